Context: an optimization exercise on an open-source flow, tuned for small area. The choices shown serve that exercise and are no tape-out recipe.
At most, simulation tests tie the RTL to the original design; equivalence was not proved.
The runs stand in the order in which they began. Some may have run side by side, so a run need not build on the results above it, and the first need not be the original design.
Some runs may be left out. An edit can pass the tests and still lose a function that they never use.
For runs 2 to 8, 28 and 29, only the layout was checked, not whether the RTL still works.
The clock input has no modelled driver; a real chip could not lean on it and would need a root buffer or a full tree.
Power is estimated from default activity; no workload was simulated.

==> design/flow/design.v <==
`timescale 1ns / 1ps
module FIFO #(
	parameter WIDTH = 8,
	parameter DEPTH = 8
	)(
	input clk,
	input rst_n,
	input [WIDTH - 1:0] writeData,
	input writeEn,
	output [WIDTH - 1:0] readData,
	input readEn,
	output full,
	output empty
	);
	logic [WIDTH - 1:0] readDataReg;
	assign readData = readDataReg;
	logic [$clog2(DEPTH):0] readPtr, writePtr;
	logic [WIDTH - 1:0] mem [DEPTH - 1:0];
	assign full = (writePtr[$clog2(DEPTH) - 1:0] == readPtr[$clog2(DEPTH) - 1:0]) && (writePtr[$clog2(DEPTH)] != readPtr[$clog2(DEPTH)]);
	assign empty = writePtr == readPtr;
	always @(posedge clk) begin
		if (~rst_n) begin
			readPtr <= 0;
			writePtr <= 0;
			readDataReg <= 0;
		end else begin
		if (writeEn) begin  
			writePtr <= writePtr + 1;
			mem[writePtr[$clog2(DEPTH) - 1:0]] <= writeData;
		end
		if (readEn) begin
			readPtr <= readPtr + 1;
			readDataReg <= mem[readPtr[$clog2(DEPTH) - 1:0]];
		end
		end
	end
endmodule
`timescale 1ns / 1ps
module SPIwithFIFO #(
	parameter WIDTH = 8,
	parameter TxFIFODepth = 8,
	parameter RxFIFODepth = 8
	)(
	input clk,
	input rst_n,
    input CS_n,
    input SCLK,
    input MOSI,
    output MISO,
	output [WIDTH - 1:0] RXdata,
	input readEn,
	output RXFIFOempty,
	output RXFIFOfull,
	output TXFIFOempty,
	output TXFIFOfull,
	input [WIDTH - 1:0] TXdata,
	input writeEn
    );
	logic CS_nHist;  
	logic CS_nFallingEdge;
	assign CS_nFallingEdge = {CS_nHist, CS_n} == 2'b10;
    logic [WIDTH - 1:0] shiftIn;
    logic [WIDTH - 1:0] shiftOut;
    assign MISO = shiftOut[WIDTH - 1];
    logic [$clog2(WIDTH):0] rxBitCount;  
	logic [$clog2(WIDTH):0] txBitCount;
    logic prevSCLK;
	logic shiftInFull;  
    assign shiftInFull = rxBitCount == WIDTH;
	logic shiftOutEmpty;  
	assign shiftOutEmpty = txBitCount == 0;
	logic writeRXFIFO;
	FIFO #(.WIDTH(WIDTH), .DEPTH(RxFIFODepth)) RXFIFO (
		.clk(clk),
		.rst_n(rst_n),
		.writeData(shiftIn),
		.writeEn(writeRXFIFO),
		.readData(RXdata),
		.readEn(readEn),
		.full(RXFIFOfull),
		.empty(RXFIFOempty)
	);
	localparam IDLE = 2'b00;
	localparam WAIT_FOR_DATA = 2'b01;
	localparam LOAD_DATA = 2'b10;
	logic readTXFIFO;
	logic [WIDTH - 1:0] TXFIFOdata;
	logic [1:0] TXFIFOReadState;
	FIFO #(.WIDTH(WIDTH), .DEPTH(TxFIFODepth)) TXFIFO (
		.clk(clk),
		.rst_n(rst_n),
		.writeData(TXdata),
		.writeEn(writeEn),
		.readData(TXFIFOdata),
		.readEn(readTXFIFO),
		.full(TXFIFOfull),
		.empty(TXFIFOempty)
	);
    always @ (posedge clk) begin
		CS_nHist <= CS_n;
		if (~rst_n) begin
			shiftIn <= 0;
			shiftOut <= 0;
			rxBitCount <= 0;
			txBitCount <= WIDTH;
			prevSCLK <= 0;
			writeRXFIFO <= 1'b0;
			readTXFIFO <= 1'b0;
			TXFIFOReadState <= IDLE;
		end else begin
		case (TXFIFOReadState)
			IDLE: begin
				if (shiftOutEmpty && ~TXFIFOempty && ~CS_nFallingEdge) begin  
					readTXFIFO <= 1'b1;
					txBitCount <= WIDTH;
					TXFIFOReadState <= WAIT_FOR_DATA;
				end else readTXFIFO <= 1'b0;
			end
			WAIT_FOR_DATA: begin
				TXFIFOReadState <= LOAD_DATA;
				readTXFIFO <= 1'b0;
			end
			LOAD_DATA: begin
				shiftOut <= TXFIFOdata;
				TXFIFOReadState <= IDLE;
			end
			default: TXFIFOReadState <= IDLE;
		endcase
		if (shiftInFull && ~RXFIFOfull && ~CS_nFallingEdge) begin
			writeRXFIFO <= 1'b1;
			rxBitCount <= 0;
		end else begin
			writeRXFIFO <= 1'b0;
		end
    	if (CS_nFallingEdge) begin  
    		prevSCLK <= 0;
    		rxBitCount <= 0;
			txBitCount <= WIDTH;
		end else begin
    		prevSCLK <= SCLK;
    		if ({prevSCLK, SCLK} == 2'b01) begin  
    			shiftIn <= {shiftIn[WIDTH - 2:0], MOSI};
    			rxBitCount <= rxBitCount + 1'd1;
    		end else if ({prevSCLK, SCLK} == 2'b10) begin  
    			shiftOut <= {shiftOut[WIDTH - 2:0], 1'b0};
				txBitCount <= txBitCount - 1'd1;
    		end
    	end
		end
    end
endmodule
==> design/flow/run.sh <==
#!/bin/bash
# synth_recipe.tcl (not shown) runs the flow's synth.tcl, then flattens the netlist and writes it again
# the make line also repeats each setting of config.mk as NAME=value (left out here)
make -C /OpenROAD-flow-scripts/flow DESIGN_CONFIG=/design/flow/config.mk WORK_HOME=/design/flow/orfs CLKGATE_MAP_FILE= SYNTH_SCRIPT=/design/flow/synth_recipe.tcl finish
==> design/flow/config.mk <==
export PLATFORM = sky130hd
export DESIGN_NAME = SPIwithFIFO
export DESIGN_NICKNAME = SPIwithFIFO
export VERILOG_FILES = /design/flow/design.v
export SDC_FILE = /design/flow/constraint.sdc
export NUM_CORES = 4
export LEC_CHECK = 0
export CAP_MARGIN = 20
export CORE_MARGIN = 2
export CORE_UTILIZATION = 40
export SLEW_MARGIN = 20
==> design/flow/constraint.sdc <==
create_clock -name core_clock -period 5.0 [get_ports {clk}]
set_input_delay 1.0000 -clock core_clock [delete_from_list [all_inputs] [get_ports {clk}]]
set_output_delay 1.0000 -clock core_clock [all_outputs]
set_load 0.01 [all_outputs]
==> insert_results.sql, run 1 <==
INSERT INTO impl_metrics (metric_group, metric, value, unit) VALUES
('place', 'post_dp_cell_area', '7950', 'µm²'),
('floorplanning', 'io-pin-count', '28', ''),
('place', 'placedCellCount', '728', ''),
('layout', 'design.final.nets', '536', ''),
('setup_path', 'cp_max_fo', '19', ''),
('setup_path', 'worst_path_largest_cell_delay', '910', 'ps'),
('power', 'fin_total_pwr', '3.19', 'mW'),
('min_path', 'source_of_the_worst_hold_timing_path', 'TXFIFOReadState[0]', ''),
('layout', 'n_fill_cell', '1594', ''),
('floorplanning', 'fp.dieW', '141', 'µm'),
('floorplanning', 'floorplan.initialDensity', '40.4', '%'),
('floorplanning', 'die_height', '141', 'µm'),
('timing', 'setup_total_negative_slack', '0', 'ps'),
('floorplanning', 'fp.coreArea', '18600', 'µm²'),
('clocking', 'clock_pin_transition_on_the_worst_setup_and_hold_timing_paths', '70', 'ps'),
('route', 'detailedRoute.firstIterationViolations', '223', ''),
('power', 'power-per-cell-area', '372', 'nW/µm²'),
('timing', 'worst_pin_slew', '1060', 'ps'),
('route', 'first_pass_iters', '4', ''),
('flow_run', 'drv.max_cap_violation_count', '0', ''),
('timing', 'setup-violations-final', '0', ''),
('clocking', 'post_cts.repair.setup_buffers', '0', ''),
('route', 'wirelength', '14.2', 'mm'),
('timing', 'finalHoldWorstSlack', '448', 'ps'),
('run_status', 'status', 'finished clean', ''),
('setup_path', 'list_of_cells_traversed_by_the_critical_path', 'xor2_1 -> nor4_4 -> clkdlybuf4s50_1', ''),
('synth', 'ys_seq_elements', '190', ''),
('power', 'vdd_ir_drop_max', '260', 'µV'),
('setup_path', 'regToRegStartpoint', 'RXFIFO.readPtr[2]', ''),
('layout', 'final_area', '8590', 'µm²'),
('setup_path', 'timing.critical_path.required', '4000', 'ps'),
('global_routing', 'antenna_found_initial', '0', ''),
('floorplanning', 'placement_rows', '50', ''),
('floorplanning', 'die_area', '19900', 'µm²'),
('layout', 'finalNonFillerCells', '760', ''),
('place', 'gp_congestion', '0.774', ''),
('route', 'route.vias.total', '4012', ''),
('synth', 'postSynthNetCount', '512', ''),
('power', 'leakage_component_of_the_power', '2.97', 'nW'),
('clocking', 'hold_buffers', '0', ''),
('timing', 'max_freq', '270', 'MHz'),
('layout', 'syn_to_final_growth', '14.3', '%'),
('synth', 'synth_cell_types', '42', ''),
('route', 'via_per_inst', '5.28', ''),
('synth', 'seq_area_frac_synth', '67.7', '%'),
('clocking', 'cts_inserted_buffers', '17', ''),
('synth', 'synth-edff-count', '128', ''),
('clocking', 'tritoncts', 'done', ''),
('clocking', 'clkSinkCount', '190', ''),
('layout', 'drive_above_1_share', '15.0', '%'),
('timing', 'timing.max_slew.rel_slack', '28.5', '%'),
('synth', 'ys_dominant_reg_cell', 'sky130_fd_sc_hd__edfxtp_1', ''),
('setup_path', 'cp_slowest_cell', 'sky130_fd_sc_hd__dfxtp_1', ''),
('clocking', 'post_cts.resized_instances', '0', ''),
('setup_path', 'timing.critical_path.to_type', 'primary output', ''),
('synth', 'synth-async-reset-ratio', '0', '%'),
('place', 'port-buffer-count', '27', ''),
('synth', 'netlist_area', '7510', 'µm²'),
('setup_path', 'crit_start', 'RXFIFO.readPtr[2]', ''),
('clocking', 'root_buffer', 'sky130_fd_sc_hd__clkbuf_16', ''),
('synth', 'netlist_instances', '489', ''),
('setup_path', 'crit_arrival', '2710', 'ps'),
('global_routing', 'grt_max_degree', '33', ''),
('timing', 'final_period_demand_of_the_worst_path', '3710', 'ps'),
('synth', 'ys_warn_count', '2', ''),
('clocking', 'cts_max_path_buffers', '2', ''),
('setup_path', 'critical_path.startpoint_type', 'register', ''),
('route', 'remaining_drc_errors', '0', ''),
('layout', 'insertedDiodeCount', '0', ''),
('clocking', 'cts.htree.levels', '4', ''),
('timing', 'rsz0062_at_grt', 'false', '');
-- final timing paths --
kind / to / cells past startpoint
max reg2reg: rxBitCount[1] / 4
min reg2reg: TXFIFOReadState[1] / 2
max: RXFIFOfull / 3
min: TXFIFOReadState[1] / 2
-- report_power, final --
group          internal, mW  switching [mW]  total, mW  leakage [nW]
combinational        0.0624          0.0722      0.135         0.967
sequential             1.69          0.0156       1.70          1.71
clock                 0.717           0.639       1.36         0.291
total                  2.47           0.727       3.19          2.97
-- kinds of logic after synthesis --
family | after synthesis | share of synthesized area, %
mux | 44 | 11.4
buf+inv | 30 | 2.33
xor+xnor | 20 | 2.43
simple gates | 139 | 9.48
flops | 190 | 67.7
compound gates | 58 | 5.36
fa+ha+maj | 8 | 1.33
-- routing by layer --
| metal | global-route usage [%] | part of all wire (%) | up-vias |
|---|---|---|---|
| li1 | - | - | 1901 |
| met1 | 18.5 | 42 | 2023 |
| met2 | 26.8 | 54 | 76 |
| met3 | 3.74 | 3.2 | 12 |
| met4 | 5.42 | 0.96 | 0 |
| met5 | 0 | 0 | - |
-- cells in the final DEF, fill, tap and decap left out, types with 4 or more instances in the layout --
cell,count
sky130_fd_sc_hd__a21boi_0,7
sky130_fd_sc_hd__a21boi_1,4
sky130_fd_sc_hd__and2_1,13
sky130_fd_sc_hd__clkbuf_16,17
sky130_fd_sc_hd__clkdlybuf4s50_1,26
sky130_fd_sc_hd__dfxtp_1,62
sky130_fd_sc_hd__edfxtp_1,128
sky130_fd_sc_hd__ha_1,8
sky130_fd_sc_hd__inv_1,5
sky130_fd_sc_hd__inv_6,6
sky130_fd_sc_hd__mux2i_1,12
sky130_fd_sc_hd__mux4_1,4
sky130_fd_sc_hd__mux4_2,28
sky130_fd_sc_hd__nand2_1,43
sky130_fd_sc_hd__nand2b_1,12
sky130_fd_sc_hd__nand3_1,10
sky130_fd_sc_hd__nand4_1,4
sky130_fd_sc_hd__nor2_1,27
sky130_fd_sc_hd__nor2b_1,5
sky130_fd_sc_hd__nor3_1,4
sky130_fd_sc_hd__nor3_2,10
sky130_fd_sc_hd__o211a_1,7
sky130_fd_sc_hd__o21ai_0,16
sky130_fd_sc_hd__o22ai_1,18
sky130_fd_sc_hd__xnor2_1,14
sky130_fd_sc_hd__xor2_1,5
-- cells in the mapped netlist (all sizes together) (2+ instances only) --
| library cell | n | share of area, % |
|---|---|---|
| clkbuf | 12 | 0.60 |
| o211a | 7 | 0.93 |
| nand2 | 43 | 2.1 |
| inv | 5 | 0.25 |
| nor3 | 14 | 0.93 |
| nor2 | 27 | 1.3 |
| mux2i | 12 | 1.6 |
| and2b | 2 | 0.20 |
| o22ai | 18 | 1.5 |
| xnor2 | 14 | 1.6 |
| nand2b | 12 | 1.0 |
| o21ai | 16 | 1.1 |
| nand3 | 10 | 0.67 |
| dfxtp | 62 | 17 |
| xor2 | 6 | 0.80 |
| ha | 8 | 1.3 |
| nor2b | 5 | 0.42 |
| and2 | 13 | 1.1 |
| a21boi | 11 | 1.1 |
| nor4 | 2 | 0.57 |
| edfxtp | 128 | 51 |
| mux4 | 32 | 9.8 |
| buf | 13 | 1.5 |
| nand4 | 4 | 0.33 |
-- critical path, delay by kind of cell, from the launching register on --
kind                      cells  cell delay [ps]
buffers and inverters         1              630
DFF                           1              910
xor gates and xnor gates      1              240
and+or+nand+nor               1              490
-- registers in the layout, summed over array words and instances, names as in the netlist, 4 cells and up --
name	count
RXFIFO.readDataReg	8
rxBitCount	4
RXFIFO.readPtr	4
RXFIFO.mem	64
TXFIFO.writePtr	4
shiftOut	8
TXFIFO.mem	64
TXFIFO.readDataReg	8
shiftIn	8
txBitCount	4
RXFIFO.writePtr	4
TXFIFO.readPtr	4
-- final cells by class --
type	instances	area, µm²	share of cell area [%]
Clock inverter	15	174	2.03
Timing Repair Buffer	30	288	3.35
Sequential cell	190	5080	59.2
Clock buffer	17	425	4.95
Inverter	5	18.8	0.219
Tap cell	234	293	3.41
Multi-Input combinational cell	269	2300	26.8
==> run 2: changes to the inputs <==
==> design/flow/design.v (replaced) <==
`timescale 1ns / 1ps
module FIFO #(
	parameter WIDTH = 8,
	parameter DEPTH = 8
	)(
	input clk,
	input rst_n,
	input [WIDTH - 1:0] writeData,
	input writeEn,
	output [WIDTH - 1:0] readData,
	input readEn,
	output full,
	output empty
	);
	localparam AW = $clog2(DEPTH);
	logic [AW:0] lastPtr, writePtr;
	logic [AW:0] readPtr;
	logic [WIDTH - 1:0] mem [DEPTH - 1:0];
	assign readPtr = lastPtr + 1'b1;
	assign readData = mem[lastPtr[AW - 1:0]];
	assign full = (writePtr[AW - 1:0] == readPtr[AW - 1:0]) && (writePtr[AW] != readPtr[AW]);
	assign empty = writePtr == readPtr;
	always @(posedge clk) begin
		if (writeEn)
			mem[writePtr[AW - 1:0]] <= writeData;
		if (~rst_n) begin
			lastPtr <= {(AW + 1){1'b1}};
			writePtr <= 0;
		end else begin
			if (writeEn)
				writePtr <= writePtr + 1'b1;
			if (readEn)
				lastPtr <= readPtr;
		end
	end
endmodule
`timescale 1ns / 1ps
module SPIwithFIFO #(
	parameter WIDTH = 8,
	parameter TxFIFODepth = 8,
	parameter RxFIFODepth = 8
	)(
	input clk,
	input rst_n,
    input CS_n,
    input SCLK,
    input MOSI,
    output MISO,
	output [WIDTH - 1:0] RXdata,
	input readEn,
	output RXFIFOempty,
	output RXFIFOfull,
	output TXFIFOempty,
	output TXFIFOfull,
	input [WIDTH - 1:0] TXdata,
	input writeEn
    );
	localparam RXAW = $clog2(RxFIFODepth);
	localparam CW = $clog2(WIDTH);
	logic CS_nHist;  
	logic prevSCLK;
	logic CS_nFallingEdge;
	logic sclkRise, sclkFall;
	assign CS_nFallingEdge = CS_nHist & ~CS_n;
	assign sclkRise = ~prevSCLK & SCLK;
	assign sclkFall = prevSCLK & ~SCLK;
	always @(posedge clk) begin
		CS_nHist <= CS_n;
		prevSCLK <= SCLK;
	end
	logic [WIDTH - 1:0] shiftIn;
	logic [CW - 1:0] rxBitCount;
	logic rxByteDone;    
	logic writeRXFIFO;   
	always @(posedge clk) begin
		if (sclkRise)
			shiftIn <= {shiftIn[WIDTH - 2:0], MOSI};
		if (~rst_n) begin
			rxBitCount <= 0;
			rxByteDone <= 1'b0;
			writeRXFIFO <= 1'b0;
		end else begin
			writeRXFIFO <= rxByteDone;
			rxByteDone <= sclkRise && (&rxBitCount);
			if (CS_nFallingEdge)
				rxBitCount <= 0;
			else if (sclkRise)
				rxBitCount <= rxBitCount + 1'b1;
		end
	end
	logic [WIDTH - 1:0] rxMem [RxFIFODepth - 1:0];
	logic [RXAW - 1:0] rxLast, rxWrite;
	logic [RXAW - 1:0] rxRead;
	logic rxPending;
	logic rxSevenQueued;
	logic rxMemWrite;
	assign rxRead = rxLast + 1'b1;
	assign RXdata = rxMem[rxLast];
	assign RXFIFOempty = rxWrite == rxRead;
	assign RXFIFOfull = rxPending;
	assign rxSevenQueued = rxWrite == rxLast;
	assign rxMemWrite = writeRXFIFO ? (~rxSevenQueued | readEn) : (rxPending & readEn);
	always @(posedge clk) begin
		if (~rst_n)
			rxMem[RxFIFODepth - 1] <= 0;  
		else if (rxMemWrite)
			rxMem[rxWrite] <= shiftIn;
		if (~rst_n) begin
			rxLast <= RxFIFODepth - 1;
			rxWrite <= 0;
			rxPending <= 1'b0;
		end else begin
			if (readEn)
				rxLast <= rxRead;
			if (rxMemWrite)
				rxWrite <= rxWrite + 1'b1;
			if (rxPending)
				rxPending <= ~readEn;
			else
				rxPending <= writeRXFIFO & rxSevenQueued & ~readEn;
		end
	end
	logic [WIDTH - 1:0] shiftOut;
	logic [CW:0] txBitCount;
	logic readTXFIFO;   
	logic loadTX;       
	logic [WIDTH - 1:0] TXFIFOdata;
	assign MISO = shiftOut[WIDTH - 1];
	FIFO #(.WIDTH(WIDTH), .DEPTH(TxFIFODepth)) TXFIFO (
		.clk(clk),
		.rst_n(rst_n),
		.writeData(TXdata),
		.writeEn(writeEn),
		.readData(TXFIFOdata),
		.readEn(readTXFIFO),
		.full(TXFIFOfull),
		.empty(TXFIFOempty)
	);
	logic startTX;
	assign startTX = ~readTXFIFO & ~loadTX && txBitCount == 0 && ~TXFIFOempty && ~CS_nFallingEdge;
	always @(posedge clk) begin
		if (~rst_n) begin
			shiftOut <= 0;
			txBitCount <= WIDTH;
			readTXFIFO <= 1'b0;
			loadTX <= 1'b0;
		end else begin
			readTXFIFO <= startTX;
			loadTX <= readTXFIFO;
			if (sclkFall)
				shiftOut <= {shiftOut[WIDTH - 2:0], 1'b0};
			else if (loadTX)
				shiftOut <= TXFIFOdata;
			if (sclkFall)
				txBitCount <= txBitCount - 1'b1;
			else if (startTX | CS_nFallingEdge)
				txBitCount <= WIDTH;
		end
	end
endmodule
==> run 2 against run 1 <==
  * Routed wire length fell by 11%
  * Combinational power rose by about 30%
  * Cell count fell by 12%
  * Register-to-register slack got worse by 300 ps
==> insert_results.sql, run 2 <==
INSERT INTO impl_metrics (metric_group, metric, value, unit) VALUES
('layout', 'final_area', '8010', 'µm²'),
('min_path', 'source_of_the_worst_hold_timing_path', 'rxByteDone', ''),
('power', 'fin_total_pwr', '3.01', 'mW'),
('min_path', 'min_to', 'writeRXFIFO', ''),
('place', 'gp_congestion', '0.725', ''),
('power', 'power-per-cell-area', '376', 'nW/µm²'),
('synth', 'synth_top_area_cell', 'sky130_fd_sc_hd__edfxtp_1', ''),
('run_status', 'status', 'finished clean', ''),
('timing', 'period_share', '69.9', '%'),
('layout', 'finalNonFillerCells', '671', ''),
('route', 'remaining_drc_errors', '0', ''),
('synth', 'ys_warn_count', '2', ''),
('timing', 'finalHoldViolations', '0', ''),
('setup_path', 'setup.worst_path.class', 'register to primary output', ''),
('floorplanning', 'fp.dieW', '137', 'µm'),
('floorplanning', 'placement_rows', '48', ''),
('timing', 'timing.max_slew.rel_slack', '32.5', '%'),
('route', 'detailedRoute.firstIterationViolations', '181', ''),
('timing', 'final_period_demand_of_the_worst_path', '3490', 'ps'),
('synth', 'seq_area_frac_synth', '69.1', '%'),
('power', 'leakage_component_of_the_power', '2.89', 'nW'),
('setup_path', 'reg2reg_to', 'rxMem[1][5]', ''),
('layout', 'drive_above_1_share', '15.9', '%'),
('clocking', 'hold_buffers', '0', ''),
('global_routing', 'grt_pass1_wl', '19.8', 'mm'),
('setup_path', 'rrSetupSlack', '2590', 'ps'),
('route', 'route.detailed.wl_per_inst', '18.8', 'µm'),
('setup_path', 'buffering_stage_count_on_the_worst_path_with_inverters_included', '1', ''),
('setup_path', 'critical_path.startpoint_type', 'register', ''),
('layout', 'layout_commonest_cell', 'sky130_fd_sc_hd__edfxtp_1', ''),
('global_routing', 'antenna_found_initial', '0', ''),
('place', 'placedCellCount', '639', ''),
('synth', 'post-synth-top-area-fraction', '57.3', '%'),
('synth', 'netlist_instances', '410', ''),
('setup_path', 'timing.critical_path.to_type', 'primary output', ''),
('clocking', 'clkSinkCount', '178', ''),
('route', 'route.vias.total', '3507', ''),
('setup_path', 'critPathTopFamily', 'flip-flops', ''),
('floorplanning', 'io-pin-count', '28', ''),
('min_path', 'timing.hold.worst.class', 'register to register', ''),
('timing', 'rsz0062_at_grt', 'false', ''),
('timing', 'worst_pin_slew', '1010', 'ps'),
('layout', 'utilization', '46.2', '%'),
('setup_path', 'crit_arrival', '2490', 'ps'),
('floorplanning', 'fp.coreArea', '17400', 'µm²'),
('setup_path', 'reg2regPathDepth', '4', ''),
('place', 'post-place-ws', '1500', 'ps'),
('global_routing', 'grt-ovfl-total', '0', ''),
('synth', 'synth_area_per_cell', '17.4', 'µm²'),
('route', 'routed_antenna_nets', '0', ''),
('synth', 'postSynthNetCount', '432', ''),
('timing', 'timing.final.max_slew_violations', '0', ''),
('place', 'port-buffer-count', '27', ''),
('route', 'via_per_inst', '5.23', ''),
('layout', 'insertedDiodeCount', '0', ''),
('timing', 'setup-violations-final', '0', ''),
('place', 'dp.final_hpwl', '8.04', 'mm'),
('global_routing', 'via_count_of_the_first_global_routing_pass', '3605', ''),
('synth', 'ys_dominant_reg_cell', 'sky130_fd_sc_hd__edfxtp_1', ''),
('global_routing', 'grt_usage', '14.6', '%'),
('setup_path', 'list_of_cells_traversed_by_the_critical_path', 'mux4_2 -> mux2_2 -> clkdlybuf4s50_1', ''),
('route', 'first_pass_iters', '4', ''),
('clocking', 'post_cts.resized_instances', '0', ''),
('place', 'post_dp_cell_area', '7490', 'µm²'),
('timing', 'max_freq', '286', 'MHz'),
('setup_path', 'cp_slowest_cell', 'sky130_fd_sc_hd__dfxtp_1', ''),
('synth', 'yosysMostFrequentCell', 'sky130_fd_sc_hd__edfxtp_1', ''),
('synth', 'ys_seq_elements', '178', ''),
('layout', 'design.final.nets', '455', ''),
('clocking', 'post_cts.repair.setup_buffers', '0', ''),
('clocking', 'tritoncts', 'done', ''),
('timing', 'fin_ws', '1510', 'ps'),
('synth', 'synth_cell_types', '49', ''),
('floorplanning', 'floorplan.initialDensity', '41.1', '%'),
('setup_path', 'regToRegStartpoint', 'rxWrite[2]', ''),
('layout', 'n_fill_cell', '1470', ''),
('global_routing', 'grt_max_degree', '36', ''),
('clocking', 'root_buffer', 'sky130_fd_sc_hd__clkbuf_16', ''),
('setup_path', 'cp_max_fo', '16', ''),
('layout', 'syn_to_final_growth', '12.4', '%'),
('synth', 'synth_commonest_cells', 'sky130_fd_sc_hd__edfxtp_1, sky130_fd_sc_hd__dfxtp_1, sky130_fd_sc_hd__mux4_2', ''),
('power', 'vdd_ir_drop_max', '250', 'µV'),
('synth', 'netlist_area', '7130', 'µm²'),
('setup_path', 'worst_path_largest_cell_delay', '890', 'ps'),
('synth', 'synthTopCellsByArea', 'sky130_fd_sc_hd__edfxtp_1, sky130_fd_sc_hd__dfxtp_1, sky130_fd_sc_hd__mux4_2', ''),
('setup_path', 'timing.critical_path.required', '4000', 'ps'),
('clocking', 'cts_inserted_buffers', '17', ''),
('min_path', 'worst_hold_path.num_cells', '1', ''),
('synth', 'synth-edff-count', '136', ''),
('timing', 'worst_clk_skew', '7.36', 'ps'),
('layout', 'commonest_cells_after_routing_fill_and_taps_aside', 'sky130_fd_sc_hd__edfxtp_1, sky130_fd_sc_hd__dfxtp_1, sky130_fd_sc_hd__mux4_2, sky130_fd_sc_hd__clkdlybuf4s50_1, sky130_fd_sc_hd__nand2_1', ''),
('route', 'wirelength', '12.6', 'mm'),
('clocking', 'clk_latency', '430', 'ps'),
('clocking', 'cts.htree.levels', '4', ''),
('timing', 'setup_total_negative_slack', '0', 'ps'),
('synth', 'synth-async-reset-ratio', '0', '%'),
('floorplanning', 'die_height', '137', 'µm'),
('clocking', 'cts_max_path_buffers', '2', ''),
('clocking', 'clock_pin_transition_on_the_worst_setup_and_hold_timing_paths', '60', 'ps'),
('timing', 'finalHoldWorstSlack', '434', 'ps'),
('flow_run', 'drv.max_cap_violation_count', '0', ''),
('floorplanning', 'die_area', '18900', 'µm²');
run 2: worst max path at each step:
stage	from	end	slack (ps)	cells past startpoint
floorplan	rst_n	rxMem[2][0]	2390	4
finish	register	RXdata[2]	1510	3
CTS	register	RXdata[2]	1040	3
detailed placement	register	RXdata[2]	1500	3
global placement	register	RXdata[3]	1520	3
global route	register	RXdata[2]	1370	3
run 2: routing by layer:
layer / up-vias / wire length [µm] / track usage [%]
li1: 1646 / - / -
met1: 1793 / 5670 / 18.5
met2: 50 / 6250 / 23.6
met3: 18 / 429 / 4.01
met4: 0 / 248 / 6.53
met5: - / 0 / 0
run 2: logic make-up after synthesis:
group / synth area share (%)
AO/OA/AOI/OAI: 4.41
XOR/XNOR: 2.16
adder cells (fa/ha/maj): 1.23
buffers and inverters: 3.23
flip-flops: 69.1
multiplexers: 13.7
AND/OR/NAND/NOR: 6.14
run 2: layout make-up:
| class | count | area (µm²) | share of cell area, % |
|---|---|---|---|
| inverters | 3 | 11.3 | 0.141 |
| clock buffers | 20 | 437 | 5.45 |
| multi-input cells | 203 | 1980 | 24.7 |
| repair buffers | 30 | 293 | 3.65 |
| flip-flops and latches | 178 | 4930 | 61.5 |
| clock inverters | 12 | 83.8 | 1.05 |
| well taps | 225 | 282 | 3.51 |
run 2: power by group:
part / internal (mW) / switching [mW] / total (mW)
registers: 1.61 / 0.0366 / 1.65
logic: 0.0988 / 0.0761 / 0.175
clock network: 0.637 / 0.551 / 1.19
==> run 3: changes to the inputs <==
--- a/design/flow/config.mk
+++ b/design/flow/config.mk
@@ -5,6 +5,7 @@
 export SDC_FILE = /design/flow/constraint.sdc
 export NUM_CORES = 4
 export LEC_CHECK = 0
+export ABC_AREA = 1
 export CAP_MARGIN = 20
 export CORE_MARGIN = 2
 export CORE_UTILIZATION = 40
==> run 3 against run 2 <==
  * Sequential power is essentially flat
  * Register-to-register slack gained 130 ps
  * Clock power is 21% higher
  * Largest cell class unchanged
  * Sequential share of layout area fell by 1.9 points
  * Cell count grew 36%
  * Die area increased by 0.48%
  * Clock skew grew 0.71 ps
  * First-iteration DRC count increased by 110%
  * Via count is 36% higher
  * Combinational power grew 11%
  * Fmax shrank 13%
  * Global-route usage up 2.2 points
  * Critical path type unchanged
==> insert_results.sql, run 3 <==
INSERT INTO impl_metrics (metric_group, metric, value, unit) VALUES
('run_status', 'status', 'finished clean', ''),
('layout', 'insertedDiodeCount', '0', ''),
('place', 'placedCellCount', '880', ''),
('layout', 'final_area', '8270', 'µm²'),
('place', 'post_dp_cell_area', '7620', 'µm²'),
('setup_path', 'timing.critical_path.to_type', 'primary output', ''),
('setup_path', 'timing.critical_path.required', '4000', 'ps'),
('global_routing', 'grt_usage', '16.8', '%'),
('global_routing', 'global_route.peak_usage_layer', 'met2', ''),
('timing', 'worst_pin_slew', '1050', 'ps'),
('clocking', 'root_buffer', 'sky130_fd_sc_hd__clkbuf_16', ''),
('floorplanning', 'die_height', '138', 'µm'),
('setup_path', 'list_of_cells_traversed_by_the_critical_path', 'buf_4 -> inv_1 -> nor2_1 -> o32ai_1 -> nand2_1 -> nand2_1 -> clkdlybuf4s50_1', ''),
('power', 'power-per-cell-area', '395', 'nW/µm²'),
('synth', 'ys_seq_elements', '178', ''),
('layout', 'finalNonFillerCells', '912', ''),
('synth', 'ys_dominant_reg_cell', 'sky130_fd_sc_hd__edfxtp_1', ''),
('power', 'vdd_ir_drop_max', '344', 'µV'),
('synth', 'yosysMostFrequentCell', 'sky130_fd_sc_hd__edfxtp_1', ''),
('synth', 'seq_area_frac_synth', '68.8', '%'),
('floorplanning', 'fp.coreArea', '17400', 'µm²'),
('synth', 'synth_cell_types', '31', ''),
('clocking', 'hold_buffers', '0', ''),
('route', 'remaining_drc_errors', '0', ''),
('power', 'leakage_component_of_the_power', '3.01', 'nW'),
('power', 'fin_total_pwr', '3.27', 'mW'),
('timing', 'finalHoldViolations', '0', ''),
('synth', 'ys_warn_count', '2', ''),
('setup_path', 'setup.worst_path.class', 'register to primary output', ''),
('synth', 'postSynthNetCount', '673', ''),
('layout', 'layout_commonest_cell', 'sky130_fd_sc_hd__edfxtp_1', ''),
('min_path', 'source_of_the_worst_hold_timing_path', 'rxByteDone', ''),
('synth', 'post-synth-top-area-fraction', '57.0', '%'),
('floorplanning', 'fp.dieW', '138', 'µm'),
('place', 'dp.final_hpwl', '9.11', 'mm'),
('setup_path', 'crit_arrival', '3000', 'ps'),
('global_routing', 'use_met1', '21.9', '%'),
('clocking', 'tritoncts', 'done', ''),
('timing', 'timing.final.max_slew_violations', '0', ''),
('timing', 'period_share', '80.1', '%'),
('route', 'route.vias.total', '4771', ''),
('synth', 'synthTopCellsByArea', 'sky130_fd_sc_hd__edfxtp_1, sky130_fd_sc_hd__dfxtp_1, sky130_fd_sc_hd__nor2_1', ''),
('min_path', 'timing.hold.worst.class', 'register to register', ''),
('synth', 'synth-async-reset-ratio', '0', '%'),
('flow_run', 'drv.max_cap_violation_count', '0', ''),
('synth', 'synth_top_area_cell', 'sky130_fd_sc_hd__edfxtp_1', ''),
('floorplanning', 'io-pin-count', '28', ''),
('timing', 'setup_total_negative_slack', '0', 'ps'),
('place', 'gp_congestion', '0.793', ''),
('timing', 'fin_ws', '996', 'ps'),
('route', 'detailedRoute.firstIterationViolations', '374', ''),
('layout', 'syn_to_final_growth', '15.4', '%'),
('route', 'via_per_inst', '5.23', ''),
('floorplanning', 'placement_rows', '48', ''),
('timing', 'final_period_demand_of_the_worst_path', '4000', 'ps'),
('floorplanning', 'die_area', '19000', 'µm²'),
('clocking', 'clk_latency', '430', 'ps'),
('setup_path', 'cp_slowest_cell', 'sky130_fd_sc_hd__inv_1', ''),
('clocking', 'cts.htree.levels', '4', ''),
('clocking', 'post_cts.resized_instances', '0', ''),
('layout', 'commonest_cells_after_routing_fill_and_taps_aside', 'sky130_fd_sc_hd__edfxtp_1, sky130_fd_sc_hd__nor2_1, sky130_fd_sc_hd__nand2_1, sky130_fd_sc_hd__inv_1, sky130_fd_sc_hd__o21ai_0', ''),
('setup_path', 'critical_path.startpoint_type', 'register', ''),
('timing', 'setup-violations-final', '0', ''),
('synth', 'synth_area_per_cell', '11.0', 'µm²'),
('route', 'routed_antenna_nets', '0', ''),
('setup_path', 'worst_path_largest_cell_delay', '770', 'ps'),
('synth', 'netlist_instances', '651', ''),
('synth', 'synth-edff-count', '136', ''),
('place', 'post-place-ws', '1550', 'ps'),
('layout', 'design.final.nets', '696', ''),
('setup_path', 'regToRegStartpoint', 'rxWrite[0]', ''),
('global_routing', 'antenna_found_initial', '0', ''),
('clocking', 'clkSinkCount', '178', ''),
('global_routing', 'grt_pass1_wl', '23.4', 'mm'),
('clocking', 'cts_inserted_buffers', '17', ''),
('timing', 'rsz0062_at_grt', 'false', ''),
('floorplanning', 'floorplan.initialDensity', '41.1', '%'),
('setup_path', 'buffering_stage_count_on_the_worst_path_with_inverters_included', '3', ''),
('global_routing', 'global_route.usage.met3', '4.01', '%'),
('route', 'first_pass_iters', '5', ''),
('global_routing', 'grt_max_degree', '34', ''),
('global_routing', 'grt.met2_usage', '27.3', '%'),
('setup_path', 'cp_max_fo', '33', ''),
('timing', 'max_freq', '250', 'MHz'),
('clocking', 'clock_pin_transition_on_the_worst_setup_and_hold_timing_paths', '70', 'ps'),
('global_routing', 'via_count_of_the_first_global_routing_pass', '4491', ''),
('route', 'route.detailed.wl_per_inst', '16.2', 'µm'),
('clocking', 'post_cts.repair.setup_buffers', '0', ''),
('timing', 'timing.max_slew.rel_slack', '30.1', '%'),
('setup_path', 'critPathTopFamily', 'buffers and inverters', ''),
('place', 'port-buffer-count', '27', ''),
('timing', 'worst_clk_skew', '8.07', 'ps'),
('synth', 'netlist_area', '7160', 'µm²'),
('layout', 'n_fill_cell', '1556', ''),
('setup_path', 'critPathMostFrequentCell', 'sky130_fd_sc_hd__nand2_1', ''),
('route', 'wirelength', '14.8', 'mm'),
('clocking', 'cts_max_path_buffers', '2', ''),
('global_routing', 'grt-ovfl-total', '0', ''),
('synth', 'synth_commonest_cells', 'sky130_fd_sc_hd__edfxtp_1, sky130_fd_sc_hd__nor2_1, sky130_fd_sc_hd__nand2_1', ''),
('layout', 'drive_above_1_share', '6.55', '%');
-- run 3: path summary, 6_finish.rpt --
kind              slack, ps  cells after the start           to
setup reg to reg       2720                      7  rxMem[2][0]
hold / removal          420                      2  writeRXFIFO
hold reg to reg         420                      2  writeRXFIFO
setup / recovery       1000                      7    RXdata[5]
-- run 3: logic make-up after synthesis --
| family | synth area share [%] |
|---|---|
| DFF | 68.8 |
| AOI/OAI and AO/OA | 11.1 |
| and+or+nand+nor | 13.9 |
| adders and majority gates | 1.22 |
| xor gates and xnor gates | 0.489 |
| buffers and inverters | 4.58 |
-- run 3: per-stage QoR --
step	hold WS, ps	util (%)
finish	422	47.5
global route	469	47.5
CTS	433	47.4
detailed placement	411	43.8
global placement	416	43.8
floorplan	390	-
-- run 3: area by class of cell --
type                    instances  area (µm²)  area share, %
well taps                     225         282           3.40
clock inverters                14         211           2.56
repair buffers                 29         285           3.45
clock buffers                  18         429           5.19
flip-flops and latches        178        4930           59.6
multi-input cells             389        1910           23.1
inverters                      59         221           2.68
-- run 3: layer usage --
| layer | wire, µm | share of wire [%] |
|---|---|---|
| met5 | 0 | 0 |
| met4 | 197 | 1.3 |
| met3 | 718 | 4.9 |
| met2 | 7010 | 47 |
| met1 | 6840 | 46 |
-- run 3: power by group --
| part | switching, mW | internal (mW) |
|---|---|---|
| sequential | 0.0236 | 1.61 |
| clock | 0.586 | 0.854 |
| combinational | 0.115 | 0.0800 |
-- run 3: worst register-to-register path, cell delays in order (launching register included) --
cell and delay [ps]:
sky130_fd_sc_hd__dfxtp_1 460, sky130_fd_sc_hd__xor2_1 210, sky130_fd_sc_hd__nor2_1 60, sky130_fd_sc_hd__nand2_1 120, sky130_fd_sc_hd__nand2_2 70, sky130_fd_sc_hd__nand2_4 120
sky130_fd_sc_hd__nand4_1 130, sky130_fd_sc_hd__nor2_1 730
==> run 4: changes to the inputs <==
--- a/design/flow/config.mk
+++ b/design/flow/config.mk
@@ -5,8 +5,9 @@
 export SDC_FILE = /design/flow/constraint.sdc
 export NUM_CORES = 4
 export LEC_CHECK = 0
-export ABC_AREA = 1
 export CAP_MARGIN = 20
 export CORE_MARGIN = 2
 export CORE_UTILIZATION = 40
+export CTS_BUF_LIST = sky130_fd_sc_hd__clkbuf_8
+export CTS_CLUSTER_SIZE = 24
 export SLEW_MARGIN = 20
==> run 4 against run 3 <==
  * Synthesized cell count fell by 37%
  * Synthesized area is 0.49% lower
  * Fmax rose by 14%
  * Cell count down 26%
  * Sequential power about the same
  * Clock power down 41%
==> insert_results.sql, run 4 <==
INSERT INTO impl_metrics (metric_group, metric, value, unit) VALUES
('synth', 'ys_seq_elements', '178', ''),
('timing', 'worst_clk_skew', '12.8', 'ps'),
('global_routing', 'grt_max_degree', '36', ''),
('setup_path', 'setup.worst_path.class', 'register to primary output', ''),
('clocking', 'post_cts.resized_instances', '0', ''),
('setup_path', 'timing.critical_path.to_type', 'primary output', ''),
('route', 'routed_antenna_nets', '0', ''),
('global_routing', 'via_count_of_the_first_global_routing_pass', '3563', ''),
('setup_path', 'cp_max_fo', '16', ''),
('timing', 'finalHoldViolations', '0', ''),
('route', 'wirelength', '12.5', 'mm'),
('timing', 'worst_pin_slew', '1010', 'ps'),
('clocking', 'clock_pin_transition_on_the_worst_setup_and_hold_timing_paths', '90', 'ps'),
('min_path', 'worst_hold_path.num_cells', '1', ''),
('timing', 'timing.final.max_slew_violations', '0', ''),
('timing', 'period_share', '70.4', '%'),
('clocking', 'clk_latency', '450', 'ps'),
('setup_path', 'critical_path.startpoint_type', 'register', ''),
('clocking', 'cts_max_path_buffers', '2', ''),
('setup_path', 'crit_arrival', '2520', 'ps'),
('floorplanning', 'fp.coreArea', '17400', 'µm²'),
('synth', 'post-synth-top-area-fraction', '57.3', '%'),
('layout', 'commonest_cells_after_routing_fill_and_taps_aside', 'sky130_fd_sc_hd__edfxtp_1, sky130_fd_sc_hd__dfxtp_1, sky130_fd_sc_hd__mux4_2, sky130_fd_sc_hd__clkdlybuf4s50_1, sky130_fd_sc_hd__nand2_1', ''),
('clocking', 'clkSinkCount', '178', ''),
('timing', 'max_freq', '284', 'MHz'),
('route', 'route.vias.total', '3470', ''),
('place', 'placedCellCount', '639', ''),
('timing', 'rsz0062_at_grt', 'false', ''),
('clocking', 'cts_inserted_buffers', '17', ''),
('synth', 'synth-edff-count', '136', ''),
('synth', 'yosysMostFrequentCell', 'sky130_fd_sc_hd__edfxtp_1', ''),
('min_path', 'min_to', 'writeRXFIFO', ''),
('synth', 'synth_commonest_cells', 'sky130_fd_sc_hd__edfxtp_1, sky130_fd_sc_hd__dfxtp_1, sky130_fd_sc_hd__mux4_2', ''),
('layout', 'layout_commonest_cell', 'sky130_fd_sc_hd__edfxtp_1', ''),
('power', 'power.share.switching', '23.2', '%'),
('layout', 'design.final.nets', '455', ''),
('floorplanning', 'placement_rows', '48', ''),
('layout', 'finalNonFillerCells', '671', ''),
('min_path', 'source_of_the_worst_hold_timing_path', 'rxByteDone', ''),
('power', 'comb_power_share', '6.6', '%'),
('global_routing', 'grt_usage', '14.4', '%'),
('synth', 'synth_area_per_cell', '17.4', 'µm²'),
('synth', 'ys_dominant_reg_cell', 'sky130_fd_sc_hd__edfxtp_1', ''),
('flow_run', 'drv.max_cap_violation_count', '0', ''),
('power', 'p_int', '2.05', 'mW'),
('power', 'power-per-cell-area', '341', 'nW/µm²'),
('route', 'detailedRoute.firstIterationViolations', '148', ''),
('clocking', 'cts.htree.levels', '4', ''),
('synth', 'netlist_area', '7130', 'µm²'),
('power', 'leakage_component_of_the_power', '2.81', 'nW'),
('floorplanning', 'die_height', '137', 'µm'),
('power', 'fin_total_pwr', '2.67', 'mW'),
('floorplanning', 'die_area', '18900', 'µm²'),
('global_routing', 'grt-ovfl-total', '0', ''),
('power', 'net_load_switching_power', '619', 'µW'),
('timing', 'final_period_demand_of_the_worst_path', '3520', 'ps'),
('synth', 'synthTopCellsByArea', 'sky130_fd_sc_hd__edfxtp_1, sky130_fd_sc_hd__dfxtp_1, sky130_fd_sc_hd__mux4_2', ''),
('power', 'vdd_ir_drop_max', '153', 'µV'),
('global_routing', 'grt_pass1_wl', '19.6', 'mm'),
('synth', 'netlist_instances', '410', ''),
('route', 'first_pass_iters', '4', ''),
('synth', 'synth-async-reset-ratio', '0', '%'),
('layout', 'drive_above_1_share', '15.9', '%'),
('layout', 'utilization', '45.1', '%'),
('global_routing', 'antenna_found_initial', '0', ''),
('clocking', 'tritoncts', 'done', ''),
('timing', 'setup_total_negative_slack', '0', 'ps'),
('run_status', 'status', 'finished clean', ''),
('route', 'via_per_inst', '5.17', ''),
('synth', 'synth_top_area_cell', 'sky130_fd_sc_hd__edfxtp_1', ''),
('power', 'power_frac_clock', '31.8', '%'),
('place', 'gp_congestion', '0.725', ''),
('synth', 'seq_area_frac_synth', '69.1', '%'),
('timing', 'finalHoldWorstSlack', '441', 'ps'),
('route', 'remaining_drc_errors', '0', ''),
('floorplanning', 'fp.dieW', '137', 'µm'),
('setup_path', 'rrSetupSlack', '2570', 'ps'),
('floorplanning', 'floorplan.initialDensity', '41.1', '%'),
('clocking', 'root_buffer', 'sky130_fd_sc_hd__clkbuf_8', ''),
('min_path', 'timing.hold.worst.class', 'register to register', ''),
('clocking', 'hold_buffers', '0', ''),
('clocking', 'post_cts.repair.setup_buffers', '0', ''),
('floorplanning', 'io-pin-count', '28', ''),
('setup_path', 'regToRegStartpoint', 'rxWrite[2]', ''),
('timing', 'setup-violations-final', '0', ''),
('timing', 'timing.max_slew.rel_slack', '32.6', '%'),
('layout', 'insertedDiodeCount', '0', ''),
('synth', 'ys_warn_count', '2', ''),
('place', 'dp.final_hpwl', '8.04', 'mm'),
('synth', 'synth_cell_types', '49', ''),
('setup_path', 'timing.critical_path.required', '4000', 'ps'),
('setup_path', 'reg2regPathDepth', '4', ''),
('layout', 'n_fill_cell', '1493', ''),
('route', 'route.detailed.wl_per_inst', '18.7', 'µm'),
('place', 'port-buffer-count', '27', ''),
('layout', 'syn_to_final_growth', '9.72', '%'),
('power', 'power_frac_seq', '61.7', '%'),
('synth', 'postSynthNetCount', '432', ''),
('setup_path', 'reg2reg_to', 'rxMem[3][3]', '');
run 4: power groups by stage:
stage / sequential, mW / clock, mW / combinational (mW)
floorplan: 1.65 / 0 / 0.136
global placement: 1.68 / 0 / 0.174
detailed placement: 1.68 / 0 / 0.177
CTS: 1.65 / 0.874 / 0.178
global route: 1.65 / 0.928 / 0.190
finish: 1.64 / 0.847 / 0.175
run 4: how the worst max path moves through the flow:
stage,from,endpoint,slack (ps),depth (start not counted)
5_1_grt,register,RXdata[2],1330,3
2_1_floorplan,rst_n,rxMem[2][0],2390,4
3_3_place_gp,register,RXdata[3],1520,3
3_5_place_dp,register,RXdata[2],1500,3
4_1_cts,register,RXdata[2],990,3
6_report,register,RXdata[3],1480,3
run 4: metrics by stage:
step	setup WS, ps	instance area (µm²)
after global placement	1520	7490
after floorplan	2390	7130
after global routing	1330	7820
after detailed placement	1500	7490
final	1480	7820
after CTS	994	7820
run 4: kinds of logic (layout without fill, tap and decap cells):
group,Yosys count,count (layout),share of synthesized area (%)
simple gates,82,82,6.14
fa+ha+maj,7,7,1.23
xor+xnor,16,16,2.16
compound gates,43,43,4.41
buf+inv,29,65,3.23
flops,178,178,69.1
mux,55,55,13.7
run 4: worst max-delay path, stage by stage (launching register included):
cell                              delay [ps]
sky130_fd_sc_hd__dfxtp_1                 890
sky130_fd_sc_hd__mux4_2                  400
sky130_fd_sc_hd__mux2_2                  300
sky130_fd_sc_hd__clkdlybuf4s50_1         480
run 4: routing by layer:
layer | track usage, % | routed length (µm) | part of all wire [%] | vias up
met5 | 0 | 0 | 0 | -
met4 | 5.33 | 151 | 1.2 | 0
met3 | 4.12 | 393 | 3.1 | 11
met2 | 23.4 | 6320 | 50 | 44
met1 | 18.3 | 5660 | 45 | 1771
li1 | - | - | - | 1644
run 4: final cells by class:
type                    count  area (µm²)  area share [%]
flip-flops and latches    178        4930            63.0
multi-input cells         203        1980            25.3
repair buffers             30         293            3.74
well taps                 225         282            3.60
clock buffers              17         234            2.99
clock inverters            15        95.1            1.22
inverters                   3        11.3           0.144
==> run 5: changes to the inputs <==
--- a/design/flow/design.v
+++ b/design/flow/design.v
@@ -15,14 +15,20 @@
 	localparam AW = $clog2(DEPTH);
 	logic [AW:0] lastPtr, writePtr;
 	logic [AW:0] readPtr;
-	logic [WIDTH - 1:0] mem [DEPTH - 1:0];
+	logic [DEPTH - 1:0][WIDTH - 1:0] mem;  
 	assign readPtr = lastPtr + 1'b1;
 	assign readData = mem[lastPtr[AW - 1:0]];
 	assign full = (writePtr[AW - 1:0] == readPtr[AW - 1:0]) && (writePtr[AW] != readPtr[AW]);
 	assign empty = writePtr == readPtr;
+	genvar i;
+	generate
+		for (i = 0; i < DEPTH; i = i + 1) begin : slot
+			always @(posedge clk)
+				if (writeEn && writePtr[AW - 1:0] == i)
+					mem[i] <= writeData;
+		end
+	endgenerate
 	always @(posedge clk) begin
-		if (writeEn)
-			mem[writePtr[AW - 1:0]] <= writeData;
 		if (~rst_n) begin
 			lastPtr <= {(AW + 1){1'b1}};
 			writePtr <= 0;
@@ -88,7 +94,7 @@
 				rxBitCount <= rxBitCount + 1'b1;
 		end
 	end
-	logic [WIDTH - 1:0] rxMem [RxFIFODepth - 1:0];
+	logic [RxFIFODepth - 1:0][WIDTH - 1:0] rxMem;  
 	logic [RXAW - 1:0] rxLast, rxWrite;
 	logic [RXAW - 1:0] rxRead;
 	logic rxPending;
@@ -100,11 +106,18 @@
 	assign RXFIFOfull = rxPending;
 	assign rxSevenQueued = rxWrite == rxLast;
 	assign rxMemWrite = writeRXFIFO ? (~rxSevenQueued | readEn) : (rxPending & readEn);
+	genvar i;
+	generate
+		for (i = 0; i < RxFIFODepth; i = i + 1) begin : rxSlot
+			always @(posedge clk)
+				if (~rst_n) begin
+					if (i == RxFIFODepth - 1)
+						rxMem[i] <= 0;  
+				end else if (rxMemWrite && rxWrite == i)
+					rxMem[i] <= shiftIn;
+		end
+	endgenerate
 	always @(posedge clk) begin
-		if (~rst_n)
-			rxMem[RxFIFODepth - 1] <= 0;  
-		else if (rxMemWrite)
-			rxMem[rxWrite] <= shiftIn;
 		if (~rst_n) begin
 			rxLast <= RxFIFODepth - 1;
 			rxWrite <= 0;
--- a/design/flow/config.mk
+++ b/design/flow/config.mk
@@ -7,7 +7,6 @@
 export LEC_CHECK = 0
 export CAP_MARGIN = 20
 export CORE_MARGIN = 2
-export CORE_UTILIZATION = 40
+export CORE_UTILIZATION = 65
 export CTS_BUF_LIST = sky130_fd_sc_hd__clkbuf_8
-export CTS_CLUSTER_SIZE = 24
 export SLEW_MARGIN = 20
==> run 5 against run 4 <==
  * Synthesized cell count grew 4.4%
  * Power fell by 1.1%
  * First-iteration DRC count is 37% higher
  * Clock skew down 5.5 ps
  * Die area decreased by 38%
  * Worst setup slack got worse by 79 ps
  * Largest power group unchanged
  * Still clean
  * Routed wire length decreased by 6.8%
  * Sequential share of layout area is 2.1 points lower
  * Highest routed layer unchanged
  * Core utilization is 27 points higher
==> insert_results.sql, run 5 <==
INSERT INTO impl_metrics (metric_group, metric, value, unit) VALUES
('setup_path', 'worst_path_largest_cell_delay', '530', 'ps'),
('synth', 'synth_top_area_cell', 'sky130_fd_sc_hd__edfxtp_1', ''),
('setup_path', 'cp_slowest_cell', 'sky130_fd_sc_hd__clkdlybuf4s50_1', ''),
('synth', 'synth_cell_types', '43', ''),
('setup_path', 'cp_max_fo', '14', ''),
('run_status', 'status', 'finished clean', ''),
('global_routing', 'via_count_of_the_first_global_routing_pass', '3577', ''),
('route', 'route.vias.total', '3603', ''),
('floorplanning', 'die_height', '109', 'µm'),
('min_path', 'min_to', 'writeRXFIFO', ''),
('setup_path', 'regToRegStartpoint', 'rxLast[0]', ''),
('clocking', 'cts.htree.levels', '4', ''),
('synth', 'netlist_area', '7100', 'µm²'),
('global_routing', 'grt_pass1_wl', '18.7', 'mm'),
('min_path', 'worst_hold_path.num_cells', '1', ''),
('synth', 'synthTopCellsByArea', 'sky130_fd_sc_hd__edfxtp_1, sky130_fd_sc_hd__dfxtp_1, sky130_fd_sc_hd__mux4_2', ''),
('floorplanning', 'io-pin-count', '28', ''),
('clocking', 'tritoncts', 'done', ''),
('place', 'dp.final_hpwl', '7.85', 'mm'),
('synth', 'ys_warn_count', '2', ''),
('timing', 'final_period_demand_of_the_worst_path', '3600', 'ps'),
('setup_path', 'reg2reg_to', 'rxMem[6]', ''),
('power', 'power-per-cell-area', '339', 'nW/µm²'),
('clocking', 'post_cts.resized_instances', '0', ''),
('synth', 'synth_commonest_cells', 'sky130_fd_sc_hd__edfxtp_1, sky130_fd_sc_hd__dfxtp_1, sky130_fd_sc_hd__nand2_1', ''),
('power', 'vdd_ir_drop_max', '301', 'µV'),
('timing', 'setup-violations-final', '0', ''),
('floorplanning', 'fp.dieW', '109', 'µm'),
('route', 'detailedRoute.firstIterationViolations', '203', ''),
('synth', 'post-synth-top-area-fraction', '54.1', '%'),
('timing', 'finalHoldWorstSlack', '440', 'ps'),
('setup_path', 'rrSetupSlack', '2450', 'ps'),
('flow_run', 'drv.max_cap_violation_count', '0', ''),
('route', 'routed_antenna_nets', '0', ''),
('layout', 'design.final.nets', '485', ''),
('setup_path', 'timing.critical_path.required', '4000', 'ps'),
('global_routing', 'grt-ovfl-total', '0', ''),
('layout', 'syn_to_final_growth', '9.41', '%'),
('layout', 'drive_above_1_share', '15.5', '%'),
('timing', 'max_freq', '278', 'MHz'),
('synth', 'synth-async-reset-ratio', '0', '%'),
('synth', 'ys_seq_elements', '172', ''),
('power', 'leakage_component_of_the_power', '2.76', 'nW'),
('global_routing', 'antenna_found_initial', '0', ''),
('clocking', 'cts_max_path_buffers', '2', ''),
('synth', 'netlist_instances', '428', ''),
('global_routing', 'grt_usage', '22.4', '%'),
('timing', 'worst_clk_skew', '7.27', 'ps'),
('place', 'gp_congestion', '0.725', ''),
('min_path', 'source_of_the_worst_hold_timing_path', 'rxByteDone', ''),
('clocking', 'post_cts.repair.setup_buffers', '0', ''),
('synth', 'ys_dominant_reg_cell', 'sky130_fd_sc_hd__edfxtp_1', ''),
('clocking', 'clock_pin_transition_on_the_worst_setup_and_hold_timing_paths', '90', 'ps'),
('route', 'route.detailed.wl_per_inst', '19.3', 'µm'),
('timing', 'timing.max_slew.rel_slack', '41.8', '%'),
('synth', 'yosysMostFrequentCell', 'sky130_fd_sc_hd__edfxtp_1', ''),
('setup_path', 'crit_arrival', '2600', 'ps'),
('synth', 'synth-edff-count', '128', ''),
('timing', 'timing.final.max_slew_violations', '0', ''),
('synth', 'synth_area_per_cell', '16.6', 'µm²'),
('timing', 'finalHoldViolations', '0', ''),
('synth', 'seq_area_frac_synth', '66.5', '%'),
('route', 'first_pass_iters', '4', ''),
('layout', 'commonest_cells_after_routing_fill_and_taps_aside', 'sky130_fd_sc_hd__edfxtp_1, sky130_fd_sc_hd__dfxtp_1, sky130_fd_sc_hd__nand2_1, sky130_fd_sc_hd__clkdlybuf4s50_1, sky130_fd_sc_hd__mux2i_1', ''),
('clocking', 'root_buffer', 'sky130_fd_sc_hd__clkbuf_8', ''),
('floorplanning', 'die_area', '11800', 'µm²'),
('floorplanning', 'fp.coreArea', '10700', 'µm²'),
('clocking', 'hold_buffers', '0', ''),
('clocking', 'clkSinkCount', '172', ''),
('layout', 'layout_commonest_cell', 'sky130_fd_sc_hd__edfxtp_1', ''),
('timing', 'rsz0062_at_grt', 'false', ''),
('layout', 'insertedDiodeCount', '0', ''),
('floorplanning', 'floorplan.initialDensity', '66.1', '%'),
('place', 'port-buffer-count', '27', ''),
('timing', 'worst_pin_slew', '871', 'ps'),
('route', 'via_per_inst', '5.95', ''),
('setup_path', 'reg2regPathDepth', '5', ''),
('clocking', 'clk_latency', '460', 'ps'),
('timing', 'setup_total_negative_slack', '0', 'ps'),
('timing', 'period_share', '72.0', '%'),
('setup_path', 'critical_path.startpoint_type', 'register', ''),
('setup_path', 'setup.worst_path.class', 'register to primary output', ''),
('route', 'remaining_drc_errors', '0', ''),
('setup_path', 'timing.critical_path.to_type', 'primary output', ''),
('min_path', 'timing.hold.worst.class', 'register to register', ''),
('synth', 'postSynthNetCount', '460', ''),
('clocking', 'cts_inserted_buffers', '17', ''),
('route', 'wirelength', '11.7', 'mm'),
('setup_path', 'list_of_cells_traversed_by_the_critical_path', 'buf_4 -> ha_1 -> xor2_1 -> nor3_2 -> and2_1 -> clkdlybuf4s50_1', ''),
('global_routing', 'grt_max_degree', '53', ''),
('floorplanning', 'placement_rows', '38', '');
==> run 5: cell types whose count changed after synthesis, moves of 5 or more <==
cell | previous run | this run
sky130_fd_sc_hd__mux4_2 | 27 | 21
sky130_fd_sc_hd__mux4_1 | 5 | 11
sky130_fd_sc_hd__nand2b_1 | 8 | 1
sky130_fd_sc_hd__clkbuf_1 | 5 | 15
sky130_fd_sc_hd__ha_1 | 7 | 17
sky130_fd_sc_hd__mux2i_1 | 15 | 22
sky130_fd_sc_hd__nor2_1 | 16 | 10
sky130_fd_sc_hd__and4_1 | 0 | 6
sky130_fd_sc_hd__and3_1 | 5 | 10
sky130_fd_sc_hd__clkbuf_8 | 6 | 0
sky130_fd_sc_hd__nand2_1 | 19 | 27
sky130_fd_sc_hd__inv_1 | 3 | 10
sky130_fd_sc_hd__edfxtp_1 | 136 | 128
==> run 5: how the worst max path moves through the flow <==
stage	start	endpoint	slack (ps)	depth (start not counted)
floorplan	rxLast[0]	RXdata[0]	2500	4
global placement	rxLast[0]	RXdata[3]	1570	3
detailed placement	rxLast[0]	RXdata[6]	1510	3
CTS	rxLast[0]	RXdata[5]	980	3
global route	rxLast[0]	RXFIFOempty	1270	4
finish	TXFIFO.lastPtr[0]	TXFIFOempty	1400	6
==> run 5: cells by family after synthesis <==
| kind of cell | Yosys count | share of synthesized area (%) |
|---|---|---|
| muxes | 62 | 15.1 |
| xor gates and xnor gates | 16 | 2.19 |
| buffers and inverters | 37 | 2.84 |
| DFF | 172 | 66.5 |
| adders and majority gates | 17 | 3.00 |
| and+or+nand+nor | 78 | 5.75 |
| AOI/OAI and AO/OA | 46 | 4.58 |
==> run 5: routing by layer <==
layer / part of all wire (%) / track usage (%)
met1: 42 / 27.8
met2: 51 / 37.6
met3: 4.6 / 5.18
met4: 2.4 / 10.2
met5: 0 / 0
==> run 5: layout make-up <==
cell class	instances	area (µm²)
Tap cell	140	175
Multi-Input combinational cell	219	2180
Sequential cell	172	4730
Clock buffer	17	234
Timing Repair Buffer	33	315
Inverter	10	37.5
Clock inverter	15	104
Fill cell	698	2980
==> run 5: where the power goes <==
part	internal (mW)	total (mW)	leakage, nW	switching, mW
combinational	0.118	0.213	1.08	0.0946
clock	0.340	0.828	0.168	0.488
sequential	1.56	1.59	1.52	0.0373
total	2.02	2.64	2.76	0.620
==> run 5: through the flow <==
| step | setup WS [ps] | instance area (µm²) | util [%] | power (mW) | std cells |
|---|---|---|---|---|---|
| floorplan | 2500 | 7100 | - | 1.77 | 428 |
| global placement | 1570 | 7430 | 69.1 | 1.84 | 574 |
| detailed placement | 1510 | 7430 | 69.1 | 1.84 | 574 |
| CTS | 979 | 7760 | 72.3 | 2.66 | 606 |
| global route | 1270 | 7770 | 72.3 | 2.74 | 606 |
| finish | 1400 | 7770 | 72.3 | 2.64 | 606 |
==> run 5: critical path, delay by kind of cell, from the launching register on <==
family | cells | cell delay, ps
adders and majority gates | 1 | 310
xor gates and xnor gates | 1 | 180
DFF | 1 | 310
and+or+nand+nor | 2 | 520
buffers and inverters | 2 | 800
==> run 6: changes to the inputs <==
--- a/design/flow/config.mk
+++ b/design/flow/config.mk
@@ -8,5 +8,5 @@
 export CAP_MARGIN = 20
 export CORE_MARGIN = 2
 export CORE_UTILIZATION = 65
-export CTS_BUF_LIST = sky130_fd_sc_hd__clkbuf_8
+export CTS_BUF_LIST = sky130_fd_sc_hd__clkbuf_4 sky130_fd_sc_hd__clkbuf_8
 export SLEW_MARGIN = 20
==> run 6 against run 5 <==
  * Global-route usage stayed put
  * Core utilization is 0.070 points higher
  * Non-clock buffer count stayed put
  * Worst hold slack hardly changed
  * Register-to-register slack hardly changed
  * Still clean on timing, DRC and antenna
  * Via count is 0.39% higher
  * First-iteration DRC count stayed put
==> insert_results.sql, run 6 <==
INSERT INTO impl_metrics (metric_group, metric, value, unit) VALUES
('synth', 'yosysMostFrequentCell', 'sky130_fd_sc_hd__edfxtp_1', ''),
('synth', 'synthTopCellsByArea', 'sky130_fd_sc_hd__edfxtp_1, sky130_fd_sc_hd__dfxtp_1, sky130_fd_sc_hd__mux4_2', ''),
('synth', 'synth_commonest_cells', 'sky130_fd_sc_hd__edfxtp_1, sky130_fd_sc_hd__dfxtp_1, sky130_fd_sc_hd__nand2_1', ''),
('place', 'post_dp_cell_area', '7430', 'µm²'),
('timing', 'setup_total_negative_slack', '0', 'ps'),
('timing', 'final_period_demand_of_the_worst_path', '3600', 'ps'),
('power', 'vdd_ir_drop_max', '301', 'µV'),
('global_routing', 'grt_pass1_wl', '18.7', 'mm'),
('setup_path', 'cp_max_fo', '14', ''),
('setup_path', 'cp_slowest_cell', 'sky130_fd_sc_hd__clkdlybuf4s50_1', ''),
('layout', 'finalNonFillerCells', '606', ''),
('synth', 'synth-edff-count', '128', ''),
('route', 'via_per_inst', '5.97', ''),
('clocking', 'cts.htree.levels', '4', ''),
('setup_path', 'critPathTopFamily', 'buffers and inverters', ''),
('global_routing', 'grt-ovfl-total', '0', ''),
('floorplanning', 'placement_rows', '38', ''),
('clocking', 'post_cts.repair.setup_buffers', '0', ''),
('layout', 'drive_above_1_share', '15.9', '%'),
('route', 'route.vias.total', '3617', ''),
('floorplanning', 'die_area', '11800', 'µm²'),
('clocking', 'hold_buffers', '0', ''),
('place', 'port-buffer-count', '27', ''),
('layout', 'syn_to_final_growth', '9.52', '%'),
('setup_path', 'timing.critical_path.required', '4000', 'ps'),
('clocking', 'cts_inserted_buffers', '17', ''),
('timing', 'worst_pin_slew', '870', 'ps'),
('setup_path', 'buffering_stage_count_on_the_worst_path_with_inverters_included', '2', ''),
('timing', 'timing.max_slew.rel_slack', '42.0', '%'),
('floorplanning', 'floorplan.initialDensity', '66.1', '%'),
('timing', 'max_freq', '278', 'MHz'),
('floorplanning', 'io-pin-count', '28', ''),
('run_status', 'status', 'finished clean', ''),
('synth', 'seq_area_frac_synth', '66.5', '%'),
('layout', 'final_area', '7770', 'µm²'),
('clocking', 'clk_latency', '460', 'ps'),
('layout', 'layout_commonest_cell', 'sky130_fd_sc_hd__edfxtp_1', ''),
('route', 'detailedRoute.firstIterationViolations', '203', ''),
('power', 'power-per-cell-area', '341', 'nW/µm²'),
('place', 'dp.final_hpwl', '7.85', 'mm'),
('synth', 'netlist_area', '7100', 'µm²'),
('layout', 'insertedDiodeCount', '0', ''),
('clocking', 'root_buffer', 'sky130_fd_sc_hd__clkbuf_8', ''),
('timing', 'rsz0062_at_grt', 'false', ''),
('timing', 'setup-violations-final', '0', ''),
('power', 'leakage_component_of_the_power', '2.76', 'nW'),
('synth', 'postSynthNetCount', '460', ''),
('flow_run', 'drv.max_cap_violation_count', '0', ''),
('place', 'gp_congestion', '0.725', ''),
('place', 'placedCellCount', '574', ''),
('route', 'route.detailed.wl_per_inst', '19.2', 'µm'),
('clocking', 'clock_pin_transition_on_the_worst_setup_and_hold_timing_paths', '90', 'ps'),
('setup_path', 'list_of_cells_traversed_by_the_critical_path', 'buf_4 -> ha_1 -> xor2_1 -> nor3_2 -> and2_1 -> clkdlybuf4s50_1', ''),
('clocking', 'post_cts.resized_instances', '0', ''),
('setup_path', 'timing.critical_path.to_type', 'primary output', ''),
('route', 'routed_antenna_nets', '0', ''),
('setup_path', 'crit_arrival', '2600', 'ps'),
('synth', 'netlist_instances', '428', ''),
('synth', 'synth-async-reset-ratio', '0', '%'),
('min_path', 'timing.hold.worst.class', 'register to register', ''),
('global_routing', 'grt_max_degree', '53', ''),
('route', 'remaining_drc_errors', '0', ''),
('synth', 'synth_area_per_cell', '16.6', 'µm²'),
('route', 'first_pass_iters', '4', ''),
('synth', 'post-synth-top-area-fraction', '54.1', '%'),
('setup_path', 'critical_path.startpoint_type', 'register', ''),
('synth', 'ys_seq_elements', '172', ''),
('layout', 'utilization', '72.4', '%'),
('global_routing', 'grt_usage', '22.4', '%'),
('timing', 'worst_clk_skew', '7.13', 'ps'),
('route', 'wirelength', '11.6', 'mm'),
('setup_path', 'setup.worst_path.class', 'register to primary output', ''),
('timing', 'period_share', '71.9', '%'),
('floorplanning', 'fp.dieW', '109', 'µm'),
('layout', 'commonest_cells_after_routing_fill_and_taps_aside', 'sky130_fd_sc_hd__edfxtp_1, sky130_fd_sc_hd__dfxtp_1, sky130_fd_sc_hd__nand2_1, sky130_fd_sc_hd__clkdlybuf4s50_1, sky130_fd_sc_hd__mux2i_1', ''),
('clocking', 'cts_max_path_buffers', '2', ''),
('synth', 'synth_top_area_cell', 'sky130_fd_sc_hd__edfxtp_1', ''),
('synth', 'ys_warn_count', '2', ''),
('synth', 'synth_cell_types', '43', ''),
('timing', 'timing.final.max_slew_violations', '0', ''),
('global_routing', 'antenna_found_initial', '0', ''),
('global_routing', 'via_count_of_the_first_global_routing_pass', '3577', ''),
('floorplanning', 'die_height', '109', 'µm'),
('setup_path', 'worst_path_largest_cell_delay', '530', 'ps'),
('layout', 'design.final.nets', '485', ''),
('floorplanning', 'fp.coreArea', '10700', 'µm²'),
('synth', 'ys_dominant_reg_cell', 'sky130_fd_sc_hd__edfxtp_1', ''),
('clocking', 'tritoncts', 'done', ''),
('timing', 'finalHoldViolations', '0', ''),
('clocking', 'clkSinkCount', '172', '');
## run 6: final cells by class
| type | count | area (µm²) |
|---|---|---|
| flip-flops and latches | 172 | 4730 |
| repair buffers | 33 | 315 |
| inverters | 10 | 37.5 |
| well taps | 140 | 175 |
| clock buffers | 19 | 249 |
| multi-input cells | 219 | 2180 |
| clock inverters | 13 | 96.3 |
| fillers | 696 | 2970 |
## run 6: layer usage
metal	vias to the layer above	track usage, %	part of all wire [%]
met5	-	0	0
met4	0	10.2	2.4
met3	21	5.18	5.1
met2	85	37.6	51
met1	1800	27.8	41
li1	1711	-	-
## run 6: worst reg2reg max path, delay by kind of cell (launching register included)
| family | cells | cell delay, ps |
|---|---|---|
| AND/OR/NAND/NOR | 2 | 790 |
| XOR/XNOR | 1 | 320 |
| flip-flops | 1 | 720 |
| AO/OA/AOI/OAI | 1 | 140 |
| buffers and inverters | 1 | 230 |
## run 6: worst paths after layout
check,to,from,slack (ps),cells past startpoint
hold reg to reg,writeRXFIFO,rxByteDone,440,1
setup reg to reg,rxMem[6],rxLast[0],2450,5
setup / recovery,TXFIFOempty,TXFIFO.lastPtr[0],1400,6
hold / removal,writeRXFIFO,rxByteDone,440,1
## run 6: through the flow
stage,power (mW),setup slack [ps],hold slack [ps]
5_1_grt,2.75,1270,471
4_1_cts,2.67,979,449
3_5_place_dp,1.84,1510,426
6_report,2.65,1400,440
3_3_place_gp,1.84,1570,415
2_1_floorplan,1.77,2500,412
## run 6: cells by family (layout without fill, tap and decap cells)
| kind of cell | Yosys count | after routing | share of synthesized area [%] |
|---|---|---|---|
| compound gates | 46 | 46 | 4.58 |
| mux | 62 | 62 | 15.1 |
| fa+ha+maj | 17 | 17 | 3.00 |
| flops | 172 | 172 | 66.5 |
| simple gates | 78 | 78 | 5.75 |
| xor+xnor | 16 | 16 | 2.19 |
| buf+inv | 37 | 75 | 2.84 |
## run 6: report_power, final
| part | internal, mW | switching, mW |
|---|---|---|
| sequential | 1.56 | 0.0374 |
| clock | 0.355 | 0.486 |
| combinational | 0.118 | 0.0945 |
==> run 7: changes to the inputs <==
==> design/flow/design.v (replaced) <==
`timescale 1ns / 1ps
module FIFO #(
	parameter WIDTH = 8,
	parameter DEPTH = 8
	)(
	input clk,
	input rst_n,
	input [WIDTH - 1:0] writeData,
	input writeEn,
	output [WIDTH - 1:0] readData,
	input readEn,
	output full,
	output empty
	);
	logic [2:0] lastPtr, writePtr;  
	logic [2:0] readPtr, writeNext;
	logic wrapped;  
	logic [DEPTH - 1:0][WIDTH - 1:0] mem;
	logic [WIDTH - 1:0] readMux;
	assign readPtr = {lastPtr[1:0], ~(lastPtr[2] ^ (lastPtr[1] & ~lastPtr[0]))};
	assign writeNext = {writePtr[1:0], ~(writePtr[2] ^ (writePtr[1] & ~writePtr[0]))};
	assign full = (writePtr == readPtr) & wrapped;
	assign empty = (writePtr == readPtr) & ~wrapped;
	always_comb begin
		readMux = 0;
		for (int j = 0; j < DEPTH; j = j + 1)
			readMux = readMux | (mem[j] & {WIDTH{lastPtr == j}});
	end
	assign readData = readMux;
	genvar i;
	generate
		for (i = 0; i < DEPTH; i = i + 1) begin : slot
			always @(posedge clk)
				if (writeEn && writePtr == i)
					mem[i] <= writeData;
		end
	endgenerate
	always @(posedge clk) begin
		if (~rst_n) begin
			lastPtr <= 3'b100;
			writePtr <= 3'b000;
			wrapped <= 1'b0;
		end else begin
			if (writeEn)
				writePtr <= writeNext;
			if (readEn)
				lastPtr <= readPtr;
			if (writeEn | readEn)
				wrapped <= writeEn;
		end
	end
endmodule
`timescale 1ns / 1ps
module SPIwithFIFO #(
	parameter WIDTH = 8,
	parameter TxFIFODepth = 8,
	parameter RxFIFODepth = 8
	)(
	input clk,
	input rst_n,
    input CS_n,
    input SCLK,
    input MOSI,
    output MISO,
	output [WIDTH - 1:0] RXdata,
	input readEn,
	output RXFIFOempty,
	output RXFIFOfull,
	output TXFIFOempty,
	output TXFIFOfull,
	input [WIDTH - 1:0] TXdata,
	input writeEn
    );
	logic CS_nHist;  
	logic prevSCLK;
	logic CS_nFallingEdge;
	logic sclkRise, sclkFall;
	assign CS_nFallingEdge = CS_nHist & ~CS_n;
	assign sclkRise = ~prevSCLK & SCLK;
	assign sclkFall = prevSCLK & ~SCLK;
	always @(posedge clk) begin
		CS_nHist <= CS_n;
		prevSCLK <= SCLK;
	end
	logic [WIDTH - 1:0] shiftIn;
	logic [2:0] rxBitCount;   
	logic rxByteDone;    
	logic writeRXFIFO;   
	always @(posedge clk) begin
		if (sclkRise)
			shiftIn <= {shiftIn[WIDTH - 2:0], MOSI};
		if (~rst_n) begin
			rxBitCount <= 3'b000;
			rxByteDone <= 1'b0;
			writeRXFIFO <= 1'b0;
		end else begin
			writeRXFIFO <= rxByteDone;
			rxByteDone <= sclkRise && rxBitCount == 3'b100;  
			if (CS_nFallingEdge)
				rxBitCount <= 3'b000;
			else if (sclkRise)
				rxBitCount <= {rxBitCount[1:0], ~(rxBitCount[2] ^ (rxBitCount[1] & ~rxBitCount[0]))};
		end
	end
	logic [RxFIFODepth - 1:0][WIDTH - 1:0] rxMem;
	logic [2:0] rxLast, rxWrite;
	logic [2:0] rxRead, rxWriteNext;
	logic rxPending;
	logic rxSevenQueued;
	logic rxMemWrite;
	logic [WIDTH - 1:0] rxMux;
	assign rxRead = {rxLast[1:0], ~(rxLast[2] ^ (rxLast[1] & ~rxLast[0]))};
	assign rxWriteNext = {rxWrite[1:0], ~(rxWrite[2] ^ (rxWrite[1] & ~rxWrite[0]))};
	always_comb begin
		rxMux = 0;
		for (int j = 0; j < RxFIFODepth; j = j + 1)
			rxMux = rxMux | (rxMem[j] & {WIDTH{rxLast == j}});
	end
	assign RXdata = rxMux;
	assign RXFIFOempty = rxWrite == rxRead;
	assign RXFIFOfull = rxPending;
	assign rxSevenQueued = rxWrite == rxLast;
	assign rxMemWrite = writeRXFIFO ? (~rxSevenQueued | readEn) : (rxPending & readEn);
	genvar i;
	generate
		for (i = 0; i < RxFIFODepth; i = i + 1) begin : rxSlot
			always @(posedge clk)
				if (~rst_n) begin
					if (i == 3'b100)
						rxMem[i] <= 0;  
				end else if (rxMemWrite && rxWrite == i)
					rxMem[i] <= shiftIn;
		end
	endgenerate
	always @(posedge clk) begin
		if (~rst_n) begin
			rxLast <= 3'b100;
			rxWrite <= 3'b000;
			rxPending <= 1'b0;
		end else begin
			if (readEn)
				rxLast <= rxRead;
			if (rxMemWrite)
				rxWrite <= rxWriteNext;
			if (rxPending)
				rxPending <= ~readEn;
			else
				rxPending <= writeRXFIFO & rxSevenQueued & ~readEn;
		end
	end
	logic [WIDTH - 1:0] shiftOut;
	logic [3:0] txBitCount;
	logic [3:0] txBitCountDec;
	logic readTXFIFO;   
	logic loadTX;       
	logic [WIDTH - 1:0] TXFIFOdata;
	assign MISO = shiftOut[WIDTH - 1];
	assign txBitCountDec = {txBitCount[2:0],
		txBitCount[2] ? (txBitCount[3] ^ (txBitCount[1] & txBitCount[0])) : ~txBitCount[3]};
	FIFO #(.WIDTH(WIDTH), .DEPTH(TxFIFODepth)) TXFIFO (
		.clk(clk),
		.rst_n(rst_n),
		.writeData(TXdata),
		.writeEn(writeEn),
		.readData(TXFIFOdata),
		.readEn(readTXFIFO),
		.full(TXFIFOfull),
		.empty(TXFIFOempty)
	);
	logic startTX;
	assign startTX = ~readTXFIFO & ~loadTX && txBitCount == 4'b0000 && ~TXFIFOempty && ~CS_nFallingEdge;
	always @(posedge clk) begin
		if (~rst_n) begin
			shiftOut <= 0;
			txBitCount <= 4'b0110;
			readTXFIFO <= 1'b0;
			loadTX <= 1'b0;
		end else begin
			readTXFIFO <= startTX;
			loadTX <= readTXFIFO;
			if (sclkFall)
				shiftOut <= {shiftOut[WIDTH - 2:0], 1'b0};
			else if (loadTX)
				shiftOut <= TXFIFOdata;
			if (sclkFall)
				txBitCount <= txBitCountDec;
			else if (startTX | CS_nFallingEdge)
				txBitCount <= 4'b0110;
		end
	end
endmodule
--- a/design/flow/config.mk
+++ b/design/flow/config.mk
@@ -7,6 +7,6 @@
 export LEC_CHECK = 0
 export CAP_MARGIN = 20
 export CORE_MARGIN = 2
-export CORE_UTILIZATION = 65
-export CTS_BUF_LIST = sky130_fd_sc_hd__clkbuf_4 sky130_fd_sc_hd__clkbuf_8
+export CORE_UTILIZATION = 40
+export CTS_BUF_LIST = sky130_fd_sc_hd__clkbuf_8
 export SLEW_MARGIN = 20
==> run 7 against run 6 <==
  * Worst setup slack got worse by 850 ps
  * Final area fell by 0.45%
  * Global-route usage fell by 6.6 points
  * Synthesized area fell by 2.9%
  * Flip-flop and latch count fell by 1
  * Clock-buffer cell count fell by 2
==> insert_results.sql, run 7 <==
INSERT INTO impl_metrics (metric_group, metric, value, unit) VALUES
('setup_path', 'rrSetupSlack', '2080', 'ps'),
('layout', 'drive_above_1_share', '11.9', '%'),
('route', 'routed_antenna_nets', '0', ''),
('clocking', 'post_cts.resized_instances', '0', ''),
('power', 'leakage_component_of_the_power', '2.64', 'nW'),
('global_routing', 'grt-ovfl-total', '0', ''),
('synth', 'ys_warn_count', '2', ''),
('synth', 'ys_seq_elements', '171', ''),
('synth', 'post-synth-top-area-fraction', '55.7', '%'),
('clocking', 'cts_inserted_buffers', '17', ''),
('place', 'port-buffer-count', '27', ''),
('clocking', 'clkSinkCount', '171', ''),
('layout', 'multi_input_comb_area', '2010', 'µm²'),
('setup_path', 'crit_arrival', '3440', 'ps'),
('setup_path', 'critical_path.startpoint_type', 'register', ''),
('route', 'remaining_drc_errors', '0', ''),
('clocking', 'clock_pin_transition_on_the_worst_setup_and_hold_timing_paths', '90', 'ps'),
('timing', 'rsz0062_at_grt', 'false', ''),
('global_routing', 'grt.met2_usage', '24.8', '%'),
('synth', 'yosysMostFrequentCell', 'sky130_fd_sc_hd__edfxtp_1', ''),
('setup_path', 'setup.worst_path.class', 'register to primary output', ''),
('synth', 'synth_cell_types', '52', ''),
('place', 'dp.final_hpwl', '9.13', 'mm'),
('global_routing', 'grt_max_degree', '41', ''),
('synth', 'netlist_instances', '490', ''),
('timing', 'finalHoldViolations', '0', ''),
('timing', 'fin_ws', '558', 'ps'),
('place', 'post-place-ws', '1090', 'ps'),
('layout', 'final_area', '7740', 'µm²'),
('synth', 'synth_area_per_cell', '14.1', 'µm²'),
('flow_run', 'drv.max_cap_violation_count', '0', ''),
('route', 'route.vias.total', '4000', ''),
('synth', 'netlist_area', '6900', 'µm²'),
('route', 'route.detailed.wl_per_inst', '18.1', 'µm'),
('setup_path', 'cp_max_fo', '20', ''),
('route', 'via_per_inst', '5.35', ''),
('floorplanning', 'io-pin-count', '28', ''),
('place', 'gp_congestion', '0.755', ''),
('global_routing', 'antenna_found_initial', '0', ''),
('clocking', 'tritoncts', 'done', ''),
('global_routing', 'via_count_of_the_first_global_routing_pass', '3982', ''),
('layout', 'n_fill_cell', '1512', ''),
('timing', 'worst_clk_skew', '9.89', 'ps'),
('place', 'post_dp_cell_area', '7350', 'µm²'),
('route', 'first_pass_iters', '5', ''),
('clocking', 'clk_latency', '450', 'ps'),
('synth', 'synth-async-reset-ratio', '0', '%'),
('layout', 'commonest_cells_after_routing_fill_and_taps_aside', 'sky130_fd_sc_hd__edfxtp_1, sky130_fd_sc_hd__dfxtp_1, sky130_fd_sc_hd__nand2_1, sky130_fd_sc_hd__mux2i_1, sky130_fd_sc_hd__clkdlybuf4s50_1', ''),
('layout', 'insertedDiodeCount', '0', ''),
('floorplanning', 'fp.coreArea', '17100', 'µm²'),
('timing', 'setup-violations-final', '0', ''),
('synth', 'synth-edff-count', '128', ''),
('floorplanning', 'floorplan.initialDensity', '40.4', '%'),
('clocking', 'cts.htree.levels', '4', ''),
('setup_path', 'timing.critical_path.required', '4000', 'ps'),
('global_routing', 'use_met1', '20.9', '%'),
('timing', 'timing.final.max_slew_violations', '0', ''),
('timing', 'final_period_demand_of_the_worst_path', '4440', 'ps'),
('layout', 'syn_to_final_growth', '12.2', '%'),
('floorplanning', 'placement_rows', '48', ''),
('floorplanning', 'die_area', '18300', 'µm²'),
('min_path', 'timing.hold.worst.class', 'register to register', ''),
('route', 'detailedRoute.firstIterationViolations', '250', ''),
('synth', 'synthTopCellsByArea', 'sky130_fd_sc_hd__edfxtp_1, sky130_fd_sc_hd__dfxtp_1, sky130_fd_sc_hd__mux2i_1', ''),
('floorplanning', 'die_height', '135', 'µm'),
('clocking', 'hold_buffers', '0', ''),
('global_routing', 'global_route.peak_usage_layer', 'met2', ''),
('timing', 'worst_pin_slew', '1000', 'ps'),
('power', 'power-per-cell-area', '341', 'nW/µm²'),
('clocking', 'post_cts.repair.setup_buffers', '0', ''),
('layout', 'seqCellArea', '4700', 'µm²'),
('timing', 'timing.max_slew.rel_slack', '33.0', '%'),
('setup_path', 'timing.critical_path.to_type', 'primary output', ''),
('synth', 'synth_top_area_cell', 'sky130_fd_sc_hd__edfxtp_1', ''),
('layout', 'layout_commonest_cell', 'sky130_fd_sc_hd__edfxtp_1', ''),
('synth', 'postSynthNetCount', '513', ''),
('timing', 'max_freq', '225', 'MHz'),
('global_routing', 'grt_usage', '15.8', '%'),
('run_status', 'status', 'finished clean', ''),
('global_routing', 'global_route.usage.met3', '4.30', '%'),
('global_routing', 'grt_pass1_wl', '21.7', 'mm'),
('place', 'placedCellCount', '715', ''),
('synth', 'synth_commonest_cells', 'sky130_fd_sc_hd__edfxtp_1, sky130_fd_sc_hd__dfxtp_1, sky130_fd_sc_hd__nand2_1', ''),
('timing', 'period_share', '88.8', '%'),
('floorplanning', 'fp.dieW', '135', 'µm'),
('timing', 'setup_total_negative_slack', '0', 'ps'),
('layout', 'finalNonFillerCells', '747', ''),
('clocking', 'cts_max_path_buffers', '2', ''),
('synth', 'ys_dominant_reg_cell', 'sky130_fd_sc_hd__edfxtp_1', ''),
('synth', 'seq_area_frac_synth', '68.2', '%'),
('clocking', 'root_buffer', 'sky130_fd_sc_hd__clkbuf_8', ''),
('power', 'vdd_ir_drop_max', '232', 'µV'),
('route', 'wirelength', '13.5', 'mm'),
('layout', 'design.final.nets', '532', '');
-- run 7: cell types whose count changed after synthesis, moves of 7 or more --
cell	before	now
sky130_fd_sc_hd__nor2_1	10	17
sky130_fd_sc_hd__ha_1	17	8
sky130_fd_sc_hd__mux4_2	21	6
sky130_fd_sc_hd__xnor2_1	9	0
sky130_fd_sc_hd__nand2_1	27	42
sky130_fd_sc_hd__mux2i_1	22	30
sky130_fd_sc_hd__a22oi_1	0	14
sky130_fd_sc_hd__nand3_1	2	14
sky130_fd_sc_hd__nor2b_1	4	16
sky130_fd_sc_hd__o211ai_1	7	17
sky130_fd_sc_hd__o21ai_0	4	15
sky130_fd_sc_hd__mux4_1	11	0
sky130_fd_sc_hd__buf_1	0	7
-- run 7: logic make-up (layout without fill, tap and decap cells) --
logic type	Yosys count	after routing	synth area share, %
AO/OA/AOI/OAI	94	94	9.80
XOR/XNOR	9	9	1.47
adder cells (fa/ha/maj)	8	8	1.45
buffers and inverters	41	73	2.61
flip-flops	171	171	68.2
multiplexers	44	44	7.62
AND/OR/NAND/NOR	123	123	8.84
-- run 7: area by class of cell --
cell class / count / share of cell area, %
Multi-Input combinational cell: 278 / 26.0
Inverter: 6 / 0.291
Clock inverter: 15 / 2.04
Timing Repair Buffer: 35 / 4.20
Sequential cell: 171 / 60.8
Tap cell: 225 / 3.64
Clock buffer: 17 / 3.02
-- run 7: metal layers --
metal	up-vias	part of all wire, %
li1	1889	-
met1	2010	45
met2	84	48
met3	17	4.3
met4	0	2.2
met5	-	0
-- run 7: power breakdown --
| group | internal [mW] | total [mW] | switching [mW] |
|---|---|---|---|
| Clock | 0.415 | 0.954 | 0.539 |
| Sequential | 1.54 | 1.56 | 0.0198 |
| Combinational | 0.0569 | 0.123 | 0.0658 |
| Total | 2.01 | 2.64 | 0.625 |
-- run 7: worst max-delay path: stages (launching register included) --
cell and delay (ps):
sky130_fd_sc_hd__dfxtp_1 990, sky130_fd_sc_hd__inv_1 260, sky130_fd_sc_hd__ha_1 410, sky130_fd_sc_hd__xor2_1 190
sky130_fd_sc_hd__nor4_1 500, sky130_fd_sc_hd__clkdlybuf4s50_1 650
-- run 7: final timing paths --
path / from / end / cells past startpoint
worst max-delay path: TXFIFO.lastPtr[2] / TXFIFOempty / 5
worst min register to register: rxByteDone / writeRXFIFO / 1
worst min-delay path: rxByteDone / writeRXFIFO / 1
worst max register to register: TXFIFO.lastPtr[2] / txBitCount[1] / 6
-- run 7: metrics by stage --
step | power, mW | hold slack [ps] | util [%]
finish | 2.64 | 459 | 45.4
global route | 2.73 | 471 | 45.4
CTS | 2.66 | 459 | 45.4
detailed placement | 1.72 | 435 | 43.1
global placement | 1.71 | 440 | 43.1
floorplan | 1.65 | 412 | -
==> run 8: changes to the inputs <==
==> design/flow/design.v (replaced) <==
`timescale 1ns / 1ps
module FIFO #(
	parameter WIDTH = 8,
	parameter DEPTH = 8
	)(
	input clk,
	input rst_n,
	input [WIDTH - 1:0] writeData,
	input writeEn,
	output [WIDTH - 1:0] readData,
	input readEn,
	output full,
	output empty
	);
	localparam AW = $clog2(DEPTH);
	logic [AW:0] count;  
	logic [DEPTH - 1:0][WIDTH - 1:0] mem;
	assign full = count[AW];
	assign empty = count == 0;
	assign readData = mem[count[AW - 1:0]];
	always @(posedge clk) begin
		if (writeEn)
			mem <= {mem[DEPTH - 2:0], writeData};
		if (~rst_n)
			count <= 0;
		else if (writeEn & ~readEn)
			count <= count + 1'b1;
		else if (readEn & ~writeEn)
			count <= count - 1'b1;
	end
endmodule
`timescale 1ns / 1ps
module SPIwithFIFO #(
	parameter WIDTH = 8,
	parameter TxFIFODepth = 8,
	parameter RxFIFODepth = 8
	)(
	input clk,
	input rst_n,
    input CS_n,
    input SCLK,
    input MOSI,
    output MISO,
	output [WIDTH - 1:0] RXdata,
	input readEn,
	output RXFIFOempty,
	output RXFIFOfull,
	output TXFIFOempty,
	output TXFIFOfull,
	input [WIDTH - 1:0] TXdata,
	input writeEn
    );
	localparam RXAW = $clog2(RxFIFODepth);
	logic CS_nHist;  
	logic prevSCLK;
	logic CS_nFallingEdge;
	logic sclkRise, sclkFall;
	assign CS_nFallingEdge = CS_nHist & ~CS_n;
	assign sclkRise = ~prevSCLK & SCLK;
	assign sclkFall = prevSCLK & ~SCLK;
	always @(posedge clk) begin
		CS_nHist <= CS_n;
		prevSCLK <= SCLK;
	end
	logic [WIDTH - 1:0] shiftIn;
	logic [2:0] rxBitCount;
	logic rxByteDone;    
	logic writeRXFIFO;   
	always @(posedge clk) begin
		if (sclkRise)
			shiftIn <= {shiftIn[WIDTH - 2:0], MOSI};
		if (~rst_n) begin
			rxBitCount <= 3'b000;
			rxByteDone <= 1'b0;
			writeRXFIFO <= 1'b0;
		end else begin
			writeRXFIFO <= rxByteDone;
			rxByteDone <= sclkRise && rxBitCount == 3'b100;  
			if (CS_nFallingEdge)
				rxBitCount <= 3'b000;
			else if (sclkRise)
				rxBitCount <= {rxBitCount[1:0], ~(rxBitCount[2] ^ (rxBitCount[1] & ~rxBitCount[0]))};
		end
	end
	logic [RxFIFODepth - 1:0][WIDTH - 1:0] rxMem;
	logic [RXAW - 1:0] rxCount;  
	logic rxPending;
	logic rxShift;
	assign RXdata = rxMem[rxCount];
	assign RXFIFOempty = rxCount == 0;
	assign RXFIFOfull = rxPending;
	assign rxShift = writeRXFIFO ? (~&rxCount | readEn) : (rxPending & readEn);
	always @(posedge clk) begin
		if (~rst_n)
			rxMem[0] <= 0;  
		else if (rxShift)
			rxMem <= {rxMem[RxFIFODepth - 2:0], shiftIn};
		if (~rst_n) begin
			rxCount <= 0;
			rxPending <= 1'b0;
		end else begin
			if (rxShift & ~readEn)
				rxCount <= rxCount + 1'b1;
			else if (readEn & ~rxShift)
				rxCount <= rxCount - 1'b1;
			if (rxPending)
				rxPending <= ~readEn;
			else
				rxPending <= writeRXFIFO & (&rxCount) & ~readEn;
		end
	end
	logic [WIDTH - 1:0] shiftOut;
	logic [3:0] txBitCount;
	logic [3:0] txBitCountDec;
	logic readTXFIFO;   
	logic loadTX;       
	logic [WIDTH - 1:0] TXFIFOdata;
	assign MISO = shiftOut[WIDTH - 1];
	assign txBitCountDec = {txBitCount[2:0],
		txBitCount[2] ? (txBitCount[3] ^ (txBitCount[1] & txBitCount[0])) : ~txBitCount[3]};
	FIFO #(.WIDTH(WIDTH), .DEPTH(TxFIFODepth)) TXFIFO (
		.clk(clk),
		.rst_n(rst_n),
		.writeData(TXdata),
		.writeEn(writeEn),
		.readData(TXFIFOdata),
		.readEn(readTXFIFO),
		.full(TXFIFOfull),
		.empty(TXFIFOempty)
	);
	logic startTX;
	assign startTX = ~readTXFIFO & ~loadTX && txBitCount == 4'b0000 && ~TXFIFOempty && ~CS_nFallingEdge;
	always @(posedge clk) begin
		if (~rst_n) begin
			shiftOut <= 0;
			txBitCount <= 4'b0110;
			readTXFIFO <= 1'b0;
			loadTX <= 1'b0;
		end else begin
			readTXFIFO <= startTX;
			loadTX <= readTXFIFO;
			if (sclkFall)
				shiftOut <= {shiftOut[WIDTH - 2:0], 1'b0};
			else if (loadTX)
				shiftOut <= TXFIFOdata;
			if (sclkFall)
				txBitCount <= txBitCountDec;
			else if (startTX | CS_nFallingEdge)
				txBitCount <= 4'b0110;
		end
	end
endmodule
==> run 8 against run 7 <==
  * Critical path depth shrank 1
  * Routed wire length shrank 21%
  * Clock power shrank 8.6%
  * Worst setup slack gained 700 ps
  * Clock-buffer cell count grew 3
  * Sequential power is essentially flat
  * Worst hold slack lost 14 ps
  * Cell count shrank 13%
  * Sequential share of layout area grew 1.4 points
  * Largest power group unchanged
==> insert_results.sql, run 8 <==
INSERT INTO impl_metrics (metric_group, metric, value, unit) VALUES
('global_routing', 'grt_pass1_wl', '18.0', 'mm'),
('setup_path', 'critPathTopFamily', 'multiplexers', ''),
('synth', 'synth_top_area_cell', 'sky130_fd_sc_hd__edfxtp_1', ''),
('route', 'met3WireLength', '418', 'µm'),
('place', 'dp.final_hpwl', '6.82', 'mm'),
('clocking', 'post_cts.resized_instances', '0', ''),
('floorplanning', 'die_area', '17400', 'µm²'),
('global_routing', 'via_count_of_the_first_global_routing_pass', '3470', ''),
('clocking', 'cts_inserted_buffers', '17', ''),
('layout', 'finalNonFillerCells', '653', ''),
('layout', 'seqCellArea', '4590', 'µm²'),
('global_routing', 'grt_usage', '13.1', '%'),
('setup_path', 'reg2reg_to', 'rxCount[2]', ''),
('setup_path', 'worst_path_largest_cell_delay', '620', 'ps'),
('clocking', 'clock_pin_transition_on_the_worst_setup_and_hold_timing_paths', '80', 'ps'),
('power', 'p_int', '2.07', 'mW'),
('layout', 'syn_to_final_growth', '12.4', '%'),
('clocking', 'root_buffer', 'sky130_fd_sc_hd__clkbuf_8', ''),
('timing', 'worst_clk_skew', '7.80', 'ps'),
('clocking', 'clk_latency', '450', 'ps'),
('setup_path', 'list_of_cells_traversed_by_the_critical_path', 'buf_4 -> mux4_1 -> mux2_2 -> clkdlybuf4s50_1', ''),
('route', 'topRoutingLayerUsed', 'met4', ''),
('floorplanning', 'floorplan.initialDensity', '41.2', '%'),
('synth', 'seq_area_frac_synth', '69.9', '%'),
('floorplanning', 'die_height', '132', 'µm'),
('setup_path', 'critical_path.startpoint_type', 'register', ''),
('clocking', 'post_cts.repair.setup_buffers', '0', ''),
('route', 'remaining_drc_errors', '0', ''),
('setup_path', 'timing.critical_path.required', '4000', 'ps'),
('route', 'via_per_inst', '5.10', ''),
('global_routing', 'grt_max_degree', '65', ''),
('route', 'routed_antenna_nets', '0', ''),
('route', 'detailedRoute.firstIterationViolations', '167', ''),
('layout', 'multi_input_comb_area', '1830', 'µm²'),
('floorplanning', 'fp.dieW', '132', 'µm'),
('timing', 'worst_pin_slew', '901', 'ps'),
('synth', 'synth_cell_types', '42', ''),
('power', 'leakage_component_of_the_power', '2.49', 'nW'),
('synth', 'post-synth-top-area-fraction', '58.6', '%'),
('layout', 'drive_above_1_share', '11.2', '%'),
('floorplanning', 'io-pin-count', '28', ''),
('timing', 'timing.max_slew.rel_slack', '39.9', '%'),
('power', 'comb_power_share', '9.2', '%'),
('setup_path', 'regToRegStartpoint', 'rxCount[1]', ''),
('synth', 'netlist_area', '6560', 'µm²'),
('route', 'm1WireLength', '5.16', 'mm'),
('layout', 'layout_commonest_cell', 'sky130_fd_sc_hd__edfxtp_1', ''),
('setup_path', 'timing.critical_path.to_type', 'primary output', ''),
('run_status', 'status', 'finished clean', ''),
('place', 'port-buffer-count', '27', ''),
('power', 'power-per-cell-area', '364', 'nW/µm²'),
('timing', 'period_share', '74.9', '%'),
('place', 'gp_congestion', '0.731', ''),
('synth', 'netlist_instances', '395', ''),
('timing', 'final_period_demand_of_the_worst_path', '3740', 'ps'),
('clocking', 'cts_max_path_buffers', '2', ''),
('route', 'first_pass_iters', '5', ''),
('setup_path', 'reg2regPathDepth', '9', ''),
('route', 'routed-wl-met2', '4.95', 'mm'),
('timing', 'setup_total_negative_slack', '0', 'ps'),
('synth', 'yosysMostFrequentCell', 'sky130_fd_sc_hd__edfxtp_1', ''),
('synth', 'synth_area_per_cell', '16.6', 'µm²'),
('clocking', 'cts.htree.levels', '4', ''),
('clocking', 'hold_buffers', '0', ''),
('setup_path', 'rrSetupSlack', '2020', 'ps'),
('route', 'route.detailed.wl_per_inst', '16.4', 'µm'),
('clocking', 'clkSinkCount', '165', ''),
('flow_run', 'drv.max_cap_violation_count', '0', ''),
('min_path', 'timing.hold.worst.class', 'register to register', ''),
('synth', 'postSynthNetCount', '416', ''),
('power', 'vdd_ir_drop_max', '181', 'µV'),
('power', 'power.share.switching', '22.7', '%'),
('timing', 'setup-violations-final', '0', ''),
('setup_path', 'setup.worst_path.class', 'register to primary output', ''),
('synth', 'synth-edff-count', '128', ''),
('synth', 'ys_seq_elements', '165', ''),
('synth', 'ys_dominant_reg_cell', 'sky130_fd_sc_hd__edfxtp_1', ''),
('floorplanning', 'placement_rows', '46', ''),
('min_path', 'source_of_the_worst_hold_timing_path', 'rxMem[46]', ''),
('global_routing', 'antenna_found_initial', '0', ''),
('layout', 'insertedDiodeCount', '0', ''),
('clocking', 'tritoncts', 'done', ''),
('setup_path', 'cp_slowest_cell', 'sky130_fd_sc_hd__dfxtp_1', ''),
('route', 'wirelength', '10.7', 'mm'),
('setup_path', 'buffering_stage_count_on_the_worst_path_with_inverters_included', '2', ''),
('layout', 'design.final.nets', '445', ''),
('synth', 'synth_commonest_cells', 'sky130_fd_sc_hd__edfxtp_1, sky130_fd_sc_hd__dfxtp_1, sky130_fd_sc_hd__nand2_1', ''),
('power', 'power_frac_clock', '32.5', '%'),
('synth', 'ys_warn_count', '2', ''),
('place', 'placedCellCount', '621', ''),
('power', 'power_frac_seq', '58.3', '%'),
('min_path', 'worst_hold_path.num_cells', '0', ''),
('power', 'net_load_switching_power', '609', 'µW'),
('synth', 'synth-async-reset-ratio', '0', '%'),
('min_path', 'min_to', 'rxMem[54]', ''),
('timing', 'timing.final.max_slew_violations', '0', ''),
('timing', 'rsz0062_at_grt', 'false', ''),
('setup_path', 'cp_max_fo', '13', ''),
('setup_path', 'crit_arrival', '2740', 'ps'),
('global_routing', 'grt-ovfl-total', '0', ''),
('timing', 'max_freq', '267', 'MHz'),
('timing', 'finalHoldViolations', '0', ''),
('floorplanning', 'fp.coreArea', '15900', 'µm²'),
('synth', 'synthTopCellsByArea', 'sky130_fd_sc_hd__edfxtp_1, sky130_fd_sc_hd__dfxtp_1, sky130_fd_sc_hd__mux4_1', ''),
('route', 'route.vias.total', '3333', ''),
('timing', 'finalHoldWorstSlack', '445', 'ps'),
('layout', 'commonest_cells_after_routing_fill_and_taps_aside', 'sky130_fd_sc_hd__edfxtp_1, sky130_fd_sc_hd__dfxtp_1, sky130_fd_sc_hd__nand2_1, sky130_fd_sc_hd__mux2i_1, sky130_fd_sc_hd__clkdlybuf4s50_1', ''),
('layout', 'n_fill_cell', '1377', '');
==> run 8: cell count changes after synthesis, sizes merged, moves of 7 or more <==
cell,before,now
a21oi,19,5
clkbuf,22,9
nor2b,16,8
nand2,42,35
nor2,17,3
o211ai,17,1
mux4,6,18
xor2,9,1
==> run 8: final cells by class <==
type | count | area share (%)
clock inverters | 12 | 1.20
well taps | 216 | 3.66
repair buffers | 32 | 4.10
multi-input cells | 202 | 24.8
flip-flops and latches | 165 | 62.2
inverters | 6 | 0.305
clock buffers | 20 | 3.73
==> run 8: cell families after synthesis <==
group	count (synthesis)	share of synthesized area, %
simple gates	84	7.02
flops	165	69.9
compound gates	49	5.40
buf+inv	28	2.33
xor+xnor	5	0.667
fa+ha+maj	6	1.37
mux	58	13.3
==> run 8: worst max path at each step <==
stage	to	depth (start not counted)	startpoint
after floorplan	rxMem[10]	3	rst_n
after global placement	RXdata[1]	4	rxCount[0]
after detailed placement	rxCount[2]	10	readEn
after CTS	RXdata[2]	4	rxCount[0]
after global routing	RXdata[3]	4	rxCount[0]
final	RXdata[3]	4	rxCount[0]
==> run 8: metal layers <==
layer | vias up | track usage [%]
li1 | 1598 | -
met1 | 1658 | 17.5
met2 | 62 | 20.1
met3 | 15 | 3.73
met4 | 0 | 5.62
met5 | - | 0
==> run 8: through the flow <==
stage               setup WS, ps  instance area [µm²]  utilization (%)  power (mW)
detailed placement          1630                 7010             44.0        1.85
global route                1090                 7380             46.3        2.80
global placement            1750                 7010             44.0        1.84
CTS                         1190                 7380             46.3        2.71
floorplan                    555                 6560                -        1.75
finish                      1260                 7380             46.3        2.68
==> run 8: power by group through the flow <==
stage,sequential [mW],clock [mW],combinational [mW]
floorplan,1.57,0,0.176
global placement,1.59,0,0.244
detailed placement,1.60,0,0.249
CTS,1.56,0.900,0.250
global route,1.57,0.955,0.269
finish,1.56,0.872,0.247
==> run 9: changes to the inputs <==
--- a/design/flow/design.v
+++ b/design/flow/design.v
@@ -7,7 +7,7 @@
 	input rst_n,
 	input [WIDTH - 1:0] writeData,
 	input writeEn,
-	output [WIDTH - 1:0] readData,
+	output logic [WIDTH - 1:0] readData,
 	input readEn,
 	output full,
 	output empty
@@ -17,7 +17,11 @@
 	logic [DEPTH - 1:0][WIDTH - 1:0] mem;
 	assign full = count[AW];
 	assign empty = count == 0;
-	assign readData = mem[count[AW - 1:0]];
+	always_comb begin
+		readData = 0;
+		for (int j = 0; j < DEPTH; j = j + 1)
+			readData = readData | (mem[j] & {WIDTH{count[AW - 1:0] == j}});
+	end
 	always @(posedge clk) begin
 		if (writeEn)
 			mem <= {mem[DEPTH - 2:0], writeData};
@@ -86,7 +90,13 @@
 	logic [RXAW - 1:0] rxCount;  
 	logic rxPending;
 	logic rxShift;
-	assign RXdata = rxMem[rxCount];
+	logic [WIDTH - 1:0] rxMux;
+	always_comb begin
+		rxMux = 0;
+		for (int j = 0; j < RxFIFODepth; j = j + 1)
+			rxMux = rxMux | (rxMem[j] & {WIDTH{rxCount == j}});
+	end
+	assign RXdata = rxMux;
 	assign RXFIFOempty = rxCount == 0;
 	assign RXFIFOfull = rxPending;
 	assign rxShift = writeRXFIFO ? (~&rxCount | readEn) : (rxPending & readEn);
==> run 9 against run 8 <==
  * Critical path depth grew 2
  * Power grew 6.6%
  * Clock-buffer cell count shrank 3
  * Fmax fell by 1.4%
  * Combinational power grew 17%
  * Non-clock buffer count increased by 2
  * Largest power group unchanged
  * Highest routed layer unchanged
==> insert_results.sql, run 9 <==
INSERT INTO impl_metrics (metric_group, metric, value, unit) VALUES
('clocking', 'clock_pin_transition_on_the_worst_setup_and_hold_timing_paths', '90', 'ps'),
('route', 'wirelength', '11.7', 'mm'),
('clocking', 'hold_buffers', '0', ''),
('place', 'dp.final_hpwl', '7.16', 'mm'),
('synth', 'muxShareOfSynthArea', '6.49', '%'),
('power', 'leakage_component_of_the_power', '2.49', 'nW'),
('setup_path', 'timing.critical_path.to_type', 'primary output', ''),
('synth', 'netlist_area', '6460', 'µm²'),
('layout', 'insertedDiodeCount', '0', ''),
('setup_path', 'crit_arrival', '2800', 'ps'),
('global_routing', 'grt_max_degree', '65', ''),
('floorplanning', 'die_height', '131', 'µm'),
('setup_path', 'cp_slowest_cell', 'sky130_fd_sc_hd__a222oi_1', ''),
('clocking', 'cts_inserted_buffers', '17', ''),
('floorplanning', 'io-pin-count', '28', ''),
('timing', 'setup-violations-final', '0', ''),
('layout', 'multi_input_comb_area', '1730', 'µm²'),
('global_routing', 'grt-ovfl-total', '0', ''),
('synth', 'ys_warn_count', '2', ''),
('floorplanning', 'die_area', '17200', 'µm²'),
('route', 'route.vias.total', '3594', ''),
('layout', 'commonest_cells_after_routing_fill_and_taps_aside', 'sky130_fd_sc_hd__edfxtp_1, sky130_fd_sc_hd__dfxtp_1, sky130_fd_sc_hd__clkdlybuf4s50_1, sky130_fd_sc_hd__mux2i_1, sky130_fd_sc_hd__nand2_1', ''),
('synth', 'yosysMostFrequentCell', 'sky130_fd_sc_hd__edfxtp_1', ''),
('clocking', 'clkSinkCount', '165', ''),
('setup_path', 'worstSetupPathDepth', '6', ''),
('synth', 'synth_area_per_cell', '15.3', 'µm²'),
('run_status', 'status', 'finished clean', ''),
('place', 'gp_congestion', '0.724', ''),
('clocking', 'tritoncts', 'done', ''),
('global_routing', 'grt_pass1_wl', '19.4', 'mm'),
('setup_path', 'cp_max_fo', '17', ''),
('synth', 'seq_area_frac_synth', '71.0', '%'),
('clocking', 'clk_latency', '450', 'ps'),
('floorplanning', 'fp.coreArea', '15800', 'µm²'),
('synth', 'post_synth_fa_ha_maj_area_fraction', '2.44', '%'),
('synth', 'post-synth-top-area-fraction', '59.5', '%'),
('setup_path', 'critPathTopFamily', 'compound AO/OA/AOI/OAI gates', ''),
('setup_path', 'worst_path_largest_cell_delay', '500', 'ps'),
('setup_path', 'reg2reg_to', 'rxMem[30]', ''),
('setup_path', 'setup.worst_path.class', 'register to primary output', ''),
('layout', 'syn_to_final_growth', '14.1', '%'),
('timing', 'setup_total_negative_slack', '0', 'ps'),
('clocking', 'post_cts.repair.setup_buffers', '0', ''),
('route', 'first_pass_iters', '6', ''),
('setup_path', 'rrSetupSlack', '1900', 'ps'),
('clocking', 'post_cts.resized_instances', '0', ''),
('floorplanning', 'floorplan.initialDensity', '40.8', '%'),
('synth', 'synth_top_family_by_area', 'compound AO/OA/AOI/OAI gates', ''),
('timing', 'worst_clk_skew', '13.3', 'ps'),
('timing', 'final_period_demand_of_the_worst_path', '3800', 'ps'),
('min_path', 'timing.hold.worst.class', 'register to register', ''),
('synth', 'synth_cell_types', '52', ''),
('synth', 'synthTopCellsByArea', 'sky130_fd_sc_hd__edfxtp_1, sky130_fd_sc_hd__dfxtp_1, sky130_fd_sc_hd__mux2i_1', ''),
('place', 'post_dp_cell_area', '6950', 'µm²'),
('layout', 'layout_commonest_cell', 'sky130_fd_sc_hd__edfxtp_1', ''),
('min_path', 'worst_hold_path.num_cells', '0', ''),
('min_path', 'source_of_the_worst_hold_timing_path', 'TXFIFO.mem[9]', ''),
('layout', 'seqCellArea', '4580', 'µm²'),
('layout', 'design.final.nets', '478', ''),
('global_routing', 'antenna_found_initial', '0', ''),
('clocking', 'cts.htree.levels', '4', ''),
('min_path', 'min_to', 'TXFIFO.mem[17]', ''),
('synth', 'synth_commonest_cells', 'sky130_fd_sc_hd__edfxtp_1, sky130_fd_sc_hd__dfxtp_1, sky130_fd_sc_hd__mux2i_1', ''),
('setup_path', 'reg2regPathDepth', '5', ''),
('setup_path', 'list_of_cells_traversed_by_the_critical_path', 'inv_1 -> ha_1 -> a222oi_1 -> mux2i_1 -> a221o_1 -> clkdlybuf4s50_1', ''),
('power', 'vdd_ir_drop_max', '217', 'µV'),
('setup_path', 'regToRegStartpoint', 'rxCount[0]', ''),
('timing', 'timing.max_slew.rel_slack', '38.0', '%'),
('place', 'port-buffer-count', '27', ''),
('synth', 'yosys.area_share.xor_xnor', '0.814', '%'),
('route', 'via_per_inst', '5.29', ''),
('setup_path', 'buffering_stage_count_on_the_worst_path_with_inverters_included', '2', ''),
('route', 'route.detailed.wl_per_inst', '17.2', 'µm'),
('route', 'routed_antenna_nets', '0', ''),
('synth', 'synth-async-reset-ratio', '0', '%'),
('synth', 'synth-edff-count', '128', ''),
('timing', 'finalHoldViolations', '0', ''),
('floorplanning', 'fp.dieW', '131', 'µm'),
('clocking', 'cts_max_path_buffers', '2', ''),
('synth', 'netlist_instances', '421', ''),
('timing', 'max_freq', '263', 'MHz'),
('timing', 'rsz0062_at_grt', 'false', ''),
('global_routing', 'via_count_of_the_first_global_routing_pass', '3679', ''),
('place', 'placedCellCount', '648', ''),
('synth', 'synth_compound_gate_area_share', '10.1', '%'),
('layout', 'final_area', '7370', 'µm²'),
('timing', 'timing.final.max_slew_violations', '0', ''),
('route', 'remaining_drc_errors', '0', ''),
('setup_path', 'critical_path.startpoint_type', 'register', ''),
('layout', 'n_fill_cell', '1389', ''),
('global_routing', 'grt_usage', '14.9', '%'),
('layout', 'drive_above_1_share', '11.0', '%'),
('power', 'power-per-cell-area', '388', 'nW/µm²'),
('synth', 'synth_simple_gate_area_share', '6.94', '%'),
('synth', 'postSynthNetCount', '448', ''),
('synth', 'ys_dominant_reg_cell', 'sky130_fd_sc_hd__edfxtp_1', ''),
('layout', 'finalNonFillerCells', '680', ''),
('synth', 'ys_seq_elements', '165', ''),
('flow_run', 'drv.max_cap_violation_count', '0', ''),
('synth', 'synth_top_area_cell', 'sky130_fd_sc_hd__edfxtp_1', ''),
('clocking', 'root_buffer', 'sky130_fd_sc_hd__clkbuf_8', ''),
('setup_path', 'timing.critical_path.required', '4000', 'ps'),
('floorplanning', 'placement_rows', '46', ''),
('timing', 'period_share', '75.9', '%'),
('timing', 'worst_pin_slew', '924', 'ps'),
('route', 'detailedRoute.firstIterationViolations', '287', '');
## run 9: changes by cell type in the layout (fill, tap and decap cells not counted), sizes merged, moves of 7 or more
cell	change
o21ai	+9
nand3	-7
mux4	-14
mux2i	-7
nand2	-15
a22oi	-12
inv	+9
a222oi	+16
a221o	+11
ha	+7
a32o	-7
nor2b	+9
## run 9: cells by family after synthesis
family,after synthesis
flops,165
compound gates,88
simple gates,80
mux,36
buf+inv,34
fa+ha+maj,12
xor+xnor,6
## run 9: through the flow
stage / power (mW) / worst slack, ps / hold slack, ps / util [%]
3_3_place_gp: 1.86 / 1600 / 424 / 43.9
6_report: 2.86 / 1200 / 439 / 46.6
5_1_grt: 2.98 / 1030 / 455 / 46.6
3_5_place_dp: 1.87 / 1520 / 429 / 43.9
4_1_cts: 2.90 / 1160 / 444 / 46.6
2_1_floorplan: 1.76 / 1830 / 412 / -
## run 9: power by group
part | total, mW | switching [mW] | internal [mW]
combinational | 0.288 | 0.153 | 0.135
sequential | 1.55 | 0.0258 | 1.52
clock | 1.03 | 0.517 | 0.508
total | 2.86 | 0.697 | 2.16
## run 9: worst reg2reg max path: cells and delay by family, from the launching register on
family | cells | cell delay, ps
AND/OR/NAND/NOR | 1 | 650
flip-flops | 1 | 350
adder cells (fa/ha/maj) | 2 | 620
AO/OA/AOI/OAI | 1 | 810
buffers and inverters | 1 | 370
## run 9: worst max path at each step
stage	start	to	slack, ps
detailed placement	readEn	rxMem[55]	1520
floorplan	readEn	rxMem[10]	1830
global route	rxCount[0]	RXdata[1]	1030
CTS	rxCount[0]	RXdata[2]	1160
global placement	readEn	rxMem[47]	1600
finish	rxCount[0]	RXdata[2]	1200
## run 9: routing by layer
metal | share of wire, % | global-route usage [%]
met2 | 45 | 21.7
met1 | 50 | 21.3
met4 | 1.2 | 4.69
met5 | 0 | 0
met3 | 4.3 | 4.75
## run 9: area by class of cell
class	count	area share (%)
Clock buffer	17	3.17
Clock inverter	15	2.61
Inverter	11	0.560
Multi-Input combinational cell	222	23.5
Sequential cell	165	62.2
Tap cell	216	3.67
Timing Repair Buffer	34	4.31
==> run 10: changes to the inputs <==
==> design/flow/flow/run.sh (new file) <==
#!/bin/bash
export BUFFER_PORTS_ARGS="-buffer_cell sky130_fd_sc_hd__buf_1"
export CTS_ARGS="-sink_clustering_enable -repair_clock_nets -sink_clustering_size 30 -sink_clustering_max_diameter 150 -sink_buffer_max_cap_derate 1.0 -buf_list sky130_fd_sc_hd__clkbuf_8"
bash standard.sh > standard.log 2>&1
==> design/flow/standard.sh (new file) <==
#!/bin/bash
# synth_recipe.tcl (not shown) runs the flow's synth.tcl, then flattens the netlist and writes it again
# the make line also repeats each setting of config.mk as NAME=value (left out here)
make -C /OpenROAD-flow-scripts/flow DESIGN_CONFIG=/design/flow/config.mk WORK_HOME=/design/flow/orfs CLKGATE_MAP_FILE= SYNTH_SCRIPT=/design/flow/synth_recipe.tcl "${@:-finish}"
removed: design/flow/run.sh
==> run 10 against run 9 <==
  * Die area stayed put
  * Routed wire length increased by 1.9%
  * Global-route usage grew 0.13 points
  * Synthesized cell count unchanged
  * Worst hold slack better by 5.1 ps
  * Clock power down 9.8%
  * Critical path type unchanged
  * Largest power group unchanged
  * Worst setup slack improved by 320 ps
  * First-iteration DRC count up 14%
  * Largest cell class unchanged
==> insert_results.sql, run 10 <==
INSERT INTO impl_metrics (metric_group, metric, value, unit) VALUES
('synth', 'postSynthNetCount', '448', ''),
('clocking', 'clock_pin_transition_on_the_worst_setup_and_hold_timing_paths', '90', 'ps'),
('timing', 'final_period_demand_of_the_worst_path', '3480', 'ps'),
('global_routing', 'grt_usage', '15.0', '%'),
('place', 'port-buffer-count', '27', ''),
('floorplanning', 'floorplan.initialDensity', '40.8', '%'),
('setup_path', 'reg2regPathDepth', '5', ''),
('synth', 'post_synth_fa_ha_maj_area_fraction', '2.44', '%'),
('clocking', 'post_cts.resized_instances', '0', ''),
('clocking', 'tritoncts', 'done', ''),
('power', 'p_int', '2.03', 'mW'),
('global_routing', 'grt_max_degree', '65', ''),
('setup_path', 'critical_path.startpoint_type', 'register', ''),
('power', 'net_load_switching_power', '705', 'µW'),
('min_path', 'timing.hold.worst.class', 'register to register', ''),
('clocking', 'clkSinkCount', '165', ''),
('layout', 'syn_to_final_growth', '10.9', '%'),
('timing', 'max_freq', '287', 'MHz'),
('power', 'power-per-cell-area', '382', 'nW/µm²'),
('setup_path', 'regToRegStartpoint', 'rxCount[0]', ''),
('route', 'route.vias.total', '3607', ''),
('floorplanning', 'placement_rows', '46', ''),
('timing', 'finalHoldViolations', '0', ''),
('synth', 'synth_top_area_cell', 'sky130_fd_sc_hd__edfxtp_1', ''),
('synth', 'ys_dominant_reg_cell', 'sky130_fd_sc_hd__edfxtp_1', ''),
('floorplanning', 'fp.dieW', '131', 'µm'),
('power', 'power_frac_clock', '33.9', '%'),
('setup_path', 'cp_max_fo', '17', ''),
('synth', 'synth_area_per_cell', '15.3', 'µm²'),
('route', 'routed_antenna_nets', '0', ''),
('timing', 'finalHoldWorstSlack', '445', 'ps'),
('route', 'route.detailed.wl_per_inst', '17.6', 'µm'),
('layout', 'insertedDiodeCount', '0', ''),
('timing', 'rsz0062_at_grt', 'false', ''),
('synth', 'synth_simple_gate_area_share', '6.94', '%'),
('place', 'dp.final_hpwl', '7.28', 'mm'),
('clocking', 'hold_buffers', '0', ''),
('timing', 'setup-violations-final', '0', ''),
('clocking', 'cts_max_path_buffers', '2', ''),
('power', 'comb_power_share', '9.6', '%'),
('global_routing', 'via_count_of_the_first_global_routing_pass', '3607', ''),
('synth', 'synth_compound_gate_area_share', '10.1', '%'),
('setup_path', 'setup.worst_path.class', 'register to primary output', ''),
('flow_run', 'drv.max_cap_violation_count', '0', ''),
('clocking', 'post_cts.repair.setup_buffers', '0', ''),
('floorplanning', 'fp.coreArea', '15800', 'µm²'),
('clocking', 'clk_latency', '450', 'ps'),
('synth', 'netlist_instances', '421', ''),
('layout', 'drive_above_1_share', '10.8', '%'),
('synth', 'netlist_area', '6460', 'µm²'),
('timing', 'worst_pin_slew', '946', 'ps'),
('setup_path', 'crit_start', 'rxCount[0]', ''),
('global_routing', 'antenna_found_initial', '0', ''),
('power', 'power_frac_seq', '56.5', '%'),
('synth', 'ys_warn_count', '2', ''),
('clocking', 'cts_inserted_buffers', '17', ''),
('timing', 'worst_clk_skew', '13.9', 'ps'),
('synth', 'synth_cell_types', '52', ''),
('route', 'remaining_drc_errors', '0', ''),
('route', 'wirelength', '11.9', 'mm'),
('timing', 'timing.final.max_slew_violations', '0', ''),
('global_routing', 'grt-ovfl-total', '0', ''),
('setup_path', 'rrSetupSlack', '1650', 'ps'),
('synth', 'synth_commonest_cells', 'sky130_fd_sc_hd__edfxtp_1, sky130_fd_sc_hd__dfxtp_1, sky130_fd_sc_hd__mux2i_1', ''),
('synth', 'muxShareOfSynthArea', '6.49', '%'),
('floorplanning', 'io-pin-count', '28', ''),
('synth', 'synthTopCellsByArea', 'sky130_fd_sc_hd__edfxtp_1, sky130_fd_sc_hd__dfxtp_1, sky130_fd_sc_hd__mux2i_1', ''),
('setup_path', 'crit_arrival', '2480', 'ps'),
('setup_path', 'timing.critical_path.required', '4000', 'ps'),
('synth', 'synth_top_family_by_area', 'compound AO/OA/AOI/OAI gates', ''),
('route', 'via_per_inst', '5.31', ''),
('timing', 'period_share', '69.6', '%'),
('floorplanning', 'die_area', '17200', 'µm²'),
('synth', 'synth-edff-count', '128', ''),
('timing', 'setup_total_negative_slack', '0', 'ps'),
('setup_path', 'timing.critical_path.to_type', 'primary output', ''),
('layout', 'design.final.nets', '477', ''),
('synth', 'yosysMostFrequentCell', 'sky130_fd_sc_hd__edfxtp_1', ''),
('place', 'gp_congestion', '0.719', ''),
('clocking', 'root_buffer', 'sky130_fd_sc_hd__clkbuf_8', ''),
('layout', 'commonest_cells_after_routing_fill_and_taps_aside', 'sky130_fd_sc_hd__edfxtp_1, sky130_fd_sc_hd__dfxtp_1, sky130_fd_sc_hd__buf_1, sky130_fd_sc_hd__mux2i_1, sky130_fd_sc_hd__nand2_1', ''),
('setup_path', 'critical_path.endpoint', 'RXdata[7]', ''),
('layout', 'layout_commonest_cell', 'sky130_fd_sc_hd__edfxtp_1', ''),
('power', 'leakage_component_of_the_power', '2.40', 'nW'),
('power', 'vdd_ir_drop_max', '172', 'µV'),
('synth', 'ys_seq_elements', '165', ''),
('route', 'first_pass_iters', '6', ''),
('route', 'detailedRoute.firstIterationViolations', '328', ''),
('clocking', 'cts.htree.levels', '4', ''),
('synth', 'seq_area_frac_synth', '71.0', '%'),
('run_status', 'status', 'finished clean', ''),
('synth', 'post-synth-top-area-fraction', '59.5', '%'),
('floorplanning', 'die_height', '131', 'µm'),
('setup_path', 'reg2reg_to', 'rxMem[31]', ''),
('synth', 'synth-async-reset-ratio', '0', '%'),
('global_routing', 'grt_pass1_wl', '19.3', 'mm'),
('timing', 'timing.max_slew.rel_slack', '36.5', '%'),
('power', 'power.share.switching', '25.8', '%'),
('synth', 'yosys.area_share.xor_xnor', '0.814', '%');
==> run 10: worst max-delay path: stages (launching register included) <==
cell and delay [ps]:
sky130_fd_sc_hd__dfxtp_1 410, sky130_fd_sc_hd__inv_1 110, sky130_fd_sc_hd__ha_1 480, sky130_fd_sc_hd__a222oi_1 490, sky130_fd_sc_hd__mux2i_1 150, sky130_fd_sc_hd__a221o_1 270
sky130_fd_sc_hd__buf_1 130
==> run 10: power by group through the flow <==
stage / sequential, mW / combinational (mW) / clock [mW]
after floorplan: 1.57 / 0.187 / 0
after global placement: 1.57 / 0.259 / 0
after detailed placement: 1.58 / 0.264 / 0
after CTS: 1.55 / 0.266 / 0.954
after global routing: 1.55 / 0.293 / 1.02
final: 1.55 / 0.263 / 0.929
==> run 10: metal layers <==
layer,vias to the layer above,track usage (%),part of all wire [%]
met1,1797,21.3,48
met5,-,0,0
met3,10,4.30,5.5
li1,1703,-,-
met4,0,5.76,1.3
met2,97,22.1,45
==> run 10: final cells by class <==
cell class,instances,area (µm²)
Multi-Input combinational cell,222,1730
Sequential cell,165,4580
Fill cell,1401,8670
Inverter,11,41.3
Clock inverter,15,151
Timing Repair Buffer,33,148
Tap cell,216,270
Clock buffer,17,234
==> run 10: logic make-up after synthesis <==
kind of cell | after synthesis
flip-flops | 165
AO/OA/AOI/OAI | 88
AND/OR/NAND/NOR | 80
multiplexers | 36
buffers and inverters | 34
adder cells (fa/ha/maj) | 12
XOR/XNOR | 6
==> run 10: how the worst min path moves through the flow <==
stage | slack (ps) | from | depth (start not counted) | endpoint
detailed placement | 430 | rxByteDone | 1 | writeRXFIFO
floorplan | 410 | rxByteDone | 1 | writeRXFIFO
CTS | 450 | TXFIFO.mem[50] | 0 | TXFIFO.mem[58]
global route | 450 | TXFIFO.mem[50] | 0 | TXFIFO.mem[58]
finish | 440 | rxByteDone | 1 | writeRXFIFO
global placement | 420 | TXFIFO.mem[37] | 0 | TXFIFO.mem[45]
==> run 10: per-stage QoR <==
| step | util (%) | total power [mW] | cells | setup WS [ps] | cell area, µm² |
|---|---|---|---|---|---|
| final | 45.2 | 2.74 | 679 | 1520 | 7160 |
| after global routing | 45.2 | 2.86 | 679 | 1310 | 7160 |
| after detailed placement | 42.8 | 1.84 | 647 | 1570 | 6780 |
| after global placement | 42.8 | 1.83 | 647 | 1720 | 6780 |
| after floorplan | - | 1.76 | 421 | 1830 | 6460 |
| after CTS | 45.2 | 2.77 | 679 | 1500 | 7160 |
==> run 11: changes to the inputs <==
==> design/flow/flow/run.sh (replaced) <==
#!/bin/bash
# Standard layout, with the port buffers made from the smallest buffer cell
# and larger clock tree clusters.
export BUFFER_PORTS_ARGS="-buffer_cell sky130_fd_sc_hd__buf_1"
export CTS_ARGS="-sink_clustering_enable -repair_clock_nets -sink_clustering_size 30 -sink_clustering_max_diameter 150 -buf_list sky130_fd_sc_hd__clkbuf_16"
bash standard.sh > standard.log 2>&1
==> run 11 against run 10 <==
  * Routed wire length hardly changed
  * Die area stayed put
  * Non-clock buffer count stayed put
  * Combinational power hardly changed
  * Clock power is 36% higher
  * Global-route usage is 0.095 points higher
  * Critical path type unchanged
  * Highest routed layer unchanged
==> insert_results.sql, run 11 <==
INSERT INTO impl_metrics (metric_group, metric, value, unit) VALUES
('run_status', 'status', 'finished clean', ''),
('timing', 'rsz0062_at_grt', 'false', ''),
('floorplanning', 'die_height', '131', 'µm'),
('global_routing', 'grt_usage', '15.1', '%'),
('layout', 'drive_above_1_share', '10.8', '%'),
('floorplanning', 'fp.coreArea', '15800', 'µm²'),
('setup_path', 'worst_path_largest_cell_delay', '470', 'ps'),
('floorplanning', 'floorplan.initialDensity', '40.8', '%'),
('synth', 'synth_top_area_cell', 'sky130_fd_sc_hd__edfxtp_1', ''),
('synth', 'yosysMostFrequentCell', 'sky130_fd_sc_hd__edfxtp_1', ''),
('timing', 'final_period_demand_of_the_worst_path', '3430', 'ps'),
('route', 'via_per_inst', '5.37', ''),
('timing', 'max_freq', '291', 'MHz'),
('layout', 'syn_to_final_growth', '13.8', '%'),
('floorplanning', 'die_area', '17200', 'µm²'),
('place', 'dp.final_hpwl', '7.28', 'mm'),
('synth', 'seq_area_frac_synth', '71.0', '%'),
('clocking', 'cts.htree.levels', '4', ''),
('place', 'gp_congestion', '0.719', ''),
('clocking', 'root_buffer', 'sky130_fd_sc_hd__clkbuf_16', ''),
('setup_path', 'setup.worst_path.class', 'register to primary output', ''),
('layout', 'commonest_cells_after_routing_fill_and_taps_aside', 'sky130_fd_sc_hd__edfxtp_1, sky130_fd_sc_hd__dfxtp_1, sky130_fd_sc_hd__buf_1, sky130_fd_sc_hd__mux2i_1, sky130_fd_sc_hd__nand2_1', ''),
('timing', 'timing.final.max_slew_violations', '0', ''),
('setup_path', 'crit_start', 'rxCount[0]', ''),
('route', 'detailedRoute.firstIterationViolations', '286', ''),
('synth', 'ys_dominant_reg_cell', 'sky130_fd_sc_hd__edfxtp_1', ''),
('global_routing', 'grt-ovfl-total', '0', ''),
('setup_path', 'timing.critical_path.required', '4000', 'ps'),
('route', 'routed_antenna_nets', '0', ''),
('setup_path', 'worstSetupPathDepth', '6', ''),
('clocking', 'tritoncts', 'done', ''),
('clocking', 'cts_inserted_buffers', '17', ''),
('min_path', 'timing.hold.worst.class', 'register to register', ''),
('global_routing', 'grt_pass1_wl', '19.4', 'mm'),
('setup_path', 'cp_max_fo', '17', ''),
('setup_path', 'buffering_stage_count_on_the_worst_path_with_inverters_included', '2', ''),
('power', 'power-per-cell-area', '418', 'nW/µm²'),
('route', 'route.detailed.wl_per_inst', '17.6', 'µm'),
('setup_path', 'timing.critical_path.to_type', 'primary output', ''),
('synth', 'synthTopCellsByArea', 'sky130_fd_sc_hd__edfxtp_1, sky130_fd_sc_hd__dfxtp_1, sky130_fd_sc_hd__mux2i_1', ''),
('synth', 'ys_warn_count', '2', ''),
('global_routing', 'via_count_of_the_first_global_routing_pass', '3644', ''),
('place', 'placedCellCount', '647', ''),
('timing', 'period_share', '68.7', '%'),
('synth', 'synth_commonest_cells', 'sky130_fd_sc_hd__edfxtp_1, sky130_fd_sc_hd__dfxtp_1, sky130_fd_sc_hd__mux2i_1', ''),
('synth', 'synth-async-reset-ratio', '0', '%'),
('timing', 'finalHoldViolations', '0', ''),
('synth', 'synth_area_per_cell', '15.3', 'µm²'),
('timing', 'worst_pin_slew', '941', 'ps'),
('setup_path', 'list_of_cells_traversed_by_the_critical_path', 'inv_1 -> ha_1 -> a222oi_1 -> mux2i_1 -> a221o_1 -> buf_1', ''),
('clocking', 'post_cts.resized_instances', '0', ''),
('power', 'leakage_component_of_the_power', '2.48', 'nW'),
('layout', 'design.final.nets', '477', ''),
('min_path', 'source_of_the_worst_hold_timing_path', 'TXFIFO.mem[15]', ''),
('place', 'port-buffer-count', '27', ''),
('floorplanning', 'placement_rows', '46', ''),
('timing', 'setup_total_negative_slack', '0', 'ps'),
('floorplanning', 'io-pin-count', '28', ''),
('flow_run', 'drv.max_cap_violation_count', '0', ''),
('power', 'vdd_ir_drop_max', '260', 'µV'),
('min_path', 'worst_hold_path.num_cells', '0', ''),
('synth', 'synth_cell_types', '52', ''),
('timing', 'setup-violations-final', '0', ''),
('layout', 'insertedDiodeCount', '0', ''),
('clocking', 'clk_latency', '430', 'ps'),
('setup_path', 'crit_arrival', '2430', 'ps'),
('clocking', 'clkSinkCount', '165', ''),
('clocking', 'hold_buffers', '0', ''),
('synth', 'ys_seq_elements', '165', ''),
('clocking', 'post_cts.repair.setup_buffers', '0', ''),
('synth', 'netlist_area', '6460', 'µm²'),
('setup_path', 'cp_slowest_cell', 'sky130_fd_sc_hd__ha_1', ''),
('layout', 'finalNonFillerCells', '679', ''),
('global_routing', 'antenna_found_initial', '0', ''),
('synth', 'post-synth-top-area-fraction', '59.5', '%'),
('synth', 'postSynthNetCount', '448', ''),
('timing', 'timing.max_slew.rel_slack', '36.9', '%'),
('clocking', 'cts_max_path_buffers', '2', ''),
('synth', 'synth-edff-count', '128', ''),
('route', 'remaining_drc_errors', '0', ''),
('setup_path', 'regToRegStartpoint', 'rxCount[0]', ''),
('timing', 'worst_clk_skew', '16.5', 'ps'),
('setup_path', 'reg2regPathDepth', '5', ''),
('floorplanning', 'fp.dieW', '131', 'µm'),
('route', 'route.vias.total', '3644', ''),
('setup_path', 'critical_path.startpoint_type', 'register', ''),
('setup_path', 'critPathTopFamily', 'compound AO/OA/AOI/OAI gates', ''),
('synth', 'netlist_instances', '421', ''),
('layout', 'layout_commonest_cell', 'sky130_fd_sc_hd__edfxtp_1', ''),
('route', 'first_pass_iters', '8', ''),
('clocking', 'clock_pin_transition_on_the_worst_setup_and_hold_timing_paths', '70', 'ps'),
('global_routing', 'grt_max_degree', '65', ''),
('route', 'wirelength', '11.9', 'mm');
run 11: cell counts after synthesis:
Identical to the previous run, type by type.
run 11: cells by family after synthesis:
logic type | after synthesis | share of synthesized area [%]
AO/OA/AOI/OAI | 88 | 10.1
XOR/XNOR | 6 | 0.814
adder cells (fa/ha/maj) | 12 | 2.44
buffers and inverters | 34 | 2.23
flip-flops | 165 | 71.0
multiplexers | 36 | 6.49
AND/OR/NAND/NOR | 80 | 6.94
run 11: through the flow:
stage | hold slack [ps] | cell area [µm²] | power, mW | worst slack (ps) | utilization (%)
3_3_place_gp | 422 | 6780 | 1.83 | 1720 | 42.8
2_1_floorplan | 412 | 6460 | 1.76 | 1830 | -
3_5_place_dp | 433 | 6780 | 1.84 | 1570 | 42.8
6_report | 434 | 7350 | 3.07 | 1570 | 46.5
4_1_cts | 447 | 7350 | 3.11 | 1550 | 46.5
5_1_grt | 447 | 7350 | 3.20 | 1360 | 46.5
run 11: cell type report:
cell class                 count  area, µm²
clock buffer                  17        425
sequential                   165       4580
timing repair buffer          33        148
inverter                      11       41.3
multi-input combinational    222       1730
clock inverter                15        151
tap                          216        270
fill                        1375       8480
run 11: path summary, 6_finish.rpt:
path	end	slack, ps
worst min register to register	TXFIFO.mem[23]	430
worst min-delay path	TXFIFO.mem[23]	430
worst max-delay path	RXdata[1]	1570
worst max register to register	rxMem[12]	1650
run 11: per-layer routing:
| layer | track usage (%) | share of wire [%] |
|---|---|---|
| met2 | 22.2 | 46 |
| met4 | 6.57 | 1.2 |
| met5 | 0 | 0 |
| met1 | 21.2 | 48 |
| met3 | 4.22 | 5.1 |
run 11: where the power goes:
part,total (mW),internal (mW),leakage (nW),switching [mW]
Sequential,1.55,1.52,1.51,0.0269
Combinational,0.262,0.108,0.698,0.154
Clock,1.26,0.697,0.276,0.564
run 11: worst reg2reg max path, delay by kind of cell (launching register included):
| family | cells | cell delay [ps] |
|---|---|---|
| AND/OR/NAND/NOR | 1 | 870 |
| AO/OA/AOI/OAI | 1 | 820 |
| adder cells (fa/ha/maj) | 2 | 600 |
| buffers and inverters | 1 | 400 |
| flip-flops | 1 | 350 |
==> run 12: changes to the inputs <==
--- a/design/flow/design.v
+++ b/design/flow/design.v
@@ -7,7 +7,7 @@
 	input rst_n,
 	input [WIDTH - 1:0] writeData,
 	input writeEn,
-	output logic [WIDTH - 1:0] readData,
+	output [WIDTH - 1:0] readData,
 	input readEn,
 	output full,
 	output empty
@@ -17,11 +17,7 @@
 	logic [DEPTH - 1:0][WIDTH - 1:0] mem;
 	assign full = count[AW];
 	assign empty = count == 0;
-	always_comb begin
-		readData = 0;
-		for (int j = 0; j < DEPTH; j = j + 1)
-			readData = readData | (mem[j] & {WIDTH{count[AW - 1:0] == j}});
-	end
+	assign readData = mem[count[AW - 1:0]];
 	always @(posedge clk) begin
 		if (writeEn)
 			mem <= {mem[DEPTH - 2:0], writeData};
@@ -91,7 +87,7 @@
 	logic rxPending;
 	logic rxShift;
 	logic [WIDTH - 1:0] rxMux;
-	always_comb begin
+	always @* begin
 		rxMux = 0;
 		for (int j = 0; j < RxFIFODepth; j = j + 1)
 			rxMux = rxMux | (rxMem[j] & {WIDTH{rxCount == j}});
==> design/flow/flow/run.sh (replaced) <==
#!/bin/bash
# The standard layout (standard.sh), except that the input and output
# ports get the smallest buffer cell. Each tool's output goes to the ORFS logs
# under orfs/logs; standard.log holds the make output.
export BUFFER_PORTS_ARGS="-buffer_cell sky130_fd_sc_hd__buf_1"
bash standard.sh > standard.log 2>&1
--- a/design/flow/config.mk
+++ b/design/flow/config.mk
@@ -7,6 +7,6 @@
 export LEC_CHECK = 0
 export CAP_MARGIN = 20
 export CORE_MARGIN = 2
-export CORE_UTILIZATION = 40
+export CORE_UTILIZATION = 75
 export CTS_BUF_LIST = sky130_fd_sc_hd__clkbuf_8
 export SLEW_MARGIN = 20
==> run 12 against run 11 <==
  * Still clean
  * Synthesized cell count shrank 3.8%
  * Synthesized area grew 0.33%
  * Sequential power is essentially flat
  * Critical path type unchanged
  * Largest power group unchanged
==> insert_results.sql, run 12 <==
INSERT INTO impl_metrics (metric_group, metric, value, unit) VALUES
('run_status', 'status', 'finished clean', ''),
('synth', 'post_synth_fa_ha_maj_area_fraction', '2.43', '%'),
('place', 'post-place-ws', '2010', 'ps'),
('global_routing', 'antenna_found_initial', '0', ''),
('timing', 'fin_ws', '1470', 'ps'),
('synth', 'muxShareOfSynthArea', '8.26', '%'),
('setup_path', 'critical_path.startpoint_type', 'register', ''),
('layout', 'design.final.nets', '458', ''),
('power', 'power_frac_clock', '35.3', '%'),
('place', 'placedCellCount', '516', ''),
('timing', 'setup_total_negative_slack', '0', 'ps'),
('synth', 'yosysMostFrequentCell', 'sky130_fd_sc_hd__edfxtp_1', ''),
('global_routing', 'via_count_of_the_first_global_routing_pass', '3562', ''),
('timing', 'period_share', '70.6', '%'),
('synth', 'synth_cell_types', '40', ''),
('place', 'dp.final_hpwl', '7.26', 'mm'),
('global_routing', 'grt_pass1_wl', '18.8', 'mm'),
('clocking', 'clk_latency', '460', 'ps'),
('clocking', 'tritoncts', 'done', ''),
('synth', 'synth_commonest_cells', 'sky130_fd_sc_hd__edfxtp_1, sky130_fd_sc_hd__mux2i_1, sky130_fd_sc_hd__dfxtp_1', ''),
('timing', 'max_freq', '283', 'MHz'),
('layout', 'insertedDiodeCount', '0', ''),
('synth', 'seq_area_frac_synth', '70.7', '%'),
('synth', 'synth-async-reset-ratio', '0', '%'),
('clocking', 'cts_max_path_buffers', '2', ''),
('power', 'power-per-cell-area', '396', 'nW/µm²'),
('place', 'gp_congestion', '0.772', ''),
('route', 'via_per_inst', '6.58', ''),
('floorplanning', 'die_height', '97.0', 'µm'),
('timing', 'timing.max_slew.rel_slack', '28.8', '%'),
('floorplanning', 'fp.coreArea', '8300', 'µm²'),
('floorplanning', 'floorplan.initialDensity', '78.1', '%'),
('power', 'power_frac_seq', '55.9', '%'),
('clocking', 'cts_inserted_buffers', '17', ''),
('setup_path', 'rrSetupSlack', '2530', 'ps'),
('layout', 'n_fill_cell', '405', ''),
('power', 'comb_power_share', '8.8', '%'),
('setup_path', 'crit_arrival', '2530', 'ps'),
('setup_path', 'cp_max_fo', '17', ''),
('timing', 'worst_clk_skew', '16.6', 'ps'),
('route', 'route.detailed.wl_per_inst', '21.6', 'µm'),
('clocking', 'clock_pin_transition_on_the_worst_setup_and_hold_timing_paths', '80', 'ps'),
('route', 'first_pass_iters', '8', ''),
('flow_run', 'drv.max_cap_violation_count', '0', ''),
('power', 'fin_total_pwr', '2.79', 'mW'),
('synth', 'synthTopCellsByArea', 'sky130_fd_sc_hd__edfxtp_1, sky130_fd_sc_hd__dfxtp_1, sky130_fd_sc_hd__mux2i_1', ''),
('timing', 'worst_pin_slew', '1070', 'ps'),
('timing', 'final_period_demand_of_the_worst_path', '3530', 'ps'),
('synth', 'post-synth-top-area-fraction', '59.3', '%'),
('synth', 'netlist_area', '6480', 'µm²'),
('layout', 'commonest_cells_after_routing_fill_and_taps_aside', 'sky130_fd_sc_hd__edfxtp_1, sky130_fd_sc_hd__mux2i_1, sky130_fd_sc_hd__dfxtp_1, sky130_fd_sc_hd__buf_1, sky130_fd_sc_hd__nand2_1', ''),
('layout', 'seqCellArea', '4590', 'µm²'),
('timing', 'rsz0062_at_grt', 'false', ''),
('layout', 'drive_above_1_share', '10.1', '%'),
('route', 'detailedRoute.firstIterationViolations', '369', ''),
('layout', 'finalNonFillerCells', '549', ''),
('synth', 'netlist_instances', '405', ''),
('power', 'p_int', '2.11', 'mW'),
('synth', 'synth_compound_gate_area_share', '8.32', '%'),
('power', 'power.share.switching', '24.2', '%'),
('timing', 'timing.final.max_slew_violations', '0', ''),
('synth', 'synth_simple_gate_area_share', '6.99', '%'),
('synth', 'yosys.area_share.xor_xnor', '0.676', '%'),
('synth', 'ys_seq_elements', '165', ''),
('setup_path', 'timing.critical_path.to_type', 'primary output', ''),
('clocking', 'hold_buffers', '0', ''),
('place', 'port-buffer-count', '27', ''),
('min_path', 'timing.hold.worst.class', 'register to register', ''),
('layout', 'layout_commonest_cell', 'sky130_fd_sc_hd__edfxtp_1', ''),
('clocking', 'post_cts.repair.setup_buffers', '0', ''),
('floorplanning', 'io-pin-count', '28', ''),
('clocking', 'clkSinkCount', '165', ''),
('floorplanning', 'placement_rows', '33', ''),
('timing', 'setup-violations-final', '0', ''),
('global_routing', 'grt-ovfl-total', '0', ''),
('clocking', 'root_buffer', 'sky130_fd_sc_hd__clkbuf_8', ''),
('route', 'wirelength', '11.9', 'mm'),
('layout', 'syn_to_final_growth', '8.65', '%'),
('clocking', 'post_cts.resized_instances', '0', ''),
('clocking', 'cts.htree.levels', '4', ''),
('global_routing', 'grt_usage', '26.1', '%'),
('floorplanning', 'die_area', '9400', 'µm²'),
('synth', 'synth_top_area_cell', 'sky130_fd_sc_hd__edfxtp_1', ''),
('layout', 'multi_input_comb_area', '1730', 'µm²'),
('synth', 'ys_warn_count', '2', ''),
('global_routing', 'grt_max_degree', '65', ''),
('route', 'remaining_drc_errors', '0', ''),
('setup_path', 'setup.worst_path.class', 'register to primary output', ''),
('setup_path', 'timing.critical_path.required', '4000', 'ps'),
('route', 'route.vias.total', '3612', ''),
('route', 'routed_antenna_nets', '0', ''),
('synth', 'synth_top_family_by_area', 'compound AO/OA/AOI/OAI gates', ''),
('power', 'vdd_ir_drop_max', '367', 'µV'),
('power', 'net_load_switching_power', '676', 'µW'),
('floorplanning', 'fp.dieW', '97.0', 'µm'),
('synth', 'synth_area_per_cell', '16.0', 'µm²'),
('synth', 'postSynthNetCount', '432', ''),
('synth', 'synth-edff-count', '128', ''),
('timing', 'finalHoldViolations', '0', ''),
('power', 'leakage_component_of_the_power', '2.42', 'nW'),
('synth', 'ys_dominant_reg_cell', 'sky130_fd_sc_hd__edfxtp_1', '');
==> run 12: final timing paths <==
check	start	end	cells past startpoint
max	rxCount[0]	RXdata[1]	6
min	rxByteDone	writeRXFIFO	1
max reg2reg	rxCount[0]	rxCount[2]	8
min reg2reg	rxByteDone	writeRXFIFO	1
==> run 12: layout make-up <==
cell class / count / area share [%]
Multi-Input combinational cell: 210 / 24.6
Tap cell: 105 / 1.87
Clock buffer: 20 / 3.91
Clock inverter: 12 / 2.01
Sequential cell: 165 / 65.1
Timing Repair Buffer: 31 / 2.17
Inverter: 6 / 0.320
==> run 12: critical path: stages (launching register included) <==
cell and delay, ps:
sky130_fd_sc_hd__dfxtp_1 410, sky130_fd_sc_hd__inv_1 110, sky130_fd_sc_hd__ha_1 470, sky130_fd_sc_hd__a222oi_1 540, sky130_fd_sc_hd__mux2i_1 150, sky130_fd_sc_hd__a221o_1 270, sky130_fd_sc_hd__buf_1 120
==> run 12: cells by family after synthesis <==
kind of cell,Yosys count
multiplexers,51
flip-flops,165
XOR/XNOR,5
AO/OA/AOI/OAI,65
AND/OR/NAND/NOR,77
adder cells (fa/ha/maj),12
buffers and inverters,30
==> run 12: power groups by stage <==
stage / combinational [mW] / clock [mW] / sequential [mW]
final: 0.245 / 0.986 / 1.56
after global routing: 0.266 / 1.04 / 1.57
after CTS: 0.233 / 0.998 / 1.57
after detailed placement: 0.230 / 0 / 1.60
after global placement: 0.219 / 0 / 1.59
after floorplan: 0.187 / 0 / 1.57
==> run 12: metrics by stage <==
stage                     utilization [%]  cell area [µm²]  hold slack, ps
after floorplan                         -             6480             412
after global placement               79.5             6600             417
after detailed placement             79.5             6600             433
after CTS                            84.5             7010             449
after global routing                 84.8             7040             459
final                                84.8             7040             446
==> run 12: metal layers <==
metal	up-vias	part of all wire, %	GRT usage (%)
li1	1641	-	-
met1	1783	42	37.8
met2	170	47	38.0
met3	18	8.8	8.09
met4	0	1.8	9.64
met5	-	0	0
==> run 13: changes to the inputs <==
--- a/design/flow/config.mk
+++ b/design/flow/config.mk
@@ -5,8 +5,8 @@
 export SDC_FILE = /design/flow/constraint.sdc
 export NUM_CORES = 4
 export LEC_CHECK = 0
-export CAP_MARGIN = 20
+export CAP_MARGIN = 0
 export CORE_MARGIN = 2
 export CORE_UTILIZATION = 75
 export CTS_BUF_LIST = sky130_fd_sc_hd__clkbuf_8
-export SLEW_MARGIN = 20
+export SLEW_MARGIN = 0
==> run 13 against run 12 <==
  * Still clean on timing, DRC and antenna
  * Worst hold slack is essentially flat
  * Clock-buffer cell count is the same
  * Fmax is essentially flat
  * Clock skew grew 0.60 ps
  * Synthesized cell count is the same
  * Via count shrank 1.1%
  * Die area is the same
  * First-iteration DRC count grew 17%
  * Sequential share of layout area grew 0.27 points
  * Critical endpoint unchanged
==> insert_results.sql, run 13 <==
INSERT INTO impl_metrics (metric_group, metric, value, unit) VALUES
('timing', 'period_share', '70.6', '%'),
('timing', 'rsz0062_at_grt', 'false', ''),
('synth', 'synthTopCellsByArea', 'sky130_fd_sc_hd__edfxtp_1, sky130_fd_sc_hd__dfxtp_1, sky130_fd_sc_hd__mux2i_1', ''),
('setup_path', 'critical_path.startpoint_type', 'register', ''),
('clocking', 'post_cts.repair.setup_buffers', '0', ''),
('synth', 'netlist_area', '6480', 'µm²'),
('timing', 'setup_total_negative_slack', '0', 'ps'),
('synth', 'postSynthNetCount', '432', ''),
('synth', 'synth_top_area_cell', 'sky130_fd_sc_hd__edfxtp_1', ''),
('min_path', 'timing.hold.worst.class', 'register to register', ''),
('layout', 'seqCellArea', '4590', 'µm²'),
('power', 'vdd_ir_drop_max', '368', 'µV'),
('clocking', 'clkSinkCount', '165', ''),
('layout', 'design.final.nets', '457', ''),
('setup_path', 'crit_arrival', '2530', 'ps'),
('flow_run', 'drv.max_cap_violation_count', '0', ''),
('clocking', 'hold_buffers', '0', ''),
('synth', 'synth-edff-count', '128', ''),
('timing', 'timing.final.max_slew_violations', '0', ''),
('global_routing', 'antenna_found_initial', '0', ''),
('global_routing', 'grt_max_degree', '65', ''),
('timing', 'timing.max_slew.rel_slack', '17.7', '%'),
('route', 'detailedRoute.firstIterationViolations', '431', ''),
('synth', 'ys_seq_elements', '165', ''),
('power', 'leakage_component_of_the_power', '2.41', 'nW'),
('layout', 'layout_commonest_cell', 'sky130_fd_sc_hd__edfxtp_1', ''),
('floorplanning', 'die_area', '9400', 'µm²'),
('place', 'port-buffer-count', '27', ''),
('clocking', 'cts_max_path_buffers', '2', ''),
('layout', 'drive_above_1_share', '9.93', '%'),
('route', 'remaining_drc_errors', '0', ''),
('place', 'post-place-ws', '2010', 'ps'),
('clocking', 'post_cts.resized_instances', '0', ''),
('layout', 'commonest_cells_after_routing_fill_and_taps_aside', 'sky130_fd_sc_hd__edfxtp_1, sky130_fd_sc_hd__mux2i_1, sky130_fd_sc_hd__dfxtp_1, sky130_fd_sc_hd__buf_1, sky130_fd_sc_hd__nand2_1', ''),
('floorplanning', 'fp.coreArea', '8300', 'µm²'),
('timing', 'finalHoldWorstSlack', '446', 'ps'),
('layout', 'syn_to_final_growth', '8.21', '%'),
('layout', 'final_area', '7010', 'µm²'),
('timing', 'setup-violations-final', '0', ''),
('timing', 'worst_pin_slew', '1230', 'ps'),
('setup_path', 'timing.critical_path.required', '4000', 'ps'),
('timing', 'max_freq', '283', 'MHz'),
('timing', 'fin_ws', '1470', 'ps'),
('floorplanning', 'io-pin-count', '28', ''),
('route', 'route.vias.total', '3572', ''),
('run_status', 'status', 'finished clean', ''),
('floorplanning', 'placement_rows', '33', ''),
('power', 'power-per-cell-area', '397', 'nW/µm²'),
('synth', 'synth_commonest_cells', 'sky130_fd_sc_hd__edfxtp_1, sky130_fd_sc_hd__mux2i_1, sky130_fd_sc_hd__dfxtp_1', ''),
('route', 'wirelength', '11.8', 'mm'),
('power', 'fin_total_pwr', '2.79', 'mW'),
('layout', 'multi_input_comb_area', '1730', 'µm²'),
('place', 'post_dp_cell_area', '6600', 'µm²'),
('global_routing', 'grt_pass1_wl', '18.8', 'mm'),
('place', 'gp_congestion', '0.772', ''),
('setup_path', 'cp_max_fo', '17', ''),
('route', 'routed_antenna_nets', '0', ''),
('route', 'first_pass_iters', '7', ''),
('clocking', 'cts.htree.levels', '4', ''),
('global_routing', 'grt_usage', '26.1', '%'),
('synth', 'synth_cell_types', '40', ''),
('setup_path', 'setup.worst_path.class', 'register to primary output', ''),
('route', 'route.detailed.wl_per_inst', '21.5', 'µm'),
('floorplanning', 'floorplan.initialDensity', '78.1', '%'),
('route', 'via_per_inst', '6.52', ''),
('clocking', 'tritoncts', 'done', ''),
('global_routing', 'grt-ovfl-total', '0', ''),
('synth', 'post-synth-top-area-fraction', '59.3', '%'),
('timing', 'worst_clk_skew', '17.2', 'ps'),
('timing', 'final_period_demand_of_the_worst_path', '3530', 'ps'),
('place', 'dp.final_hpwl', '7.26', 'mm'),
('synth', 'yosysMostFrequentCell', 'sky130_fd_sc_hd__edfxtp_1', ''),
('floorplanning', 'die_height', '97.0', 'µm'),
('synth', 'netlist_instances', '405', ''),
('synth', 'synth_area_per_cell', '16.0', 'µm²'),
('layout', 'n_fill_cell', '409', ''),
('setup_path', 'timing.critical_path.to_type', 'primary output', ''),
('floorplanning', 'fp.dieW', '97.0', 'µm'),
('synth', 'ys_warn_count', '2', ''),
('synth', 'ys_dominant_reg_cell', 'sky130_fd_sc_hd__edfxtp_1', ''),
('layout', 'insertedDiodeCount', '0', ''),
('timing', 'finalHoldViolations', '0', ''),
('clocking', 'cts_inserted_buffers', '17', ''),
('clocking', 'clk_latency', '460', 'ps'),
('synth', 'synth-async-reset-ratio', '0', '%'),
('clocking', 'root_buffer', 'sky130_fd_sc_hd__clkbuf_8', ''),
('clocking', 'clock_pin_transition_on_the_worst_setup_and_hold_timing_paths', '80', 'ps'),
('global_routing', 'via_count_of_the_first_global_routing_pass', '3562', ''),
('synth', 'seq_area_frac_synth', '70.7', '%');
run 13: cell counts after synthesis:
Identical to the previous run, type by type.
run 13: per-layer routing:
metal / wire (µm) / global-route usage (%) / part of all wire [%] / vias up
met5: 0 / 0 / 0 / -
met4: 204 / 9.64 / 1.7 / 0
met3: 969 / 8.09 / 8.2 / 17
met2: 5540 / 38.0 / 47 / 159
met1: 5050 / 37.8 / 43 / 1764
li1: - / - / - / 1632
run 13: final cells by class:
type	count	area share, %
clock buffers	20	3.93
inverters	6	0.321
multi-input cells	210	24.7
repair buffers	30	1.78
clock inverters	12	2.02
well taps	105	1.87
flip-flops and latches	165	65.4
run 13: cells by family after synthesis:
| logic type | share of synthesized area [%] |
|---|---|
| adders and majority gates | 2.43 |
| xor gates and xnor gates | 0.676 |
| DFF | 70.7 |
| and+or+nand+nor | 6.99 |
| AOI/OAI and AO/OA | 8.32 |
| muxes | 8.26 |
| buffers and inverters | 2.57 |
run 13: path summary, 6_finish.rpt:
kind | startpoint | endpoint | slack (ps) | cells after the start
max reg2reg | rxCount[0] | rxMem[19] | 2190 | 5
min reg2reg | rxByteDone | writeRXFIFO | 450 | 1
max | rxCount[0] | RXdata[1] | 1470 | 6
min | rxByteDone | writeRXFIFO | 450 | 1
run 13: where the power goes:
part	leakage, nW	internal [mW]	switching [mW]
Sequential	1.49	1.52	0.0474
Clock	0.207	0.491	0.496
Combinational	0.707	0.102	0.131
Total	2.41	2.11	0.675
run 13: worst max-delay path: stages (launching register included):
cell and delay (ps):
sky130_fd_sc_hd__dfxtp_1 400, sky130_fd_sc_hd__inv_1 100, sky130_fd_sc_hd__ha_1 450, sky130_fd_sc_hd__a222oi_1 560
sky130_fd_sc_hd__mux2i_1 150, sky130_fd_sc_hd__a221o_1 270, sky130_fd_sc_hd__buf_1 120
run 13: through the flow:
stage	instances	util, %
2_1_floorplan	405	-
3_3_place_gp	516	79.5
3_5_place_dp	516	79.5
4_1_cts	548	84.5
5_1_grt	548	84.5
6_report	548	84.5
==> run 14: changes to the inputs <==
--- a/design/flow/design.v
+++ b/design/flow/design.v
@@ -7,7 +7,7 @@
 	input rst_n,
 	input [WIDTH - 1:0] writeData,
 	input writeEn,
-	output [WIDTH - 1:0] readData,
+	output logic [WIDTH - 1:0] readData,
 	input readEn,
 	output full,
 	output empty
@@ -17,7 +17,11 @@
 	logic [DEPTH - 1:0][WIDTH - 1:0] mem;
 	assign full = count[AW];
 	assign empty = count == 0;
-	assign readData = mem[count[AW - 1:0]];
+	always_comb begin
+		readData = 0;
+		for (int j = 0; j < DEPTH; j = j + 1)
+			readData = readData | (mem[j] & {WIDTH{count[AW - 1:0] == j}});
+	end
 	always @(posedge clk) begin
 		if (writeEn)
 			mem <= {mem[DEPTH - 2:0], writeData};
@@ -87,7 +91,7 @@
 	logic rxPending;
 	logic rxShift;
 	logic [WIDTH - 1:0] rxMux;
-	always @* begin
+	always_comb begin
 		rxMux = 0;
 		for (int j = 0; j < RxFIFODepth; j = j + 1)
 			rxMux = rxMux | (rxMem[j] & {WIDTH{rxCount == j}});
==> design/flow/flow/run.sh (replaced) <==
#!/bin/bash
export BUFFER_PORTS_ARGS="-buffer_cell sky130_fd_sc_hd__buf_1"
export CTS_ARGS="-repair_clock_nets -buf_list sky130_fd_sc_hd__clkbuf_8"
bash standard.sh > standard.log 2>&1
==> design/flow/config.mk (replaced) <==
export PLATFORM = sky130hd
export DESIGN_NAME = SPIwithFIFO
export DESIGN_NICKNAME = SPIwithFIFO
export VERILOG_FILES = /design/flow/design.v
export SDC_FILE = /design/flow/constraint.sdc
export NUM_CORES = 4
export LEC_CHECK = 0
export CAP_MARGIN = 20
export CORE_MARGIN = 2
export CORE_UTILIZATION = 70
export CTS_BUF_LIST = sky130_fd_sc_hd__clkbuf_8
export SLEW_MARGIN = 20
==> run 14 against run 13 <==
  * Highest routed layer unchanged
  * Clock power down 12%
  * Clock-buffer cell count fell by 3
  * Worst setup slack improved by 140 ps
  * Register-to-register slack lost 460 ps
==> insert_results.sql, run 14 <==
INSERT INTO impl_metrics (metric_group, metric, value, unit) VALUES
('run_status', 'status', 'finished clean', ''),
('synth', 'yosysMostFrequentCell', 'sky130_fd_sc_hd__edfxtp_1', ''),
('synth', 'netlist_instances', '421', ''),
('timing', 'max_freq', '295', 'MHz'),
('setup_path', 'timing.critical_path.to_type', 'primary output', ''),
('timing', 'timing.max_slew.rel_slack', '35.3', '%'),
('min_path', 'min_to', 'rxMem[20]', ''),
('route', 'first_pass_iters', '5', ''),
('synth', 'netlist_area', '6460', 'µm²'),
('layout', 'n_fill_cell', '551', ''),
('synth', 'synth_area_per_cell', '15.3', 'µm²'),
('timing', 'worst_pin_slew', '964', 'ps'),
('synth', 'ys_dominant_reg_cell', 'sky130_fd_sc_hd__edfxtp_1', ''),
('synth', 'ys_warn_count', '2', ''),
('flow_run', 'drv.max_cap_violation_count', '0', ''),
('floorplanning', 'fp.coreArea', '9110', 'µm²'),
('synth', 'synth-async-reset-ratio', '0', '%'),
('min_path', 'source_of_the_worst_hold_timing_path', 'rxMem[12]', ''),
('setup_path', 'regToRegStartpoint', 'rxCount[0]', ''),
('layout', 'syn_to_final_growth', '8.25', '%'),
('synth', 'synthTopCellsByArea', 'sky130_fd_sc_hd__edfxtp_1, sky130_fd_sc_hd__dfxtp_1, sky130_fd_sc_hd__mux2i_1', ''),
('clocking', 'cts.htree.levels', '4', ''),
('synth', 'synth_commonest_cells', 'sky130_fd_sc_hd__edfxtp_1, sky130_fd_sc_hd__dfxtp_1, sky130_fd_sc_hd__mux2i_1', ''),
('synth', 'postSynthNetCount', '448', ''),
('layout', 'finalNonFillerCells', '573', ''),
('place', 'gp_congestion', '0.773', ''),
('clocking', 'post_cts.repair.setup_buffers', '0', ''),
('timing', 'timing.final.max_slew_violations', '0', ''),
('synth', 'synth-edff-count', '128', ''),
('clocking', 'clock_pin_transition_on_the_worst_setup_and_hold_timing_paths', '100', 'ps'),
('layout', 'commonest_cells_after_routing_fill_and_taps_aside', 'sky130_fd_sc_hd__edfxtp_1, sky130_fd_sc_hd__dfxtp_1, sky130_fd_sc_hd__buf_1, sky130_fd_sc_hd__mux2i_1, sky130_fd_sc_hd__nand2_1', ''),
('setup_path', 'timing.critical_path.required', '4000', 'ps'),
('synth', 'synth_top_area_cell', 'sky130_fd_sc_hd__edfxtp_1', ''),
('min_path', 'timing.hold.worst.class', 'register to register', ''),
('route', 'route.vias.total', '3617', ''),
('clocking', 'tritoncts', 'done', ''),
('floorplanning', 'floorplan.initialDensity', '70.9', '%'),
('timing', 'final_period_demand_of_the_worst_path', '3390', 'ps'),
('timing', 'setup_total_negative_slack', '0', 'ps'),
('timing', 'period_share', '67.8', '%'),
('clocking', 'cts_inserted_buffers', '17', ''),
('route', 'via_per_inst', '6.31', ''),
('place', 'placedCellCount', '541', ''),
('setup_path', 'critical_path.startpoint_type', 'register', ''),
('route', 'routed_antenna_nets', '0', ''),
('synth', 'post-synth-top-area-fraction', '59.5', '%'),
('power', 'leakage_component_of_the_power', '2.38', 'nW'),
('route', 'wirelength', '10.4', 'mm'),
('global_routing', 'grt_pass1_wl', '17.0', 'mm'),
('clocking', 'clkSinkCount', '165', ''),
('floorplanning', 'die_height', '100', 'µm'),
('timing', 'setup-violations-final', '0', ''),
('timing', 'rsz0062_at_grt', 'false', ''),
('setup_path', 'crit_arrival', '2390', 'ps'),
('synth', 'ys_seq_elements', '165', ''),
('power', 'power-per-cell-area', '381', 'nW/µm²'),
('route', 'route.detailed.wl_per_inst', '18.2', 'µm'),
('route', 'remaining_drc_errors', '0', ''),
('synth', 'seq_area_frac_synth', '71.0', '%'),
('floorplanning', 'fp.dieW', '100', 'µm'),
('setup_path', 'rrSetupSlack', '1730', 'ps'),
('timing', 'worst_clk_skew', '17.5', 'ps'),
('clocking', 'clk_latency', '440', 'ps'),
('layout', 'insertedDiodeCount', '0', ''),
('floorplanning', 'die_area', '10000', 'µm²'),
('setup_path', 'reg2reg_to', 'rxMem[53]', ''),
('layout', 'layout_commonest_cell', 'sky130_fd_sc_hd__edfxtp_1', ''),
('global_routing', 'grt_max_degree', '65', ''),
('timing', 'finalHoldWorstSlack', '451', 'ps'),
('clocking', 'post_cts.resized_instances', '0', ''),
('clocking', 'root_buffer', 'sky130_fd_sc_hd__clkbuf_8', ''),
('global_routing', 'grt_usage', '22.1', '%'),
('setup_path', 'reg2regPathDepth', '5', ''),
('min_path', 'worst_hold_path.num_cells', '0', ''),
('setup_path', 'setup.worst_path.class', 'register to primary output', ''),
('global_routing', 'grt-ovfl-total', '0', ''),
('floorplanning', 'io-pin-count', '28', ''),
('layout', 'drive_above_1_share', '10.6', '%'),
('layout', 'design.final.nets', '476', ''),
('global_routing', 'via_count_of_the_first_global_routing_pass', '3544', ''),
('timing', 'finalHoldViolations', '0', ''),
('setup_path', 'cp_max_fo', '17', ''),
('power', 'vdd_ir_drop_max', '256', 'µV'),
('floorplanning', 'placement_rows', '35', ''),
('place', 'port-buffer-count', '27', ''),
('global_routing', 'antenna_found_initial', '0', ''),
('clocking', 'cts_max_path_buffers', '2', ''),
('synth', 'synth_cell_types', '52', ''),
('place', 'dp.final_hpwl', '6.56', 'mm'),
('route', 'detailedRoute.firstIterationViolations', '243', ''),
('clocking', 'hold_buffers', '0', '');
[run 14: through the flow]
| step | area [µm²] | power (mW) | utilization (%) | worst slack, ps |
|---|---|---|---|---|
| 2_1_floorplan | 6460 | 1.76 | - | 1830 |
| 4_1_cts | 6990 | 2.68 | 76.8 | 1580 |
| 3_5_place_dp | 6640 | 1.83 | 72.9 | 1620 |
| 5_1_grt | 6990 | 2.76 | 76.8 | 1430 |
| 6_report | 6990 | 2.66 | 76.8 | 1610 |
| 3_3_place_gp | 6640 | 1.82 | 72.9 | 1730 |
[run 14: worst max path at each step]
stage	startpoint	to	slack, ps
detailed placement	readEn	rxMem[38]	1620
global placement	readEn	rxMem[38]	1730
finish	rxCount[0]	RXdata[6]	1610
floorplan	readEn	rxMem[10]	1830
global route	rxCount[0]	RXdata[0]	1430
CTS	rxCount[0]	RXdata[5]	1580
[run 14: critical path, cell delays in order, from the launching register on]
cell and delay [ps]:
sky130_fd_sc_hd__dfxtp_1 400, sky130_fd_sc_hd__inv_1 100, sky130_fd_sc_hd__ha_1 450, sky130_fd_sc_hd__a222oi_1 480
sky130_fd_sc_hd__mux2i_1 130, sky130_fd_sc_hd__a221o_1 260, sky130_fd_sc_hd__buf_1 130
[run 14: cell families (layout without fill, tap and decap cells)]
group | Yosys count | count (layout) | share of synthesized area, %
buffers and inverters | 34 | 75 | 2.23
DFF | 165 | 165 | 71.0
muxes | 36 | 36 | 6.49
xor gates and xnor gates | 6 | 6 | 0.814
and+or+nand+nor | 80 | 80 | 6.94
AOI/OAI and AO/OA | 88 | 88 | 10.1
adders and majority gates | 12 | 12 | 2.44
[run 14: final cells by class]
type	count	area, µm²	area share, %
flip-flops and latches	165	4580	65.6
multi-input cells	222	1730	24.8
clock buffers	17	234	3.35
repair buffers	32	140	2.00
well taps	111	139	1.99
clock inverters	15	121	1.74
inverters	11	41.3	0.591
[run 14: where the power goes]
part | total (mW) | switching, mW | internal [mW]
clock | 0.864 | 0.506 | 0.357
combinational | 0.248 | 0.140 | 0.107
sequential | 1.55 | 0.0320 | 1.52
[run 14: routing by layer]
layer / part of all wire (%) / routed length [µm] / GRT usage [%]
met1: 45 / 4660 / 28.9
met2: 50 / 5160 / 35.9
met3: 4.5 / 468 / 5.29
met4: 1.3 / 131 / 9.80
met5: 0 / 0 / 0
==> run 15: changes to the inputs <==
==> design/flow/flow/run.sh (replaced) <==
#!/bin/bash
export BUFFER_PORTS_ARGS="-buffer_cell sky130_fd_sc_hd__buf_1"
export CTS_ARGS="-sink_clustering_enable -repair_clock_nets -sink_clustering_levels 1 -sink_clustering_size 30 -sink_clustering_max_diameter 300 -buf_list sky130_fd_sc_hd__clkbuf_8"
bash standard.sh > standard.log 2>&1
==> run 15 against run 14 <==
  * Still clean on timing, DRC and antenna
  * Synthesized area stayed put
  * Worst setup slack is the same
  * Critical path depth is the same
  * Non-clock buffer count unchanged
  * Combinational power about the same
  * Die area stayed put
  * Flip-flop and latch count did not move
  * Global-route usage stayed put
  * Critical path type unchanged
==> insert_results.sql, run 15 <==
INSERT INTO impl_metrics (metric_group, metric, value, unit) VALUES
('layout', 'finalNonFillerCells', '573', ''),
('synth', 'ys_warn_count', '2', ''),
('route', 'remaining_drc_errors', '0', ''),
('timing', 'max_freq', '295', 'MHz'),
('power', 'comb_power_share', '9.3', '%'),
('layout', 'drive_above_1_share', '10.6', '%'),
('floorplanning', 'placement_rows', '35', ''),
('synth', 'yosys.area_share.xor_xnor', '0.814', '%'),
('place', 'gp_congestion', '0.773', ''),
('timing', 'rsz0062_at_grt', 'false', ''),
('synth', 'ys_dominant_reg_cell', 'sky130_fd_sc_hd__edfxtp_1', ''),
('place', 'post-place-ws', '1620', 'ps'),
('timing', 'worst_clk_skew', '17.5', 'ps'),
('route', 'met3WireLength', '468', 'µm'),
('synth', 'synth-async-reset-ratio', '0', '%'),
('setup_path', 'cp_max_fo', '17', ''),
('route', 'detailedRoute.firstIterationViolations', '243', ''),
('place', 'placedCellCount', '541', ''),
('layout', 'commonest_cells_after_routing_fill_and_taps_aside', 'sky130_fd_sc_hd__edfxtp_1, sky130_fd_sc_hd__dfxtp_1, sky130_fd_sc_hd__buf_1, sky130_fd_sc_hd__mux2i_1, sky130_fd_sc_hd__nand2_1', ''),
('floorplanning', 'die_area', '10000', 'µm²'),
('synth', 'netlist_area', '6460', 'µm²'),
('global_routing', 'antenna_found_initial', '0', ''),
('synth', 'muxShareOfSynthArea', '6.49', '%'),
('power', 'net_load_switching_power', '679', 'µW'),
('place', 'post_dp_cell_area', '6640', 'µm²'),
('power', 'power-per-cell-area', '381', 'nW/µm²'),
('layout', 'layout_commonest_cell', 'sky130_fd_sc_hd__edfxtp_1', ''),
('synth', 'postSynthNetCount', '448', ''),
('synth', 'netlist_instances', '421', ''),
('setup_path', 'crit_arrival', '2390', 'ps'),
('clocking', 'post_cts.resized_instances', '0', ''),
('run_status', 'status', 'finished clean', ''),
('synth', 'synth_area_per_cell', '15.3', 'µm²'),
('power', 'power_frac_seq', '58.3', '%'),
('power', 'power_frac_clock', '32.4', '%'),
('synth', 'synthTopCellsByArea', 'sky130_fd_sc_hd__edfxtp_1, sky130_fd_sc_hd__dfxtp_1, sky130_fd_sc_hd__mux2i_1', ''),
('clocking', 'cts_max_path_buffers', '2', ''),
('route', 'm1WireLength', '4.66', 'mm'),
('floorplanning', 'fp.dieW', '100', 'µm'),
('clocking', 'tritoncts', 'done', ''),
('clocking', 'clk_latency', '440', 'ps'),
('place', 'port-buffer-count', '27', ''),
('synth', 'synth_top_family_by_area', 'compound AO/OA/AOI/OAI gates', ''),
('synth', 'yosysMostFrequentCell', 'sky130_fd_sc_hd__edfxtp_1', ''),
('flow_run', 'drv.max_cap_violation_count', '0', ''),
('synth', 'synth_commonest_cells', 'sky130_fd_sc_hd__edfxtp_1, sky130_fd_sc_hd__dfxtp_1, sky130_fd_sc_hd__mux2i_1', ''),
('setup_path', 'timing.critical_path.to_type', 'primary output', ''),
('floorplanning', 'floorplan.initialDensity', '70.9', '%'),
('timing', 'worst_pin_slew', '964', 'ps'),
('synth', 'seq_area_frac_synth', '71.0', '%'),
('route', 'routed_antenna_nets', '0', ''),
('timing', 'setup-violations-final', '0', ''),
('clocking', 'clock_pin_transition_on_the_worst_setup_and_hold_timing_paths', '100', 'ps'),
('synth', 'synth-edff-count', '128', ''),
('timing', 'finalHoldWorstSlack', '451', 'ps'),
('synth', 'post_synth_fa_ha_maj_area_fraction', '2.44', '%'),
('clocking', 'cts.htree.levels', '4', ''),
('timing', 'final_period_demand_of_the_worst_path', '3390', 'ps'),
('route', 'wirelength', '10.4', 'mm'),
('floorplanning', 'io-pin-count', '28', ''),
('min_path', 'timing.hold.worst.class', 'register to register', ''),
('synth', 'synth_cell_types', '52', ''),
('place', 'dp.final_hpwl', '6.56', 'mm'),
('synth', 'post-synth-top-area-fraction', '59.5', '%'),
('layout', 'insertedDiodeCount', '0', ''),
('synth', 'synth_compound_gate_area_share', '10.1', '%'),
('global_routing', 'grt-ovfl-total', '0', ''),
('power', 'p_int', '1.98', 'mW'),
('route', 'routed-wl-met2', '5.16', 'mm'),
('route', 'route.vias.total', '3617', ''),
('layout', 'final_area', '6990', 'µm²'),
('clocking', 'cts_inserted_buffers', '17', ''),
('setup_path', 'critical_path.startpoint_type', 'register', ''),
('power', 'vdd_ir_drop_max', '256', 'µV'),
('route', 'first_pass_iters', '5', ''),
('timing', 'fin_ws', '1610', 'ps'),
('route', 'via_per_inst', '6.31', ''),
('route', 'topRoutingLayerUsed', 'met4', ''),
('clocking', 'post_cts.repair.setup_buffers', '0', ''),
('timing', 'period_share', '67.8', '%'),
('layout', 'design.final.nets', '476', ''),
('global_routing', 'grt_usage', '22.1', '%'),
('clocking', 'root_buffer', 'sky130_fd_sc_hd__clkbuf_8', ''),
('synth', 'synth_simple_gate_area_share', '6.94', '%'),
('layout', 'syn_to_final_growth', '8.25', '%'),
('power', 'power.share.switching', '25.5', '%'),
('clocking', 'clkSinkCount', '165', ''),
('clocking', 'hold_buffers', '0', ''),
('global_routing', 'via_count_of_the_first_global_routing_pass', '3544', ''),
('power', 'leakage_component_of_the_power', '2.38', 'nW'),
('floorplanning', 'die_height', '100', 'µm'),
('timing', 'timing.final.max_slew_violations', '0', ''),
('synth', 'ys_seq_elements', '165', ''),
('route', 'route.detailed.wl_per_inst', '18.2', 'µm'),
('global_routing', 'grt_max_degree', '65', ''),
('synth', 'synth_top_area_cell', 'sky130_fd_sc_hd__edfxtp_1', ''),
('setup_path', 'setup.worst_path.class', 'register to primary output', ''),
('setup_path', 'timing.critical_path.required', '4000', 'ps'),
('timing', 'timing.max_slew.rel_slack', '35.3', '%'),
('global_routing', 'grt_pass1_wl', '17.0', 'mm'),
('timing', 'setup_total_negative_slack', '0', 'ps'),
('timing', 'finalHoldViolations', '0', ''),
('floorplanning', 'fp.coreArea', '9110', 'µm²');
[run 15: cell counts in the layout (fill, tap and decap cells not counted)]
Identical to the previous run, type by type.
[run 15: through the flow]
stage,power (mW),utilization [%]
floorplan,1.76,-
global route,2.76,76.8
global placement,1.82,72.9
CTS,2.68,76.8
finish,2.66,76.8
detailed placement,1.83,72.9
[run 15: final timing paths]
kind	to	depth (start not counted)	slack, ps	from
max reg2reg	rxMem[53]	5	1730	rxCount[0]
min	rxMem[20]	0	450	rxMem[12]
max	RXdata[6]	6	1610	rxCount[0]
min reg2reg	rxMem[20]	0	450	rxMem[12]
[run 15: critical path: stages, from the launching register on]
cell and delay (ps):
sky130_fd_sc_hd__dfxtp_1 400, sky130_fd_sc_hd__inv_1 100, sky130_fd_sc_hd__ha_1 450, sky130_fd_sc_hd__a222oi_1 480, sky130_fd_sc_hd__mux2i_1 130, sky130_fd_sc_hd__a221o_1 260, sky130_fd_sc_hd__buf_1 130
[run 15: power groups by stage]
stage / Clock [mW] / Sequential [mW] / Combinational, mW
floorplan: 0 / 1.57 / 0.187
detailed placement: 0 / 1.58 / 0.248
global route: 0.927 / 1.56 / 0.274
global placement: 0 / 1.58 / 0.243
CTS: 0.878 / 1.55 / 0.248
finish: 0.864 / 1.55 / 0.248
[run 15: logic make-up (layout without fill, tap and decap cells)]
group,after synthesis,count (layout)
multiplexers,36,36
XOR/XNOR,6,6
adder cells (fa/ha/maj),12,12
flip-flops,165,165
AND/OR/NAND/NOR,80,80
buffers and inverters,34,75
AO/OA/AOI/OAI,88,88
[run 15: metal layers]
layer,vias up,global-route usage (%)
li1,1701,-
met1,1798,28.9
met2,108,35.9
met3,10,5.29
met4,0,9.80
met5,-,0
[run 15: final cells by class]
cell class / count / area [µm²]
Clock inverter: 15 / 121
Clock buffer: 17 / 234
Inverter: 11 / 41.3
Sequential cell: 165 / 4580
Multi-Input combinational cell: 222 / 1730
Timing Repair Buffer: 32 / 140
Tap cell: 111 / 139
Fill cell: 551 / 2120
==> run 16: changes to the inputs <==
==> design/flow/flow/run.sh (replaced) <==
#!/bin/bash
# The standard layout (standard.sh), except that:
# - the input and output ports get the smallest buffer cell;
# - clock tree synthesis adds no dummy loads (cells that only balance the
#   load of the clock tree's leaf nets).
# Each tool's output goes to its own log under orfs/logs; standard.log holds
# the make output.
export BUFFER_PORTS_ARGS="-buffer_cell sky130_fd_sc_hd__buf_1"
export CTS_ARGS="-sink_clustering_enable -repair_clock_nets -buf_list sky130_fd_sc_hd__clkbuf_8 -dont_use_dummy_load"
bash standard.sh > standard.log 2>&1
==> run 16 against run 15 <==
  * Sequential power barely moved
  * Routed wire length down 0.47%
  * Sequential share of layout area grew 1.2 points
  * Cell count decreased by 2.6%
  * Highest routed layer unchanged
  * Clock-buffer cell count stayed put
==> insert_results.sql, run 16 <==
INSERT INTO impl_metrics (metric_group, metric, value, unit) VALUES
('global_routing', 'grt-ovfl-total', '0', ''),
('global_routing', 'grt_pass1_wl', '16.8', 'mm'),
('timing', 'worst_clk_skew', '32.1', 'ps'),
('synth', 'postSynthNetCount', '448', ''),
('setup_path', 'reg2regPathDepth', '5', ''),
('global_routing', 'grt_max_degree', '65', ''),
('clocking', 'tritoncts', 'done', ''),
('power', 'power-per-cell-area', '362', 'nW/µm²'),
('place', 'post-place-ws', '1620', 'ps'),
('timing', 'final_period_demand_of_the_worst_path', '3380', 'ps'),
('power', 'vdd_ir_drop_max', '215', 'µV'),
('layout', 'final_area', '6870', 'µm²'),
('setup_path', 'cp_max_fo', '17', ''),
('synth', 'post-synth-top-area-fraction', '59.5', '%'),
('timing', 'setup_total_negative_slack', '0', 'ps'),
('layout', 'multi_input_comb_area', '1730', 'µm²'),
('setup_path', 'worstSetupPathDepth', '6', ''),
('route', 'wirelength', '10.4', 'mm'),
('setup_path', 'setup.worst_path.class', 'register to primary output', ''),
('floorplanning', 'io-pin-count', '28', ''),
('clocking', 'clock_pin_transition_on_the_worst_setup_and_hold_timing_paths', '100', 'ps'),
('floorplanning', 'die_area', '10000', 'µm²'),
('clocking', 'cts_inserted_buffers', '17', ''),
('power', 'net_load_switching_power', '561', 'µW'),
('timing', 'setup-violations-final', '0', ''),
('layout', 'design.final.nets', '476', ''),
('layout', 'seqCellArea', '4580', 'µm²'),
('floorplanning', 'die_height', '100', 'µm'),
('layout', 'commonest_cells_after_routing_fill_and_taps_aside', 'sky130_fd_sc_hd__edfxtp_1, sky130_fd_sc_hd__dfxtp_1, sky130_fd_sc_hd__buf_1, sky130_fd_sc_hd__mux2i_1, sky130_fd_sc_hd__nand2_1', ''),
('power', 'leakage_component_of_the_power', '2.32', 'nW'),
('route', 'remaining_drc_errors', '0', ''),
('layout', 'insertedDiodeCount', '0', ''),
('floorplanning', 'floorplan.initialDensity', '70.9', '%'),
('floorplanning', 'placement_rows', '35', ''),
('synth', 'synth_commonest_cells', 'sky130_fd_sc_hd__edfxtp_1, sky130_fd_sc_hd__dfxtp_1, sky130_fd_sc_hd__mux2i_1', ''),
('setup_path', 'list_of_cells_traversed_by_the_critical_path', 'inv_1 -> ha_1 -> a222oi_1 -> mux2i_1 -> a221o_1 -> buf_1', ''),
('synth', 'synth_area_per_cell', '15.3', 'µm²'),
('route', 'first_pass_iters', '10', ''),
('clocking', 'clk_latency', '430', 'ps'),
('timing', 'rsz0062_at_grt', 'false', ''),
('timing', 'timing.final.max_slew_violations', '0', ''),
('min_path', 'worst_hold_path.num_cells', '0', ''),
('setup_path', 'crit_start', 'rxCount[0]', ''),
('floorplanning', 'fp.dieW', '100', 'µm'),
('floorplanning', 'fp.coreArea', '9110', 'µm²'),
('place', 'gp_congestion', '0.773', ''),
('place', 'post_dp_cell_area', '6640', 'µm²'),
('synth', 'synth-async-reset-ratio', '0', '%'),
('route', 'detailedRoute.firstIterationViolations', '254', ''),
('timing', 'finalHoldViolations', '0', ''),
('global_routing', 'via_count_of_the_first_global_routing_pass', '3503', ''),
('global_routing', 'antenna_found_initial', '0', ''),
('route', 'route.vias.total', '3550', ''),
('synth', 'seq_area_frac_synth', '71.0', '%'),
('power', 'power_frac_clock', '27.7', '%'),
('clocking', 'hold_buffers', '0', ''),
('clocking', 'post_cts.resized_instances', '0', ''),
('setup_path', 'regToRegStartpoint', 'rxCount[0]', ''),
('setup_path', 'crit_arrival', '2380', 'ps'),
('min_path', 'timing.hold.worst.class', 'register to register', ''),
('global_routing', 'grt_usage', '21.9', '%'),
('route', 'routed_antenna_nets', '0', ''),
('synth', 'ys_dominant_reg_cell', 'sky130_fd_sc_hd__edfxtp_1', ''),
('place', 'port-buffer-count', '27', ''),
('timing', 'fin_ws', '1620', 'ps'),
('power', 'comb_power_share', '9.9', '%'),
('synth', 'ys_seq_elements', '165', ''),
('timing', 'finalHoldWorstSlack', '435', 'ps'),
('layout', 'layout_commonest_cell', 'sky130_fd_sc_hd__edfxtp_1', ''),
('place', 'placedCellCount', '541', ''),
('min_path', 'source_of_the_worst_hold_timing_path', 'rxMem[36]', ''),
('route', 'route.detailed.wl_per_inst', '18.6', 'µm'),
('place', 'dp.final_hpwl', '6.56', 'mm'),
('setup_path', 'critical_path.startpoint_type', 'register', ''),
('synth', 'netlist_instances', '421', ''),
('power', 'power.share.switching', '22.5', '%'),
('setup_path', 'buffering_stage_count_on_the_worst_path_with_inverters_included', '2', ''),
('clocking', 'post_cts.repair.setup_buffers', '0', ''),
('clocking', 'clkSinkCount', '165', ''),
('synth', 'synthTopCellsByArea', 'sky130_fd_sc_hd__edfxtp_1, sky130_fd_sc_hd__dfxtp_1, sky130_fd_sc_hd__mux2i_1', ''),
('layout', 'finalNonFillerCells', '558', ''),
('synth', 'synth-edff-count', '128', ''),
('power', 'power_frac_seq', '62.4', '%'),
('layout', 'drive_above_1_share', '7.83', '%'),
('route', 'via_per_inst', '6.36', ''),
('flow_run', 'drv.max_cap_violation_count', '0', ''),
('layout', 'syn_to_final_growth', '6.37', '%'),
('synth', 'ys_warn_count', '2', ''),
('timing', 'period_share', '67.5', '%'),
('setup_path', 'cp_slowest_cell', 'sky130_fd_sc_hd__a222oi_1', ''),
('setup_path', 'timing.critical_path.required', '4000', 'ps'),
('setup_path', 'critPathTopFamily', 'compound AO/OA/AOI/OAI gates', ''),
('synth', 'yosysMostFrequentCell', 'sky130_fd_sc_hd__edfxtp_1', ''),
('setup_path', 'timing.critical_path.to_type', 'primary output', ''),
('timing', 'timing.max_slew.rel_slack', '35.3', '%'),
('synth', 'netlist_area', '6460', 'µm²'),
('timing', 'worst_pin_slew', '964', 'ps'),
('synth', 'synth_top_area_cell', 'sky130_fd_sc_hd__edfxtp_1', ''),
('layout', 'n_fill_cell', '573', ''),
('setup_path', 'worst_path_largest_cell_delay', '460', 'ps'),
('run_status', 'status', 'finished clean', ''),
('clocking', 'root_buffer', 'sky130_fd_sc_hd__clkbuf_8', ''),
('timing', 'max_freq', '296', 'MHz'),
('clocking', 'cts_max_path_buffers', '2', ''),
('synth', 'synth_cell_types', '52', ''),
('power', 'p_int', '1.93', 'mW'),
('clocking', 'cts.htree.levels', '4', ''),
('setup_path', 'rrSetupSlack', '1720', 'ps');
## run 16: cell counts after synthesis
No cell type changed its count.
## run 16: stage by stage
stage                     utilization (%)  total power [mW]
after floorplan                         -              1.76
after global placement               72.9              1.82
after detailed placement             72.9              1.83
after CTS                            75.4              2.51
after global routing                 75.4              2.58
final                                75.4              2.49
## run 16: layer usage
metal	GRT usage, %	part of all wire [%]
met1	28.7	46
met5	0	0
met2	35.6	49
met3	5.08	3.8
met4	9.80	1.3
## run 16: worst paths after layout
check / to
setup / recovery: RXdata[4]
hold / removal: rxMem[44]
setup reg to reg: rxMem[14]
hold reg to reg: rxMem[44]
## run 16: cell type report
cell class	count	share of cell area, %
tap	111	2.02
clock buffer	17	3.41
timing repair buffer	32	2.04
multi-input combinational	222	25.2
sequential	165	66.7
inverter	11	0.601
## run 16: cells by family after synthesis
logic type / count (synthesis) / share of synthesized area, %
AO/OA/AOI/OAI: 88 / 10.1
XOR/XNOR: 6 / 0.814
adder cells (fa/ha/maj): 12 / 2.44
buffers and inverters: 34 / 2.23
flip-flops: 165 / 71.0
multiplexers: 36 / 6.49
AND/OR/NAND/NOR: 80 / 6.94
## run 16: power by group through the flow
stage                     clock, mW  sequential (mW)  combinational [mW]
after floorplan                   0             1.57               0.187
after global placement            0             1.58               0.243
after detailed placement          0             1.58               0.248
after CTS                     0.706             1.55               0.248
after global routing          0.750             1.56               0.274
final                         0.689             1.55               0.248
## run 16: worst reg2reg max path, stage by stage (launching register included)
cell	delay, ps
sky130_fd_sc_hd__dfxtp_1	350
sky130_fd_sc_hd__ha_1	230
sky130_fd_sc_hd__ha_1	340
sky130_fd_sc_hd__o21ai_1	820
sky130_fd_sc_hd__and2_2	820
sky130_fd_sc_hd__buf_4	410
==> run 17: changes to the inputs <==
--- a/design/flow/design.v
+++ b/design/flow/design.v
@@ -7,7 +7,7 @@
 	input rst_n,
 	input [WIDTH - 1:0] writeData,
 	input writeEn,
-	output logic [WIDTH - 1:0] readData,
+	output [WIDTH - 1:0] readData,
 	input readEn,
 	output full,
 	output empty
@@ -17,11 +17,7 @@
 	logic [DEPTH - 1:0][WIDTH - 1:0] mem;
 	assign full = count[AW];
 	assign empty = count == 0;
-	always_comb begin
-		readData = 0;
-		for (int j = 0; j < DEPTH; j = j + 1)
-			readData = readData | (mem[j] & {WIDTH{count[AW - 1:0] == j}});
-	end
+	assign readData = mem[count[AW - 1:0]];
 	always @(posedge clk) begin
 		if (writeEn)
 			mem <= {mem[DEPTH - 2:0], writeData};
@@ -91,7 +87,7 @@
 	logic rxPending;
 	logic rxShift;
 	logic [WIDTH - 1:0] rxMux;
-	always_comb begin
+	always @* begin
 		rxMux = 0;
 		for (int j = 0; j < RxFIFODepth; j = j + 1)
 			rxMux = rxMux | (rxMem[j] & {WIDTH{rxCount == j}});
==> run 17 against run 16 <==
  * Global-route usage shrank 0.49 points
  * Highest routed layer unchanged
  * Largest cell class unchanged
  * Register-to-register slack better by 850 ps
  * Combinational power is 11% lower
  * Clock-buffer cell count unchanged
  * First-iteration DRC count down 24%
  * Flip-flop and latch count stayed put
  * Routed wire length is 4.6% lower
  * Worst hold slack worse by 16 ps
  * Fmax down 0.13%
==> insert_results.sql, run 17 <==
INSERT INTO impl_metrics (metric_group, metric, value, unit) VALUES
('route', 'first_pass_iters', '6', ''),
('setup_path', 'crit_start', 'rxCount[0]', ''),
('layout', 'drive_above_1_share', '6.78', '%'),
('synth', 'synth_commonest_cells', 'sky130_fd_sc_hd__edfxtp_1, sky130_fd_sc_hd__mux2i_1, sky130_fd_sc_hd__dfxtp_1', ''),
('layout', 'seqCellArea', '4590', 'µm²'),
('route', 'detailedRoute.firstIterationViolations', '194', ''),
('setup_path', 'critical_path.startpoint_type', 'register', ''),
('floorplanning', 'placement_rows', '35', ''),
('setup_path', 'buffering_stage_count_on_the_worst_path_with_inverters_included', '2', ''),
('synth', 'ys_seq_elements', '165', ''),
('timing', 'setup-violations-final', '0', ''),
('floorplanning', 'floorplan.initialDensity', '71.1', '%'),
('clocking', 'clkSinkCount', '165', ''),
('clocking', 'cts_max_path_buffers', '2', ''),
('global_routing', 'grt_usage', '21.4', '%'),
('timing', 'worst_clk_skew', '32.3', 'ps'),
('global_routing', 'grt-ovfl-total', '0', ''),
('clocking', 'post_cts.resized_instances', '0', ''),
('timing', 'timing.final.max_slew_violations', '0', ''),
('setup_path', 'timing.critical_path.required', '4000', 'ps'),
('clocking', 'root_buffer', 'sky130_fd_sc_hd__clkbuf_8', ''),
('power', 'fin_total_pwr', '2.47', 'mW'),
('power', 'leakage_component_of_the_power', '2.32', 'nW'),
('floorplanning', 'fp.coreArea', '9110', 'µm²'),
('layout', 'n_fill_cell', '568', ''),
('clocking', 'cts.htree.levels', '4', ''),
('synth', 'netlist_instances', '405', ''),
('clocking', 'hold_buffers', '0', ''),
('setup_path', 'rrSetupSlack', '2570', 'ps'),
('synth', 'post-synth-top-area-fraction', '59.3', '%'),
('synth', 'synth-async-reset-ratio', '0', '%'),
('floorplanning', 'die_area', '10000', 'µm²'),
('setup_path', 'setup.worst_path.class', 'register to primary output', ''),
('synth', 'synth_area_per_cell', '16.0', 'µm²'),
('layout', 'commonest_cells_after_routing_fill_and_taps_aside', 'sky130_fd_sc_hd__edfxtp_1, sky130_fd_sc_hd__mux2i_1, sky130_fd_sc_hd__dfxtp_1, sky130_fd_sc_hd__buf_1, sky130_fd_sc_hd__nand2_1', ''),
('place', 'gp_congestion', '0.774', ''),
('clocking', 'post_cts.repair.setup_buffers', '0', ''),
('timing', 'setup_total_negative_slack', '0', 'ps'),
('timing', 'finalHoldWorstSlack', '419', 'ps'),
('run_status', 'status', 'finished clean', ''),
('setup_path', 'critPathTopFamily', 'compound AO/OA/AOI/OAI gates', ''),
('route', 'route.detailed.wl_per_inst', '18.4', 'µm'),
('global_routing', 'global_route.usage.met3', '4.60', '%'),
('setup_path', 'list_of_cells_traversed_by_the_critical_path', 'inv_1 -> ha_1 -> a222oi_1 -> mux2i_1 -> a221o_1 -> buf_1', ''),
('synth', 'postSynthNetCount', '432', ''),
('place', 'port-buffer-count', '27', ''),
('setup_path', 'timing.critical_path.to_type', 'primary output', ''),
('global_routing', 'grt.met2_usage', '35.0', '%'),
('synth', 'netlist_area', '6480', 'µm²'),
('global_routing', 'use_met1', '28.7', '%'),
('global_routing', 'via_count_of_the_first_global_routing_pass', '3402', ''),
('synth', 'ys_warn_count', '2', ''),
('timing', 'period_share', '67.6', '%'),
('setup_path', 'regToRegStartpoint', 'rxCount[0]', ''),
('layout', 'layout_commonest_cell', 'sky130_fd_sc_hd__edfxtp_1', ''),
('route', 'route.vias.total', '3364', ''),
('layout', 'syn_to_final_growth', '5.52', '%'),
('setup_path', 'cp_slowest_cell', 'sky130_fd_sc_hd__a222oi_1', ''),
('route', 'remaining_drc_errors', '0', ''),
('clocking', 'tritoncts', 'done', ''),
('synth', 'synth_cell_types', '40', ''),
('min_path', 'timing.hold.worst.class', 'register to register', ''),
('place', 'dp.final_hpwl', '6.34', 'mm'),
('floorplanning', 'die_height', '100', 'µm'),
('min_path', 'source_of_the_worst_hold_timing_path', 'rxByteDone', ''),
('layout', 'utilization', '75.1', '%'),
('layout', 'design.final.nets', '457', ''),
('route', 'via_per_inst', '6.24', ''),
('timing', 'finalHoldViolations', '0', ''),
('synth', 'synth-edff-count', '128', ''),
('setup_path', 'reg2regPathDepth', '5', ''),
('flow_run', 'drv.max_cap_violation_count', '0', ''),
('timing', 'timing.max_slew.rel_slack', '27.0', '%'),
('floorplanning', 'io-pin-count', '28', ''),
('setup_path', 'worstSetupPathDepth', '6', ''),
('global_routing', 'antenna_found_initial', '0', ''),
('min_path', 'min_to', 'writeRXFIFO', ''),
('synth', 'synthTopCellsByArea', 'sky130_fd_sc_hd__edfxtp_1, sky130_fd_sc_hd__dfxtp_1, sky130_fd_sc_hd__mux2i_1', ''),
('min_path', 'worst_hold_path.num_cells', '1', ''),
('route', 'routed_antenna_nets', '0', ''),
('synth', 'ys_dominant_reg_cell', 'sky130_fd_sc_hd__edfxtp_1', ''),
('clocking', 'clk_latency', '440', 'ps'),
('setup_path', 'crit_arrival', '2380', 'ps'),
('clocking', 'clock_pin_transition_on_the_worst_setup_and_hold_timing_paths', '80', 'ps'),
('global_routing', 'grt_max_degree', '65', ''),
('power', 'power-per-cell-area', '361', 'nW/µm²'),
('layout', 'multi_input_comb_area', '1730', 'µm²'),
('floorplanning', 'fp.dieW', '100', 'µm'),
('synth', 'seq_area_frac_synth', '70.7', '%'),
('synth', 'yosysMostFrequentCell', 'sky130_fd_sc_hd__edfxtp_1', ''),
('route', 'wirelength', '9.89', 'mm'),
('timing', 'worst_pin_slew', '1090', 'ps'),
('layout', 'insertedDiodeCount', '0', ''),
('power', 'vdd_ir_drop_max', '249', 'µV'),
('global_routing', 'grt_pass1_wl', '16.7', 'mm'),
('setup_path', 'worst_path_largest_cell_delay', '470', 'ps'),
('clocking', 'cts_inserted_buffers', '17', ''),
('timing', 'final_period_demand_of_the_worst_path', '3380', 'ps'),
('timing', 'rsz0062_at_grt', 'false', ''),
('synth', 'synth_top_area_cell', 'sky130_fd_sc_hd__edfxtp_1', ''),
('timing', 'max_freq', '296', 'MHz'),
('setup_path', 'cp_max_fo', '17', ''),
('setup_path', 'reg2reg_to', 'rxMem[48]', ''),
('global_routing', 'global_route.peak_usage_layer', 'met2', '');
-- run 17: cells by family after synthesis --
kind of cell	after synthesis	share of synthesized area, %
compound gates	65	8.32
xor+xnor	5	0.676
buf+inv	30	2.57
flops	165	70.7
simple gates	77	6.99
fa+ha+maj	12	2.43
mux	51	8.26
-- run 17: layer usage --
metal  vias up  part of all wire [%]
met4         0                  0.97
met3         9                   4.2
met5         -                     0
met1      1655                    46
met2        79                    49
li1       1621                     -
-- run 17: through the flow --
stage	setup slack [ps]	cell area, µm²	cells
2_1_floorplan	1760	6480	405
3_3_place_gp	2110	6600	522
3_5_place_dp	2000	6600	522
4_1_cts	1600	6840	539
5_1_grt	1450	6840	539
6_report	1620	6840	539
-- run 17: worst register-to-register path, stage by stage (launching register included) --
cell and delay [ps]:
sky130_fd_sc_hd__dfxtp_1 350, sky130_fd_sc_hd__ha_1 240, sky130_fd_sc_hd__ha_1 350, sky130_fd_sc_hd__a21oi_1 240, sky130_fd_sc_hd__buf_4 230, sky130_fd_sc_hd__and2_4 630
-- run 17: worst max path at each step --
stage	to	slack [ps]
floorplan	rxMem[10]	1760
global placement	rxMem[38]	2110
detailed placement	rxMem[29]	2000
CTS	RXdata[4]	1600
global route	RXdata[0]	1450
finish	RXdata[4]	1620
-- run 17: final cells by class --
class | count | area share (%)
timing repair buffer | 30 | 1.83
tap | 111 | 2.03
sequential | 165 | 67.1
clock buffer | 17 | 3.42
multi-input combinational | 210 | 25.3
inverter | 6 | 0.329
-- run 17: where the power goes --
| group | total (mW) | switching [mW] | internal, mW |
|---|---|---|---|
| Clock | 0.680 | 0.380 | 0.300 |
| Combinational | 0.221 | 0.119 | 0.102 |
| Sequential | 1.56 | 0.0454 | 1.52 |
==> run 18: changes to the inputs <==
--- a/design/flow/design.v
+++ b/design/flow/design.v
@@ -134,11 +134,16 @@
 		.full(TXFIFOfull),
 		.empty(TXFIFOempty)
 	);
+	logic shiftOutEn;
+	logic [WIDTH - 1:0] shiftOutNext;
+	assign shiftOutEn = ~rst_n | sclkFall | loadTX;
+	assign shiftOutNext = ~rst_n ? {WIDTH{1'b0}} : sclkFall ? {shiftOut[WIDTH - 2:0], 1'b0} : TXFIFOdata;
 	logic startTX;
 	assign startTX = ~readTXFIFO & ~loadTX && txBitCount == 4'b0000 && ~TXFIFOempty && ~CS_nFallingEdge;
 	always @(posedge clk) begin
+		if (shiftOutEn)
+			shiftOut <= shiftOutNext;
 		if (~rst_n) begin
-			shiftOut <= 0;
 			txBitCount <= 4'b0110;
 			readTXFIFO <= 1'b0;
 			loadTX <= 1'b0;
@@ -146,10 +151,6 @@
 			readTXFIFO <= startTX;
 			loadTX <= readTXFIFO;
 			if (sclkFall)
-				shiftOut <= {shiftOut[WIDTH - 2:0], 1'b0};
-			else if (loadTX)
-				shiftOut <= TXFIFOdata;
-			if (sclkFall)
 				txBitCount <= txBitCountDec;
 			else if (startTX | CS_nFallingEdge)
 				txBitCount <= 4'b0110;
==> run 18 against run 17 <==
  * Still clean on timing, DRC and antenna
  * Routed wire length is 1.6% higher
  * First-iteration DRC count is 28% higher
  * Worst hold slack better by 15 ps
  * Cell count is 2.6% lower
  * Synthesized cell count is 3.7% lower
  * Combinational power is 3% higher
  * Final area is 1.0% lower
  * Sequential power hardly changed
  * Clock power is 0.7% higher
  * Core utilization is 2.2 points higher
  * Worst setup slack better by 39 ps
  * Critical path type unchanged
  * Critical endpoint is now RXdata[0]
  * Largest cell class unchanged
  * Largest power group unchanged
==> insert_results.sql, run 18 <==
INSERT INTO impl_metrics (metric_group, metric, value, unit) VALUES
('run_status', 'status', 'finished clean', ''),
('timing', 'setup_total_negative_slack', '0', 'ps'),
('clocking', 'cts_max_path_buffers', '2', ''),
('synth', 'yosysMostFrequentCell', 'sky130_fd_sc_hd__edfxtp_1', ''),
('timing', 'worst_pin_slew', '969', 'ps'),
('layout', 'final_area', '6770', 'µm²'),
('timing', 'rsz0062_at_grt', 'false', ''),
('setup_path', 'reg2regPathDepth', '6', ''),
('synth', 'synth_area_per_cell', '16.3', 'µm²'),
('place', 'post-place-ws', '2060', 'ps'),
('clocking', 'cts.htree.levels', '4', ''),
('global_routing', 'via_count_of_the_first_global_routing_pass', '3183', ''),
('timing', 'worst_clk_skew', '25.1', 'ps'),
('setup_path', 'regToRegStartpoint', 'rxCount[0]', ''),
('setup_path', 'rrSetupSlack', '2250', 'ps'),
('place', 'post_dp_cell_area', '6530', 'µm²'),
('timing', 'period_share', '66.8', '%'),
('power', 'leakage_component_of_the_power', '2.26', 'nW'),
('layout', 'design.final.nets', '446', ''),
('setup_path', 'timing.critical_path.required', '4000', 'ps'),
('timing', 'finalHoldViolations', '0', ''),
('power', 'fin_total_pwr', '2.49', 'mW'),
('timing', 'timing.final.max_slew_violations', '0', ''),
('place', 'port-buffer-count', '27', ''),
('setup_path', 'list_of_cells_traversed_by_the_critical_path', 'inv_2 -> ha_1 -> a22o_1 -> a221oi_1 -> o21ai_0 -> buf_1', ''),
('setup_path', 'crit_arrival', '2340', 'ps'),
('synth', 'synth_commonest_cells', 'sky130_fd_sc_hd__edfxtp_1, sky130_fd_sc_hd__nor2_1, sky130_fd_sc_hd__dfxtp_1', ''),
('floorplanning', 'die_height', '99.3', 'µm'),
('route', 'detailedRoute.firstIterationViolations', '249', ''),
('clocking', 'clock_pin_transition_on_the_worst_setup_and_hold_timing_paths', '80', 'ps'),
('global_routing', 'grt_max_degree', '65', ''),
('setup_path', 'reg2reg_to', 'rxMem[30]', ''),
('synth', 'synthTopCellsByArea', 'sky130_fd_sc_hd__edfxtp_1, sky130_fd_sc_hd__dfxtp_1, sky130_fd_sc_hd__mux4_2', ''),
('place', 'gp_congestion', '0.806', ''),
('min_path', 'timing.hold.worst.class', 'register to register', ''),
('place', 'dp.final_hpwl', '6.29', 'mm'),
('power', 'vdd_ir_drop_max', '219', 'µV'),
('clocking', 'clk_latency', '430', 'ps'),
('setup_path', 'timing.critical_path.to_type', 'primary output', ''),
('clocking', 'tritoncts', 'done', ''),
('setup_path', 'worst_path_largest_cell_delay', '600', 'ps'),
('layout', 'layout_commonest_cell', 'sky130_fd_sc_hd__edfxtp_1', ''),
('setup_path', 'buffering_stage_count_on_the_worst_path_with_inverters_included', '2', ''),
('synth', 'ys_seq_elements', '165', ''),
('synth', 'post-synth-top-area-fraction', '64.3', '%'),
('floorplanning', 'die_area', '9860', 'µm²'),
('min_path', 'worst_hold_path.num_cells', '0', ''),
('route', 'routed_antenna_nets', '0', ''),
('clocking', 'clkSinkCount', '165', ''),
('timing', 'setup-violations-final', '0', ''),
('floorplanning', 'floorplan.initialDensity', '72.5', '%'),
('setup_path', 'cp_slowest_cell', 'sky130_fd_sc_hd__dfxtp_1', ''),
('route', 'via_per_inst', '6.36', ''),
('synth', 'netlist_instances', '390', ''),
('flow_run', 'drv.max_cap_violation_count', '0', ''),
('floorplanning', 'fp.coreArea', '8760', 'µm²'),
('route', 'route.detailed.wl_per_inst', '19.1', 'µm'),
('synth', 'synth-edff-count', '136', ''),
('timing', 'timing.max_slew.rel_slack', '35.3', '%'),
('clocking', 'post_cts.resized_instances', '0', ''),
('clocking', 'root_buffer', 'sky130_fd_sc_hd__clkbuf_8', ''),
('floorplanning', 'placement_rows', '34', ''),
('route', 'remaining_drc_errors', '0', ''),
('setup_path', 'setup.worst_path.class', 'register to primary output', ''),
('synth', 'synth_top_area_cell', 'sky130_fd_sc_hd__edfxtp_1', ''),
('setup_path', 'critical_path.startpoint_type', 'register', ''),
('synth', 'ys_dominant_reg_cell', 'sky130_fd_sc_hd__edfxtp_1', ''),
('min_path', 'source_of_the_worst_hold_timing_path', 'TXFIFO.mem[22]', ''),
('power', 'power-per-cell-area', '368', 'nW/µm²'),
('floorplanning', 'fp.dieW', '99.3', 'µm'),
('timing', 'max_freq', '299', 'MHz'),
('floorplanning', 'io-pin-count', '28', ''),
('synth', 'seq_area_frac_synth', '73.4', '%'),
('route', 'wirelength', '10.1', 'mm'),
('synth', 'synth_cell_types', '44', ''),
('route', 'first_pass_iters', '5', ''),
('setup_path', 'cp_max_fo', '12', ''),
('clocking', 'cts_inserted_buffers', '17', ''),
('layout', 'multi_input_comb_area', '1580', 'µm²'),
('min_path', 'min_to', 'TXFIFO.mem[30]', ''),
('route', 'route.vias.total', '3337', ''),
('synth', 'netlist_area', '6360', 'µm²'),
('synth', 'ys_warn_count', '2', ''),
('layout', 'drive_above_1_share', '11.0', '%'),
('layout', 'syn_to_final_growth', '6.48', '%'),
('layout', 'insertedDiodeCount', '0', ''),
('timing', 'final_period_demand_of_the_worst_path', '3340', 'ps'),
('global_routing', 'grt-ovfl-total', '0', ''),
('global_routing', 'antenna_found_initial', '0', ''),
('layout', 'utilization', '77.2', '%'),
('global_routing', 'grt_pass1_wl', '16.2', 'mm'),
('synth', 'synth-async-reset-ratio', '0', '%'),
('synth', 'postSynthNetCount', '417', ''),
('setup_path', 'worstSetupPathDepth', '6', ''),
('layout', 'commonest_cells_after_routing_fill_and_taps_aside', 'sky130_fd_sc_hd__edfxtp_1, sky130_fd_sc_hd__nor2_1, sky130_fd_sc_hd__dfxtp_1, sky130_fd_sc_hd__buf_1, sky130_fd_sc_hd__mux2i_1', ''),
('setup_path', 'critPathTopFamily', 'flip-flops', ''),
('global_routing', 'grt_usage', '21.6', '%'),
('clocking', 'hold_buffers', '0', ''),
('layout', 'seqCellArea', '4660', 'µm²'),
('clocking', 'post_cts.repair.setup_buffers', '0', ''),
('timing', 'fin_ws', '1660', 'ps'),
('layout', 'n_fill_cell', '531', '');
[run 18: cell types whose count changed in the layout (fill, tap and decap cells not counted), sizes merged, moves of 10 or more]
cell,delta
a22oi,-14
mux2i,-31
nand2,-10
nor2,+24
[run 18: report_power, final]
group | internal [mW] | total (mW) | switching [mW] | leakage, nW
combinational | 0.101 | 0.227 | 0.126 | 0.623
clock | 0.300 | 0.685 | 0.385 | 0.122
sequential | 1.54 | 1.58 | 0.0404 | 1.51
[run 18: metal layers]
layer	vias to the layer above	routed length (µm)	global-route usage [%]
met4	0	77	5.16
met5	-	0	0
met1	1641	4980	33.8
met2	117	4440	30.4
met3	7	555	6.61
li1	1572	-	-
[run 18: area by class of cell]
class	count	area share [%]
Clock buffer	17	3.46
Inverter	7	0.388
Multi-Input combinational cell	197	23.3
Sequential cell	165	68.9
Tap cell	108	2.00
Timing Repair Buffer	31	1.96
[run 18: worst register-to-register path: stages, from the launching register on]
cell	delay, ps
sky130_fd_sc_hd__dfxtp_1	350
sky130_fd_sc_hd__ha_1	240
sky130_fd_sc_hd__ha_1	370
sky130_fd_sc_hd__a21oi_1	200
sky130_fd_sc_hd__buf_4	210
sky130_fd_sc_hd__and2_2	520
sky130_fd_sc_hd__buf_4	490
[run 18: worst max path at each step]
| stage | from | to |
|---|---|---|
| global placement | readEn | rxMem[47] |
| global route | rxCount[2] | RXdata[0] |
| detailed placement | readEn | rxMem[55] |
| finish | rxCount[2] | RXdata[0] |
| floorplan | readEn | rxMem[10] |
| CTS | rxCount[0] | RXdata[5] |
[run 18: per-stage QoR]
step,std cells,hold slack (ps)
after global placement,508,423
after detailed placement,508,429
after floorplan,390,412
after global routing,525,436
final,525,434
after CTS,525,433
[run 18: cell families (layout without fill, tap and decap cells)]
family / count (synthesis) / count (layout) / share of synthesized area (%)
flip-flops: 165 / 165 / 73.4
adder cells (fa/ha/maj): 12 / 12 / 2.48
AO/OA/AOI/OAI: 63 / 63 / 7.85
AND/OR/NAND/NOR: 82 / 82 / 6.30
buffers and inverters: 28 / 55 / 1.85
XOR/XNOR: 5 / 5 / 0.689
multiplexers: 35 / 35 / 7.44
==> run 19: changes to the inputs <==
--- a/design/flow/config.mk
+++ b/design/flow/config.mk
@@ -7,6 +7,6 @@
 export LEC_CHECK = 0
 export CAP_MARGIN = 20
 export CORE_MARGIN = 2
-export CORE_UTILIZATION = 70
+export CORE_UTILIZATION = 80
 export CTS_BUF_LIST = sky130_fd_sc_hd__clkbuf_8
 export SLEW_MARGIN = 20
==> run 19 against run 18 <==
  * Combinational power grew 8%
  * Clock skew grew 3.5 ps
  * Core utilization grew 10 points
  * Clock power is essentially flat
  * Largest power group unchanged
==> insert_results.sql, run 19 <==
INSERT INTO impl_metrics (metric_group, metric, value, unit) VALUES
('synth', 'synth_cell_types', '44', ''),
('route', 'routed_antenna_nets', '0', ''),
('layout', 'drive_above_1_share', '11.0', '%'),
('power', 'net_load_switching_power', '577', 'µW'),
('layout', 'commonest_cells_after_routing_fill_and_taps_aside', 'sky130_fd_sc_hd__edfxtp_1, sky130_fd_sc_hd__nor2_1, sky130_fd_sc_hd__dfxtp_1, sky130_fd_sc_hd__buf_1, sky130_fd_sc_hd__mux2i_1', ''),
('route', 'wirelength', '12.3', 'mm'),
('synth', 'synth_commonest_cells', 'sky130_fd_sc_hd__edfxtp_1, sky130_fd_sc_hd__nor2_1, sky130_fd_sc_hd__dfxtp_1', ''),
('floorplanning', 'fp.dieW', '93.1', 'µm'),
('power', 'power_frac_clock', '27.3', '%'),
('layout', 'seqCellArea', '4660', 'µm²'),
('power', 'power.share.switching', '22.9', '%'),
('run_status', 'status', 'finished clean', ''),
('floorplanning', 'placement_rows', '32', ''),
('global_routing', 'grt_pass1_wl', '19.2', 'mm'),
('timing', 'rsz0062_at_grt', 'false', ''),
('synth', 'postSynthNetCount', '417', ''),
('synth', 'synth-async-reset-ratio', '0', '%'),
('setup_path', 'rrSetupSlack', '2520', 'ps'),
('clocking', 'clkSinkCount', '165', ''),
('layout', 'final_area', '6760', 'µm²'),
('setup_path', 'reg2reg_to', 'rxCount[2]', ''),
('clocking', 'cts.htree.levels', '4', ''),
('synth', 'ys_warn_count', '2', ''),
('place', 'dp.final_hpwl', '7.57', 'mm'),
('setup_path', 'cp_slowest_cell', 'sky130_fd_sc_hd__a222oi_1', ''),
('layout', 'layout_commonest_cell', 'sky130_fd_sc_hd__edfxtp_1', ''),
('setup_path', 'reg2regPathDepth', '8', ''),
('place', 'post_dp_cell_area', '6530', 'µm²'),
('global_routing', 'antenna_found_initial', '0', ''),
('setup_path', 'crit_start', 'rxCount[0]', ''),
('power', 'power-per-cell-area', '373', 'nW/µm²'),
('timing', 'worst_pin_slew', '1010', 'ps'),
('layout', 'multi_input_comb_area', '1580', 'µm²'),
('setup_path', 'timing.critical_path.required', '4000', 'ps'),
('floorplanning', 'die_height', '93.1', 'µm'),
('setup_path', 'regToRegStartpoint', 'rxCount[0]', ''),
('timing', 'finalHoldViolations', '0', ''),
('route', 'first_pass_iters', '6', ''),
('power', 'vdd_ir_drop_max', '288', 'µV'),
('timing', 'timing.max_slew.rel_slack', '32.3', '%'),
('global_routing', 'grt_max_degree', '65', ''),
('clocking', 'tritoncts', 'done', ''),
('timing', 'worst_clk_skew', '28.6', 'ps'),
('power', 'p_int', '1.94', 'mW'),
('timing', 'timing.final.max_slew_violations', '0', ''),
('route', 'route.detailed.wl_per_inst', '23.7', 'µm'),
('synth', 'seq_area_frac_synth', '73.4', '%'),
('power', 'leakage_component_of_the_power', '2.26', 'nW'),
('place', 'port-buffer-count', '27', ''),
('synth', 'ys_dominant_reg_cell', 'sky130_fd_sc_hd__edfxtp_1', ''),
('global_routing', 'grt_usage', '30.6', '%'),
('timing', 'setup-violations-final', '0', ''),
('timing', 'max_freq', '292', 'MHz'),
('clocking', 'post_cts.repair.setup_buffers', '0', ''),
('floorplanning', 'io-pin-count', '28', ''),
('synth', 'netlist_instances', '390', ''),
('global_routing', 'via_count_of_the_first_global_routing_pass', '3534', ''),
('setup_path', 'worst_path_largest_cell_delay', '480', 'ps'),
('setup_path', 'critical_path.endpoint', 'RXdata[6]', ''),
('layout', 'n_fill_cell', '298', ''),
('clocking', 'hold_buffers', '0', ''),
('floorplanning', 'die_area', '8670', 'µm²'),
('synth', 'synthTopCellsByArea', 'sky130_fd_sc_hd__edfxtp_1, sky130_fd_sc_hd__dfxtp_1, sky130_fd_sc_hd__mux4_2', ''),
('clocking', 'post_cts.resized_instances', '0', ''),
('setup_path', 'crit_arrival', '2430', 'ps'),
('min_path', 'timing.hold.worst.class', 'register to register', ''),
('power', 'comb_power_share', '9.8', '%'),
('place', 'gp_congestion', '0.866', ''),
('synth', 'ys_seq_elements', '165', ''),
('layout', 'insertedDiodeCount', '0', ''),
('synth', 'yosysMostFrequentCell', 'sky130_fd_sc_hd__edfxtp_1', ''),
('route', 'remaining_drc_errors', '0', ''),
('setup_path', 'setup.worst_path.class', 'register to primary output', ''),
('layout', 'design.final.nets', '446', ''),
('clocking', 'clk_latency', '430', 'ps'),
('clocking', 'clock_pin_transition_on_the_worst_setup_and_hold_timing_paths', '80', 'ps'),
('synth', 'synth_area_per_cell', '16.3', 'µm²'),
('synth', 'synth_top_area_cell', 'sky130_fd_sc_hd__edfxtp_1', ''),
('setup_path', 'cp_max_fo', '14', ''),
('route', 'via_per_inst', '7.08', ''),
('floorplanning', 'fp.coreArea', '7730', 'µm²'),
('setup_path', 'critical_path.startpoint_type', 'register', ''),
('clocking', 'cts_max_path_buffers', '2', ''),
('route', 'route.vias.total', '3677', ''),
('synth', 'post-synth-top-area-fraction', '64.3', '%'),
('synth', 'netlist_area', '6360', 'µm²'),
('layout', 'syn_to_final_growth', '6.36', '%'),
('timing', 'setup_total_negative_slack', '0', 'ps'),
('synth', 'synth-edff-count', '136', ''),
('global_routing', 'grt-ovfl-total', '0', ''),
('clocking', 'cts_inserted_buffers', '17', ''),
('timing', 'period_share', '68.5', '%'),
('route', 'detailedRoute.firstIterationViolations', '636', ''),
('timing', 'final_period_demand_of_the_worst_path', '3430', 'ps'),
('flow_run', 'drv.max_cap_violation_count', '0', ''),
('setup_path', 'timing.critical_path.to_type', 'primary output', ''),
('floorplanning', 'floorplan.initialDensity', '82.3', '%'),
('clocking', 'root_buffer', 'sky130_fd_sc_hd__clkbuf_8', ''),
('power', 'power_frac_seq', '63.0', '%'),
('setup_path', 'list_of_cells_traversed_by_the_critical_path', 'inv_1 -> ha_1 -> a222oi_1 -> mux2i_1 -> a221o_1 -> buf_1', '');
[run 19: cell counts after synthesis]
No cell type changed its count.
[run 19: cell families (layout without fill, tap and decap cells)]
| group | after synthesis | count (layout) | synth area share [%] |
|---|---|---|---|
| flops | 165 | 165 | 73.4 |
| simple gates | 82 | 82 | 6.30 |
| compound gates | 63 | 63 | 7.85 |
| mux | 35 | 35 | 7.44 |
| buf+inv | 28 | 55 | 1.85 |
| fa+ha+maj | 12 | 12 | 2.48 |
| xor+xnor | 5 | 5 | 0.689 |
[run 19: worst min-delay path by stage]
stage / start / end / slack [ps] / cells after the start
final: TXFIFO.mem[20] / TXFIFO.mem[28] / 440 / 0
after detailed placement: rxByteDone / writeRXFIFO / 430 / 1
after floorplan: rxByteDone / writeRXFIFO / 410 / 1
after global routing: TXFIFO.mem[30] / TXFIFO.mem[38] / 450 / 0
after global placement: rxByteDone / writeRXFIFO / 420 / 1
after CTS: rxMem[52] / rxMem[60] / 440 / 0
[run 19: power groups by stage]
stage	clock network (mW)	registers [mW]	logic [mW]
6_report	0.688	1.59	0.246
5_1_grt	0.738	1.59	0.262
4_1_cts	0.691	1.59	0.241
3_5_place_dp	0	1.62	0.235
3_3_place_gp	0	1.61	0.219
2_1_floorplan	0	1.59	0.177
[run 19: per-stage QoR]
stage | power, mW | setup WS [ps] | utilization (%) | hold WS (ps) | cells
final | 2.52 | 1570 | 87.5 | 439 | 519
after global routing | 2.59 | 1460 | 87.5 | 446 | 519
after CTS | 2.52 | 1610 | 87.5 | 438 | 519
after detailed placement | 1.85 | 2060 | 84.5 | 426 | 502
after global placement | 1.83 | 2220 | 84.5 | 417 | 502
after floorplan | 1.77 | 1800 | - | 412 | 390
[run 19: final cells by class]
type	instances	share of cell area, %
clock buffer	17	3.46
inverter	7	0.389
multi-input combinational	197	23.3
sequential	165	69.0
tap	102	1.89
timing repair buffer	31	1.96
[run 19: worst max-delay path: cells and delay by family, from the launching register on]
family                     cells  cell delay (ps)
adders and majority gates      1              430
buffers and inverters          2              260
DFF                            1              410
AOI/OAI and AO/OA              2              760
muxes                          1              150
[run 19: layer usage]
layer  track usage, %  part of all wire (%)  vias up
met3             6.85                   9.0       36
met2             47.6                    49      272
met1             43.0                    40     1801
met4             12.9                   2.5        0
met5                0                     0        -
li1                 -                     -     1568
==> run 20: changes to the inputs <==
--- a/design/flow/config.mk
+++ b/design/flow/config.mk
@@ -7,6 +7,6 @@
 export LEC_CHECK = 0
 export CAP_MARGIN = 20
 export CORE_MARGIN = 2
-export CORE_UTILIZATION = 80
+export CORE_UTILIZATION = 60
 export CTS_BUF_LIST = sky130_fd_sc_hd__clkbuf_8
 export SLEW_MARGIN = 20
==> run 20 against run 19 <==
  * Flip-flop and latch count is the same
  * First-iteration DRC count shrank 71%
  * Global-route usage shrank 10 points
  * Register-to-register slack gained 30 ps
  * Fmax grew 3.0%
  * Cell count grew 6.6%
==> insert_results.sql, run 20 <==
INSERT INTO impl_metrics (metric_group, metric, value, unit) VALUES
('run_status', 'status', 'finished clean', ''),
('route', 'first_pass_iters', '5', ''),
('setup_path', 'reg2regPathDepth', '6', ''),
('global_routing', 'grt_max_degree', '65', ''),
('clocking', 'cts_inserted_buffers', '17', ''),
('global_routing', 'grt_pass1_wl', '17.0', 'mm'),
('setup_path', 'regToRegStartpoint', 'rxCount[0]', ''),
('clocking', 'clock_pin_transition_on_the_worst_setup_and_hold_timing_paths', '70', 'ps'),
('global_routing', 'via_count_of_the_first_global_routing_pass', '3277', ''),
('route', 'wirelength', '10.4', 'mm'),
('synth', 'ys_seq_elements', '165', ''),
('power', 'comb_power_share', '9.2', '%'),
('setup_path', 'list_of_cells_traversed_by_the_critical_path', 'inv_2 -> ha_1 -> a22o_1 -> a221oi_1 -> o21ai_0 -> buf_1', ''),
('floorplanning', 'fp.coreArea', '10300', 'µm²'),
('floorplanning', 'die_area', '11400', 'µm²'),
('clocking', 'root_buffer', 'sky130_fd_sc_hd__clkbuf_8', ''),
('synth', 'synth-edff-count', '136', ''),
('power', 'power_frac_clock', '27.6', '%'),
('min_path', 'source_of_the_worst_hold_timing_path', 'TXFIFO.mem[2]', ''),
('power', 'fin_total_pwr', '2.50', 'mW'),
('clocking', 'clk_latency', '450', 'ps'),
('setup_path', 'setup.worst_path.class', 'register to primary output', ''),
('clocking', 'cts.htree.levels', '4', ''),
('synth', 'synth_cell_types', '44', ''),
('route', 'via_per_inst', '6.06', ''),
('flow_run', 'drv.max_cap_violation_count', '0', ''),
('setup_path', 'rrSetupSlack', '2550', 'ps'),
('global_routing', 'grt_usage', '20.1', '%'),
('timing', 'finalHoldViolations', '0', ''),
('synth', 'synth_top_area_cell', 'sky130_fd_sc_hd__edfxtp_1', ''),
('timing', 'timing.max_slew.rel_slack', '34.1', '%'),
('route', 'detailedRoute.firstIterationViolations', '184', ''),
('power', 'power-per-cell-area', '368', 'nW/µm²'),
('route', 'route.detailed.wl_per_inst', '18.8', 'µm'),
('place', 'gp_congestion', '0.755', ''),
('clocking', 'post_cts.resized_instances', '0', ''),
('setup_path', 'critical_path.startpoint_type', 'register', ''),
('timing', 'finalHoldWorstSlack', '444', 'ps'),
('place', 'dp.final_hpwl', '6.41', 'mm'),
('synth', 'ys_warn_count', '2', ''),
('layout', 'drive_above_1_share', '11.0', '%'),
('power', 'net_load_switching_power', '560', 'µW'),
('synth', 'netlist_area', '6360', 'µm²'),
('setup_path', 'crit_arrival', '2330', 'ps'),
('clocking', 'clkSinkCount', '165', ''),
('synth', 'yosysMostFrequentCell', 'sky130_fd_sc_hd__edfxtp_1', ''),
('layout', 'design.final.nets', '446', ''),
('timing', 'period_share', '66.6', '%'),
('timing', 'final_period_demand_of_the_worst_path', '3330', 'ps'),
('layout', 'syn_to_final_growth', '7.03', '%'),
('synth', 'synthTopCellsByArea', 'sky130_fd_sc_hd__edfxtp_1, sky130_fd_sc_hd__dfxtp_1, sky130_fd_sc_hd__mux4_2', ''),
('setup_path', 'timing.critical_path.to_type', 'primary output', ''),
('power', 'vdd_ir_drop_max', '240', 'µV'),
('synth', 'synth-async-reset-ratio', '0', '%'),
('power', 'power.share.switching', '22.4', '%'),
('min_path', 'timing.hold.worst.class', 'register to register', ''),
('place', 'port-buffer-count', '27', ''),
('setup_path', 'buffering_stage_count_on_the_worst_path_with_inverters_included', '2', ''),
('timing', 'setup_total_negative_slack', '0', 'ps'),
('route', 'remaining_drc_errors', '0', ''),
('synth', 'ys_dominant_reg_cell', 'sky130_fd_sc_hd__edfxtp_1', ''),
('timing', 'timing.final.max_slew_violations', '0', ''),
('setup_path', 'cp_max_fo', '12', ''),
('synth', 'postSynthNetCount', '417', ''),
('timing', 'rsz0062_at_grt', 'false', ''),
('power', 'power_frac_seq', '63.3', '%'),
('setup_path', 'cp_slowest_cell', 'sky130_fd_sc_hd__dfxtp_1', ''),
('synth', 'post-synth-top-area-fraction', '64.3', '%'),
('route', 'routed_antenna_nets', '0', ''),
('min_path', 'min_to', 'TXFIFO.mem[10]', ''),
('timing', 'worst_clk_skew', '15.0', 'ps'),
('setup_path', 'reg2reg_to', 'rxMem[45]', ''),
('setup_path', 'timing.critical_path.required', '4000', 'ps'),
('floorplanning', 'die_height', '107', 'µm'),
('setup_path', 'worst_path_largest_cell_delay', '570', 'ps'),
('power', 'p_int', '1.94', 'mW'),
('floorplanning', 'floorplan.initialDensity', '61.6', '%'),
('floorplanning', 'placement_rows', '37', ''),
('floorplanning', 'fp.dieW', '107', 'µm'),
('synth', 'netlist_instances', '390', ''),
('synth', 'seq_area_frac_synth', '73.4', '%'),
('clocking', 'hold_buffers', '0', ''),
('route', 'route.vias.total', '3349', ''),
('floorplanning', 'io-pin-count', '28', ''),
('timing', 'max_freq', '300', 'MHz'),
('layout', 'layout_commonest_cell', 'sky130_fd_sc_hd__edfxtp_1', ''),
('layout', 'commonest_cells_after_routing_fill_and_taps_aside', 'sky130_fd_sc_hd__edfxtp_1, sky130_fd_sc_hd__nor2_1, sky130_fd_sc_hd__dfxtp_1, sky130_fd_sc_hd__buf_1, sky130_fd_sc_hd__mux2i_1', ''),
('timing', 'worst_pin_slew', '986', 'ps'),
('global_routing', 'grt-ovfl-total', '0', ''),
('clocking', 'tritoncts', 'done', ''),
('timing', 'setup-violations-final', '0', ''),
('clocking', 'cts_max_path_buffers', '2', ''),
('power', 'leakage_component_of_the_power', '2.26', 'nW'),
('synth', 'synth_area_per_cell', '16.3', 'µm²'),
('synth', 'synth_commonest_cells', 'sky130_fd_sc_hd__edfxtp_1, sky130_fd_sc_hd__nor2_1, sky130_fd_sc_hd__dfxtp_1', ''),
('setup_path', 'critPathTopFamily', 'compound AO/OA/AOI/OAI gates', ''),
('clocking', 'post_cts.repair.setup_buffers', '0', ''),
('min_path', 'worst_hold_path.num_cells', '0', ''),
('global_routing', 'antenna_found_initial', '0', ''),
('layout', 'insertedDiodeCount', '0', ''),
('layout', 'n_fill_cell', '730', '');
==> run 20: worst max path at each step <==
stage          startpoint        end  slack, ps  depth (start not counted)
2_1_floorplan      readEn  rxMem[10]       1800                          4
3_3_place_gp   rxCount[0]  RXdata[1]       2160                          6
3_5_place_dp   rxCount[0]  RXdata[6]       2150                          6
4_1_cts        rxCount[0]  RXdata[7]       1640                          6
5_1_grt        rxCount[2]  RXdata[4]       1440                          6
6_report       rxCount[2]  RXdata[0]       1670                          6
==> run 20: area by class of cell <==
type	instances	area [µm²]	area share [%]
clock buffers	17	234	3.44
inverters	7	26.3	0.386
multi-input cells	197	1580	23.2
flip-flops and latches	165	4660	68.6
well taps	136	170	2.50
repair buffers	31	133	1.95
==> run 20: power groups by stage <==
stage	sequential (mW)	clock [mW]	combinational, mW
6_report	1.58	0.690	0.229
3_3_place_gp	1.61	0	0.227
2_1_floorplan	1.59	0	0.177
3_5_place_dp	1.61	0	0.231
4_1_cts	1.58	0.710	0.231
5_1_grt	1.59	0.766	0.256
==> run 20: layer usage <==
| metal | wire, µm | share of wire (%) | track usage [%] | up-vias |
|---|---|---|---|---|
| li1 | - | - | - | 1571 |
| met1 | 5170 | 50 | 30.2 | 1665 |
| met2 | 4510 | 43 | 27.4 | 97 |
| met3 | 574 | 5.5 | 6.02 | 16 |
| met4 | 161 | 1.5 | 8.81 | 0 |
| met5 | 0 | 0 | 0 | - |
==> run 20: logic make-up (layout without fill, tap and decap cells) <==
family,Yosys count,after routing,synth area share (%)
buffers and inverters,28,55,1.85
xor gates and xnor gates,5,5,0.689
DFF,165,165,73.4
and+or+nand+nor,82,82,6.30
adders and majority gates,12,12,2.48
AOI/OAI and AO/OA,63,63,7.85
muxes,35,35,7.44
==> run 20: through the flow <==
stage                     instances  utilization, %  instance area, µm²  setup WS (ps)
after floorplan                 390               -                6360           1800
after global placement          536            63.6                6570           2160
after detailed placement        536            63.6                6570           2150
after CTS                       553            65.9                6800           1640
after global routing            553            65.9                6800           1440
final                           553            65.9                6800           1670
==> run 21: changes to the inputs <==
--- a/design/flow/design.v
+++ b/design/flow/design.v
@@ -7,26 +7,39 @@
 	input rst_n,
 	input [WIDTH - 1:0] writeData,
 	input writeEn,
-	output [WIDTH - 1:0] readData,
+	output logic [WIDTH - 1:0] readData,
 	input readEn,
 	output full,
 	output empty
 	);
-	localparam AW = $clog2(DEPTH);
-	logic [AW:0] count;  
+	logic [4:0] count;
+	logic [8:0] at;  
 	logic [DEPTH - 1:0][WIDTH - 1:0] mem;
-	assign full = count[AW];
-	assign empty = count == 0;
-	assign readData = mem[count[AW - 1:0]];
+	assign at[0] = ~count[4] & ~count[0];
+	assign at[1] = ~count[1] & count[0];
+	assign at[2] = ~count[2] & count[1];
+	assign at[3] = ~count[3] & count[2];
+	assign at[4] = ~count[4] & count[3];
+	assign at[5] = count[4] & count[0];
+	assign at[6] = count[1] & ~count[0];
+	assign at[7] = count[2] & ~count[1];
+	assign at[8] = count[3] & ~count[2];
+	assign full = at[8];
+	assign empty = at[0];
+	always @* begin
+		readData = 0;
+		for (int j = 0; j < DEPTH; j = j + 1)
+			readData = readData | (mem[j] & {WIDTH{at[j]}});
+	end
 	always @(posedge clk) begin
 		if (writeEn)
 			mem <= {mem[DEPTH - 2:0], writeData};
 		if (~rst_n)
 			count <= 0;
 		else if (writeEn & ~readEn)
-			count <= count + 1'b1;
+			count <= {count[3:0], ~count[4]};
 		else if (readEn & ~writeEn)
-			count <= count - 1'b1;
+			count <= {~count[0], count[4:1]};
 	end
 endmodule
 `timescale 1ns / 1ps
@@ -83,19 +96,31 @@
 		end
 	end
 	logic [RxFIFODepth - 1:0][WIDTH - 1:0] rxMem;
-	logic [RXAW - 1:0] rxCount;  
+	logic [3:0] rxCount;
+	logic [3:0] rxCountUp, rxCountDown;
+	logic [7:0] rxAt;  
+	assign rxCountUp = {rxCount[2:0], ~rxCount[3]};
+	assign rxCountDown = {~rxCount[0], rxCount[3:1]};
+	assign rxAt[0] = ~rxCount[3] & ~rxCount[0];
+	assign rxAt[1] = ~rxCount[1] & rxCount[0];
+	assign rxAt[2] = ~rxCount[2] & rxCount[1];
+	assign rxAt[3] = ~rxCount[3] & rxCount[2];
+	assign rxAt[4] = rxCount[3] & rxCount[0];
+	assign rxAt[5] = rxCount[1] & ~rxCount[0];
+	assign rxAt[6] = rxCount[2] & ~rxCount[1];
+	assign rxAt[7] = rxCount[3] & ~rxCount[2];
 	logic rxPending;
 	logic rxShift;
 	logic [WIDTH - 1:0] rxMux;
 	always @* begin
 		rxMux = 0;
 		for (int j = 0; j < RxFIFODepth; j = j + 1)
-			rxMux = rxMux | (rxMem[j] & {WIDTH{rxCount == j}});
+			rxMux = rxMux | (rxMem[j] & {WIDTH{rxAt[j]}});
 	end
 	assign RXdata = rxMux;
-	assign RXFIFOempty = rxCount == 0;
+	assign RXFIFOempty = rxAt[0];
 	assign RXFIFOfull = rxPending;
-	assign rxShift = writeRXFIFO ? (~&rxCount | readEn) : (rxPending & readEn);
+	assign rxShift = writeRXFIFO ? (~rxAt[7] | readEn) : (rxPending & readEn);
 	always @(posedge clk) begin
 		if (~rst_n)
 			rxMem[0] <= 0;  
@@ -106,13 +131,13 @@
 			rxPending <= 1'b0;
 		end else begin
 			if (rxShift & ~readEn)
-				rxCount <= rxCount + 1'b1;
+				rxCount <= rxCountUp;
 			else if (readEn & ~rxShift)
-				rxCount <= rxCount - 1'b1;
+				rxCount <= rxCountDown;
 			if (rxPending)
 				rxPending <= ~readEn;
 			else
-				rxPending <= writeRXFIFO & (&rxCount) & ~readEn;
+				rxPending <= writeRXFIFO & rxAt[7] & ~readEn;
 		end
 	end
 	logic [WIDTH - 1:0] shiftOut;
--- a/design/flow/config.mk
+++ b/design/flow/config.mk
@@ -7,6 +7,6 @@
 export LEC_CHECK = 0
 export CAP_MARGIN = 20
 export CORE_MARGIN = 2
-export CORE_UTILIZATION = 60
+export CORE_UTILIZATION = 70
 export CTS_BUF_LIST = sky130_fd_sc_hd__clkbuf_8
 export SLEW_MARGIN = 20
==> run 21 against run 20 <==
  * Cell count down 1.6%
  * Synthesized cell count is 6.2% higher
  * Combinational power decreased by 32%
  * Die area fell by 15%
  * Synthesized area is 1.4% lower
  * Flip-flop and latch count is 2 higher
  * Clock-buffer cell count did not move
  * Critical endpoint is now RXdata[1]
==> insert_results.sql, run 21 <==
INSERT INTO impl_metrics (metric_group, metric, value, unit) VALUES
('timing', 'setup_total_negative_slack', '0', 'ps'),
('clocking', 'cts_max_path_buffers', '2', ''),
('synth', 'synth-edff-count', '136', ''),
('route', 'first_pass_iters', '5', ''),
('power', 'power.share.switching', '21.7', '%'),
('global_routing', 'grt_pass1_wl', '18.7', 'mm'),
('global_routing', 'via_count_of_the_first_global_routing_pass', '3441', ''),
('clocking', 'post_cts.repair.setup_buffers', '0', ''),
('synth', 'synth_cell_types', '44', ''),
('layout', 'drive_above_1_share', '6.88', '%'),
('floorplanning', 'fp.dieW', '98.6', 'µm'),
('global_routing', 'grt-ovfl-total', '0', ''),
('setup_path', 'worst_path_largest_cell_delay', '630', 'ps'),
('clocking', 'post_cts.resized_instances', '0', ''),
('power', 'p_int', '1.91', 'mW'),
('route', 'route.vias.total', '3696', ''),
('timing', 'finalHoldViolations', '0', ''),
('synth', 'ys_warn_count', '2', ''),
('power', 'power_frac_seq', '65.4', '%'),
('synth', 'yosysMostFrequentCell', 'sky130_fd_sc_hd__edfxtp_1', ''),
('layout', 'design.final.nets', '455', ''),
('timing', 'timing.final.max_slew_violations', '0', ''),
('synth', 'postSynthNetCount', '431', ''),
('synth', 'seq_area_frac_synth', '75.0', '%'),
('synth', 'ys_dominant_reg_cell', 'sky130_fd_sc_hd__edfxtp_1', ''),
('clocking', 'root_buffer', 'sky130_fd_sc_hd__clkbuf_8', ''),
('synth', 'synth_area_per_cell', '15.1', 'µm²'),
('clocking', 'cts_inserted_buffers', '17', ''),
('synth', 'synth_commonest_cells', 'sky130_fd_sc_hd__edfxtp_1, sky130_fd_sc_hd__dfxtp_1, sky130_fd_sc_hd__a22oi_1', ''),
('timing', 'period_share', '63.6', '%'),
('floorplanning', 'floorplan.initialDensity', '71.9', '%'),
('place', 'gp_congestion', '0.794', ''),
('power', 'net_load_switching_power', '530', 'µW'),
('power', 'power-per-cell-area', '367', 'nW/µm²'),
('synth', 'synth_top_area_cell', 'sky130_fd_sc_hd__edfxtp_1', ''),
('timing', 'worst_clk_skew', '31.3', 'ps'),
('setup_path', 'timing.critical_path.required', '4000', 'ps'),
('run_status', 'status', 'finished clean', ''),
('route', 'remaining_drc_errors', '0', ''),
('floorplanning', 'placement_rows', '34', ''),
('clocking', 'clk_latency', '430', 'ps'),
('clocking', 'cts.htree.levels', '4', ''),
('global_routing', 'antenna_found_initial', '0', ''),
('layout', 'commonest_cells_after_routing_fill_and_taps_aside', 'sky130_fd_sc_hd__edfxtp_1, sky130_fd_sc_hd__dfxtp_1, sky130_fd_sc_hd__a22oi_1, sky130_fd_sc_hd__nor2_1, sky130_fd_sc_hd__buf_1', ''),
('timing', 'rsz0062_at_grt', 'false', ''),
('clocking', 'hold_buffers', '0', ''),
('layout', 'layout_commonest_cell', 'sky130_fd_sc_hd__edfxtp_1', ''),
('place', 'dp.final_hpwl', '7.49', 'mm'),
('layout', 'syn_to_final_growth', '6.11', '%'),
('synth', 'ys_seq_elements', '167', ''),
('global_routing', 'grt_max_degree', '65', ''),
('synth', 'netlist_area', '6270', 'µm²'),
('setup_path', 'cp_slowest_cell', 'sky130_fd_sc_hd__dfxtp_1', ''),
('floorplanning', 'die_area', '9730', 'µm²'),
('timing', 'final_period_demand_of_the_worst_path', '3180', 'ps'),
('place', 'port-buffer-count', '27', ''),
('synth', 'synth-async-reset-ratio', '0', '%'),
('synth', 'synthTopCellsByArea', 'sky130_fd_sc_hd__edfxtp_1, sky130_fd_sc_hd__dfxtp_1, sky130_fd_sc_hd__a22oi_1', ''),
('synth', 'post-synth-top-area-fraction', '65.1', '%'),
('power', 'vdd_ir_drop_max', '261', 'µV'),
('route', 'via_per_inst', '6.79', ''),
('layout', 'n_fill_cell', '525', ''),
('route', 'routed_antenna_nets', '0', ''),
('timing', 'setup-violations-final', '0', ''),
('clocking', 'clock_pin_transition_on_the_worst_setup_and_hold_timing_paths', '90', 'ps'),
('flow_run', 'drv.max_cap_violation_count', '0', ''),
('global_routing', 'grt_usage', '25.3', '%'),
('clocking', 'clkSinkCount', '167', ''),
('floorplanning', 'die_height', '98.6', 'µm'),
('timing', 'max_freq', '315', 'MHz'),
('route', 'wirelength', '11.8', 'mm'),
('synth', 'netlist_instances', '414', ''),
('timing', 'worst_pin_slew', '761', 'ps'),
('setup_path', 'list_of_cells_traversed_by_the_critical_path', 'inv_1 -> a221oi_1 -> o22ai_1 -> buf_1', ''),
('power', 'fin_total_pwr', '2.44', 'mW'),
('setup_path', 'crit_arrival', '2180', 'ps'),
('power', 'comb_power_share', '6.4', '%'),
('setup_path', 'cp_max_fo', '14', ''),
('clocking', 'tritoncts', 'done', ''),
('power', 'power_frac_clock', '28.2', '%'),
('route', 'route.detailed.wl_per_inst', '21.7', 'µm'),
('min_path', 'timing.hold.worst.class', 'register to register', ''),
('timing', 'timing.max_slew.rel_slack', '49.2', '%'),
('setup_path', 'timing.critical_path.to_type', 'primary output', ''),
('setup_path', 'critical_path.startpoint_type', 'register', ''),
('layout', 'insertedDiodeCount', '0', ''),
('floorplanning', 'io-pin-count', '28', ''),
('power', 'leakage_component_of_the_power', '2.15', 'nW'),
('setup_path', 'setup.worst_path.class', 'register to primary output', ''),
('route', 'detailedRoute.firstIterationViolations', '392', ''),
('floorplanning', 'fp.coreArea', '8720', 'µm²');
==> run 21: cell count changes after synthesis, moves of 9 or more <==
cell                       before  now
sky130_fd_sc_hd__a22oi_1        2   27
sky130_fd_sc_hd__ha_1          11    2
sky130_fd_sc_hd__mux4_2         9    0
sky130_fd_sc_hd__a221oi_1       5   23
sky130_fd_sc_hd__a211oi_1       5   15
sky130_fd_sc_hd__a222oi_1      11    1
sky130_fd_sc_hd__nor2b_1       15    6
==> run 21: logic make-up (layout without fill, tap and decap cells) <==
group / count (synthesis) / count (layout) / share of synthesized area [%]
compound gates: 123 / 123 / 14.5
fa+ha+maj: 2 / 2 / 0.399
buf+inv: 37 / 59 / 2.48
flops: 167 / 167 / 75.1
mux: 10 / 10 / 1.60
simple gates: 75 / 75 / 6.03
==> run 21: worst paths after layout <==
check                  start     endpoint  slack, ps  cells after the start
hold / removal    rxByteDone  writeRXFIFO        420                      1
setup / recovery  rxCount[0]    RXdata[1]       1820                      4
setup reg to reg  rxCount[3]   rxCount[1]       2540                      6
hold reg to reg   rxByteDone  writeRXFIFO        420                      1
==> run 21: layout make-up <==
type	instances	area (µm²)	share of cell area, %
flip-flops and latches	167	4700	70.7
clock buffers	17	234	3.52
inverters	13	48.8	0.734
repair buffers	29	118	1.77
multi-input cells	210	1410	21.2
well taps	108	135	2.03
==> run 21: critical path: cells and delay by family (launching register included) <==
kind / cells / cell delay (ps)
AOI/OAI and AO/OA: 2 / 570
DFF: 1 / 630
buffers and inverters: 2 / 560
==> run 21: metal layers <==
layer	routed length [µm]	share of wire (%)	GRT usage [%]	vias up
met3	868	7.3	5.67	14
met2	5420	46	35.4	182
met5	0	0	0	-
met4	120	1.0	6.53	0
met1	5430	46	41.1	1821
li1	-	-	-	1679
==> run 21: power groups by stage <==
stage          logic (mW)  registers, mW  clock network (mW)
2_1_floorplan       0.116           1.60                   0
3_3_place_gp        0.149           1.62                   0
3_5_place_dp        0.153           1.63                   0
4_1_cts             0.155           1.60               0.699
5_1_grt             0.172           1.60               0.743
6_report            0.156           1.60               0.689
==> run 21: metrics by stage <==
stage          area [µm²]  cells  worst slack (ps)  utilization (%)  hold slack [ps]
5_1_grt              6650    544              1740             76.3              431
4_1_cts              6650    544              1870             76.3              423
2_1_floorplan        6270    414              1860                -              412
6_report             6650    544              1820             76.3              422
3_3_place_gp         6420    527              1980             73.6              420
3_5_place_dp         6420    527              2020             73.6              424
==> run 22: changes to the inputs <==
--- a/design/flow/design.v
+++ b/design/flow/design.v
@@ -12,20 +12,20 @@
 	output full,
 	output empty
 	);
-	logic [4:0] count;
-	logic [8:0] at;  
+	logic [3:0] count;
+	logic isFull;
 	logic [DEPTH - 1:0][WIDTH - 1:0] mem;
-	assign at[0] = ~count[4] & ~count[0];
+	logic [7:0] at;  
+	assign at[0] = ~count[3] & ~count[0];
 	assign at[1] = ~count[1] & count[0];
 	assign at[2] = ~count[2] & count[1];
 	assign at[3] = ~count[3] & count[2];
-	assign at[4] = ~count[4] & count[3];
-	assign at[5] = count[4] & count[0];
-	assign at[6] = count[1] & ~count[0];
-	assign at[7] = count[2] & ~count[1];
-	assign at[8] = count[3] & ~count[2];
-	assign full = at[8];
-	assign empty = at[0];
+	assign at[4] = count[3] & count[0];
+	assign at[5] = count[1] & ~count[0];
+	assign at[6] = count[2] & ~count[1];
+	assign at[7] = count[3] & ~count[2];
+	assign full = isFull;
+	assign empty = at[0] & ~isFull;
 	always @* begin
 		readData = 0;
 		for (int j = 0; j < DEPTH; j = j + 1)
@@ -34,12 +34,16 @@
 	always @(posedge clk) begin
 		if (writeEn)
 			mem <= {mem[DEPTH - 2:0], writeData};
-		if (~rst_n)
+		if (~rst_n) begin
 			count <= 0;
-		else if (writeEn & ~readEn)
-			count <= {count[3:0], ~count[4]};
-		else if (readEn & ~writeEn)
-			count <= {~count[0], count[4:1]};
+			isFull <= 1'b0;
+		end else if (writeEn & ~readEn) begin
+			count <= {count[2:0], ~count[3]};
+			isFull <= at[7];
+		end else if (readEn & ~writeEn) begin
+			count <= {~count[0], count[3:1]};
+			isFull <= 1'b0;
+		end
 	end
 endmodule
 `timescale 1ns / 1ps
==> run 22 against run 21 <==
  * Sequential share of layout area rose by 0.15 points
  * Sequential power hardly changed
  * Worst setup slack worse by 270 ps
  * Core utilization fell by 0.16 points
  * Via count fell by 2.3%
  * Non-clock buffer count increased by 1
  * Die area about the same
  * Combinational power shrank 8%
  * Critical path depth increased by 1
  * First-iteration DRC count grew 9.7%
  * Synthesized area hardly changed
  * Routed wire length shrank 2.3%
==> insert_results.sql, run 22 <==
INSERT INTO impl_metrics (metric_group, metric, value, unit) VALUES
('run_status', 'status', 'finished clean', ''),
('timing', 'fin_ws', '1550', 'ps'),
('clocking', 'root_buffer', 'sky130_fd_sc_hd__clkbuf_8', ''),
('timing', 'setup-violations-final', '0', ''),
('place', 'placedCellCount', '509', ''),
('layout', 'multi_input_comb_area', '1390', 'µm²'),
('setup_path', 'timing.critical_path.required', '4000', 'ps'),
('floorplanning', 'placement_rows', '34', ''),
('global_routing', 'grt_max_degree', '65', ''),
('route', 'remaining_drc_errors', '0', ''),
('setup_path', 'cp_slowest_cell', 'sky130_fd_sc_hd__dfxtp_1', ''),
('timing', 'period_share', '69.0', '%'),
('setup_path', 'critical_path.startpoint_type', 'register', ''),
('layout', 'n_fill_cell', '522', ''),
('layout', 'insertedDiodeCount', '0', ''),
('synth', 'synth-edff-count', '136', ''),
('synth', 'seq_area_frac_synth', '75.1', '%'),
('layout', 'seqCellArea', '4700', 'µm²'),
('route', 'via_per_inst', '6.86', ''),
('timing', 'final_period_demand_of_the_worst_path', '3450', 'ps'),
('layout', 'final_area', '6640', 'µm²'),
('place', 'gp_congestion', '0.840', ''),
('route', 'detailedRoute.firstIterationViolations', '430', ''),
('timing', 'timing.final.max_slew_violations', '0', ''),
('route', 'first_pass_iters', '5', ''),
('layout', 'layout_commonest_cell', 'sky130_fd_sc_hd__edfxtp_1', ''),
('timing', 'worst_pin_slew', '862', 'ps'),
('setup_path', 'timing.critical_path.to_type', 'primary output', ''),
('synth', 'post-synth-top-area-fraction', '65.2', '%'),
('floorplanning', 'die_area', '9720', 'µm²'),
('clocking', 'clkSinkCount', '167', ''),
('place', 'post_dp_cell_area', '6400', 'µm²'),
('setup_path', 'list_of_cells_traversed_by_the_critical_path', 'inv_1 -> a22o_1 -> a222oi_1 -> o221ai_1 -> buf_1', ''),
('floorplanning', 'io-pin-count', '28', ''),
('clocking', 'cts_max_path_buffers', '2', ''),
('setup_path', 'worst_path_largest_cell_delay', '600', 'ps'),
('timing', 'setup_total_negative_slack', '0', 'ps'),
('global_routing', 'grt_pass1_wl', '18.4', 'mm'),
('layout', 'syn_to_final_growth', '5.93', '%'),
('synth', 'ys_dominant_reg_cell', 'sky130_fd_sc_hd__edfxtp_1', ''),
('clocking', 'post_cts.resized_instances', '0', ''),
('floorplanning', 'die_height', '98.6', 'µm'),
('layout', 'utilization', '76.1', '%'),
('route', 'routed_antenna_nets', '0', ''),
('synth', 'postSynthNetCount', '415', ''),
('place', 'dp.final_hpwl', '7.06', 'mm'),
('clocking', 'hold_buffers', '0', ''),
('synth', 'synth_area_per_cell', '15.7', 'µm²'),
('global_routing', 'antenna_found_initial', '0', ''),
('clocking', 'tritoncts', 'done', ''),
('global_routing', 'grt-ovfl-total', '0', ''),
('route', 'route.detailed.wl_per_inst', '22.0', 'µm'),
('synth', 'netlist_area', '6270', 'µm²'),
('clocking', 'clock_pin_transition_on_the_worst_setup_and_hold_timing_paths', '80', 'ps'),
('timing', 'max_freq', '290', 'MHz'),
('timing', 'worst_clk_skew', '27.0', 'ps'),
('layout', 'drive_above_1_share', '7.18', '%'),
('clocking', 'post_cts.repair.setup_buffers', '0', ''),
('layout', 'finalNonFillerCells', '526', ''),
('synth', 'synth_commonest_cells', 'sky130_fd_sc_hd__edfxtp_1, sky130_fd_sc_hd__a221oi_1, sky130_fd_sc_hd__dfxtp_1', ''),
('synth', 'synth-async-reset-ratio', '0', '%'),
('synth', 'netlist_instances', '398', ''),
('setup_path', 'critPathTopFamily', 'compound AO/OA/AOI/OAI gates', ''),
('setup_path', 'crit_arrival', '2450', 'ps'),
('power', 'vdd_ir_drop_max', '315', 'µV'),
('place', 'port-buffer-count', '27', ''),
('synth', 'synthTopCellsByArea', 'sky130_fd_sc_hd__edfxtp_1, sky130_fd_sc_hd__dfxtp_1, sky130_fd_sc_hd__a221oi_1', ''),
('synth', 'synth_cell_types', '46', ''),
('global_routing', 'grt_usage', '24.8', '%'),
('layout', 'commonest_cells_after_routing_fill_and_taps_aside', 'sky130_fd_sc_hd__edfxtp_1, sky130_fd_sc_hd__a221oi_1, sky130_fd_sc_hd__dfxtp_1, sky130_fd_sc_hd__buf_1, sky130_fd_sc_hd__nor2_1', ''),
('clocking', 'cts.htree.levels', '4', ''),
('min_path', 'timing.hold.worst.class', 'register to register', ''),
('global_routing', 'via_count_of_the_first_global_routing_pass', '3423', ''),
('layout', 'design.final.nets', '437', ''),
('synth', 'ys_seq_elements', '167', ''),
('timing', 'timing.max_slew.rel_slack', '42.5', '%'),
('place', 'post-place-ws', '1920', 'ps'),
('floorplanning', 'fp.coreArea', '8720', 'µm²'),
('setup_path', 'setup.worst_path.class', 'register to primary output', ''),
('setup_path', 'cp_max_fo', '16', ''),
('timing', 'rsz0062_at_grt', 'false', ''),
('synth', 'synth_top_area_cell', 'sky130_fd_sc_hd__edfxtp_1', ''),
('floorplanning', 'floorplan.initialDensity', '71.9', '%'),
('clocking', 'cts_inserted_buffers', '17', ''),
('route', 'wirelength', '11.6', 'mm'),
('power', 'leakage_component_of_the_power', '2.14', 'nW'),
('timing', 'finalHoldViolations', '0', ''),
('floorplanning', 'fp.dieW', '98.6', 'µm'),
('synth', 'yosysMostFrequentCell', 'sky130_fd_sc_hd__edfxtp_1', ''),
('power', 'power-per-cell-area', '367', 'nW/µm²'),
('setup_path', 'buffering_stage_count_on_the_worst_path_with_inverters_included', '2', ''),
('route', 'route.vias.total', '3610', ''),
('flow_run', 'drv.max_cap_violation_count', '0', ''),
('synth', 'ys_warn_count', '2', ''),
('clocking', 'clk_latency', '420', 'ps');
-- run 22: cell type report --
class | instances | share of cell area (%)
clock buffer | 17 | 3.52
inverter | 12 | 0.679
tap | 108 | 2.04
multi-input combinational | 192 | 21.0
timing repair buffer | 30 | 1.89
sequential | 167 | 70.9
-- run 22: kinds of logic (layout without fill, tap and decap cells) --
group	after synthesis	in the layout	synth area share (%)
flip-flops	167	167	75.1
AO/OA/AOI/OAI	118	118	15.0
AND/OR/NAND/NOR	62	62	5.25
buffers and inverters	39	59	2.70
multiplexers	10	10	1.60
adder cells (fa/ha/maj)	2	2	0.399
-- run 22: final timing paths --
path / from / endpoint / slack (ps) / depth (start not counted)
worst max-delay path: rxCount[1] / RXdata[0] / 1550 / 5
worst min-delay path: TXFIFO.mem[43] / TXFIFO.mem[51] / 430 / 0
worst max register to register: rxCount[2] / rxMem[19] / 2520 / 4
worst min register to register: TXFIFO.mem[43] / TXFIFO.mem[51] / 430 / 0
-- run 22: worst reg2reg max path, stage by stage, from the launching register on --
cell	delay, ps
sky130_fd_sc_hd__dfxtp_1	620
sky130_fd_sc_hd__and2b_1	320
sky130_fd_sc_hd__a21oi_1	190
sky130_fd_sc_hd__and2_2	500
sky130_fd_sc_hd__buf_4	490
-- run 22: metrics by stage --
stage	hold WS [ps]	power [mW]
3_3_place_gp	413	1.76
4_1_cts	428	2.45
3_5_place_dp	421	1.77
6_report	427	2.44
5_1_grt	435	2.51
2_1_floorplan	412	1.71
-- run 22: power breakdown --
group	total, mW	internal, mW	switching (mW)
registers	1.60	1.55	0.0465
clock network	0.692	0.301	0.392
logic	0.144	0.0554	0.0886
-- run 22: routing by layer --
| layer | GRT usage (%) | wire length [µm] | vias up |
|---|---|---|---|
| li1 | - | - | 1652 |
| met1 | 39.5 | 5430 | 1776 |
| met2 | 33.9 | 5100 | 165 |
| met3 | 7.09 | 876 | 17 |
| met4 | 7.27 | 148 | 0 |
| met5 | 0 | 0 | - |
==> run 23: changes to the inputs <==
==> design/flow/run.sh (new file) <==
#!/bin/bash
# synth_recipe.tcl (not shown) runs the flow's synth.tcl, then flattens the netlist and writes it again
# the make line also repeats each setting of config.mk as NAME=value (left out here)
make -C /OpenROAD-flow-scripts/flow DESIGN_CONFIG=/design/flow/config.mk WORK_HOME=/design/flow/orfs CLKGATE_MAP_FILE= SYNTH_SCRIPT=/design/flow/synth_recipe.tcl finish
removed: design/flow/flow/run.sh
removed: design/flow/standard.sh
==> run 23 against run 22 <==
  * Clock skew is 14 ps lower
  * First-iteration DRC count is 18% lower
  * Worst hold slack better by 16 ps
  * Critical path type unchanged
  * Critical endpoint is now RXdata[7]
==> insert_results.sql, run 23 <==
INSERT INTO impl_metrics (metric_group, metric, value, unit) VALUES
('synth', 'ys_seq_elements', '167', ''),
('clocking', 'clk_latency', '440', 'ps'),
('setup_path', 'regToRegStartpoint', 'rxCount[2]', ''),
('synth', 'postSynthNetCount', '415', ''),
('setup_path', 'worst_path_largest_cell_delay', '620', 'ps'),
('clocking', 'clock_pin_transition_on_the_worst_setup_and_hold_timing_paths', '80', 'ps'),
('global_routing', 'via_count_of_the_first_global_routing_pass', '3558', ''),
('setup_path', 'list_of_cells_traversed_by_the_critical_path', 'inv_1 -> a22o_1 -> a222oi_1 -> o221ai_1 -> clkdlybuf4s50_1', ''),
('floorplanning', 'floorplan.initialDensity', '71.9', '%'),
('layout', 'commonest_cells_after_routing_fill_and_taps_aside', 'sky130_fd_sc_hd__edfxtp_1, sky130_fd_sc_hd__a221oi_1, sky130_fd_sc_hd__dfxtp_1, sky130_fd_sc_hd__clkdlybuf4s50_1, sky130_fd_sc_hd__nor2_1', ''),
('timing', 'worst_pin_slew', '905', 'ps'),
('clocking', 'post_cts.repair.setup_buffers', '0', ''),
('power', 'leakage_component_of_the_power', '2.28', 'nW'),
('setup_path', 'reg2regPathDepth', '4', ''),
('power', 'power-per-cell-area', '382', 'nW/µm²'),
('setup_path', 'critical_path.startpoint_type', 'register', ''),
('synth', 'synthTopCellsByArea', 'sky130_fd_sc_hd__edfxtp_1, sky130_fd_sc_hd__dfxtp_1, sky130_fd_sc_hd__a221oi_1', ''),
('setup_path', 'cp_max_fo', '16', ''),
('synth', 'synth_top_area_cell', 'sky130_fd_sc_hd__edfxtp_1', ''),
('min_path', 'timing.hold.worst.class', 'register to register', ''),
('floorplanning', 'placement_rows', '34', ''),
('route', 'remaining_drc_errors', '0', ''),
('clocking', 'cts.htree.levels', '4', ''),
('timing', 'setup-violations-final', '0', ''),
('setup_path', 'reg2reg_to', 'rxMem[22]', ''),
('min_path', 'min_to', 'writeRXFIFO', ''),
('synth', 'synth_commonest_cells', 'sky130_fd_sc_hd__edfxtp_1, sky130_fd_sc_hd__a221oi_1, sky130_fd_sc_hd__dfxtp_1', ''),
('setup_path', 'rrSetupSlack', '2390', 'ps'),
('clocking', 'hold_buffers', '0', ''),
('place', 'gp_congestion', '0.820', ''),
('setup_path', 'setup.worst_path.class', 'register to primary output', ''),
('place', 'dp.final_hpwl', '7.01', 'mm'),
('global_routing', 'grt_pass1_wl', '18.6', 'mm'),
('synth', 'synth_cell_types', '46', ''),
('synth', 'synth-edff-count', '136', ''),
('route', 'route.vias.total', '3670', ''),
('setup_path', 'timing.critical_path.to_type', 'primary output', ''),
('route', 'wirelength', '11.6', 'mm'),
('route', 'via_per_inst', '6.78', ''),
('floorplanning', 'die_height', '98.6', 'µm'),
('min_path', 'worst_hold_path.num_cells', '1', ''),
('synth', 'post-synth-top-area-fraction', '65.2', '%'),
('flow_run', 'drv.max_cap_violation_count', '0', ''),
('floorplanning', 'fp.dieW', '98.6', 'µm'),
('floorplanning', 'io-pin-count', '28', ''),
('layout', 'drive_above_1_share', '9.70', '%'),
('synth', 'ys_warn_count', '2', ''),
('clocking', 'post_cts.resized_instances', '0', ''),
('synth', 'netlist_area', '6270', 'µm²'),
('route', 'detailedRoute.firstIterationViolations', '353', ''),
('layout', 'finalNonFillerCells', '541', ''),
('layout', 'layout_commonest_cell', 'sky130_fd_sc_hd__edfxtp_1', ''),
('synth', 'yosysMostFrequentCell', 'sky130_fd_sc_hd__edfxtp_1', ''),
('synth', 'ys_dominant_reg_cell', 'sky130_fd_sc_hd__edfxtp_1', ''),
('setup_path', 'cp_slowest_cell', 'sky130_fd_sc_hd__dfxtp_1', ''),
('timing', 'max_freq', '265', 'MHz'),
('layout', 'insertedDiodeCount', '0', ''),
('run_status', 'status', 'finished clean', ''),
('clocking', 'root_buffer', 'sky130_fd_sc_hd__clkbuf_8', ''),
('layout', 'design.final.nets', '437', ''),
('timing', 'period_share', '75.6', '%'),
('min_path', 'source_of_the_worst_hold_timing_path', 'rxByteDone', ''),
('route', 'routed_antenna_nets', '0', ''),
('place', 'placedCellCount', '509', ''),
('route', 'route.detailed.wl_per_inst', '21.4', 'µm'),
('floorplanning', 'die_area', '9720', 'µm²'),
('layout', 'n_fill_cell', '479', ''),
('layout', 'utilization', '79.4', '%'),
('synth', 'seq_area_frac_synth', '75.1', '%'),
('timing', 'setup_total_negative_slack', '0', 'ps'),
('timing', 'timing.final.max_slew_violations', '0', ''),
('synth', 'synth-async-reset-ratio', '0', '%'),
('synth', 'synth_area_per_cell', '15.7', 'µm²'),
('floorplanning', 'fp.coreArea', '8720', 'µm²'),
('route', 'first_pass_iters', '8', ''),
('clocking', 'cts_inserted_buffers', '17', ''),
('timing', 'timing.max_slew.rel_slack', '39.7', '%'),
('place', 'port-buffer-count', '27', ''),
('setup_path', 'crit_arrival', '2780', 'ps'),
('layout', 'syn_to_final_growth', '10.6', '%'),
('global_routing', 'grt_max_degree', '65', ''),
('clocking', 'cts_max_path_buffers', '2', ''),
('synth', 'netlist_instances', '398', ''),
('setup_path', 'timing.critical_path.required', '4000', 'ps'),
('timing', 'worst_clk_skew', '13.3', 'ps'),
('clocking', 'clkSinkCount', '167', ''),
('global_routing', 'antenna_found_initial', '0', ''),
('timing', 'final_period_demand_of_the_worst_path', '3780', 'ps'),
('clocking', 'tritoncts', 'done', ''),
('timing', 'rsz0062_at_grt', 'false', ''),
('global_routing', 'grt_usage', '25.1', '%'),
('power', 'vdd_ir_drop_max', '276', 'µV'),
('timing', 'finalHoldViolations', '0', ''),
('global_routing', 'grt-ovfl-total', '0', '');
run 23: cell type report:
cell class                      instances  area [µm²]  area share (%)
Clock buffer                           17         234            3.38
Tap cell                              108         135            1.95
Clock inverter                         15         128            1.84
Multi-Input combinational cell        192        1390            20.1
Inverter                               12        45.0           0.650
Sequential cell                       167        4700            67.9
Timing Repair Buffer                   30         288            4.15
run 23: report_power, final:
part	leakage (nW)	switching [mW]	total, mW	internal [mW]
Clock	0.192	0.492	0.887	0.395
Combinational	0.558	0.0873	0.163	0.0761
Sequential	1.53	0.0457	1.60	1.55
Total	2.28	0.625	2.65	2.02
run 23: worst max path at each step:
stage,from,endpoint,slack [ps],cells after the start
3_5_place_dp,rst_n,rxMem[54],1490,3
5_1_grt,rxCount[1],RXdata[7],1010,5
4_1_cts,rxCount[1],RXdata[7],1250,5
2_1_floorplan,rst_n,rxMem[10],1710,3
6_report,rxCount[1],RXdata[7],1220,5
3_3_place_gp,rst_n,rxMem[14],1570,3
run 23: metrics by stage:
step	power, mW	setup WS, ps	hold WS, ps	cell area, µm²
final	2.65	1220	443	6930
after global placement	1.78	1570	417	6570
after floorplan	1.71	1710	412	6270
after detailed placement	1.79	1490	423	6570
after CTS	2.65	1250	443	6930
after global routing	2.73	1010	455	6930
run 23: worst max-delay path, delay by kind of cell, from the launching register on:
kind | cells | cell delay [ps]
buffers and inverters | 2 | 890
AOI/OAI and AO/OA | 3 | 830
DFF | 1 | 620
run 23: cells by family after synthesis:
family / share of synthesized area, %
buffers and inverters: 2.70
DFF: 75.1
adders and majority gates: 0.399
muxes: 1.60
AOI/OAI and AO/OA: 15.0
and+or+nand+nor: 5.25
run 23: metal layers:
metal | vias to the layer above | wire, µm | global-route usage (%)
met5 | - | 0 | 0
met4 | 0 | 176 | 7.17
met3 | 21 | 935 | 6.95
met2 | 173 | 5280 | 35.7
met1 | 1807 | 5200 | 39.1
li1 | 1669 | - | -
==> run 24: changes to the inputs <==
==> design/flow/flow/run.sh (new file) <==
#!/bin/bash
# The standard layout (standard.sh), except that:
# - the combinational logic is remapped for area after floorplan
#   (flow/restructure.tcl, OpenROAD's restructure; its ABC log goes to
#   rmp_work/abc.log);
# - the input and output ports get the smallest buffer cell;
# - clock tree synthesis adds no dummy loads (cells that only balance the
#   load of the clock tree's leaf nets).
# Each ORFS step writes its own log under orfs/logs; standard.log holds the
# make output.
export RMP_WORK_DIR=$PWD/rmp_work
export POST_FLOORPLAN_TCL=$PWD/flow/restructure.tcl
export BUFFER_PORTS_ARGS="-buffer_cell sky130_fd_sc_hd__buf_1"
export CTS_ARGS="-sink_clustering_enable -repair_clock_nets -buf_list sky130_fd_sc_hd__clkbuf_8 -dont_use_dummy_load"
bash standard.sh > standard.log 2>&1
==> design/flow/flow/restructure.tcl (new file) <==
# Sourced by ORFS at the end of floorplan (POST_FLOORPLAN_TCL): remap the
# combinational logic between the registers for area with OpenROAD's
# restructure (ABC). Registers and ports are left as synthesis made them.
file mkdir $::env(RMP_WORK_DIR)
remove_buffers
report_design_area
restructure -target area \
  -liberty_file $::env(PLATFORM_DIR)/lib/sky130_fd_sc_hd__tt_025C_1v80.lib \
  -tiehi_port sky130_fd_sc_hd__conb_1/HI -tielo_port sky130_fd_sc_hd__conb_1/LO \
  -work_dir $::env(RMP_WORK_DIR) -abc_logfile $::env(RMP_WORK_DIR)/abc.log
report_design_area
report_worst_slack -max
==> design/flow/standard.sh (new file) <==
#!/bin/bash
# synth_recipe.tcl (not shown) runs the flow's synth.tcl, then flattens the netlist and writes it again
# the make line also repeats each setting of config.mk as NAME=value (left out here)
make -C /OpenROAD-flow-scripts/flow DESIGN_CONFIG=/design/flow/config.mk WORK_HOME=/design/flow/orfs CLKGATE_MAP_FILE= SYNTH_SCRIPT=/design/flow/synth_recipe.tcl "${@:-finish}"
removed: design/flow/run.sh
==> run 24 against run 23 <==
  * Still clean
  * First-iteration DRC count increased by 9.1%
  * Synthesized cell count unchanged
  * Global-route usage shrank 1.4 points
  * Via count fell by 0.25%
  * Cell count fell by 4.4%
  * Critical endpoint unchanged
  * Highest routed layer unchanged
==> insert_results.sql, run 24 <==
INSERT INTO impl_metrics (metric_group, metric, value, unit) VALUES
('clocking', 'cts_inserted_buffers', '17', ''),
('clocking', 'cts.htree.levels', '4', ''),
('timing', 'timing.final.max_slew_violations', '0', ''),
('global_routing', 'grt_pass1_wl', '17.7', 'mm'),
('global_routing', 'grt-ovfl-total', '0', ''),
('layout', 'syn_to_final_growth', '4.99', '%'),
('timing', 'worst_clk_skew', '18.5', 'ps'),
('run_status', 'status', 'finished clean', ''),
('floorplanning', 'die_height', '98.6', 'µm'),
('timing', 'rsz0062_at_grt', 'false', ''),
('setup_path', 'critical_path.startpoint_type', 'register', ''),
('timing', 'final_period_demand_of_the_worst_path', '3500', 'ps'),
('synth', 'synth_cell_types', '46', ''),
('power', 'vdd_ir_drop_max', '313', 'µV'),
('layout', 'insertedDiodeCount', '0', ''),
('timing', 'setup-violations-final', '0', ''),
('global_routing', 'via_count_of_the_first_global_routing_pass', '3379', ''),
('clocking', 'tritoncts', 'done', ''),
('min_path', 'timing.hold.worst.class', 'register to register', ''),
('clocking', 'hold_buffers', '0', ''),
('clocking', 'root_buffer', 'sky130_fd_sc_hd__clkbuf_8', ''),
('synth', 'post-synth-top-area-fraction', '65.2', '%'),
('layout', 'finalNonFillerCells', '517', ''),
('floorplanning', 'fp.coreArea', '8720', 'µm²'),
('route', 'wirelength', '11.2', 'mm'),
('synth', 'netlist_area', '6270', 'µm²'),
('synth', 'ys_dominant_reg_cell', 'sky130_fd_sc_hd__edfxtp_1', ''),
('route', 'topRoutingLayerUsed', 'met4', ''),
('synth', 'ys_warn_count', '2', ''),
('route', 'via_per_inst', '7.08', ''),
('timing', 'finalHoldViolations', '0', ''),
('place', 'dp.final_hpwl', '6.90', 'mm'),
('power', 'power-per-cell-area', '370', 'nW/µm²'),
('floorplanning', 'fp.dieW', '98.6', 'µm'),
('route', 'detailedRoute.firstIterationViolations', '385', ''),
('min_path', 'worst_hold_path.num_cells', '0', ''),
('floorplanning', 'floorplan.initialDensity', '71.9', '%'),
('place', 'placedCellCount', '500', ''),
('synth', 'yosysMostFrequentCell', 'sky130_fd_sc_hd__edfxtp_1', ''),
('layout', 'drive_above_1_share', '5.38', '%'),
('route', 'm1WireLength', '5.03', 'mm'),
('clocking', 'post_cts.repair.setup_buffers', '0', ''),
('setup_path', 'timing.critical_path.required', '4000', 'ps'),
('route', 'route.vias.total', '3661', ''),
('clocking', 'clock_pin_transition_on_the_worst_setup_and_hold_timing_paths', '80', 'ps'),
('synth', 'synth_area_per_cell', '15.7', 'µm²'),
('timing', 'timing.max_slew.rel_slack', '36.2', '%'),
('timing', 'worst_pin_slew', '948', 'ps'),
('power', 'leakage_component_of_the_power', '2.10', 'nW'),
('clocking', 'cts_max_path_buffers', '2', ''),
('route', 'route.detailed.wl_per_inst', '21.7', 'µm'),
('synth', 'synth_top_area_cell', 'sky130_fd_sc_hd__edfxtp_1', ''),
('clocking', 'clkSinkCount', '167', ''),
('route', 'remaining_drc_errors', '0', ''),
('route', 'met3WireLength', '1.16', 'mm'),
('place', 'port-buffer-count', '27', ''),
('route', 'first_pass_iters', '6', ''),
('setup_path', 'setup.worst_path.class', 'register to primary output', ''),
('place', 'gp_congestion', '0.838', ''),
('layout', 'design.final.nets', '426', ''),
('layout', 'commonest_cells_after_routing_fill_and_taps_aside', 'sky130_fd_sc_hd__edfxtp_1, sky130_fd_sc_hd__a221oi_1, sky130_fd_sc_hd__dfxtp_1, sky130_fd_sc_hd__buf_1, sky130_fd_sc_hd__clkinv_1', ''),
('timing', 'period_share', '69.9', '%'),
('route', 'routed_antenna_nets', '0', ''),
('clocking', 'clk_latency', '430', 'ps'),
('setup_path', 'cp_max_fo', '15', ''),
('synth', 'synth_commonest_cells', 'sky130_fd_sc_hd__edfxtp_1, sky130_fd_sc_hd__a221oi_1, sky130_fd_sc_hd__dfxtp_1', ''),
('synth', 'postSynthNetCount', '415', ''),
('synth', 'netlist_instances', '398', ''),
('synth', 'seq_area_frac_synth', '75.1', '%'),
('power', 'fin_total_pwr', '2.43', 'mW'),
('setup_path', 'timing.critical_path.to_type', 'primary output', ''),
('clocking', 'post_cts.resized_instances', '0', ''),
('floorplanning', 'io-pin-count', '28', ''),
('synth', 'synth-edff-count', '136', ''),
('route', 'routed-wl-met2', '4.96', 'mm'),
('floorplanning', 'placement_rows', '34', ''),
('synth', 'ys_seq_elements', '167', ''),
('floorplanning', 'die_area', '9720', 'µm²'),
('global_routing', 'antenna_found_initial', '0', ''),
('synth', 'synthTopCellsByArea', 'sky130_fd_sc_hd__edfxtp_1, sky130_fd_sc_hd__dfxtp_1, sky130_fd_sc_hd__a221oi_1', ''),
('setup_path', 'crit_arrival', '2500', 'ps'),
('synth', 'synth-async-reset-ratio', '0', '%'),
('timing', 'max_freq', '286', 'MHz'),
('timing', 'setup_total_negative_slack', '0', 'ps'),
('layout', 'utilization', '75.4', '%'),
('flow_run', 'drv.max_cap_violation_count', '0', ''),
('layout', 'layout_commonest_cell', 'sky130_fd_sc_hd__edfxtp_1', ''),
('setup_path', 'reg2regPathDepth', '6', ''),
('global_routing', 'grt_usage', '23.8', '%'),
('global_routing', 'grt_max_degree', '57', '');
[run 24: cells by family after synthesis]
logic type	count (synthesis)	synth area share, %
simple gates	62	5.25
flops	167	75.1
mux	10	1.60
buf+inv	39	2.70
fa+ha+maj	2	0.399
compound gates	118	15.0
[run 24: path summary, 6_finish.rpt]
kind | slack, ps | to | from
worst min register to register | 440 | rxMem[50] | rxMem[42]
worst max-delay path | 1500 | RXdata[7] | rxCount[3]
worst min-delay path | 440 | rxMem[50] | rxMem[42]
worst max register to register | 1610 | rxMem[20] | rxCount[3]
[run 24: worst max-delay path, stage by stage (launching register included)]
cell                       delay [ps]
sky130_fd_sc_hd__dfxtp_1          670
sky130_fd_sc_hd__clkinv_1         490
sky130_fd_sc_hd__nor2_1           450
sky130_fd_sc_hd__a222oi_1         160
sky130_fd_sc_hd__o221ai_1         130
sky130_fd_sc_hd__buf_1            180
[run 24: routing by layer]
metal	vias up	GRT usage, %
met3	10	6.03
met1	1778	37.6
met5	-	0
li1	1655	-
met2	218	33.6
met4	0	6.53
[run 24: stage by stage]
| step | hold WS [ps] | instance area (µm²) | setup WS (ps) |
|---|---|---|---|
| after floorplan | 412 | 6270 | 1710 |
| after global placement | 416 | 6340 | 1820 |
| after detailed placement | 428 | 6340 | 1660 |
| after CTS | 438 | 6580 | 1490 |
| after global routing | 453 | 6580 | 1200 |
| final | 436 | 6580 | 1500 |
[run 24: cell type report]
| cell class | count | area (µm²) |
|---|---|---|
| Clock buffer | 17 | 234 |
| Fill cell | 524 | 2140 |
| Inverter | 26 | 97.6 |
| Multi-Input combinational cell | 169 | 1280 |
| Sequential cell | 167 | 4700 |
| Tap cell | 108 | 135 |
| Timing Repair Buffer | 30 | 125 |
[run 24: power by group]
group          total [mW]  switching (mW)  internal (mW)  leakage (nW)
Sequential           1.60          0.0470           1.56          1.54
Clock               0.683           0.383          0.300         0.122
Combinational       0.149          0.0916         0.0573         0.437
Total                2.43           0.521           1.91          2.10
==> run 25: changes to the inputs <==
--- a/design/flow/design.v
+++ b/design/flow/design.v
@@ -12,20 +12,20 @@
 	output full,
 	output empty
 	);
-	logic [3:0] count;
-	logic isFull;
+	logic [4:0] count;
+	logic [8:0] at;  
 	logic [DEPTH - 1:0][WIDTH - 1:0] mem;
-	logic [7:0] at;  
-	assign at[0] = ~count[3] & ~count[0];
+	assign at[0] = ~count[4] & ~count[0];
 	assign at[1] = ~count[1] & count[0];
 	assign at[2] = ~count[2] & count[1];
 	assign at[3] = ~count[3] & count[2];
-	assign at[4] = count[3] & count[0];
-	assign at[5] = count[1] & ~count[0];
-	assign at[6] = count[2] & ~count[1];
-	assign at[7] = count[3] & ~count[2];
-	assign full = isFull;
-	assign empty = at[0] & ~isFull;
+	assign at[4] = ~count[4] & count[3];
+	assign at[5] = count[4] & count[0];
+	assign at[6] = count[1] & ~count[0];
+	assign at[7] = count[2] & ~count[1];
+	assign at[8] = count[3] & ~count[2];
+	assign full = at[8];
+	assign empty = at[0];
 	always @* begin
 		readData = 0;
 		for (int j = 0; j < DEPTH; j = j + 1)
@@ -34,16 +34,12 @@
 	always @(posedge clk) begin
 		if (writeEn)
 			mem <= {mem[DEPTH - 2:0], writeData};
-		if (~rst_n) begin
+		if (~rst_n)
 			count <= 0;
-			isFull <= 1'b0;
-		end else if (writeEn & ~readEn) begin
-			count <= {count[2:0], ~count[3]};
-			isFull <= at[7];
-		end else if (readEn & ~writeEn) begin
-			count <= {~count[0], count[3:1]};
-			isFull <= 1'b0;
-		end
+		else if (writeEn & ~readEn)
+			count <= {count[3:0], ~count[4]};
+		else if (readEn & ~writeEn)
+			count <= {~count[0], count[4:1]};
 	end
 endmodule
 `timescale 1ns / 1ps
==> run 25 against run 24 <==
  * Core utilization is 0.14 points higher
  * Clock power is 0.6% higher
  * Cell count is 1.9% higher
  * Critical endpoint unchanged
==> insert_results.sql, run 25 <==
INSERT INTO impl_metrics (metric_group, metric, value, unit) VALUES
('run_status', 'status', 'finished clean', ''),
('synth', 'post-synth-top-area-fraction', '65.1', '%'),
('clocking', 'post_cts.repair.setup_buffers', '0', ''),
('layout', 'insertedDiodeCount', '0', ''),
('synth', 'synth_commonest_cells', 'sky130_fd_sc_hd__edfxtp_1, sky130_fd_sc_hd__dfxtp_1, sky130_fd_sc_hd__a22oi_1', ''),
('setup_path', 'reg2regPathDepth', '6', ''),
('floorplanning', 'io-pin-count', '28', ''),
('synth', 'seq_area_frac_synth', '75.0', '%'),
('power', 'fin_total_pwr', '2.44', 'mW'),
('route', 'detailedRoute.firstIterationViolations', '325', ''),
('layout', 'finalNonFillerCells', '527', ''),
('power', 'vdd_ir_drop_max', '273', 'µV'),
('floorplanning', 'floorplan.initialDensity', '71.9', '%'),
('layout', 'design.final.nets', '436', ''),
('global_routing', 'grt_usage', '24.5', '%'),
('global_routing', 'grt-ovfl-total', '0', ''),
('timing', 'max_freq', '276', 'MHz'),
('floorplanning', 'die_area', '9730', 'µm²'),
('setup_path', 'regToRegStartpoint', 'rxCount[3]', ''),
('timing', 'rsz0062_at_grt', 'false', ''),
('layout', 'syn_to_final_growth', '5.15', '%'),
('clocking', 'root_buffer', 'sky130_fd_sc_hd__clkbuf_8', ''),
('route', 'remaining_drc_errors', '0', ''),
('layout', 'drive_above_1_share', '5.25', '%'),
('timing', 'timing.final.max_slew_violations', '0', ''),
('floorplanning', 'die_height', '98.6', 'µm'),
('synth', 'netlist_area', '6270', 'µm²'),
('synth', 'synthTopCellsByArea', 'sky130_fd_sc_hd__edfxtp_1, sky130_fd_sc_hd__dfxtp_1, sky130_fd_sc_hd__a22oi_1', ''),
('timing', 'finalHoldWorstSlack', '432', 'ps'),
('synth', 'ys_seq_elements', '167', ''),
('setup_path', 'reg2reg_to', 'rxMem[51]', ''),
('place', 'post_dp_cell_area', '6360', 'µm²'),
('place', 'placedCellCount', '510', ''),
('floorplanning', 'fp.coreArea', '8720', 'µm²'),
('timing', 'finalHoldViolations', '0', ''),
('timing', 'timing.max_slew.rel_slack', '36.6', '%'),
('route', 'route.vias.total', '3662', ''),
('layout', 'layout_commonest_cell', 'sky130_fd_sc_hd__edfxtp_1', ''),
('synth', 'synth_top_area_cell', 'sky130_fd_sc_hd__edfxtp_1', ''),
('global_routing', 'antenna_found_initial', '0', ''),
('min_path', 'timing.hold.worst.class', 'register to register', ''),
('min_path', 'min_to', 'rxMem[59]', ''),
('setup_path', 'timing.critical_path.to_type', 'primary output', ''),
('place', 'dp.final_hpwl', '7.31', 'mm'),
('setup_path', 'cp_max_fo', '13', ''),
('synth', 'ys_dominant_reg_cell', 'sky130_fd_sc_hd__edfxtp_1', ''),
('synth', 'netlist_instances', '414', ''),
('timing', 'period_share', '72.5', '%'),
('synth', 'synth-async-reset-ratio', '0', '%'),
('clocking', 'hold_buffers', '0', ''),
('route', 'routed_antenna_nets', '0', ''),
('timing', 'setup-violations-final', '0', ''),
('synth', 'yosysMostFrequentCell', 'sky130_fd_sc_hd__edfxtp_1', ''),
('global_routing', 'via_count_of_the_first_global_routing_pass', '3594', ''),
('place', 'port-buffer-count', '27', ''),
('setup_path', 'crit_arrival', '2630', 'ps'),
('setup_path', 'critical_path.startpoint_type', 'register', ''),
('setup_path', 'setup.worst_path.class', 'register to primary output', ''),
('min_path', 'source_of_the_worst_hold_timing_path', 'rxMem[51]', ''),
('clocking', 'cts_inserted_buffers', '17', ''),
('route', 'wirelength', '11.4', 'mm'),
('floorplanning', 'fp.dieW', '98.6', 'µm'),
('timing', 'setup_total_negative_slack', '0', 'ps'),
('route', 'route.detailed.wl_per_inst', '21.7', 'µm'),
('global_routing', 'grt_max_degree', '57', ''),
('setup_path', 'timing.critical_path.required', '4000', 'ps'),
('timing', 'worst_pin_slew', '940', 'ps'),
('layout', 'commonest_cells_after_routing_fill_and_taps_aside', 'sky130_fd_sc_hd__edfxtp_1, sky130_fd_sc_hd__dfxtp_1, sky130_fd_sc_hd__a22oi_1, sky130_fd_sc_hd__clkinv_1, sky130_fd_sc_hd__buf_1', ''),
('clocking', 'tritoncts', 'done', ''),
('synth', 'postSynthNetCount', '431', ''),
('power', 'power-per-cell-area', '370', 'nW/µm²'),
('place', 'gp_congestion', '0.818', ''),
('clocking', 'clkSinkCount', '167', ''),
('clocking', 'cts.htree.levels', '4', ''),
('flow_run', 'drv.max_cap_violation_count', '0', ''),
('clocking', 'clock_pin_transition_on_the_worst_setup_and_hold_timing_paths', '90', 'ps'),
('layout', 'utilization', '75.6', '%'),
('min_path', 'worst_hold_path.num_cells', '0', ''),
('synth', 'synth-edff-count', '136', ''),
('timing', 'final_period_demand_of_the_worst_path', '3630', 'ps'),
('global_routing', 'grt_pass1_wl', '18.3', 'mm'),
('route', 'first_pass_iters', '8', ''),
('synth', 'ys_warn_count', '2', ''),
('timing', 'fin_ws', '1370', 'ps'),
('clocking', 'clk_latency', '430', 'ps'),
('clocking', 'post_cts.resized_instances', '0', ''),
('clocking', 'cts_max_path_buffers', '2', ''),
('power', 'leakage_component_of_the_power', '2.11', 'nW'),
('synth', 'synth_area_per_cell', '15.1', 'µm²'),
('floorplanning', 'placement_rows', '34', ''),
('layout', 'final_area', '6590', 'µm²'),
('synth', 'synth_cell_types', '44', ''),
('setup_path', 'rrSetupSlack', '1530', 'ps'),
('route', 'via_per_inst', '6.95', ''),
('place', 'post-place-ws', '1570', 'ps'),
('timing', 'worst_clk_skew', '24.0', 'ps');
==> run 25: worst max-delay path by stage <==
stage | from | to | cells after the start
after floorplan | readEn | rxMem[10] | 4
final | rxCount[3] | RXdata[7] | 5
after global placement | rxCount[3] | rxMem[11] | 6
after global routing | rxCount[3] | RXdata[7] | 5
after CTS | rxCount[3] | RXdata[7] | 5
after detailed placement | rxCount[3] | rxMem[49] | 6
==> run 25: metal layers <==
layer  vias up  global-route usage (%)  share of wire, %
met5         -                       0                 0
met4         0                    9.91               2.0
met3        19                    6.52               6.2
met2       164                    38.8                50
met1      1818                    33.2                42
li1       1661                       -                 -
==> run 25: layout make-up <==
| type | count | area (µm²) |
|---|---|---|
| clock buffers | 17 | 234 |
| fillers | 500 | 2130 |
| inverters | 27 | 101 |
| multi-input cells | 178 | 1290 |
| flip-flops and latches | 167 | 4700 |
| well taps | 108 | 135 |
| repair buffers | 30 | 125 |
==> run 25: where the power goes <==
group | total (mW) | internal [mW] | switching (mW) | leakage [nW]
Sequential | 1.60 | 1.56 | 0.0446 | 1.54
Clock | 0.687 | 0.300 | 0.387 | 0.122
Combinational | 0.153 | 0.0591 | 0.0934 | 0.444
Total | 2.44 | 1.92 | 0.525 | 2.11
==> run 25: logic make-up after synthesis <==
family                   count (synthesis)  share of synthesized area [%]
multiplexers                            10                           1.60
AO/OA/AOI/OAI                          123                           14.5
flip-flops                             167                           75.1
AND/OR/NAND/NOR                         75                           6.03
adder cells (fa/ha/maj)                  2                          0.399
buffers and inverters                   37                           2.48
==> run 25: critical path: stages, from the launching register on <==
cell,delay [ps]
sky130_fd_sc_hd__dfxtp_1,610
sky130_fd_sc_hd__clkinv_1,480
sky130_fd_sc_hd__nor2_1,590
sky130_fd_sc_hd__a222oi_1,220
sky130_fd_sc_hd__o221ai_1,120
sky130_fd_sc_hd__buf_1,180
==> run 26: changes to the inputs <==
--- a/design/flow/design.v
+++ b/design/flow/design.v
@@ -12,20 +12,20 @@
 	output full,
 	output empty
 	);
-	logic [4:0] count;
-	logic [8:0] at;  
+	logic [3:0] count;
+	logic isFull;
 	logic [DEPTH - 1:0][WIDTH - 1:0] mem;
-	assign at[0] = ~count[4] & ~count[0];
+	logic [7:0] at;  
+	assign at[0] = ~count[3] & ~count[0];
 	assign at[1] = ~count[1] & count[0];
 	assign at[2] = ~count[2] & count[1];
 	assign at[3] = ~count[3] & count[2];
-	assign at[4] = ~count[4] & count[3];
-	assign at[5] = count[4] & count[0];
-	assign at[6] = count[1] & ~count[0];
-	assign at[7] = count[2] & ~count[1];
-	assign at[8] = count[3] & ~count[2];
-	assign full = at[8];
-	assign empty = at[0];
+	assign at[4] = count[3] & count[0];
+	assign at[5] = count[1] & ~count[0];
+	assign at[6] = count[2] & ~count[1];
+	assign at[7] = count[3] & ~count[2];
+	assign full = isFull;
+	assign empty = at[0] & ~isFull;
 	always @* begin
 		readData = 0;
 		for (int j = 0; j < DEPTH; j = j + 1)
@@ -34,12 +34,16 @@
 	always @(posedge clk) begin
 		if (writeEn)
 			mem <= {mem[DEPTH - 2:0], writeData};
-		if (~rst_n)
+		if (~rst_n) begin
 			count <= 0;
-		else if (writeEn & ~readEn)
-			count <= {count[3:0], ~count[4]};
-		else if (readEn & ~writeEn)
-			count <= {~count[0], count[4:1]};
+			isFull <= 1'b0;
+		end else if (writeEn & ~readEn) begin
+			count <= {count[2:0], ~count[3]};
+			isFull <= at[7];
+		end else if (readEn & ~writeEn) begin
+			count <= {~count[0], count[3:1]};
+			isFull <= 1'b0;
+		end
 	end
 endmodule
 `timescale 1ns / 1ps
--- a/design/flow/flow/restructure.tcl
+++ b/design/flow/flow/restructure.tcl
@@ -9,4 +9,9 @@
   -tiehi_port sky130_fd_sc_hd__conb_1/HI -tielo_port sky130_fd_sc_hd__conb_1/LO \
   -work_dir $::env(RMP_WORK_DIR) -abc_logfile $::env(RMP_WORK_DIR)/abc.log
 report_design_area
+restructure -target area \
+  -liberty_file $::env(PLATFORM_DIR)/lib/sky130_fd_sc_hd__tt_025C_1v80.lib \
+  -tiehi_port sky130_fd_sc_hd__conb_1/HI -tielo_port sky130_fd_sc_hd__conb_1/LO \
+  -work_dir $::env(RMP_WORK_DIR) -abc_logfile $::env(RMP_WORK_DIR)/abc2.log
+report_design_area
 report_worst_slack -max
==> run 26 against run 25 <==
  * Highest routed layer unchanged
  * Still clean on timing, DRC and antenna
  * Largest cell class unchanged
  * Clock-buffer cell count unchanged
  * Largest power group unchanged
  * Critical path depth unchanged
  * Final area is 0.34% lower
  * Critical endpoint unchanged
  * Worst setup slack got worse by 25 ps
==> insert_results.sql, run 26 <==
INSERT INTO impl_metrics (metric_group, metric, value, unit) VALUES
('timing', 'setup-violations-final', '0', ''),
('timing', 'setup_total_negative_slack', '0', 'ps'),
('layout', 'design.final.nets', '425', ''),
('synth', 'yosys.area_share.xor_xnor', '0', '%'),
('synth', 'synth_top_area_cell', 'sky130_fd_sc_hd__edfxtp_1', ''),
('global_routing', 'via_count_of_the_first_global_routing_pass', '3458', ''),
('global_routing', 'antenna_found_initial', '0', ''),
('min_path', 'min_to', 'rxMem[17]', ''),
('timing', 'fin_ws', '1350', 'ps'),
('floorplanning', 'io-pin-count', '28', ''),
('synth', 'muxShareOfSynthArea', '1.60', '%'),
('place', 'post-place-ws', '1640', 'ps'),
('timing', 'max_freq', '274', 'MHz'),
('setup_path', 'crit_arrival', '2650', 'ps'),
('timing', 'worst_clk_skew', '31.5', 'ps'),
('timing', 'finalHoldViolations', '0', ''),
('setup_path', 'cp_max_fo', '16', ''),
('clocking', 'post_cts.repair.setup_buffers', '0', ''),
('synth', 'post_synth_fa_ha_maj_area_fraction', '0.399', '%'),
('floorplanning', 'floorplan.initialDensity', '71.9', '%'),
('route', 'routed_antenna_nets', '0', ''),
('global_routing', 'grt_max_degree', '57', ''),
('setup_path', 'reg2regPathDepth', '6', ''),
('floorplanning', 'fp.coreArea', '8720', 'µm²'),
('floorplanning', 'die_area', '9720', 'µm²'),
('clocking', 'clock_pin_transition_on_the_worst_setup_and_hold_timing_paths', '80', 'ps'),
('place', 'dp.final_hpwl', '6.94', 'mm'),
('global_routing', 'grt-ovfl-total', '0', ''),
('layout', 'layout_commonest_cell', 'sky130_fd_sc_hd__edfxtp_1', ''),
('synth', 'synth_area_per_cell', '15.7', 'µm²'),
('synth', 'synth_top_family_by_area', 'compound AO/OA/AOI/OAI gates', ''),
('clocking', 'root_buffer', 'sky130_fd_sc_hd__clkbuf_8', ''),
('power', 'vdd_ir_drop_max', '253', 'µV'),
('synth', 'synth-async-reset-ratio', '0', '%'),
('place', 'gp_congestion', '0.789', ''),
('synth', 'synth-edff-count', '136', ''),
('synth', 'synth_cell_types', '46', ''),
('flow_run', 'drv.max_cap_violation_count', '0', ''),
('setup_path', 'rrSetupSlack', '1570', 'ps'),
('synth', 'ys_warn_count', '2', ''),
('place', 'post_dp_cell_area', '6330', 'µm²'),
('setup_path', 'reg2reg_to', 'rxMem[30]', ''),
('synth', 'seq_area_frac_synth', '75.1', '%'),
('timing', 'timing.max_slew.rel_slack', '38.8', '%'),
('floorplanning', 'fp.dieW', '98.6', 'µm'),
('layout', 'drive_above_1_share', '5.39', '%'),
('min_path', 'timing.hold.worst.class', 'register to register', ''),
('floorplanning', 'die_height', '98.6', 'µm'),
('clocking', 'post_cts.resized_instances', '0', ''),
('setup_path', 'timing.critical_path.to_type', 'primary output', ''),
('synth', 'post-synth-top-area-fraction', '65.2', '%'),
('timing', 'period_share', '73.0', '%'),
('setup_path', 'regToRegStartpoint', 'rxCount[3]', ''),
('global_routing', 'grt_usage', '23.8', '%'),
('clocking', 'cts_inserted_buffers', '17', ''),
('synth', 'yosysMostFrequentCell', 'sky130_fd_sc_hd__edfxtp_1', ''),
('route', 'via_per_inst', '7.06', ''),
('min_path', 'worst_hold_path.num_cells', '0', ''),
('clocking', 'tritoncts', 'done', ''),
('run_status', 'status', 'finished clean', ''),
('layout', 'commonest_cells_after_routing_fill_and_taps_aside', 'sky130_fd_sc_hd__edfxtp_1, sky130_fd_sc_hd__a221oi_1, sky130_fd_sc_hd__dfxtp_1, sky130_fd_sc_hd__buf_1, sky130_fd_sc_hd__clkinv_1', ''),
('timing', 'final_period_demand_of_the_worst_path', '3650', 'ps'),
('clocking', 'clkSinkCount', '167', ''),
('route', 'wirelength', '11.2', 'mm'),
('timing', 'finalHoldWorstSlack', '442', 'ps'),
('synth', 'ys_dominant_reg_cell', 'sky130_fd_sc_hd__edfxtp_1', ''),
('power', 'power-per-cell-area', '370', 'nW/µm²'),
('global_routing', 'grt_pass1_wl', '17.6', 'mm'),
('route', 'route.vias.total', '3641', ''),
('layout', 'insertedDiodeCount', '0', ''),
('synth', 'postSynthNetCount', '415', ''),
('clocking', 'clk_latency', '430', 'ps'),
('layout', 'syn_to_final_growth', '4.83', '%'),
('clocking', 'hold_buffers', '0', ''),
('timing', 'rsz0062_at_grt', 'false', ''),
('synth', 'synth_commonest_cells', 'sky130_fd_sc_hd__edfxtp_1, sky130_fd_sc_hd__a221oi_1, sky130_fd_sc_hd__dfxtp_1', ''),
('floorplanning', 'placement_rows', '34', ''),
('timing', 'timing.final.max_slew_violations', '0', ''),
('route', 'detailedRoute.firstIterationViolations', '367', ''),
('clocking', 'cts_max_path_buffers', '2', ''),
('route', 'remaining_drc_errors', '0', ''),
('layout', 'final_area', '6570', 'µm²'),
('synth', 'synth_compound_gate_area_share', '15.0', '%'),
('route', 'first_pass_iters', '5', ''),
('setup_path', 'timing.critical_path.required', '4000', 'ps'),
('setup_path', 'critical_path.startpoint_type', 'register', ''),
('synth', 'ys_seq_elements', '167', ''),
('clocking', 'cts.htree.levels', '4', ''),
('synth', 'synth_simple_gate_area_share', '5.25', '%'),
('route', 'route.detailed.wl_per_inst', '21.7', 'µm'),
('setup_path', 'setup.worst_path.class', 'register to primary output', ''),
('synth', 'netlist_area', '6270', 'µm²'),
('place', 'port-buffer-count', '27', ''),
('timing', 'worst_pin_slew', '909', 'ps'),
('synth', 'synthTopCellsByArea', 'sky130_fd_sc_hd__edfxtp_1, sky130_fd_sc_hd__dfxtp_1, sky130_fd_sc_hd__a221oi_1', ''),
('power', 'leakage_component_of_the_power', '2.09', 'nW'),
('synth', 'netlist_instances', '398', ''),
('min_path', 'source_of_the_worst_hold_timing_path', 'rxMem[9]', '');
[run 26: cell count changes after synthesis, sizes merged, moves of 6 or more]
cell    previous run  this run
a221oi            23        34
o221ai             1        11
a22oi             27        19
a31oi              8         1
a21oi             14         8
[run 26: routing by layer]
layer | global-route usage (%) | wire length, µm | vias up
li1 | - | - | 1645
met1 | 37.7 | 5270 | 1815
met2 | 32.6 | 4960 | 170
met3 | 6.74 | 886 | 11
met4 | 7.27 | 101 | 0
met5 | 0 | 0 | -
[run 26: logic make-up (layout without fill, tap and decap cells)]
logic type	after synthesis	count (layout)
AO/OA/AOI/OAI	118	130
adder cells (fa/ha/maj)	2	0
buffers and inverters	39	73
flip-flops	167	167
multiplexers	10	0
AND/OR/NAND/NOR	62	38
[run 26: power by group]
group	leakage, nW	internal (mW)	switching, mW	total, mW
sequential	1.54	1.56	0.0471	1.60
clock	0.122	0.300	0.381	0.681
combinational	0.428	0.0564	0.0896	0.146
[run 26: per-stage QoR]
stage / total power [mW] / utilization, % / cells
after floorplan: 1.71 / - / 398
after global placement: 1.77 / 72.6 / 499
after detailed placement: 1.78 / 72.6 / 499
after CTS: 2.44 / 75.3 / 516
after global routing: 2.51 / 75.3 / 516
final: 2.43 / 75.3 / 516
[run 26: critical path, cell delays in order, from the launching register on]
cell and delay (ps):
sky130_fd_sc_hd__dfxtp_1 700, sky130_fd_sc_hd__clkinv_1 510, sky130_fd_sc_hd__nor2_1 500, sky130_fd_sc_hd__a222oi_1 190, sky130_fd_sc_hd__o221ai_1 150, sky130_fd_sc_hd__buf_1 190
[run 26: how the worst max path moves through the flow]
stage | startpoint | endpoint | slack, ps | cells after the start
2_1_floorplan | rst_n | rxMem[10] | 1710 | 3
3_3_place_gp | rxCount[3] | rxMem[54] | 1900 | 6
3_5_place_dp | rxCount[3] | rxMem[36] | 1640 | 6
4_1_cts | rxCount[3] | RXdata[7] | 1380 | 5
5_1_grt | rxCount[3] | RXdata[7] | 1190 | 5
6_report | rxCount[3] | RXdata[7] | 1350 | 5
[run 26: cell type report]
class,instances,area [µm²]
inverter,26,97.6
sequential,167,4700
timing repair buffer,30,125
multi-input combinational,168,1270
clock buffer,17,234
tap,108,135
fill,513,2150
==> run 27: changes to the inputs <==
--- a/design/flow/flow/run.sh
+++ b/design/flow/flow/run.sh
@@ -5,11 +5,14 @@
 #   rmp_work/abc.log);
 # - the input and output ports get the smallest buffer cell;
 # - clock tree synthesis adds no dummy loads (cells that only balance the
-#   load of the clock tree's leaf nets).
+#   load of the clock tree's leaf nets);
+# - after clock tree synthesis, pairs of nearby leaf buffers with few sinks
+#   are merged into one (flow/merge_clock_leaves.tcl).
 # Each ORFS step writes its own log under orfs/logs; standard.log holds the
 # make output.
 export RMP_WORK_DIR=$PWD/rmp_work
 export POST_FLOORPLAN_TCL=$PWD/flow/restructure.tcl
+export POST_CTS_TCL=$PWD/flow/merge_clock_leaves.tcl
 export BUFFER_PORTS_ARGS="-buffer_cell sky130_fd_sc_hd__buf_1"
 export CTS_ARGS="-sink_clustering_enable -repair_clock_nets -buf_list sky130_fd_sc_hd__clkbuf_8 -dont_use_dummy_load"
 bash standard.sh > standard.log 2>&1
==> design/flow/flow/merge_clock_leaves.tcl (new file) <==
# Merge clock tree leaf buffers in pairs where the pair is close together and
# small: the sinks of one leaf buffer move to the other, which is placed at the
# centre of all its sinks, and the emptied buffer is removed. Leaf buffers are
# the ones clock_tree_synthesis names clkbuf_<level>_<index>_0_<clock> at the
# deepest level. Each buffer takes part in one merge at most.
set block [ord::get_db_block]
# limits on a merged pair: distance between the buffers (dbu) and sinks
set max_dist 40000
set max_sinks 20

proc inst_center {inst} {
  set b [$inst getBBox]
  return [list [expr {([$b xMin] + [$b xMax]) / 2}] [expr {([$b yMin] + [$b yMax]) / 2}]]
}

proc net_sinks {net} {
  return [expr {[llength [$net getITerms]] - 1}]
}

set level -1
foreach inst [$block getInsts] {
  if {[regexp {^clkbuf_(\d+)_\d+_0_} [$inst getName] -> l] && $l > $level} {
    set level $l
  }
}
set leaves {}
foreach inst [$block getInsts] {
  if {[string match "clkbuf_${level}_*_0_*" [$inst getName]]} {
    lappend leaves $inst
  }
}
puts "merge_clock_leaves: [llength $leaves] leaf buffers at level $level"

set remaining $leaves
while {1} {
  set best_d -1
  foreach a $remaining {
    lassign [inst_center $a] ax ay
    set sa [net_sinks [[$a findITerm X] getNet]]
    foreach b $remaining {
      if {[$a getName] eq [$b getName]} { continue }
      set sb [net_sinks [[$b findITerm X] getNet]]
      if {$sa + $sb > $max_sinks} { continue }
      lassign [inst_center $b] bx by
      set d [expr {abs($ax - $bx) + abs($ay - $by)}]
      if {$d > $max_dist} { continue }
      if {$best_d < 0 || $d < $best_d} {
        set best_d $d
        set keep $a
        set drop $b
      }
    }
  }
  if {$best_d < 0} { break }
  set net_keep [[$keep findITerm X] getNet]
  set net_drop [[$drop findITerm X] getNet]
  set moved 0
  foreach it [$net_drop getITerms] {
    if {[[$it getInst] getName] eq [$drop getName]} { continue }
    $it disconnect
    $it connect $net_keep
    incr moved
  }
  puts "merge_clock_leaves: [$drop getName] -> [$keep getName], $moved sinks moved, [net_sinks $net_keep] in all, [expr {$best_d / 1000.0}] um apart"
  # place the kept buffer at the centre of its sinks
  set sx 0
  set sy 0
  set n 0
  foreach it [$net_keep getITerms] {
    if {[[$it getInst] getName] eq [$keep getName]} { continue }
    lassign [inst_center [$it getInst]] x y
    set sx [expr {$sx + $x}]
    set sy [expr {$sy + $y}]
    incr n
  }
  set b [$keep getBBox]
  $keep setLocation [expr {$sx / $n - ([$b xMax] - [$b xMin]) / 2}] [expr {$sy / $n - ([$b yMax] - [$b yMin]) / 2}]
  [$drop findITerm A] disconnect
  [$drop findITerm X] disconnect
  odb::dbInst_destroy $drop
  odb::dbNet_destroy $net_drop
  set rest {}
  foreach i $remaining {
    if {[$i getName] ne [$keep getName] && [$i getName] ne [$drop getName]} { lappend rest $i }
  }
  set remaining $rest
}

detailed_placement
check_placement -verbose
==> run 27 against run 26 <==
  * Power fell by 4.2%
  * Via count fell by 1.5%
  * Fmax barely moved
  * Combinational power barely moved
  * Worst setup slack got worse by 0.92 ps
  * Die area did not move
  * Non-clock buffer count did not move
  * Critical path type unchanged
  * Largest power group unchanged
  * Highest routed layer unchanged
==> insert_results.sql, run 27 <==
INSERT INTO impl_metrics (metric_group, metric, value, unit) VALUES
('synth', 'synthTopCellsByArea', 'sky130_fd_sc_hd__edfxtp_1, sky130_fd_sc_hd__dfxtp_1, sky130_fd_sc_hd__a221oi_1', ''),
('setup_path', 'critPathTopFamily', 'flip-flops', ''),
('synth', 'synth_simple_gate_area_share', '5.25', '%'),
('synth', 'muxShareOfSynthArea', '1.60', '%'),
('floorplanning', 'die_area', '9720', 'µm²'),
('setup_path', 'setup.worst_path.class', 'register to primary output', ''),
('clocking', 'clkSinkCount', '167', ''),
('layout', 'design.final.nets', '420', ''),
('synth', 'ys_seq_elements', '167', ''),
('global_routing', 'antenna_found_initial', '0', ''),
('place', 'dp.final_hpwl', '6.94', 'mm'),
('global_routing', 'grt_usage', '23.5', '%'),
('synth', 'synth-async-reset-ratio', '0', '%'),
('place', 'gp_congestion', '0.789', ''),
('layout', 'layout_commonest_cell', 'sky130_fd_sc_hd__edfxtp_1', ''),
('timing', 'worst_pin_slew', '883', 'ps'),
('floorplanning', 'floorplan.initialDensity', '71.9', '%'),
('setup_path', 'timing.critical_path.required', '4000', 'ps'),
('min_path', 'timing.hold.worst.class', 'register to register', ''),
('synth', 'ys_warn_count', '2', ''),
('floorplanning', 'fp.coreArea', '8720', 'µm²'),
('route', 'first_pass_iters', '5', ''),
('synth', 'synth_cell_types', '46', ''),
('timing', 'setup-violations-final', '0', ''),
('timing', 'final_period_demand_of_the_worst_path', '3650', 'ps'),
('global_routing', 'grt_pass1_wl', '17.5', 'mm'),
('route', 'route.detailed.wl_per_inst', '21.9', 'µm'),
('route', 'detailedRoute.firstIterationViolations', '386', ''),
('setup_path', 'list_of_cells_traversed_by_the_critical_path', 'clkinv_1 -> nor2_1 -> a222oi_1 -> o221ai_1 -> buf_1', ''),
('power', 'net_load_switching_power', '502', 'µW'),
('floorplanning', 'fp.dieW', '98.6', 'µm'),
('power', 'power-per-cell-area', '358', 'nW/µm²'),
('clocking', 'clock_pin_transition_on_the_worst_setup_and_hold_timing_paths', '100', 'ps'),
('timing', 'timing.final.max_slew_violations', '0', ''),
('synth', 'synth-edff-count', '136', ''),
('synth', 'post_synth_fa_ha_maj_area_fraction', '0.399', '%'),
('synth', 'synth_compound_gate_area_share', '15.0', '%'),
('synth', 'synth_commonest_cells', 'sky130_fd_sc_hd__edfxtp_1, sky130_fd_sc_hd__a221oi_1, sky130_fd_sc_hd__dfxtp_1', ''),
('synth', 'ys_dominant_reg_cell', 'sky130_fd_sc_hd__edfxtp_1', ''),
('floorplanning', 'placement_rows', '34', ''),
('power', 'power.share.switching', '21.6', '%'),
('power', 'leakage_component_of_the_power', '2.06', 'nW'),
('global_routing', 'via_count_of_the_first_global_routing_pass', '3421', ''),
('timing', 'max_freq', '274', 'MHz'),
('synth', 'netlist_instances', '398', ''),
('layout', 'commonest_cells_after_routing_fill_and_taps_aside', 'sky130_fd_sc_hd__edfxtp_1, sky130_fd_sc_hd__a221oi_1, sky130_fd_sc_hd__dfxtp_1, sky130_fd_sc_hd__buf_1, sky130_fd_sc_hd__clkinv_1', ''),
('route', 'remaining_drc_errors', '0', ''),
('layout', 'syn_to_final_growth', '3.73', '%'),
('run_status', 'status', 'finished clean', ''),
('route', 'wirelength', '11.2', 'mm'),
('timing', 'setup_total_negative_slack', '0', 'ps'),
('layout', 'multi_input_comb_area', '1270', 'µm²'),
('setup_path', 'worst_path_largest_cell_delay', '730', 'ps'),
('setup_path', 'buffering_stage_count_on_the_worst_path_with_inverters_included', '2', ''),
('synth', 'post-synth-top-area-fraction', '65.2', '%'),
('setup_path', 'critical_path.startpoint_type', 'register', ''),
('synth', 'yosys.area_share.xor_xnor', '0', '%'),
('place', 'port-buffer-count', '27', ''),
('layout', 'drive_above_1_share', '4.22', '%'),
('power', 'vdd_ir_drop_max', '216', 'µV'),
('setup_path', 'timing.critical_path.to_type', 'primary output', ''),
('power', 'power_frac_seq', '68.8', '%'),
('timing', 'period_share', '73.1', '%'),
('synth', 'netlist_area', '6270', 'µm²'),
('power', 'power_frac_clock', '24.9', '%'),
('flow_run', 'drv.max_cap_violation_count', '0', ''),
('route', 'via_per_inst', '7.02', ''),
('global_routing', 'grt_max_degree', '57', ''),
('route', 'route.vias.total', '3588', ''),
('global_routing', 'grt-ovfl-total', '0', ''),
('floorplanning', 'io-pin-count', '28', ''),
('setup_path', 'cp_slowest_cell', 'sky130_fd_sc_hd__dfxtp_1', ''),
('synth', 'seq_area_frac_synth', '75.1', '%'),
('synth', 'synth_area_per_cell', '15.7', 'µm²'),
('timing', 'timing.max_slew.rel_slack', '40.5', '%'),
('layout', 'finalNonFillerCells', '511', ''),
('synth', 'yosysMostFrequentCell', 'sky130_fd_sc_hd__edfxtp_1', ''),
('layout', 'n_fill_cell', '519', ''),
('layout', 'insertedDiodeCount', '0', ''),
('timing', 'worst_clk_skew', '19.8', 'ps'),
('layout', 'seqCellArea', '4700', 'µm²'),
('power', 'p_int', '1.83', 'mW'),
('route', 'routed_antenna_nets', '0', ''),
('setup_path', 'crit_arrival', '2650', 'ps'),
('clocking', 'clk_latency', '410', 'ps'),
('timing', 'rsz0062_at_grt', 'false', ''),
('timing', 'finalHoldViolations', '0', ''),
('synth', 'postSynthNetCount', '415', ''),
('floorplanning', 'die_height', '98.6', 'µm'),
('synth', 'synth_top_family_by_area', 'compound AO/OA/AOI/OAI gates', ''),
('power', 'comb_power_share', '6.3', '%'),
('synth', 'synth_top_area_cell', 'sky130_fd_sc_hd__edfxtp_1', ''),
('place', 'placedCellCount', '499', ''),
('setup_path', 'cp_max_fo', '16', '');
-- run 27: changes by cell type in the layout (fill, tap and decap cells not counted) --
cell	previous run	this run
sky130_fd_sc_hd__clkbuf_8	17	12
-- run 27: final cells by class --
cell class / count / area share (%)
sequential: 167 / 72.4
multi-input combinational: 168 / 19.6
clock buffer: 12 / 2.54
inverter: 26 / 1.50
timing repair buffer: 30 / 1.92
tap: 108 / 2.08
-- run 27: kinds of logic after synthesis --
kind of cell	Yosys count
and+or+nand+nor	62
AOI/OAI and AO/OA	118
adders and majority gates	2
buffers and inverters	39
muxes	10
DFF	167
-- run 27: metrics by stage --
step / utilization (%) / total power [mW] / setup WS, ps / cell area (µm²) / hold WS, ps
6_report: 74.5 / 2.33 / 1350 / 6500 / 437
3_5_place_dp: 72.6 / 1.78 / 1640 / 6330 / 429
3_3_place_gp: 72.6 / 1.77 / 1900 / 6330 / 417
5_1_grt: 74.5 / 2.40 / 1190 / 6500 / 461
2_1_floorplan: - / 1.71 / 1710 / 6270 / 412
-- run 27: worst paths after layout --
check / from / slack [ps] / to / cells after the start
max reg2reg: rxCount[3] / 1580 / rxMem[60] / 6
min: readTXFIFO / 440 / loadTX / 2
min reg2reg: readTXFIFO / 440 / loadTX / 2
max: rxCount[3] / 1350 / RXdata[7] / 5
-- run 27: power groups by stage --
| stage | Clock, mW | Combinational (mW) | Sequential [mW] |
|---|---|---|---|
| 6_report | 0.581 | 0.147 | 1.60 |
| 5_1_grt | 0.636 | 0.160 | 1.61 |
| 3_5_place_dp | 0 | 0.145 | 1.63 |
| 2_1_floorplan | 0 | 0.111 | 1.60 |
| 3_3_place_gp | 0 | 0.141 | 1.63 |
-- run 27: layer usage --
metal  global-route usage [%]  vias to the layer above  share of wire [%]
li1                         -                     1630                  -
met1                     37.1                     1773                 47
met2                     33.1                      173                 44
met3                     5.46                       12                7.5
met4                     7.90                        0                1.2
met5                        0                        -                  0
-- run 27: tightest hold or removal path, stage by stage, from the launching register on --
cell and delay (ps):
sky130_fd_sc_hd__dfxtp_1 320, sky130_fd_sc_hd__clkinv_1 60, sky130_fd_sc_hd__nor2_1 40
==> run 28: changes to the inputs <==
--- a/design/flow/design.v
+++ b/design/flow/design.v
@@ -7,43 +7,26 @@
 	input rst_n,
 	input [WIDTH - 1:0] writeData,
 	input writeEn,
-	output logic [WIDTH - 1:0] readData,
+	output [WIDTH - 1:0] readData,
 	input readEn,
 	output full,
 	output empty
 	);
-	logic [3:0] count;
-	logic isFull;
+	localparam AW = $clog2(DEPTH);
+	logic [AW:0] count;  
 	logic [DEPTH - 1:0][WIDTH - 1:0] mem;
-	logic [7:0] at;  
-	assign at[0] = ~count[3] & ~count[0];
-	assign at[1] = ~count[1] & count[0];
-	assign at[2] = ~count[2] & count[1];
-	assign at[3] = ~count[3] & count[2];
-	assign at[4] = count[3] & count[0];
-	assign at[5] = count[1] & ~count[0];
-	assign at[6] = count[2] & ~count[1];
-	assign at[7] = count[3] & ~count[2];
-	assign full = isFull;
-	assign empty = at[0] & ~isFull;
-	always @* begin
-		readData = 0;
-		for (int j = 0; j < DEPTH; j = j + 1)
-			readData = readData | (mem[j] & {WIDTH{at[j]}});
-	end
+	assign full = count[AW];
+	assign empty = count == 0;
+	assign readData = mem[count[AW - 1:0]];
 	always @(posedge clk) begin
 		if (writeEn)
 			mem <= {mem[DEPTH - 2:0], writeData};
-		if (~rst_n) begin
+		if (~rst_n)
 			count <= 0;
-			isFull <= 1'b0;
-		end else if (writeEn & ~readEn) begin
-			count <= {count[2:0], ~count[3]};
-			isFull <= at[7];
-		end else if (readEn & ~writeEn) begin
-			count <= {~count[0], count[3:1]};
-			isFull <= 1'b0;
-		end
+		else if (writeEn & ~readEn)
+			count <= count + 1'b1;
+		else if (readEn & ~writeEn)
+			count <= count - 1'b1;
 	end
 endmodule
 `timescale 1ns / 1ps
==> run 28 against run 27 <==
  * Clock power is 4.3% higher
  * Synthesized area increased by 1.2%
  * Worst setup slack worse by 26 ps
  * Non-clock buffer count grew 4
  * Synthesized cell count grew 1.0%
  * Global-route usage increased by 0.14 points
  * Sequential power about the same
  * Clock skew is 20 ps higher
  * Critical path depth did not move
  * Cell count grew 3.3%
  * Largest cell class unchanged
==> insert_results.sql, run 28 <==
INSERT INTO impl_metrics (metric_group, metric, value, unit) VALUES
('setup_path', 'worst_path_largest_cell_delay', '670', 'ps'),
('synth', 'synthTopCellsByArea', 'sky130_fd_sc_hd__edfxtp_1, sky130_fd_sc_hd__dfxtp_1, sky130_fd_sc_hd__mux2i_1', ''),
('global_routing', 'grt_usage', '23.7', '%'),
('floorplanning', 'fp.dieW', '99.2', 'µm'),
('synth', 'synth-edff-count', '136', ''),
('setup_path', 'setup.worst_path.class', 'register to primary output', ''),
('min_path', 'timing.hold.worst.class', 'register to register', ''),
('synth', 'postSynthNetCount', '422', ''),
('synth', 'synth_cell_types', '44', ''),
('layout', 'layout_commonest_cell', 'sky130_fd_sc_hd__edfxtp_1', ''),
('flow_run', 'drv.max_cap_violation_count', '0', ''),
('setup_path', 'buffering_stage_count_on_the_worst_path_with_inverters_included', '2', ''),
('synth', 'post-synth-top-area-fraction', '64.4', '%'),
('setup_path', 'crit_arrival', '2680', 'ps'),
('power', 'leakage_component_of_the_power', '2.09', 'nW'),
('timing', 'max_freq', '272', 'MHz'),
('global_routing', 'grt-ovfl-total', '0', ''),
('setup_path', 'timing.critical_path.required', '4000', 'ps'),
('timing', 'worst_clk_skew', '39.3', 'ps'),
('place', 'gp_congestion', '0.839', ''),
('route', 'wirelength', '11.1', 'mm'),
('synth', 'yosysMostFrequentCell', 'sky130_fd_sc_hd__edfxtp_1', ''),
('clocking', 'clkSinkCount', '166', ''),
('power', 'vdd_ir_drop_max', '270', 'µV'),
('floorplanning', 'die_height', '99.2', 'µm'),
('layout', 'syn_to_final_growth', '4.09', '%'),
('timing', 'finalHoldWorstSlack', '437', 'ps'),
('route', 'route.vias.total', '3621', ''),
('route', 'routed_antenna_nets', '0', ''),
('floorplanning', 'floorplan.initialDensity', '72.3', '%'),
('floorplanning', 'placement_rows', '34', ''),
('global_routing', 'via_count_of_the_first_global_routing_pass', '3536', ''),
('synth', 'seq_area_frac_synth', '73.9', '%'),
('global_routing', 'grt_max_degree', '65', ''),
('layout', 'commonest_cells_after_routing_fill_and_taps_aside', 'sky130_fd_sc_hd__edfxtp_1, sky130_fd_sc_hd__clkinv_1, sky130_fd_sc_hd__o221a_1, sky130_fd_sc_hd__dfxtp_1, sky130_fd_sc_hd__buf_1', ''),
('route', 'remaining_drc_errors', '0', ''),
('timing', 'final_period_demand_of_the_worst_path', '3680', 'ps'),
('timing', 'worst_pin_slew', '926', 'ps'),
('floorplanning', 'io-pin-count', '28', ''),
('synth', 'ys_seq_elements', '166', ''),
('place', 'port-buffer-count', '27', ''),
('setup_path', 'rrSetupSlack', '1440', 'ps'),
('timing', 'finalHoldViolations', '0', ''),
('run_status', 'status', 'finished clean', ''),
('synth', 'netlist_area', '6340', 'µm²'),
('synth', 'synth_commonest_cells', 'sky130_fd_sc_hd__edfxtp_1, sky130_fd_sc_hd__dfxtp_1, sky130_fd_sc_hd__nor2_1', ''),
('setup_path', 'list_of_cells_traversed_by_the_critical_path', 'clkinv_1 -> nor2_1 -> a222oi_1 -> o221ai_1 -> buf_1', ''),
('timing', 'timing.final.max_slew_violations', '0', ''),
('global_routing', 'grt_pass1_wl', '17.7', 'mm'),
('synth', 'synth-async-reset-ratio', '0', '%'),
('clocking', 'clk_latency', '430', 'ps'),
('synth', 'ys_dominant_reg_cell', 'sky130_fd_sc_hd__edfxtp_1', ''),
('timing', 'setup_total_negative_slack', '0', 'ps'),
('synth', 'ys_warn_count', '2', ''),
('timing', 'timing.max_slew.rel_slack', '37.6', '%'),
('route', 'first_pass_iters', '7', ''),
('synth', 'synth_top_area_cell', 'sky130_fd_sc_hd__edfxtp_1', ''),
('layout', 'drive_above_1_share', '5.24', '%'),
('power', 'power-per-cell-area', '359', 'nW/µm²'),
('timing', 'setup-violations-final', '0', ''),
('floorplanning', 'fp.coreArea', '8760', 'µm²'),
('route', 'via_per_inst', '6.86', ''),
('layout', 'finalNonFillerCells', '528', ''),
('synth', 'synth_area_per_cell', '15.8', 'µm²'),
('setup_path', 'critical_path.startpoint_type', 'register', ''),
('place', 'dp.final_hpwl', '7.19', 'mm'),
('timing', 'period_share', '73.6', '%'),
('layout', 'insertedDiodeCount', '0', ''),
('global_routing', 'antenna_found_initial', '0', ''),
('timing', 'rsz0062_at_grt', 'false', ''),
('setup_path', 'timing.critical_path.to_type', 'primary output', ''),
('floorplanning', 'die_area', '9830', 'µm²'),
('layout', 'design.final.nets', '437', ''),
('setup_path', 'cp_max_fo', '14', ''),
('setup_path', 'cp_slowest_cell', 'sky130_fd_sc_hd__dfxtp_1', ''),
('synth', 'netlist_instances', '402', ''),
('place', 'placedCellCount', '515', ''),
('setup_path', 'critPathTopFamily', 'buffers and inverters', ''),
('route', 'route.detailed.wl_per_inst', '21.1', 'µm'),
('clocking', 'clock_pin_transition_on_the_worst_setup_and_hold_timing_paths', '110', 'ps'),
('route', 'detailedRoute.firstIterationViolations', '233', '');
==> run 28: metal layers <==
metal	track usage [%]	vias to the layer above	wire length, µm	part of all wire (%)
met5	0	-	0	0
met4	11.7	0	300	2.7
met3	4.43	28	619	5.6
met2	38.5	135	5510	49
met1	31.2	1787	4720	42
li1	-	1671	-	-
==> run 28: report_power, final <==
| group | internal (mW) | switching (mW) | leakage (nW) |
|---|---|---|---|
| clock network | 0.233 | 0.374 | 0.0935 |
| logic | 0.0648 | 0.108 | 0.461 |
| registers | 1.55 | 0.0392 | 1.54 |
==> run 28: per-stage QoR <==
step / area (µm²) / power (mW) / worst slack [ps] / util, %
after floorplan: 6340 / 1.75 / 1810 / -
after global placement: 6420 / 1.78 / 1740 / 73.3
after detailed placement: 6420 / 1.79 / 1540 / 73.3
after global routing: 6600 / 2.44 / 1120 / 75.3
final: 6600 / 2.37 / 1320 / 75.3
==> run 28: kinds of logic after synthesis <==
group / share of synthesized area, %
DFF: 73.9
AOI/OAI and AO/OA: 9.59
and+or+nand+nor: 5.68
muxes: 7.34
buffers and inverters: 1.97
adders and majority gates: 1.11
xor gates and xnor gates: 0.415
==> run 28: cell type report <==
| cell class | count | area, µm² |
|---|---|---|
| multi-input cells | 174 | 1320 |
| flip-flops and latches | 166 | 4680 |
| fillers | 534 | 2160 |
| clock buffers | 13 | 179 |
| well taps | 108 | 135 |
| repair buffers | 34 | 155 |
| inverters | 33 | 124 |
==> run 28: worst paths after layout <==
| check | endpoint | startpoint | cells after the start |
|---|---|---|---|
| worst max-delay path | RXdata[2] | rxCount[3] | 5 |
| worst min-delay path | rxMem[47] | rxMem[39] | 0 |
| worst max register to register | rxMem[17] | rxCount[3] | 6 |
| worst min register to register | rxMem[47] | rxMem[39] | 0 |
==> run 28: worst reg2reg max path, delay by kind of cell, from the launching register on <==
family | cells | cell delay (ps)
AOI/OAI and AO/OA | 1 | 780
buffers and inverters | 3 | 1210
DFF | 1 | 490
and+or+nand+nor | 2 | 730
==> run 29: changes to the inputs <==
--- a/design/flow/design.v
+++ b/design/flow/design.v
@@ -7,26 +7,43 @@
 	input rst_n,
 	input [WIDTH - 1:0] writeData,
 	input writeEn,
-	output [WIDTH - 1:0] readData,
+	output logic [WIDTH - 1:0] readData,
 	input readEn,
 	output full,
 	output empty
 	);
-	localparam AW = $clog2(DEPTH);
-	logic [AW:0] count;  
+	logic [3:0] count;
+	logic isFull;
 	logic [DEPTH - 1:0][WIDTH - 1:0] mem;
-	assign full = count[AW];
-	assign empty = count == 0;
-	assign readData = mem[count[AW - 1:0]];
+	logic [7:0] at;  
+	assign at[0] = ~count[3] & ~count[0];
+	assign at[1] = ~count[1] & count[0];
+	assign at[2] = ~count[2] & count[1];
+	assign at[3] = ~count[3] & count[2];
+	assign at[4] = count[3] & count[0];
+	assign at[5] = count[1] & ~count[0];
+	assign at[6] = count[2] & ~count[1];
+	assign at[7] = count[3] & ~count[2];
+	assign full = isFull;
+	assign empty = at[0] & ~isFull;
+	always @* begin
+		readData = 0;
+		for (int j = 0; j < DEPTH; j = j + 1)
+			readData = readData | (mem[j] & {WIDTH{at[j]}});
+	end
 	always @(posedge clk) begin
 		if (writeEn)
 			mem <= {mem[DEPTH - 2:0], writeData};
-		if (~rst_n)
+		if (~rst_n) begin
 			count <= 0;
-		else if (writeEn & ~readEn)
-			count <= count + 1'b1;
-		else if (readEn & ~writeEn)
-			count <= count - 1'b1;
+			isFull <= 1'b0;
+		end else if (writeEn & ~readEn) begin
+			count <= {count[2:0], ~count[3]};
+			isFull <= at[7];
+		end else if (readEn & ~writeEn) begin
+			count <= {~count[0], count[3:1]};
+			isFull <= 1'b0;
+		end
 	end
 endmodule
 `timescale 1ns / 1ps
@@ -84,48 +101,28 @@
 	end
 	logic [RxFIFODepth - 1:0][WIDTH - 1:0] rxMem;
 	logic [3:0] rxCount;
-	logic [3:0] rxCountUp, rxCountDown;
-	logic [7:0] rxAt;  
-	assign rxCountUp = {rxCount[2:0], ~rxCount[3]};
-	assign rxCountDown = {~rxCount[0], rxCount[3:1]};
-	assign rxAt[0] = ~rxCount[3] & ~rxCount[0];
-	assign rxAt[1] = ~rxCount[1] & rxCount[0];
-	assign rxAt[2] = ~rxCount[2] & rxCount[1];
-	assign rxAt[3] = ~rxCount[3] & rxCount[2];
-	assign rxAt[4] = rxCount[3] & rxCount[0];
-	assign rxAt[5] = rxCount[1] & ~rxCount[0];
-	assign rxAt[6] = rxCount[2] & ~rxCount[1];
-	assign rxAt[7] = rxCount[3] & ~rxCount[2];
-	logic rxPending;
 	logic rxShift;
 	logic [WIDTH - 1:0] rxMux;
 	always @* begin
 		rxMux = 0;
 		for (int j = 0; j < RxFIFODepth; j = j + 1)
-			rxMux = rxMux | (rxMem[j] & {WIDTH{rxAt[j]}});
+			rxMux = rxMux | (rxMem[j] & {WIDTH{rxCount == j || (j == RxFIFODepth - 1 && rxCount[3])}});
 	end
 	assign RXdata = rxMux;
-	assign RXFIFOempty = rxAt[0];
-	assign RXFIFOfull = rxPending;
-	assign rxShift = writeRXFIFO ? (~rxAt[7] | readEn) : (rxPending & readEn);
+	assign RXFIFOempty = rxCount == 0;
+	assign RXFIFOfull = rxCount[3];
+	assign rxShift = writeRXFIFO ? (rxCount != 7 | readEn) : (rxCount[3] & readEn);
 	always @(posedge clk) begin
 		if (~rst_n)
 			rxMem[0] <= 0;  
 		else if (rxShift)
 			rxMem <= {rxMem[RxFIFODepth - 2:0], shiftIn};
-		if (~rst_n) begin
+		if (~rst_n)
 			rxCount <= 0;
-			rxPending <= 1'b0;
-		end else begin
-			if (rxShift & ~readEn)
-				rxCount <= rxCountUp;
-			else if (readEn & ~rxShift)
-				rxCount <= rxCountDown;
-			if (rxPending)
-				rxPending <= ~readEn;
-			else
-				rxPending <= writeRXFIFO & rxAt[7] & ~readEn;
-		end
+		else if (writeRXFIFO & ~readEn)
+			rxCount <= rxCount + 1'b1;
+		else if (readEn & ~writeRXFIFO)
+			rxCount <= rxCount - 1'b1;
 	end
 	logic [WIDTH - 1:0] shiftOut;
 	logic [3:0] txBitCount;
==> run 29 against run 28 <==
  * Clock skew fell by 9.2 ps
  * Clock power fell by 3.5%
  * Sequential share of layout area rose by 0.49 points
  * Clock-buffer cell count fell by 1
  * Flip-flop and latch count did not move
==> insert_results.sql, run 29 <==
INSERT INTO impl_metrics (metric_group, metric, value, unit) VALUES
('timing', 'period_share', '75.2', '%'),
('route', 'first_pass_iters', '5', ''),
('route', 'route.vias.total', '3701', ''),
('setup_path', 'crit_arrival', '2760', 'ps'),
('timing', 'setup_total_negative_slack', '0', 'ps'),
('setup_path', 'critPathMostFrequentCell', 'sky130_fd_sc_hd__clkinv_1', ''),
('global_routing', 'grt-ovfl-total', '0', ''),
('route', 'wirelength', '11.6', 'mm'),
('timing', 'timing.final.max_slew_violations', '0', ''),
('setup_path', 'timing.critical_path.to_type', 'primary output', ''),
('synth', 'synth-edff-count', '136', ''),
('power', 'vdd_ir_drop_max', '233', 'µV'),
('layout', 'syn_to_final_growth', '2.87', '%'),
('layout', 'design.final.nets', '444', ''),
('global_routing', 'grt_max_degree', '67', ''),
('layout', 'n_fill_cell', '541', ''),
('global_routing', 'grt_pass1_wl', '18.9', 'mm'),
('floorplanning', 'placement_rows', '34', ''),
('run_status', 'status', 'finished clean', ''),
('route', 'route.detailed.wl_per_inst', '21.7', 'µm'),
('global_routing', 'grt_usage', '25.0', '%'),
('timing', 'setup-violations-final', '0', ''),
('synth', 'synth_top_family_by_area', 'compound AO/OA/AOI/OAI gates', ''),
('floorplanning', 'fp.coreArea', '8760', 'µm²'),
('layout', 'commonest_cells_after_routing_fill_and_taps_aside', 'sky130_fd_sc_hd__edfxtp_1, sky130_fd_sc_hd__a221oi_1, sky130_fd_sc_hd__dfxtp_1, sky130_fd_sc_hd__clkinv_1, sky130_fd_sc_hd__buf_1', ''),
('power', 'leakage_component_of_the_power', '2.10', 'nW'),
('power', 'fin_total_pwr', '2.42', 'mW'),
('setup_path', 'critical_path.startpoint_type', 'register', ''),
('synth', 'muxShareOfSynthArea', '0.628', '%'),
('setup_path', 'cp_max_fo', '18', ''),
('timing', 'final_period_demand_of_the_worst_path', '3760', 'ps'),
('layout', 'insertedDiodeCount', '0', ''),
('synth', 'post-synth-top-area-fraction', '64.1', '%'),
('global_routing', 'via_count_of_the_first_global_routing_pass', '3526', ''),
('timing', 'timing.max_slew.rel_slack', '34.1', '%'),
('synth', 'netlist_instances', '436', ''),
('floorplanning', 'die_area', '9880', 'µm²'),
('synth', 'ys_dominant_reg_cell', 'sky130_fd_sc_hd__edfxtp_1', ''),
('route', 'routed_antenna_nets', '0', ''),
('clocking', 'clk_latency', '400', 'ps'),
('place', 'dp.final_hpwl', '7.21', 'mm'),
('synth', 'yosysMostFrequentCell', 'sky130_fd_sc_hd__edfxtp_1', ''),
('floorplanning', 'fp.dieW', '99.4', 'µm'),
('setup_path', 'cp_slowest_cell', 'sky130_fd_sc_hd__dfxtp_1', ''),
('timing', 'worst_clk_skew', '30.1', 'ps'),
('synth', 'synth_compound_gate_area_share', '14.3', '%'),
('setup_path', 'timing.critical_path.required', '4000', 'ps'),
('synth', 'synth_cell_types', '45', ''),
('power', 'power-per-cell-area', '369', 'nW/µm²'),
('synth', 'yosys.area_share.xor_xnor', '0.412', '%'),
('route', 'via_per_inst', '6.92', ''),
('place', 'port-buffer-count', '27', ''),
('layout', 'final_area', '6550', 'µm²'),
('timing', 'worst_pin_slew', '984', 'ps'),
('synth', 'synth_top_area_cell', 'sky130_fd_sc_hd__edfxtp_1', ''),
('global_routing', 'antenna_found_initial', '0', ''),
('synth', 'seq_area_frac_synth', '73.5', '%'),
('floorplanning', 'floorplan.initialDensity', '72.7', '%'),
('layout', 'drive_above_1_share', '4.68', '%'),
('setup_path', 'setup.worst_path.class', 'register to primary output', ''),
('synth', 'synth_area_per_cell', '14.6', 'µm²'),
('synth', 'synthTopCellsByArea', 'sky130_fd_sc_hd__edfxtp_1, sky130_fd_sc_hd__dfxtp_1, sky130_fd_sc_hd__a221oi_1', ''),
('place', 'gp_congestion', '0.837', ''),
('flow_run', 'drv.max_cap_violation_count', '0', ''),
('setup_path', 'worst_path_largest_cell_delay', '570', 'ps'),
('synth', 'ys_seq_elements', '166', ''),
('timing', 'finalHoldViolations', '0', ''),
('synth', 'synth-async-reset-ratio', '0', '%'),
('synth', 'synth_commonest_cells', 'sky130_fd_sc_hd__edfxtp_1, sky130_fd_sc_hd__nand2_1, sky130_fd_sc_hd__a221oi_1, sky130_fd_sc_hd__dfxtp_1, sky130_fd_sc_hd__clkbuf_1', ''),
('synth', 'post_synth_fa_ha_maj_area_fraction', '1.37', '%'),
('floorplanning', 'die_height', '99.4', 'µm'),
('layout', 'layout_commonest_cell', 'sky130_fd_sc_hd__edfxtp_1', ''),
('setup_path', 'list_of_cells_traversed_by_the_critical_path', 'clkinv_1 -> nor3_1 -> nand2b_1 -> a222oi_1 -> clkinv_1 -> buf_1', ''),
('synth', 'ys_warn_count', '2', ''),
('synth', 'postSynthNetCount', '458', ''),
('timing', 'rsz0062_at_grt', 'false', ''),
('synth', 'netlist_area', '6370', 'µm²'),
('min_path', 'timing.hold.worst.class', 'register to register', ''),
('clocking', 'clkSinkCount', '166', ''),
('synth', 'synth_simple_gate_area_share', '7.15', '%'),
('clocking', 'clock_pin_transition_on_the_worst_setup_and_hold_timing_paths', '110', 'ps'),
('timing', 'max_freq', '266', 'MHz'),
('route', 'remaining_drc_errors', '0', ''),
('place', 'post_dp_cell_area', '6390', 'µm²'),
('floorplanning', 'io-pin-count', '28', ''),
('route', 'detailedRoute.firstIterationViolations', '321', '');
## run 29: worst max-delay path: cells and delay by family, from the launching register on
| kind | cells | cell delay [ps] |
|---|---|---|
| AND/OR/NAND/NOR | 2 | 830 |
| buffers and inverters | 3 | 770 |
| flip-flops | 1 | 570 |
| AO/OA/AOI/OAI | 1 | 170 |
## run 29: per-layer routing
layer	global-route usage, %	routed length (µm)
met3	5.06	783
met1	39.6	5320
met5	0	0
met4	6.74	129
met2	36.1	5350
## run 29: cell families after synthesis
logic type               after synthesis
AO/OA/AOI/OAI                        121
multiplexers                           4
flip-flops                           166
AND/OR/NAND/NOR                       95
adder cells (fa/ha/maj)                7
XOR/XNOR                               3
buffers and inverters                 40
## run 29: layout make-up
class | instances | area [µm²] | area share [%]
inverter | 29 | 109 | 1.66
clock buffer | 12 | 165 | 2.52
sequential | 166 | 4680 | 71.5
multi-input combinational | 187 | 1310 | 20.0
tap | 108 | 135 | 2.06
timing repair buffer | 33 | 151 | 2.31
## run 29: report_power, final
part	internal (mW)	leakage (nW)	total, mW	switching, mW
clock	0.216	0.0863	0.585	0.369
sequential	1.57	1.54	1.62	0.0516
combinational	0.0803	0.475	0.216	0.136
## run 29: path summary, 6_finish.rpt
kind	start	end	slack [ps]	cells past startpoint
setup / recovery	rxCount[2]	RXdata[6]	1240	6
hold / removal	rxBitCount[0]	rxByteDone	430	1
setup reg to reg	rxCount[3]	rxMem[62]	1780	5
hold reg to reg	rxBitCount[0]	rxByteDone	430	1
## run 29: metrics by stage
stage	hold WS (ps)	setup slack, ps	util (%)	instances
floorplan	412	1720	-	436
global placement	412	1690	72.8	522
detailed placement	424	1550	72.9	523
global route	462	963	74.8	535
finish	433	1240	74.8	535

port drivers added, routing unchanged:
No port has a modelled driver above. Below, the same layouts with a new extraction and two added sets of constraints.
Step 1, drivers: a clkbuf_16 drives clk and a buf_2 each remaining input, both assumed.
Step 2 times the ports against the registers' clock, not the clock port: input delays grow and output delays shrink by t, the midpoint of the rising clock arrivals with the driver on.
Three values: ideal ports, drivers, drivers and shift; two values: the first two.
| run | shift t [ns] | setup slack, ns | worst hold slack (ns) | latest minus earliest clock arrival (ns) | cell pins on the clock port's net |
|---|---|---|---|---|---|
| run 1 | 0.469 | 1.293 / 1.250 / 1.719 | 0.448 / 0.448 / 0.448 | 0.021 / 0.022 | 1 |
| run 2 | 0.470 | 1.507 / 1.461 / 1.546 | 0.434 / 0.434 / 0.434 | 0.010 / 0.010 | 1 |
| run 3 | 0.474 | 0.996 / 0.952 / 1.426 | 0.422 / 0.422 / 0.422 | 0.008 / 0.009 | 1 |
| run 4 | 0.479 | 1.481 / 1.443 / 1.528 | 0.441 / 0.441 / 0.441 | 0.013 / 0.013 | 1 |
| run 5 | 0.491 | 1.402 / 1.368 / 1.859 | 0.440 / 0.440 / 0.440 | 0.009 / 0.009 | 1 |
| run 6 | 0.491 | 1.404 / 1.370 / 1.861 | 0.440 / 0.440 / 0.440 | 0.009 / 0.008 | 1 |
| run 7 | 0.487 | 0.558 / 0.520 / 1.007 | 0.459 / 0.459 / 0.459 | 0.011 / 0.011 | 1 |
| run 8 | 0.480 | 1.257 / 1.221 / 1.616 | 0.445 / 0.445 / 0.445 | 0.012 / 0.013 | 1 |
| run 9 | 0.477 | 1.205 / 1.168 / 1.574 | 0.439 / 0.439 / 0.439 | 0.016 / 0.016 | 1 |
| run 10 | 0.483 | 1.521 / 1.483 / 1.650 | 0.445 / 0.445 / 0.445 | 0.016 / 0.017 | 1 |
| run 11 | 0.461 | 1.567 / 1.524 / 1.653 | 0.434 / 0.434 / 0.434 | 0.018 / 0.018 | 1 |
| run 12 | 0.484 | 1.471 / 1.436 / 1.920 | 0.446 / 0.446 / 0.446 | 0.017 / 0.017 | 1 |
| run 13 | 0.485 | 1.471 / 1.437 / 1.922 | 0.446 / 0.446 / 0.446 | 0.018 / 0.018 | 1 |
| run 14 | 0.467 | 1.608 / 1.571 / 1.694 | 0.451 / 0.451 / 0.451 | 0.018 / 0.017 | 1 |
| run 15 | 0.467 | 1.608 / 1.571 / 1.694 | 0.451 / 0.451 / 0.451 | 0.018 / 0.017 | 1 |
| run 16 | 0.453 | 1.625 / 1.589 / 1.656 | 0.435 / 0.435 / 0.435 | 0.036 / 0.035 | 1 |
| run 17 | 0.449 | 1.620 / 1.590 / 2.038 | 0.419 / 0.419 / 0.419 | 0.034 / 0.035 | 1 |
| run 18 | 0.450 | 1.659 / 1.625 / 2.051 | 0.434 / 0.434 / 0.434 | 0.032 / 0.032 | 1 |
| run 19 | 0.457 | 1.573 / 1.538 / 1.995 | 0.439 / 0.439 / 0.439 | 0.032 / 0.033 | 1 |
| run 20 | 0.476 | 1.671 / 1.635 / 2.111 | 0.444 / 0.444 / 0.444 | 0.015 / 0.015 | 1 |
| run 21 | 0.447 | 1.821 / 1.788 / 1.977 | 0.422 / 0.422 / 0.422 | 0.033 / 0.033 | 1 |
| run 22 | 0.444 | 1.550 / 1.518 / 1.921 | 0.427 / 0.427 / 0.427 | 0.033 / 0.034 | 1 |
| run 23 | 0.474 | 1.220 / 1.186 / 1.480 | 0.443 / 0.443 / 0.443 | 0.020 / 0.020 | 1 |
| run 24 | 0.455 | 1.503 / 1.470 / 1.613 | 0.436 / 0.436 / 0.436 | 0.024 / 0.025 | 1 |
| run 25 | 0.458 | 1.373 / 1.339 / 1.530 | 0.432 / 0.432 / 0.432 | 0.025 / 0.025 | 1 |
| run 26 | 0.451 | 1.348 / 1.316 / 1.573 | 0.442 / 0.442 / 0.442 | 0.035 / 0.035 | 1 |
| run 27 | 0.429 | 1.347 / 1.315 / 1.580 | 0.437 / 0.437 / 0.437 | 0.022 / 0.023 | 1 |
| run 28 | 0.442 | 1.321 / 1.288 / 1.441 | 0.437 / 0.437 / 0.437 | 0.039 / 0.039 | 1 |
| run 29 | 0.420 | 1.239 / 1.206 / 1.528 | 0.433 / 0.433 / 0.433 | 0.030 / 0.030 | 1 |
After both steps setup and hold are still met in every run listed.
